Background: an optimization exercise with open tools, aiming at small area. Do not read the settings as production practice. At most, simulation tests tie the RTL to the original design; equivalence was not proved. Order is by start time. A run may have started before the one above it ended, and the first run may already hold edits. Some runs may be left out. An edit can pass the tests and still lose a function that they never use. No functional check of the RTL was part of runs 2 to 5, 14 and 15.

[flow/config.mk]
export PLATFORM = sky130hd
export DESIGN_NAME = cordic_B
export DESIGN_NICKNAME = cordic_B
export VERILOG_FILES = /design/flow/design.v
export SDC_FILE = /design/flow/constraint.sdc
export NUM_CORES = 4
export LEC_CHECK = 0
export CAP_MARGIN = 20
export CORE_MARGIN = 2
export CORE_UTILIZATION = 40
export PLACE_DENSITY = 0.6
export SLEW_MARGIN = 20
[flow/constraint.sdc]
create_clock -name core_clock -period 6.0 [get_ports {clk}]
set_input_delay 1.2000 -clock core_clock [delete_from_list [all_inputs] [get_ports {clk}]]
set_output_delay 1.2000 -clock core_clock [all_outputs]
set_load 0.01 [all_outputs]
[flow/design.v]
module cordic_B(
input 						clk,
input 						rst_n,
input	signed [31:0]		x,
input	signed [31:0]		y,
input						start,
input						start1,
output 	reg signed[31:0]	angle,
output 	wire signed[31:0]	anglef
);
parameter angle_0 = 32'd2949120;		 
parameter angle_1 = 32'd1740992;      
parameter angle_2 = 32'd919872;       
parameter angle_3 = 32'd466944;       
parameter angle_4 = 32'd234368;       
parameter angle_5 = 32'd117312;      
parameter angle_6 = 32'd58688;       
parameter angle_7 = 32'd29312;       
parameter angle_8 = 32'd14656;       
parameter angle_9 = 32'd7360;       
parameter angle_10 = 32'd3648;       
parameter angle_11 = 32'd1856;	     
parameter angle_12 = 32'd896;       
parameter angle_13 = 32'd448;       
parameter angle_14 = 32'd256;       
parameter angle_15 = 32'd128;       
parameter pipeline = 16;
reg signed 	[31:0] 		x0,y0,z0;
reg signed 	[31:0] 		x1,y1,z1;
reg signed 	[31:0] 		x2,y2,z2;
reg signed 	[31:0] 		x3,y3,z3;
reg signed 	[31:0] 		x4,y4,z4;
reg signed 	[31:0] 		x5,y5,z5;
reg signed 	[31:0] 		x6,y6,z6;
reg signed 	[31:0] 		x7,y7,z7;
reg signed 	[31:0] 		x8,y8,z8;
reg signed 	[31:0] 		x9,y9,z9;
reg signed 	[31:0] 		x10,y10,z10;
reg signed 	[31:0] 		x11,y11,z11;
reg signed 	[31:0] 		x12,y12,z12;
reg signed 	[31:0] 		x13,y13,z13;
reg signed 	[31:0] 		x14,y14,z14;
reg signed 	[31:0] 		x15,y15,z15;
reg signed 	[31:0] 		x16,y16,z16;
reg signed [31:0] x_processed;
reg signed [31:0] y_processed;
reg [1:0] xy_sign;
wire signed [31:0] xf;
wire finished1;
wire aftertreatx_y;
wire signed [31:0] yf;
reg first_block_done;
always @(posedge clk or negedge rst_n) begin
  if (!rst_n) begin
    xy_sign <= 2'b00;
    x_processed <= 32'h0;
    y_processed <= 32'h0;
    first_block_done <= 1'b0;
  end else if (start) begin
    if (x < 0 && y < 0) begin
      xy_sign <= 2'b11;
      x_processed <= -x;
      y_processed <= -y;
    end else if (y < 0 && x > 0) begin
      xy_sign <= 2'b01;
      x_processed <= x;
      y_processed <= -y;
    end else if (y > 0 && x < 0) begin
      xy_sign <= 2'b10;
      x_processed <= -x;
      y_processed <= y;
    end else begin
      xy_sign <= 2'b00;
      x_processed <= x;
      y_processed <= y;
    end
    first_block_done <= 1'b1;
  end
end
assign xf = x_processed;
assign yf = y_processed; 
assign finished1 = first_block_done;
assign aftertreatx_y = xy_sign;
reg  [4:0]           count;
always@(posedge clk or negedge rst_n)begin
	if(!rst_n)
		count <= 'b0;
	else if(finished1)begin
		if(count != 5'd18)
			count <= count + 1'b1;
		else 
			count <= count;
	end
end
wire finished2;
assign finished2 = (count == 5'd18)?1'b1:1'b0;
always@(posedge clk or negedge rst_n)begin
	if(!rst_n)begin
		x0 <= 'b0;
		y0 <= 'b0;
		z0 <= 'b0;
	end
	else begin
		x0 <= xf<<<16;
		y0 <= yf<<<16;
		z0 <= 'b0;
	end
end 
always@(posedge clk or negedge rst_n)begin 
	if(!rst_n)begin
		x1 <= 'b0;
		y1 <= 'b0;
		z1 <= 'b0;
	end
	else if(!y0[31]) begin					
		x1 <= x0 + y0;
		y1 <= y0 - x0;
		z1 <= z0 + angle_0;
	end
	else begin
		x1 <= x0 - y0;
		y1 <= y0 + x0;
		z1 <= z0 - angle_0;		
	end
end 
always@(posedge clk or negedge rst_n)begin 
	if(!rst_n)begin
		x2 <= 'b0;
		y2 <= 'b0;
		z2 <= 'b0;
	end
	else if(!y1[31]) begin
		x2 <= x1 + (y1>>>1);
		y2 <= y1 - (x1>>>1);
		z2 <= z1 + angle_1;
	end
	else begin
		x2 <= x1 - (y1>>>1);
		y2 <= y1 + (x1>>>1);
		z2 <= z1 - angle_1;	
	end
end 
always@(posedge clk or negedge rst_n)begin 
	if(!rst_n)begin
		x3 <= 'b0;
		y3 <= 'b0;
		z3 <= 'b0;
	end
	else if(!y2[31]) begin
		x3 <= x2 + (y2>>>2);
		y3 <= y2 - (x2>>>2);
		z3 <= z2 + angle_2;
	end
	else begin
		x3 <= x2 - (y2>>>2);
		y3 <= y2 + (x2>>>2);
		z3 <= z2 - angle_2;	
	end
end 
always@(posedge clk or negedge rst_n)begin 
	if(!rst_n)begin
		x4 <= 'b0;
		y4 <= 'b0;
		z4 <= 'b0;
	end
	else if(!y3[31]) begin
		x4 <= x3 + (y3>>>3);
		y4 <= y3 - (x3>>>3);
		z4 <= z3 + angle_3;
	end
	else begin
		x4 <= x3 - (y3>>>3);
		y4 <= y3 + (x3>>>3);
		z4 <= z3 - angle_3;	
	end
end 
always@(posedge clk or negedge rst_n)begin 
	if(!rst_n)begin
		x5 <= 'b0;
		y5 <= 'b0;
		z5 <= 'b0;
	end
	else if(!y4[31]) begin
		x5 <= x4 + (y4>>>4);
		y5 <= y4 - (x4>>>4);
		z5 <= z4 + angle_4;
	end
	else begin
		x5 <= x4 - (y4>>>4);
		y5 <= y4 + (x4>>>4);
		z5 <= z4 - angle_4;	
	end
end 
always@(posedge clk or negedge rst_n)begin 
	if(!rst_n)begin
		x6 <= 'b0;
		y6 <= 'b0;
		z6 <= 'b0;
	end
	else if(!y5[31]) begin
		x6 <= x5 + (y5>>>5);
		y6 <= y5 - (x5>>>5);
		z6 <= z5 + angle_5;
	end
	else begin
		x6 <= x5 - (y5>>>5);
		y6 <= y5 + (x5>>>5);
		z6 <= z5 - angle_5;	
	end
end 
always@(posedge clk or negedge rst_n)begin 
	if(!rst_n)begin
		x7 <= 'b0;
		y7 <= 'b0;
		z7 <= 'b0;
	end
	else if(!y6[31]) begin
		x7 <= x6 + (y6>>>6);
		y7 <= y6 - (x6>>>6);
		z7 <= z6 + angle_6;
	end
	else begin
		x7 <= x6 - (y6>>>6);
		y7 <= y6 + (x6>>>6);
		z7 <= z6 - angle_6;	
	end
end 
always@(posedge clk or negedge rst_n)begin 
	if(!rst_n)begin
		x8 <= 'b0;
		y8 <= 'b0;
		z8 <= 'b0;
	end
	else if(!y7[31]) begin
		x8 <= x7 + (y7>>>7);
		y8 <= y7 - (x7>>>7);
		z8 <= z7 + angle_7;
	end
	else begin
		x8 <= x7 - (y7>>>7);
		y8 <= y7 + (x7>>>7);
		z8 <= z7 - angle_7;	
	end
end 
always@(posedge clk or negedge rst_n)begin 
	if(!rst_n)begin
		x9 <= 'b0;
		y9 <= 'b0;
		z9 <= 'b0;
	end
	else if(!y8[31]) begin
		x9 <= x8 + (y8>>>8);
		y9 <= y8 - (x8>>>8);
		z9 <= z8 + angle_8;
	end
	else begin
		x9 <= x8 - (y8>>>8);
		y9 <= y8 + (x8>>>8);
		z9 <= z8 - angle_8;	
	end
end 
always@(posedge clk or negedge rst_n)begin 
	if(!rst_n)begin
		x10 <= 'b0;
		y10 <= 'b0;
		z10 <= 'b0;
	end
	else if(!y9[31]) begin
		x10 <= x9 + (y9>>>9);
		y10 <= y9 - (x9>>>9);
		z10 <= z9 + angle_9;
	end
	else begin
		x10 <= x9 - (y9>>>9);
		y10 <= y9 + (x9>>>9);
		z10 <= z9 - angle_9;	
	end
end 
always@(posedge clk or negedge rst_n)begin 
	if(!rst_n)begin
		x11 <= 'b0;
		y11 <= 'b0;
		z11 <= 'b0;
	end
	else if(!y10[31]) begin
		x11 <= x10 + (y10>>>10);
		y11 <= y10 - (x10>>>10);
		z11 <= z10 + angle_10;
	end
	else begin
		x11 <= x10 - (y10>>>10);
		y11 <= y10 + (x10>>>10);
		z11 <= z10 - angle_10;	
	end
end 
always@(posedge clk or negedge rst_n)begin 
	if(!rst_n)begin
		x12 <= 'b0;
		y12 <= 'b0;
		z12 <= 'b0;
	end
	else if(!y11[31]) begin
		x12 <= x11 + (y11>>>11);
		y12 <= y11 - (x11>>>11);
		z12 <= z11 + angle_11;
	end
	else begin
		x12 <= x11 - (y11>>>11);
		y12 <= y11 + (x11>>>11);
		z12 <= z11 - angle_11;	
	end
end 
always@(posedge clk or negedge rst_n)begin 
	if(!rst_n)begin
		x13 <= 'b0;
		y13 <= 'b0;
		z13 <= 'b0;
	end
	else if(!y12[31]) begin
		x13 <= x12 + (y12>>>12);
		y13 <= y12 - (x12>>>12);
		z13 <= z12 + angle_12;
	end
	else begin
		x13 <= x12 - (y12>>>12);
		y13 <= y12 + (x12>>>12);
		z13 <= z12 - angle_12;	
	end
end 
always@(posedge clk or negedge rst_n)begin 
	if(!rst_n)begin
		x14 <= 'b0;
		y14 <= 'b0;
		z14 <= 'b0;
	end
	else if(!y13[31]) begin
		x14 <= x13 + (y13>>>13);
		y14 <= y13 - (x13>>>13);
		z14 <= z13 + angle_13;
	end
	else begin
		x14 <= x13 - (y13>>>13);
		y14 <= y13 + (x13>>>13);
		z14 <= z13 - angle_13;	
	end
end 
always@(posedge clk or negedge rst_n)begin 
	if(!rst_n)begin
		x15 <= 'b0;
		y15 <= 'b0;
		z15 <= 'b0;
	end
	else if(!y14[31]) begin
		x15 <= x14 + (y14>>>14);
		y15 <= y14 - (x14>>>14);
		z15 <= z14 + angle_14;
	end
	else begin
		x15 <= x14 - (y14>>>14);
		y15 <= y14 + (x14>>>14);
		z15 <= z14 - angle_14;	
	end
end 
always@(posedge clk or negedge rst_n)begin 
	if(!rst_n)begin
		x16 <= 'b0;
		y16 <= 'b0;
		z16 <= 'b0;
	end
	else if(!y15[31]) begin
		x16 <= x15 + (y15>>>15);
		y16 <= y15 - (x15>>>15);
		z16 <= z15 + angle_15;
	end
	else begin
		x16 <= x15 - (y15>>>15);
		y16 <= y15 + (x15>>>15);
		z16 <= z15 - angle_15;	
	end
end 
always@(posedge clk or negedge rst_n)begin
	if(!rst_n)begin
		angle <= 'b0;
	end
	else begin
		angle <= z16>>>16;
	end
end 
reg signed [31:0] angle_processed;
always @(posedge clk or negedge rst_n) begin
  if (!rst_n) begin
    angle_processed <= 32'h0;
  end else if (start) begin
    if (x < 0 && y < 0) begin
       angle_processed <= -angle;
    end else if (y < 0 && x > 0) begin
	   angle_processed <= -angle;
    end else if (y > 0 && x < 0) begin
       angle_processed <= -angle;
    end else begin
       angle_processed <= angle;
    end
  end
end
assign anglef = angle_processed;
endmodule
[flow/run.sh]
#!/bin/bash
# synth_recipe.tcl (not shown) runs the flow's synth.tcl, then flattens the netlist and writes it again
# the make line also repeats each setting of config.mk as NAME=value (left out here)
make -C /OpenROAD-flow-scripts/flow DESIGN_CONFIG=/design/flow/config.mk WORK_HOME=/design/flow/orfs CLKGATE_MAP_FILE= SYNTH_SCRIPT=/design/flow/synth_recipe.tcl finish
==> results.sh, run 1 <==
export IMPL_ctsHtreeMaxLevel=4
export IMPL_post_cts_buffers=0
export IMPL_grt_pass1_wl_um=405000
export IMPL_grt_remaining_overflow=0
export IMPL_unrepaired_setup_endpoints_after_global_routing="false"
export IMPL_max_cap_viol_count=0
export IMPL_setup_tns_after_final_layout_ns=0
export IMPL_yosysUniqueCellTypes=111
export IMPL_netlist_top_cells_count="sky130_fd_sc_hd__dfrtp_1, sky130_fd_sc_hd__ha_1, sky130_fd_sc_hd__a21oi_1"
export IMPL_simple_gate_share_of_the_synthesized_area=0.145
export IMPL_synth_area_um2=95800
export IMPL_design_core_area_um2=238000
export IMPL_detail_route_wirelength_um=251000
export IMPL_clkLatencyLatePin_ns=0.79
export IMPL_synthArstFlopShare=1.00
export IMPL_outcome="complete, no violations"
export IMPL_area_growth_syn_to_layout_pct=10.5
export IMPL_syn_instance_count=10600
export IMPL_syn_num_nets=11800
export IMPL_clock_tree_from_tritoncts="built"
export IMPL_gpl_final_weighted_congestion=0.949
export IMPL_synth_seq_cells=1240
export IMPL_hold_path_cell_count=0
export IMPL_post_route_min_period_ns=5.09
export IMPL_synth_top_family_by_area="compound AO/OA/AOI/OAI gates"
export IMPL_post_synth_top_area_cell="sky130_fd_sc_hd__dfrtp_1"
export IMPL_timing_critical_path_fanout_max=7
export IMPL_synth_edff_count=0
export IMPL_route_detailed_wl_per_inst_um=17.9
export IMPL_tritoncts_num_sinks=1240
export IMPL_ant_nets=0
export IMPL_first_iter_violations=4735
export IMPL_max_slew_margin=0.268
export IMPL_min_from="z16[24]"
export IMPL_finalHoldViolations=0
export IMPL_dieArea_um2=244000
export IMPL_vias_per_cell=5.48
export IMPL_grt_antenna_before_repair=5
export IMPL_worst_hold_path_endpoint="angle[8]"
export IMPL_synth_main_ff_cell="sky130_fd_sc_hd__dfrtp_1"
export IMPL_crit_arrival_ns=5.78
export IMPL_r2r_setup_slack_ns=0.91
export IMPL_critPathLaunchType="flop"
export IMPL_final_setup_viol_count=0
export IMPL_worst_hold_path_type="flop to flop"
export IMPL_post_cts_hold_buffer_count=0
export IMPL_final_max_slew_viol_count=0
export IMPL_synth_top_cells_by_area="sky130_fd_sc_hd__dfrtp_1, sky130_fd_sc_hd__ha_1, sky130_fd_sc_hd__xnor2_1"
export IMPL_start_util=0.403
export IMPL_reg2reg_to="x8[31]"
export IMPL_fin_skew_ns=0.0249
export IMPL_first_global_vias=75400
export IMPL_layout_drive_gt1_share=0.0421
export IMPL_min_period_over_period=0.848
export IMPL_clk_transition_reported_paths_ns=0.06
export IMPL_dieHeight_um=493
export IMPL_finalNetCount=12000
export IMPL_post_synth_top_area_fraction=0.324
export IMPL_drc=0
export IMPL_critPathRequiredTime_ns=6.70
export IMPL_worst_slew_pin_transition_ns=1.08
export IMPL_r2r_start="y7[7]"
export IMPL_global_route_usage_total=0.203
export IMPL_cts_root_buf="sky130_fd_sc_hd__clkbuf_16"
export IMPL_r2r_worst_path_cells=20
export IMPL_cts_repair_resized=0
export IMPL_count_of_buffers_from_port_buffering=130
export IMPL_path_class="flop to flop"
export IMPL_worst_setup_path_end_kind="flop"
export IMPL_cts_path_max_buffers=3
export IMPL_achievable_frequency_mhz=197
export IMPL_grt_start_max_net_pins=146
export IMPL_yosys_mux_area_fraction=0.00698
export IMPL_die_width_um=493
export IMPL_num_io_pins=132
export IMPL_synth_compound_area_share=0.199
export IMPL_cts_inserted_buffers=142
export IMPL_multiInputGateArea_um2=62300
export IMPL_rows=179
export IMPL_synthAdderAreaFrac=0.163
export IMPL_place_detailed_hpwl_um=199000
export IMPL_post_synth_top_count_cell="sky130_fd_sc_hd__dfrtp_1"
export IMPL_synth_xor_area_frac=0.135
export IMPL_synth_yosys_seq_area_share=0.324
export IMPL_vias=76700
export IMPL_synth_warnings=1
export IMPL_nFillCells=22700
export IMPL_area_sequential_um2=31000
export IMPL_detailed_routing_iterations_pass_1=6
export IMPL_synth_area_per_cell_um2=9.08
==> area by class of cell <==
| class | instances | area share |
|---|---|---|
| antenna | 5 | 0.000118 |
| clock buffer | 195 | 0.0388 |
| clock inverter | 65 | 0.00763 |
| sequential | 1240 | 0.293 |
| multi-input combinational | 8652 | 0.588 |
| inverter | 477 | 0.0169 |
| tap | 3167 | 0.0374 |
| timing repair buffer | 194 | 0.0181 |
==> cells by family after synthesis <==
| logic type | count (synthesis) |
|---|---|
| buffers and inverters | 662 |
| and+or+nand+nor | 2893 |
| xor gates and xnor gates | 1481 |
| DFF | 1240 |
| adders and majority gates | 1222 |
| other | 1 |
| AOI/OAI and AO/OA | 2993 |
| muxes | 62 |
==> per-layer routing <==
layer,share of wire,wire (µm),track usage
met1,0.45,114000,0.266
met2,0.48,120000,0.347
met3,0.035,8850,0.0245
met4,0.030,7590,0.0624
met5,0.00013,33,0
==> worst max-delay path by stage <==
| stage | startpoint | end | slack (ns) |
|---|---|---|---|
| 2_1_floorplan | y6[31] | y7[30] | 1.78 |
| 3_3_place_gp | y8[8] | x9[31] | 1.01 |
| 3_5_place_dp | y7[7] | x8[31] | 1.03 |
| 4_1_cts | y7[7] | x8[31] | 0.99 |
| 5_1_grt | x8[13] | y9[31] | 0.46 |
| 6_report | y7[7] | x8[31] | 0.91 |
==> through the flow <==
| stage | setup slack, ns | util | std cells | hold WS (ns) | instance area, µm² |
|---|---|---|---|---|---|
| 2_1_floorplan | 1.78 | - | 10600 | 0.331 | 95800 |
| 3_3_place_gp | 1.01 | 0.424 | 13700 | 0.334 | 101000 |
| 3_5_place_dp | 1.03 | 0.424 | 13700 | 0.336 | 101000 |
| 4_1_cts | 0.992 | 0.445 | 14000 | 0.343 | 106000 |
| 5_1_grt | 0.464 | 0.445 | 14000 | 0.354 | 106000 |
| 6_report | 0.912 | 0.445 | 14000 | 0.348 | 106000 |
==> state kept, by name (all words and copies together) (netlist names), 30 cells and up <==
| signal | flops |
|---|---|
| x10 | 32 |
| x11 | 32 |
| x9 | 32 |
| x13 | 32 |
| y7 | 32 |
| y6 | 31 |
| y8 | 32 |
| y10 | 32 |
| x12 | 32 |
| x7 | 32 |
| angle_processed | 32 |
| y14 | 32 |
| y9 | 32 |
| y12 | 32 |
| y13 | 32 |
| x8 | 32 |
| y11 | 32 |
| x6 | 30 |
==> critical path, cell delays in order (launching register included) <==
cell and delay (ns):
sky130_fd_sc_hd__dfrtp_1 0.42, sky130_fd_sc_hd__inv_1 0.09, sky130_fd_sc_hd__ha_1 0.18, sky130_fd_sc_hd__nand2b_1 0.09
sky130_fd_sc_hd__or4_1 0.47, sky130_fd_sc_hd__nor3b_1 0.49, sky130_fd_sc_hd__nand2_1 0.33, sky130_fd_sc_hd__nor2_1 0.16
sky130_fd_sc_hd__nor2_1 0.06, sky130_fd_sc_hd__xnor2_1 0.16, sky130_fd_sc_hd__ha_1 0.39, sky130_fd_sc_hd__a21o_1 0.20
sky130_fd_sc_hd__a21o_1 0.17, sky130_fd_sc_hd__a21o_1 0.17, sky130_fd_sc_hd__a21o_1 0.17, sky130_fd_sc_hd__a21oi_1 0.17
sky130_fd_sc_hd__o21ai_0 0.14, sky130_fd_sc_hd__a311oi_1 0.62, sky130_fd_sc_hd__o21ai_0 0.19, sky130_fd_sc_hd__a21oi_1 0.21
sky130_fd_sc_hd__xnor2_1 0.14
==> placed cells by master (no fill, tap or decap), drive strengths merged, types with 47 or more instances in the layout <==
cell	n
and2	66
nor2	1023
buf	66
a21oi	1091
o21a	123
ha	1181
clkbuf	195
nor3	285
clkdlybuf4s50	128
or3	73
o211ai	47
nand2	559
dfrtp	1240
nand4	68
nand3	163
and3	98
xnor2	942
a21o	485
o21ai	467
o31ai	65
a31oi	117
a211oi	77
o21bai	161
nor2b	154
inv	485
nand2b	142
nor4	90
xor2	539
Power of run 1 is not shown: default switching activity piles up to over one toggle a cycle in this logic, so the estimate is an artifact.
==> inputs of run 2 (changes only) <==
==> flow/design.v (replaced) <==
module cordic_B(
  input                    clk,
  input                    rst_n,
  input  signed [31:0]     x,
  input  signed [31:0]     y,
  input                    start,
  input                    start1,
  output wire signed [31:0] angle,
  output wire signed [31:0] anglef
);
wire x_neg = x[31] & (|y);
wire y_neg = y[31] & (|x);
reg [15:0] xp, yp;
always @(posedge clk or negedge rst_n)
  if (!rst_n) begin xp <= 16'd0; yp <= 16'd0; end
  else if (start) begin
    xp <= x_neg ? -x[15:0] : x[15:0];
    yp <= y_neg ? -y[15:0] : y[15:0];
  end
wire signed [31:0] xf1 = {xp, 16'd0};
wire signed [31:0] yf2 = {yp, 16'd0};
wire b3 = yf2[31];
wire signed [31:0] Y4 = yf2 >>> 0;
wire signed [31:0] X5 = xf1 >>> 0;
wire [16:0] xn6 = {xf1[31:16], 1'b1} + {Y4[31:16] ^ {16{b3}}, b3};
wire [16:0] yn7 = {yf2[31:16], 1'b1} + {X5[31:16] ^ {16{~b3}}, ~b3};
wire [15:0] xo8 = xn6[16:1];
wire [15:0] yo9 = yn7[16:1];
reg [15:0] c1_x;
reg [15:0] c1_y;
always @(posedge clk) begin c1_x <= xo8; c1_y <= yo9; end
reg [0:0] c1_b;
always @(posedge clk) c1_b <= {b3};
wire signed [31:0] xf10 = {c1_x, 16'd0};
wire signed [31:0] yf11 = {c1_y, 16'd0};
wire b12 = yf11[31];
wire signed [31:0] Y13 = yf11 >>> 1;
wire signed [31:0] X14 = xf10 >>> 1;
wire [17:0] xn15 = {xf10[31:15], 1'b1} + {Y13[31:15] ^ {17{b12}}, b12};
wire [17:0] yn16 = {yf11[31:15], 1'b1} + {X14[31:15] ^ {17{~b12}}, ~b12};
wire [16:0] xo17 = xn15[17:1];
wire [16:0] yo18 = yn16[17:1];
reg [16:0] c2_x;
reg [16:0] c2_y;
always @(posedge clk) begin c2_x <= xo17; c2_y <= yo18; end
reg [1:0] c2_b;
always @(posedge clk) c2_b <= {b12, c1_b[0]};
wire signed [31:0] xf19 = {c2_x, 15'd0};
wire signed [31:0] yf20 = {c2_y, 15'd0};
wire b21 = yf20[31];
wire signed [31:0] Y22 = yf20 >>> 2;
wire signed [31:0] X23 = xf19 >>> 2;
wire [19:0] xn24 = {xf19[31:13], 1'b1} + {Y22[31:13] ^ {19{b21}}, b21};
wire [19:0] yn25 = {yf20[31:13], 1'b1} + {X23[31:13] ^ {19{~b21}}, ~b21};
wire [18:0] xo26 = xn24[19:1];
wire [18:0] yo27 = yn25[19:1];
reg [18:0] c3_x;
reg [18:0] c3_y;
always @(posedge clk) begin c3_x <= xo26; c3_y <= yo27; end
reg [2:0] c3_b;
always @(posedge clk) c3_b <= {b21, c2_b[1], c2_b[0]};
wire signed [31:0] xf28 = {c3_x, 13'd0};
wire signed [31:0] yf29 = {c3_y, 13'd0};
wire b30 = yf29[31];
wire signed [31:0] Y31 = yf29 >>> 3;
wire signed [31:0] X32 = xf28 >>> 3;
wire [22:0] xn33 = {xf28[31:10], 1'b1} + {Y31[31:10] ^ {22{b30}}, b30};
wire [22:0] yn34 = {yf29[31:10], 1'b1} + {X32[31:10] ^ {22{~b30}}, ~b30};
wire [21:0] xo35 = xn33[22:1];
wire [21:0] yo36 = yn34[22:1];
reg [21:0] c4_x;
reg [21:0] c4_y;
always @(posedge clk) begin c4_x <= xo35; c4_y <= yo36; end
reg [3:0] c4_b;
always @(posedge clk) c4_b <= {b30, c3_b[2], c3_b[1], c3_b[0]};
wire signed [31:0] xf37 = {c4_x, 10'd0};
wire signed [31:0] yf38 = {c4_y, 10'd0};
wire b39 = yf38[31];
wire signed [31:0] Y40 = yf38 >>> 4;
wire signed [31:0] X41 = xf37 >>> 4;
wire [26:0] xn42 = {xf37[31:6], 1'b1} + {Y40[31:6] ^ {26{b39}}, b39};
wire [26:0] yn43 = {yf38[31:6], 1'b1} + {X41[31:6] ^ {26{~b39}}, ~b39};
wire [25:0] xo44 = xn42[26:1];
wire [25:0] yo45 = yn43[26:1];
reg [25:0] c5_x;
reg [25:0] c5_y;
always @(posedge clk) begin c5_x <= xo44; c5_y <= yo45; end
reg [4:0] c5_b;
always @(posedge clk) c5_b <= {b39, c4_b[3], c4_b[2], c4_b[1], c4_b[0]};
wire signed [31:0] xf46 = {c5_x, 6'd0};
wire signed [31:0] yf47 = {c5_y, 6'd0};
wire b48 = yf47[31];
wire signed [31:0] Y49 = yf47 >>> 5;
wire signed [31:0] X50 = xf46 >>> 5;
wire [31:0] xn51 = {xf46[31:1], 1'b1} + {Y49[31:1] ^ {31{b48}}, b48};
wire [31:0] yn52 = {yf47[31:1], 1'b1} + {X50[31:1] ^ {31{~b48}}, ~b48};
wire [30:0] xo53 = xn51[31:1];
wire [30:0] yo54 = yn52[31:1];
reg [30:0] c6_x;
reg [30:0] c6_y;
always @(posedge clk) begin c6_x <= xo53; c6_y <= yo54; end
reg [5:0] c6_b;
always @(posedge clk) c6_b <= {b48, c5_b[4], c5_b[3], c5_b[2], c5_b[1], c5_b[0]};
wire signed [31:0] xf55 = {c6_x, 1'd0};
wire signed [31:0] yf56 = {c6_y, 1'd0};
wire b57 = yf56[31];
wire signed [31:0] Y58 = yf56 >>> 6;
wire signed [31:0] X59 = xf55 >>> 6;
wire [32:0] xn60 = {xf55[31:0], 1'b1} + {Y58[31:0] ^ {32{b57}}, b57};
wire [32:0] yn61 = {yf56[31:0], 1'b1} + {X59[31:0] ^ {32{~b57}}, ~b57};
wire [31:0] xo62 = xn60[32:1];
wire [31:0] yo63 = yn61[32:1];
reg [31:0] c7_x;
reg [31:0] c7_y;
always @(posedge clk) begin c7_x <= xo62; c7_y <= yo63; end
reg [6:0] c7_b;
always @(posedge clk) c7_b <= {b57, c6_b[5], c6_b[4], c6_b[3], c6_b[2], c6_b[1], c6_b[0]};
wire signed [31:0] xf64 = c7_x;
wire signed [31:0] yf65 = c7_y;
wire b66 = yf65[31];
wire signed [31:0] Y67 = yf65 >>> 7;
wire signed [31:0] X68 = xf64 >>> 7;
wire [32:0] xn69 = {xf64[31:0], 1'b1} + {Y67[31:0] ^ {32{b66}}, b66};
wire [32:0] yn70 = {yf65[31:0], 1'b1} + {X68[31:0] ^ {32{~b66}}, ~b66};
wire [31:0] xo71 = xn69[32:1];
wire [31:0] yo72 = yn70[32:1];
reg [31:0] c8_x;
reg [31:0] c8_y;
always @(posedge clk) begin c8_x <= xo71; c8_y <= yo72; end
reg [7:0] c8_b;
always @(posedge clk) c8_b <= {b66, c7_b[6], c7_b[5], c7_b[4], c7_b[3], c7_b[2], c7_b[1], c7_b[0]};
wire signed [31:0] xf73 = c8_x;
wire signed [31:0] yf74 = c8_y;
wire b75 = yf74[31];
wire signed [31:0] Y76 = yf74 >>> 8;
wire signed [31:0] X77 = xf73 >>> 8;
wire [32:0] xn78 = {xf73[31:0], 1'b1} + {Y76[31:0] ^ {32{b75}}, b75};
wire [32:0] yn79 = {yf74[31:0], 1'b1} + {X77[31:0] ^ {32{~b75}}, ~b75};
wire [31:0] xo80 = xn78[32:1];
wire [31:0] yo81 = yn79[32:1];
reg [31:0] c9_x;
reg [31:0] c9_y;
always @(posedge clk) begin c9_x <= xo80; c9_y <= yo81; end
reg [8:0] c9_b;
always @(posedge clk) c9_b <= {b75, c8_b[7], c8_b[6], c8_b[5], c8_b[4], c8_b[3], c8_b[2], c8_b[1], c8_b[0]};
wire signed [31:0] xf82 = c9_x;
wire signed [31:0] yf83 = c9_y;
wire b84 = yf83[31];
wire signed [31:0] Y85 = yf83 >>> 9;
wire signed [31:0] X86 = xf82 >>> 9;
wire [32:0] xn87 = {xf82[31:0], 1'b1} + {Y85[31:0] ^ {32{b84}}, b84};
wire [32:0] yn88 = {yf83[31:0], 1'b1} + {X86[31:0] ^ {32{~b84}}, ~b84};
wire [31:0] xo89 = xn87[32:1];
wire [31:0] yo90 = yn88[32:1];
reg [31:0] c10_x;
reg [31:0] c10_y;
always @(posedge clk) begin c10_x <= xo89; c10_y <= yo90; end
reg [9:0] c10_b;
always @(posedge clk) c10_b <= {b84, c9_b[8], c9_b[7], c9_b[6], c9_b[5], c9_b[4], c9_b[3], c9_b[2], c9_b[1], c9_b[0]};
wire signed [31:0] xf91 = c10_x;
wire signed [31:0] yf92 = c10_y;
wire b93 = yf92[31];
wire signed [31:0] Y94 = yf92 >>> 10;
wire signed [31:0] X95 = xf91 >>> 10;
wire [32:0] xn96 = {xf91[31:0], 1'b1} + {Y94[31:0] ^ {32{b93}}, b93};
wire [32:0] yn97 = {yf92[31:0], 1'b1} + {X95[31:0] ^ {32{~b93}}, ~b93};
wire [31:0] xo98 = xn96[32:1];
wire [31:0] yo99 = yn97[32:1];
reg [31:0] c11_x;
reg [31:0] c11_y;
always @(posedge clk) begin c11_x <= xo98; c11_y <= yo99; end
reg [10:0] c11_b;
always @(posedge clk) c11_b <= {b93, c10_b[9], c10_b[8], c10_b[7], c10_b[6], c10_b[5], c10_b[4], c10_b[3], c10_b[2], c10_b[1], c10_b[0]};
wire signed [31:0] xf100 = c11_x;
wire signed [31:0] yf101 = c11_y;
wire b102 = yf101[31];
wire signed [31:0] Y103 = yf101 >>> 11;
wire signed [31:0] X104 = xf100 >>> 11;
wire [32:0] xn105 = {xf100[31:0], 1'b1} + {Y103[31:0] ^ {32{b102}}, b102};
wire [32:0] yn106 = {yf101[31:0], 1'b1} + {X104[31:0] ^ {32{~b102}}, ~b102};
wire [31:0] xo107 = xn105[32:1];
wire [31:0] yo108 = yn106[32:1];
reg [31:0] c12_x;
reg [31:0] c12_y;
always @(posedge clk) begin c12_x <= xo107; c12_y <= yo108; end
reg [11:0] c12_b;
always @(posedge clk) c12_b <= {b102, c11_b[10], c11_b[9], c11_b[8], c11_b[7], c11_b[6], c11_b[5], c11_b[4], c11_b[3], c11_b[2], c11_b[1], c11_b[0]};
wire signed [31:0] xf109 = c12_x;
wire signed [31:0] yf110 = c12_y;
wire b111 = yf110[31];
wire signed [31:0] Y112 = yf110 >>> 12;
wire signed [31:0] X113 = xf109 >>> 12;
wire [32:0] xn114 = {xf109[31:0], 1'b1} + {Y112[31:0] ^ {32{b111}}, b111};
wire [32:0] yn115 = {yf110[31:0], 1'b1} + {X113[31:0] ^ {32{~b111}}, ~b111};
wire [31:0] xo116 = xn114[32:1];
wire [31:0] yo117 = yn115[32:1];
reg [31:0] c13_x;
reg [31:0] c13_y;
always @(posedge clk) begin c13_x <= xo116; c13_y <= yo117; end
reg [12:0] c13_b;
always @(posedge clk) c13_b <= {b111, c12_b[11], c12_b[10], c12_b[9], c12_b[8], c12_b[7], c12_b[6], c12_b[5], c12_b[4], c12_b[3], c12_b[2], c12_b[1], c12_b[0]};
wire signed [31:0] xf118 = c13_x;
wire signed [31:0] yf119 = c13_y;
wire b120 = yf119[31];
wire signed [31:0] Y121 = yf119 >>> 13;
wire signed [31:0] X122 = xf118 >>> 13;
wire [32:0] xn123 = {xf118[31:0], 1'b1} + {Y121[31:0] ^ {32{b120}}, b120};
wire [32:0] yn124 = {yf119[31:0], 1'b1} + {X122[31:0] ^ {32{~b120}}, ~b120};
wire [17:0] xo125 = xn123[32:15];
wire [31:0] yo126 = yn124[32:1];
reg [17:0] c14_x;
reg [31:0] c14_y;
always @(posedge clk) begin c14_x <= xo125; c14_y <= yo126; end
reg [13:0] c14_b;
always @(posedge clk) c14_b <= {b120, c13_b[12], c13_b[11], c13_b[10], c13_b[9], c13_b[8], c13_b[7], c13_b[6], c13_b[5], c13_b[4], c13_b[3], c13_b[2], c13_b[1], c13_b[0]};
wire signed [31:0] xf127 = {c14_x, 14'd0};
wire signed [31:0] yf128 = c14_y;
wire b129 = yf128[31];
wire signed [31:0] X130 = xf127 >>> 14;
wire [32:0] yn131 = {yf128, 1'b1} + {X130 ^ {32{~b129}}, ~b129};
wire b132 = yn131[32];
reg [15:0] c15_b;
always @(posedge clk) c15_b <= {b132, b129, c14_b[13], c14_b[12], c14_b[11], c14_b[10], c14_b[9], c14_b[8], c14_b[7], c14_b[6], c14_b[5], c14_b[4], c14_b[3], c14_b[2], c14_b[1], c14_b[0]};
wire [23:0] f133_t = 24'd0
  + (c15_b[0] ? 24'd5898240 : 24'd0)
  + (c15_b[1] ? 24'd3481984 : 24'd0)
  + (c15_b[2] ? 24'd1839744 : 24'd0)
  + (c15_b[3] ? 24'd933888 : 24'd0)
  + (c15_b[4] ? 24'd468736 : 24'd0)
  + (c15_b[5] ? 24'd234624 : 24'd0)
  + (c15_b[6] ? 24'd117376 : 24'd0)
  + (c15_b[7] ? 24'd58624 : 24'd0)
  + (c15_b[8] ? 24'd29312 : 24'd0)
  + (c15_b[9] ? 24'd14720 : 24'd0)
  + (c15_b[10] ? 24'd7296 : 24'd0)
  + (c15_b[11] ? 24'd3712 : 24'd0)
  + (c15_b[12] ? 24'd1792 : 24'd0)
  + (c15_b[13] ? 24'd896 : 24'd0)
  + (c15_b[14] ? 24'd512 : 24'd0)
  + (c15_b[15] ? 24'd256 : 24'd0)
;
wire [23:0] f133_z = 24'd6545856 - f133_t;
wire [7:0] f133 = f133_z[23:16];
reg [7:0] c16_f;
always @(posedge clk) c16_f <= f133;
reg [7:0] c17_f;
always @(posedge clk) c17_f <= c16_f;
reg [4:0] cnt;
always @(posedge clk or negedge rst_n)
  if (!rst_n) cnt <= 5'd0;
  else if (cnt != 5'd17) cnt <= cnt + 5'd1;
reg [7:0] rom;
always @(*)
  case (cnt)
    5'd0: rom = 8'd0;
    5'd1: rom = 8'd0;
    5'd2: rom = 8'd0;
    5'd3: rom = 8'd0;
    5'd4: rom = 8'd0;
    5'd5: rom = 8'd0;
    5'd6: rom = 8'd0;
    5'd7: rom = 8'd0;
    5'd8: rom = 8'd0;
    5'd9: rom = 8'd0;
    5'd10: rom = 8'd1;
    5'd11: rom = 8'd3;
    5'd12: rom = 8'd7;
    5'd13: rom = 8'd14;
    5'd14: rom = 8'd28;
    5'd15: rom = 8'd54;
    5'd16: rom = 8'd99;
    default: rom = c17_f;
  endcase
reg [7:0] a_r, af_r;
wire af_neg = (x[31] & (|y)) | (y[31] & ~x[31] & (|x));
always @(posedge clk or negedge rst_n)
  if (!rst_n) a_r <= 8'd0;
  else a_r <= rom;
always @(posedge clk or negedge rst_n)
  if (!rst_n) af_r <= 8'd0;
  else if (start) af_r <= af_neg ? -a_r : a_r;
assign angle = {{24{a_r[7]}}, a_r};
assign anglef = {{24{af_r[7]}}, af_r};
endmodule
==> results.sh, run 2 <==
export IMPL_first_iter_violations=2655
export IMPL_crit_arrival_ns=6.23
export IMPL_cts_path_max_buffers=3
export IMPL_start_util=0.403
export IMPL_clkLatencyLatePin_ns=0.73
export IMPL_grt_pass1_wl_um=250000
export IMPL_syn_num_nets=7562
export IMPL_netlist_top_cells_count="sky130_fd_sc_hd__dfxtp_1, sky130_fd_sc_hd__xnor2_1, sky130_fd_sc_hd__ha_1"
export IMPL_ant_nets=0
export IMPL_synth_main_ff_cell="sky130_fd_sc_hd__dfxtp_1"
export IMPL_achievable_frequency_mhz=178
export IMPL_route_detailed_wl_per_inst_um=17.8
export IMPL_synth_seq_cells=950
export IMPL_vias_per_cell=5.25
export IMPL_count_of_buffers_from_port_buffering=130
export IMPL_post_route_min_period_ns=5.61
export IMPL_clock_tree_from_tritoncts="built"
export IMPL_synth_edff_count=0
export IMPL_synth_warnings=1
export IMPL_post_synth_top_count_cell="sky130_fd_sc_hd__dfxtp_1"
export IMPL_global_route_usage_total=0.198
export IMPL_rows=143
export IMPL_critPathRequiredTime_ns=6.62
export IMPL_synth_top_cells_by_area="sky130_fd_sc_hd__dfxtp_1, sky130_fd_sc_hd__ha_1, sky130_fd_sc_hd__xnor2_1"
export IMPL_yosysUniqueCellTypes=101
export IMPL_num_io_pins=132
export IMPL_path_class="flop to flop"
export IMPL_highest_layer="met4"
export IMPL_wl_met3_um=5230
export IMPL_outcome="complete, no violations"
export IMPL_post_synth_top_area_fraction=0.292
export IMPL_final_setup_viol_count=0
export IMPL_synth_area_per_cell_um2=9.18
export IMPL_tritoncts_num_sinks=950
export IMPL_max_cap_viol_count=0
export IMPL_area_growth_syn_to_layout_pct=11.2
export IMPL_grt_antenna_before_repair=4
export IMPL_finalNetCount=7643
export IMPL_timing_critical_path_fanout_max=5
export IMPL_met1Wirelength_um=70400
export IMPL_detail_route_wirelength_um=158000
export IMPL_cts_root_buf="sky130_fd_sc_hd__clkbuf_16"
export IMPL_fin_skew_ns=0.0473
export IMPL_gpl_final_weighted_congestion=0.902
export IMPL_first_global_vias=46000
export IMPL_cts_inserted_buffers=105
export IMPL_synth_area_um2=61400
export IMPL_setup_tns_after_final_layout_ns=0
export IMPL_detailed_routing_iterations_pass_1=5
export IMPL_worst_hold_path_type="flop to flop"
export IMPL_synthArstFlopShare=0.0558
export IMPL_layout_drive_gt1_share=0.0456
export IMPL_synth_yosys_seq_area_share=0.314
export IMPL_dieArea_um2=157000
export IMPL_die_width_um=396
export IMPL_drc=0
export IMPL_layout_cells_most_common="sky130_fd_sc_hd__dfxtp_1"
export IMPL_critPathLaunchType="flop"
export IMPL_cts_repair_resized=0
export IMPL_post_cts_hold_buffer_count=0
export IMPL_post_synth_top_area_cell="sky130_fd_sc_hd__dfxtp_1"
export IMPL_layout_common_cells="sky130_fd_sc_hd__dfxtp_1, sky130_fd_sc_hd__xnor2_1, sky130_fd_sc_hd__ha_1"
export IMPL_max_slew_margin=0.348
export IMPL_ctsHtreeMaxLevel=3
export IMPL_syn_instance_count=6693
export IMPL_design_core_area_um2=152000
export IMPL_worst_setup_path_end_kind="flop"
export IMPL_min_period_over_period=0.936
export IMPL_grt_remaining_overflow=0
export IMPL_final_max_slew_viol_count=0
export IMPL_grt_start_max_net_pins=54
export IMPL_dieHeight_um=396
export IMPL_unrepaired_setup_endpoints_after_global_routing="false"
export IMPL_worst_slew_pin_transition_ns=0.978
export IMPL_met2RoutedLength_um=77500
export IMPL_vias=46700
export IMPL_place_detailed_hpwl_um=128000
export IMPL_finalHoldViolations=0
export IMPL_clk_transition_reported_paths_ns=0.07
export IMPL_post_cts_buffers=0
run 2: cell count changes in the layout (fill, tap and decap cells not counted), moves of 198 or more:
cell,before,now
sky130_fd_sc_hd__a21o_1,485,287
sky130_fd_sc_hd__a21oi_1,1090,541
sky130_fd_sc_hd__dfrtp_1,1229,52
sky130_fd_sc_hd__dfxtp_1,0,884
sky130_fd_sc_hd__ha_1,1181,756
sky130_fd_sc_hd__inv_1,475,257
sky130_fd_sc_hd__nand2_1,556,307
sky130_fd_sc_hd__nor2_1,1021,444
run 2: final timing paths:
path                            startpoint       end  slack [ns]  cells past startpoint
max in group asynchronous            rst_n    yp[15]        4.93                      2
min in group asynchronous            rst_n    yp[15]        0.60                      2
worst min-delay path              c13_b[2]  c14_b[2]        0.30                      0
worst min register to register    c13_b[2]  c14_b[2]        0.30                      0
worst max-delay path             c15_b[11]  c16_f[7]        0.39                     22
worst max register to register   c15_b[11]  c16_f[7]        0.39                     22
run 2: area by class of cell:
type | instances | area (µm²)
inverters | 257 | 965
diodes | 1 | 2.50
well taps | 2030 | 2540
fillers | 14700 | 83900
repair buffers | 160 | 1520
clock buffers | 147 | 3110
flip-flops and latches | 950 | 19300
multi-input cells | 5300 | 40300
clock inverters | 51 | 606
run 2: kinds of logic after synthesis:
group,count (synthesis),share of synthesized area
AO/OA/AOI/OAI,1701,0.180
XOR/XNOR,1307,0.186
adder cells (fa/ha/maj),801,0.169
buffers and inverters,443,0.0305
flip-flops,950,0.314
multiplexers,14,0.00244
AND/OR/NAND/NOR,1477,0.118
run 2: routing by layer:
metal,global-route usage,vias to the layer above
li1,-,23700
met3,0.0227,245
met2,0.352,791
met5,0,-
met1,0.248,21900
met4,0.0656,0
run 2: worst max-delay path: stages (launching register included):
cell                      delay [ns]
sky130_fd_sc_hd__dfxtp_1        0.37
sky130_fd_sc_hd__inv_1          0.15
sky130_fd_sc_hd__fa_1           0.39
sky130_fd_sc_hd__inv_1          0.08
sky130_fd_sc_hd__fa_1           0.15
sky130_fd_sc_hd__inv_1          0.05
sky130_fd_sc_hd__fa_1           0.44
sky130_fd_sc_hd__fa_1           0.50
sky130_fd_sc_hd__fa_1           0.55
sky130_fd_sc_hd__inv_1          0.05
sky130_fd_sc_hd__fa_1           0.48
sky130_fd_sc_hd__inv_1          0.04
sky130_fd_sc_hd__ha_1           0.26
sky130_fd_sc_hd__o21a_1         0.17
sky130_fd_sc_hd__o21a_1         0.17
sky130_fd_sc_hd__o21ai_0        0.22
sky130_fd_sc_hd__a21oi_1        0.14
sky130_fd_sc_hd__o41a_1         0.36
sky130_fd_sc_hd__a21o_1         0.21
sky130_fd_sc_hd__a21o_1         0.20
sky130_fd_sc_hd__a21o_1         0.21
sky130_fd_sc_hd__a31oi_1        0.20
sky130_fd_sc_hd__xnor2_1        0.13
run 2: through the flow:
| step | cells | cell area [µm²] | setup slack, ns | utilization | hold WS, ns |
|---|---|---|---|---|---|
| final | 8896 | 68300 | 0.386 | 0.449 | 0.302 |
| after global routing | 8896 | 68300 | 0.00586 | 0.449 | 0.321 |
| after CTS | 8895 | 68300 | 0.291 | 0.449 | 0.287 |
| after detailed placement | 8697 | 64600 | 0.335 | 0.424 | 0.312 |
| after global placement | 8697 | 64600 | 0.319 | 0.424 | 0.311 |
| after floorplan | 6693 | 61400 | 0.746 | - | 0.310 |
Power of run 2 is left out for the same reason.
==> inputs of run 3 (changes only) <==
==> flow/design.v (replaced) <==
module cordic_B(
  input                     clk,
  input                     rst_n,
  input  signed [31:0]      x,
  input  signed [31:0]      y,
  input                     start,
  input                     start1,
  output wire signed [31:0] angle,
  output wire signed [31:0] anglef
);
wire x_neg = x[31] & (|y);
wire y_neg = y[31] & (|x);
wire [15:0] xin = x_neg ? -x[15:0] : x[15:0];
wire [15:0] yin = y_neg ? -y[15:0] : y[15:0];
wire s1 = yin[15];
wire [15:0] u2 = yin ^ {16{s1}};
wire [31:0] uf3 = {u2, {16{s1}}};
wire signed [31:0] xf4 = {xin, 16'd0};
wire signed [31:0] X5 = xf4 >>> 0;
wire [31:0] U6 = uf3 >> 0;
wire [16:0] xn7_t = {xf4[31:16], 1'b1} + {U6[31:16], s1};
wire [15:0] xn7 = xn7_t[16:1];
wire [15:0] v8 = uf3[31:16] - X5[31:16];
reg [15:0] c0_x;
reg [15:0] c0_v;
reg [0:0] c0_s;
always @(posedge clk or negedge rst_n)
  if (!rst_n) begin
    c0_x <= 16'd0;
    c0_v <= 16'd0;
    c0_s <= 1'd0;
  end else if (start) begin
    c0_x <= xn7;
    c0_v <= v8;
    c0_s <= {s1};
  end
wire s9 = c0_s[0] ^ c0_v[15];
wire [15:0] u10 = c0_v ^ {16{c0_v[15]}};
wire [31:0] uf11 = {u10, {16{s9}}};
wire signed [31:0] xf12 = {c0_x, 16'd0};
wire signed [31:0] X13 = xf12 >>> 1;
wire [31:0] U14 = uf11 >> 1;
wire [17:0] xn15_t = {xf12[31:15], 1'b1} + {U14[31:15], s9};
wire [16:0] xn15 = xn15_t[17:1];
wire [16:0] v16 = uf11[31:15] - X13[31:15];
reg [16:0] c1_x;
reg [16:0] c1_v;
reg [1:0] c1_s;
always @(posedge clk) begin
  c1_x <= xn15;
  c1_v <= v16;
  c1_s <= {s9, c0_s[0]};
end
wire s17 = c1_s[1] ^ c1_v[16];
wire [16:0] u18 = c1_v ^ {17{c1_v[16]}};
wire [31:0] uf19 = {u18, {15{s17}}};
wire signed [31:0] xf20 = {c1_x, 15'd0};
wire signed [31:0] X21 = xf20 >>> 2;
wire [31:0] U22 = uf19 >> 2;
wire [19:0] xn23_t = {xf20[31:13], 1'b1} + {U22[31:13], s17};
wire [18:0] xn23 = xn23_t[19:1];
wire [18:0] v24 = uf19[31:13] - X21[31:13];
reg [18:0] c2_x;
reg [18:0] c2_v;
reg [2:0] c2_s;
always @(posedge clk) begin
  c2_x <= xn23;
  c2_v <= v24;
  c2_s <= {s17, c1_s[1], c1_s[0]};
end
wire s25 = c2_s[2] ^ c2_v[18];
wire [18:0] u26 = c2_v ^ {19{c2_v[18]}};
wire [31:0] uf27 = {u26, {13{s25}}};
wire signed [31:0] xf28 = {c2_x, 13'd0};
wire signed [31:0] X29 = xf28 >>> 3;
wire [31:0] U30 = uf27 >> 3;
wire [22:0] xn31_t = {xf28[31:10], 1'b1} + {U30[31:10], s25};
wire [21:0] xn31 = xn31_t[22:1];
wire [21:0] v32 = uf27[31:10] - X29[31:10];
reg [21:0] c3_x;
reg [21:0] c3_v;
reg [3:0] c3_s;
always @(posedge clk) begin
  c3_x <= xn31;
  c3_v <= v32;
  c3_s <= {s25, c2_s[2], c2_s[1], c2_s[0]};
end
wire s33 = c3_s[3] ^ c3_v[21];
wire [21:0] u34 = c3_v ^ {22{c3_v[21]}};
wire [31:0] uf35 = {u34, {10{s33}}};
wire signed [31:0] xf36 = {c3_x, 10'd0};
wire signed [31:0] X37 = xf36 >>> 4;
wire [31:0] U38 = uf35 >> 4;
wire [26:0] xn39_t = {xf36[31:6], 1'b1} + {U38[31:6], s33};
wire [25:0] xn39 = xn39_t[26:1];
wire [25:0] v40 = uf35[31:6] - X37[31:6];
reg [25:0] c4_x;
reg [25:0] c4_v;
reg [4:0] c4_s;
always @(posedge clk) begin
  c4_x <= xn39;
  c4_v <= v40;
  c4_s <= {s33, c3_s[3], c3_s[2], c3_s[1], c3_s[0]};
end
wire s41 = c4_s[4] ^ c4_v[25];
wire [25:0] u42 = c4_v ^ {26{c4_v[25]}};
wire [31:0] uf43 = {u42, {6{s41}}};
wire signed [31:0] xf44 = {c4_x, 6'd0};
wire signed [31:0] X45 = xf44 >>> 5;
wire [31:0] U46 = uf43 >> 5;
wire [31:0] xn47_t = {xf44[31:1], 1'b1} + {U46[31:1], s41};
wire [30:0] xn47 = xn47_t[31:1];
wire [30:0] v48 = uf43[31:1] - X45[31:1];
reg [30:0] c5_x;
reg [30:0] c5_v;
reg [5:0] c5_s;
always @(posedge clk) begin
  c5_x <= xn47;
  c5_v <= v48;
  c5_s <= {s41, c4_s[4], c4_s[3], c4_s[2], c4_s[1], c4_s[0]};
end
wire s49 = c5_s[5] ^ c5_v[30];
wire [30:0] u50 = c5_v ^ {31{c5_v[30]}};
wire [31:0] uf51 = {u50, {1{s49}}};
wire signed [31:0] xf52 = {c5_x, 1'd0};
wire signed [31:0] X53 = xf52 >>> 6;
wire [31:0] U54 = uf51 >> 6;
wire [32:0] xn55_t = {xf52[31:0], 1'b1} + {U54[31:0], s49};
wire [31:0] xn55 = xn55_t[32:1];
wire [31:0] v56 = uf51[31:0] - X53[31:0];
reg [31:0] c6_x;
reg [31:0] c6_v;
reg [6:0] c6_s;
always @(posedge clk) begin
  c6_x <= xn55;
  c6_v <= v56;
  c6_s <= {s49, c5_s[5], c5_s[4], c5_s[3], c5_s[2], c5_s[1], c5_s[0]};
end
wire s57 = c6_s[6] ^ c6_v[31];
wire [31:0] u58 = c6_v ^ {32{c6_v[31]}};
wire [31:0] uf59 = u58;
wire signed [31:0] xf60 = c6_x;
wire signed [31:0] X61 = xf60 >>> 7;
wire [31:0] U62 = uf59 >> 7;
wire [32:0] xn63_t = {xf60[31:0], 1'b1} + {U62[31:0], s57};
wire [31:0] xn63 = xn63_t[32:1];
wire [31:0] v64 = uf59[31:0] - X61[31:0];
reg [31:0] c7_x;
reg [31:0] c7_v;
reg [7:0] c7_s;
always @(posedge clk) begin
  c7_x <= xn63;
  c7_v <= v64;
  c7_s <= {s57, c6_s[6], c6_s[5], c6_s[4], c6_s[3], c6_s[2], c6_s[1], c6_s[0]};
end
wire s65 = c7_s[7] ^ c7_v[31];
wire [31:0] u66 = c7_v ^ {32{c7_v[31]}};
wire [31:0] uf67 = u66;
wire signed [31:0] xf68 = c7_x;
wire signed [31:0] X69 = xf68 >>> 8;
wire [31:0] U70 = uf67 >> 8;
wire [32:0] xn71_t = {xf68[31:0], 1'b1} + {U70[31:0], s65};
wire [31:0] xn71 = xn71_t[32:1];
wire [31:0] v72 = uf67[31:0] - X69[31:0];
reg [31:0] c8_x;
reg [31:0] c8_v;
reg [8:0] c8_s;
always @(posedge clk) begin
  c8_x <= xn71;
  c8_v <= v72;
  c8_s <= {s65, c7_s[7], c7_s[6], c7_s[5], c7_s[4], c7_s[3], c7_s[2], c7_s[1], c7_s[0]};
end
wire s73 = c8_s[8] ^ c8_v[31];
wire [31:0] u74 = c8_v ^ {32{c8_v[31]}};
wire [31:0] uf75 = u74;
wire signed [31:0] xf76 = c8_x;
wire signed [31:0] X77 = xf76 >>> 9;
wire [31:0] U78 = uf75 >> 9;
wire [32:0] xn79_t = {xf76[31:0], 1'b1} + {U78[31:0], s73};
wire [31:0] xn79 = xn79_t[32:1];
wire [31:0] v80 = uf75[31:0] - X77[31:0];
reg [31:0] c9_x;
reg [31:0] c9_v;
reg [9:0] c9_s;
always @(posedge clk) begin
  c9_x <= xn79;
  c9_v <= v80;
  c9_s <= {s73, c8_s[8], c8_s[7], c8_s[6], c8_s[5], c8_s[4], c8_s[3], c8_s[2], c8_s[1], c8_s[0]};
end
wire s81 = c9_s[9] ^ c9_v[31];
wire [31:0] u82 = c9_v ^ {32{c9_v[31]}};
wire [31:0] uf83 = u82;
wire signed [31:0] xf84 = c9_x;
wire signed [31:0] X85 = xf84 >>> 10;
wire [31:0] U86 = uf83 >> 10;
wire [32:0] xn87_t = {xf84[31:0], 1'b1} + {U86[31:0], s81};
wire [31:0] xn87 = xn87_t[32:1];
wire [31:0] v88 = uf83[31:0] - X85[31:0];
reg [31:0] c10_x;
reg [31:0] c10_v;
reg [10:0] c10_s;
always @(posedge clk) begin
  c10_x <= xn87;
  c10_v <= v88;
  c10_s <= {s81, c9_s[9], c9_s[8], c9_s[7], c9_s[6], c9_s[5], c9_s[4], c9_s[3], c9_s[2], c9_s[1], c9_s[0]};
end
wire s89 = c10_s[10] ^ c10_v[31];
wire [31:0] u90 = c10_v ^ {32{c10_v[31]}};
wire [31:0] uf91 = u90;
wire signed [31:0] xf92 = c10_x;
wire signed [31:0] X93 = xf92 >>> 11;
wire [31:0] U94 = uf91 >> 11;
wire [32:0] xn95_t = {xf92[31:0], 1'b1} + {U94[31:0], s89};
wire [31:0] xn95 = xn95_t[32:1];
wire [31:0] v96 = uf91[31:0] - X93[31:0];
reg [31:0] c11_x;
reg [31:0] c11_v;
reg [11:0] c11_s;
always @(posedge clk) begin
  c11_x <= xn95;
  c11_v <= v96;
  c11_s <= {s89, c10_s[10], c10_s[9], c10_s[8], c10_s[7], c10_s[6], c10_s[5], c10_s[4], c10_s[3], c10_s[2], c10_s[1], c10_s[0]};
end
wire s97 = c11_s[11] ^ c11_v[31];
wire [31:0] u98 = c11_v ^ {32{c11_v[31]}};
wire [31:0] uf99 = u98;
wire signed [31:0] xf100 = c11_x;
wire signed [31:0] X101 = xf100 >>> 12;
wire [31:0] U102 = uf99 >> 12;
wire [32:0] xn103_t = {xf100[31:0], 1'b1} + {U102[31:0], s97};
wire [31:0] xn103 = xn103_t[32:1];
wire [31:0] v104 = uf99[31:0] - X101[31:0];
reg [31:0] c12_x;
reg [31:0] c12_v;
reg [12:0] c12_s;
always @(posedge clk) begin
  c12_x <= xn103;
  c12_v <= v104;
  c12_s <= {s97, c11_s[11], c11_s[10], c11_s[9], c11_s[8], c11_s[7], c11_s[6], c11_s[5], c11_s[4], c11_s[3], c11_s[2], c11_s[1], c11_s[0]};
end
wire s105 = c12_s[12] ^ c12_v[31];
wire [31:0] u106 = c12_v ^ {32{c12_v[31]}};
wire [31:0] uf107 = u106;
wire signed [31:0] xf108 = c12_x;
wire signed [31:0] X109 = xf108 >>> 13;
wire [31:0] U110 = uf107 >> 13;
wire [32:0] xn111_t = {xf108[31:0], 1'b1} + {U110[31:0], s105};
wire [17:0] xn111 = xn111_t[32:15];
wire [31:0] v112 = uf107[31:0] - X109[31:0];
reg [17:0] c13_x;
reg [31:0] c13_v;
reg [13:0] c13_s;
always @(posedge clk) begin
  c13_x <= xn111;
  c13_v <= v112;
  c13_s <= {s105, c12_s[12], c12_s[11], c12_s[10], c12_s[9], c12_s[8], c12_s[7], c12_s[6], c12_s[5], c12_s[4], c12_s[3], c12_s[2], c12_s[1], c12_s[0]};
end
wire s113 = c13_s[13] ^ c13_v[31];
wire [31:0] u114 = c13_v ^ {32{c13_v[31]}};
wire [31:0] uf115 = u114;
wire signed [31:0] xf116 = {c13_x, 14'd0};
wire signed [31:0] X117 = xf116 >>> 14;
wire [31:0] v118 = uf115 - X117;
wire s119 = s113 ^ v118[31];
reg [15:0] c14_s;
always @(posedge clk) begin
  c14_s <= {s119, s113, c13_s[13], c13_s[12], c13_s[11], c13_s[10], c13_s[9], c13_s[8], c13_s[7], c13_s[6], c13_s[5], c13_s[4], c13_s[3], c13_s[2], c13_s[1], c13_s[0]};
end
wire [23:0] f120_t = 24'd0
  + (c14_s[0] ? 24'd5898240 : 24'd0)
  + (c14_s[1] ? 24'd3481984 : 24'd0)
  + (c14_s[2] ? 24'd1839744 : 24'd0)
  + (c14_s[3] ? 24'd933888 : 24'd0)
  + (c14_s[4] ? 24'd468736 : 24'd0)
  + (c14_s[5] ? 24'd234624 : 24'd0)
  + (c14_s[6] ? 24'd117376 : 24'd0)
  + (c14_s[7] ? 24'd58624 : 24'd0)
  + (c14_s[8] ? 24'd29312 : 24'd0)
  + (c14_s[9] ? 24'd14720 : 24'd0)
  + (c14_s[10] ? 24'd7296 : 24'd0)
  + (c14_s[11] ? 24'd3712 : 24'd0)
  + (c14_s[12] ? 24'd1792 : 24'd0)
  + (c14_s[13] ? 24'd896 : 24'd0)
  + (c14_s[14] ? 24'd512 : 24'd0)
  + (c14_s[15] ? 24'd256 : 24'd0)
;
wire [23:0] f120_z = 24'd6545856 - f120_t;
wire [7:0] f120 = f120_z[23:16];
reg [7:0] c15_f;
always @(posedge clk) begin
  c15_f <= f120;
end
reg [7:0] c16_f;
always @(posedge clk) begin
  c16_f <= c15_f;
end
reg [7:0] c17_f;
always @(posedge clk) begin
  c17_f <= c16_f;
end
reg [4:0] cnt;
always @(posedge clk or negedge rst_n)
  if (!rst_n) cnt <= 5'd0;
  else if (cnt != 5'd17) cnt <= cnt + 5'd1;
reg [7:0] a_next;
always @(*)
  case (cnt)
    5'd0: a_next = 8'd0;
    5'd1: a_next = 8'd0;
    5'd2: a_next = 8'd0;
    5'd3: a_next = 8'd0;
    5'd4: a_next = 8'd0;
    5'd5: a_next = 8'd0;
    5'd6: a_next = 8'd0;
    5'd7: a_next = 8'd0;
    5'd8: a_next = 8'd0;
    5'd9: a_next = 8'd0;
    5'd10: a_next = 8'd1;
    5'd11: a_next = 8'd3;
    5'd12: a_next = 8'd7;
    5'd13: a_next = 8'd14;
    5'd14: a_next = 8'd28;
    5'd15: a_next = 8'd54;
    5'd16: a_next = 8'd99;
    default: a_next = c17_f;
  endcase
reg [7:0] a_r, af_r;
wire af_neg = (x[31] & (|y)) | (y[31] & ~x[31] & (|x));
always @(posedge clk or negedge rst_n)
  if (!rst_n) a_r <= 8'd0;
  else a_r <= a_next;
always @(posedge clk or negedge rst_n)
  if (!rst_n) af_r <= 8'd0;
  else if (start) af_r <= af_neg ? -a_r : a_r;
assign angle = {{24{a_r[7]}}, a_r};
assign anglef = {{24{af_r[7]}}, af_r};
endmodule
==> results.sh, run 3 <==
export IMPL_outcome="complete, no violations"
export IMPL_design_core_area_um2=150000
export IMPL_hold_path_cell_count=0
export IMPL_globalRoute_busiestLayer="met2"
export IMPL_synth_area_um2=60400
export IMPL_clock_tree_from_tritoncts="built"
export IMPL_worst_setup_path_end_kind="flop"
export IMPL_hold_slack_ns=0.304
export IMPL_drc=0
export IMPL_critical_path_max_stage_delay_ns=0.65
export IMPL_global_route_usage_total=0.193
export IMPL_cts_root_buf="sky130_fd_sc_hd__clkbuf_16"
export IMPL_multiInputGateArea_um2=38400
export IMPL_synth_area_per_cell_um2=8.86
export IMPL_count_of_buffers_from_port_buffering=130
export IMPL_finalNetCount=7890
export IMPL_crit_chain="clkdlybuf4s50_1, or4_4, or4_1, o41ai_4, nor3_1, nor2_2, xor2_1, ha_1, o21ba_2, o21ai_0, a21oi_1, o31ai_1, buf_4, a21oi_1, a221o_1, o21ba_2, o21bai_1, a21oi_1, o311ai_0"
export IMPL_area_sequential_um2=18800
export IMPL_r2r_worst_path_cells=22
export IMPL_clk_transition_reported_paths_ns=0.06
export IMPL_tritoncts_num_sinks=926
export IMPL_r2r_setup_slack_ns=0.56
export IMPL_min_from="c8_s[4]"
export IMPL_layout_cells_most_common="sky130_fd_sc_hd__dfxtp_1"
export IMPL_path_class="input port to flop"
export IMPL_max_slew_margin=0.380
export IMPL_worst_slew_pin_transition_ns=0.930
export IMPL_critPathLaunchType="input port"
export IMPL_nFillCells=14500
export IMPL_die_width_um=393
export IMPL_unrepaired_setup_endpoints_after_global_routing="false"
export IMPL_cts_path_max_buffers=3
export IMPL_achievable_frequency_mhz=180
export IMPL_vias_per_cell=5.16
export IMPL_grt_remaining_overflow=0
export IMPL_setup_tns_after_final_layout_ns=0
export IMPL_crit_arrival_ns=6.15
export IMPL_first_global_vias=45000
export IMPL_final_setup_viol_count=0
export IMPL_r2r_start="c14_s[10]"
export IMPL_route_detailed_wl_per_inst_um=16.7
export IMPL_globalRouteMet3Util=0.0274
export IMPL_synth_warnings=1
export IMPL_detailed_routing_iterations_pass_1=6
export IMPL_num_io_pins=132
export IMPL_synth_top_cells_by_area="sky130_fd_sc_hd__dfxtp_1, sky130_fd_sc_hd__ha_1, sky130_fd_sc_hd__xnor2_1"
export IMPL_worst_hold_path_type="flop to flop"
export IMPL_cts_inserted_buffers=104
export IMPL_layout_drive_gt1_share=0.0503
export IMPL_post_synth_top_area_fraction=0.289
export IMPL_min_period_over_period=0.926
export IMPL_first_iter_violations=3009
export IMPL_ctsHtreeMaxLevel=3
export IMPL_netlist_top_cells_count="sky130_fd_sc_hd__dfxtp_1, sky130_fd_sc_hd__ha_1, sky130_fd_sc_hd__inv_1"
export IMPL_post_route_min_period_ns=5.56
export IMPL_timing_critical_path_fanout_max=4
export IMPL_place_detailed_instances=8901
export IMPL_synth_edff_count=0
export IMPL_synth_main_ff_cell="sky130_fd_sc_hd__dfxtp_1"
export IMPL_cp_slowest_cell="sky130_fd_sc_hd__or4_1"
export IMPL_yosysUniqueCellTypes=85
export IMPL_clkLatencyLatePin_ns=0.74
export IMPL_synth_seq_cells=926
export IMPL_post_synth_top_area_cell="sky130_fd_sc_hd__dfxtp_1"
export IMPL_grtUsageMet2=0.319
export IMPL_rows=142
export IMPL_synth_yosys_seq_area_share=0.312
export IMPL_layout_common_cells="sky130_fd_sc_hd__dfxtp_1, sky130_fd_sc_hd__ha_1, sky130_fd_sc_hd__inv_1"
export IMPL_met1_demand_to_capacity_share_in_global_routing=0.259
export IMPL_final_max_slew_viol_count=0
export IMPL_post_synth_top_count_cell="sky130_fd_sc_hd__dfxtp_1"
export IMPL_worst_hold_path_endpoint="c9_s[4]"
export IMPL_post_layout_cell_count=9096
export IMPL_fin_skew_ns=0.0888
export IMPL_area_growth_syn_to_layout_pct=12.8
export IMPL_critPathRequiredTime_ns=6.60
export IMPL_grt_pass1_wl_um=239000
export IMPL_crit_path_frequent_cell="sky130_fd_sc_hd__a21oi_1"
export IMPL_synthArstFlopShare=0.0583
export IMPL_dieArea_um2=154000
export IMPL_grt_antenna_before_repair=16
export IMPL_detail_route_wirelength_um=152000
export IMPL_dieHeight_um=393
export IMPL_ant_nets=0
export IMPL_syn_instance_count=6811
export IMPL_start_util=0.403
export IMPL_reg2reg_to="c15_f[6]"
export IMPL_grt_start_max_net_pins=74
export IMPL_syn_num_nets=7710
export IMPL_max_cap_viol_count=0
export IMPL_gpl_final_weighted_congestion=0.920
export IMPL_place_detailed_hpwl_um=125000
export IMPL_vias=47000
export IMPL_finalHoldViolations=0
-- run 3: worst max path at each step --
stage	start	endpoint	slack, ns	cells after the start
after detailed placement	x[3]	c0_v[15]	-0.31	19
after CTS	c14_s[10]	c15_f[6]	0.32	22
after floorplan	x[3]	c0_v[15]	0.09	18
after global placement	x[7]	c0_v[13]	-0.24	20
final	x[3]	c0_v[15]	0.44	19
after global routing	c14_s[11]	c15_f[6]	0.09	22
-- run 3: through the flow --
step | util | worst slack [ns] | cell area [µm²]
2_1_floorplan | - | 0.0861 | 60400
3_3_place_gp | 0.428 | -0.241 | 64200
3_5_place_dp | 0.428 | -0.312 | 64200
4_1_cts | 0.455 | 0.318 | 68100
5_1_grt | 0.455 | 0.0892 | 68100
6_report | 0.455 | 0.443 | 68100
-- run 3: kinds of logic after synthesis --
group,synth area share
buf+inv,0.0532
fa+ha+maj,0.180
mux,0.00257
xor+xnor,0.150
simple gates,0.125
compound gates,0.177
flops,0.312
-- run 3: area by class of cell --
cell class              count  share of cell area
clock inverters            55              0.0139
repair buffers            226              0.0295
well taps                2016              0.0370
inverters                 654              0.0361
diodes                      1           0.0000368
flip-flops and latches    926               0.276
multi-input cells        5079               0.563
clock buffers             139              0.0437
-- run 3: worst max-delay path: cells and delay by family --
family          cells  cell delay [ns]
buf+inv             2             0.58
fa+ha+maj           1             0.28
xor+xnor            1             0.22
simple gates        4             1.53
compound gates     11             2.34
-- run 3: per-layer routing --
metal,share of wire,up-vias
li1,-,24000
met1,0.47,21700
met2,0.45,930
met3,0.047,240
met4,0.029,6
met5,0.00023,-
-- run 3: repair_timing --
action / 4_1_cts / 5_1_grt
endpoints found under the setup margin: 0 / 1
hold buffers: 0 / 0
resized for setup: 0 / 2
setup buffers: 0 / 0
Power of run 3 is left out for the same reason.
==> inputs of run 4 (changes only) <==
==> flow/design.v (replaced) <==
module cordic_B(
  input                     clk,
  input                     rst_n,
  input  signed [31:0]      x,
  input  signed [31:0]      y,
  input                     start,
  input                     start1,
  output wire signed [31:0] angle,
  output wire signed [31:0] anglef
);
wire x_neg = x[31] & (|y);
wire y_neg = y[31] & (|x);
wire [15:0] xin = x_neg ? -x[15:0] : x[15:0];
wire [15:0] yin = y_neg ? -y[15:0] : y[15:0];
reg [15:0] c0_x;
reg [15:0] c0_y;
always @(posedge clk or negedge rst_n)
  if (!rst_n) begin
    c0_x <= 16'd0;
    c0_y <= 16'd0;
  end else if (start) begin
    c0_x <= xin;
    c0_y <= yin;
  end
wire s1 = c0_y[15];
wire [15:0] u2 = c0_y ^ {16{s1}};
wire [31:0] uf3 = {u2, {16{s1}}};
wire signed [31:0] xf4 = {c0_x, 16'd0};
wire signed [31:0] X5 = xf4 >>> 0;
wire [31:0] U6 = uf3 >> 0;
wire [16:0] xn7_t = {xf4[31:16], 1'b1} + {U6[31:16], s1};
wire [15:0] xn7 = xn7_t[16:1];
wire [15:0] v8 = uf3[31:16] - X5[31:16];
reg [15:0] c1_x;
reg [15:0] c1_v;
reg [0:0] c1_s;
always @(posedge clk) begin
  c1_x <= xn7;
  c1_v <= v8;
  c1_s <= {s1};
end
wire s9 = c1_s[0] ^ c1_v[15];
wire [15:0] u10 = c1_v ^ {16{c1_v[15]}};
wire [31:0] uf11 = {u10, {16{s9}}};
wire signed [31:0] xf12 = {c1_x, 16'd0};
wire signed [31:0] X13 = xf12 >>> 1;
wire [31:0] U14 = uf11 >> 1;
wire [17:0] xn15_t = {xf12[31:15], 1'b1} + {U14[31:15], s9};
wire [16:0] xn15 = xn15_t[17:1];
wire [16:0] v16 = uf11[31:15] - X13[31:15];
reg [16:0] c2_x;
reg [16:0] c2_v;
reg [1:0] c2_s;
always @(posedge clk) begin
  c2_x <= xn15;
  c2_v <= v16;
  c2_s <= {s9, c1_s[0]};
end
wire s17 = c2_s[1] ^ c2_v[16];
wire [16:0] u18 = c2_v ^ {17{c2_v[16]}};
wire [31:0] uf19 = {u18, {15{s17}}};
wire signed [31:0] xf20 = {c2_x, 15'd0};
wire signed [31:0] X21 = xf20 >>> 2;
wire [31:0] U22 = uf19 >> 2;
wire [19:0] xn23_t = {xf20[31:13], 1'b1} + {U22[31:13], s17};
wire [18:0] xn23 = xn23_t[19:1];
wire [18:0] v24 = uf19[31:13] - X21[31:13];
reg [18:0] c3_x;
reg [18:0] c3_v;
reg [2:0] c3_s;
always @(posedge clk) begin
  c3_x <= xn23;
  c3_v <= v24;
  c3_s <= {s17, c2_s[1], c2_s[0]};
end
wire s25 = c3_s[2] ^ c3_v[18];
wire [18:0] u26 = c3_v ^ {19{c3_v[18]}};
wire [31:0] uf27 = {u26, {13{s25}}};
wire signed [31:0] xf28 = {c3_x, 13'd0};
wire signed [31:0] X29 = xf28 >>> 3;
wire [31:0] U30 = uf27 >> 3;
wire [22:0] xn31_t = {xf28[31:10], 1'b1} + {U30[31:10], s25};
wire [21:0] xn31 = xn31_t[22:1];
wire [21:0] v32 = uf27[31:10] - X29[31:10];
reg [21:0] c4_x;
reg [21:0] c4_v;
reg [3:0] c4_s;
always @(posedge clk) begin
  c4_x <= xn31;
  c4_v <= v32;
  c4_s <= {s25, c3_s[2], c3_s[1], c3_s[0]};
end
wire s33 = c4_s[3] ^ c4_v[21];
wire [21:0] u34 = c4_v ^ {22{c4_v[21]}};
wire [31:0] uf35 = {u34, {10{s33}}};
wire signed [31:0] xf36 = {c4_x, 10'd0};
wire signed [31:0] X37 = xf36 >>> 4;
wire [31:0] U38 = uf35 >> 4;
wire [26:0] xn39_t = {xf36[31:6], 1'b1} + {U38[31:6], s33};
wire [25:0] xn39 = xn39_t[26:1];
wire [25:0] v40 = uf35[31:6] - X37[31:6];
reg [25:0] c5_x;
reg [25:0] c5_v;
reg [4:0] c5_s;
always @(posedge clk) begin
  c5_x <= xn39;
  c5_v <= v40;
  c5_s <= {s33, c4_s[3], c4_s[2], c4_s[1], c4_s[0]};
end
wire s41 = c5_s[4] ^ c5_v[25];
wire [25:0] u42 = c5_v ^ {26{c5_v[25]}};
wire [31:0] uf43 = {u42, {6{s41}}};
wire signed [31:0] xf44 = {c5_x, 6'd0};
wire signed [31:0] X45 = xf44 >>> 5;
wire [31:0] U46 = uf43 >> 5;
wire [31:0] xn47_t = {xf44[31:1], 1'b1} + {U46[31:1], s41};
wire [30:0] xn47 = xn47_t[31:1];
wire [30:0] v48 = uf43[31:1] - X45[31:1];
reg [30:0] c6_x;
reg [30:0] c6_v;
reg [5:0] c6_s;
always @(posedge clk) begin
  c6_x <= xn47;
  c6_v <= v48;
  c6_s <= {s41, c5_s[4], c5_s[3], c5_s[2], c5_s[1], c5_s[0]};
end
wire s49 = c6_s[5] ^ c6_v[30];
wire [30:0] u50 = c6_v ^ {31{c6_v[30]}};
wire [31:0] uf51 = {u50, {1{s49}}};
wire signed [31:0] xf52 = {c6_x, 1'd0};
wire signed [31:0] X53 = xf52 >>> 6;
wire [31:0] U54 = uf51 >> 6;
wire [32:0] xn55_t = {xf52[31:0], 1'b1} + {U54[31:0], s49};
wire [31:0] xn55 = xn55_t[32:1];
wire [31:0] v56 = uf51[31:0] - X53[31:0];
reg [31:0] c7_x;
reg [31:0] c7_v;
reg [6:0] c7_s;
always @(posedge clk) begin
  c7_x <= xn55;
  c7_v <= v56;
  c7_s <= {s49, c6_s[5], c6_s[4], c6_s[3], c6_s[2], c6_s[1], c6_s[0]};
end
wire s57 = c7_s[6] ^ c7_v[31];
wire [31:0] u58 = c7_v ^ {32{c7_v[31]}};
wire [31:0] uf59 = u58;
wire signed [31:0] xf60 = c7_x;
wire signed [31:0] X61 = xf60 >>> 7;
wire [31:0] U62 = uf59 >> 7;
wire [32:0] xn63_t = {xf60[31:0], 1'b1} + {U62[31:0], s57};
wire [31:0] xn63 = xn63_t[32:1];
wire [31:0] v64 = uf59[31:0] - X61[31:0];
reg [31:0] c8_x;
reg [31:0] c8_v;
reg [7:0] c8_s;
always @(posedge clk) begin
  c8_x <= xn63;
  c8_v <= v64;
  c8_s <= {s57, c7_s[6], c7_s[5], c7_s[4], c7_s[3], c7_s[2], c7_s[1], c7_s[0]};
end
wire s65 = c8_s[7] ^ c8_v[31];
wire [31:0] u66 = c8_v ^ {32{c8_v[31]}};
wire [31:0] uf67 = u66;
wire signed [31:0] xf68 = c8_x;
wire signed [31:0] X69 = xf68 >>> 8;
wire [31:0] U70 = uf67 >> 8;
wire [32:0] xn71_t = {xf68[31:0], 1'b1} + {U70[31:0], s65};
wire [31:0] xn71 = xn71_t[32:1];
wire [31:0] v72 = uf67[31:0] - X69[31:0];
reg [31:0] c9_x;
reg [31:0] c9_v;
reg [8:0] c9_s;
always @(posedge clk) begin
  c9_x <= xn71;
  c9_v <= v72;
  c9_s <= {s65, c8_s[7], c8_s[6], c8_s[5], c8_s[4], c8_s[3], c8_s[2], c8_s[1], c8_s[0]};
end
wire s73 = c9_s[8] ^ c9_v[31];
wire [31:0] u74 = c9_v ^ {32{c9_v[31]}};
wire [31:0] uf75 = u74;
wire signed [31:0] xf76 = c9_x;
wire signed [31:0] X77 = xf76 >>> 9;
wire [31:0] U78 = uf75 >> 9;
wire [32:0] xn79_t = {xf76[31:0], 1'b1} + {U78[31:0], s73};
wire [31:0] xn79 = xn79_t[32:1];
wire [31:0] v80 = uf75[31:0] - X77[31:0];
reg [31:0] c10_x;
reg [31:0] c10_v;
reg [9:0] c10_s;
always @(posedge clk) begin
  c10_x <= xn79;
  c10_v <= v80;
  c10_s <= {s73, c9_s[8], c9_s[7], c9_s[6], c9_s[5], c9_s[4], c9_s[3], c9_s[2], c9_s[1], c9_s[0]};
end
wire s81 = c10_s[9] ^ c10_v[31];
wire [31:0] u82 = c10_v ^ {32{c10_v[31]}};
wire [31:0] uf83 = u82;
wire signed [31:0] xf84 = c10_x;
wire signed [31:0] X85 = xf84 >>> 10;
wire [31:0] U86 = uf83 >> 10;
wire [32:0] xn87_t = {xf84[31:0], 1'b1} + {U86[31:0], s81};
wire [31:0] xn87 = xn87_t[32:1];
wire [31:0] v88 = uf83[31:0] - X85[31:0];
reg [31:0] c11_x;
reg [31:0] c11_v;
reg [10:0] c11_s;
always @(posedge clk) begin
  c11_x <= xn87;
  c11_v <= v88;
  c11_s <= {s81, c10_s[9], c10_s[8], c10_s[7], c10_s[6], c10_s[5], c10_s[4], c10_s[3], c10_s[2], c10_s[1], c10_s[0]};
end
wire s89 = c11_s[10] ^ c11_v[31];
wire [31:0] u90 = c11_v ^ {32{c11_v[31]}};
wire [31:0] uf91 = u90;
wire signed [31:0] xf92 = c11_x;
wire signed [31:0] X93 = xf92 >>> 11;
wire [31:0] U94 = uf91 >> 11;
wire [32:0] xn95_t = {xf92[31:0], 1'b1} + {U94[31:0], s89};
wire [31:0] xn95 = xn95_t[32:1];
wire [31:0] v96 = uf91[31:0] - X93[31:0];
reg [31:0] c12_x;
reg [31:0] c12_v;
reg [11:0] c12_s;
always @(posedge clk) begin
  c12_x <= xn95;
  c12_v <= v96;
  c12_s <= {s89, c11_s[10], c11_s[9], c11_s[8], c11_s[7], c11_s[6], c11_s[5], c11_s[4], c11_s[3], c11_s[2], c11_s[1], c11_s[0]};
end
wire s97 = c12_s[11] ^ c12_v[31];
wire [31:0] u98 = c12_v ^ {32{c12_v[31]}};
wire [31:0] uf99 = u98;
wire signed [31:0] xf100 = c12_x;
wire signed [31:0] X101 = xf100 >>> 12;
wire [31:0] U102 = uf99 >> 12;
wire [32:0] xn103_t = {xf100[31:0], 1'b1} + {U102[31:0], s97};
wire [31:0] xn103 = xn103_t[32:1];
wire [31:0] v104 = uf99[31:0] - X101[31:0];
reg [31:0] c13_x;
reg [31:0] c13_v;
reg [12:0] c13_s;
always @(posedge clk) begin
  c13_x <= xn103;
  c13_v <= v104;
  c13_s <= {s97, c12_s[11], c12_s[10], c12_s[9], c12_s[8], c12_s[7], c12_s[6], c12_s[5], c12_s[4], c12_s[3], c12_s[2], c12_s[1], c12_s[0]};
end
wire s105 = c13_s[12] ^ c13_v[31];
wire [31:0] u106 = c13_v ^ {32{c13_v[31]}};
wire [31:0] uf107 = u106;
wire signed [31:0] xf108 = c13_x;
wire signed [31:0] X109 = xf108 >>> 13;
wire [31:0] U110 = uf107 >> 13;
wire [32:0] xn111_t = {xf108[31:0], 1'b1} + {U110[31:0], s105};
wire [17:0] xn111 = xn111_t[32:15];
wire [31:0] v112 = uf107[31:0] - X109[31:0];
reg [17:0] c14_x;
reg [31:0] c14_v;
reg [13:0] c14_s;
always @(posedge clk) begin
  c14_x <= xn111;
  c14_v <= v112;
  c14_s <= {s105, c13_s[12], c13_s[11], c13_s[10], c13_s[9], c13_s[8], c13_s[7], c13_s[6], c13_s[5], c13_s[4], c13_s[3], c13_s[2], c13_s[1], c13_s[0]};
end
wire s113 = c14_s[13] ^ c14_v[31];
wire [31:0] u114 = c14_v ^ {32{c14_v[31]}};
wire [31:0] uf115 = u114;
wire signed [31:0] xf116 = {c14_x, 14'd0};
wire signed [31:0] X117 = xf116 >>> 14;
wire [31:0] v118 = uf115 - X117;
wire s119 = s113 ^ v118[31];
reg [15:0] c15_s;
always @(posedge clk) begin
  c15_s <= {s119, s113, c14_s[13], c14_s[12], c14_s[11], c14_s[10], c14_s[9], c14_s[8], c14_s[7], c14_s[6], c14_s[5], c14_s[4], c14_s[3], c14_s[2], c14_s[1], c14_s[0]};
end
wire [23:0] f120_t = 24'd0
  + (c15_s[0] ? 24'd5898240 : 24'd0)
  + (c15_s[1] ? 24'd3481984 : 24'd0)
  + (c15_s[2] ? 24'd1839744 : 24'd0)
  + (c15_s[3] ? 24'd933888 : 24'd0)
  + (c15_s[4] ? 24'd468736 : 24'd0)
  + (c15_s[5] ? 24'd234624 : 24'd0)
  + (c15_s[6] ? 24'd117376 : 24'd0)
  + (c15_s[7] ? 24'd58624 : 24'd0)
  + (c15_s[8] ? 24'd29312 : 24'd0)
  + (c15_s[9] ? 24'd14720 : 24'd0)
  + (c15_s[10] ? 24'd7296 : 24'd0)
  + (c15_s[11] ? 24'd3712 : 24'd0)
  + (c15_s[12] ? 24'd1792 : 24'd0)
  + (c15_s[13] ? 24'd896 : 24'd0)
  + (c15_s[14] ? 24'd512 : 24'd0)
  + (c15_s[15] ? 24'd256 : 24'd0)
;
wire [23:0] f120_z = 24'd6545856 - f120_t;
wire [7:0] f120 = f120_z[23:16];
reg [7:0] c16_f;
always @(posedge clk) begin
  c16_f <= f120;
end
reg [7:0] c17_f;
always @(posedge clk) begin
  c17_f <= c16_f;
end
reg [4:0] cnt;
always @(posedge clk or negedge rst_n)
  if (!rst_n) cnt <= 5'd0;
  else if (cnt != 5'd17) cnt <= cnt + 5'd1;
reg [7:0] a_next;
always @(*)
  case (cnt)
    5'd0: a_next = 8'd0;
    5'd1: a_next = 8'd0;
    5'd2: a_next = 8'd0;
    5'd3: a_next = 8'd0;
    5'd4: a_next = 8'd0;
    5'd5: a_next = 8'd0;
    5'd6: a_next = 8'd0;
    5'd7: a_next = 8'd0;
    5'd8: a_next = 8'd0;
    5'd9: a_next = 8'd0;
    5'd10: a_next = 8'd1;
    5'd11: a_next = 8'd3;
    5'd12: a_next = 8'd7;
    5'd13: a_next = 8'd14;
    5'd14: a_next = 8'd28;
    5'd15: a_next = 8'd54;
    5'd16: a_next = 8'd99;
    default: a_next = c17_f;
  endcase
reg [7:0] a_r, af_r;
wire af_neg = (x[31] & (|y)) | (y[31] & ~x[31] & (|x));
always @(posedge clk or negedge rst_n)
  if (!rst_n) a_r <= 8'd0;
  else a_r <= a_next;
always @(posedge clk or negedge rst_n)
  if (!rst_n) af_r <= 8'd0;
  else if (start) af_r <= af_neg ? -a_r : a_r;
assign angle = {{24{a_r[7]}}, a_r};
assign anglef = {{24{af_r[7]}}, af_r};
endmodule
==> results.sh, run 4 <==
export IMPL_synth_seq_cells=950
export IMPL_final_max_slew_viol_count=0
export IMPL_detail_route_wirelength_um=153000
export IMPL_synth_warnings=1
export IMPL_critPathRequiredTime_ns=6.66
export IMPL_post_synth_top_area_fraction=0.293
export IMPL_synth_main_ff_cell="sky130_fd_sc_hd__dfxtp_1"
export IMPL_route_detailed_wl_per_inst_um=16.9
export IMPL_syn_instance_count=6804
export IMPL_finish_utilization=0.450
export IMPL_yosys_mux_area_fraction=0.00227
export IMPL_fin_skew_ns=0.0272
export IMPL_max_cap_viol_count=0
export IMPL_setup_tns_after_final_layout_ns=0
export IMPL_detailed_routing_iterations_pass_1=5
export IMPL_hold_slack_ns=0.316
export IMPL_rows=143
export IMPL_cts_path_max_buffers=3
export IMPL_synth_yosys_seq_area_share=0.315
export IMPL_worst_hold_path_type="flop to flop"
export IMPL_critical_path_max_stage_delay_ns=0.55
export IMPL_count_of_buffers_from_port_buffering=130
export IMPL_synth_xor_area_frac=0.156
export IMPL_grt_start_max_net_pins=54
export IMPL_grt_antenna_before_repair=5
export IMPL_synth_top_cells_by_area="sky130_fd_sc_hd__dfxtp_1, sky130_fd_sc_hd__ha_1, sky130_fd_sc_hd__xor2_1"
export IMPL_tritoncts_num_sinks=950
export IMPL_crit_arrival_ns=6.21
export IMPL_path_class="flop to flop"
export IMPL_grt_pass1_wl_um=243000
export IMPL_first_iter_violations=2681
export IMPL_ctsHtreeMaxLevel=3
export IMPL_min_period_over_period=0.925
export IMPL_synth_compound_area_share=0.183
export IMPL_synthAdderAreaFrac=0.178
export IMPL_syn_num_nets=7704
export IMPL_crit_path_frequent_cell="sky130_fd_sc_hd__fa_1"
export IMPL_layout_common_cells="sky130_fd_sc_hd__dfxtp_1, sky130_fd_sc_hd__ha_1, sky130_fd_sc_hd__inv_1"
export IMPL_global_route_usage_total=0.191
export IMPL_place_detailed_hpwl_um=126000
export IMPL_layout_drive_gt1_share=0.0444
export IMPL_post_cts_buffers=0
export IMPL_crit_chain="inv_1, fa_1, inv_1, fa_1, inv_1, fa_1, fa_1, fa_1, inv_1, fa_1, inv_1, ha_1, o21a_1, o21a_1, o21ai_2, a21oi_1, o41a_1, a41o_1, or2_2, a21oi_1, xnor2_1"
export IMPL_synth_edff_count=0
export IMPL_outcome="complete, no violations"
export IMPL_post_synth_top_count_cell="sky130_fd_sc_hd__dfxtp_1"
export IMPL_nFillCells=14600
export IMPL_synthArstFlopShare=0.0558
export IMPL_synth_area_um2=61200
export IMPL_final_design_area_no_fill_um2=68400
export IMPL_clkLatencyLatePin_ns=0.73
export IMPL_grt_remaining_overflow=0
export IMPL_layout_cells_most_common="sky130_fd_sc_hd__dfxtp_1"
export IMPL_clock_tree_from_tritoncts="built"
export IMPL_dieArea_um2=156000
export IMPL_simple_gate_share_of_the_synthesized_area=0.115
export IMPL_critPathLaunchType="flop"
export IMPL_timing_critical_path_fanout_max=4
export IMPL_vias_per_cell=5.17
export IMPL_vias=46700
export IMPL_post_route_min_period_ns=5.55
export IMPL_cts_root_buf="sky130_fd_sc_hd__clkbuf_16"
export IMPL_final_setup_viol_count=0
export IMPL_synth_area_per_cell_um2=8.99
export IMPL_finalNetCount=7812
export IMPL_die_width_um=395
export IMPL_unrepaired_setup_endpoints_after_global_routing="false"
export IMPL_area_growth_syn_to_layout_pct=11.7
export IMPL_netlist_top_cells_count="sky130_fd_sc_hd__dfxtp_1, sky130_fd_sc_hd__ha_1, sky130_fd_sc_hd__inv_1"
export IMPL_finalHoldViolations=0
export IMPL_post_synth_top_area_cell="sky130_fd_sc_hd__dfxtp_1"
export IMPL_clk_transition_reported_paths_ns=0.06
export IMPL_cts_inserted_buffers=108
export IMPL_worst_slew_pin_transition_ns=1.15
export IMPL_ant_nets=0
export IMPL_max_slew_margin=0.231
export IMPL_num_io_pins=132
export IMPL_design_core_area_um2=152000
export IMPL_synth_top_family_by_area="compound AO/OA/AOI/OAI gates"
export IMPL_cp_slowest_cell="sky130_fd_sc_hd__fa_1"
export IMPL_placement_cell_area_um2=64400
export IMPL_dieHeight_um=395
export IMPL_worst_setup_path_end_kind="flop"
export IMPL_drc=0
export IMPL_gpl_final_weighted_congestion=0.888
export IMPL_start_util=0.403
export IMPL_achievable_frequency_mhz=180
export IMPL_yosysUniqueCellTypes=94
export IMPL_first_global_vias=44900
run 4: layout make-up:
type / instances / area [µm²] / area share
Multi-Input combinational cell: 5080 / 38800 / 0.568
Sequential cell: 950 / 19300 / 0.282
Clock buffer: 133 / 2960 / 0.0433
Tap cell: 2030 / 2540 / 0.0372
Inverter: 622 / 2330 / 0.0342
Timing Repair Buffer: 150 / 1440 / 0.0211
Clock inverter: 72 / 990 / 0.0145
Antenna cell: 1 / 2.50 / 0.0000366
run 4: timing repair:
action                                  CTS  global route
endpoints found under the hold margin     0             0
hold buffers                              0             0
endpoints found under the setup margin    0             3
gates resized for setup                   0             2
run 4: cell families (layout without fill, tap and decap cells):
kind of cell	Yosys count	in the layout
and+or+nand+nor	1426	1426
AOI/OAI and AO/OA	1720	1720
other	0	1
adders and majority gates	832	832
xor gates and xnor gates	1089	1089
DFF	950	950
buffers and inverters	774	977
muxes	13	13
run 4: per-stage QoR:
stage,worst slack (ns),instances
detailed placement,0.203,8832
global route,0.0503,9037
finish,0.448,9038
global placement,0.229,8832
floorplan,0.778,6804
CTS,0.186,9037
run 4: worst max-delay path: cells and delay by family, from the launching register on:
kind | cells | cell delay, ns
AO/OA/AOI/OAI | 7 | 1.52
adder cells (fa/ha/maj) | 7 | 2.82
XOR/XNOR | 1 | 0.13
flip-flops | 1 | 0.36
AND/OR/NAND/NOR | 1 | 0.30
buffers and inverters | 5 | 0.36
run 4: worst paths after layout:
kind / from / end / slack, ns / cells after the start
setup / recovery: c15_s[10] / c16_f[6] / 0.45 / 21
hold / removal: c9_s[0] / c10_s[0] / 0.32 / 0
setup reg to reg: c15_s[10] / c16_f[6] / 0.45 / 21
hold reg to reg: c9_s[0] / c10_s[0] / 0.32 / 0
max in group asynchronous: rst_n / af_r[6] / 4.93 / 2
min in group asynchronous: rst_n / c0_x[14] / 0.57 / 2
run 4: per-layer routing:
metal,part of all wire,global-route usage
met5,0.000078,0
met4,0.023,0.0474
met3,0.036,0.0217
met2,0.47,0.321
met1,0.47,0.260
Power of run 4 is left out for the same reason.
--- run 5: outline of the changes from run 4 ---
flow/design.v: 338 -> 3585 lines; modules unchanged: 0
  cordic_B: edited, 338 -> 3585 lines, shown in part
==> module cordic_B, changes in run 5, first 40 of 3742 lines <==
@@ -12,288 +12,3535 @@
 wire y_neg = y[31] & (|x);
 wire [15:0] xin = x_neg ? -x[15:0] : x[15:0];
 wire [15:0] yin = y_neg ? -y[15:0] : y[15:0];
+wire s1 = yin[15];
+wire [15:0] u2 = yin ^ {16{s1}};
+wire [31:0] uf3 = {u2, {16{s1}}};
+wire signed [31:0] xf4 = {xin, 16'd0};
+wire signed [31:0] X5 = xf4 >>> 0;
+wire [31:0] U6 = uf3 >> 0;
+wire [15:0] xn7_s_a = xf4[31:16];
+wire [15:0] xn7_s_b = U6[31:16];
+wire [15:0] xn7_s_p = xn7_s_a ^ xn7_s_b;
+wire [15:0] xn7_s_g = xn7_s_a & xn7_s_b;
+wire xn7_s_G1 = xn7_s_g[0] | (xn7_s_p[0] & s1);
+wire xn7_s_G2 = xn7_s_g[2] | (xn7_s_p[2] & xn7_s_g[1]);
+wire xn7_s_P2 = xn7_s_p[2] & xn7_s_p[1];
+wire xn7_s_G3 = xn7_s_g[4] | (xn7_s_p[4] & xn7_s_g[3]);
+wire xn7_s_P3 = xn7_s_p[4] & xn7_s_p[3];
+wire xn7_s_G4 = xn7_s_g[6] | (xn7_s_p[6] & xn7_s_g[5]);
+wire xn7_s_P4 = xn7_s_p[6] & xn7_s_p[5];
+wire xn7_s_G5 = xn7_s_g[8] | (xn7_s_p[8] & xn7_s_g[7]);
+wire xn7_s_P5 = xn7_s_p[8] & xn7_s_p[7];
+wire xn7_s_G6 = xn7_s_g[10] | (xn7_s_p[10] & xn7_s_g[9]);
+wire xn7_s_P6 = xn7_s_p[10] & xn7_s_p[9];
+wire xn7_s_G7 = xn7_s_g[12] | (xn7_s_p[12] & xn7_s_g[11]);
+wire xn7_s_P7 = xn7_s_p[12] & xn7_s_p[11];
+wire xn7_s_G8 = xn7_s_g[14] | (xn7_s_p[14] & xn7_s_g[13]);
+wire xn7_s_P8 = xn7_s_p[14] & xn7_s_p[13];
+wire xn7_s_G9 = xn7_s_g[1] | (xn7_s_p[1] & xn7_s_G1);
+wire xn7_s_G10 = xn7_s_G2 | (xn7_s_P2 & xn7_s_G1);
+wire xn7_s_G11 = xn7_s_g[5] | (xn7_s_p[5] & xn7_s_G3);
+wire xn7_s_P11 = xn7_s_p[5] & xn7_s_P3;
+wire xn7_s_G12 = xn7_s_G4 | (xn7_s_P4 & xn7_s_G3);
+wire xn7_s_P12 = xn7_s_P4 & xn7_s_P3;
+wire xn7_s_G13 = xn7_s_g[9] | (xn7_s_p[9] & xn7_s_G5);
+wire xn7_s_P13 = xn7_s_p[9] & xn7_s_P5;
+wire xn7_s_G14 = xn7_s_G6 | (xn7_s_P6 & xn7_s_G5);
+wire xn7_s_P14 = xn7_s_P6 & xn7_s_P5;
+wire xn7_s_G15 = xn7_s_g[13] | (xn7_s_p[13] & xn7_s_G7);
==> results.sh, run 5 <==
export IMPL_yosysUniqueCellTypes=79
export IMPL_start_util=0.404
export IMPL_max_slew_margin=0.339
export IMPL_setup_tns_after_final_layout_ns=0
export IMPL_path_class="flop to flop"
export IMPL_fin_skew_ns=0.0262
export IMPL_first_global_vias=37200
export IMPL_design_core_area_um2=136000
export IMPL_final_max_slew_viol_count=0
export IMPL_ant_nets=0
export IMPL_grt_pass1_wl_um=185000
export IMPL_critical_path_top_delay_family="adder cells"
export IMPL_reg2reg_to="c15_f[7]"
export IMPL_global_route_usage_total=0.160
export IMPL_max_cap_viol_count=0
export IMPL_area_growth_syn_to_layout_pct=12.9
export IMPL_dieArea_um2=140000
export IMPL_grt_antenna_before_repair=0
export IMPL_min_from="c12_s[5]"
export IMPL_synth_main_ff_cell="sky130_fd_sc_hd__dfxtp_1"
export IMPL_post_synth_top_area_fraction=0.319
export IMPL_synth_seq_cells=926
export IMPL_r2r_setup_slack_ns=0.43
export IMPL_first_iter_violations=1430
export IMPL_timing_critical_path_fanout_max=4
export IMPL_synth_yosys_seq_area_share=0.344
export IMPL_cp_slowest_cell="sky130_fd_sc_hd__fa_1"
export IMPL_syn_num_nets=6607
export IMPL_cts_inserted_buffers=100
export IMPL_detail_route_wirelength_um=112000
export IMPL_crit_arrival_ns=6.18
export IMPL_place_detailed_hpwl_um=92300
export IMPL_clk_transition_reported_paths_ns=0.06
export IMPL_r2r_start="c14_s[10]"
export IMPL_synth_warnings=1
export IMPL_num_io_pins=132
export IMPL_post_cts_buffers=0
export IMPL_post_route_min_period_ns=5.57
export IMPL_worst_hold_path_endpoint="c13_s[5]"
export IMPL_achievable_frequency_mhz=179
export IMPL_critPathRequiredTime_ns=6.61
export IMPL_post_synth_top_count_cell="sky130_fd_sc_hd__dfxtp_1"
export IMPL_gpl_final_weighted_congestion=0.847
export IMPL_outcome="complete, no violations"
export IMPL_vias_per_cell=4.79
export IMPL_clkLatencyLatePin_ns=0.69
export IMPL_post_synth_top_area_cell="sky130_fd_sc_hd__dfxtp_1"
export IMPL_final_setup_viol_count=0
export IMPL_cp_num_cells=23
export IMPL_worst_slew_pin_transition_ns=0.984
export IMPL_clock_tree_from_tritoncts="built"
export IMPL_count_of_buffers_from_port_buffering=130
export IMPL_synth_top_cells_by_area="sky130_fd_sc_hd__dfxtp_1, sky130_fd_sc_hd__ha_1, sky130_fd_sc_hd__xor2_1"
export IMPL_synth_area_um2=54700
export IMPL_synth_edff_count=0
export IMPL_die_width_um=374
export IMPL_finalHoldViolations=0
export IMPL_r2r_worst_path_cells=23
export IMPL_netlist_top_cells_count="sky130_fd_sc_hd__dfxtp_1, sky130_fd_sc_hd__ha_1, sky130_fd_sc_hd__inv_1"
export IMPL_hold_path_cell_count=0
export IMPL_dieHeight_um=374
export IMPL_worst_hold_path_type="flop to flop"
export IMPL_drc=0
export IMPL_vias=36600
export IMPL_cts_root_buf="sky130_fd_sc_hd__clkbuf_16"
export IMPL_grt_remaining_overflow=0
export IMPL_detailed_routing_iterations_pass_1=7
export IMPL_ctsHtreeMaxLevel=3
export IMPL_cts_path_max_buffers=3
export IMPL_critPathLaunchType="flop"
export IMPL_layout_drive_gt1_share=0.0458
export IMPL_grt_start_max_net_pins=58
export IMPL_rows=135
export IMPL_synthArstFlopShare=0.0583
export IMPL_finalNetCount=6768
export IMPL_layout_common_cells="sky130_fd_sc_hd__dfxtp_1, sky130_fd_sc_hd__ha_1, sky130_fd_sc_hd__inv_1"
export IMPL_crit_chain="inv_1, fa_1, inv_1, ha_1, inv_1, fa_1, fa_1, inv_1, fa_1, fa_1, inv_1, ha_1, o21a_1, o21a_1, o21a_1, o21ai_0, nand2b_1, a21oi_2, o21ai_0, nand4_1, nand3_1, o41ai_1, xnor2_1"
export IMPL_min_period_over_period=0.929
export IMPL_syn_instance_count=5623
export IMPL_tritoncts_num_sinks=926
export IMPL_layout_cells_most_common="sky130_fd_sc_hd__dfxtp_1"
export IMPL_antenna_diode_count=0
export IMPL_critical_path_max_stage_delay_ns=0.55
export IMPL_synth_area_per_cell_um2=9.73
export IMPL_route_detailed_wl_per_inst_um=14.7
export IMPL_cp_num_buf_inv=5
export IMPL_worst_setup_path_end_kind="flop"
export IMPL_unrepaired_setup_endpoints_after_global_routing="false"
[run 5: through the flow]
stage,cells,worst slack [ns],hold WS (ns),utilization,instance area [µm²]
floorplan,5623,0.373,0.310,-,54700
global placement,7463,0.186,0.310,0.427,58000
detailed placement,7463,0.137,0.312,0.427,58000
CTS,7649,0.300,0.315,0.455,61800
global route,7649,0.0731,0.312,0.455,61800
finish,7649,0.427,0.312,0.455,61800
[run 5: cell families (layout without fill, tap and decap cells)]
logic type,count (synthesis),count (layout),share of synthesized area
AOI/OAI and AO/OA,952,952,0.114
xor gates and xnor gates,981,981,0.157
adders and majority gates,916,916,0.230
buffers and inverters,782,1027,0.0571
DFF,926,926,0.344
muxes,17,17,0.00325
and+or+nand+nor,1049,1049,0.0950
[run 5: layout make-up]
class | instances | area (µm²)
fillers | 12800 | 73900
multi-input cells | 3915 | 32800
flip-flops and latches | 926 | 18800
clock buffers | 137 | 2900
inverters | 671 | 2520
well taps | 1781 | 2230
repair buffers | 170 | 1590
clock inverters | 49 | 908
[run 5: how the worst max path moves through the flow]
stage	start	to	slack, ns
2_1_floorplan	x[0]	c0_v[15]	0.37
3_3_place_gp	y[3]	c0_v[15]	0.19
3_5_place_dp	y[3]	c0_v[15]	0.14
4_1_cts	c14_s[10]	c15_f[7]	0.30
5_1_grt	c14_s[10]	c15_f[7]	0.07
6_report	c14_s[10]	c15_f[7]	0.43
[run 5: worst register-to-register path, cell delays in order, from the launching register on]
cell                       delay, ns
sky130_fd_sc_hd__dfxtp_1        0.36
sky130_fd_sc_hd__inv_1          0.14
sky130_fd_sc_hd__fa_1           0.55
sky130_fd_sc_hd__inv_1          0.04
sky130_fd_sc_hd__ha_1           0.17
sky130_fd_sc_hd__inv_1          0.08
sky130_fd_sc_hd__fa_1           0.42
sky130_fd_sc_hd__fa_1           0.54
sky130_fd_sc_hd__inv_1          0.05
sky130_fd_sc_hd__fa_1           0.46
sky130_fd_sc_hd__fa_1           0.50
sky130_fd_sc_hd__inv_1          0.04
sky130_fd_sc_hd__ha_1           0.26
sky130_fd_sc_hd__o21a_1         0.10
sky130_fd_sc_hd__o21a_1         0.17
sky130_fd_sc_hd__o21a_1         0.16
sky130_fd_sc_hd__o21ai_0        0.14
sky130_fd_sc_hd__nand2b_1       0.11
sky130_fd_sc_hd__a21oi_2        0.22
sky130_fd_sc_hd__o21ai_0        0.22
sky130_fd_sc_hd__nand4_1        0.17
sky130_fd_sc_hd__nand3_1        0.10
sky130_fd_sc_hd__o41ai_1        0.33
sky130_fd_sc_hd__xnor2_1        0.16
[run 5: per-layer routing]
layer	track usage	part of all wire	vias to the layer above
met4	0.0507	0.030	0
met2	0.304	0.52	405
li1	-	-	19100
met5	0	0	-
met3	0.0234	0.026	193
met1	0.182	0.43	16900
[run 5: timing repair]
action | in CTS | in global routing
setup endpoints to repair | 0 | 1
hold endpoints to repair | 0 | 0
resized for setup | 0 | 1
hold buffers | 0 | 0
Power of run 5 is left out for the same reason.
==> inputs of run 6 (changes only) <==
--- a/flow/design.v
+++ b/flow/design.v
@@ -3514,33 +3514,197 @@
 always @(posedge clk) begin
   c14_s <= {s119, s113, c13_s[13], c13_s[12], c13_s[11], c13_s[10], c13_s[9], c13_s[8], c13_s[7], c13_s[6], c13_s[5], c13_s[4], c13_s[3], c13_s[2], c13_s[1], c13_s[0]};
 end
-wire [23:0] f120_t = 24'd0
-  + (c14_s[0] ? 24'd5898240 : 24'd0)
-  + (c14_s[1] ? 24'd3481984 : 24'd0)
-  + (c14_s[2] ? 24'd1839744 : 24'd0)
-  + (c14_s[3] ? 24'd933888 : 24'd0)
-  + (c14_s[4] ? 24'd468736 : 24'd0)
-  + (c14_s[5] ? 24'd234624 : 24'd0)
-  + (c14_s[6] ? 24'd117376 : 24'd0)
-  + (c14_s[7] ? 24'd58624 : 24'd0)
-  + (c14_s[8] ? 24'd29312 : 24'd0)
-  + (c14_s[9] ? 24'd14720 : 24'd0)
-  + (c14_s[10] ? 24'd7296 : 24'd0)
-  + (c14_s[11] ? 24'd3712 : 24'd0)
-  + (c14_s[12] ? 24'd1792 : 24'd0)
-  + (c14_s[13] ? 24'd896 : 24'd0)
-  + (c14_s[14] ? 24'd512 : 24'd0)
-  + (c14_s[15] ? 24'd256 : 24'd0)
-;
-wire [23:0] f120_z = 24'd6545856 - f120_t;
-wire [7:0] f120 = f120_z[23:16];
-reg [7:0] c15_f;
+wire f120_s121 = ~c14_s[1] ^ ~c14_s[2] ^ ~c14_s[5];
+wire f120_c122 = (~c14_s[1] & ~c14_s[2]) | (~c14_s[5] & (~c14_s[1] ^ ~c14_s[2]));
+wire f120_s123 = ~c14_s[6] ^ ~c14_s[8] ^ ~c14_s[9];
+wire f120_c124 = (~c14_s[6] & ~c14_s[8]) | (~c14_s[9] & (~c14_s[6] ^ ~c14_s[8]));
+wire f120_s125 = ~c14_s[10] ^ ~c14_s[11] ^ ~c14_s[13];
+wire f120_c126 = (~c14_s[10] & ~c14_s[11]) | (~c14_s[13] & (~c14_s[10] ^ ~c14_s[11]));
+wire f120_s127 = ~c14_s[1] ^ ~c14_s[4] ^ ~c14_s[7];
+wire f120_c128 = (~c14_s[1] & ~c14_s[4]) | (~c14_s[7] & (~c14_s[1] ^ ~c14_s[4]));
+wire f120_s129 = ~c14_s[9] ^ ~c14_s[12] ^ ~c14_s[13];
+wire f120_c130 = (~c14_s[9] & ~c14_s[12]) | (~c14_s[13] & (~c14_s[9] ^ ~c14_s[12]));
+wire f120_s131 = ~c14_s[2] ^ ~c14_s[4] ^ ~c14_s[6];
+wire f120_c132 = (~c14_s[2] & ~c14_s[4]) | (~c14_s[6] & (~c14_s[2] ^ ~c14_s[4]));
+wire f120_s133 = ~c14_s[8] ^ ~c14_s[11] ^ ~c14_s[12];
+wire f120_c134 = (~c14_s[8] & ~c14_s[11]) | (~c14_s[12] & (~c14_s[8] ^ ~c14_s[11]));
+wire f120_s135 = ~c14_s[13] ^ ~c14_s[14] ^ 1'b1;
+wire f120_c136 = (~c14_s[13] & ~c14_s[14]) | (1'b1 & (~c14_s[13] ^ ~c14_s[14]));
+wire f120_s137 = ~c14_s[4] ^ ~c14_s[5] ^ ~c14_s[7];
+wire f120_c138 = (~c14_s[4] & ~c14_s[5]) | (~c14_s[7] & (~c14_s[4] ^ ~c14_s[5]));
+wire f120_s139 = ~c14_s[10] ^ ~c14_s[11] ^ ~c14_s[12];
+wire f120_c140 = (~c14_s[10] & ~c14_s[11]) | (~c14_s[12] & (~c14_s[10] ^ ~c14_s[11]));
+wire f120_s141 = ~c14_s[6] ^ ~c14_s[9] ^ ~c14_s[10];
+wire f120_c142 = (~c14_s[6] & ~c14_s[9]) | (~c14_s[10] & (~c14_s[6] ^ ~c14_s[9]));
+wire f120_s143 = ~c14_s[11] ^ 1'b1;
+wire f120_c144 = ~c14_s[11] & 1'b1;
+wire f120_s145 = ~c14_s[2] ^ ~c14_s[5] ^ ~c14_s[8];
+wire f120_c146 = (~c14_s[2] & ~c14_s[5]) | (~c14_s[8] & (~c14_s[2] ^ ~c14_s[5]));
+wire f120_s147 = ~c14_s[9] ^ ~c14_s[10] ^ 1'b1;
+wire f120_c148 = (~c14_s[9] & ~c14_s[10]) | (1'b1 & (~c14_s[9] ^ ~c14_s[10]));
+wire f120_s149 = ~c14_s[1] ^ ~c14_s[4] ^ ~c14_s[7];
+wire f120_c150 = (~c14_s[1] & ~c14_s[4]) | (~c14_s[7] & (~c14_s[1] ^ ~c14_s[4]));
+wire f120_s151 = ~c14_s[8] ^ ~c14_s[9];
+wire f120_c152 = ~c14_s[8] & ~c14_s[9];
+wire f120_s153 = ~c14_s[3] ^ ~c14_s[6] ^ ~c14_s[7];
+wire f120_c154 = (~c14_s[3] & ~c14_s[6]) | (~c14_s[7] & (~c14_s[3] ^ ~c14_s[6]));
+wire f120_s155 = ~c14_s[5] ^ ~c14_s[6] ^ ~c14_s[7];
+wire f120_c156 = (~c14_s[5] & ~c14_s[6]) | (~c14_s[7] & (~c14_s[5] ^ ~c14_s[6]));
+wire f120_s157 = ~c14_s[1] ^ ~c14_s[4] ^ ~c14_s[5];
+wire f120_c158 = (~c14_s[1] & ~c14_s[4]) | (~c14_s[5] & (~c14_s[1] ^ ~c14_s[4]));
+wire f120_s159 = ~c14_s[0] ^ ~c14_s[3] ^ ~c14_s[4];
+wire f120_c160 = (~c14_s[0] & ~c14_s[3]) | (~c14_s[4] & (~c14_s[0] ^ ~c14_s[3]));
+wire f120_s161 = ~c14_s[1] ^ ~c14_s[2] ^ ~c14_s[3];
+wire f120_c162 = (~c14_s[1] & ~c14_s[2]) | (~c14_s[3] & (~c14_s[1] ^ ~c14_s[2]));
+wire f120_s163 = ~c14_s[4] ^ 1'b1;
+wire f120_c164 = ~c14_s[4] & 1'b1;
+wire f120_s165 = ~c14_s[0] ^ ~c14_s[2] ^ ~c14_s[3];
+wire f120_c166 = (~c14_s[0] & ~c14_s[2]) | (~c14_s[3] & (~c14_s[0] ^ ~c14_s[2]));
+wire f120_s167 = ~c14_s[0] ^ ~c14_s[1] ^ ~c14_s[2];
+wire f120_c168 = (~c14_s[0] & ~c14_s[1]) | (~c14_s[2] & (~c14_s[0] ^ ~c14_s[1]));
+wire f120_s169 = f120_s121 ^ f120_s123 ^ f120_s125;
+wire f120_c170 = (f120_s121 & f120_s123) | (f120_s125 & (f120_s121 ^ f120_s123));
+wire f120_s171 = f120_c122 ^ f120_c124 ^ f120_c126;
+wire f120_c172 = (f120_c122 & f120_c124) | (f120_c126 & (f120_c122 ^ f120_c124));
+wire f120_s173 = f120_s127 ^ f120_s129 ^ ~c14_s[15];
+wire f120_c174 = (f120_s127 & f120_s129) | (~c14_s[15] & (f120_s127 ^ f120_s129));
+wire f120_s175 = f120_c128 ^ f120_c130 ^ f120_s131;
+wire f120_c176 = (f120_c128 & f120_c130) | (f120_s131 & (f120_c128 ^ f120_c130));
+wire f120_s177 = f120_s133 ^ f120_s135;
+wire f120_c178 = f120_s133 & f120_s135;
+wire f120_s179 = f120_c132 ^ f120_c134 ^ f120_c136;
+wire f120_c180 = (f120_c132 & f120_c134) | (f120_c136 & (f120_c132 ^ f120_c134));
+wire f120_s181 = f120_s137 ^ f120_s139 ^ 1'b1;
+wire f120_c182 = (f120_s137 & f120_s139) | (1'b1 & (f120_s137 ^ f120_s139));
+wire f120_s183 = f120_c138 ^ f120_c140 ^ f120_s141;
+wire f120_c184 = (f120_c138 & f120_c140) | (f120_s141 & (f120_c138 ^ f120_c140));
+wire f120_s185 = f120_c142 ^ f120_c144 ^ f120_s145;
+wire f120_c186 = (f120_c142 & f120_c144) | (f120_s145 & (f120_c142 ^ f120_c144));
+wire f120_s187 = f120_c146 ^ f120_c148 ^ f120_s149;
+wire f120_c188 = (f120_c146 & f120_c148) | (f120_s149 & (f120_c146 ^ f120_c148));
+wire f120_s189 = f120_c150 ^ f120_c152 ^ f120_s153;
+wire f120_c190 = (f120_c150 & f120_c152) | (f120_s153 & (f120_c150 ^ f120_c152));
+wire f120_s191 = f120_c156 ^ f120_s157 ^ ~c14_s[6];
+wire f120_c192 = (f120_c156 & f120_s157) | (~c14_s[6] & (f120_c156 ^ f120_s157));
+wire f120_s193 = f120_c158 ^ f120_s159 ^ ~c14_s[5];
+wire f120_c194 = (f120_c158 & f120_s159) | (~c14_s[5] & (f120_c158 ^ f120_s159));
+wire f120_s195 = f120_c160 ^ f120_s161 ^ f120_s163;
+wire f120_c196 = (f120_c160 & f120_s161) | (f120_s163 & (f120_c160 ^ f120_s161));
+wire f120_s197 = f120_c162 ^ f120_c164 ^ f120_s165;
+wire f120_c198 = (f120_c162 & f120_c164) | (f120_s165 & (f120_c162 ^ f120_c164));
+wire f120_s199 = f120_c166 ^ f120_s167 ^ 1'b1;
+wire f120_c200 = (f120_c166 & f120_s167) | (1'b1 & (f120_c166 ^ f120_s167));
+wire f120_s201 = f120_c170 ^ f120_s171 ^ f120_s173;
+wire f120_c202 = (f120_c170 & f120_s171) | (f120_s173 & (f120_c170 ^ f120_s171));
+wire f120_s203 = f120_c172 ^ f120_c174 ^ f120_s175;
+wire f120_c204 = (f120_c172 & f120_c174) | (f120_s175 & (f120_c172 ^ f120_c174));
+wire f120_s205 = f120_c176 ^ f120_c178 ^ f120_s179;
+wire f120_c206 = (f120_c176 & f120_c178) | (f120_s179 & (f120_c176 ^ f120_c178));
+wire f120_s207 = f120_c180 ^ f120_c182 ^ f120_s183;
+wire f120_c208 = (f120_c180 & f120_c182) | (f120_s183 & (f120_c180 ^ f120_c182));
+wire f120_s209 = f120_c184 ^ f120_s185 ^ f120_s147;
+wire f120_c210 = (f120_c184 & f120_s185) | (f120_s147 & (f120_c184 ^ f120_s185));
+wire f120_s211 = f120_c186 ^ f120_s187 ^ f120_s151;
+wire f120_c212 = (f120_c186 & f120_s187) | (f120_s151 & (f120_c186 ^ f120_s187));
+wire f120_s213 = f120_c188 ^ f120_s189 ^ ~c14_s[8];
+wire f120_c214 = (f120_c188 & f120_s189) | (~c14_s[8] & (f120_c188 ^ f120_s189));
+wire f120_s215 = f120_c190 ^ f120_c154 ^ f120_s155;
+wire f120_c216 = (f120_c190 & f120_c154) | (f120_s155 & (f120_c190 ^ f120_c154));
+wire f120_s217 = f120_c196 ^ f120_s197 ^ 1'b1;
+wire f120_c218 = (f120_c196 & f120_s197) | (1'b1 & (f120_c196 ^ f120_s197));
+wire f120_s219 = f120_c200 ^ f120_c168 ^ ~c14_s[1];
+wire f120_c220 = (f120_c200 & f120_c168) | (~c14_s[1] & (f120_c200 ^ f120_c168));
+wire f120_s221 = f120_c202 ^ f120_s203 ^ f120_s177;
+wire f120_c222 = (f120_c202 & f120_s203) | (f120_s177 & (f120_c202 ^ f120_s203));
+wire f120_s223 = f120_c204 ^ f120_s205 ^ f120_s181;
+wire f120_c224 = (f120_c204 & f120_s205) | (f120_s181 & (f120_c204 ^ f120_s205));
+wire f120_s225 = f120_c206 ^ f120_s207 ^ f120_s143;
+wire f120_c226 = (f120_c206 & f120_s207) | (f120_s143 & (f120_c206 ^ f120_s207));
+wire f120_s227 = f120_c218 ^ f120_c198 ^ f120_s199;
+wire f120_c228 = (f120_c218 & f120_c198) | (f120_s199 & (f120_c218 ^ f120_c198));
+wire f120_s229 = f120_c226 ^ f120_c208 ^ f120_s209;
+wire f120_c230 = (f120_c226 & f120_c208) | (f120_s209 & (f120_c226 ^ f120_c208));
+wire f120_s231 = f120_c230 ^ f120_c210 ^ f120_s211;
+wire f120_c232 = (f120_c230 & f120_c210) | (f120_s211 & (f120_c230 ^ f120_c210));
+wire f120_s233 = f120_c232 ^ f120_c212 ^ f120_s213;
+wire f120_c234 = (f120_c232 & f120_c212) | (f120_s213 & (f120_c232 ^ f120_c212));
+wire f120_s235 = f120_c234 ^ f120_c214 ^ f120_s215;
+wire f120_c236 = (f120_c234 & f120_c214) | (f120_s215 & (f120_c234 ^ f120_c214));
+wire f120_s237 = f120_c236 ^ f120_c216 ^ f120_s191;
+wire f120_c238 = (f120_c236 & f120_c216) | (f120_s191 & (f120_c236 ^ f120_c216));
+wire f120_s239 = f120_c238 ^ f120_c192 ^ f120_s193;
+wire f120_c240 = (f120_c238 & f120_c192) | (f120_s193 & (f120_c238 ^ f120_c192));
+wire f120_s241 = f120_c240 ^ f120_c194 ^ f120_s195;
+wire f120_c242 = (f120_c240 & f120_c194) | (f120_s195 & (f120_c240 ^ f120_c194));
+wire [10:0] f120_lo_a = {1'b0, f120_s235, f120_s233, f120_s231, f120_s229, f120_c224, f120_c222, f120_s221, f120_s201, f120_s169, 1'b1};
+wire [10:0] f120_lo_b = {1'b0, 1'b0, 1'b0, 1'b0, 1'b0, f120_s225, f120_s223, 1'b0, 1'b0, 1'b0, 1'b0};
+wire [10:0] f120_lo_p = f120_lo_a ^ f120_lo_b;
+wire [10:0] f120_lo_g = f120_lo_a & f120_lo_b;
+wire f120_lo_G1 = f120_lo_g[0] | (f120_lo_p[0] & 1'b0);
+wire f120_lo_G2 = f120_lo_g[2] | (f120_lo_p[2] & f120_lo_g[1]);
+wire f120_lo_P2 = f120_lo_p[2] & f120_lo_p[1];
+wire f120_lo_G3 = f120_lo_g[4] | (f120_lo_p[4] & f120_lo_g[3]);
+wire f120_lo_P3 = f120_lo_p[4] & f120_lo_p[3];
+wire f120_lo_G4 = f120_lo_g[6] | (f120_lo_p[6] & f120_lo_g[5]);
+wire f120_lo_P4 = f120_lo_p[6] & f120_lo_p[5];
+wire f120_lo_G5 = f120_lo_g[8] | (f120_lo_p[8] & f120_lo_g[7]);
+wire f120_lo_P5 = f120_lo_p[8] & f120_lo_p[7];
+wire f120_lo_G6 = f120_lo_g[10] | (f120_lo_p[10] & f120_lo_g[9]);
+wire f120_lo_P6 = f120_lo_p[10] & f120_lo_p[9];
+wire f120_lo_G7 = f120_lo_g[1] | (f120_lo_p[1] & f120_lo_G1);
+wire f120_lo_G8 = f120_lo_G2 | (f120_lo_P2 & f120_lo_G1);
+wire f120_lo_G9 = f120_lo_g[5] | (f120_lo_p[5] & f120_lo_G3);
+wire f120_lo_P9 = f120_lo_p[5] & f120_lo_P3;
+wire f120_lo_G10 = f120_lo_G4 | (f120_lo_P4 & f120_lo_G3);
+wire f120_lo_P10 = f120_lo_P4 & f120_lo_P3;
+wire f120_lo_G11 = f120_lo_g[9] | (f120_lo_p[9] & f120_lo_G5);
+wire f120_lo_P11 = f120_lo_p[9] & f120_lo_P5;
+wire f120_lo_G12 = f120_lo_G6 | (f120_lo_P6 & f120_lo_G5);
+wire f120_lo_P12 = f120_lo_P6 & f120_lo_P5;
+wire f120_lo_G13 = f120_lo_g[3] | (f120_lo_p[3] & f120_lo_G8);
+wire f120_lo_G14 = f120_lo_G3 | (f120_lo_P3 & f120_lo_G8);
+wire f120_lo_G15 = f120_lo_G9 | (f120_lo_P9 & f120_lo_G8);
+wire f120_lo_G16 = f120_lo_G10 | (f120_lo_P10 & f120_lo_G8);
+wire f120_lo_G17 = f120_lo_g[7] | (f120_lo_p[7] & f120_lo_G16);
+wire f120_lo_G18 = f120_lo_G5 | (f120_lo_P5 & f120_lo_G16);
+wire f120_lo_G19 = f120_lo_G11 | (f120_lo_P11 & f120_lo_G16);
+wire f120_lo_G20 = f120_lo_G12 | (f120_lo_P12 & f120_lo_G16);
+wire [10:0] f120_lo = {f120_lo_p[10] ^ f120_lo_G19, f120_lo_p[9] ^ f120_lo_G18, f120_lo_p[8] ^ f120_lo_G17, f120_lo_p[7] ^ f120_lo_G16, f120_lo_p[6] ^ f120_lo_G15, f120_lo_p[5] ^ f120_lo_G14, f120_lo_p[4] ^ f120_lo_G13, f120_lo_p[3] ^ f120_lo_G8, f120_lo_p[2] ^ f120_lo_G7, f120_lo_p[1] ^ f120_lo_G1, f120_lo_p[0] ^ 1'b0};
+wire f120_ci = f120_lo[10];
+reg [7:0] c15_r0;
+reg [7:0] c15_r1;
+reg [0:0] c15_ci;
 always @(posedge clk) begin
-  c15_f <= f120;
+  c15_r0 <= {1'b1, f120_c220, f120_c228, f120_s227, f120_c242, f120_s241, f120_s239, f120_s237};
+  c15_r1 <= {1'b0, ~c14_s[0], f120_s219, 1'b0, f120_s217, 1'b0, 1'b0, 1'b0};
+  c15_ci <= f120_ci;
 end
+wire [7:0] f243_a = c15_r0;
+wire [7:0] f243_b = c15_r1;
+wire [7:0] f243_p = f243_a ^ f243_b;
+wire [7:0] f243_g = f243_a & f243_b;
+wire f243_G1 = f243_g[0] | (f243_p[0] & c15_ci);
+wire f243_G2 = f243_g[2] | (f243_p[2] & f243_g[1]);
+wire f243_P2 = f243_p[2] & f243_p[1];
+wire f243_G3 = f243_g[4] | (f243_p[4] & f243_g[3]);
+wire f243_P3 = f243_p[4] & f243_p[3];
+wire f243_G4 = f243_g[6] | (f243_p[6] & f243_g[5]);
+wire f243_P4 = f243_p[6] & f243_p[5];
+wire f243_G5 = f243_g[1] | (f243_p[1] & f243_G1);
+wire f243_G6 = f243_G2 | (f243_P2 & f243_G1);
+wire f243_G7 = f243_g[5] | (f243_p[5] & f243_G3);
+wire f243_P7 = f243_p[5] & f243_P3;
+wire f243_G8 = f243_G4 | (f243_P4 & f243_G3);
+wire f243_P8 = f243_P4 & f243_P3;
+wire f243_G9 = f243_g[3] | (f243_p[3] & f243_G6);
+wire f243_G10 = f243_G3 | (f243_P3 & f243_G6);
+wire f243_G11 = f243_G7 | (f243_P7 & f243_G6);
+wire f243_G12 = f243_G8 | (f243_P8 & f243_G6);
+wire f243_G13 = f243_g[7] | (f243_p[7] & f243_G12);
+wire [7:0] f243 = {f243_p[7] ^ f243_G12, f243_p[6] ^ f243_G11, f243_p[5] ^ f243_G10, f243_p[4] ^ f243_G9, f243_p[3] ^ f243_G6, f243_p[2] ^ f243_G5, f243_p[1] ^ f243_G1, f243_p[0] ^ c15_ci};
 reg [7:0] c16_f;
 always @(posedge clk) begin
-  c16_f <= c15_f;
+  c16_f <= f243;
 end
 reg [7:0] c17_f;
 always @(posedge clk) begin
==> results.sh, run 6 <==
export IMPL_global_route_usage_total=0.167
export IMPL_post_synth_top_area_cell="sky130_fd_sc_hd__dfxtp_1"
export IMPL_achievable_frequency_mhz=188
export IMPL_r2r_start="c14_s[11]"
export IMPL_tritoncts_num_sinks=929
export IMPL_place_detailed_hpwl_um=93500
export IMPL_hold_slack_ns=0.312
export IMPL_area_growth_syn_to_layout_pct=12.9
export IMPL_post_route_min_period_ns=5.32
export IMPL_drc=0
export IMPL_synth_top_cells_by_area="sky130_fd_sc_hd__dfxtp_1, sky130_fd_sc_hd__ha_1, sky130_fd_sc_hd__xor2_1"
export IMPL_post_synth_top_area_fraction=0.325
export IMPL_synth_area_um2=53900
export IMPL_clock_tree_from_tritoncts="built"
export IMPL_gpl_final_weighted_congestion=0.848
export IMPL_reg2reg_to="c15_r0[2]"
export IMPL_crit_arrival_ns=5.89
export IMPL_cts_repair_resized=0
export IMPL_dieArea_um2=138000
export IMPL_max_cap_viol_count=0
export IMPL_vias_per_cell=4.77
export IMPL_clkLatencyLatePin_ns=0.70
export IMPL_fin_skew_ns=0.0291
export IMPL_min_period_over_period=0.887
export IMPL_grt_remaining_overflow=0
export IMPL_netlist_top_cells_count="sky130_fd_sc_hd__dfxtp_1, sky130_fd_sc_hd__ha_1, sky130_fd_sc_hd__inv_1"
export IMPL_critPathRequiredTime_ns=6.57
export IMPL_count_of_buffers_from_port_buffering=130
export IMPL_synth_seq_cells=929
export IMPL_dieHeight_um=371
export IMPL_syn_num_nets=6429
export IMPL_first_global_vias=36500
export IMPL_synth_warnings=1
export IMPL_finalHoldViolations=0
export IMPL_route_detailed_wl_per_inst_um=15.0
export IMPL_path_class="input port to flop"
export IMPL_grt_pass1_wl_um=186000
export IMPL_clk_transition_reported_paths_ns=0.06
export IMPL_outcome="complete, no violations"
export IMPL_layout_common_cells="sky130_fd_sc_hd__dfxtp_1, sky130_fd_sc_hd__ha_1, sky130_fd_sc_hd__inv_1"
export IMPL_layout_cells_most_common="sky130_fd_sc_hd__dfxtp_1"
export IMPL_cts_root_buf="sky130_fd_sc_hd__clkbuf_16"
export IMPL_critPathLaunchType="input port"
export IMPL_num_io_pins=132
export IMPL_unrepaired_setup_endpoints_after_global_routing="false"
export IMPL_grt_start_max_net_pins=72
export IMPL_detail_route_wirelength_um=114000
export IMPL_synth_area_per_cell_um2=9.79
export IMPL_cts_inserted_buffers=100
export IMPL_synth_yosys_seq_area_share=0.350
export IMPL_post_cts_buffers=0
export IMPL_worst_hold_path_type="flop to flop"
export IMPL_finalNetCount=6617
export IMPL_die_width_um=371
export IMPL_final_setup_viol_count=0
export IMPL_destination_of_the_critical_timing_path="c0_v[15]"
export IMPL_r2r_worst_path_cells=16
export IMPL_worst_setup_path_end_kind="flop"
export IMPL_worst_setup_path_startpoint="x[17]"
export IMPL_layout_drive_gt1_share=0.0549
export IMPL_worst_slew_pin_transition_ns=0.889
export IMPL_design_core_area_um2=134000
export IMPL_rows=134
export IMPL_ant_nets=0
export IMPL_synth_main_ff_cell="sky130_fd_sc_hd__dfxtp_1"
export IMPL_timing_critical_path_fanout_max=6
export IMPL_start_util=0.403
export IMPL_grt_antenna_before_repair=1
export IMPL_max_slew_margin=0.406
export IMPL_final_max_slew_viol_count=0
export IMPL_post_cts_hold_buffer_count=0
export IMPL_post_synth_top_count_cell="sky130_fd_sc_hd__dfxtp_1"
export IMPL_yosysUniqueCellTypes=94
export IMPL_first_iter_violations=1543
export IMPL_ctsHtreeMaxLevel=3
export IMPL_vias=36000
export IMPL_detailed_routing_iterations_pass_1=5
export IMPL_syn_instance_count=5508
export IMPL_synth_edff_count=0
export IMPL_cts_path_max_buffers=3
export IMPL_synthArstFlopShare=0.0581
export IMPL_r2r_setup_slack_ns=0.72
==> run 6: cell types whose count changed after synthesis, moves of 33 or more <==
cell,change
sky130_fd_sc_hd__o21ai_1,+60
sky130_fd_sc_hd__a21oi_1,-42
sky130_fd_sc_hd__nand2_1,+33
sky130_fd_sc_hd__o21ai_0,-48
sky130_fd_sc_hd__ha_1,-67
sky130_fd_sc_hd__inv_1,-43
==> run 6: final cells by class <==
cell class              instances  area, µm²
fillers                     12700      72800
multi-input cells            3835      32100
flip-flops and latches        929      18900
clock buffers                 138       2850
inverters                     632       2370
well taps                    1768       2210
repair buffers                198       1810
clock inverters                47        673
diodes                          1       2.50
==> run 6: worst min-delay path by stage <==
stage,from,endpoint,slack [ns],cells after the start
global route,c9_s[8],c10_s[8],0.32,0
CTS,c13_s[11],c14_s[11],0.30,0
finish,c13_s[11],c14_s[11],0.31,0
global placement,c11_s[1],c12_s[1],0.31,0
floorplan,c9_s[0],c10_s[0],0.31,0
detailed placement,c10_s[2],c11_s[2],0.31,0
==> run 6: per-stage QoR <==
stage               setup TNS, ns  instance area, µm²  utilization  worst slack (ns)  std cells
finish                          0               60900        0.455             0.676       7548
global route                    0               60900        0.455             0.246       7547
CTS                             0               60900        0.455             0.694       7547
detailed placement       -0.00690               57300        0.429          -0.00690       7362
global placement          -0.0307               57300        0.429           -0.0307       7362
floorplan                       0               53900            -            0.0995       5508
==> run 6: kinds of logic (layout without fill, tap and decap cells) <==
| group | after synthesis | after routing | synth area share |
|---|---|---|---|
| adders and majority gates | 853 | 853 | 0.220 |
| buffers and inverters | 744 | 1015 | 0.0554 |
| and+or+nand+nor | 1061 | 1061 | 0.0976 |
| other | 0 | 1 | 0 |
| AOI/OAI and AO/OA | 926 | 926 | 0.115 |
| muxes | 17 | 17 | 0.00330 |
| DFF | 929 | 929 | 0.350 |
| xor gates and xnor gates | 978 | 978 | 0.159 |
==> run 6: layer usage <==
metal | global-route usage | share of wire | wire length, µm | vias up
met5 | 0 | 0 | 0 | -
met1 | 0.215 | 0.47 | 53000 | 16700
li1 | - | - | - | 18800
met2 | 0.291 | 0.48 | 54800 | 354
met4 | 0.0435 | 0.024 | 2750 | 0
met3 | 0.0246 | 0.027 | 3020 | 154
==> run 6: critical path, stage by stage <==
cell	delay [ns]
sky130_fd_sc_hd__clkdlybuf4s50_1	0.39
sky130_fd_sc_hd__or4_1	0.52
sky130_fd_sc_hd__nor4_1	0.24
sky130_fd_sc_hd__buf_4	0.17
sky130_fd_sc_hd__nand2_1	0.06
sky130_fd_sc_hd__and2_1	0.23
sky130_fd_sc_hd__nand2_1	0.13
sky130_fd_sc_hd__xor2_2	0.19
sky130_fd_sc_hd__buf_4	0.19
sky130_fd_sc_hd__xnor2_1	0.11
sky130_fd_sc_hd__ha_1	0.32
sky130_fd_sc_hd__inv_2	0.03
sky130_fd_sc_hd__a21oi_1	0.18
sky130_fd_sc_hd__o21bai_1	0.09
sky130_fd_sc_hd__a21oi_1	0.21
sky130_fd_sc_hd__o31ai_1	0.12
sky130_fd_sc_hd__a31oi_1	0.26
sky130_fd_sc_hd__nor4b_1	0.45
sky130_fd_sc_hd__o41ai_1	0.14
sky130_fd_sc_hd__buf_4	0.15
sky130_fd_sc_hd__a21oi_1	0.16
sky130_fd_sc_hd__xnor2_1	0.08
sky130_fd_sc_hd__mux2_2	0.26
Power of run 6 is left out for the same reason.
==> inputs of run 7 (changes only) <==
--- a/flow/config.mk
+++ b/flow/config.mk
@@ -8,5 +8,8 @@
 export CAP_MARGIN = 20
 export CORE_MARGIN = 2
 export CORE_UTILIZATION = 40
+export CTS_BUF_LIST = sky130_fd_sc_hd__clkbuf_16
+export CTS_CLUSTER_DIAMETER = 100
+export CTS_CLUSTER_SIZE = 30
 export PLACE_DENSITY = 0.6
 export SLEW_MARGIN = 20
==> results.sh, run 7 <==
export IMPL_clk_transition_reported_paths_ns=0.11
export IMPL_synth_xor_area_frac=0.159
export IMPL_synth_warnings=1
export IMPL_grt_pass1_wl_um=183000
export IMPL_gpl_final_weighted_congestion=0.848
export IMPL_min_period_over_period=0.900
export IMPL_tritoncts_num_sinks=929
export IMPL_area_growth_syn_to_layout_pct=8.65
export IMPL_vias=35500
export IMPL_crit_chain="clkdlybuf4s50_1, or4_1, nor4_1, buf_4, nand2_1, and2_1, nand2_1, xor2_2, xor2_1, buf_4, ha_1, o21bai_1, a21oi_1, o21bai_1, a21oi_1, o31ai_1, a31oi_1, nor4b_1, o41ai_1, buf_4, a21oi_1, xnor2_1, mux2_2"
export IMPL_route_detailed_wl_per_inst_um=15.0
export IMPL_critPathLaunchType="input port"
export IMPL_cp_slowest_cell="sky130_fd_sc_hd__or4_1"
export IMPL_hold_path_cell_count=0
export IMPL_synth_seq_cells=929
export IMPL_rows=134
export IMPL_clock_tree_from_tritoncts="built"
export IMPL_finalNetCount=6556
export IMPL_simple_gate_share_of_the_synthesized_area=0.0976
export IMPL_post_layout_cell_count=7421
export IMPL_layout_common_cells="sky130_fd_sc_hd__dfxtp_1, sky130_fd_sc_hd__ha_1, sky130_fd_sc_hd__inv_1"
export IMPL_final_setup_viol_count=0
export IMPL_post_cts_hold_buffer_count=0
export IMPL_synth_yosys_seq_area_share=0.350
export IMPL_ant_nets=0
export IMPL_ctsHtreeMaxLevel=2
export IMPL_place_detailed_hpwl_um=93500
export IMPL_post_cts_buffers=0
export IMPL_cts_repair_resized=0
export IMPL_crit_arrival_ns=5.92
export IMPL_grt_start_max_net_pins=72
export IMPL_nFillCells=12900
export IMPL_yosys_mux_area_fraction=0.00330
export IMPL_cts_path_max_buffers=3
export IMPL_fin_skew_ns=0.0232
export IMPL_worst_setup_path_end_kind="flop"
export IMPL_critPathRequiredTime_ns=6.52
export IMPL_synth_top_cells_by_area="sky130_fd_sc_hd__dfxtp_1, sky130_fd_sc_hd__ha_1, sky130_fd_sc_hd__xor2_1"
export IMPL_synth_compound_area_share=0.115
export IMPL_design_core_area_um2=134000
export IMPL_place_detailed_instances=7362
export IMPL_synth_main_ff_cell="sky130_fd_sc_hd__dfxtp_1"
export IMPL_first_global_vias=35700
export IMPL_critical_path_max_stage_delay_ns=0.52
export IMPL_netlist_top_cells_count="sky130_fd_sc_hd__dfxtp_1, sky130_fd_sc_hd__ha_1, sky130_fd_sc_hd__inv_1"
export IMPL_die_width_um=371
export IMPL_max_cap_viol_count=0
export IMPL_detail_route_wirelength_um=111000
export IMPL_synth_area_per_cell_um2=9.79
export IMPL_count_of_buffers_from_port_buffering=130
export IMPL_post_synth_top_count_cell="sky130_fd_sc_hd__dfxtp_1"
export IMPL_worst_slew_pin_transition_ns=0.887
export IMPL_num_io_pins=132
export IMPL_dieHeight_um=371
export IMPL_layout_cells_most_common="sky130_fd_sc_hd__dfxtp_1"
export IMPL_post_route_min_period_ns=5.40
export IMPL_area_sequential_um2=18900
export IMPL_outcome="complete, no violations"
export IMPL_yosysUniqueCellTypes=94
export IMPL_achievable_frequency_mhz=185
export IMPL_unrepaired_setup_endpoints_after_global_routing="false"
export IMPL_multiInputGateArea_um2=32100
export IMPL_synthAdderAreaFrac=0.220
export IMPL_synth_area_um2=53900
export IMPL_r2r_worst_path_cells=16
export IMPL_finish_utilization=0.438
export IMPL_grt_antenna_before_repair=1
export IMPL_synth_top_family_by_area="adder cells"
export IMPL_syn_num_nets=6429
export IMPL_cts_root_buf="sky130_fd_sc_hd__clkbuf_16"
export IMPL_path_class="input port to flop"
export IMPL_timing_critical_path_fanout_max=6
export IMPL_final_max_slew_viol_count=0
export IMPL_start_util=0.403
export IMPL_cts_inserted_buffers=39
export IMPL_post_synth_top_area_fraction=0.325
export IMPL_grt_remaining_overflow=0
export IMPL_finalHoldViolations=0
export IMPL_vias_per_cell=4.78
export IMPL_clkLatencyLatePin_ns=0.64
export IMPL_dieArea_um2=138000
export IMPL_syn_instance_count=5508
export IMPL_post_synth_top_area_cell="sky130_fd_sc_hd__dfxtp_1"
export IMPL_detailed_routing_iterations_pass_1=5
export IMPL_drc=0
export IMPL_synth_edff_count=0
export IMPL_first_iter_violations=1580
export IMPL_worst_hold_path_type="flop to flop"
export IMPL_max_slew_margin=0.408
export IMPL_global_route_usage_total=0.163
export IMPL_synthArstFlopShare=0.0581
export IMPL_layout_drive_gt1_share=0.0357
==> run 7: cell types whose count changed in the layout (fill, tap and decap cells not counted), sizes merged <==
cell / previous run / this run
clkbuf: 138 / 41
clkinv: 25 / 5
bufinv: 12 / 3
clkinvlp: 7 / 0
inv: 635 / 641
==> run 7: per-stage QoR <==
step                      hold slack (ns)  setup TNS [ns]  setup slack [ns]  cell area [µm²]
final                               0.312               0             0.600            58600
after global routing                0.326               0             0.197            58600
after CTS                           0.319               0             0.629            58600
after detailed placement            0.312        -0.00690          -0.00690            57300
after global placement              0.310         -0.0307           -0.0307            57300
after floorplan                     0.310               0            0.0995            53900
==> run 7: layout make-up <==
| type | instances | share of cell area |
|---|---|---|
| Multi-Input combinational cell | 3835 | 0.547 |
| Sequential cell | 929 | 0.322 |
| Inverter | 632 | 0.0405 |
| Tap cell | 1768 | 0.0378 |
| Timing Repair Buffer | 198 | 0.0310 |
| Clock buffer | 41 | 0.0175 |
| Clock inverter | 17 | 0.00352 |
| Antenna cell | 1 | 0.0000427 |
==> run 7: per-layer routing <==
layer,global-route usage,routed length [µm],vias up
li1,-,-,18600
met1,0.215,52600,16500
met2,0.286,53900,296
met3,0.0155,2540,111
met4,0.0389,2440,0
met5,0,0,-
==> run 7: critical path: cells and delay by family <==
| family | cells | cell delay (ns) |
|---|---|---|
| xor gates and xnor gates | 3 | 0.40 |
| AOI/OAI and AO/OA | 8 | 1.38 |
| buffers and inverters | 4 | 0.87 |
| muxes | 1 | 0.27 |
| adders and majority gates | 1 | 0.16 |
| and+or+nand+nor | 6 | 1.63 |
==> run 7: cells by family after synthesis <==
family,after synthesis
AOI/OAI and AO/OA,926
xor gates and xnor gates,978
adders and majority gates,853
buffers and inverters,744
DFF,929
muxes,17
and+or+nand+nor,1061
==> run 7: worst paths after layout <==
check,start,end,slack (ns)
worst max-delay path,x[17],c0_v[15],0.60
min in group asynchronous,rst_n,c0_x[1],0.70
max in group asynchronous,rst_n,c0_v[14],4.81
worst min register to register,c13_s[11],c14_s[11],0.31
worst min-delay path,c13_s[11],c14_s[11],0.31
worst max register to register,c14_s[11],c15_r0[2],0.71
Power of run 7 is left out for the same reason.
==> inputs of run 8 (changes only) <==
--- a/flow/config.mk
+++ b/flow/config.mk
@@ -8,8 +8,8 @@
 export CAP_MARGIN = 20
 export CORE_MARGIN = 2
 export CORE_UTILIZATION = 40
-export CTS_BUF_LIST = sky130_fd_sc_hd__clkbuf_16
-export CTS_CLUSTER_DIAMETER = 100
-export CTS_CLUSTER_SIZE = 30
+export CTS_BUF_LIST = sky130_fd_sc_hd__clkbuf_8
+export CTS_CLUSTER_DIAMETER = 60
+export CTS_CLUSTER_SIZE = 18
 export PLACE_DENSITY = 0.6
 export SLEW_MARGIN = 20
==> results.sh, run 8 <==
export IMPL_post_route_min_period_ns=5.27
export IMPL_count_of_buffers_from_port_buffering=130
export IMPL_syn_instance_count=5508
export IMPL_crit_arrival_ns=5.93
export IMPL_grt_antenna_before_repair=3
export IMPL_cts_repair_resized=0
export IMPL_post_cts_buffers=0
export IMPL_cts_path_max_buffers=3
export IMPL_layout_common_cells="sky130_fd_sc_hd__dfxtp_1, sky130_fd_sc_hd__ha_1, sky130_fd_sc_hd__inv_1"
export IMPL_fin_skew_ns=0.0449
export IMPL_clk_transition_reported_paths_ns=0.11
export IMPL_design_core_area_um2=134000
export IMPL_path_class="flop to flop"
export IMPL_detailed_routing_iterations_pass_1=5
export IMPL_tritoncts_num_sinks=929
export IMPL_syn_num_nets=6429
export IMPL_yosysUniqueCellTypes=94
export IMPL_synth_seq_cells=929
export IMPL_first_global_vias=36300
export IMPL_dieHeight_um=371
export IMPL_synth_main_ff_cell="sky130_fd_sc_hd__dfxtp_1"
export IMPL_vias=35800
export IMPL_synthArstFlopShare=0.0581
export IMPL_post_cts_hold_buffer_count=0
export IMPL_timing_critical_path_fanout_max=5
export IMPL_outcome="complete, no violations"
export IMPL_grt_remaining_overflow=0
export IMPL_first_iter_violations=1619
export IMPL_final_setup_viol_count=0
export IMPL_post_synth_top_area_fraction=0.325
export IMPL_unrepaired_setup_endpoints_after_global_routing="false"
export IMPL_area_growth_syn_to_layout_pct=10.0
export IMPL_rows=134
export IMPL_min_period_over_period=0.879
export IMPL_post_synth_top_area_cell="sky130_fd_sc_hd__dfxtp_1"
export IMPL_synth_yosys_seq_area_share=0.350
export IMPL_setup_tns_after_final_layout_ns=0
export IMPL_critPathRequiredTime_ns=6.66
export IMPL_achievable_frequency_mhz=190
export IMPL_synth_edff_count=0
export IMPL_netlist_top_cells_count="sky130_fd_sc_hd__dfxtp_1, sky130_fd_sc_hd__ha_1, sky130_fd_sc_hd__inv_1"
export IMPL_route_detailed_wl_per_inst_um=15.0
export IMPL_finalNetCount=6604
export IMPL_synth_area_per_cell_um2=9.79
export IMPL_die_width_um=371
export IMPL_final_max_slew_viol_count=0
export IMPL_critPathLaunchType="flop"
export IMPL_ctsHtreeMaxLevel=3
export IMPL_worst_hold_path_type="flop to flop"
export IMPL_gpl_final_weighted_congestion=0.848
export IMPL_global_route_usage_total=0.166
export IMPL_layout_drive_gt1_share=0.0529
export IMPL_cts_inserted_buffers=87
export IMPL_grt_pass1_wl_um=185000
export IMPL_finalHoldViolations=0
export IMPL_synth_area_um2=53900
export IMPL_cts_root_buf="sky130_fd_sc_hd__clkbuf_8"
export IMPL_max_cap_viol_count=0
export IMPL_post_synth_top_count_cell="sky130_fd_sc_hd__dfxtp_1"
export IMPL_nFillCells=12900
export IMPL_synth_top_cells_by_area="sky130_fd_sc_hd__dfxtp_1, sky130_fd_sc_hd__ha_1, sky130_fd_sc_hd__xor2_1"
export IMPL_ant_nets=0
export IMPL_clock_tree_from_tritoncts="built"
export IMPL_detail_route_wirelength_um=113000
export IMPL_worst_setup_path_end_kind="flop"
export IMPL_synth_warnings=1
export IMPL_drc=0
export IMPL_place_detailed_hpwl_um=93500
export IMPL_layout_cells_most_common="sky130_fd_sc_hd__dfxtp_1"
export IMPL_worst_slew_pin_transition_ns=0.893
export IMPL_max_slew_margin=0.404
export IMPL_vias_per_cell=4.76
export IMPL_dieArea_um2=138000
export IMPL_clkLatencyLatePin_ns=0.80
export IMPL_num_io_pins=132
export IMPL_grt_start_max_net_pins=72
export IMPL_start_util=0.403
==> run 8: cell counts after synthesis <==
No cell type changed its count.
==> run 8: cell type report <==
type,count,area (µm²),area share
multi-input cells,3835,32100,0.541
flip-flops and latches,929,18900,0.318
inverters,632,2370,0.0400
well taps,1768,2210,0.0373
repair buffers,198,1810,0.0306
clock buffers,93,1280,0.0216
clock inverters,65,678,0.0114
diodes,4,10.0,0.000169
==> run 8: cell families after synthesis <==
group,Yosys count,share of synthesized area
and+or+nand+nor,1061,0.0976
xor gates and xnor gates,978,0.159
DFF,929,0.350
AOI/OAI and AO/OA,926,0.115
adders and majority gates,853,0.220
buffers and inverters,744,0.0554
muxes,17,0.00330
==> run 8: per-layer routing <==
layer / up-vias / GRT usage / share of wire
li1: 18700 / - / -
met1: 16600 / 0.215 / 0.47
met2: 352 / 0.290 / 0.48
met3: 155 / 0.0238 / 0.027
met4: 0 / 0.0420 / 0.024
met5: - / 0 / 0
==> run 8: through the flow <==
stage               instances   util  instance area [µm²]  hold slack, ns  worst slack (ns)
CTS                      7520  0.444                59300           0.305             0.691
global placement         7362  0.429                57300           0.310           -0.0307
global route             7523  0.444                59300           0.318             0.375
finish                   7524  0.444                59300           0.321             0.727
floorplan                5508      -                53900           0.310            0.0995
detailed placement       7362  0.429                57300           0.312          -0.00690
==> run 8: path summary, 6_finish.rpt <==
| kind | startpoint | end | slack, ns | depth (start not counted) |
|---|---|---|---|---|
| hold / removal | c9_s[8] | c10_s[8] | 0.32 | 0 |
| setup / recovery | c14_s[9] | c15_r0[2] | 0.73 | 14 |
| min in group asynchronous | rst_n | c0_v[0] | 0.55 | 2 |
| hold reg to reg | c9_s[8] | c10_s[8] | 0.32 | 0 |
| max in group asynchronous | rst_n | cnt[1] | 4.96 | 2 |
| setup reg to reg | c14_s[9] | c15_r0[2] | 0.73 | 14 |
==> run 8: worst max-delay path, cell delays in order (launching register included) <==
cell and delay [ns]:
sky130_fd_sc_hd__dfxtp_1 0.49, sky130_fd_sc_hd__fa_1 0.51, sky130_fd_sc_hd__fa_1 0.54, sky130_fd_sc_hd__fa_1 0.54, sky130_fd_sc_hd__inv_1 0.05, sky130_fd_sc_hd__fa_1 0.37
sky130_fd_sc_hd__inv_1 0.07, sky130_fd_sc_hd__fa_1 0.15, sky130_fd_sc_hd__inv_1 0.05, sky130_fd_sc_hd__fa_1 0.37, sky130_fd_sc_hd__fa_1 0.39, sky130_fd_sc_hd__fa_1 0.42
sky130_fd_sc_hd__fa_1 0.39, sky130_fd_sc_hd__fa_1 0.39, sky130_fd_sc_hd__fa_1 0.42
Power of run 8 is left out for the same reason.
==> inputs of run 9 (changes only) <==
--- a/flow/config.mk
+++ b/flow/config.mk
@@ -9,7 +9,7 @@
 export CORE_MARGIN = 2
 export CORE_UTILIZATION = 40
 export CTS_BUF_LIST = sky130_fd_sc_hd__clkbuf_8
-export CTS_CLUSTER_DIAMETER = 60
-export CTS_CLUSTER_SIZE = 18
+export CTS_CLUSTER_DIAMETER = 50
+export CTS_CLUSTER_SIZE = 14
 export PLACE_DENSITY = 0.6
 export SLEW_MARGIN = 20
==> results.sh, run 9 <==
export IMPL_synthAdderAreaFrac=0.220
export IMPL_post_route_min_period_ns=5.28
export IMPL_dieHeight_um=371
export IMPL_detailed_routing_iterations_pass_1=5
export IMPL_synth_area_um2=53900
export IMPL_layout_common_cells="sky130_fd_sc_hd__dfxtp_1, sky130_fd_sc_hd__ha_1, sky130_fd_sc_hd__inv_1"
export IMPL_critical_path_max_stage_delay_ns=0.54
export IMPL_post_synth_top_count_cell="sky130_fd_sc_hd__dfxtp_1"
export IMPL_grt_remaining_overflow=0
export IMPL_final_setup_viol_count=0
export IMPL_clkLatencyLatePin_ns=0.81
export IMPL_unrepaired_setup_endpoints_after_global_routing="false"
export IMPL_detail_route_wirelength_um=113000
export IMPL_num_io_pins=132
export IMPL_finalNetCount=6623
export IMPL_crit_chain="fa_1, fa_1, fa_1, inv_1, fa_1, inv_1, fa_1, inv_1, fa_1, fa_1, fa_1, fa_1, fa_1, fa_1"
export IMPL_synth_top_family_by_area="adder cells"
export IMPL_critPathLaunchType="flop"
export IMPL_grt_start_max_net_pins=72
export IMPL_area_growth_syn_to_layout_pct=11.0
export IMPL_layout_cells_most_common="sky130_fd_sc_hd__dfxtp_1"
export IMPL_timing_critical_path_fanout_max=5
export IMPL_nFillCells=12800
export IMPL_vias_per_cell=4.76
export IMPL_grt_antenna_before_repair=3
export IMPL_layout_drive_gt1_share=0.0579
export IMPL_max_slew_margin=0.386
export IMPL_design_core_area_um2=134000
export IMPL_first_global_vias=36500
export IMPL_syn_instance_count=5508
export IMPL_cts_inserted_buffers=106
export IMPL_synth_yosys_seq_area_share=0.350
export IMPL_post_synth_top_area_fraction=0.325
export IMPL_place_detailed_hpwl_um=93500
export IMPL_post_synth_top_area_cell="sky130_fd_sc_hd__dfxtp_1"
export IMPL_post_cts_buffers=0
export IMPL_final_max_slew_viol_count=0
export IMPL_clock_tree_from_tritoncts="built"
export IMPL_tritoncts_num_sinks=929
export IMPL_synth_top_cells_by_area="sky130_fd_sc_hd__dfxtp_1, sky130_fd_sc_hd__ha_1, sky130_fd_sc_hd__xor2_1"
export IMPL_yosysUniqueCellTypes=94
export IMPL_route_detailed_wl_per_inst_um=15.0
export IMPL_die_width_um=371
export IMPL_hold_slack_ns=0.312
export IMPL_path_class="flop to flop"
export IMPL_critical_path_top_delay_family="adder cells"
export IMPL_dieArea_um2=138000
export IMPL_achievable_frequency_mhz=189
export IMPL_worst_slew_pin_transition_ns=0.919
export IMPL_synth_xor_area_frac=0.159
export IMPL_cts_root_buf="sky130_fd_sc_hd__clkbuf_8"
export IMPL_yosys_mux_area_fraction=0.00330
export IMPL_r2r_setup_slack_ns=0.72
export IMPL_global_route_usage_total=0.166
export IMPL_ctsHtreeMaxLevel=3
export IMPL_outcome="complete, no violations"
export IMPL_cp_slowest_cell="sky130_fd_sc_hd__fa_1"
export IMPL_synthArstFlopShare=0.0581
export IMPL_cts_path_max_buffers=3
export IMPL_worst_setup_path_end_kind="flop"
export IMPL_simple_gate_share_of_the_synthesized_area=0.0976
export IMPL_max_cap_viol_count=0
export IMPL_grt_pass1_wl_um=185000
export IMPL_syn_num_nets=6429
export IMPL_start_util=0.403
export IMPL_gpl_final_weighted_congestion=0.848
export IMPL_count_of_buffers_from_port_buffering=130
export IMPL_first_iter_violations=1596
export IMPL_rows=134
export IMPL_drc=0
export IMPL_cts_repair_resized=0
export IMPL_finalHoldViolations=0
export IMPL_synth_main_ff_cell="sky130_fd_sc_hd__dfxtp_1"
export IMPL_min_period_over_period=0.880
export IMPL_vias=36000
export IMPL_synth_edff_count=0
export IMPL_post_cts_hold_buffer_count=0
export IMPL_netlist_top_cells_count="sky130_fd_sc_hd__dfxtp_1, sky130_fd_sc_hd__ha_1, sky130_fd_sc_hd__inv_1"
export IMPL_synth_warnings=1
export IMPL_synth_area_per_cell_um2=9.79
export IMPL_critPathRequiredTime_ns=6.67
export IMPL_crit_arrival_ns=5.96
export IMPL_synth_compound_area_share=0.115
export IMPL_synth_seq_cells=929
export IMPL_worst_hold_path_type="flop to flop"
export IMPL_ant_nets=0
export IMPL_clk_transition_reported_paths_ns=0.08
export IMPL_cp_num_buf_inv=3
export IMPL_fin_skew_ns=0.0510
export IMPL_crit_path_frequent_cell="sky130_fd_sc_hd__fa_1"
## run 9: cell counts after synthesis
Identical to the previous run, type by type.
## run 9: metrics by stage
step	cells	utilization	setup TNS, ns	worst slack, ns	area, µm²
final	7553	0.448	0	0.717	59800
after floorplan	5508	-	0	0.0995	53900
after global placement	7362	0.429	-0.0307	-0.0307	57300
after global routing	7552	0.448	0	0.389	59800
after detailed placement	7362	0.429	-0.00690	-0.00690	57300
after CTS	7550	0.448	0	0.691	59800
## run 9: final timing paths
| check | to | startpoint | depth (start not counted) |
|---|---|---|---|
| max | c15_r0[2] | c14_s[9] | 14 |
| min | c14_s[2] | c13_s[2] | 0 |
| max reg2reg | c15_r0[2] | c14_s[9] | 14 |
| min reg2reg | c14_s[2] | c13_s[2] | 0 |
| max in group asynchronous | af_r[7] | rst_n | 2 |
| min in group asynchronous | c0_x[1] | rst_n | 2 |
## run 9: area by class of cell
class                   count  area [µm²]  area share
diodes                      3        7.51    0.000125
clock buffers             118        1620      0.0271
clock inverters            70         868      0.0145
inverters                 632        2370      0.0396
multi-input cells        3835       32100       0.536
flip-flops and latches    929       18900       0.315
well taps                1768        2210      0.0370
repair buffers            198        1810      0.0303
## run 9: per-layer routing
layer,share of wire,track usage
met1,0.47,0.214
met2,0.48,0.288
met3,0.029,0.0254
met4,0.024,0.0450
met5,0,0
## run 9: cells by family (layout without fill, tap and decap cells)
group | Yosys count | after routing
compound gates | 926 | 926
xor+xnor | 978 | 978
mux | 17 | 17
fa+ha+maj | 853 | 853
flops | 929 | 929
simple gates | 1061 | 1061
other cells | 0 | 3
buf+inv | 744 | 1018
## run 9: worst register-to-register path: cells and delay by family, from the launching register on
family                   cells  cell delay [ns]
flip-flops                   1             0.48
adder cells (fa/ha/maj)     11             4.49
buffers and inverters        3             0.17
Power of run 9 is left out for the same reason.
==> inputs of run 10 (changes only) <==
--- a/flow/config.mk
+++ b/flow/config.mk
@@ -8,8 +8,8 @@
 export CAP_MARGIN = 20
 export CORE_MARGIN = 2
 export CORE_UTILIZATION = 40
-export CTS_BUF_LIST = sky130_fd_sc_hd__clkbuf_8
+export CTS_BUF_LIST = sky130_fd_sc_hd__clkbuf_4 sky130_fd_sc_hd__clkbuf_8
 export CTS_CLUSTER_DIAMETER = 50
-export CTS_CLUSTER_SIZE = 14
+export CTS_CLUSTER_SIZE = 12
 export PLACE_DENSITY = 0.6
 export SLEW_MARGIN = 20
==> results.sh, run 10 <==
export IMPL_post_layout_cell_count=7553
export IMPL_place_detailed_hpwl_um=93500
export IMPL_crit_arrival_ns=5.95
export IMPL_cp_num_cells=16
export IMPL_dieHeight_um=371
export IMPL_synth_top_cells_by_area="sky130_fd_sc_hd__dfxtp_1, sky130_fd_sc_hd__ha_1, sky130_fd_sc_hd__xor2_1"
export IMPL_synth_area_per_cell_um2=9.79
export IMPL_final_max_slew_viol_count=0
export IMPL_drc=0
export IMPL_clock_tree_from_tritoncts="built"
export IMPL_place_detailed_instances=7362
export IMPL_setup_tns_after_final_layout_ns=0
export IMPL_crit_path_frequent_cell="sky130_fd_sc_hd__fa_1"
export IMPL_synth_seq_cells=929
export IMPL_pre_cts_slack_ns=-0.00690
export IMPL_synth_yosys_seq_area_share=0.350
export IMPL_post_cts_buffers=0
export IMPL_tritoncts_num_sinks=929
export IMPL_critPathLaunchType="flop"
export IMPL_clk_transition_reported_paths_ns=0.07
export IMPL_worst_hold_path_type="flop to flop"
export IMPL_design_core_area_um2=134000
export IMPL_post_synth_top_area_cell="sky130_fd_sc_hd__dfxtp_1"
export IMPL_global_route_usage_total=0.166
export IMPL_critical_path_top_delay_family="adder cells"
export IMPL_max_cap_viol_count=0
export IMPL_cp_num_buf_inv=5
export IMPL_synth_area_um2=53900
export IMPL_syn_num_nets=6429
export IMPL_worst_setup_path_end_kind="flop"
export IMPL_vias=36000
export IMPL_synth_main_ff_cell="sky130_fd_sc_hd__dfxtp_1"
export IMPL_vias_per_cell=4.77
export IMPL_fin_skew_ns=0.0370
export IMPL_die_width_um=371
export IMPL_crit_chain="inv_1, fa_1, inv_1, fa_1, fa_1, inv_1, fa_1, inv_1, fa_1, inv_1, fa_1, fa_1, fa_1, fa_1, fa_1, fa_1"
export IMPL_grt_pass1_wl_um=186000
export IMPL_detailed_routing_iterations_pass_1=5
export IMPL_synth_warnings=1
export IMPL_cts_root_buf="sky130_fd_sc_hd__clkbuf_8"
export IMPL_critPathRequiredTime_ns=6.67
export IMPL_timing_critical_path_fanout_max=4
export IMPL_cp_slowest_cell="sky130_fd_sc_hd__fa_1"
export IMPL_path_class="flop to flop"
export IMPL_cts_repair_resized=0
export IMPL_setup_slack_ns=0.721
export IMPL_max_slew_margin=0.405
export IMPL_first_global_vias=36500
export IMPL_hold_slack_ns=0.311
export IMPL_clkLatencyLatePin_ns=0.81
export IMPL_min_period_over_period=0.880
export IMPL_final_setup_viol_count=0
export IMPL_worst_slew_pin_transition_ns=0.891
export IMPL_grt_start_max_net_pins=72
export IMPL_layout_cells_most_common="sky130_fd_sc_hd__dfxtp_1"
export IMPL_post_synth_top_count_cell="sky130_fd_sc_hd__dfxtp_1"
export IMPL_rows=134
export IMPL_count_of_buffers_from_port_buffering=130
export IMPL_post_route_min_period_ns=5.28
export IMPL_ctsHtreeMaxLevel=3
export IMPL_outcome="complete, no violations"
export IMPL_first_iter_violations=1553
export IMPL_finalHoldViolations=0
export IMPL_start_util=0.403
export IMPL_cts_inserted_buffers=109
export IMPL_num_io_pins=132
export IMPL_yosysUniqueCellTypes=94
export IMPL_unrepaired_setup_endpoints_after_global_routing="false"
export IMPL_synth_edff_count=0
export IMPL_finalNetCount=6626
export IMPL_ant_nets=0
export IMPL_syn_instance_count=5508
export IMPL_cts_path_max_buffers=3
export IMPL_grt_remaining_overflow=0
export IMPL_detail_route_wirelength_um=113000
export IMPL_r2r_worst_path_cells=16
export IMPL_post_synth_top_area_fraction=0.325
export IMPL_netlist_top_cells_count="sky130_fd_sc_hd__dfxtp_1, sky130_fd_sc_hd__ha_1, sky130_fd_sc_hd__inv_1"
export IMPL_post_cts_hold_buffer_count=0
export IMPL_grt_antenna_before_repair=3
export IMPL_layout_drive_gt1_share=0.0586
export IMPL_route_detailed_wl_per_inst_um=15.0
export IMPL_hold_path_cell_count=0
export IMPL_area_growth_syn_to_layout_pct=10.9
export IMPL_achievable_frequency_mhz=189
export IMPL_critical_path_max_stage_delay_ns=0.54
export IMPL_layout_common_cells="sky130_fd_sc_hd__dfxtp_1, sky130_fd_sc_hd__ha_1, sky130_fd_sc_hd__inv_1"
export IMPL_synthArstFlopShare=0.0581
export IMPL_dieArea_um2=138000
export IMPL_gpl_final_weighted_congestion=0.848
run 10: cell counts after synthesis:
Identical to the previous run, type by type.
run 10: per-stage QoR:
stage                util  cell area [µm²]
floorplan               -            53900
global placement    0.429            57300
detailed placement  0.429            57300
CTS                 0.448            59800
global route        0.448            59800
finish              0.448            59800
run 10: metal layers:
layer  share of wire  vias up  GRT usage
li1                -    18800          -
met2            0.48      416      0.288
met1            0.46    16700      0.214
met4           0.024        0     0.0455
met5               0        -          0
met3           0.031      164     0.0248
run 10: area by class of cell:
class                   count  area, µm²
clock inverters            47        607
clock buffers             141       1860
diodes                      3       7.51
fillers                 12800      73800
inverters                 632       2370
flip-flops and latches    929      18900
multi-input cells        3835      32100
repair buffers            198       1810
well taps                1768       2210
run 10: final timing paths:
check,to,slack (ns),startpoint
max,c15_r0[2],0.72,c14_s[11]
min,c14_s[6],0.31,c13_s[6]
max reg2reg,c15_r0[2],0.72,c14_s[11]
min reg2reg,c14_s[6],0.31,c13_s[6]
max in group asynchronous,c0_v[14],4.97,rst_n
min in group asynchronous,c0_v[0],0.53,rst_n
run 10: kinds of logic after synthesis:
group,count (synthesis),share of synthesized area
AOI/OAI and AO/OA,926,0.115
xor gates and xnor gates,978,0.159
adders and majority gates,853,0.220
buffers and inverters,744,0.0554
DFF,929,0.350
muxes,17,0.00330
and+or+nand+nor,1061,0.0976
run 10: worst reg2reg max path, cell delays in order (launching register included):
cell                      delay, ns
sky130_fd_sc_hd__dfxtp_1       0.49
sky130_fd_sc_hd__inv_1         0.13
sky130_fd_sc_hd__fa_1          0.37
sky130_fd_sc_hd__inv_1         0.08
sky130_fd_sc_hd__fa_1          0.45
sky130_fd_sc_hd__fa_1          0.54
sky130_fd_sc_hd__inv_1         0.05
sky130_fd_sc_hd__fa_1          0.37
sky130_fd_sc_hd__inv_1         0.07
sky130_fd_sc_hd__fa_1          0.15
sky130_fd_sc_hd__inv_1         0.05
sky130_fd_sc_hd__fa_1          0.37
sky130_fd_sc_hd__fa_1          0.39
sky130_fd_sc_hd__fa_1          0.42
sky130_fd_sc_hd__fa_1          0.39
sky130_fd_sc_hd__fa_1          0.39
sky130_fd_sc_hd__fa_1          0.42
Power of run 10 is left out for the same reason.
==> inputs of run 11 (changes only) <==
--- a/flow/config.mk
+++ b/flow/config.mk
@@ -8,8 +8,8 @@
 export CAP_MARGIN = 20
 export CORE_MARGIN = 2
 export CORE_UTILIZATION = 40
-export CTS_BUF_LIST = sky130_fd_sc_hd__clkbuf_4 sky130_fd_sc_hd__clkbuf_8
-export CTS_CLUSTER_DIAMETER = 50
-export CTS_CLUSTER_SIZE = 12
+export CTS_BUF_LIST = sky130_fd_sc_hd__clkbuf_16
+export CTS_CLUSTER_DIAMETER = 80
+export CTS_CLUSTER_SIZE = 24
 export PLACE_DENSITY = 0.6
 export SLEW_MARGIN = 20
==> results.sh, run 11 <==
export IMPL_outcome="complete, no violations"
export IMPL_unrepaired_setup_endpoints_after_global_routing="false"
export IMPL_place_detailed_hpwl_um=93500
export IMPL_post_cts_hold_buffer_count=0
export IMPL_reg2reg_to="c15_r0[2]"
export IMPL_post_route_min_period_ns=5.34
export IMPL_grt_pass1_wl_um=183000
export IMPL_max_slew_margin=0.404
export IMPL_design_core_area_um2=134000
export IMPL_synth_seq_cells=929
export IMPL_layout_cells_most_common="sky130_fd_sc_hd__dfxtp_1"
export IMPL_post_cts_buffers=0
export IMPL_synth_main_ff_cell="sky130_fd_sc_hd__dfxtp_1"
export IMPL_synth_edff_count=0
export IMPL_post_synth_top_count_cell="sky130_fd_sc_hd__dfxtp_1"
export IMPL_post_synth_top_area_fraction=0.325
export IMPL_final_setup_viol_count=0
export IMPL_fin_skew_ns=0.0306
export IMPL_netlist_top_cells_count="sky130_fd_sc_hd__dfxtp_1, sky130_fd_sc_hd__ha_1, sky130_fd_sc_hd__inv_1"
export IMPL_synth_warnings=1
export IMPL_tritoncts_num_sinks=929
export IMPL_detailed_routing_iterations_pass_1=5
export IMPL_critPathRequiredTime_ns=6.56
export IMPL_num_io_pins=132
export IMPL_crit_arrival_ns=5.90
export IMPL_timing_critical_path_fanout_max=6
export IMPL_cts_inserted_buffers=50
export IMPL_dieArea_um2=138000
export IMPL_drc=0
export IMPL_clk_transition_reported_paths_ns=0.09
export IMPL_clkLatencyLatePin_ns=0.67
export IMPL_hold_slack_ns=0.327
export IMPL_cts_path_max_buffers=3
export IMPL_antenna_diode_count=0
export IMPL_cts_root_buf="sky130_fd_sc_hd__clkbuf_16"
export IMPL_first_iter_violations=1621
export IMPL_synthArstFlopShare=0.0581
export IMPL_place_detailed_instances=7362
export IMPL_layout_common_cells="sky130_fd_sc_hd__dfxtp_1, sky130_fd_sc_hd__ha_1, sky130_fd_sc_hd__inv_1"
export IMPL_ant_nets=0
export IMPL_min_period_over_period=0.890
export IMPL_cts_repair_resized=0
export IMPL_first_global_vias=35900
export IMPL_ctsHtreeMaxLevel=2
export IMPL_count_of_buffers_from_port_buffering=130
export IMPL_worst_slew_pin_transition_ns=0.893
export IMPL_r2r_setup_slack_ns=0.73
export IMPL_gpl_final_weighted_congestion=0.848
export IMPL_synth_area_per_cell_um2=9.79
export IMPL_r2r_worst_path_cells=14
export IMPL_layout_drive_gt1_share=0.0393
export IMPL_grt_antenna_before_repair=0
export IMPL_vias_per_cell=4.80
export IMPL_r2r_start="c14_s[9]"
export IMPL_path_class="input port to flop"
export IMPL_start_util=0.403
export IMPL_finish_utilization=0.441
export IMPL_route_detailed_wl_per_inst_um=15.0
export IMPL_clock_tree_from_tritoncts="built"
export IMPL_worst_setup_path_end_kind="flop"
export IMPL_global_route_usage_total=0.164
export IMPL_die_width_um=371
export IMPL_post_synth_top_area_cell="sky130_fd_sc_hd__dfxtp_1"
export IMPL_setup_slack_ns=0.662
export IMPL_worst_hold_path_type="flop to flop"
export IMPL_synth_yosys_seq_area_share=0.350
export IMPL_final_max_slew_viol_count=0
export IMPL_grt_remaining_overflow=0
export IMPL_synth_area_um2=53900
export IMPL_worst_setup_path_startpoint="x[17]"
export IMPL_finalHoldViolations=0
export IMPL_grt_start_max_net_pins=72
export IMPL_max_cap_viol_count=0
export IMPL_syn_num_nets=6429
export IMPL_destination_of_the_critical_timing_path="c0_v[15]"
export IMPL_achievable_frequency_mhz=187
export IMPL_critPathLaunchType="input port"
export IMPL_yosysUniqueCellTypes=94
export IMPL_pre_cts_slack_ns=-0.00690
export IMPL_rows=134
export IMPL_dieHeight_um=371
export IMPL_area_growth_syn_to_layout_pct=9.26
export IMPL_synth_top_cells_by_area="sky130_fd_sc_hd__dfxtp_1, sky130_fd_sc_hd__ha_1, sky130_fd_sc_hd__xor2_1"
export IMPL_syn_instance_count=5508
export IMPL_post_layout_cell_count=7441
export IMPL_finalNetCount=6567
export IMPL_vias=35700
export IMPL_detail_route_wirelength_um=112000
[run 11: logic make-up (layout without fill, tap and decap cells)]
family,Yosys count,in the layout,synth area share
compound gates,926,926,0.115
xor+xnor,978,978,0.159
fa+ha+maj,853,853,0.220
buf+inv,744,909,0.0554
flops,929,929,0.350
mux,17,17,0.00330
simple gates,1061,1061,0.0976
[run 11: per-layer routing]
layer / share of wire / GRT usage
met3: 0.025 / 0.0161
met2: 0.48 / 0.288
met5: 0 / 0
met4: 0.023 / 0.0406
met1: 0.47 / 0.214
[run 11: worst min path at each step]
stage	from	end	slack, ns	cells past startpoint
finish	c13_s[11]	c14_s[11]	0.33	0
floorplan	c9_s[0]	c10_s[0]	0.31	0
global placement	c11_s[1]	c12_s[1]	0.31	0
global route	c16_f[7]	c17_f[7]	0.34	0
CTS	c13_s[2]	c14_s[2]	0.33	0
detailed placement	c10_s[2]	c11_s[2]	0.31	0
[run 11: layout make-up]
class	instances	area, µm²
Multi-Input combinational cell	3835	32100
Fill cell	12900	74700
Tap cell	1768	2210
Timing Repair Buffer	198	1810
Inverter	632	2370
Sequential cell	929	18900
Clock buffer	51	1280
Clock inverter	28	289
[run 11: metrics by stage]
| step | setup TNS (ns) | instance area, µm² |
|---|---|---|
| after global routing | 0 | 58900 |
| final | 0 | 58900 |
| after floorplan | 0 | 53900 |
| after global placement | -0.0307 | 57300 |
| after CTS | 0 | 58900 |
| after detailed placement | -0.00690 | 57300 |
[run 11: worst max-delay path: stages]
cell,delay (ns)
sky130_fd_sc_hd__clkdlybuf4s50_1,0.39
sky130_fd_sc_hd__or4_1,0.52
sky130_fd_sc_hd__nor4_1,0.23
sky130_fd_sc_hd__buf_4,0.17
sky130_fd_sc_hd__nand2_1,0.06
sky130_fd_sc_hd__and2_1,0.23
sky130_fd_sc_hd__nand2_1,0.13
sky130_fd_sc_hd__xor2_2,0.19
sky130_fd_sc_hd__buf_4,0.19
sky130_fd_sc_hd__xnor2_1,0.11
sky130_fd_sc_hd__ha_1,0.32
sky130_fd_sc_hd__inv_2,0.03
sky130_fd_sc_hd__a21oi_1,0.18
sky130_fd_sc_hd__o21bai_1,0.10
sky130_fd_sc_hd__a21oi_1,0.21
sky130_fd_sc_hd__o31ai_1,0.12
sky130_fd_sc_hd__a31oi_1,0.26
sky130_fd_sc_hd__nor4b_1,0.45
sky130_fd_sc_hd__o41ai_1,0.14
sky130_fd_sc_hd__buf_4,0.15
sky130_fd_sc_hd__a21oi_1,0.16
sky130_fd_sc_hd__xnor2_1,0.08
sky130_fd_sc_hd__mux2_2,0.26
Power of run 11 is left out for the same reason.
==> inputs of run 12 (changes only) <==
==> flow/flow/run.sh (new file) <==
#!/bin/bash
# Own layout flow: the standard ORFS flow (standard.sh), with two changes:
#  - ABC maps the logic with an area-oriented script (flow/abc.script) in
#    place of ORFS's abc_speed.script; Yosys's synthesis script and every
#    register it makes are unchanged;
#  - port buffers use the platform's smallest buffer.
set -euo pipefail
here=$(pwd)
rm -rf "$here/scripts"
cp -r "$FLOW_HOME/scripts" "$here/scripts"
cp "$here/flow/abc.script" "$here/scripts/abc_speed.script"
export SCRIPTS_DIR="$here/scripts"
export BUFFER_PORTS_ARGS="-buffer_cell sky130_fd_sc_hd__buf_1"
bash standard.sh > "$here/standard_flow.log" 2>&1
==> flow/flow/abc.script (new file) <==
&get -n
&st
&dch -f
&nf -a -R 1000
&put
buffer -c
topo
stime -c
upsize -c
dnsize -c
==> flow/standard.sh (new file) <==
#!/bin/bash
# synth_recipe.tcl (not shown) runs the flow's synth.tcl, then flattens the netlist and writes it again
# the make line also repeats each setting of config.mk as NAME=value (left out here)
make -C /OpenROAD-flow-scripts/flow DESIGN_CONFIG=/design/flow/config.mk WORK_HOME=/design/flow/orfs CLKGATE_MAP_FILE= SYNTH_SCRIPT=/design/flow/synth_recipe.tcl "${@:-finish}"
removed: flow/run.sh
==> results.sh, run 12 <==
export IMPL_r2r_start="c14_s[6]"
export IMPL_min_from="c16_f[2]"
export IMPL_finalNetCount=6267
export IMPL_area_growth_syn_to_layout_pct=7.66
export IMPL_route_detailed_wl_per_inst_um=14.9
export IMPL_max_cap_viol_count=0
export IMPL_worst_setup_path_startpoint="c14_s[6]"
export IMPL_path_class="flop to flop"
export IMPL_ant_nets=0
export IMPL_dieHeight_um=365
export IMPL_global_route_usage_total=0.160
export IMPL_worst_slew_pin_transition_ns=1.03
export IMPL_post_synth_top_area_fraction=0.336
export IMPL_drc=0
export IMPL_clock_tree_from_tritoncts="built"
export IMPL_synth_top_cells_by_area="sky130_fd_sc_hd__dfxtp_1, sky130_fd_sc_hd__ha_1, sky130_fd_sc_hd__xor2_1"
export IMPL_cts_repair_resized=0
export IMPL_area_sequential_um2=18900
export IMPL_rows=132
export IMPL_grt_antenna_before_repair=0
export IMPL_syn_instance_count=5237
export IMPL_detail_route_wirelength_um=106000
export IMPL_post_synth_top_area_cell="sky130_fd_sc_hd__dfxtp_1"
export IMPL_die_width_um=365
export IMPL_fin_skew_ns=0.0425
export IMPL_syn_num_nets=6158
export IMPL_netlist_top_cells_count="sky130_fd_sc_hd__dfxtp_1, sky130_fd_sc_hd__ha_1, sky130_fd_sc_hd__inv_1"
export IMPL_grt_pass1_wl_um=173000
export IMPL_worst_setup_path_end_kind="flop"
export IMPL_grt_remaining_overflow=0
export IMPL_synth_area_um2=52100
export IMPL_detailed_routing_iterations_pass_1=7
export IMPL_synth_seq_cells=929
export IMPL_post_cts_buffers=0
export IMPL_final_setup_viol_count=0
export IMPL_post_route_min_period_ns=5.36
export IMPL_count_of_buffers_from_port_buffering=130
export IMPL_vias=33900
export IMPL_critPathRequiredTime_ns=6.54
export IMPL_layout_drive_gt1_share=0.0322
export IMPL_post_cts_hold_buffer_count=0
export IMPL_first_iter_violations=1353
export IMPL_dieArea_um2=133000
export IMPL_synthArstFlopShare=0.0581
export IMPL_multiInputGateArea_um2=30300
export IMPL_synth_warnings=1
export IMPL_layout_common_cells="sky130_fd_sc_hd__dfxtp_1, sky130_fd_sc_hd__ha_1, sky130_fd_sc_hd__inv_1"
export IMPL_start_util=0.403
export IMPL_synth_main_ff_cell="sky130_fd_sc_hd__dfxtp_1"
export IMPL_finish_utilization=0.434
export IMPL_outcome="complete, no violations"
export IMPL_worst_hold_path_type="flop to flop"
export IMPL_cts_path_max_buffers=3
export IMPL_finalHoldViolations=0
export IMPL_synth_yosys_seq_area_share=0.362
export IMPL_grt_start_max_net_pins=82
export IMPL_crit_arrival_ns=5.90
export IMPL_unrepaired_setup_endpoints_after_global_routing="false"
export IMPL_setup_tns_after_final_layout_ns=0
export IMPL_clk_transition_reported_paths_ns=0.09
export IMPL_layout_cells_most_common="sky130_fd_sc_hd__dfxtp_1"
export IMPL_min_period_over_period=0.893
export IMPL_cts_root_buf="sky130_fd_sc_hd__clkbuf_16"
export IMPL_vias_per_cell=4.77
export IMPL_hold_slack_ns=0.316
export IMPL_yosysUniqueCellTypes=76
export IMPL_final_design_area_no_fill_um2=56100
export IMPL_final_max_slew_viol_count=0
export IMPL_critPathLaunchType="flop"
export IMPL_timing_critical_path_fanout_max=6
export IMPL_antenna_diode_count=0
export IMPL_first_global_vias=33700
export IMPL_gpl_final_weighted_congestion=0.884
export IMPL_tritoncts_num_sinks=929
export IMPL_placement_cell_area_um2=54600
export IMPL_ctsHtreeMaxLevel=2
export IMPL_design_core_area_um2=129000
export IMPL_clkLatencyLatePin_ns=0.68
export IMPL_place_detailed_hpwl_um=88100
export IMPL_num_io_pins=132
export IMPL_cts_inserted_buffers=50
export IMPL_nFillCells=12600
export IMPL_post_synth_top_count_cell="sky130_fd_sc_hd__dfxtp_1"
export IMPL_achievable_frequency_mhz=187
export IMPL_synth_edff_count=0
export IMPL_synth_area_per_cell_um2=9.96
export IMPL_max_slew_margin=0.295
## run 12: layout make-up
class / count / share of cell area
sequential: 929 / 0.336
timing repair buffer: 177 / 0.0150
clock buffer: 52 / 0.0232
clock inverter: 29 / 0.00508
tap: 1742 / 0.0388
multi-input combinational: 3568 / 0.540
inverter: 620 / 0.0415
## run 12: worst paths after layout
path | to | depth (start not counted) | slack, ns
max reg2reg | c15_r0[2] | 14 | 0.64
min in group asynchronous | c0_v[14] | 2 | 0.67
min reg2reg | c17_f[2] | 0 | 0.32
max in group asynchronous | cnt[2] | 2 | 4.82
min | c17_f[2] | 0 | 0.32
max | c15_r0[2] | 14 | 0.64
## run 12: through the flow
stage	setup WS, ns	instances
detailed placement	0.255	7036
floorplan	0.0674	5237
global route	0.365	7117
finish	0.640	7117
global placement	0.236	7036
CTS	0.579	7117
## run 12: metal layers
metal	vias to the layer above	GRT usage	share of wire
met1	15900	0.206	0.47
met2	320	0.284	0.49
met3	138	0.0146	0.021
met4	0	0.0462	0.026
met5	-	0	0
li1	17600	-	-
## run 12: kinds of logic (layout without fill, tap and decap cells)
logic type / Yosys count / in the layout / share of synthesized area
DFF: 929 / 929 / 0.362
buffers and inverters: 740 / 878 / 0.0569
AOI/OAI and AO/OA: 883 / 883 / 0.105
adders and majority gates: 853 / 853 / 0.227
muxes: 3 / 3 / 0.000744
and+or+nand+nor: 775 / 775 / 0.0716
xor gates and xnor gates: 1054 / 1054 / 0.177
## run 12: worst max-delay path, stage by stage (launching register included)
cell and delay (ns):
sky130_fd_sc_hd__dfxtp_1 0.61, sky130_fd_sc_hd__fa_1 0.50, sky130_fd_sc_hd__fa_1 0.51, sky130_fd_sc_hd__fa_1 0.54
sky130_fd_sc_hd__inv_1 0.05, sky130_fd_sc_hd__fa_1 0.38, sky130_fd_sc_hd__inv_1 0.07, sky130_fd_sc_hd__fa_1 0.15
sky130_fd_sc_hd__inv_1 0.05, sky130_fd_sc_hd__fa_1 0.38, sky130_fd_sc_hd__fa_1 0.40, sky130_fd_sc_hd__fa_1 0.39
sky130_fd_sc_hd__fa_1 0.38, sky130_fd_sc_hd__fa_1 0.38, sky130_fd_sc_hd__fa_1 0.43
Power of run 12 is left out for the same reason.
==> inputs of run 13 (changes only) <==
==> flow/flow/abc.script (replaced) <==
&get -n
&st
&syn2
&dch -f
&nf -R 1000
&put
buffer -c
topo
stime -c
upsize -c
dnsize -c
==> results.sh, run 13 <==
export IMPL_route_detailed_wl_per_inst_um=14.1
export IMPL_area_sequential_um2=18900
export IMPL_synth_xor_area_frac=0.167
export IMPL_drc=0
export IMPL_nFillCells=12200
export IMPL_post_synth_top_count_cell="sky130_fd_sc_hd__dfxtp_1"
export IMPL_cts_root_buf="sky130_fd_sc_hd__clkbuf_16"
export IMPL_post_synth_top_area_cell="sky130_fd_sc_hd__dfxtp_1"
export IMPL_dieArea_um2=131000
export IMPL_min_period_over_period=1.01
export IMPL_die_width_um=362
export IMPL_worst_hold_path_type="flop to flop"
export IMPL_global_route_usage_total=0.153
export IMPL_crit_arrival_ns=6.53
export IMPL_reg2reg_to="c10_v[30]"
export IMPL_cts_inserted_buffers=49
export IMPL_final_design_area_no_fill_um2=55700
export IMPL_outcome="finished with violations"
export IMPL_grt_start_max_net_pins=55
export IMPL_worst_hold_path_endpoint="c14_s[10]"
export IMPL_design_core_area_um2=127000
export IMPL_post_layout_cell_count=7039
export IMPL_final_max_slew_viol_count=0
export IMPL_detail_route_wirelength_um=99600
export IMPL_worst_setup_path_startpoint="x[5]"
export IMPL_layout_drive_gt1_share=0.0441
export IMPL_post_cts_hold_buffer_count=0
export IMPL_fin_skew_ns=0.0291
export IMPL_layout_common_cells="sky130_fd_sc_hd__dfxtp_1, sky130_fd_sc_hd__ha_1, sky130_fd_sc_hd__inv_1"
export IMPL_clk_transition_reported_paths_ns=0.09
export IMPL_max_cap_viol_count=0
export IMPL_clock_tree_from_tritoncts="built"
export IMPL_place_detailed_hpwl_um=83600
export IMPL_syn_num_nets=6087
export IMPL_detailed_routing_iterations_pass_1=5
export IMPL_synthAdderAreaFrac=0.231
export IMPL_synth_edff_count=0
export IMPL_finalNetCount=6273
export IMPL_critical_path_max_stage_delay_ns=0.53
export IMPL_min_from="c13_s[10]"
export IMPL_netlist_top_cells_count="sky130_fd_sc_hd__dfxtp_1, sky130_fd_sc_hd__ha_1, sky130_fd_sc_hd__inv_1"
export IMPL_setup_slack_ns=-0.0416
export IMPL_cp_slowest_cell="sky130_fd_sc_hd__or4_4"
export IMPL_cts_path_max_buffers=3
export IMPL_synth_top_cells_by_area="sky130_fd_sc_hd__dfxtp_1, sky130_fd_sc_hd__ha_1, sky130_fd_sc_hd__xor2_1"
export IMPL_vias_per_cell=4.66
export IMPL_worst_slew_pin_transition_ns=0.857
export IMPL_rows=131
export IMPL_yosysUniqueCellTypes=65
export IMPL_synth_area_per_cell_um2=9.91
export IMPL_placement_cell_area_um2=54100
export IMPL_critPathRequiredTime_ns=6.49
export IMPL_synth_warnings=1
export IMPL_clkLatencyLatePin_ns=0.66
export IMPL_synth_seq_cells=929
export IMPL_hold_slack_ns=0.315
export IMPL_syn_instance_count=5166
export IMPL_path_class="input port to flop"
export IMPL_tritoncts_num_sinks=929
export IMPL_simple_gate_share_of_the_synthesized_area=0.0892
export IMPL_synth_area_um2=51200
export IMPL_first_iter_violations=1265
export IMPL_vias=32800
export IMPL_synth_yosys_seq_area_share=0.368
export IMPL_critPathLaunchType="input port"
export IMPL_r2r_worst_path_cells=27
export IMPL_synth_main_ff_cell="sky130_fd_sc_hd__dfxtp_1"
export IMPL_max_slew_margin=0.423
export IMPL_place_detailed_instances=6957
export IMPL_grt_remaining_overflow=0
export IMPL_post_route_min_period_ns=6.04
export IMPL_gpl_final_weighted_congestion=0.862
export IMPL_achievable_frequency_mhz=166
export IMPL_r2r_setup_slack_ns=0.51
export IMPL_first_global_vias=32900
export IMPL_grt_pass1_wl_um=164000
export IMPL_post_synth_top_area_fraction=0.342
export IMPL_dieHeight_um=362
export IMPL_r2r_start="c9_v[31]"
export IMPL_synth_top_family_by_area="adder cells"
export IMPL_layout_cells_most_common="sky130_fd_sc_hd__dfxtp_1"
export IMPL_hold_path_cell_count=0
export IMPL_ctsHtreeMaxLevel=2
export IMPL_start_util=0.402
export IMPL_unrepaired_setup_endpoints_after_global_routing="true"
export IMPL_synthArstFlopShare=0.0581
export IMPL_timing_critical_path_fanout_max=4
export IMPL_finalHoldViolations=0
export IMPL_crit_path_frequent_cell="sky130_fd_sc_hd__nor2_1"
export IMPL_count_of_buffers_from_port_buffering=130
export IMPL_multiInputGateArea_um2=29600
export IMPL_ant_nets=0
export IMPL_grt_antenna_before_repair=6
export IMPL_synth_compound_area_share=0.0889
export IMPL_num_io_pins=132
export IMPL_yosys_mux_area_fraction=0.000220
export IMPL_setup_tns_after_final_layout_ns=-0.0416
export IMPL_final_setup_viol_count=1
export IMPL_antenna_diode_count=0
export IMPL_violations="negative setup slack"
export IMPL_worst_setup_path_end_kind="flop"
export IMPL_area_growth_syn_to_layout_pct=8.78
run 13: final cells by class:
cell class / count / area share
sequential: 929 / 0.339
multi-input combinational: 3535 / 0.532
clock inverter: 26 / 0.00449
inverter: 590 / 0.0398
clock buffer: 50 / 0.0225
tap: 1662 / 0.0373
timing repair buffer: 247 / 0.0250
run 13: what timing repair did:
item | 4_1_cts | 5_1_grt
buffers inserted | 0 | 7
resized for setup | 0 | 20
pin swaps | 1 | 13
setup endpoints to repair | 1 | 9
run 13: cells by family after synthesis:
group           Yosys count
xor+xnor                975
compound gates          745
simple gates            961
flops                   929
fa+ha+maj               853
mux                       1
buf+inv                 702
run 13: worst max path at each step:
stage               endpoint  slack, ns  cells after the start
floorplan           c0_v[15]      -0.64                     32
global placement    c0_v[15]      -0.77                     33
detailed placement  c0_v[15]      -0.71                     33
CTS                 c0_v[15]       0.03                     33
global route        c0_v[15]      -0.46                     33
finish              c0_v[15]      -0.04                     33
run 13: worst max-delay path: cells and delay by family:
family,cells,cell delay (ns)
XOR/XNOR,3,0.50
AO/OA/AOI/OAI,7,1.27
AND/OR/NAND/NOR,20,3.09
adder cells (fa/ha/maj),1,0.20
buffers and inverters,2,0.25
run 13: metal layers:
metal	wire length (µm)	vias to the layer above	part of all wire	GRT usage
li1	-	17200	-	-
met4	3110	0	0.031	0.0477
met5	0	-	0	0
met3	2110	130	0.021	0.0150
met2	49700	264	0.50	0.279
met1	44700	15200	0.45	0.190
run 13: through the flow:
step	setup WS (ns)	utilization
finish	-0.0416	0.437
global route	-0.461	0.437
CTS	0.0264	0.436
detailed placement	-0.714	0.425
global placement	-0.772	0.425
floorplan	-0.642	-
Power of run 13 is left out for the same reason.
==> inputs of run 14 (changes only) <==
--- a/flow/design.v
+++ b/flow/design.v
@@ -265,18 +265,10 @@
 wire v16_G34 = v16_g[15] | (v16_p[15] & v16_G33);
 wire v16_G35 = v16_G9 | (v16_P9 & v16_G33);
 wire [16:0] v16 = {v16_p[16] ^ v16_G34, v16_p[15] ^ v16_G33, v16_p[14] ^ v16_G32, v16_p[13] ^ v16_G31, v16_p[12] ^ v16_G30, v16_p[11] ^ v16_G29, v16_p[10] ^ v16_G28, v16_p[9] ^ v16_G27, v16_p[8] ^ v16_G26, v16_p[7] ^ v16_G21, v16_p[6] ^ v16_G20, v16_p[5] ^ v16_G19, v16_p[4] ^ v16_G18, v16_p[3] ^ v16_G11, v16_p[2] ^ v16_G10, v16_p[1] ^ v16_G1, v16_p[0] ^ 1'b1};
-reg [16:0] c1_x;
-reg [16:0] c1_v;
-reg [1:0] c1_s;
-always @(posedge clk) begin
-  c1_x <= xn15;
-  c1_v <= v16;
-  c1_s <= {s9, c0_s[0]};
-end
-wire s17 = c1_s[1] ^ c1_v[16];
-wire [16:0] u18 = c1_v ^ {17{c1_v[16]}};
+wire s17 = s9 ^ v16[16];
+wire [16:0] u18 = v16 ^ {17{v16[16]}};
 wire [31:0] uf19 = {u18, {15{s17}}};
-wire signed [31:0] xf20 = {c1_x, 15'd0};
+wire signed [31:0] xf20 = {xn15, 15'd0};
 wire signed [31:0] X21 = xf20 >>> 2;
 wire [31:0] U22 = uf19 >> 2;
 wire [18:0] xn23_s_a = xf20[31:13];
@@ -412,18 +404,18 @@
 wire v24_G39 = v24_G19 | (v24_P19 & v24_G36);
 wire v24_G40 = v24_G20 | (v24_P20 & v24_G36);
 wire [18:0] v24 = {v24_p[18] ^ v24_G39, v24_p[17] ^ v24_G38, v24_p[16] ^ v24_G37, v24_p[15] ^ v24_G36, v24_p[14] ^ v24_G35, v24_p[13] ^ v24_G34, v24_p[12] ^ v24_G33, v24_p[11] ^ v24_G32, v24_p[10] ^ v24_G31, v24_p[9] ^ v24_G30, v24_p[8] ^ v24_G29, v24_p[7] ^ v24_G24, v24_p[6] ^ v24_G23, v24_p[5] ^ v24_G22, v24_p[4] ^ v24_G21, v24_p[3] ^ v24_G12, v24_p[2] ^ v24_G11, v24_p[1] ^ v24_G1, v24_p[0] ^ 1'b1};
-reg [18:0] c2_x;
-reg [18:0] c2_v;
-reg [2:0] c2_s;
+reg [18:0] c1_x;
+reg [18:0] c1_v;
+reg [2:0] c1_s;
 always @(posedge clk) begin
-  c2_x <= xn23;
-  c2_v <= v24;
-  c2_s <= {s17, c1_s[1], c1_s[0]};
+  c1_x <= xn23;
+  c1_v <= v24;
+  c1_s <= {s17, s9, c0_s[0]};
 end
-wire s25 = c2_s[2] ^ c2_v[18];
-wire [18:0] u26 = c2_v ^ {19{c2_v[18]}};
+wire s25 = c1_s[2] ^ c1_v[18];
+wire [18:0] u26 = c1_v ^ {19{c1_v[18]}};
 wire [31:0] uf27 = {u26, {13{s25}}};
-wire signed [31:0] xf28 = {c2_x, 13'd0};
+wire signed [31:0] xf28 = {c1_x, 13'd0};
 wire signed [31:0] X29 = xf28 >>> 3;
 wire [31:0] U30 = uf27 >> 3;
 wire [21:0] xn31_s_a = xf28[31:10];
@@ -585,18 +577,10 @@
 wire v32_G47 = v32_G32 | (v32_P32 & v32_G41);
 wire v32_G48 = v32_G33 | (v32_P33 & v32_G41);
 wire [21:0] v32 = {v32_p[21] ^ v32_G47, v32_p[20] ^ v32_G46, v32_p[19] ^ v32_G45, v32_p[18] ^ v32_G44, v32_p[17] ^ v32_G43, v32_p[16] ^ v32_G42, v32_p[15] ^ v32_G41, v32_p[14] ^ v32_G40, v32_p[13] ^ v32_G39, v32_p[12] ^ v32_G38, v32_p[11] ^ v32_G37, v32_p[10] ^ v32_G36, v32_p[9] ^ v32_G35, v32_p[8] ^ v32_G34, v32_p[7] ^ v32_G26, v32_p[6] ^ v32_G25, v32_p[5] ^ v32_G24, v32_p[4] ^ v32_G23, v32_p[3] ^ v32_G13, v32_p[2] ^ v32_G12, v32_p[1] ^ v32_G1, v32_p[0] ^ 1'b1};
-reg [21:0] c3_x;
-reg [21:0] c3_v;
-reg [3:0] c3_s;
-always @(posedge clk) begin
-  c3_x <= xn31;
-  c3_v <= v32;
-  c3_s <= {s25, c2_s[2], c2_s[1], c2_s[0]};
-end
-wire s33 = c3_s[3] ^ c3_v[21];
-wire [21:0] u34 = c3_v ^ {22{c3_v[21]}};
+wire s33 = s25 ^ v32[21];
+wire [21:0] u34 = v32 ^ {22{v32[21]}};
 wire [31:0] uf35 = {u34, {10{s33}}};
-wire signed [31:0] xf36 = {c3_x, 10'd0};
+wire signed [31:0] xf36 = {xn31, 10'd0};
 wire signed [31:0] X37 = xf36 >>> 4;
 wire [31:0] U38 = uf35 >> 4;
 wire [25:0] xn39_s_a = xf36[31:6];
@@ -798,18 +782,18 @@
 wire v40_G59 = v40_G48 | (v40_P48 & v40_G46);
 wire v40_G60 = v40_G49 | (v40_P49 & v40_G46);
 wire [25:0] v40 = {v40_p[25] ^ v40_G59, v40_p[24] ^ v40_G58, v40_p[23] ^ v40_G57, v40_p[22] ^ v40_G56, v40_p[21] ^ v40_G55, v40_p[20] ^ v40_G54, v40_p[19] ^ v40_G53, v40_p[18] ^ v40_G52, v40_p[17] ^ v40_G51, v40_p[16] ^ v40_G50, v40_p[15] ^ v40_G46, v40_p[14] ^ v40_G45, v40_p[13] ^ v40_G44, v40_p[12] ^ v40_G43, v40_p[11] ^ v40_G42, v40_p[10] ^ v40_G41, v40_p[9] ^ v40_G40, v40_p[8] ^ v40_G39, v40_p[7] ^ v40_G30, v40_p[6] ^ v40_G29, v40_p[5] ^ v40_G28, v40_p[4] ^ v40_G27, v40_p[3] ^ v40_G15, v40_p[2] ^ v40_G14, v40_p[1] ^ v40_G1, v40_p[0] ^ 1'b1};
-reg [25:0] c4_x;
-reg [25:0] c4_v;
-reg [4:0] c4_s;
+reg [25:0] c2_x;
+reg [25:0] c2_v;
+reg [4:0] c2_s;
 always @(posedge clk) begin
-  c4_x <= xn39;
-  c4_v <= v40;
-  c4_s <= {s33, c3_s[3], c3_s[2], c3_s[1], c3_s[0]};
+  c2_x <= xn39;
+  c2_v <= v40;
+  c2_s <= {s33, s25, c1_s[2], c1_s[1], c1_s[0]};
 end
-wire s41 = c4_s[4] ^ c4_v[25];
-wire [25:0] u42 = c4_v ^ {26{c4_v[25]}};
+wire s41 = c2_s[4] ^ c2_v[25];
+wire [25:0] u42 = c2_v ^ {26{c2_v[25]}};
 wire [31:0] uf43 = {u42, {6{s41}}};
-wire signed [31:0] xf44 = {c4_x, 6'd0};
+wire signed [31:0] xf44 = {c2_x, 6'd0};
 wire signed [31:0] X45 = xf44 >>> 5;
 wire [31:0] U46 = uf43 >> 5;
 wire [30:0] xn47_s_a = xf44[31:1];
@@ -1081,18 +1065,10 @@
 wire v48_G79 = v48_G63 | (v48_P63 & v48_G56);
 wire v48_G80 = v48_G64 | (v48_P64 & v48_G56);
 wire [30:0] v48 = {v48_p[30] ^ v48_G79, v48_p[29] ^ v48_G78, v48_p[28] ^ v48_G77, v48_p[27] ^ v48_G76, v48_p[26] ^ v48_G75, v48_p[25] ^ v48_G74, v48_p[24] ^ v48_G73, v48_p[23] ^ v48_G72, v48_p[22] ^ v48_G71, v48_p[21] ^ v48_G70, v48_p[20] ^ v48_G69, v48_p[19] ^ v48_G68, v48_p[18] ^ v48_G67, v48_p[17] ^ v48_G66, v48_p[16] ^ v48_G65, v48_p[15] ^ v48_G56, v48_p[14] ^ v48_G55, v48_p[13] ^ v48_G54, v48_p[12] ^ v48_G53, v48_p[11] ^ v48_G52, v48_p[10] ^ v48_G51, v48_p[9] ^ v48_G50, v48_p[8] ^ v48_G49, v48_p[7] ^ v48_G36, v48_p[6] ^ v48_G35, v48_p[5] ^ v48_G34, v48_p[4] ^ v48_G33, v48_p[3] ^ v48_G18, v48_p[2] ^ v48_G17, v48_p[1] ^ v48_G1, v48_p[0] ^ 1'b1};
-reg [30:0] c5_x;
-reg [30:0] c5_v;
-reg [5:0] c5_s;
-always @(posedge clk) begin
-  c5_x <= xn47;
-  c5_v <= v48;
-  c5_s <= {s41, c4_s[4], c4_s[3], c4_s[2], c4_s[1], c4_s[0]};
-end
-wire s49 = c5_s[5] ^ c5_v[30];
-wire [30:0] u50 = c5_v ^ {31{c5_v[30]}};
+wire s49 = s41 ^ v48[30];
+wire [30:0] u50 = v48 ^ {31{v48[30]}};
 wire [31:0] uf51 = {u50, {1{s49}}};
-wire signed [31:0] xf52 = {c5_x, 1'd0};
+wire signed [31:0] xf52 = {xn47, 1'd0};
 wire signed [31:0] X53 = xf52 >>> 6;
 wire [31:0] U54 = uf51 >> 6;
 wire [31:0] xn55_s_a = xf52[31:0];
@@ -1366,18 +1342,18 @@
 wire v56_G80 = v56_G64 | (v56_P64 & v56_G56);
 wire v56_G81 = v56_g[31] | (v56_p[31] & v56_G80);
 wire [31:0] v56 = {v56_p[31] ^ v56_G80, v56_p[30] ^ v56_G79, v56_p[29] ^ v56_G78, v56_p[28] ^ v56_G77, v56_p[27] ^ v56_G76, v56_p[26] ^ v56_G75, v56_p[25] ^ v56_G74, v56_p[24] ^ v56_G73, v56_p[23] ^ v56_G72, v56_p[22] ^ v56_G71, v56_p[21] ^ v56_G70, v56_p[20] ^ v56_G69, v56_p[19] ^ v56_G68, v56_p[18] ^ v56_G67, v56_p[17] ^ v56_G66, v56_p[16] ^ v56_G65, v56_p[15] ^ v56_G56, v56_p[14] ^ v56_G55, v56_p[13] ^ v56_G54, v56_p[12] ^ v56_G53, v56_p[11] ^ v56_G52, v56_p[10] ^ v56_G51, v56_p[9] ^ v56_G50, v56_p[8] ^ v56_G49, v56_p[7] ^ v56_G36, v56_p[6] ^ v56_G35, v56_p[5] ^ v56_G34, v56_p[4] ^ v56_G33, v56_p[3] ^ v56_G18, v56_p[2] ^ v56_G17, v56_p[1] ^ v56_G1, v56_p[0] ^ 1'b1};
-reg [31:0] c6_x;
-reg [31:0] c6_v;
-reg [6:0] c6_s;
+reg [31:0] c3_x;
+reg [31:0] c3_v;
+reg [6:0] c3_s;
 always @(posedge clk) begin
-  c6_x <= xn55;
-  c6_v <= v56;
-  c6_s <= {s49, c5_s[5], c5_s[4], c5_s[3], c5_s[2], c5_s[1], c5_s[0]};
+  c3_x <= xn55;
+  c3_v <= v56;
+  c3_s <= {s49, s41, c2_s[4], c2_s[3], c2_s[2], c2_s[1], c2_s[0]};
 end
-wire s57 = c6_s[6] ^ c6_v[31];
-wire [31:0] u58 = c6_v ^ {32{c6_v[31]}};
+wire s57 = c3_s[6] ^ c3_v[31];
+wire [31:0] u58 = c3_v ^ {32{c3_v[31]}};
 wire [31:0] uf59 = u58;
-wire signed [31:0] xf60 = c6_x;
+wire signed [31:0] xf60 = c3_x;
 wire signed [31:0] X61 = xf60 >>> 7;
 wire [31:0] U62 = uf59 >> 7;
 wire [31:0] xn63_s_a = xf60[31:0];
@@ -1651,18 +1627,10 @@
 wire v64_G80 = v64_G64 | (v64_P64 & v64_G56);
 wire v64_G81 = v64_g[31] | (v64_p[31] & v64_G80);
 wire [31:0] v64 = {v64_p[31] ^ v64_G80, v64_p[30] ^ v64_G79, v64_p[29] ^ v64_G78, v64_p[28] ^ v64_G77, v64_p[27] ^ v64_G76, v64_p[26] ^ v64_G75, v64_p[25] ^ v64_G74, v64_p[24] ^ v64_G73, v64_p[23] ^ v64_G72, v64_p[22] ^ v64_G71, v64_p[21] ^ v64_G70, v64_p[20] ^ v64_G69, v64_p[19] ^ v64_G68, v64_p[18] ^ v64_G67, v64_p[17] ^ v64_G66, v64_p[16] ^ v64_G65, v64_p[15] ^ v64_G56, v64_p[14] ^ v64_G55, v64_p[13] ^ v64_G54, v64_p[12] ^ v64_G53, v64_p[11] ^ v64_G52, v64_p[10] ^ v64_G51, v64_p[9] ^ v64_G50, v64_p[8] ^ v64_G49, v64_p[7] ^ v64_G36, v64_p[6] ^ v64_G35, v64_p[5] ^ v64_G34, v64_p[4] ^ v64_G33, v64_p[3] ^ v64_G18, v64_p[2] ^ v64_G17, v64_p[1] ^ v64_G1, v64_p[0] ^ 1'b1};
-reg [31:0] c7_x;
-reg [31:0] c7_v;
-reg [7:0] c7_s;
-always @(posedge clk) begin
-  c7_x <= xn63;
-  c7_v <= v64;
-  c7_s <= {s57, c6_s[6], c6_s[5], c6_s[4], c6_s[3], c6_s[2], c6_s[1], c6_s[0]};
-end
-wire s65 = c7_s[7] ^ c7_v[31];
-wire [31:0] u66 = c7_v ^ {32{c7_v[31]}};
+wire s65 = s57 ^ v64[31];
+wire [31:0] u66 = v64 ^ {32{v64[31]}};
 wire [31:0] uf67 = u66;
-wire signed [31:0] xf68 = c7_x;
+wire signed [31:0] xf68 = xn63;
 wire signed [31:0] X69 = xf68 >>> 8;
 wire [31:0] U70 = uf67 >> 8;
 wire [31:0] xn71_s_a = xf68[31:0];
@@ -1936,18 +1904,18 @@
 wire v72_G80 = v72_G64 | (v72_P64 & v72_G56);
 wire v72_G81 = v72_g[31] | (v72_p[31] & v72_G80);
 wire [31:0] v72 = {v72_p[31] ^ v72_G80, v72_p[30] ^ v72_G79, v72_p[29] ^ v72_G78, v72_p[28] ^ v72_G77, v72_p[27] ^ v72_G76, v72_p[26] ^ v72_G75, v72_p[25] ^ v72_G74, v72_p[24] ^ v72_G73, v72_p[23] ^ v72_G72, v72_p[22] ^ v72_G71, v72_p[21] ^ v72_G70, v72_p[20] ^ v72_G69, v72_p[19] ^ v72_G68, v72_p[18] ^ v72_G67, v72_p[17] ^ v72_G66, v72_p[16] ^ v72_G65, v72_p[15] ^ v72_G56, v72_p[14] ^ v72_G55, v72_p[13] ^ v72_G54, v72_p[12] ^ v72_G53, v72_p[11] ^ v72_G52, v72_p[10] ^ v72_G51, v72_p[9] ^ v72_G50, v72_p[8] ^ v72_G49, v72_p[7] ^ v72_G36, v72_p[6] ^ v72_G35, v72_p[5] ^ v72_G34, v72_p[4] ^ v72_G33, v72_p[3] ^ v72_G18, v72_p[2] ^ v72_G17, v72_p[1] ^ v72_G1, v72_p[0] ^ 1'b1};
-reg [31:0] c8_x;
-reg [31:0] c8_v;
-reg [8:0] c8_s;
+reg [31:0] c4_x;
+reg [31:0] c4_v;
+reg [8:0] c4_s;
 always @(posedge clk) begin
-  c8_x <= xn71;
-  c8_v <= v72;
-  c8_s <= {s65, c7_s[7], c7_s[6], c7_s[5], c7_s[4], c7_s[3], c7_s[2], c7_s[1], c7_s[0]};
+  c4_x <= xn71;
+  c4_v <= v72;
+  c4_s <= {s65, s57, c3_s[6], c3_s[5], c3_s[4], c3_s[3], c3_s[2], c3_s[1], c3_s[0]};
 end
-wire s73 = c8_s[8] ^ c8_v[31];
-wire [31:0] u74 = c8_v ^ {32{c8_v[31]}};
+wire s73 = c4_s[8] ^ c4_v[31];
+wire [31:0] u74 = c4_v ^ {32{c4_v[31]}};
 wire [31:0] uf75 = u74;
-wire signed [31:0] xf76 = c8_x;
+wire signed [31:0] xf76 = c4_x;
 wire signed [31:0] X77 = xf76 >>> 9;
 wire [31:0] U78 = uf75 >> 9;
 wire [31:0] xn79_s_a = xf76[31:0];
@@ -2221,18 +2189,10 @@
 wire v80_G80 = v80_G64 | (v80_P64 & v80_G56);
 wire v80_G81 = v80_g[31] | (v80_p[31] & v80_G80);
 wire [31:0] v80 = {v80_p[31] ^ v80_G80, v80_p[30] ^ v80_G79, v80_p[29] ^ v80_G78, v80_p[28] ^ v80_G77, v80_p[27] ^ v80_G76, v80_p[26] ^ v80_G75, v80_p[25] ^ v80_G74, v80_p[24] ^ v80_G73, v80_p[23] ^ v80_G72, v80_p[22] ^ v80_G71, v80_p[21] ^ v80_G70, v80_p[20] ^ v80_G69, v80_p[19] ^ v80_G68, v80_p[18] ^ v80_G67, v80_p[17] ^ v80_G66, v80_p[16] ^ v80_G65, v80_p[15] ^ v80_G56, v80_p[14] ^ v80_G55, v80_p[13] ^ v80_G54, v80_p[12] ^ v80_G53, v80_p[11] ^ v80_G52, v80_p[10] ^ v80_G51, v80_p[9] ^ v80_G50, v80_p[8] ^ v80_G49, v80_p[7] ^ v80_G36, v80_p[6] ^ v80_G35, v80_p[5] ^ v80_G34, v80_p[4] ^ v80_G33, v80_p[3] ^ v80_G18, v80_p[2] ^ v80_G17, v80_p[1] ^ v80_G1, v80_p[0] ^ 1'b1};
-reg [31:0] c9_x;
-reg [31:0] c9_v;
-reg [9:0] c9_s;
-always @(posedge clk) begin
-  c9_x <= xn79;
-  c9_v <= v80;
-  c9_s <= {s73, c8_s[8], c8_s[7], c8_s[6], c8_s[5], c8_s[4], c8_s[3], c8_s[2], c8_s[1], c8_s[0]};
-end
-wire s81 = c9_s[9] ^ c9_v[31];
-wire [31:0] u82 = c9_v ^ {32{c9_v[31]}};
+wire s81 = s73 ^ v80[31];
+wire [31:0] u82 = v80 ^ {32{v80[31]}};
 wire [31:0] uf83 = u82;
-wire signed [31:0] xf84 = c9_x;
+wire signed [31:0] xf84 = xn79;
 wire signed [31:0] X85 = xf84 >>> 10;
 wire [31:0] U86 = uf83 >> 10;
 wire [31:0] xn87_s_a = xf84[31:0];
@@ -2506,18 +2466,18 @@
 wire v88_G80 = v88_G64 | (v88_P64 & v88_G56);
 wire v88_G81 = v88_g[31] | (v88_p[31] & v88_G80);
 wire [31:0] v88 = {v88_p[31] ^ v88_G80, v88_p[30] ^ v88_G79, v88_p[29] ^ v88_G78, v88_p[28] ^ v88_G77, v88_p[27] ^ v88_G76, v88_p[26] ^ v88_G75, v88_p[25] ^ v88_G74, v88_p[24] ^ v88_G73, v88_p[23] ^ v88_G72, v88_p[22] ^ v88_G71, v88_p[21] ^ v88_G70, v88_p[20] ^ v88_G69, v88_p[19] ^ v88_G68, v88_p[18] ^ v88_G67, v88_p[17] ^ v88_G66, v88_p[16] ^ v88_G65, v88_p[15] ^ v88_G56, v88_p[14] ^ v88_G55, v88_p[13] ^ v88_G54, v88_p[12] ^ v88_G53, v88_p[11] ^ v88_G52, v88_p[10] ^ v88_G51, v88_p[9] ^ v88_G50, v88_p[8] ^ v88_G49, v88_p[7] ^ v88_G36, v88_p[6] ^ v88_G35, v88_p[5] ^ v88_G34, v88_p[4] ^ v88_G33, v88_p[3] ^ v88_G18, v88_p[2] ^ v88_G17, v88_p[1] ^ v88_G1, v88_p[0] ^ 1'b1};
-reg [31:0] c10_x;
-reg [31:0] c10_v;
-reg [10:0] c10_s;
+reg [31:0] c5_x;
+reg [31:0] c5_v;
+reg [10:0] c5_s;
 always @(posedge clk) begin
-  c10_x <= xn87;
-  c10_v <= v88;
-  c10_s <= {s81, c9_s[9], c9_s[8], c9_s[7], c9_s[6], c9_s[5], c9_s[4], c9_s[3], c9_s[2], c9_s[1], c9_s[0]};
+  c5_x <= xn87;
+  c5_v <= v88;
+  c5_s <= {s81, s73, c4_s[8], c4_s[7], c4_s[6], c4_s[5], c4_s[4], c4_s[3], c4_s[2], c4_s[1], c4_s[0]};
 end
-wire s89 = c10_s[10] ^ c10_v[31];
-wire [31:0] u90 = c10_v ^ {32{c10_v[31]}};
+wire s89 = c5_s[10] ^ c5_v[31];
+wire [31:0] u90 = c5_v ^ {32{c5_v[31]}};
 wire [31:0] uf91 = u90;
-wire signed [31:0] xf92 = c10_x;
+wire signed [31:0] xf92 = c5_x;
 wire signed [31:0] X93 = xf92 >>> 11;
 wire [31:0] U94 = uf91 >> 11;
 wire [31:0] xn95_s_a = xf92[31:0];
@@ -2791,18 +2751,10 @@
 wire v96_G80 = v96_G64 | (v96_P64 & v96_G56);
 wire v96_G81 = v96_g[31] | (v96_p[31] & v96_G80);
 wire [31:0] v96 = {v96_p[31] ^ v96_G80, v96_p[30] ^ v96_G79, v96_p[29] ^ v96_G78, v96_p[28] ^ v96_G77, v96_p[27] ^ v96_G76, v96_p[26] ^ v96_G75, v96_p[25] ^ v96_G74, v96_p[24] ^ v96_G73, v96_p[23] ^ v96_G72, v96_p[22] ^ v96_G71, v96_p[21] ^ v96_G70, v96_p[20] ^ v96_G69, v96_p[19] ^ v96_G68, v96_p[18] ^ v96_G67, v96_p[17] ^ v96_G66, v96_p[16] ^ v96_G65, v96_p[15] ^ v96_G56, v96_p[14] ^ v96_G55, v96_p[13] ^ v96_G54, v96_p[12] ^ v96_G53, v96_p[11] ^ v96_G52, v96_p[10] ^ v96_G51, v96_p[9] ^ v96_G50, v96_p[8] ^ v96_G49, v96_p[7] ^ v96_G36, v96_p[6] ^ v96_G35, v96_p[5] ^ v96_G34, v96_p[4] ^ v96_G33, v96_p[3] ^ v96_G18, v96_p[2] ^ v96_G17, v96_p[1] ^ v96_G1, v96_p[0] ^ 1'b1};
-reg [31:0] c11_x;
-reg [31:0] c11_v;
-reg [11:0] c11_s;
-always @(posedge clk) begin
-  c11_x <= xn95;
-  c11_v <= v96;
-  c11_s <= {s89, c10_s[10], c10_s[9], c10_s[8], c10_s[7], c10_s[6], c10_s[5], c10_s[4], c10_s[3], c10_s[2], c10_s[1], c10_s[0]};
-end
-wire s97 = c11_s[11] ^ c11_v[31];
-wire [31:0] u98 = c11_v ^ {32{c11_v[31]}};
+wire s97 = s89 ^ v96[31];
+wire [31:0] u98 = v96 ^ {32{v96[31]}};
 wire [31:0] uf99 = u98;
-wire signed [31:0] xf100 = c11_x;
+wire signed [31:0] xf100 = xn95;
 wire signed [31:0] X101 = xf100 >>> 12;
 wire [31:0] U102 = uf99 >> 12;
 wire [31:0] xn103_s_a = xf100[31:0];
@@ -3076,18 +3028,18 @@
 wire v104_G80 = v104_G64 | (v104_P64 & v104_G56);
 wire v104_G81 = v104_g[31] | (v104_p[31] & v104_G80);
 wire [31:0] v104 = {v104_p[31] ^ v104_G80, v104_p[30] ^ v104_G79, v104_p[29] ^ v104_G78, v104_p[28] ^ v104_G77, v104_p[27] ^ v104_G76, v104_p[26] ^ v104_G75, v104_p[25] ^ v104_G74, v104_p[24] ^ v104_G73, v104_p[23] ^ v104_G72, v104_p[22] ^ v104_G71, v104_p[21] ^ v104_G70, v104_p[20] ^ v104_G69, v104_p[19] ^ v104_G68, v104_p[18] ^ v104_G67, v104_p[17] ^ v104_G66, v104_p[16] ^ v104_G65, v104_p[15] ^ v104_G56, v104_p[14] ^ v104_G55, v104_p[13] ^ v104_G54, v104_p[12] ^ v104_G53, v104_p[11] ^ v104_G52, v104_p[10] ^ v104_G51, v104_p[9] ^ v104_G50, v104_p[8] ^ v104_G49, v104_p[7] ^ v104_G36, v104_p[6] ^ v104_G35, v104_p[5] ^ v104_G34, v104_p[4] ^ v104_G33, v104_p[3] ^ v104_G18, v104_p[2] ^ v104_G17, v104_p[1] ^ v104_G1, v104_p[0] ^ 1'b1};
-reg [31:0] c12_x;
-reg [31:0] c12_v;
-reg [12:0] c12_s;
+reg [31:0] c6_x;
+reg [31:0] c6_v;
+reg [12:0] c6_s;
 always @(posedge clk) begin
-  c12_x <= xn103;
-  c12_v <= v104;
-  c12_s <= {s97, c11_s[11], c11_s[10], c11_s[9], c11_s[8], c11_s[7], c11_s[6], c11_s[5], c11_s[4], c11_s[3], c11_s[2], c11_s[1], c11_s[0]};
+  c6_x <= xn103;
+  c6_v <= v104;
+  c6_s <= {s97, s89, c5_s[10], c5_s[9], c5_s[8], c5_s[7], c5_s[6], c5_s[5], c5_s[4], c5_s[3], c5_s[2], c5_s[1], c5_s[0]};
 end
-wire s105 = c12_s[12] ^ c12_v[31];
-wire [31:0] u106 = c12_v ^ {32{c12_v[31]}};
+wire s105 = c6_s[12] ^ c6_v[31];
+wire [31:0] u106 = c6_v ^ {32{c6_v[31]}};
 wire [31:0] uf107 = u106;
-wire signed [31:0] xf108 = c12_x;
+wire signed [31:0] xf108 = c6_x;
 wire signed [31:0] X109 = xf108 >>> 13;
 wire [31:0] U110 = uf107 >> 13;
 wire [31:0] xn111_s_a = xf108[31:0];
@@ -3361,18 +3313,10 @@
 wire v112_G80 = v112_G64 | (v112_P64 & v112_G56);
 wire v112_G81 = v112_g[31] | (v112_p[31] & v112_G80);
 wire [31:0] v112 = {v112_p[31] ^ v112_G80, v112_p[30] ^ v112_G79, v112_p[29] ^ v112_G78, v112_p[28] ^ v112_G77, v112_p[27] ^ v112_G76, v112_p[26] ^ v112_G75, v112_p[25] ^ v112_G74, v112_p[24] ^ v112_G73, v112_p[23] ^ v112_G72, v112_p[22] ^ v112_G71, v112_p[21] ^ v112_G70, v112_p[20] ^ v112_G69, v112_p[19] ^ v112_G68, v112_p[18] ^ v112_G67, v112_p[17] ^ v112_G66, v112_p[16] ^ v112_G65, v112_p[15] ^ v112_G56, v112_p[14] ^ v112_G55, v112_p[13] ^ v112_G54, v112_p[12] ^ v112_G53, v112_p[11] ^ v112_G52, v112_p[10] ^ v112_G51, v112_p[9] ^ v112_G50, v112_p[8] ^ v112_G49, v112_p[7] ^ v112_G36, v112_p[6] ^ v112_G35, v112_p[5] ^ v112_G34, v112_p[4] ^ v112_G33, v112_p[3] ^ v112_G18, v112_p[2] ^ v112_G17, v112_p[1] ^ v112_G1, v112_p[0] ^ 1'b1};
-reg [17:0] c13_x;
-reg [31:0] c13_v;
-reg [13:0] c13_s;
-always @(posedge clk) begin
-  c13_x <= xn111;
-  c13_v <= v112;
-  c13_s <= {s105, c12_s[12], c12_s[11], c12_s[10], c12_s[9], c12_s[8], c12_s[7], c12_s[6], c12_s[5], c12_s[4], c12_s[3], c12_s[2], c12_s[1], c12_s[0]};
-end
-wire s113 = c13_s[13] ^ c13_v[31];
-wire [31:0] u114 = c13_v ^ {32{c13_v[31]}};
+wire s113 = s105 ^ v112[31];
+wire [31:0] u114 = v112 ^ {32{v112[31]}};
 wire [31:0] uf115 = u114;
-wire signed [31:0] xf116 = {c13_x, 14'd0};
+wire signed [31:0] xf116 = {xn111, 14'd0};
 wire signed [31:0] X117 = xf116 >>> 14;
 wire [31:0] v118_a = uf115;
 wire [31:0] v118_b = ~X117;
@@ -3510,64 +3454,64 @@
 wire v118_G81 = v118_g[31] | (v118_p[31] & v118_G80);
 wire [31:0] v118 = {v118_p[31] ^ v118_G80, v118_p[30] ^ v118_G79, v118_p[29] ^ v118_G78, v118_p[28] ^ v118_G77, v118_p[27] ^ v118_G76, v118_p[26] ^ v118_G75, v118_p[25] ^ v118_G74, v118_p[24] ^ v118_G73, v118_p[23] ^ v118_G72, v118_p[22] ^ v118_G71, v118_p[21] ^ v118_G70, v118_p[20] ^ v118_G69, v118_p[19] ^ v118_G68, v118_p[18] ^ v118_G67, v118_p[17] ^ v118_G66, v118_p[16] ^ v118_G65, v118_p[15] ^ v118_G56, v118_p[14] ^ v118_G55, v118_p[13] ^ v118_G54, v118_p[12] ^ v118_G53, v118_p[11] ^ v118_G52, v118_p[10] ^ v118_G51, v118_p[9] ^ v118_G50, v118_p[8] ^ v118_G49, v118_p[7] ^ v118_G36, v118_p[6] ^ v118_G35, v118_p[5] ^ v118_G34, v118_p[4] ^ v118_G33, v118_p[3] ^ v118_G18, v118_p[2] ^ v118_G17, v118_p[1] ^ v118_G1, v118_p[0] ^ 1'b1};
 wire s119 = s113 ^ v118[31];
-reg [15:0] c14_s;
+reg [15:0] c7_s;
 always @(posedge clk) begin
-  c14_s <= {s119, s113, c13_s[13], c13_s[12], c13_s[11], c13_s[10], c13_s[9], c13_s[8], c13_s[7], c13_s[6], c13_s[5], c13_s[4], c13_s[3], c13_s[2], c13_s[1], c13_s[0]};
+  c7_s <= {s119, s113, s105, c6_s[12], c6_s[11], c6_s[10], c6_s[9], c6_s[8], c6_s[7], c6_s[6], c6_s[5], c6_s[4], c6_s[3], c6_s[2], c6_s[1], c6_s[0]};
 end
-wire f120_s121 = ~c14_s[1] ^ ~c14_s[2] ^ ~c14_s[5];
-wire f120_c122 = (~c14_s[1] & ~c14_s[2]) | (~c14_s[5] & (~c14_s[1] ^ ~c14_s[2]));
-wire f120_s123 = ~c14_s[6] ^ ~c14_s[8] ^ ~c14_s[9];
-wire f120_c124 = (~c14_s[6] & ~c14_s[8]) | (~c14_s[9] & (~c14_s[6] ^ ~c14_s[8]));
-wire f120_s125 = ~c14_s[10] ^ ~c14_s[11] ^ ~c14_s[13];
-wire f120_c126 = (~c14_s[10] & ~c14_s[11]) | (~c14_s[13] & (~c14_s[10] ^ ~c14_s[11]));
-wire f120_s127 = ~c14_s[1] ^ ~c14_s[4] ^ ~c14_s[7];
-wire f120_c128 = (~c14_s[1] & ~c14_s[4]) | (~c14_s[7] & (~c14_s[1] ^ ~c14_s[4]));
-wire f120_s129 = ~c14_s[9] ^ ~c14_s[12] ^ ~c14_s[13];
-wire f120_c130 = (~c14_s[9] & ~c14_s[12]) | (~c14_s[13] & (~c14_s[9] ^ ~c14_s[12]));
-wire f120_s131 = ~c14_s[2] ^ ~c14_s[4] ^ ~c14_s[6];
-wire f120_c132 = (~c14_s[2] & ~c14_s[4]) | (~c14_s[6] & (~c14_s[2] ^ ~c14_s[4]));
-wire f120_s133 = ~c14_s[8] ^ ~c14_s[11] ^ ~c14_s[12];
-wire f120_c134 = (~c14_s[8] & ~c14_s[11]) | (~c14_s[12] & (~c14_s[8] ^ ~c14_s[11]));
-wire f120_s135 = ~c14_s[13] ^ ~c14_s[14] ^ 1'b1;
-wire f120_c136 = (~c14_s[13] & ~c14_s[14]) | (1'b1 & (~c14_s[13] ^ ~c14_s[14]));
-wire f120_s137 = ~c14_s[4] ^ ~c14_s[5] ^ ~c14_s[7];
-wire f120_c138 = (~c14_s[4] & ~c14_s[5]) | (~c14_s[7] & (~c14_s[4] ^ ~c14_s[5]));
-wire f120_s139 = ~c14_s[10] ^ ~c14_s[11] ^ ~c14_s[12];
-wire f120_c140 = (~c14_s[10] & ~c14_s[11]) | (~c14_s[12] & (~c14_s[10] ^ ~c14_s[11]));
-wire f120_s141 = ~c14_s[6] ^ ~c14_s[9] ^ ~c14_s[10];
-wire f120_c142 = (~c14_s[6] & ~c14_s[9]) | (~c14_s[10] & (~c14_s[6] ^ ~c14_s[9]));
-wire f120_s143 = ~c14_s[11] ^ 1'b1;
-wire f120_c144 = ~c14_s[11] & 1'b1;
-wire f120_s145 = ~c14_s[2] ^ ~c14_s[5] ^ ~c14_s[8];
-wire f120_c146 = (~c14_s[2] & ~c14_s[5]) | (~c14_s[8] & (~c14_s[2] ^ ~c14_s[5]));
-wire f120_s147 = ~c14_s[9] ^ ~c14_s[10] ^ 1'b1;
-wire f120_c148 = (~c14_s[9] & ~c14_s[10]) | (1'b1 & (~c14_s[9] ^ ~c14_s[10]));
-wire f120_s149 = ~c14_s[1] ^ ~c14_s[4] ^ ~c14_s[7];
-wire f120_c150 = (~c14_s[1] & ~c14_s[4]) | (~c14_s[7] & (~c14_s[1] ^ ~c14_s[4]));
-wire f120_s151 = ~c14_s[8] ^ ~c14_s[9];
-wire f120_c152 = ~c14_s[8] & ~c14_s[9];
-wire f120_s153 = ~c14_s[3] ^ ~c14_s[6] ^ ~c14_s[7];
-wire f120_c154 = (~c14_s[3] & ~c14_s[6]) | (~c14_s[7] & (~c14_s[3] ^ ~c14_s[6]));
-wire f120_s155 = ~c14_s[5] ^ ~c14_s[6] ^ ~c14_s[7];
-wire f120_c156 = (~c14_s[5] & ~c14_s[6]) | (~c14_s[7] & (~c14_s[5] ^ ~c14_s[6]));
-wire f120_s157 = ~c14_s[1] ^ ~c14_s[4] ^ ~c14_s[5];
-wire f120_c158 = (~c14_s[1] & ~c14_s[4]) | (~c14_s[5] & (~c14_s[1] ^ ~c14_s[4]));
-wire f120_s159 = ~c14_s[0] ^ ~c14_s[3] ^ ~c14_s[4];
-wire f120_c160 = (~c14_s[0] & ~c14_s[3]) | (~c14_s[4] & (~c14_s[0] ^ ~c14_s[3]));
-wire f120_s161 = ~c14_s[1] ^ ~c14_s[2] ^ ~c14_s[3];
-wire f120_c162 = (~c14_s[1] & ~c14_s[2]) | (~c14_s[3] & (~c14_s[1] ^ ~c14_s[2]));
-wire f120_s163 = ~c14_s[4] ^ 1'b1;
-wire f120_c164 = ~c14_s[4] & 1'b1;
-wire f120_s165 = ~c14_s[0] ^ ~c14_s[2] ^ ~c14_s[3];
-wire f120_c166 = (~c14_s[0] & ~c14_s[2]) | (~c14_s[3] & (~c14_s[0] ^ ~c14_s[2]));
-wire f120_s167 = ~c14_s[0] ^ ~c14_s[1] ^ ~c14_s[2];
-wire f120_c168 = (~c14_s[0] & ~c14_s[1]) | (~c14_s[2] & (~c14_s[0] ^ ~c14_s[1]));
+wire f120_s121 = ~c7_s[1] ^ ~c7_s[2] ^ ~c7_s[5];
+wire f120_c122 = (~c7_s[1] & ~c7_s[2]) | (~c7_s[5] & (~c7_s[1] ^ ~c7_s[2]));
+wire f120_s123 = ~c7_s[6] ^ ~c7_s[8] ^ ~c7_s[9];
+wire f120_c124 = (~c7_s[6] & ~c7_s[8]) | (~c7_s[9] & (~c7_s[6] ^ ~c7_s[8]));
+wire f120_s125 = ~c7_s[10] ^ ~c7_s[11] ^ ~c7_s[13];
+wire f120_c126 = (~c7_s[10] & ~c7_s[11]) | (~c7_s[13] & (~c7_s[10] ^ ~c7_s[11]));
+wire f120_s127 = ~c7_s[1] ^ ~c7_s[4] ^ ~c7_s[7];
+wire f120_c128 = (~c7_s[1] & ~c7_s[4]) | (~c7_s[7] & (~c7_s[1] ^ ~c7_s[4]));
+wire f120_s129 = ~c7_s[9] ^ ~c7_s[12] ^ ~c7_s[13];
+wire f120_c130 = (~c7_s[9] & ~c7_s[12]) | (~c7_s[13] & (~c7_s[9] ^ ~c7_s[12]));
+wire f120_s131 = ~c7_s[2] ^ ~c7_s[4] ^ ~c7_s[6];
+wire f120_c132 = (~c7_s[2] & ~c7_s[4]) | (~c7_s[6] & (~c7_s[2] ^ ~c7_s[4]));
+wire f120_s133 = ~c7_s[8] ^ ~c7_s[11] ^ ~c7_s[12];
+wire f120_c134 = (~c7_s[8] & ~c7_s[11]) | (~c7_s[12] & (~c7_s[8] ^ ~c7_s[11]));
+wire f120_s135 = ~c7_s[13] ^ ~c7_s[14] ^ 1'b1;
+wire f120_c136 = (~c7_s[13] & ~c7_s[14]) | (1'b1 & (~c7_s[13] ^ ~c7_s[14]));
+wire f120_s137 = ~c7_s[4] ^ ~c7_s[5] ^ ~c7_s[7];
+wire f120_c138 = (~c7_s[4] & ~c7_s[5]) | (~c7_s[7] & (~c7_s[4] ^ ~c7_s[5]));
+wire f120_s139 = ~c7_s[10] ^ ~c7_s[11] ^ ~c7_s[12];
+wire f120_c140 = (~c7_s[10] & ~c7_s[11]) | (~c7_s[12] & (~c7_s[10] ^ ~c7_s[11]));
+wire f120_s141 = ~c7_s[6] ^ ~c7_s[9] ^ ~c7_s[10];
+wire f120_c142 = (~c7_s[6] & ~c7_s[9]) | (~c7_s[10] & (~c7_s[6] ^ ~c7_s[9]));
+wire f120_s143 = ~c7_s[11] ^ 1'b1;
+wire f120_c144 = ~c7_s[11] & 1'b1;
+wire f120_s145 = ~c7_s[2] ^ ~c7_s[5] ^ ~c7_s[8];
+wire f120_c146 = (~c7_s[2] & ~c7_s[5]) | (~c7_s[8] & (~c7_s[2] ^ ~c7_s[5]));
+wire f120_s147 = ~c7_s[9] ^ ~c7_s[10] ^ 1'b1;
+wire f120_c148 = (~c7_s[9] & ~c7_s[10]) | (1'b1 & (~c7_s[9] ^ ~c7_s[10]));
+wire f120_s149 = ~c7_s[1] ^ ~c7_s[4] ^ ~c7_s[7];
+wire f120_c150 = (~c7_s[1] & ~c7_s[4]) | (~c7_s[7] & (~c7_s[1] ^ ~c7_s[4]));
+wire f120_s151 = ~c7_s[8] ^ ~c7_s[9];
+wire f120_c152 = ~c7_s[8] & ~c7_s[9];
+wire f120_s153 = ~c7_s[3] ^ ~c7_s[6] ^ ~c7_s[7];
+wire f120_c154 = (~c7_s[3] & ~c7_s[6]) | (~c7_s[7] & (~c7_s[3] ^ ~c7_s[6]));
+wire f120_s155 = ~c7_s[5] ^ ~c7_s[6] ^ ~c7_s[7];
+wire f120_c156 = (~c7_s[5] & ~c7_s[6]) | (~c7_s[7] & (~c7_s[5] ^ ~c7_s[6]));
+wire f120_s157 = ~c7_s[1] ^ ~c7_s[4] ^ ~c7_s[5];
+wire f120_c158 = (~c7_s[1] & ~c7_s[4]) | (~c7_s[5] & (~c7_s[1] ^ ~c7_s[4]));
+wire f120_s159 = ~c7_s[0] ^ ~c7_s[3] ^ ~c7_s[4];
+wire f120_c160 = (~c7_s[0] & ~c7_s[3]) | (~c7_s[4] & (~c7_s[0] ^ ~c7_s[3]));
+wire f120_s161 = ~c7_s[1] ^ ~c7_s[2] ^ ~c7_s[3];
+wire f120_c162 = (~c7_s[1] & ~c7_s[2]) | (~c7_s[3] & (~c7_s[1] ^ ~c7_s[2]));
+wire f120_s163 = ~c7_s[4] ^ 1'b1;
+wire f120_c164 = ~c7_s[4] & 1'b1;
+wire f120_s165 = ~c7_s[0] ^ ~c7_s[2] ^ ~c7_s[3];
+wire f120_c166 = (~c7_s[0] & ~c7_s[2]) | (~c7_s[3] & (~c7_s[0] ^ ~c7_s[2]));
+wire f120_s167 = ~c7_s[0] ^ ~c7_s[1] ^ ~c7_s[2];
+wire f120_c168 = (~c7_s[0] & ~c7_s[1]) | (~c7_s[2] & (~c7_s[0] ^ ~c7_s[1]));
 wire f120_s169 = f120_s121 ^ f120_s123 ^ f120_s125;
 wire f120_c170 = (f120_s121 & f120_s123) | (f120_s125 & (f120_s121 ^ f120_s123));
 wire f120_s171 = f120_c122 ^ f120_c124 ^ f120_c126;
 wire f120_c172 = (f120_c122 & f120_c124) | (f120_c126 & (f120_c122 ^ f120_c124));
-wire f120_s173 = f120_s127 ^ f120_s129 ^ ~c14_s[15];
-wire f120_c174 = (f120_s127 & f120_s129) | (~c14_s[15] & (f120_s127 ^ f120_s129));
+wire f120_s173 = f120_s127 ^ f120_s129 ^ ~c7_s[15];
+wire f120_c174 = (f120_s127 & f120_s129) | (~c7_s[15] & (f120_s127 ^ f120_s129));
 wire f120_s175 = f120_c128 ^ f120_c130 ^ f120_s131;
 wire f120_c176 = (f120_c128 & f120_c130) | (f120_s131 & (f120_c128 ^ f120_c130));
 wire f120_s177 = f120_s133 ^ f120_s135;
@@ -3584,10 +3528,10 @@
 wire f120_c188 = (f120_c146 & f120_c148) | (f120_s149 & (f120_c146 ^ f120_c148));
 wire f120_s189 = f120_c150 ^ f120_c152 ^ f120_s153;
 wire f120_c190 = (f120_c150 & f120_c152) | (f120_s153 & (f120_c150 ^ f120_c152));
-wire f120_s191 = f120_c156 ^ f120_s157 ^ ~c14_s[6];
-wire f120_c192 = (f120_c156 & f120_s157) | (~c14_s[6] & (f120_c156 ^ f120_s157));
-wire f120_s193 = f120_c158 ^ f120_s159 ^ ~c14_s[5];
-wire f120_c194 = (f120_c158 & f120_s159) | (~c14_s[5] & (f120_c158 ^ f120_s159));
+wire f120_s191 = f120_c156 ^ f120_s157 ^ ~c7_s[6];
+wire f120_c192 = (f120_c156 & f120_s157) | (~c7_s[6] & (f120_c156 ^ f120_s157));
+wire f120_s193 = f120_c158 ^ f120_s159 ^ ~c7_s[5];
+wire f120_c194 = (f120_c158 & f120_s159) | (~c7_s[5] & (f120_c158 ^ f120_s159));
 wire f120_s195 = f120_c160 ^ f120_s161 ^ f120_s163;
 wire f120_c196 = (f120_c160 & f120_s161) | (f120_s163 & (f120_c160 ^ f120_s161));
 wire f120_s197 = f120_c162 ^ f120_c164 ^ f120_s165;
@@ -3606,14 +3550,14 @@
 wire f120_c210 = (f120_c184 & f120_s185) | (f120_s147 & (f120_c184 ^ f120_s185));
 wire f120_s211 = f120_c186 ^ f120_s187 ^ f120_s151;
 wire f120_c212 = (f120_c186 & f120_s187) | (f120_s151 & (f120_c186 ^ f120_s187));
-wire f120_s213 = f120_c188 ^ f120_s189 ^ ~c14_s[8];
-wire f120_c214 = (f120_c188 & f120_s189) | (~c14_s[8] & (f120_c188 ^ f120_s189));
+wire f120_s213 = f120_c188 ^ f120_s189 ^ ~c7_s[8];
+wire f120_c214 = (f120_c188 & f120_s189) | (~c7_s[8] & (f120_c188 ^ f120_s189));
 wire f120_s215 = f120_c190 ^ f120_c154 ^ f120_s155;
 wire f120_c216 = (f120_c190 & f120_c154) | (f120_s155 & (f120_c190 ^ f120_c154));
 wire f120_s217 = f120_c196 ^ f120_s197 ^ 1'b1;
 wire f120_c218 = (f120_c196 & f120_s197) | (1'b1 & (f120_c196 ^ f120_s197));
-wire f120_s219 = f120_c200 ^ f120_c168 ^ ~c14_s[1];
-wire f120_c220 = (f120_c200 & f120_c168) | (~c14_s[1] & (f120_c200 ^ f120_c168));
+wire f120_s219 = f120_c200 ^ f120_c168 ^ ~c7_s[1];
+wire f120_c220 = (f120_c200 & f120_c168) | (~c7_s[1] & (f120_c200 ^ f120_c168));
 wire f120_s221 = f120_c202 ^ f120_s203 ^ f120_s177;
 wire f120_c222 = (f120_c202 & f120_s203) | (f120_s177 & (f120_c202 ^ f120_s203));
 wire f120_s223 = f120_c204 ^ f120_s205 ^ f120_s181;
@@ -3671,19 +3615,19 @@
 wire f120_lo_G20 = f120_lo_G12 | (f120_lo_P12 & f120_lo_G16);
 wire [10:0] f120_lo = {f120_lo_p[10] ^ f120_lo_G19, f120_lo_p[9] ^ f120_lo_G18, f120_lo_p[8] ^ f120_lo_G17, f120_lo_p[7] ^ f120_lo_G16, f120_lo_p[6] ^ f120_lo_G15, f120_lo_p[5] ^ f120_lo_G14, f120_lo_p[4] ^ f120_lo_G13, f120_lo_p[3] ^ f120_lo_G8, f120_lo_p[2] ^ f120_lo_G7, f120_lo_p[1] ^ f120_lo_G1, f120_lo_p[0] ^ 1'b0};
 wire f120_ci = f120_lo[10];
-reg [7:0] c15_r0;
-reg [7:0] c15_r1;
-reg [0:0] c15_ci;
+reg [7:0] c8_r0;
+reg [7:0] c8_r1;
+reg [0:0] c8_ci;
 always @(posedge clk) begin
-  c15_r0 <= {1'b1, f120_c220, f120_c228, f120_s227, f120_c242, f120_s241, f120_s239, f120_s237};
-  c15_r1 <= {1'b0, ~c14_s[0], f120_s219, 1'b0, f120_s217, 1'b0, 1'b0, 1'b0};
-  c15_ci <= f120_ci;
+  c8_r0 <= {1'b1, f120_c220, f120_c228, f120_s227, f120_c242, f120_s241, f120_s239, f120_s237};
+  c8_r1 <= {1'b0, ~c7_s[0], f120_s219, 1'b0, f120_s217, 1'b0, 1'b0, 1'b0};
+  c8_ci <= f120_ci;
 end
-wire [7:0] f243_a = c15_r0;
-wire [7:0] f243_b = c15_r1;
+wire [7:0] f243_a = c8_r0;
+wire [7:0] f243_b = c8_r1;
 wire [7:0] f243_p = f243_a ^ f243_b;
 wire [7:0] f243_g = f243_a & f243_b;
-wire f243_G1 = f243_g[0] | (f243_p[0] & c15_ci);
+wire f243_G1 = f243_g[0] | (f243_p[0] & c8_ci);
 wire f243_G2 = f243_g[2] | (f243_p[2] & f243_g[1]);
 wire f243_P2 = f243_p[2] & f243_p[1];
 wire f243_G3 = f243_g[4] | (f243_p[4] & f243_g[3]);
@@ -3701,10 +3645,38 @@
 wire f243_G11 = f243_G7 | (f243_P7 & f243_G6);
 wire f243_G12 = f243_G8 | (f243_P8 & f243_G6);
 wire f243_G13 = f243_g[7] | (f243_p[7] & f243_G12);
-wire [7:0] f243 = {f243_p[7] ^ f243_G12, f243_p[6] ^ f243_G11, f243_p[5] ^ f243_G10, f243_p[4] ^ f243_G9, f243_p[3] ^ f243_G6, f243_p[2] ^ f243_G5, f243_p[1] ^ f243_G1, f243_p[0] ^ c15_ci};
+wire [7:0] f243 = {f243_p[7] ^ f243_G12, f243_p[6] ^ f243_G11, f243_p[5] ^ f243_G10, f243_p[4] ^ f243_G9, f243_p[3] ^ f243_G6, f243_p[2] ^ f243_G5, f243_p[1] ^ f243_G1, f243_p[0] ^ c8_ci};
+reg [7:0] c9_f;
+always @(posedge clk) begin
+  c9_f <= f243;
+end
+reg [7:0] c10_f;
+always @(posedge clk) begin
+  c10_f <= c9_f;
+end
+reg [7:0] c11_f;
+always @(posedge clk) begin
+  c11_f <= c10_f;
+end
+reg [7:0] c12_f;
+always @(posedge clk) begin
+  c12_f <= c11_f;
+end
+reg [7:0] c13_f;
+always @(posedge clk) begin
+  c13_f <= c12_f;
+end
+reg [7:0] c14_f;
+always @(posedge clk) begin
+  c14_f <= c13_f;
+end
+reg [7:0] c15_f;
+always @(posedge clk) begin
+  c15_f <= c14_f;
+end
 reg [7:0] c16_f;
 always @(posedge clk) begin
-  c16_f <= f243;
+  c16_f <= c15_f;
 end
 reg [7:0] c17_f;
 always @(posedge clk) begin
==> flow/flow/abc.script (replaced) <==
&get -n
&st
&dch -f
&nf -a -R 1000
&put
buffer -c
topo
stime -c
upsize -c
dnsize -c
==> results.sh, run 14 <==
export IMPL_outcome="finished with violations"
export IMPL_violations="negative setup slack"
export IMPL_clkLatencyLatePin_ns=0.61
export IMPL_grtUsageMet2=0.353
export IMPL_antenna_diode_count=0
export IMPL_fin_skew_ns=0.0298
export IMPL_unrepaired_setup_endpoints_after_global_routing="true"
export IMPL_gpl_final_weighted_congestion=0.879
export IMPL_placement_cell_area_um2=53000
export IMPL_synth_area_per_cell_um2=9.24
export IMPL_syn_instance_count=4782
export IMPL_post_synth_top_count_cell="sky130_fd_sc_hd__ha_1"
export IMPL_route_detailed_wl_per_inst_um=14.9
export IMPL_detail_route_wirelength_um=110000
export IMPL_ant_nets=0
export IMPL_max_slew_margin=0.521
export IMPL_synthArstFlopShare=0.0987
export IMPL_post_route_min_period_ns=6.45
export IMPL_final_setup_viol_count=57
export IMPL_place_detailed_hpwl_um=89100
export IMPL_globalRouteMet3Util=0.0168
export IMPL_cp_slowest_cell="sky130_fd_sc_hd__a221o_1"
export IMPL_start_util=0.405
export IMPL_synth_main_ff_cell="sky130_fd_sc_hd__dfxtp_1"
export IMPL_critical_path_max_stage_delay_ns=0.41
export IMPL_area_growth_syn_to_layout_pct=32.6
export IMPL_dieHeight_um=336
export IMPL_yosysUniqueCellTypes=96
export IMPL_post_synth_top_area_fraction=0.223
export IMPL_first_global_vias=36000
export IMPL_hold_slack_ns=0.322
export IMPL_grt_start_max_net_pins=82
export IMPL_num_io_pins=132
export IMPL_rows=121
export IMPL_clock_tree_from_tritoncts="built"
export IMPL_detailed_routing_iterations_pass_1=5
export IMPL_achievable_frequency_mhz=155
export IMPL_synth_yosys_seq_area_share=0.254
export IMPL_layout_drive_gt1_share=0.261
export IMPL_worst_slew_pin_transition_ns=0.700
export IMPL_cts_root_buf="sky130_fd_sc_hd__clkbuf_16"
export IMPL_syn_num_nets=5702
export IMPL_tritoncts_num_sinks=547
export IMPL_layout_common_cells="sky130_fd_sc_hd__buf_4, sky130_fd_sc_hd__ha_1, sky130_fd_sc_hd__inv_1"
export IMPL_synth_edff_count=0
export IMPL_grt_antenna_before_repair=1
export IMPL_synth_top_cells_by_area="sky130_fd_sc_hd__dfxtp_1, sky130_fd_sc_hd__ha_1, sky130_fd_sc_hd__xnor2_1"
export IMPL_die_width_um=336
export IMPL_max_cap_viol_count=0
export IMPL_grt_pass1_wl_um=177000
export IMPL_final_max_slew_viol_count=0
export IMPL_timing_critical_path_fanout_max=5
export IMPL_drc=0
export IMPL_critPathLaunchType="flop"
export IMPL_setup_slack_ns=-0.451
export IMPL_ctsHtreeMaxLevel=2
export IMPL_path_class="flop to flop"
export IMPL_finalNetCount=6769
export IMPL_finalHoldViolations=0
export IMPL_met1_demand_to_capacity_share_in_global_routing=0.237
export IMPL_synth_area_um2=44200
export IMPL_global_route_usage_total=0.191
export IMPL_grt_remaining_overflow=0
export IMPL_setup_tns_after_final_layout_ns=-9.80
export IMPL_cts_inserted_buffers=37
export IMPL_synth_warnings=1
export IMPL_post_cts_hold_buffer_count=0
export IMPL_cts_path_max_buffers=3
export IMPL_worst_hold_path_type="flop to flop"
export IMPL_worst_setup_path_end_kind="flop"
export IMPL_dieArea_um2=113000
export IMPL_globalRoute_busiestLayer="met2"
export IMPL_vias=35400
export IMPL_critPathRequiredTime_ns=6.50
export IMPL_count_of_buffers_from_port_buffering=130
export IMPL_design_core_area_um2=109000
export IMPL_clk_transition_reported_paths_ns=0.09
export IMPL_synth_seq_cells=547
export IMPL_final_design_area_no_fill_um2=58600
export IMPL_nFillCells=9626
export IMPL_first_iter_violations=1490
export IMPL_netlist_top_cells_count="sky130_fd_sc_hd__ha_1, sky130_fd_sc_hd__xnor2_1, sky130_fd_sc_hd__inv_1"
export IMPL_vias_per_cell=4.82
export IMPL_post_synth_top_area_cell="sky130_fd_sc_hd__dfxtp_1"
export IMPL_crit_arrival_ns=6.95
export IMPL_layout_cells_most_common="sky130_fd_sc_hd__buf_4"
export IMPL_min_period_over_period=1.08
-- run 14: cell count changes after synthesis, sizes merged, moves of 41 or more --
cell / delta
a21oi: +50
nor2: -62
dfxtp: -382
o21a: -51
xor2: -103
nand2: +85
nor2b: -49
inv: -69
nor3: -46
a211oi: +41
xnor2: +156
-- run 14: repair_timing --
action / CTS / global route
buffers inserted: 154 / 84
pin swaps: 163 / 171
resized for setup: 281 / 246
cloned: 3 / 1
setup endpoints to repair: 119 / 167
-- run 14: worst paths after layout --
| kind | cells after the start | endpoint | from | slack [ns] |
|---|---|---|---|---|
| worst max-delay path | 37 | c5_x[30] | c4_v[31] | -0.45 |
| worst min-delay path | 0 | c16_f[2] | c15_f[2] | 0.32 |
| worst max register to register | 37 | c5_x[30] | c4_v[31] | -0.45 |
| worst min register to register | 0 | c16_f[2] | c15_f[2] | 0.32 |
| max in group asynchronous | 2 | c0_v[15] | rst_n | 4.78 |
| min in group asynchronous | 2 | af_r[4] | rst_n | 0.71 |
-- run 14: final cells by class --
type,instances,area (µm²),share of cell area
repair buffers,1136,8680,0.148
multi-input cells,3606,33600,0.574
clock buffers,37,926,0.0158
well taps,1476,1850,0.0315
inverters,521,1960,0.0335
flip-flops and latches,547,11200,0.192
clock inverters,26,303,0.00517
-- run 14: cells by family (layout without fill, tap and decap cells) --
| group | count (synthesis) | in the layout | synth area share |
|---|---|---|---|
| AO/OA/AOI/OAI | 826 | 826 | 0.118 |
| XOR/XNOR | 1030 | 1030 | 0.206 |
| adder cells (fa/ha/maj) | 852 | 852 | 0.268 |
| buffers and inverters | 629 | 1720 | 0.0580 |
| flip-flops | 547 | 547 | 0.254 |
| multiplexers | 2 | 2 | 0.000482 |
| AND/OR/NAND/NOR | 896 | 896 | 0.0962 |
-- run 14: routing by layer --
layer / routed length, µm / vias to the layer above / part of all wire
met5: 0 / - / 0
met4: 2750 / 0 / 0.025
met3: 2480 / 147 / 0.023
met2: 55900 / 327 / 0.51
met1: 48700 / 16800 / 0.44
li1: - / 18100 / -
-- run 14: through the flow --
stage | utilization | setup slack (ns) | cells
after CTS | 0.519 | -0.309 | 7290
after detailed placement | 0.486 | -0.559 | 7110
after global routing | 0.536 | -0.807 | 7349
after global placement | 0.486 | -0.483 | 7110
after floorplan | - | -0.614 | 4782
final | 0.536 | -0.451 | 7349
-- run 14: critical path: cells and delay by family (launching register included) --
kind	cells	cell delay [ns]
AO/OA/AOI/OAI	12	2.18
XOR/XNOR	4	0.64
adder cells (fa/ha/maj)	2	0.64
buffers and inverters	3	0.42
flip-flops	1	0.39
AND/OR/NAND/NOR	16	2.09
Power of run 14 is left out for the same reason.
==> inputs of run 15 (changes only) <==
==> flow/flow/abc.script (replaced) <==
&get -n
&st
&dch
&nf
&st
&syn2
&if -g -K 6
&synch2
&nf
&st
&syn2
&if -g -K 6
&synch2
&nf
&st
&syn2
&if -g -K 6
&synch2
&nf
&st
&syn2
&if -g -K 6
&synch2
&nf
&st
&syn2
&if -g -K 6
&synch2
&nf
&put
buffer -c
topo
stime -c
upsize -c
dnsize -c
==> results.sh, run 15 <==
export IMPL_outcome="finished with violations"
export IMPL_violations="negative setup slack"
export IMPL_r2r_worst_path_cells=38
export IMPL_achievable_frequency_mhz=153
export IMPL_worst_hold_path_type="flop to flop"
export IMPL_dieArea_um2=118000
export IMPL_ant_nets=0
export IMPL_rows=124
export IMPL_post_synth_top_count_cell="sky130_fd_sc_hd__ha_1"
export IMPL_timing_critical_path_fanout_max=7
export IMPL_clkLatencyLatePin_ns=0.61
export IMPL_global_route_usage_total=0.198
export IMPL_worst_hold_path_endpoint="c4_s[4]"
export IMPL_setup_slack_ns=-0.545
export IMPL_clock_tree_from_tritoncts="built"
export IMPL_first_iter_violations=1693
export IMPL_synth_warnings=1
export IMPL_synth_area_per_cell_um2=9.22
export IMPL_clk_transition_reported_paths_ns=0.09
export IMPL_vias=37900
export IMPL_gpl_final_weighted_congestion=0.894
export IMPL_first_global_vias=38200
export IMPL_final_max_slew_viol_count=0
export IMPL_setup_tns_after_final_layout_ns=-22.36
export IMPL_vias_per_cell=4.87
export IMPL_grt_remaining_overflow=0
export IMPL_min_from="c3_s[4]"
export IMPL_max_slew_margin=0.441
export IMPL_crit_arrival_ns=7.07
export IMPL_synth_top_cells_by_area="sky130_fd_sc_hd__dfxtp_1, sky130_fd_sc_hd__ha_1, sky130_fd_sc_hd__xnor2_1"
export IMPL_start_util=0.404
export IMPL_synth_seq_cells=547
export IMPL_synth_yosys_seq_area_share=0.242
export IMPL_fin_skew_ns=0.0347
export IMPL_tritoncts_num_sinks=547
export IMPL_synthArstFlopShare=0.0987
export IMPL_syn_instance_count=5023
export IMPL_layout_cells_most_common="sky130_fd_sc_hd__buf_4"
export IMPL_r2r_start="c3_v[31]"
export IMPL_area_growth_syn_to_layout_pct=33.0
export IMPL_synth_main_ff_cell="sky130_fd_sc_hd__dfxtp_1"
export IMPL_count_of_buffers_from_port_buffering=130
export IMPL_place_detailed_hpwl_um=99600
export IMPL_worst_setup_path_end_kind="flop"
export IMPL_unrepaired_setup_endpoints_after_global_routing="true"
export IMPL_critPathLaunchType="flop"
export IMPL_netlist_top_cells_count="sky130_fd_sc_hd__ha_1, sky130_fd_sc_hd__xnor2_1, sky130_fd_sc_hd__inv_1"
export IMPL_layout_common_cells="sky130_fd_sc_hd__buf_4, sky130_fd_sc_hd__ha_1, sky130_fd_sc_hd__xnor2_1"
export IMPL_finalHoldViolations=0
export IMPL_synth_edff_count=0
export IMPL_hold_slack_ns=0.316
export IMPL_cts_root_buf="sky130_fd_sc_hd__clkbuf_16"
export IMPL_detailed_routing_iterations_pass_1=7
export IMPL_die_width_um=344
export IMPL_critPathRequiredTime_ns=6.53
export IMPL_grt_pass1_wl_um=190000
export IMPL_antenna_diode_count=0
export IMPL_post_synth_top_area_fraction=0.213
export IMPL_crit_path_frequent_cell="sky130_fd_sc_hd__buf_4"
export IMPL_final_setup_viol_count=91
export IMPL_yosysUniqueCellTypes=99
export IMPL_cts_path_max_buffers=3
export IMPL_layout_drive_gt1_share=0.273
export IMPL_path_class="flop to flop"
export IMPL_critical_path_max_stage_delay_ns=0.36
export IMPL_ctsHtreeMaxLevel=2
export IMPL_dieHeight_um=344
export IMPL_r2r_setup_slack_ns=-0.55
export IMPL_synth_area_um2=46300
export IMPL_grt_start_max_net_pins=72
export IMPL_reg2reg_to="c4_x[25]"
export IMPL_design_core_area_um2=115000
export IMPL_post_cts_hold_buffer_count=0
export IMPL_grt_antenna_before_repair=1
export IMPL_route_detailed_wl_per_inst_um=15.4
export IMPL_num_io_pins=132
export IMPL_finalNetCount=7159
export IMPL_cp_slowest_cell="sky130_fd_sc_hd__a2111oi_2"
export IMPL_post_synth_top_area_cell="sky130_fd_sc_hd__dfxtp_1"
export IMPL_drc=0
export IMPL_syn_num_nets=5943
export IMPL_post_route_min_period_ns=6.55
export IMPL_worst_slew_pin_transition_ns=0.827
export IMPL_min_period_over_period=1.09
export IMPL_max_cap_viol_count=0
export IMPL_hold_path_cell_count=0
export IMPL_detail_route_wirelength_um=120000
export IMPL_cts_inserted_buffers=35
==> run 15: worst max path at each step <==
stage             start  slack, ns  endpoint  cells after the start
2_1_floorplan  c3_v[31]      -0.63  c4_x[31]                     30
3_3_place_gp   c3_v[31]      -0.69  c4_x[26]                     29
3_5_place_dp   c3_v[31]      -0.73  c4_x[29]                     30
4_1_cts        c2_v[25]      -0.48  c3_v[31]                     31
5_1_grt        c3_v[31]      -0.93  c4_x[26]                     29
6_report       c3_v[31]      -0.55  c4_x[25]                     38
==> run 15: cell families after synthesis <==
| family | count (synthesis) | share of synthesized area |
|---|---|---|
| AND/OR/NAND/NOR | 1011 | 0.110 |
| buffers and inverters | 613 | 0.0550 |
| adder cells (fa/ha/maj) | 854 | 0.256 |
| multiplexers | 20 | 0.00449 |
| flip-flops | 547 | 0.242 |
| XOR/XNOR | 1009 | 0.193 |
| AO/OA/AOI/OAI | 969 | 0.140 |
==> run 15: layer usage <==
metal,track usage,share of wire
met1,0.257,0.46
met2,0.352,0.49
met3,0.0164,0.024
met4,0.0522,0.026
met5,0,0.00011
==> run 15: layout make-up <==
| cell class | instances | area, µm² |
|---|---|---|
| Clock buffer | 36 | 901 |
| Inverter | 499 | 1870 |
| Tap cell | 1512 | 1890 |
| Timing Repair Buffer | 1293 | 9750 |
| Sequential cell | 547 | 11200 |
| Multi-Input combinational cell | 3863 | 35600 |
| Clock inverter | 25 | 314 |
| Fill cell | 10300 | 52900 |
==> run 15: what timing repair did <==
| item | CTS | global route |
|---|---|---|
| buffers inserted | 135 | 68 |
| gates cloned | 4 | 1 |
| pin swaps | 160 | 182 |
| endpoints found under the setup margin | 134 | 179 |
| resized for setup | 276 | 245 |
==> run 15: metrics by stage <==
step           area, µm²  utilization  cells  setup WS, ns
4_1_cts            59900        0.523   7728        -0.476
3_5_place_dp       56300        0.492   7536        -0.731
2_1_floorplan      47200            -   5023        -0.627
5_1_grt            61600        0.538   7775        -0.925
3_3_place_gp       56300        0.491   7536        -0.690
6_report           61600        0.538   7775        -0.545
==> run 15: critical path: cells and delay by family (launching register included) <==
family,cells,cell delay (ns)
simple gates,1,0.13
compound gates,13,2.30
fa+ha+maj,3,0.97
buf+inv,17,2.20
flops,1,0.35
xor+xnor,4,0.52
Power of run 15 is left out for the same reason.
==> inputs of run 16 (changes only) <==
--- a/flow/design.v
+++ b/flow/design.v
@@ -1065,10 +1065,18 @@
 wire v48_G79 = v48_G63 | (v48_P63 & v48_G56);
 wire v48_G80 = v48_G64 | (v48_P64 & v48_G56);
 wire [30:0] v48 = {v48_p[30] ^ v48_G79, v48_p[29] ^ v48_G78, v48_p[28] ^ v48_G77, v48_p[27] ^ v48_G76, v48_p[26] ^ v48_G75, v48_p[25] ^ v48_G74, v48_p[24] ^ v48_G73, v48_p[23] ^ v48_G72, v48_p[22] ^ v48_G71, v48_p[21] ^ v48_G70, v48_p[20] ^ v48_G69, v48_p[19] ^ v48_G68, v48_p[18] ^ v48_G67, v48_p[17] ^ v48_G66, v48_p[16] ^ v48_G65, v48_p[15] ^ v48_G56, v48_p[14] ^ v48_G55, v48_p[13] ^ v48_G54, v48_p[12] ^ v48_G53, v48_p[11] ^ v48_G52, v48_p[10] ^ v48_G51, v48_p[9] ^ v48_G50, v48_p[8] ^ v48_G49, v48_p[7] ^ v48_G36, v48_p[6] ^ v48_G35, v48_p[5] ^ v48_G34, v48_p[4] ^ v48_G33, v48_p[3] ^ v48_G18, v48_p[2] ^ v48_G17, v48_p[1] ^ v48_G1, v48_p[0] ^ 1'b1};
-wire s49 = s41 ^ v48[30];
-wire [30:0] u50 = v48 ^ {31{v48[30]}};
+reg [30:0] c3_x;
+reg [30:0] c3_v;
+reg [5:0] c3_s;
+always @(posedge clk) begin
+  c3_x <= xn47;
+  c3_v <= v48;
+  c3_s <= {s41, c2_s[4], c2_s[3], c2_s[2], c2_s[1], c2_s[0]};
+end
+wire s49 = c3_s[5] ^ c3_v[30];
+wire [30:0] u50 = c3_v ^ {31{c3_v[30]}};
 wire [31:0] uf51 = {u50, {1{s49}}};
-wire signed [31:0] xf52 = {xn47, 1'd0};
+wire signed [31:0] xf52 = {c3_x, 1'd0};
 wire signed [31:0] X53 = xf52 >>> 6;
 wire [31:0] U54 = uf51 >> 6;
 wire [31:0] xn55_s_a = xf52[31:0];
@@ -1342,18 +1350,18 @@
 wire v56_G80 = v56_G64 | (v56_P64 & v56_G56);
 wire v56_G81 = v56_g[31] | (v56_p[31] & v56_G80);
 wire [31:0] v56 = {v56_p[31] ^ v56_G80, v56_p[30] ^ v56_G79, v56_p[29] ^ v56_G78, v56_p[28] ^ v56_G77, v56_p[27] ^ v56_G76, v56_p[26] ^ v56_G75, v56_p[25] ^ v56_G74, v56_p[24] ^ v56_G73, v56_p[23] ^ v56_G72, v56_p[22] ^ v56_G71, v56_p[21] ^ v56_G70, v56_p[20] ^ v56_G69, v56_p[19] ^ v56_G68, v56_p[18] ^ v56_G67, v56_p[17] ^ v56_G66, v56_p[16] ^ v56_G65, v56_p[15] ^ v56_G56, v56_p[14] ^ v56_G55, v56_p[13] ^ v56_G54, v56_p[12] ^ v56_G53, v56_p[11] ^ v56_G52, v56_p[10] ^ v56_G51, v56_p[9] ^ v56_G50, v56_p[8] ^ v56_G49, v56_p[7] ^ v56_G36, v56_p[6] ^ v56_G35, v56_p[5] ^ v56_G34, v56_p[4] ^ v56_G33, v56_p[3] ^ v56_G18, v56_p[2] ^ v56_G17, v56_p[1] ^ v56_G1, v56_p[0] ^ 1'b1};
-reg [31:0] c3_x;
-reg [31:0] c3_v;
-reg [6:0] c3_s;
+reg [31:0] c4_x;
+reg [31:0] c4_v;
+reg [6:0] c4_s;
 always @(posedge clk) begin
-  c3_x <= xn55;
-  c3_v <= v56;
-  c3_s <= {s49, s41, c2_s[4], c2_s[3], c2_s[2], c2_s[1], c2_s[0]};
+  c4_x <= xn55;
+  c4_v <= v56;
+  c4_s <= {s49, c3_s[5], c3_s[4], c3_s[3], c3_s[2], c3_s[1], c3_s[0]};
 end
-wire s57 = c3_s[6] ^ c3_v[31];
-wire [31:0] u58 = c3_v ^ {32{c3_v[31]}};
+wire s57 = c4_s[6] ^ c4_v[31];
+wire [31:0] u58 = c4_v ^ {32{c4_v[31]}};
 wire [31:0] uf59 = u58;
-wire signed [31:0] xf60 = c3_x;
+wire signed [31:0] xf60 = c4_x;
 wire signed [31:0] X61 = xf60 >>> 7;
 wire [31:0] U62 = uf59 >> 7;
 wire [31:0] xn63_s_a = xf60[31:0];
@@ -1627,10 +1635,18 @@
 wire v64_G80 = v64_G64 | (v64_P64 & v64_G56);
 wire v64_G81 = v64_g[31] | (v64_p[31] & v64_G80);
 wire [31:0] v64 = {v64_p[31] ^ v64_G80, v64_p[30] ^ v64_G79, v64_p[29] ^ v64_G78, v64_p[28] ^ v64_G77, v64_p[27] ^ v64_G76, v64_p[26] ^ v64_G75, v64_p[25] ^ v64_G74, v64_p[24] ^ v64_G73, v64_p[23] ^ v64_G72, v64_p[22] ^ v64_G71, v64_p[21] ^ v64_G70, v64_p[20] ^ v64_G69, v64_p[19] ^ v64_G68, v64_p[18] ^ v64_G67, v64_p[17] ^ v64_G66, v64_p[16] ^ v64_G65, v64_p[15] ^ v64_G56, v64_p[14] ^ v64_G55, v64_p[13] ^ v64_G54, v64_p[12] ^ v64_G53, v64_p[11] ^ v64_G52, v64_p[10] ^ v64_G51, v64_p[9] ^ v64_G50, v64_p[8] ^ v64_G49, v64_p[7] ^ v64_G36, v64_p[6] ^ v64_G35, v64_p[5] ^ v64_G34, v64_p[4] ^ v64_G33, v64_p[3] ^ v64_G18, v64_p[2] ^ v64_G17, v64_p[1] ^ v64_G1, v64_p[0] ^ 1'b1};
-wire s65 = s57 ^ v64[31];
-wire [31:0] u66 = v64 ^ {32{v64[31]}};
+reg [31:0] c5_x;
+reg [31:0] c5_v;
+reg [7:0] c5_s;
+always @(posedge clk) begin
+  c5_x <= xn63;
+  c5_v <= v64;
+  c5_s <= {s57, c4_s[6], c4_s[5], c4_s[4], c4_s[3], c4_s[2], c4_s[1], c4_s[0]};
+end
+wire s65 = c5_s[7] ^ c5_v[31];
+wire [31:0] u66 = c5_v ^ {32{c5_v[31]}};
 wire [31:0] uf67 = u66;
-wire signed [31:0] xf68 = xn63;
+wire signed [31:0] xf68 = c5_x;
 wire signed [31:0] X69 = xf68 >>> 8;
 wire [31:0] U70 = uf67 >> 8;
 wire [31:0] xn71_s_a = xf68[31:0];
@@ -1904,18 +1920,18 @@
 wire v72_G80 = v72_G64 | (v72_P64 & v72_G56);
 wire v72_G81 = v72_g[31] | (v72_p[31] & v72_G80);
 wire [31:0] v72 = {v72_p[31] ^ v72_G80, v72_p[30] ^ v72_G79, v72_p[29] ^ v72_G78, v72_p[28] ^ v72_G77, v72_p[27] ^ v72_G76, v72_p[26] ^ v72_G75, v72_p[25] ^ v72_G74, v72_p[24] ^ v72_G73, v72_p[23] ^ v72_G72, v72_p[22] ^ v72_G71, v72_p[21] ^ v72_G70, v72_p[20] ^ v72_G69, v72_p[19] ^ v72_G68, v72_p[18] ^ v72_G67, v72_p[17] ^ v72_G66, v72_p[16] ^ v72_G65, v72_p[15] ^ v72_G56, v72_p[14] ^ v72_G55, v72_p[13] ^ v72_G54, v72_p[12] ^ v72_G53, v72_p[11] ^ v72_G52, v72_p[10] ^ v72_G51, v72_p[9] ^ v72_G50, v72_p[8] ^ v72_G49, v72_p[7] ^ v72_G36, v72_p[6] ^ v72_G35, v72_p[5] ^ v72_G34, v72_p[4] ^ v72_G33, v72_p[3] ^ v72_G18, v72_p[2] ^ v72_G17, v72_p[1] ^ v72_G1, v72_p[0] ^ 1'b1};
-reg [31:0] c4_x;
-reg [31:0] c4_v;
-reg [8:0] c4_s;
+reg [31:0] c6_x;
+reg [31:0] c6_v;
+reg [8:0] c6_s;
 always @(posedge clk) begin
-  c4_x <= xn71;
-  c4_v <= v72;
-  c4_s <= {s65, s57, c3_s[6], c3_s[5], c3_s[4], c3_s[3], c3_s[2], c3_s[1], c3_s[0]};
+  c6_x <= xn71;
+  c6_v <= v72;
+  c6_s <= {s65, c5_s[7], c5_s[6], c5_s[5], c5_s[4], c5_s[3], c5_s[2], c5_s[1], c5_s[0]};
 end
-wire s73 = c4_s[8] ^ c4_v[31];
-wire [31:0] u74 = c4_v ^ {32{c4_v[31]}};
+wire s73 = c6_s[8] ^ c6_v[31];
+wire [31:0] u74 = c6_v ^ {32{c6_v[31]}};
 wire [31:0] uf75 = u74;
-wire signed [31:0] xf76 = c4_x;
+wire signed [31:0] xf76 = c6_x;
 wire signed [31:0] X77 = xf76 >>> 9;
 wire [31:0] U78 = uf75 >> 9;
 wire [31:0] xn79_s_a = xf76[31:0];
@@ -2189,10 +2205,18 @@
 wire v80_G80 = v80_G64 | (v80_P64 & v80_G56);
 wire v80_G81 = v80_g[31] | (v80_p[31] & v80_G80);
 wire [31:0] v80 = {v80_p[31] ^ v80_G80, v80_p[30] ^ v80_G79, v80_p[29] ^ v80_G78, v80_p[28] ^ v80_G77, v80_p[27] ^ v80_G76, v80_p[26] ^ v80_G75, v80_p[25] ^ v80_G74, v80_p[24] ^ v80_G73, v80_p[23] ^ v80_G72, v80_p[22] ^ v80_G71, v80_p[21] ^ v80_G70, v80_p[20] ^ v80_G69, v80_p[19] ^ v80_G68, v80_p[18] ^ v80_G67, v80_p[17] ^ v80_G66, v80_p[16] ^ v80_G65, v80_p[15] ^ v80_G56, v80_p[14] ^ v80_G55, v80_p[13] ^ v80_G54, v80_p[12] ^ v80_G53, v80_p[11] ^ v80_G52, v80_p[10] ^ v80_G51, v80_p[9] ^ v80_G50, v80_p[8] ^ v80_G49, v80_p[7] ^ v80_G36, v80_p[6] ^ v80_G35, v80_p[5] ^ v80_G34, v80_p[4] ^ v80_G33, v80_p[3] ^ v80_G18, v80_p[2] ^ v80_G17, v80_p[1] ^ v80_G1, v80_p[0] ^ 1'b1};
-wire s81 = s73 ^ v80[31];
-wire [31:0] u82 = v80 ^ {32{v80[31]}};
+reg [31:0] c7_x;
+reg [31:0] c7_v;
+reg [9:0] c7_s;
+always @(posedge clk) begin
+  c7_x <= xn79;
+  c7_v <= v80;
+  c7_s <= {s73, c6_s[8], c6_s[7], c6_s[6], c6_s[5], c6_s[4], c6_s[3], c6_s[2], c6_s[1], c6_s[0]};
+end
+wire s81 = c7_s[9] ^ c7_v[31];
+wire [31:0] u82 = c7_v ^ {32{c7_v[31]}};
 wire [31:0] uf83 = u82;
-wire signed [31:0] xf84 = xn79;
+wire signed [31:0] xf84 = c7_x;
 wire signed [31:0] X85 = xf84 >>> 10;
 wire [31:0] U86 = uf83 >> 10;
 wire [31:0] xn87_s_a = xf84[31:0];
@@ -2466,18 +2490,18 @@
 wire v88_G80 = v88_G64 | (v88_P64 & v88_G56);
 wire v88_G81 = v88_g[31] | (v88_p[31] & v88_G80);
 wire [31:0] v88 = {v88_p[31] ^ v88_G80, v88_p[30] ^ v88_G79, v88_p[29] ^ v88_G78, v88_p[28] ^ v88_G77, v88_p[27] ^ v88_G76, v88_p[26] ^ v88_G75, v88_p[25] ^ v88_G74, v88_p[24] ^ v88_G73, v88_p[23] ^ v88_G72, v88_p[22] ^ v88_G71, v88_p[21] ^ v88_G70, v88_p[20] ^ v88_G69, v88_p[19] ^ v88_G68, v88_p[18] ^ v88_G67, v88_p[17] ^ v88_G66, v88_p[16] ^ v88_G65, v88_p[15] ^ v88_G56, v88_p[14] ^ v88_G55, v88_p[13] ^ v88_G54, v88_p[12] ^ v88_G53, v88_p[11] ^ v88_G52, v88_p[10] ^ v88_G51, v88_p[9] ^ v88_G50, v88_p[8] ^ v88_G49, v88_p[7] ^ v88_G36, v88_p[6] ^ v88_G35, v88_p[5] ^ v88_G34, v88_p[4] ^ v88_G33, v88_p[3] ^ v88_G18, v88_p[2] ^ v88_G17, v88_p[1] ^ v88_G1, v88_p[0] ^ 1'b1};
-reg [31:0] c5_x;
-reg [31:0] c5_v;
-reg [10:0] c5_s;
+reg [31:0] c8_x;
+reg [31:0] c8_v;
+reg [10:0] c8_s;
 always @(posedge clk) begin
-  c5_x <= xn87;
-  c5_v <= v88;
-  c5_s <= {s81, s73, c4_s[8], c4_s[7], c4_s[6], c4_s[5], c4_s[4], c4_s[3], c4_s[2], c4_s[1], c4_s[0]};
+  c8_x <= xn87;
+  c8_v <= v88;
+  c8_s <= {s81, c7_s[9], c7_s[8], c7_s[7], c7_s[6], c7_s[5], c7_s[4], c7_s[3], c7_s[2], c7_s[1], c7_s[0]};
 end
-wire s89 = c5_s[10] ^ c5_v[31];
-wire [31:0] u90 = c5_v ^ {32{c5_v[31]}};
+wire s89 = c8_s[10] ^ c8_v[31];
+wire [31:0] u90 = c8_v ^ {32{c8_v[31]}};
 wire [31:0] uf91 = u90;
-wire signed [31:0] xf92 = c5_x;
+wire signed [31:0] xf92 = c8_x;
 wire signed [31:0] X93 = xf92 >>> 11;
 wire [31:0] U94 = uf91 >> 11;
 wire [31:0] xn95_s_a = xf92[31:0];
@@ -2751,10 +2775,18 @@
 wire v96_G80 = v96_G64 | (v96_P64 & v96_G56);
 wire v96_G81 = v96_g[31] | (v96_p[31] & v96_G80);
 wire [31:0] v96 = {v96_p[31] ^ v96_G80, v96_p[30] ^ v96_G79, v96_p[29] ^ v96_G78, v96_p[28] ^ v96_G77, v96_p[27] ^ v96_G76, v96_p[26] ^ v96_G75, v96_p[25] ^ v96_G74, v96_p[24] ^ v96_G73, v96_p[23] ^ v96_G72, v96_p[22] ^ v96_G71, v96_p[21] ^ v96_G70, v96_p[20] ^ v96_G69, v96_p[19] ^ v96_G68, v96_p[18] ^ v96_G67, v96_p[17] ^ v96_G66, v96_p[16] ^ v96_G65, v96_p[15] ^ v96_G56, v96_p[14] ^ v96_G55, v96_p[13] ^ v96_G54, v96_p[12] ^ v96_G53, v96_p[11] ^ v96_G52, v96_p[10] ^ v96_G51, v96_p[9] ^ v96_G50, v96_p[8] ^ v96_G49, v96_p[7] ^ v96_G36, v96_p[6] ^ v96_G35, v96_p[5] ^ v96_G34, v96_p[4] ^ v96_G33, v96_p[3] ^ v96_G18, v96_p[2] ^ v96_G17, v96_p[1] ^ v96_G1, v96_p[0] ^ 1'b1};
-wire s97 = s89 ^ v96[31];
-wire [31:0] u98 = v96 ^ {32{v96[31]}};
+reg [31:0] c9_x;
+reg [31:0] c9_v;
+reg [11:0] c9_s;
+always @(posedge clk) begin
+  c9_x <= xn95;
+  c9_v <= v96;
+  c9_s <= {s89, c8_s[10], c8_s[9], c8_s[8], c8_s[7], c8_s[6], c8_s[5], c8_s[4], c8_s[3], c8_s[2], c8_s[1], c8_s[0]};
+end
+wire s97 = c9_s[11] ^ c9_v[31];
+wire [31:0] u98 = c9_v ^ {32{c9_v[31]}};
 wire [31:0] uf99 = u98;
-wire signed [31:0] xf100 = xn95;
+wire signed [31:0] xf100 = c9_x;
 wire signed [31:0] X101 = xf100 >>> 12;
 wire [31:0] U102 = uf99 >> 12;
 wire [31:0] xn103_s_a = xf100[31:0];
@@ -3028,18 +3060,18 @@
 wire v104_G80 = v104_G64 | (v104_P64 & v104_G56);
 wire v104_G81 = v104_g[31] | (v104_p[31] & v104_G80);
 wire [31:0] v104 = {v104_p[31] ^ v104_G80, v104_p[30] ^ v104_G79, v104_p[29] ^ v104_G78, v104_p[28] ^ v104_G77, v104_p[27] ^ v104_G76, v104_p[26] ^ v104_G75, v104_p[25] ^ v104_G74, v104_p[24] ^ v104_G73, v104_p[23] ^ v104_G72, v104_p[22] ^ v104_G71, v104_p[21] ^ v104_G70, v104_p[20] ^ v104_G69, v104_p[19] ^ v104_G68, v104_p[18] ^ v104_G67, v104_p[17] ^ v104_G66, v104_p[16] ^ v104_G65, v104_p[15] ^ v104_G56, v104_p[14] ^ v104_G55, v104_p[13] ^ v104_G54, v104_p[12] ^ v104_G53, v104_p[11] ^ v104_G52, v104_p[10] ^ v104_G51, v104_p[9] ^ v104_G50, v104_p[8] ^ v104_G49, v104_p[7] ^ v104_G36, v104_p[6] ^ v104_G35, v104_p[5] ^ v104_G34, v104_p[4] ^ v104_G33, v104_p[3] ^ v104_G18, v104_p[2] ^ v104_G17, v104_p[1] ^ v104_G1, v104_p[0] ^ 1'b1};
-reg [31:0] c6_x;
-reg [31:0] c6_v;
-reg [12:0] c6_s;
+reg [31:0] c10_x;
+reg [31:0] c10_v;
+reg [12:0] c10_s;
 always @(posedge clk) begin
-  c6_x <= xn103;
-  c6_v <= v104;
-  c6_s <= {s97, s89, c5_s[10], c5_s[9], c5_s[8], c5_s[7], c5_s[6], c5_s[5], c5_s[4], c5_s[3], c5_s[2], c5_s[1], c5_s[0]};
+  c10_x <= xn103;
+  c10_v <= v104;
+  c10_s <= {s97, c9_s[11], c9_s[10], c9_s[9], c9_s[8], c9_s[7], c9_s[6], c9_s[5], c9_s[4], c9_s[3], c9_s[2], c9_s[1], c9_s[0]};
 end
-wire s105 = c6_s[12] ^ c6_v[31];
-wire [31:0] u106 = c6_v ^ {32{c6_v[31]}};
+wire s105 = c10_s[12] ^ c10_v[31];
+wire [31:0] u106 = c10_v ^ {32{c10_v[31]}};
 wire [31:0] uf107 = u106;
-wire signed [31:0] xf108 = c6_x;
+wire signed [31:0] xf108 = c10_x;
 wire signed [31:0] X109 = xf108 >>> 13;
 wire [31:0] U110 = uf107 >> 13;
 wire [31:0] xn111_s_a = xf108[31:0];
@@ -3313,10 +3345,18 @@
 wire v112_G80 = v112_G64 | (v112_P64 & v112_G56);
 wire v112_G81 = v112_g[31] | (v112_p[31] & v112_G80);
 wire [31:0] v112 = {v112_p[31] ^ v112_G80, v112_p[30] ^ v112_G79, v112_p[29] ^ v112_G78, v112_p[28] ^ v112_G77, v112_p[27] ^ v112_G76, v112_p[26] ^ v112_G75, v112_p[25] ^ v112_G74, v112_p[24] ^ v112_G73, v112_p[23] ^ v112_G72, v112_p[22] ^ v112_G71, v112_p[21] ^ v112_G70, v112_p[20] ^ v112_G69, v112_p[19] ^ v112_G68, v112_p[18] ^ v112_G67, v112_p[17] ^ v112_G66, v112_p[16] ^ v112_G65, v112_p[15] ^ v112_G56, v112_p[14] ^ v112_G55, v112_p[13] ^ v112_G54, v112_p[12] ^ v112_G53, v112_p[11] ^ v112_G52, v112_p[10] ^ v112_G51, v112_p[9] ^ v112_G50, v112_p[8] ^ v112_G49, v112_p[7] ^ v112_G36, v112_p[6] ^ v112_G35, v112_p[5] ^ v112_G34, v112_p[4] ^ v112_G33, v112_p[3] ^ v112_G18, v112_p[2] ^ v112_G17, v112_p[1] ^ v112_G1, v112_p[0] ^ 1'b1};
-wire s113 = s105 ^ v112[31];
-wire [31:0] u114 = v112 ^ {32{v112[31]}};
+reg [17:0] c11_x;
+reg [31:0] c11_v;
+reg [13:0] c11_s;
+always @(posedge clk) begin
+  c11_x <= xn111;
+  c11_v <= v112;
+  c11_s <= {s105, c10_s[12], c10_s[11], c10_s[10], c10_s[9], c10_s[8], c10_s[7], c10_s[6], c10_s[5], c10_s[4], c10_s[3], c10_s[2], c10_s[1], c10_s[0]};
+end
+wire s113 = c11_s[13] ^ c11_v[31];
+wire [31:0] u114 = c11_v ^ {32{c11_v[31]}};
 wire [31:0] uf115 = u114;
-wire signed [31:0] xf116 = {xn111, 14'd0};
+wire signed [31:0] xf116 = {c11_x, 14'd0};
 wire signed [31:0] X117 = xf116 >>> 14;
 wire [31:0] v118_a = uf115;
 wire [31:0] v118_b = ~X117;
@@ -3454,64 +3494,64 @@
 wire v118_G81 = v118_g[31] | (v118_p[31] & v118_G80);
 wire [31:0] v118 = {v118_p[31] ^ v118_G80, v118_p[30] ^ v118_G79, v118_p[29] ^ v118_G78, v118_p[28] ^ v118_G77, v118_p[27] ^ v118_G76, v118_p[26] ^ v118_G75, v118_p[25] ^ v118_G74, v118_p[24] ^ v118_G73, v118_p[23] ^ v118_G72, v118_p[22] ^ v118_G71, v118_p[21] ^ v118_G70, v118_p[20] ^ v118_G69, v118_p[19] ^ v118_G68, v118_p[18] ^ v118_G67, v118_p[17] ^ v118_G66, v118_p[16] ^ v118_G65, v118_p[15] ^ v118_G56, v118_p[14] ^ v118_G55, v118_p[13] ^ v118_G54, v118_p[12] ^ v118_G53, v118_p[11] ^ v118_G52, v118_p[10] ^ v118_G51, v118_p[9] ^ v118_G50, v118_p[8] ^ v118_G49, v118_p[7] ^ v118_G36, v118_p[6] ^ v118_G35, v118_p[5] ^ v118_G34, v118_p[4] ^ v118_G33, v118_p[3] ^ v118_G18, v118_p[2] ^ v118_G17, v118_p[1] ^ v118_G1, v118_p[0] ^ 1'b1};
 wire s119 = s113 ^ v118[31];
-reg [15:0] c7_s;
+reg [15:0] c12_s;
 always @(posedge clk) begin
-  c7_s <= {s119, s113, s105, c6_s[12], c6_s[11], c6_s[10], c6_s[9], c6_s[8], c6_s[7], c6_s[6], c6_s[5], c6_s[4], c6_s[3], c6_s[2], c6_s[1], c6_s[0]};
+  c12_s <= {s119, s113, c11_s[13], c11_s[12], c11_s[11], c11_s[10], c11_s[9], c11_s[8], c11_s[7], c11_s[6], c11_s[5], c11_s[4], c11_s[3], c11_s[2], c11_s[1], c11_s[0]};
 end
-wire f120_s121 = ~c7_s[1] ^ ~c7_s[2] ^ ~c7_s[5];
-wire f120_c122 = (~c7_s[1] & ~c7_s[2]) | (~c7_s[5] & (~c7_s[1] ^ ~c7_s[2]));
-wire f120_s123 = ~c7_s[6] ^ ~c7_s[8] ^ ~c7_s[9];
-wire f120_c124 = (~c7_s[6] & ~c7_s[8]) | (~c7_s[9] & (~c7_s[6] ^ ~c7_s[8]));
-wire f120_s125 = ~c7_s[10] ^ ~c7_s[11] ^ ~c7_s[13];
-wire f120_c126 = (~c7_s[10] & ~c7_s[11]) | (~c7_s[13] & (~c7_s[10] ^ ~c7_s[11]));
-wire f120_s127 = ~c7_s[1] ^ ~c7_s[4] ^ ~c7_s[7];
-wire f120_c128 = (~c7_s[1] & ~c7_s[4]) | (~c7_s[7] & (~c7_s[1] ^ ~c7_s[4]));
-wire f120_s129 = ~c7_s[9] ^ ~c7_s[12] ^ ~c7_s[13];
-wire f120_c130 = (~c7_s[9] & ~c7_s[12]) | (~c7_s[13] & (~c7_s[9] ^ ~c7_s[12]));
-wire f120_s131 = ~c7_s[2] ^ ~c7_s[4] ^ ~c7_s[6];
-wire f120_c132 = (~c7_s[2] & ~c7_s[4]) | (~c7_s[6] & (~c7_s[2] ^ ~c7_s[4]));
-wire f120_s133 = ~c7_s[8] ^ ~c7_s[11] ^ ~c7_s[12];
-wire f120_c134 = (~c7_s[8] & ~c7_s[11]) | (~c7_s[12] & (~c7_s[8] ^ ~c7_s[11]));
-wire f120_s135 = ~c7_s[13] ^ ~c7_s[14] ^ 1'b1;
-wire f120_c136 = (~c7_s[13] & ~c7_s[14]) | (1'b1 & (~c7_s[13] ^ ~c7_s[14]));
-wire f120_s137 = ~c7_s[4] ^ ~c7_s[5] ^ ~c7_s[7];
-wire f120_c138 = (~c7_s[4] & ~c7_s[5]) | (~c7_s[7] & (~c7_s[4] ^ ~c7_s[5]));
-wire f120_s139 = ~c7_s[10] ^ ~c7_s[11] ^ ~c7_s[12];
-wire f120_c140 = (~c7_s[10] & ~c7_s[11]) | (~c7_s[12] & (~c7_s[10] ^ ~c7_s[11]));
-wire f120_s141 = ~c7_s[6] ^ ~c7_s[9] ^ ~c7_s[10];
-wire f120_c142 = (~c7_s[6] & ~c7_s[9]) | (~c7_s[10] & (~c7_s[6] ^ ~c7_s[9]));
-wire f120_s143 = ~c7_s[11] ^ 1'b1;
-wire f120_c144 = ~c7_s[11] & 1'b1;
-wire f120_s145 = ~c7_s[2] ^ ~c7_s[5] ^ ~c7_s[8];
-wire f120_c146 = (~c7_s[2] & ~c7_s[5]) | (~c7_s[8] & (~c7_s[2] ^ ~c7_s[5]));
-wire f120_s147 = ~c7_s[9] ^ ~c7_s[10] ^ 1'b1;
-wire f120_c148 = (~c7_s[9] & ~c7_s[10]) | (1'b1 & (~c7_s[9] ^ ~c7_s[10]));
-wire f120_s149 = ~c7_s[1] ^ ~c7_s[4] ^ ~c7_s[7];
-wire f120_c150 = (~c7_s[1] & ~c7_s[4]) | (~c7_s[7] & (~c7_s[1] ^ ~c7_s[4]));
-wire f120_s151 = ~c7_s[8] ^ ~c7_s[9];
-wire f120_c152 = ~c7_s[8] & ~c7_s[9];
-wire f120_s153 = ~c7_s[3] ^ ~c7_s[6] ^ ~c7_s[7];
-wire f120_c154 = (~c7_s[3] & ~c7_s[6]) | (~c7_s[7] & (~c7_s[3] ^ ~c7_s[6]));
-wire f120_s155 = ~c7_s[5] ^ ~c7_s[6] ^ ~c7_s[7];
-wire f120_c156 = (~c7_s[5] & ~c7_s[6]) | (~c7_s[7] & (~c7_s[5] ^ ~c7_s[6]));
-wire f120_s157 = ~c7_s[1] ^ ~c7_s[4] ^ ~c7_s[5];
-wire f120_c158 = (~c7_s[1] & ~c7_s[4]) | (~c7_s[5] & (~c7_s[1] ^ ~c7_s[4]));
-wire f120_s159 = ~c7_s[0] ^ ~c7_s[3] ^ ~c7_s[4];
-wire f120_c160 = (~c7_s[0] & ~c7_s[3]) | (~c7_s[4] & (~c7_s[0] ^ ~c7_s[3]));
-wire f120_s161 = ~c7_s[1] ^ ~c7_s[2] ^ ~c7_s[3];
-wire f120_c162 = (~c7_s[1] & ~c7_s[2]) | (~c7_s[3] & (~c7_s[1] ^ ~c7_s[2]));
-wire f120_s163 = ~c7_s[4] ^ 1'b1;
-wire f120_c164 = ~c7_s[4] & 1'b1;
-wire f120_s165 = ~c7_s[0] ^ ~c7_s[2] ^ ~c7_s[3];
-wire f120_c166 = (~c7_s[0] & ~c7_s[2]) | (~c7_s[3] & (~c7_s[0] ^ ~c7_s[2]));
-wire f120_s167 = ~c7_s[0] ^ ~c7_s[1] ^ ~c7_s[2];
-wire f120_c168 = (~c7_s[0] & ~c7_s[1]) | (~c7_s[2] & (~c7_s[0] ^ ~c7_s[1]));
+wire f120_s121 = ~c12_s[1] ^ ~c12_s[2] ^ ~c12_s[5];
+wire f120_c122 = (~c12_s[1] & ~c12_s[2]) | (~c12_s[5] & (~c12_s[1] ^ ~c12_s[2]));
+wire f120_s123 = ~c12_s[6] ^ ~c12_s[8] ^ ~c12_s[9];
+wire f120_c124 = (~c12_s[6] & ~c12_s[8]) | (~c12_s[9] & (~c12_s[6] ^ ~c12_s[8]));
+wire f120_s125 = ~c12_s[10] ^ ~c12_s[11] ^ ~c12_s[13];
+wire f120_c126 = (~c12_s[10] & ~c12_s[11]) | (~c12_s[13] & (~c12_s[10] ^ ~c12_s[11]));
+wire f120_s127 = ~c12_s[1] ^ ~c12_s[4] ^ ~c12_s[7];
+wire f120_c128 = (~c12_s[1] & ~c12_s[4]) | (~c12_s[7] & (~c12_s[1] ^ ~c12_s[4]));
+wire f120_s129 = ~c12_s[9] ^ ~c12_s[12] ^ ~c12_s[13];
+wire f120_c130 = (~c12_s[9] & ~c12_s[12]) | (~c12_s[13] & (~c12_s[9] ^ ~c12_s[12]));
+wire f120_s131 = ~c12_s[2] ^ ~c12_s[4] ^ ~c12_s[6];
+wire f120_c132 = (~c12_s[2] & ~c12_s[4]) | (~c12_s[6] & (~c12_s[2] ^ ~c12_s[4]));
+wire f120_s133 = ~c12_s[8] ^ ~c12_s[11] ^ ~c12_s[12];
+wire f120_c134 = (~c12_s[8] & ~c12_s[11]) | (~c12_s[12] & (~c12_s[8] ^ ~c12_s[11]));
+wire f120_s135 = ~c12_s[13] ^ ~c12_s[14] ^ 1'b1;
+wire f120_c136 = (~c12_s[13] & ~c12_s[14]) | (1'b1 & (~c12_s[13] ^ ~c12_s[14]));
+wire f120_s137 = ~c12_s[4] ^ ~c12_s[5] ^ ~c12_s[7];
+wire f120_c138 = (~c12_s[4] & ~c12_s[5]) | (~c12_s[7] & (~c12_s[4] ^ ~c12_s[5]));
+wire f120_s139 = ~c12_s[10] ^ ~c12_s[11] ^ ~c12_s[12];
+wire f120_c140 = (~c12_s[10] & ~c12_s[11]) | (~c12_s[12] & (~c12_s[10] ^ ~c12_s[11]));
+wire f120_s141 = ~c12_s[6] ^ ~c12_s[9] ^ ~c12_s[10];
+wire f120_c142 = (~c12_s[6] & ~c12_s[9]) | (~c12_s[10] & (~c12_s[6] ^ ~c12_s[9]));
+wire f120_s143 = ~c12_s[11] ^ 1'b1;
+wire f120_c144 = ~c12_s[11] & 1'b1;
+wire f120_s145 = ~c12_s[2] ^ ~c12_s[5] ^ ~c12_s[8];
+wire f120_c146 = (~c12_s[2] & ~c12_s[5]) | (~c12_s[8] & (~c12_s[2] ^ ~c12_s[5]));
+wire f120_s147 = ~c12_s[9] ^ ~c12_s[10] ^ 1'b1;
+wire f120_c148 = (~c12_s[9] & ~c12_s[10]) | (1'b1 & (~c12_s[9] ^ ~c12_s[10]));
+wire f120_s149 = ~c12_s[1] ^ ~c12_s[4] ^ ~c12_s[7];
+wire f120_c150 = (~c12_s[1] & ~c12_s[4]) | (~c12_s[7] & (~c12_s[1] ^ ~c12_s[4]));
+wire f120_s151 = ~c12_s[8] ^ ~c12_s[9];
+wire f120_c152 = ~c12_s[8] & ~c12_s[9];
+wire f120_s153 = ~c12_s[3] ^ ~c12_s[6] ^ ~c12_s[7];
+wire f120_c154 = (~c12_s[3] & ~c12_s[6]) | (~c12_s[7] & (~c12_s[3] ^ ~c12_s[6]));
+wire f120_s155 = ~c12_s[5] ^ ~c12_s[6] ^ ~c12_s[7];
+wire f120_c156 = (~c12_s[5] & ~c12_s[6]) | (~c12_s[7] & (~c12_s[5] ^ ~c12_s[6]));
+wire f120_s157 = ~c12_s[1] ^ ~c12_s[4] ^ ~c12_s[5];
+wire f120_c158 = (~c12_s[1] & ~c12_s[4]) | (~c12_s[5] & (~c12_s[1] ^ ~c12_s[4]));
+wire f120_s159 = ~c12_s[0] ^ ~c12_s[3] ^ ~c12_s[4];
+wire f120_c160 = (~c12_s[0] & ~c12_s[3]) | (~c12_s[4] & (~c12_s[0] ^ ~c12_s[3]));
+wire f120_s161 = ~c12_s[1] ^ ~c12_s[2] ^ ~c12_s[3];
+wire f120_c162 = (~c12_s[1] & ~c12_s[2]) | (~c12_s[3] & (~c12_s[1] ^ ~c12_s[2]));
+wire f120_s163 = ~c12_s[4] ^ 1'b1;
+wire f120_c164 = ~c12_s[4] & 1'b1;
+wire f120_s165 = ~c12_s[0] ^ ~c12_s[2] ^ ~c12_s[3];
+wire f120_c166 = (~c12_s[0] & ~c12_s[2]) | (~c12_s[3] & (~c12_s[0] ^ ~c12_s[2]));
+wire f120_s167 = ~c12_s[0] ^ ~c12_s[1] ^ ~c12_s[2];
+wire f120_c168 = (~c12_s[0] & ~c12_s[1]) | (~c12_s[2] & (~c12_s[0] ^ ~c12_s[1]));
 wire f120_s169 = f120_s121 ^ f120_s123 ^ f120_s125;
 wire f120_c170 = (f120_s121 & f120_s123) | (f120_s125 & (f120_s121 ^ f120_s123));
 wire f120_s171 = f120_c122 ^ f120_c124 ^ f120_c126;
 wire f120_c172 = (f120_c122 & f120_c124) | (f120_c126 & (f120_c122 ^ f120_c124));
-wire f120_s173 = f120_s127 ^ f120_s129 ^ ~c7_s[15];
-wire f120_c174 = (f120_s127 & f120_s129) | (~c7_s[15] & (f120_s127 ^ f120_s129));
+wire f120_s173 = f120_s127 ^ f120_s129 ^ ~c12_s[15];
+wire f120_c174 = (f120_s127 & f120_s129) | (~c12_s[15] & (f120_s127 ^ f120_s129));
 wire f120_s175 = f120_c128 ^ f120_c130 ^ f120_s131;
 wire f120_c176 = (f120_c128 & f120_c130) | (f120_s131 & (f120_c128 ^ f120_c130));
 wire f120_s177 = f120_s133 ^ f120_s135;
@@ -3528,10 +3568,10 @@
 wire f120_c188 = (f120_c146 & f120_c148) | (f120_s149 & (f120_c146 ^ f120_c148));
 wire f120_s189 = f120_c150 ^ f120_c152 ^ f120_s153;
 wire f120_c190 = (f120_c150 & f120_c152) | (f120_s153 & (f120_c150 ^ f120_c152));
-wire f120_s191 = f120_c156 ^ f120_s157 ^ ~c7_s[6];
-wire f120_c192 = (f120_c156 & f120_s157) | (~c7_s[6] & (f120_c156 ^ f120_s157));
-wire f120_s193 = f120_c158 ^ f120_s159 ^ ~c7_s[5];
-wire f120_c194 = (f120_c158 & f120_s159) | (~c7_s[5] & (f120_c158 ^ f120_s159));
+wire f120_s191 = f120_c156 ^ f120_s157 ^ ~c12_s[6];
+wire f120_c192 = (f120_c156 & f120_s157) | (~c12_s[6] & (f120_c156 ^ f120_s157));
+wire f120_s193 = f120_c158 ^ f120_s159 ^ ~c12_s[5];
+wire f120_c194 = (f120_c158 & f120_s159) | (~c12_s[5] & (f120_c158 ^ f120_s159));
 wire f120_s195 = f120_c160 ^ f120_s161 ^ f120_s163;
 wire f120_c196 = (f120_c160 & f120_s161) | (f120_s163 & (f120_c160 ^ f120_s161));
 wire f120_s197 = f120_c162 ^ f120_c164 ^ f120_s165;
@@ -3550,14 +3590,14 @@
 wire f120_c210 = (f120_c184 & f120_s185) | (f120_s147 & (f120_c184 ^ f120_s185));
 wire f120_s211 = f120_c186 ^ f120_s187 ^ f120_s151;
 wire f120_c212 = (f120_c186 & f120_s187) | (f120_s151 & (f120_c186 ^ f120_s187));
-wire f120_s213 = f120_c188 ^ f120_s189 ^ ~c7_s[8];
-wire f120_c214 = (f120_c188 & f120_s189) | (~c7_s[8] & (f120_c188 ^ f120_s189));
+wire f120_s213 = f120_c188 ^ f120_s189 ^ ~c12_s[8];
+wire f120_c214 = (f120_c188 & f120_s189) | (~c12_s[8] & (f120_c188 ^ f120_s189));
 wire f120_s215 = f120_c190 ^ f120_c154 ^ f120_s155;
 wire f120_c216 = (f120_c190 & f120_c154) | (f120_s155 & (f120_c190 ^ f120_c154));
 wire f120_s217 = f120_c196 ^ f120_s197 ^ 1'b1;
 wire f120_c218 = (f120_c196 & f120_s197) | (1'b1 & (f120_c196 ^ f120_s197));
-wire f120_s219 = f120_c200 ^ f120_c168 ^ ~c7_s[1];
-wire f120_c220 = (f120_c200 & f120_c168) | (~c7_s[1] & (f120_c200 ^ f120_c168));
+wire f120_s219 = f120_c200 ^ f120_c168 ^ ~c12_s[1];
+wire f120_c220 = (f120_c200 & f120_c168) | (~c12_s[1] & (f120_c200 ^ f120_c168));
 wire f120_s221 = f120_c202 ^ f120_s203 ^ f120_s177;
 wire f120_c222 = (f120_c202 & f120_s203) | (f120_s177 & (f120_c202 ^ f120_s203));
 wire f120_s223 = f120_c204 ^ f120_s205 ^ f120_s181;
@@ -3615,19 +3655,19 @@
 wire f120_lo_G20 = f120_lo_G12 | (f120_lo_P12 & f120_lo_G16);
 wire [10:0] f120_lo = {f120_lo_p[10] ^ f120_lo_G19, f120_lo_p[9] ^ f120_lo_G18, f120_lo_p[8] ^ f120_lo_G17, f120_lo_p[7] ^ f120_lo_G16, f120_lo_p[6] ^ f120_lo_G15, f120_lo_p[5] ^ f120_lo_G14, f120_lo_p[4] ^ f120_lo_G13, f120_lo_p[3] ^ f120_lo_G8, f120_lo_p[2] ^ f120_lo_G7, f120_lo_p[1] ^ f120_lo_G1, f120_lo_p[0] ^ 1'b0};
 wire f120_ci = f120_lo[10];
-reg [7:0] c8_r0;
-reg [7:0] c8_r1;
-reg [0:0] c8_ci;
+reg [7:0] c13_r0;
+reg [7:0] c13_r1;
+reg [0:0] c13_ci;
 always @(posedge clk) begin
-  c8_r0 <= {1'b1, f120_c220, f120_c228, f120_s227, f120_c242, f120_s241, f120_s239, f120_s237};
-  c8_r1 <= {1'b0, ~c7_s[0], f120_s219, 1'b0, f120_s217, 1'b0, 1'b0, 1'b0};
-  c8_ci <= f120_ci;
+  c13_r0 <= {1'b1, f120_c220, f120_c228, f120_s227, f120_c242, f120_s241, f120_s239, f120_s237};
+  c13_r1 <= {1'b0, ~c12_s[0], f120_s219, 1'b0, f120_s217, 1'b0, 1'b0, 1'b0};
+  c13_ci <= f120_ci;
 end
-wire [7:0] f243_a = c8_r0;
-wire [7:0] f243_b = c8_r1;
+wire [7:0] f243_a = c13_r0;
+wire [7:0] f243_b = c13_r1;
 wire [7:0] f243_p = f243_a ^ f243_b;
 wire [7:0] f243_g = f243_a & f243_b;
-wire f243_G1 = f243_g[0] | (f243_p[0] & c8_ci);
+wire f243_G1 = f243_g[0] | (f243_p[0] & c13_ci);
 wire f243_G2 = f243_g[2] | (f243_p[2] & f243_g[1]);
 wire f243_P2 = f243_p[2] & f243_p[1];
 wire f243_G3 = f243_g[4] | (f243_p[4] & f243_g[3]);
@@ -3645,30 +3685,10 @@
 wire f243_G11 = f243_G7 | (f243_P7 & f243_G6);
 wire f243_G12 = f243_G8 | (f243_P8 & f243_G6);
 wire f243_G13 = f243_g[7] | (f243_p[7] & f243_G12);
-wire [7:0] f243 = {f243_p[7] ^ f243_G12, f243_p[6] ^ f243_G11, f243_p[5] ^ f243_G10, f243_p[4] ^ f243_G9, f243_p[3] ^ f243_G6, f243_p[2] ^ f243_G5, f243_p[1] ^ f243_G1, f243_p[0] ^ c8_ci};
-reg [7:0] c9_f;
-always @(posedge clk) begin
-  c9_f <= f243;
-end
-reg [7:0] c10_f;
-always @(posedge clk) begin
-  c10_f <= c9_f;
-end
-reg [7:0] c11_f;
-always @(posedge clk) begin
-  c11_f <= c10_f;
-end
-reg [7:0] c12_f;
-always @(posedge clk) begin
-  c12_f <= c11_f;
-end
-reg [7:0] c13_f;
-always @(posedge clk) begin
-  c13_f <= c12_f;
-end
+wire [7:0] f243 = {f243_p[7] ^ f243_G12, f243_p[6] ^ f243_G11, f243_p[5] ^ f243_G10, f243_p[4] ^ f243_G9, f243_p[3] ^ f243_G6, f243_p[2] ^ f243_G5, f243_p[1] ^ f243_G1, f243_p[0] ^ c13_ci};
 reg [7:0] c14_f;
 always @(posedge clk) begin
-  c14_f <= c13_f;
+  c14_f <= f243;
 end
 reg [7:0] c15_f;
 always @(posedge clk) begin
==> flow/flow/abc.script (replaced) <==
&get -n
&st
&dch -f
&nf -a -R 1000
&put
buffer -c
topo
stime -c
upsize -c
dnsize -c
==> results.sh, run 16 <==
export IMPL_ant_nets=0
export IMPL_layout_cells_most_common="sky130_fd_sc_hd__dfxtp_1"
export IMPL_critical_path_max_stage_delay_ns=0.44
export IMPL_layout_drive_gt1_share=0.0447
export IMPL_grt_antenna_before_repair=0
export IMPL_max_cap_viol_count=0
export IMPL_post_synth_top_area_cell="sky130_fd_sc_hd__dfxtp_1"
export IMPL_route_detailed_wl_per_inst_um=14.8
export IMPL_cp_slowest_cell="sky130_fd_sc_hd__a311o_1"
export IMPL_tritoncts_num_sinks=861
export IMPL_synthAdderAreaFrac=0.234
export IMPL_grt_pass1_wl_um=169000
export IMPL_vias=33500
export IMPL_worst_setup_path_end_kind="flop"
export IMPL_synth_edff_count=0
export IMPL_ctsHtreeMaxLevel=2
export IMPL_simple_gate_share_of_the_synthesized_area=0.0779
export IMPL_synth_seq_cells=861
export IMPL_r2r_start="c1_v[18]"
export IMPL_num_io_pins=132
export IMPL_finalHoldViolations=0
export IMPL_synthArstFlopShare=0.0627
export IMPL_final_setup_viol_count=0
export IMPL_worst_setup_path_startpoint="c1_v[18]"
export IMPL_detail_route_wirelength_um=104000
export IMPL_design_core_area_um2=126000
export IMPL_crit_chain="buf_12, xor2_1, ha_1, a21oi_1, o21ai_1, a21oi_1, o41ai_4, nand4_1, nand3_2, xnor2_4, buf_12, xor2_1, ha_1, a21oi_1, o21ai_1, a21o_1, a21oi_1, o31ai_2, a311o_1, a2111oi_1, buf_4, inv_2, a21oi_1, xnor2_1"
export IMPL_synth_warnings=1
export IMPL_max_slew_margin=0.410
export IMPL_post_synth_top_count_cell="sky130_fd_sc_hd__dfxtp_1"
export IMPL_antenna_diode_count=0
export IMPL_start_util=0.403
export IMPL_worst_hold_path_type="flop to flop"
export IMPL_yosys_mux_area_fraction=0.000840
export IMPL_clkLatencyLatePin_ns=0.66
export IMPL_critPathRequiredTime_ns=6.58
export IMPL_crit_arrival_ns=6.14
export IMPL_drc=0
export IMPL_grt_start_max_net_pins=81
export IMPL_clock_tree_from_tritoncts="built"
export IMPL_synth_compound_area_share=0.101
export IMPL_timing_critical_path_fanout_max=21
export IMPL_min_period_over_period=0.927
export IMPL_synth_yosys_seq_area_share=0.346
export IMPL_die_width_um=360
export IMPL_syn_instance_count=5183
export IMPL_place_detailed_hpwl_um=86600
export IMPL_synth_area_um2=50600
export IMPL_global_route_usage_total=0.159
export IMPL_cts_root_buf="sky130_fd_sc_hd__clkbuf_16"
export IMPL_yosysUniqueCellTypes=76
export IMPL_critPathLaunchType="flop"
export IMPL_cts_inserted_buffers=47
export IMPL_first_iter_violations=1261
export IMPL_crit_path_frequent_cell="sky130_fd_sc_hd__a21oi_1"
export IMPL_dieArea_um2=129000
export IMPL_gpl_final_weighted_congestion=0.859
export IMPL_rows=130
export IMPL_min_from="c9_s[4]"
export IMPL_pre_cts_slack_ns=0.0434
export IMPL_r2r_setup_slack_ns=0.44
export IMPL_path_class="flop to flop"
export IMPL_post_cts_hold_buffer_count=0
export IMPL_fin_skew_ns=0.0281
export IMPL_clk_transition_reported_paths_ns=0.10
export IMPL_netlist_top_cells_count="sky130_fd_sc_hd__dfxtp_1, sky130_fd_sc_hd__ha_1, sky130_fd_sc_hd__inv_1"
export IMPL_post_route_min_period_ns=5.56
export IMPL_cts_path_max_buffers=3
export IMPL_dieHeight_um=360
export IMPL_layout_common_cells="sky130_fd_sc_hd__dfxtp_1, sky130_fd_sc_hd__ha_1, sky130_fd_sc_hd__inv_1"
export IMPL_detailed_routing_iterations_pass_1=5
export IMPL_grt_remaining_overflow=0
export IMPL_finalNetCount=6263
export IMPL_post_synth_top_area_fraction=0.319
export IMPL_vias_per_cell=4.77
export IMPL_outcome="complete, no violations"
export IMPL_first_global_vias=33400
export IMPL_setup_slack_ns=0.438
export IMPL_final_max_slew_viol_count=0
export IMPL_nFillCells=12100
export IMPL_worst_slew_pin_transition_ns=0.879
export IMPL_hold_slack_ns=0.320
export IMPL_achievable_frequency_mhz=180
export IMPL_synth_top_family_by_area="adder cells"
export IMPL_synth_main_ff_cell="sky130_fd_sc_hd__dfxtp_1"
export IMPL_syn_num_nets=6103
export IMPL_synth_top_cells_by_area="sky130_fd_sc_hd__dfxtp_1, sky130_fd_sc_hd__ha_1, sky130_fd_sc_hd__xor2_1"
export IMPL_synth_area_per_cell_um2=9.77
export IMPL_synth_xor_area_frac=0.183
export IMPL_count_of_buffers_from_port_buffering=130
export IMPL_area_growth_syn_to_layout_pct=8.47
run 16: stage by stage:
stage          std cells   util  setup TNS [ns]  cell area (µm²)
2_1_floorplan       5183      -               0            50600
3_3_place_gp        6940  0.424               0            53300
3_5_place_dp        6940  0.424               0            53300
4_1_cts             7018  0.436               0            54800
5_1_grt             7021  0.437         -0.0102            54900
6_report            7021  0.437               0            54900
run 16: final cells by class:
cell class | instances | area [µm²] | area share
Inverter | 612 | 2300 | 0.0418
Clock buffer | 47 | 1180 | 0.0214
Tap cell | 1650 | 2060 | 0.0376
Clock inverter | 30 | 289 | 0.00526
Timing Repair Buffer | 226 | 1240 | 0.0226
Sequential cell | 861 | 17500 | 0.319
Multi-Input combinational cell | 3595 | 30300 | 0.552
run 16: layer usage:
metal,global-route usage,vias up,wire length (µm)
met3,0.0142,124,2260
met1,0.207,15600,48500
met4,0.0413,0,2240
met5,0,-,0
met2,0.283,297,50600
li1,-,17400,-
run 16: final timing paths:
check                            to  depth (start not counted)
min in group asynchronous  c0_x[14]                          2
hold reg to reg            c10_s[4]                          0
max in group asynchronous  c0_v[15]                          2
setup / recovery           c2_v[24]                         24
setup reg to reg           c2_v[24]                         24
hold / removal             c10_s[4]                          0
run 16: kinds of logic after synthesis:
| logic type | Yosys count |
|---|---|
| buffers and inverters | 727 |
| XOR/XNOR | 1052 |
| AO/OA/AOI/OAI | 839 |
| AND/OR/NAND/NOR | 848 |
| adder cells (fa/ha/maj) | 852 |
| multiplexers | 4 |
| flip-flops | 861 |
run 16: timing repair:
item                       in CTS  in global routing
setup buffers                   1                  2
setup endpoints to repair       2                 20
cloned                          0                  0
pin swaps                       2                  5
resized for setup               2                 24
run 16: critical path: cells and delay by family, from the launching register on:
kind            cells  cell delay (ns)
simple gates        2             0.24
buf+inv             4             0.64
fa+ha+maj           2             0.67
flops               1             0.36
xor+xnor            4             1.02
compound gates     12             2.53
Power of run 16 is left out for the same reason.
==> inputs of run 17 (changes only) <==
--- a/flow/config.mk
+++ b/flow/config.mk
@@ -7,9 +7,9 @@
 export LEC_CHECK = 0
 export CAP_MARGIN = 20
 export CORE_MARGIN = 2
-export CORE_UTILIZATION = 40
+export CORE_UTILIZATION = 55
 export CTS_BUF_LIST = sky130_fd_sc_hd__clkbuf_16
 export CTS_CLUSTER_DIAMETER = 80
 export CTS_CLUSTER_SIZE = 24
-export PLACE_DENSITY = 0.6
+export PLACE_DENSITY = 0.75
 export SLEW_MARGIN = 20
==> results.sh, run 17 <==
export IMPL_outcome="complete, no violations"
export IMPL_worst_slew_pin_transition_ns=1.07
export IMPL_post_synth_top_count_cell="sky130_fd_sc_hd__dfxtp_1"
export IMPL_setup_tns_after_final_layout_ns=0
export IMPL_ctsHtreeMaxLevel=2
export IMPL_final_setup_viol_count=0
export IMPL_unrepaired_setup_endpoints_after_global_routing="true"
export IMPL_synth_top_cells_by_area="sky130_fd_sc_hd__dfxtp_1, sky130_fd_sc_hd__ha_1, sky130_fd_sc_hd__xor2_1"
export IMPL_critPathLaunchType="flop"
export IMPL_vias_per_cell=5.25
export IMPL_grt_start_max_net_pins=81
export IMPL_gpl_final_weighted_congestion=0.905
export IMPL_r2r_setup_slack_ns=0.21
export IMPL_critical_path_max_stage_delay_ns=0.47
export IMPL_cp_slowest_cell="sky130_fd_sc_hd__dfrtp_2"
export IMPL_area_growth_syn_to_layout_pct=6.75
export IMPL_cts_path_max_buffers=3
export IMPL_place_detailed_hpwl_um=84300
export IMPL_synth_area_um2=50600
export IMPL_worst_setup_path_end_kind="flop"
export IMPL_r2r_worst_path_cells=29
export IMPL_layout_cells_most_common="sky130_fd_sc_hd__dfxtp_1"
export IMPL_post_route_min_period_ns=5.79
export IMPL_synth_area_per_cell_um2=9.77
export IMPL_hold_path_cell_count=0
export IMPL_worst_hold_path_type="flop to flop"
export IMPL_synth_yosys_seq_area_share=0.346
export IMPL_clk_transition_reported_paths_ns=0.09
export IMPL_cts_inserted_buffers=45
export IMPL_first_global_vias=34200
export IMPL_first_iter_violations=1757
export IMPL_post_cts_buffers=0
export IMPL_fin_skew_ns=0.0398
export IMPL_tritoncts_num_sinks=861
export IMPL_max_slew_margin=0.278
export IMPL_layout_drive_gt1_share=0.0386
export IMPL_grt_antenna_before_repair=1
export IMPL_ant_nets=0
export IMPL_r2r_start="c0_v[15]"
export IMPL_syn_num_nets=6103
export IMPL_dieArea_um2=94500
export IMPL_die_width_um=307
export IMPL_yosysUniqueCellTypes=76
export IMPL_synth_main_ff_cell="sky130_fd_sc_hd__dfxtp_1"
export IMPL_synth_edff_count=0
export IMPL_synth_seq_cells=861
export IMPL_post_synth_top_area_cell="sky130_fd_sc_hd__dfxtp_1"
export IMPL_drc=0
export IMPL_reg2reg_to="c1_v[18]"
export IMPL_grt_remaining_overflow=0
export IMPL_final_design_area_no_fill_um2=54000
export IMPL_max_cap_viol_count=0
export IMPL_synth_warnings=1
export IMPL_critPathRequiredTime_ns=6.48
export IMPL_rows=111
export IMPL_clkLatencyLatePin_ns=0.62
export IMPL_crit_arrival_ns=6.26
export IMPL_synthArstFlopShare=0.0627
export IMPL_finalHoldViolations=0
export IMPL_timing_critical_path_fanout_max=14
export IMPL_crit_path_frequent_cell="sky130_fd_sc_hd__a21oi_1"
export IMPL_design_core_area_um2=91400
export IMPL_destination_of_the_critical_timing_path="c1_v[18]"
export IMPL_post_synth_top_area_fraction=0.319
export IMPL_cts_root_buf="sky130_fd_sc_hd__clkbuf_16"
export IMPL_clock_tree_from_tritoncts="built"
export IMPL_vias=34200
export IMPL_start_util=0.554
export IMPL_route_detailed_wl_per_inst_um=15.6
export IMPL_post_cts_hold_buffer_count=0
export IMPL_num_io_pins=132
export IMPL_layout_common_cells="sky130_fd_sc_hd__dfxtp_1, sky130_fd_sc_hd__ha_1, sky130_fd_sc_hd__inv_1"
export IMPL_grt_pass1_wl_um=167000
export IMPL_nFillCells=7726
export IMPL_achievable_frequency_mhz=173
export IMPL_final_max_slew_viol_count=0
export IMPL_antenna_diode_count=0
export IMPL_count_of_buffers_from_port_buffering=130
export IMPL_detail_route_wirelength_um=102000
export IMPL_placement_cell_area_um2=52500
export IMPL_detailed_routing_iterations_pass_1=7
export IMPL_syn_instance_count=5183
export IMPL_worst_setup_path_startpoint="c0_v[15]"
export IMPL_dieHeight_um=307
export IMPL_global_route_usage_total=0.215
export IMPL_netlist_top_cells_count="sky130_fd_sc_hd__dfxtp_1, sky130_fd_sc_hd__ha_1, sky130_fd_sc_hd__inv_1"
export IMPL_finalNetCount=6237
export IMPL_path_class="flop to flop"
export IMPL_min_period_over_period=0.964
-- run 17: cell types whose count changed in the layout (fill, tap and decap cells not counted), moves of 2 or more --
cell                       delta
sky130_fd_sc_hd__buf_12       -2
sky130_fd_sc_hd__inv_1        -3
sky130_fd_sc_hd__buf_4       -21
sky130_fd_sc_hd__a21oi_2      -2
sky130_fd_sc_hd__clkinv_1     -3
sky130_fd_sc_hd__xnor2_1      +5
sky130_fd_sc_hd__xnor2_4      +2
sky130_fd_sc_hd__inv_6        -4
sky130_fd_sc_hd__xor2_1       -3
sky130_fd_sc_hd__xor2_2       +3
sky130_fd_sc_hd__xnor2_2      -7
-- run 17: cell families (layout without fill, tap and decap cells) --
kind of cell	after synthesis	in the layout	share of synthesized area
xor+xnor	1052	1052	0.183
simple gates	848	848	0.0779
compound gates	839	839	0.101
mux	4	4	0.000840
flops	861	861	0.346
buf+inv	727	877	0.0577
fa+ha+maj	852	852	0.234
-- run 17: what timing repair did --
action / CTS / global route
pin swaps: 2 / 6
hold endpoints to repair: 0 / 0
gates cloned: 0 / 0
setup endpoints to repair: 4 / 24
gates resized for setup: 5 / 23
-- run 17: worst min-delay path by stage --
stage	from	end
finish	c16_f[0]	c17_f[0]
global route	c16_f[0]	c17_f[0]
CTS	c11_s[7]	c12_s[7]
detailed placement	c11_s[7]	c12_s[7]
global placement	c5_s[3]	c6_s[3]
floorplan	c9_s[0]	c10_s[0]
-- run 17: critical path: cells and delay by family, from the launching register on --
kind | cells | cell delay, ns
simple gates | 3 | 0.33
fa+ha+maj | 3 | 0.92
flops | 1 | 0.47
xor+xnor | 4 | 0.66
buf+inv | 3 | 0.40
compound gates | 16 | 2.88
-- run 17: final cells by class --
type	instances	area, µm²	share of cell area
multi-input combinational	3595	30300	0.562
sequential	861	17500	0.324
inverter	612	2300	0.0425
tap	1186	1480	0.0275
clock buffer	46	1150	0.0213
timing repair buffer	202	1040	0.0193
clock inverter	17	204	0.00377
-- run 17: per-layer routing --
layer / part of all wire / vias up / GRT usage / wire length [µm]
met2: 0.51 / 475 / 0.395 / 51600
met4: 0.027 / 0 / 0.0606 / 2760
met3: 0.026 / 148 / 0.0179 / 2670
met1: 0.44 / 16200 / 0.270 / 45000
met5: 0 / - / 0 / 0
li1: - / 17400 / - / -
-- run 17: metrics by stage --
stage / worst slack [ns] / cells / util / hold slack (ns)
floorplan: 0.0104 / 5183 / - / 0.310
global placement: 0.00873 / 6456 / 0.575 / 0.310
detailed placement: -0.105 / 6456 / 0.575 / 0.312
CTS: 0.00253 / 6519 / 0.590 / 0.322
global route: -0.0820 / 6519 / 0.591 / 0.329
finish: 0.214 / 6519 / 0.591 / 0.312
Power of run 17 is left out for the same reason.
==> inputs of run 18 (changes only) <==
--- a/flow/design.v
+++ b/flow/design.v
@@ -3345,18 +3345,10 @@
 wire v112_G80 = v112_G64 | (v112_P64 & v112_G56);
 wire v112_G81 = v112_g[31] | (v112_p[31] & v112_G80);
 wire [31:0] v112 = {v112_p[31] ^ v112_G80, v112_p[30] ^ v112_G79, v112_p[29] ^ v112_G78, v112_p[28] ^ v112_G77, v112_p[27] ^ v112_G76, v112_p[26] ^ v112_G75, v112_p[25] ^ v112_G74, v112_p[24] ^ v112_G73, v112_p[23] ^ v112_G72, v112_p[22] ^ v112_G71, v112_p[21] ^ v112_G70, v112_p[20] ^ v112_G69, v112_p[19] ^ v112_G68, v112_p[18] ^ v112_G67, v112_p[17] ^ v112_G66, v112_p[16] ^ v112_G65, v112_p[15] ^ v112_G56, v112_p[14] ^ v112_G55, v112_p[13] ^ v112_G54, v112_p[12] ^ v112_G53, v112_p[11] ^ v112_G52, v112_p[10] ^ v112_G51, v112_p[9] ^ v112_G50, v112_p[8] ^ v112_G49, v112_p[7] ^ v112_G36, v112_p[6] ^ v112_G35, v112_p[5] ^ v112_G34, v112_p[4] ^ v112_G33, v112_p[3] ^ v112_G18, v112_p[2] ^ v112_G17, v112_p[1] ^ v112_G1, v112_p[0] ^ 1'b1};
-reg [17:0] c11_x;
-reg [31:0] c11_v;
-reg [13:0] c11_s;
-always @(posedge clk) begin
-  c11_x <= xn111;
-  c11_v <= v112;
-  c11_s <= {s105, c10_s[12], c10_s[11], c10_s[10], c10_s[9], c10_s[8], c10_s[7], c10_s[6], c10_s[5], c10_s[4], c10_s[3], c10_s[2], c10_s[1], c10_s[0]};
-end
-wire s113 = c11_s[13] ^ c11_v[31];
-wire [31:0] u114 = c11_v ^ {32{c11_v[31]}};
+wire s113 = s105 ^ v112[31];
+wire [31:0] u114 = v112 ^ {32{v112[31]}};
 wire [31:0] uf115 = u114;
-wire signed [31:0] xf116 = {c11_x, 14'd0};
+wire signed [31:0] xf116 = {xn111, 14'd0};
 wire signed [31:0] X117 = xf116 >>> 14;
 wire [31:0] v118_a = uf115;
 wire [31:0] v118_b = ~X117;
@@ -3494,64 +3486,64 @@
 wire v118_G81 = v118_g[31] | (v118_p[31] & v118_G80);
 wire [31:0] v118 = {v118_p[31] ^ v118_G80, v118_p[30] ^ v118_G79, v118_p[29] ^ v118_G78, v118_p[28] ^ v118_G77, v118_p[27] ^ v118_G76, v118_p[26] ^ v118_G75, v118_p[25] ^ v118_G74, v118_p[24] ^ v118_G73, v118_p[23] ^ v118_G72, v118_p[22] ^ v118_G71, v118_p[21] ^ v118_G70, v118_p[20] ^ v118_G69, v118_p[19] ^ v118_G68, v118_p[18] ^ v118_G67, v118_p[17] ^ v118_G66, v118_p[16] ^ v118_G65, v118_p[15] ^ v118_G56, v118_p[14] ^ v118_G55, v118_p[13] ^ v118_G54, v118_p[12] ^ v118_G53, v118_p[11] ^ v118_G52, v118_p[10] ^ v118_G51, v118_p[9] ^ v118_G50, v118_p[8] ^ v118_G49, v118_p[7] ^ v118_G36, v118_p[6] ^ v118_G35, v118_p[5] ^ v118_G34, v118_p[4] ^ v118_G33, v118_p[3] ^ v118_G18, v118_p[2] ^ v118_G17, v118_p[1] ^ v118_G1, v118_p[0] ^ 1'b1};
 wire s119 = s113 ^ v118[31];
-reg [15:0] c12_s;
+reg [15:0] c11_s;
 always @(posedge clk) begin
-  c12_s <= {s119, s113, c11_s[13], c11_s[12], c11_s[11], c11_s[10], c11_s[9], c11_s[8], c11_s[7], c11_s[6], c11_s[5], c11_s[4], c11_s[3], c11_s[2], c11_s[1], c11_s[0]};
+  c11_s <= {s119, s113, s105, c10_s[12], c10_s[11], c10_s[10], c10_s[9], c10_s[8], c10_s[7], c10_s[6], c10_s[5], c10_s[4], c10_s[3], c10_s[2], c10_s[1], c10_s[0]};
 end
-wire f120_s121 = ~c12_s[1] ^ ~c12_s[2] ^ ~c12_s[5];
-wire f120_c122 = (~c12_s[1] & ~c12_s[2]) | (~c12_s[5] & (~c12_s[1] ^ ~c12_s[2]));
-wire f120_s123 = ~c12_s[6] ^ ~c12_s[8] ^ ~c12_s[9];
-wire f120_c124 = (~c12_s[6] & ~c12_s[8]) | (~c12_s[9] & (~c12_s[6] ^ ~c12_s[8]));
-wire f120_s125 = ~c12_s[10] ^ ~c12_s[11] ^ ~c12_s[13];
-wire f120_c126 = (~c12_s[10] & ~c12_s[11]) | (~c12_s[13] & (~c12_s[10] ^ ~c12_s[11]));
-wire f120_s127 = ~c12_s[1] ^ ~c12_s[4] ^ ~c12_s[7];
-wire f120_c128 = (~c12_s[1] & ~c12_s[4]) | (~c12_s[7] & (~c12_s[1] ^ ~c12_s[4]));
-wire f120_s129 = ~c12_s[9] ^ ~c12_s[12] ^ ~c12_s[13];
-wire f120_c130 = (~c12_s[9] & ~c12_s[12]) | (~c12_s[13] & (~c12_s[9] ^ ~c12_s[12]));
-wire f120_s131 = ~c12_s[2] ^ ~c12_s[4] ^ ~c12_s[6];
-wire f120_c132 = (~c12_s[2] & ~c12_s[4]) | (~c12_s[6] & (~c12_s[2] ^ ~c12_s[4]));
-wire f120_s133 = ~c12_s[8] ^ ~c12_s[11] ^ ~c12_s[12];
-wire f120_c134 = (~c12_s[8] & ~c12_s[11]) | (~c12_s[12] & (~c12_s[8] ^ ~c12_s[11]));
-wire f120_s135 = ~c12_s[13] ^ ~c12_s[14] ^ 1'b1;
-wire f120_c136 = (~c12_s[13] & ~c12_s[14]) | (1'b1 & (~c12_s[13] ^ ~c12_s[14]));
-wire f120_s137 = ~c12_s[4] ^ ~c12_s[5] ^ ~c12_s[7];
-wire f120_c138 = (~c12_s[4] & ~c12_s[5]) | (~c12_s[7] & (~c12_s[4] ^ ~c12_s[5]));
-wire f120_s139 = ~c12_s[10] ^ ~c12_s[11] ^ ~c12_s[12];
-wire f120_c140 = (~c12_s[10] & ~c12_s[11]) | (~c12_s[12] & (~c12_s[10] ^ ~c12_s[11]));
-wire f120_s141 = ~c12_s[6] ^ ~c12_s[9] ^ ~c12_s[10];
-wire f120_c142 = (~c12_s[6] & ~c12_s[9]) | (~c12_s[10] & (~c12_s[6] ^ ~c12_s[9]));
-wire f120_s143 = ~c12_s[11] ^ 1'b1;
-wire f120_c144 = ~c12_s[11] & 1'b1;
-wire f120_s145 = ~c12_s[2] ^ ~c12_s[5] ^ ~c12_s[8];
-wire f120_c146 = (~c12_s[2] & ~c12_s[5]) | (~c12_s[8] & (~c12_s[2] ^ ~c12_s[5]));
-wire f120_s147 = ~c12_s[9] ^ ~c12_s[10] ^ 1'b1;
-wire f120_c148 = (~c12_s[9] & ~c12_s[10]) | (1'b1 & (~c12_s[9] ^ ~c12_s[10]));
-wire f120_s149 = ~c12_s[1] ^ ~c12_s[4] ^ ~c12_s[7];
-wire f120_c150 = (~c12_s[1] & ~c12_s[4]) | (~c12_s[7] & (~c12_s[1] ^ ~c12_s[4]));
-wire f120_s151 = ~c12_s[8] ^ ~c12_s[9];
-wire f120_c152 = ~c12_s[8] & ~c12_s[9];
-wire f120_s153 = ~c12_s[3] ^ ~c12_s[6] ^ ~c12_s[7];
-wire f120_c154 = (~c12_s[3] & ~c12_s[6]) | (~c12_s[7] & (~c12_s[3] ^ ~c12_s[6]));
-wire f120_s155 = ~c12_s[5] ^ ~c12_s[6] ^ ~c12_s[7];
-wire f120_c156 = (~c12_s[5] & ~c12_s[6]) | (~c12_s[7] & (~c12_s[5] ^ ~c12_s[6]));
-wire f120_s157 = ~c12_s[1] ^ ~c12_s[4] ^ ~c12_s[5];
-wire f120_c158 = (~c12_s[1] & ~c12_s[4]) | (~c12_s[5] & (~c12_s[1] ^ ~c12_s[4]));
-wire f120_s159 = ~c12_s[0] ^ ~c12_s[3] ^ ~c12_s[4];
-wire f120_c160 = (~c12_s[0] & ~c12_s[3]) | (~c12_s[4] & (~c12_s[0] ^ ~c12_s[3]));
-wire f120_s161 = ~c12_s[1] ^ ~c12_s[2] ^ ~c12_s[3];
-wire f120_c162 = (~c12_s[1] & ~c12_s[2]) | (~c12_s[3] & (~c12_s[1] ^ ~c12_s[2]));
-wire f120_s163 = ~c12_s[4] ^ 1'b1;
-wire f120_c164 = ~c12_s[4] & 1'b1;
-wire f120_s165 = ~c12_s[0] ^ ~c12_s[2] ^ ~c12_s[3];
-wire f120_c166 = (~c12_s[0] & ~c12_s[2]) | (~c12_s[3] & (~c12_s[0] ^ ~c12_s[2]));
-wire f120_s167 = ~c12_s[0] ^ ~c12_s[1] ^ ~c12_s[2];
-wire f120_c168 = (~c12_s[0] & ~c12_s[1]) | (~c12_s[2] & (~c12_s[0] ^ ~c12_s[1]));
+wire f120_s121 = ~c11_s[1] ^ ~c11_s[2] ^ ~c11_s[5];
+wire f120_c122 = (~c11_s[1] & ~c11_s[2]) | (~c11_s[5] & (~c11_s[1] ^ ~c11_s[2]));
+wire f120_s123 = ~c11_s[6] ^ ~c11_s[8] ^ ~c11_s[9];
+wire f120_c124 = (~c11_s[6] & ~c11_s[8]) | (~c11_s[9] & (~c11_s[6] ^ ~c11_s[8]));
+wire f120_s125 = ~c11_s[10] ^ ~c11_s[11] ^ ~c11_s[13];
+wire f120_c126 = (~c11_s[10] & ~c11_s[11]) | (~c11_s[13] & (~c11_s[10] ^ ~c11_s[11]));
+wire f120_s127 = ~c11_s[1] ^ ~c11_s[4] ^ ~c11_s[7];
+wire f120_c128 = (~c11_s[1] & ~c11_s[4]) | (~c11_s[7] & (~c11_s[1] ^ ~c11_s[4]));
+wire f120_s129 = ~c11_s[9] ^ ~c11_s[12] ^ ~c11_s[13];
+wire f120_c130 = (~c11_s[9] & ~c11_s[12]) | (~c11_s[13] & (~c11_s[9] ^ ~c11_s[12]));
+wire f120_s131 = ~c11_s[2] ^ ~c11_s[4] ^ ~c11_s[6];
+wire f120_c132 = (~c11_s[2] & ~c11_s[4]) | (~c11_s[6] & (~c11_s[2] ^ ~c11_s[4]));
+wire f120_s133 = ~c11_s[8] ^ ~c11_s[11] ^ ~c11_s[12];
+wire f120_c134 = (~c11_s[8] & ~c11_s[11]) | (~c11_s[12] & (~c11_s[8] ^ ~c11_s[11]));
+wire f120_s135 = ~c11_s[13] ^ ~c11_s[14] ^ 1'b1;
+wire f120_c136 = (~c11_s[13] & ~c11_s[14]) | (1'b1 & (~c11_s[13] ^ ~c11_s[14]));
+wire f120_s137 = ~c11_s[4] ^ ~c11_s[5] ^ ~c11_s[7];
+wire f120_c138 = (~c11_s[4] & ~c11_s[5]) | (~c11_s[7] & (~c11_s[4] ^ ~c11_s[5]));
+wire f120_s139 = ~c11_s[10] ^ ~c11_s[11] ^ ~c11_s[12];
+wire f120_c140 = (~c11_s[10] & ~c11_s[11]) | (~c11_s[12] & (~c11_s[10] ^ ~c11_s[11]));
+wire f120_s141 = ~c11_s[6] ^ ~c11_s[9] ^ ~c11_s[10];
+wire f120_c142 = (~c11_s[6] & ~c11_s[9]) | (~c11_s[10] & (~c11_s[6] ^ ~c11_s[9]));
+wire f120_s143 = ~c11_s[11] ^ 1'b1;
+wire f120_c144 = ~c11_s[11] & 1'b1;
+wire f120_s145 = ~c11_s[2] ^ ~c11_s[5] ^ ~c11_s[8];
+wire f120_c146 = (~c11_s[2] & ~c11_s[5]) | (~c11_s[8] & (~c11_s[2] ^ ~c11_s[5]));
+wire f120_s147 = ~c11_s[9] ^ ~c11_s[10] ^ 1'b1;
+wire f120_c148 = (~c11_s[9] & ~c11_s[10]) | (1'b1 & (~c11_s[9] ^ ~c11_s[10]));
+wire f120_s149 = ~c11_s[1] ^ ~c11_s[4] ^ ~c11_s[7];
+wire f120_c150 = (~c11_s[1] & ~c11_s[4]) | (~c11_s[7] & (~c11_s[1] ^ ~c11_s[4]));
+wire f120_s151 = ~c11_s[8] ^ ~c11_s[9];
+wire f120_c152 = ~c11_s[8] & ~c11_s[9];
+wire f120_s153 = ~c11_s[3] ^ ~c11_s[6] ^ ~c11_s[7];
+wire f120_c154 = (~c11_s[3] & ~c11_s[6]) | (~c11_s[7] & (~c11_s[3] ^ ~c11_s[6]));
+wire f120_s155 = ~c11_s[5] ^ ~c11_s[6] ^ ~c11_s[7];
+wire f120_c156 = (~c11_s[5] & ~c11_s[6]) | (~c11_s[7] & (~c11_s[5] ^ ~c11_s[6]));
+wire f120_s157 = ~c11_s[1] ^ ~c11_s[4] ^ ~c11_s[5];
+wire f120_c158 = (~c11_s[1] & ~c11_s[4]) | (~c11_s[5] & (~c11_s[1] ^ ~c11_s[4]));
+wire f120_s159 = ~c11_s[0] ^ ~c11_s[3] ^ ~c11_s[4];
+wire f120_c160 = (~c11_s[0] & ~c11_s[3]) | (~c11_s[4] & (~c11_s[0] ^ ~c11_s[3]));
+wire f120_s161 = ~c11_s[1] ^ ~c11_s[2] ^ ~c11_s[3];
+wire f120_c162 = (~c11_s[1] & ~c11_s[2]) | (~c11_s[3] & (~c11_s[1] ^ ~c11_s[2]));
+wire f120_s163 = ~c11_s[4] ^ 1'b1;
+wire f120_c164 = ~c11_s[4] & 1'b1;
+wire f120_s165 = ~c11_s[0] ^ ~c11_s[2] ^ ~c11_s[3];
+wire f120_c166 = (~c11_s[0] & ~c11_s[2]) | (~c11_s[3] & (~c11_s[0] ^ ~c11_s[2]));
+wire f120_s167 = ~c11_s[0] ^ ~c11_s[1] ^ ~c11_s[2];
+wire f120_c168 = (~c11_s[0] & ~c11_s[1]) | (~c11_s[2] & (~c11_s[0] ^ ~c11_s[1]));
 wire f120_s169 = f120_s121 ^ f120_s123 ^ f120_s125;
 wire f120_c170 = (f120_s121 & f120_s123) | (f120_s125 & (f120_s121 ^ f120_s123));
 wire f120_s171 = f120_c122 ^ f120_c124 ^ f120_c126;
 wire f120_c172 = (f120_c122 & f120_c124) | (f120_c126 & (f120_c122 ^ f120_c124));
-wire f120_s173 = f120_s127 ^ f120_s129 ^ ~c12_s[15];
-wire f120_c174 = (f120_s127 & f120_s129) | (~c12_s[15] & (f120_s127 ^ f120_s129));
+wire f120_s173 = f120_s127 ^ f120_s129 ^ ~c11_s[15];
+wire f120_c174 = (f120_s127 & f120_s129) | (~c11_s[15] & (f120_s127 ^ f120_s129));
 wire f120_s175 = f120_c128 ^ f120_c130 ^ f120_s131;
 wire f120_c176 = (f120_c128 & f120_c130) | (f120_s131 & (f120_c128 ^ f120_c130));
 wire f120_s177 = f120_s133 ^ f120_s135;
@@ -3568,10 +3560,10 @@
 wire f120_c188 = (f120_c146 & f120_c148) | (f120_s149 & (f120_c146 ^ f120_c148));
 wire f120_s189 = f120_c150 ^ f120_c152 ^ f120_s153;
 wire f120_c190 = (f120_c150 & f120_c152) | (f120_s153 & (f120_c150 ^ f120_c152));
-wire f120_s191 = f120_c156 ^ f120_s157 ^ ~c12_s[6];
-wire f120_c192 = (f120_c156 & f120_s157) | (~c12_s[6] & (f120_c156 ^ f120_s157));
-wire f120_s193 = f120_c158 ^ f120_s159 ^ ~c12_s[5];
-wire f120_c194 = (f120_c158 & f120_s159) | (~c12_s[5] & (f120_c158 ^ f120_s159));
+wire f120_s191 = f120_c156 ^ f120_s157 ^ ~c11_s[6];
+wire f120_c192 = (f120_c156 & f120_s157) | (~c11_s[6] & (f120_c156 ^ f120_s157));
+wire f120_s193 = f120_c158 ^ f120_s159 ^ ~c11_s[5];
+wire f120_c194 = (f120_c158 & f120_s159) | (~c11_s[5] & (f120_c158 ^ f120_s159));
 wire f120_s195 = f120_c160 ^ f120_s161 ^ f120_s163;
 wire f120_c196 = (f120_c160 & f120_s161) | (f120_s163 & (f120_c160 ^ f120_s161));
 wire f120_s197 = f120_c162 ^ f120_c164 ^ f120_s165;
@@ -3590,14 +3582,14 @@
 wire f120_c210 = (f120_c184 & f120_s185) | (f120_s147 & (f120_c184 ^ f120_s185));
 wire f120_s211 = f120_c186 ^ f120_s187 ^ f120_s151;
 wire f120_c212 = (f120_c186 & f120_s187) | (f120_s151 & (f120_c186 ^ f120_s187));
-wire f120_s213 = f120_c188 ^ f120_s189 ^ ~c12_s[8];
-wire f120_c214 = (f120_c188 & f120_s189) | (~c12_s[8] & (f120_c188 ^ f120_s189));
+wire f120_s213 = f120_c188 ^ f120_s189 ^ ~c11_s[8];
+wire f120_c214 = (f120_c188 & f120_s189) | (~c11_s[8] & (f120_c188 ^ f120_s189));
 wire f120_s215 = f120_c190 ^ f120_c154 ^ f120_s155;
 wire f120_c216 = (f120_c190 & f120_c154) | (f120_s155 & (f120_c190 ^ f120_c154));
 wire f120_s217 = f120_c196 ^ f120_s197 ^ 1'b1;
 wire f120_c218 = (f120_c196 & f120_s197) | (1'b1 & (f120_c196 ^ f120_s197));
-wire f120_s219 = f120_c200 ^ f120_c168 ^ ~c12_s[1];
-wire f120_c220 = (f120_c200 & f120_c168) | (~c12_s[1] & (f120_c200 ^ f120_c168));
+wire f120_s219 = f120_c200 ^ f120_c168 ^ ~c11_s[1];
+wire f120_c220 = (f120_c200 & f120_c168) | (~c11_s[1] & (f120_c200 ^ f120_c168));
 wire f120_s221 = f120_c202 ^ f120_s203 ^ f120_s177;
 wire f120_c222 = (f120_c202 & f120_s203) | (f120_s177 & (f120_c202 ^ f120_s203));
 wire f120_s223 = f120_c204 ^ f120_s205 ^ f120_s181;
@@ -3655,19 +3647,19 @@
 wire f120_lo_G20 = f120_lo_G12 | (f120_lo_P12 & f120_lo_G16);
 wire [10:0] f120_lo = {f120_lo_p[10] ^ f120_lo_G19, f120_lo_p[9] ^ f120_lo_G18, f120_lo_p[8] ^ f120_lo_G17, f120_lo_p[7] ^ f120_lo_G16, f120_lo_p[6] ^ f120_lo_G15, f120_lo_p[5] ^ f120_lo_G14, f120_lo_p[4] ^ f120_lo_G13, f120_lo_p[3] ^ f120_lo_G8, f120_lo_p[2] ^ f120_lo_G7, f120_lo_p[1] ^ f120_lo_G1, f120_lo_p[0] ^ 1'b0};
 wire f120_ci = f120_lo[10];
-reg [7:0] c13_r0;
-reg [7:0] c13_r1;
-reg [0:0] c13_ci;
+reg [7:0] c12_r0;
+reg [7:0] c12_r1;
+reg [0:0] c12_ci;
 always @(posedge clk) begin
-  c13_r0 <= {1'b1, f120_c220, f120_c228, f120_s227, f120_c242, f120_s241, f120_s239, f120_s237};
-  c13_r1 <= {1'b0, ~c12_s[0], f120_s219, 1'b0, f120_s217, 1'b0, 1'b0, 1'b0};
-  c13_ci <= f120_ci;
+  c12_r0 <= {1'b1, f120_c220, f120_c228, f120_s227, f120_c242, f120_s241, f120_s239, f120_s237};
+  c12_r1 <= {1'b0, ~c11_s[0], f120_s219, 1'b0, f120_s217, 1'b0, 1'b0, 1'b0};
+  c12_ci <= f120_ci;
 end
-wire [7:0] f243_a = c13_r0;
-wire [7:0] f243_b = c13_r1;
+wire [7:0] f243_a = c12_r0;
+wire [7:0] f243_b = c12_r1;
 wire [7:0] f243_p = f243_a ^ f243_b;
 wire [7:0] f243_g = f243_a & f243_b;
-wire f243_G1 = f243_g[0] | (f243_p[0] & c13_ci);
+wire f243_G1 = f243_g[0] | (f243_p[0] & c12_ci);
 wire f243_G2 = f243_g[2] | (f243_p[2] & f243_g[1]);
 wire f243_P2 = f243_p[2] & f243_p[1];
 wire f243_G3 = f243_g[4] | (f243_p[4] & f243_g[3]);
@@ -3685,10 +3677,14 @@
 wire f243_G11 = f243_G7 | (f243_P7 & f243_G6);
 wire f243_G12 = f243_G8 | (f243_P8 & f243_G6);
 wire f243_G13 = f243_g[7] | (f243_p[7] & f243_G12);
-wire [7:0] f243 = {f243_p[7] ^ f243_G12, f243_p[6] ^ f243_G11, f243_p[5] ^ f243_G10, f243_p[4] ^ f243_G9, f243_p[3] ^ f243_G6, f243_p[2] ^ f243_G5, f243_p[1] ^ f243_G1, f243_p[0] ^ c13_ci};
+wire [7:0] f243 = {f243_p[7] ^ f243_G12, f243_p[6] ^ f243_G11, f243_p[5] ^ f243_G10, f243_p[4] ^ f243_G9, f243_p[3] ^ f243_G6, f243_p[2] ^ f243_G5, f243_p[1] ^ f243_G1, f243_p[0] ^ c12_ci};
+reg [7:0] c13_f;
+always @(posedge clk) begin
+  c13_f <= f243;
+end
 reg [7:0] c14_f;
 always @(posedge clk) begin
-  c14_f <= f243;
+  c14_f <= c13_f;
 end
 reg [7:0] c15_f;
 always @(posedge clk) begin
--- a/flow/config.mk
+++ b/flow/config.mk
@@ -7,9 +7,9 @@
 export LEC_CHECK = 0
 export CAP_MARGIN = 20
 export CORE_MARGIN = 2
-export CORE_UTILIZATION = 55
+export CORE_UTILIZATION = 40
 export CTS_BUF_LIST = sky130_fd_sc_hd__clkbuf_16
 export CTS_CLUSTER_DIAMETER = 80
 export CTS_CLUSTER_SIZE = 24
-export PLACE_DENSITY = 0.75
+export PLACE_DENSITY = 0.6
 export SLEW_MARGIN = 20
==> results.sh, run 18 <==
export IMPL_max_cap_viol_count=0
export IMPL_vias=33100
export IMPL_worst_setup_path_end_kind="flop"
export IMPL_grt_remaining_overflow=0
export IMPL_finalNetCount=6235
export IMPL_netlist_top_cells_count="sky130_fd_sc_hd__dfxtp_1, sky130_fd_sc_hd__ha_1, sky130_fd_sc_hd__inv_1"
export IMPL_fin_skew_ns=0.0352
export IMPL_synthAdderAreaFrac=0.241
export IMPL_r2r_setup_slack_ns=0.32
export IMPL_synth_seq_cells=805
export IMPL_outcome="complete, no violations"
export IMPL_synth_top_family_by_area="adder cells"
export IMPL_synth_area_um2=49200
export IMPL_dieArea_um2=126000
export IMPL_cts_path_max_buffers=3
export IMPL_layout_common_cells="sky130_fd_sc_hd__dfxtp_1, sky130_fd_sc_hd__ha_1, sky130_fd_sc_hd__inv_1"
export IMPL_first_iter_violations=1304
export IMPL_count_of_buffers_from_port_buffering=130
export IMPL_worst_hold_path_type="flop to flop"
export IMPL_max_slew_margin=0.457
export IMPL_gpl_final_weighted_congestion=0.889
export IMPL_setup_tns_after_final_layout_ns=0
export IMPL_clk_transition_reported_paths_ns=0.10
export IMPL_synth_edff_count=0
export IMPL_grt_antenna_before_repair=1
export IMPL_global_route_usage_total=0.161
export IMPL_synth_main_ff_cell="sky130_fd_sc_hd__dfxtp_1"
export IMPL_syn_num_nets=6001
export IMPL_yosysUniqueCellTypes=85
export IMPL_dieHeight_um=355
export IMPL_design_core_area_um2=122000
export IMPL_antenna_diode_count=0
export IMPL_synth_xor_area_frac=0.188
export IMPL_cts_inserted_buffers=47
export IMPL_synth_area_per_cell_um2=9.68
export IMPL_layout_drive_gt1_share=0.0625
export IMPL_synth_yosys_seq_area_share=0.333
export IMPL_rows=128
export IMPL_achievable_frequency_mhz=176
export IMPL_grt_start_max_net_pins=82
export IMPL_path_class="flop to flop"
export IMPL_vias_per_cell=4.75
export IMPL_post_synth_top_area_fraction=0.306
export IMPL_placement_cell_area_um2=52400
export IMPL_clock_tree_from_tritoncts="built"
export IMPL_final_design_area_no_fill_um2=54300
export IMPL_synthArstFlopShare=0.0671
export IMPL_synth_warnings=1
export IMPL_synth_compound_area_share=0.0990
export IMPL_post_route_min_period_ns=5.68
export IMPL_tritoncts_num_sinks=805
export IMPL_route_detailed_wl_per_inst_um=14.7
export IMPL_start_util=0.404
export IMPL_finalHoldViolations=0
export IMPL_layout_cells_most_common="sky130_fd_sc_hd__dfxtp_1"
export IMPL_final_setup_viol_count=0
export IMPL_pre_cts_slack_ns=-0.218
export IMPL_detailed_routing_iterations_pass_1=5
export IMPL_post_synth_top_area_cell="sky130_fd_sc_hd__dfxtp_1"
export IMPL_area_growth_syn_to_layout_pct=10.4
export IMPL_grt_pass1_wl_um=165000
export IMPL_critPathLaunchType="flop"
export IMPL_crit_arrival_ns=6.25
export IMPL_critPathRequiredTime_ns=6.57
export IMPL_syn_instance_count=5081
export IMPL_first_global_vias=32400
export IMPL_die_width_um=355
export IMPL_clkLatencyLatePin_ns=0.65
export IMPL_setup_slack_ns=0.319
export IMPL_yosys_mux_area_fraction=0.000636
export IMPL_detail_route_wirelength_um=102000
export IMPL_simple_gate_share_of_the_synthesized_area=0.0813
export IMPL_ctsHtreeMaxLevel=2
export IMPL_post_synth_top_count_cell="sky130_fd_sc_hd__dfxtp_1"
export IMPL_num_io_pins=132
export IMPL_worst_slew_pin_transition_ns=0.807
export IMPL_cts_root_buf="sky130_fd_sc_hd__clkbuf_16"
export IMPL_ant_nets=0
export IMPL_timing_critical_path_fanout_max=15
export IMPL_min_period_over_period=0.947
export IMPL_drc=0
export IMPL_place_detailed_hpwl_um=85600
export IMPL_final_max_slew_viol_count=0
export IMPL_synth_top_cells_by_area="sky130_fd_sc_hd__dfxtp_1, sky130_fd_sc_hd__ha_1, sky130_fd_sc_hd__xor2_1"
[run 18: kinds of logic after synthesis]
| family | after synthesis |
|---|---|
| buf+inv | 700 |
| mux | 3 |
| compound gates | 808 |
| fa+ha+maj | 852 |
| flops | 805 |
| xor+xnor | 1049 |
| simple gates | 864 |
[run 18: path summary, 6_finish.rpt]
kind | start | end | depth (start not counted)
setup / recovery | c10_v[31] | c11_s[15] | 25
hold / removal | c2_s[0] | c3_s[0] | 0
setup reg to reg | c10_v[31] | c11_s[15] | 25
hold reg to reg | c2_s[0] | c3_s[0] | 0
max in group asynchronous | rst_n | c0_v[15] | 2
min in group asynchronous | rst_n | c0_x[11] | 2
[run 18: per-layer routing]
metal	vias up	part of all wire	GRT usage
met1	15400	0.46	0.209
met4	0	0.018	0.0326
met2	284	0.50	0.289
li1	17300	-	-
met3	97	0.021	0.0137
met5	-	0	0
[run 18: metrics by stage]
| step | hold WS (ns) | std cells | utilization |
|---|---|---|---|
| floorplan | 0.310 | 5081 | - |
| global placement | 0.311 | 6881 | 0.430 |
| detailed placement | 0.312 | 6881 | 0.430 |
| CTS | 0.320 | 6959 | 0.443 |
| global route | 0.329 | 6969 | 0.446 |
| finish | 0.320 | 6969 | 0.446 |
[run 18: timing repair]
action,4_1_cts,5_1_grt
buffers inserted,0,10
pin swaps,0,32
hold buffers,0,0
gates resized for setup,5,50
endpoints found under the hold margin,0,0
endpoints found under the setup margin,5,25
[run 18: layout make-up]
type / instances / area, µm²
clock buffers: 48 / 1200
clock inverters: 30 / 395
fillers: 11700 / 67600
inverters: 588 / 2210
multi-input cells: 3576 / 30300
flip-flops and latches: 805 / 16400
well taps: 1625 / 2030
repair buffers: 297 / 1800
[run 18: critical path: stages (launching register included)]
cell and delay (ns):
sky130_fd_sc_hd__dfxtp_2 0.37, sky130_fd_sc_hd__buf_12 0.16, sky130_fd_sc_hd__xor2_1 0.16, sky130_fd_sc_hd__ha_1 0.33, sky130_fd_sc_hd__a21o_1 0.13, sky130_fd_sc_hd__a31oi_1 0.07
sky130_fd_sc_hd__o31a_2 0.48, sky130_fd_sc_hd__o41ai_4 0.52, sky130_fd_sc_hd__a311oi_2 0.25, sky130_fd_sc_hd__xnor2_4 0.21, sky130_fd_sc_hd__buf_12 0.16, sky130_fd_sc_hd__buf_4 0.16
sky130_fd_sc_hd__xnor2_1 0.12, sky130_fd_sc_hd__ha_1 0.30, sky130_fd_sc_hd__o211ai_2 0.07, sky130_fd_sc_hd__a21oi_1 0.10, sky130_fd_sc_hd__a2111oi_2 0.37, sky130_fd_sc_hd__buf_4 0.21
sky130_fd_sc_hd__nor4_1 0.06, sky130_fd_sc_hd__a2111oi_1 0.36, sky130_fd_sc_hd__buf_4 0.18, sky130_fd_sc_hd__nor4_1 0.06, sky130_fd_sc_hd__nor4_2 0.29, sky130_fd_sc_hd__xor2_1 0.18
sky130_fd_sc_hd__buf_4 0.17, sky130_fd_sc_hd__xnor2_1 0.12
Power of run 18 is left out for the same reason.
==> inputs of run 19 (changes only) <==
==> flow/flow/run.sh (replaced) <==
#!/bin/bash
# Own layout flow: the standard ORFS flow (standard.sh), with two changes:
#  - ABC maps the logic with an area-oriented script (flow/abc.script) in
#    place of ORFS's abc_speed.script; Yosys's synthesis script and every
#    register it makes are unchanged;
#  - port buffers use the platform's smallest buffer;
#  - clock tree synthesis inserts no dummy loads.
set -euo pipefail
here=$(pwd)
rm -rf "$here/scripts"
cp -r "$FLOW_HOME/scripts" "$here/scripts"
cp "$here/flow/abc.script" "$here/scripts/abc_speed.script"
export SCRIPTS_DIR="$here/scripts"
export BUFFER_PORTS_ARGS="-buffer_cell sky130_fd_sc_hd__buf_1"
export CTS_ARGS="-sink_clustering_enable -repair_clock_nets -sink_clustering_size 24 -sink_clustering_max_diameter 80 -buf_list sky130_fd_sc_hd__clkbuf_16 -dont_use_dummy_load"
bash standard.sh > "$here/standard_flow.log" 2>&1
==> results.sh, run 19 <==
export IMPL_achievable_frequency_mhz=176
export IMPL_count_of_buffers_from_port_buffering=130
export IMPL_post_cts_hold_buffer_count=0
export IMPL_synth_edff_count=0
export IMPL_area_growth_syn_to_layout_pct=9.59
export IMPL_syn_instance_count=5081
export IMPL_fin_skew_ns=0.0700
export IMPL_design_core_area_um2=122000
export IMPL_r2r_start="c0_v[1]"
export IMPL_crit_path_frequent_cell="sky130_fd_sc_hd__a21oi_2"
export IMPL_rows=128
export IMPL_cp_num_buf_inv=1
export IMPL_ctsHtreeMaxLevel=2
export IMPL_r2r_setup_slack_ns=0.32
export IMPL_synth_top_cells_by_area="sky130_fd_sc_hd__dfxtp_1, sky130_fd_sc_hd__ha_1, sky130_fd_sc_hd__xor2_1"
export IMPL_r2r_worst_path_cells=33
export IMPL_grt_antenna_before_repair=1
export IMPL_max_cap_viol_count=0
export IMPL_grt_pass1_wl_um=165000
export IMPL_clkLatencyLatePin_ns=0.64
export IMPL_min_from="c2_s[0]"
export IMPL_cts_path_max_buffers=3
export IMPL_netlist_top_cells_count="sky130_fd_sc_hd__dfxtp_1, sky130_fd_sc_hd__ha_1, sky130_fd_sc_hd__inv_1"
export IMPL_synth_area_um2=49200
export IMPL_final_design_area_no_fill_um2=53900
export IMPL_cp_num_cells=33
export IMPL_critPathLaunchType="flop"
export IMPL_start_util=0.404
export IMPL_critical_path_top_delay_family="compound AO/OA/AOI/OAI gates"
export IMPL_antenna_diode_count=0
export IMPL_unrepaired_setup_endpoints_after_global_routing="true"
export IMPL_detailed_routing_iterations_pass_1=5
export IMPL_final_setup_viol_count=0
export IMPL_layout_cells_most_common="sky130_fd_sc_hd__dfxtp_1"
export IMPL_synth_yosys_seq_area_share=0.333
export IMPL_min_period_over_period=0.946
export IMPL_tritoncts_num_sinks=805
export IMPL_worst_hold_path_type="flop to flop"
export IMPL_outcome="complete, no violations"
export IMPL_vias=33000
export IMPL_hold_path_cell_count=0
export IMPL_cts_root_buf="sky130_fd_sc_hd__clkbuf_16"
export IMPL_die_width_um=355
export IMPL_reg2reg_to="c1_v[18]"
export IMPL_timing_critical_path_fanout_max=4
export IMPL_path_class="flop to flop"
export IMPL_worst_hold_path_endpoint="c3_s[0]"
export IMPL_layout_common_cells="sky130_fd_sc_hd__dfxtp_1, sky130_fd_sc_hd__ha_1, sky130_fd_sc_hd__inv_1"
export IMPL_hold_slack_ns=0.294
export IMPL_post_synth_top_count_cell="sky130_fd_sc_hd__dfxtp_1"
export IMPL_first_global_vias=32300
export IMPL_layout_drive_gt1_share=0.0589
export IMPL_synth_seq_cells=805
export IMPL_met1Wirelength_um=47400
export IMPL_final_max_slew_viol_count=0
export IMPL_syn_num_nets=6001
export IMPL_placement_cell_area_um2=52400
export IMPL_highest_layer="met4"
export IMPL_vias_per_cell=4.75
export IMPL_worst_setup_path_end_kind="flop"
export IMPL_post_synth_top_area_cell="sky130_fd_sc_hd__dfxtp_1"
export IMPL_drc=0
export IMPL_critPathRequiredTime_ns=6.50
export IMPL_gpl_final_weighted_congestion=0.889
export IMPL_detail_route_wirelength_um=102000
export IMPL_cp_slowest_cell="sky130_fd_sc_hd__dfrtp_1"
export IMPL_cts_inserted_buffers=47
export IMPL_crit_arrival_ns=6.18
export IMPL_place_detailed_hpwl_um=85600
export IMPL_dieHeight_um=355
export IMPL_worst_slew_pin_transition_ns=0.775
export IMPL_num_io_pins=132
export IMPL_clk_transition_reported_paths_ns=0.09
export IMPL_synth_area_per_cell_um2=9.68
export IMPL_clock_tree_from_tritoncts="built"
export IMPL_finalNetCount=6236
export IMPL_yosysUniqueCellTypes=85
export IMPL_wl_met3_um=2110
export IMPL_post_synth_top_area_fraction=0.306
export IMPL_finalHoldViolations=0
export IMPL_post_route_min_period_ns=5.68
export IMPL_synthArstFlopShare=0.0671
export IMPL_met2RoutedLength_um=50700
export IMPL_global_route_usage_total=0.161
export IMPL_max_slew_margin=0.479
export IMPL_synth_warnings=1
export IMPL_critical_path_max_stage_delay_ns=0.41
export IMPL_route_detailed_wl_per_inst_um=14.7
export IMPL_first_iter_violations=1353
export IMPL_dieArea_um2=126000
export IMPL_finish_utilization=0.442
export IMPL_synth_main_ff_cell="sky130_fd_sc_hd__dfxtp_1"
export IMPL_grt_start_max_net_pins=82
export IMPL_ant_nets=0
export IMPL_grt_remaining_overflow=0
## run 19: cell counts after synthesis
Identical to the previous run, type by type.
## run 19: worst max-delay path by stage
stage                  start  endpoint
detailed placement  c0_v[15]  c1_v[18]
CTS                 c0_v[15]  c1_v[16]
floorplan           c0_v[15]  c1_v[18]
finish               c0_v[1]  c1_v[18]
global placement    c0_v[15]  c1_v[18]
global route         c0_v[1]  c1_v[18]
## run 19: area by class of cell
cell class | count | area [µm²]
fillers | 11800 | 68000
flip-flops and latches | 805 | 16400
well taps | 1625 | 2030
repair buffers | 298 | 1800
clock buffers | 47 | 1180
multi-input cells | 3576 | 30300
inverters | 588 | 2210
## run 19: routing by layer
metal | vias to the layer above | GRT usage
met5 | - | 0
met4 | 0 | 0.0316
met3 | 90 | 0.0138
met2 | 263 | 0.289
met1 | 15400 | 0.209
li1 | 17200 | -
## run 19: cells by family (layout without fill, tap and decap cells)
logic type,count (synthesis),in the layout,synth area share
flip-flops,805,805,0.333
adder cells (fa/ha/maj),852,852,0.241
AO/OA/AOI/OAI,808,808,0.0990
buffers and inverters,700,933,0.0573
multiplexers,3,3,0.000636
XOR/XNOR,1049,1049,0.188
AND/OR/NAND/NOR,864,864,0.0813
## run 19: metrics by stage
| step | worst slack [ns] | setup TNS (ns) | instances |
|---|---|---|---|
| finish | 0.321 | 0 | 6939 |
| global placement | -0.171 | -0.452 | 6881 |
| CTS | 0.0314 | 0 | 6928 |
| detailed placement | -0.218 | -0.678 | 6881 |
| floorplan | -0.0457 | -0.123 | 5081 |
| global route | -0.0573 | -0.196 | 6939 |
## run 19: timing repair
item / 4_1_cts / 5_1_grt
setup endpoints to repair: 4 / 25
resized for setup: 5 / 50
buffers inserted: 0 / 11
endpoints found under the hold margin: 0 / 0
pin swaps: 0 / 33
## run 19: worst reg2reg max path: cells and delay by family, from the launching register on
family                     cells  cell delay [ns]
DFF                            1             0.41
xor gates and xnor gates       4             0.78
adders and majority gates      3             0.98
buffers and inverters          1             0.08
and+or+nand+nor                9             0.83
AOI/OAI and AO/OA             16             2.48
Power of run 19 is left out for the same reason.
==> inputs of run 20 (changes only) <==
--- a/flow/flow/run.sh
+++ b/flow/flow/run.sh
@@ -12,5 +12,5 @@
 cp "$here/flow/abc.script" "$here/scripts/abc_speed.script"
 export SCRIPTS_DIR="$here/scripts"
 export BUFFER_PORTS_ARGS="-buffer_cell sky130_fd_sc_hd__buf_1"
-export CTS_ARGS="-sink_clustering_enable -repair_clock_nets -sink_clustering_size 24 -sink_clustering_max_diameter 80 -buf_list sky130_fd_sc_hd__clkbuf_16 -dont_use_dummy_load"
+export CTS_ARGS="-sink_clustering_enable -repair_clock_nets -sink_clustering_size 28 -sink_clustering_max_diameter 80 -buf_list sky130_fd_sc_hd__clkbuf_16 -dont_use_dummy_load"
 bash standard.sh > "$here/standard_flow.log" 2>&1
==> results.sh, run 20 <==
export IMPL_min_from="c13_f[3]"
export IMPL_nFillCells=11800
export IMPL_place_detailed_hpwl_um=85600
export IMPL_design_core_area_um2=122000
export IMPL_vias=33100
export IMPL_cts_path_max_buffers=3
export IMPL_timing_critical_path_fanout_max=4
export IMPL_yosys_mux_area_fraction=0.000636
export IMPL_r2r_worst_path_cells=32
export IMPL_r2r_start="c0_v[15]"
export IMPL_die_width_um=355
export IMPL_first_global_vias=32300
export IMPL_dieArea_um2=126000
export IMPL_clk_transition_reported_paths_ns=0.10
export IMPL_r2r_setup_slack_ns=0.26
export IMPL_worst_hold_path_type="flop to flop"
export IMPL_post_synth_top_area_cell="sky130_fd_sc_hd__dfxtp_1"
export IMPL_count_of_buffers_from_port_buffering=130
export IMPL_worst_slew_pin_transition_ns=0.778
export IMPL_ant_nets=0
export IMPL_synth_top_family_by_area="adder cells"
export IMPL_synth_area_per_cell_um2=9.68
export IMPL_final_max_slew_viol_count=0
export IMPL_route_detailed_wl_per_inst_um=14.7
export IMPL_post_cts_hold_buffer_count=0
export IMPL_worst_setup_path_end_kind="flop"
export IMPL_crit_path_frequent_cell="sky130_fd_sc_hd__a21oi_2"
export IMPL_synthArstFlopShare=0.0671
export IMPL_fin_skew_ns=0.0650
export IMPL_post_route_min_period_ns=5.74
export IMPL_setup_tns_after_final_layout_ns=0
export IMPL_rows=128
export IMPL_worst_hold_path_endpoint="c14_f[3]"
export IMPL_path_class="flop to flop"
export IMPL_cts_inserted_buffers=44
export IMPL_post_synth_top_area_fraction=0.306
export IMPL_finalHoldViolations=0
export IMPL_grt_remaining_overflow=0
export IMPL_setup_slack_ns=0.258
export IMPL_dieHeight_um=355
export IMPL_synth_main_ff_cell="sky130_fd_sc_hd__dfxtp_1"
export IMPL_vias_per_cell=4.76
export IMPL_tritoncts_num_sinks=805
export IMPL_gpl_final_weighted_congestion=0.889
export IMPL_syn_instance_count=5081
export IMPL_yosysUniqueCellTypes=85
export IMPL_crit_arrival_ns=6.23
export IMPL_ctsHtreeMaxLevel=2
export IMPL_detail_route_wirelength_um=102000
export IMPL_achievable_frequency_mhz=174
export IMPL_post_synth_top_count_cell="sky130_fd_sc_hd__dfxtp_1"
export IMPL_reg2reg_to="c1_v[18]"
export IMPL_drc=0
export IMPL_synth_compound_area_share=0.0990
export IMPL_num_io_pins=132
export IMPL_unrepaired_setup_endpoints_after_global_routing="true"
export IMPL_min_period_over_period=0.957
export IMPL_grt_antenna_before_repair=1
export IMPL_cts_root_buf="sky130_fd_sc_hd__clkbuf_16"
export IMPL_start_util=0.404
export IMPL_synth_area_um2=49200
export IMPL_finalNetCount=6234
export IMPL_clkLatencyLatePin_ns=0.63
export IMPL_simple_gate_share_of_the_synthesized_area=0.0813
export IMPL_max_slew_margin=0.477
export IMPL_syn_num_nets=6001
export IMPL_antenna_diode_count=0
export IMPL_layout_cells_most_common="sky130_fd_sc_hd__dfxtp_1"
export IMPL_area_growth_syn_to_layout_pct=9.46
export IMPL_grt_start_max_net_pins=82
export IMPL_clock_tree_from_tritoncts="built"
export IMPL_synth_top_cells_by_area="sky130_fd_sc_hd__dfxtp_1, sky130_fd_sc_hd__ha_1, sky130_fd_sc_hd__xor2_1"
export IMPL_grt_pass1_wl_um=165000
export IMPL_layout_drive_gt1_share=0.0585
export IMPL_netlist_top_cells_count="sky130_fd_sc_hd__dfxtp_1, sky130_fd_sc_hd__ha_1, sky130_fd_sc_hd__inv_1"
export IMPL_synth_edff_count=0
export IMPL_detailed_routing_iterations_pass_1=5
export IMPL_critPathLaunchType="flop"
export IMPL_global_route_usage_total=0.161
export IMPL_synth_xor_area_frac=0.188
export IMPL_synthAdderAreaFrac=0.241
export IMPL_layout_common_cells="sky130_fd_sc_hd__dfxtp_1, sky130_fd_sc_hd__ha_1, sky130_fd_sc_hd__inv_1"
export IMPL_outcome="complete, no violations"
export IMPL_finish_utilization=0.442
export IMPL_synth_seq_cells=805
export IMPL_pre_cts_slack_ns=-0.218
export IMPL_synth_yosys_seq_area_share=0.333
export IMPL_critPathRequiredTime_ns=6.49
export IMPL_cp_slowest_cell="sky130_fd_sc_hd__dfrtp_2"
export IMPL_hold_path_cell_count=0
export IMPL_max_cap_viol_count=0
export IMPL_synth_warnings=1
export IMPL_critical_path_max_stage_delay_ns=0.44
export IMPL_final_setup_viol_count=0
export IMPL_first_iter_violations=1216
==> run 20: logic make-up after synthesis <==
kind of cell,after synthesis
AOI/OAI and AO/OA,808
xor gates and xnor gates,1049
adders and majority gates,852
buffers and inverters,700
DFF,805
muxes,3
and+or+nand+nor,864
==> run 20: layout make-up <==
class	instances	area, µm²	share of cell area
Clock buffer	44	1100	0.0205
Inverter	588	2210	0.0410
Multi-Input combinational cell	3576	30300	0.563
Sequential cell	805	16400	0.305
Tap cell	1625	2030	0.0378
Timing Repair Buffer	299	1810	0.0336
==> run 20: critical path, delay by kind of cell (launching register included) <==
kind,cells,cell delay (ns)
flops,1,0.44
fa+ha+maj,3,0.94
simple gates,7,0.72
xor+xnor,4,0.74
buf+inv,2,0.24
compound gates,16,2.53
==> run 20: through the flow <==
step / cell area [µm²] / hold slack [ns] / instances
after detailed placement: 52400 / 0.312 / 6881
after floorplan: 49300 / 0.310 / 5081
after CTS: 53500 / 0.312 / 6925
final: 53800 / 0.315 / 6937
after global routing: 53800 / 0.312 / 6937
after global placement: 52400 / 0.311 / 6881
==> run 20: worst max path at each step <==
stage	start	end	depth (start not counted)
final	c0_v[15]	c1_v[18]	32
after floorplan	c0_v[15]	c1_v[18]	35
after global routing	c0_v[15]	c1_v[18]	32
after global placement	c0_v[15]	c1_v[18]	33
after detailed placement	c0_v[15]	c1_v[18]	33
after CTS	c0_v[15]	c1_v[18]	33
==> run 20: per-layer routing <==
metal  global-route usage  up-vias  routed length, µm
li1                     -    17200                  -
met1                0.209    15500              47300
met2                0.290      270              51000
met3               0.0150       81               2260
met4               0.0299        0               1590
met5                    0        -                  0
==> run 20: what timing repair did <==
action / CTS / global route
endpoints found under the setup margin: 6 / 27
gates resized for setup: 6 / 49
gates cloned: 0 / 0
pin swaps: 0 / 31
buffers inserted: 0 / 12
Power of run 20 is left out for the same reason.
==> inputs of run 21 (changes only) <==
--- a/flow/flow/run.sh
+++ b/flow/flow/run.sh
@@ -12,5 +12,5 @@
 cp "$here/flow/abc.script" "$here/scripts/abc_speed.script"
 export SCRIPTS_DIR="$here/scripts"
 export BUFFER_PORTS_ARGS="-buffer_cell sky130_fd_sc_hd__buf_1"
-export CTS_ARGS="-sink_clustering_enable -repair_clock_nets -sink_clustering_size 28 -sink_clustering_max_diameter 80 -buf_list sky130_fd_sc_hd__clkbuf_16 -dont_use_dummy_load"
+export CTS_ARGS="-sink_clustering_enable -repair_clock_nets -sink_clustering_size 24 -sink_clustering_max_diameter 80 -buf_list sky130_fd_sc_hd__clkbuf_16 -dont_use_dummy_load"
 bash standard.sh > "$here/standard_flow.log" 2>&1
--- a/flow/config.mk
+++ b/flow/config.mk
@@ -8,8 +8,6 @@
 export CAP_MARGIN = 20
 export CORE_MARGIN = 2
 export CORE_UTILIZATION = 40
-export CTS_BUF_LIST = sky130_fd_sc_hd__clkbuf_16
-export CTS_CLUSTER_DIAMETER = 80
-export CTS_CLUSTER_SIZE = 24
+export GPL_TIMING_DRIVEN = 0
 export PLACE_DENSITY = 0.6
 export SLEW_MARGIN = 20
==> results.sh, run 21 <==
export IMPL_finalHoldViolations=0
export IMPL_ant_nets=0
export IMPL_crit_arrival_ns=6.37
export IMPL_syn_instance_count=5081
export IMPL_hold_slack_ns=0.319
export IMPL_gpl_final_weighted_congestion=0.870
export IMPL_drc=0
export IMPL_worst_hold_path_type="flop to flop"
export IMPL_cts_path_max_buffers=3
export IMPL_first_iter_violations=1186
export IMPL_num_io_pins=132
export IMPL_clk_transition_reported_paths_ns=0.10
export IMPL_reg2reg_to="c1_v[15]"
export IMPL_start_util=0.404
export IMPL_unrepaired_setup_endpoints_after_global_routing="true"
export IMPL_grt_remaining_overflow=0
export IMPL_critPathLaunchType="flop"
export IMPL_r2r_worst_path_cells=33
export IMPL_setup_tns_after_final_layout_ns=0
export IMPL_yosysUniqueCellTypes=85
export IMPL_post_synth_top_area_fraction=0.306
export IMPL_cts_inserted_buffers=46
export IMPL_detail_route_wirelength_um=105000
export IMPL_post_layout_cell_count=6946
export IMPL_grt_antenna_before_repair=2
export IMPL_detailed_routing_iterations_pass_1=5
export IMPL_critical_path_max_stage_delay_ns=0.58
export IMPL_route_detailed_wl_per_inst_um=15.1
export IMPL_vias_per_cell=4.78
export IMPL_r2r_setup_slack_ns=0.17
export IMPL_path_class="flop to flop"
export IMPL_post_route_min_period_ns=5.83
export IMPL_max_slew_margin=0.304
export IMPL_layout_common_cells="sky130_fd_sc_hd__dfxtp_1, sky130_fd_sc_hd__ha_1, sky130_fd_sc_hd__inv_1"
export IMPL_ctsHtreeMaxLevel=2
export IMPL_clock_tree_from_tritoncts="built"
export IMPL_count_of_buffers_from_port_buffering=129
export IMPL_max_cap_viol_count=0
export IMPL_cp_slowest_cell="sky130_fd_sc_hd__dfrtp_4"
export IMPL_design_core_area_um2=122000
export IMPL_worst_setup_path_end_kind="flop"
export IMPL_outcome="complete, no violations"
export IMPL_place_detailed_instances=6837
export IMPL_synth_edff_count=0
export IMPL_achievable_frequency_mhz=172
export IMPL_rows=128
export IMPL_layout_drive_gt1_share=0.0667
export IMPL_area_growth_syn_to_layout_pct=11.0
export IMPL_antenna_diode_count=0
export IMPL_worst_setup_path_startpoint="c0_v[15]"
export IMPL_die_width_um=355
export IMPL_critPathRequiredTime_ns=6.54
export IMPL_clkLatencyLatePin_ns=0.63
export IMPL_grt_start_max_net_pins=29
export IMPL_synth_area_um2=49200
export IMPL_synth_yosys_seq_area_share=0.333
export IMPL_place_detailed_hpwl_um=87700
export IMPL_fin_skew_ns=0.0989
export IMPL_post_cts_hold_buffer_count=0
export IMPL_final_max_slew_viol_count=0
export IMPL_timing_critical_path_fanout_max=6
export IMPL_layout_cells_most_common="sky130_fd_sc_hd__dfxtp_1"
export IMPL_synth_warnings=1
export IMPL_synthArstFlopShare=0.0671
export IMPL_synth_seq_cells=805
export IMPL_first_global_vias=32900
export IMPL_synth_top_cells_by_area="sky130_fd_sc_hd__dfxtp_1, sky130_fd_sc_hd__ha_1, sky130_fd_sc_hd__xor2_1"
export IMPL_global_route_usage_total=0.165
export IMPL_post_synth_top_count_cell="sky130_fd_sc_hd__dfxtp_1"
export IMPL_r2r_start="c0_v[15]"
export IMPL_worst_slew_pin_transition_ns=1.04
export IMPL_synth_area_per_cell_um2=9.68
export IMPL_destination_of_the_critical_timing_path="c1_v[15]"
export IMPL_netlist_top_cells_count="sky130_fd_sc_hd__dfxtp_1, sky130_fd_sc_hd__ha_1, sky130_fd_sc_hd__inv_1"
export IMPL_syn_num_nets=6001
export IMPL_crit_path_frequent_cell="sky130_fd_sc_hd__a21oi_2"
export IMPL_post_synth_top_area_cell="sky130_fd_sc_hd__dfxtp_1"
export IMPL_synth_main_ff_cell="sky130_fd_sc_hd__dfxtp_1"
export IMPL_dieHeight_um=355
export IMPL_grt_pass1_wl_um=169000
export IMPL_min_period_over_period=0.971
export IMPL_vias=33200
export IMPL_finalNetCount=6243
export IMPL_cts_root_buf="sky130_fd_sc_hd__clkbuf_16"
export IMPL_tritoncts_num_sinks=805
export IMPL_final_setup_viol_count=0
export IMPL_dieArea_um2=126000
## run 21: changes by cell type in the layout (fill, tap and decap cells not counted), sizes merged
cell,previous run,this run
buf,297,273
clkdlybuf4s18,0,1
clkbuf,46,78
## run 21: stage by stage
step / worst slack [ns] / area [µm²] / util
finish: 0.173 / 54600 / 0.448
global route: -0.165 / 54600 / 0.448
detailed placement: -2.76 / 51800 / 0.425
floorplan: -0.0457 / 49300 / -
CTS: -0.117 / 53800 / 0.441
global placement: -2.76 / 51800 / 0.425
## run 21: cell families (layout without fill, tap and decap cells)
| family | count (synthesis) | after routing | share of synthesized area |
|---|---|---|---|
| AO/OA/AOI/OAI | 808 | 808 | 0.0990 |
| XOR/XNOR | 1049 | 1049 | 0.188 |
| adder cells (fa/ha/maj) | 852 | 852 | 0.241 |
| buffers and inverters | 700 | 940 | 0.0573 |
| flip-flops | 805 | 805 | 0.333 |
| multiplexers | 3 | 3 | 0.000636 |
| AND/OR/NAND/NOR | 864 | 864 | 0.0813 |
## run 21: final cells by class
cell class,instances,area [µm²]
Clock buffer,46,1150
Timing Repair Buffer,196,1050
Sequential cell,805,16400
Multi-Input combinational cell,3576,31000
Fill cell,11700,67300
Inverter,588,2210
Buffer,110,722
Tap cell,1625,2030
## run 21: worst min path at each step
stage | from | end | slack [ns] | depth (start not counted)
2_1_floorplan | c9_s[0] | c10_s[0] | 0.31 | 0
3_3_place_gp | c14_f[7] | c15_f[7] | 0.31 | 0
3_5_place_dp | c15_f[5] | c16_f[5] | 0.31 | 0
4_1_cts | c3_s[0] | c4_s[0] | 0.31 | 0
5_1_grt | c3_s[0] | c4_s[0] | 0.33 | 0
6_report | c9_s[8] | c10_s[8] | 0.32 | 0
## run 21: critical path: cells and delay by family, from the launching register on
family                   cells  cell delay (ns)
adder cells (fa/ha/maj)      4             1.31
flip-flops                   1             0.58
XOR/XNOR                     3             0.45
buffers and inverters        4             0.40
AO/OA/AOI/OAI               15             2.25
AND/OR/NAND/NOR              7             0.72
## run 21: layer usage
layer  up-vias  share of wire  GRT usage
met1     15500           0.46      0.215
met5         -       0.000095          0
li1      17200              -          -
met3       135          0.025     0.0172
met2       333           0.48      0.289
met4         2          0.028     0.0481
## run 21: what timing repair did
item                                    4_1_cts  5_1_grt
resized for setup                           111      107
pin swaps                                    27       66
endpoints found under the setup margin       82       64
setup buffers                                27       39
Power of run 21 is left out for the same reason.
==> inputs of run 22 (changes only) <==
--- a/flow/flow/run.sh
+++ b/flow/flow/run.sh
@@ -1,5 +1,5 @@
 #!/bin/bash
-# Own layout flow: the standard ORFS flow (standard.sh), with two changes:
+# Own layout flow: the standard ORFS flow (standard.sh), with these changes:
 #  - ABC maps the logic with an area-oriented script (flow/abc.script) in
 #    place of ORFS's abc_speed.script; Yosys's synthesis script and every
 #    register it makes are unchanged;
--- a/flow/config.mk
+++ b/flow/config.mk
@@ -8,6 +8,8 @@
 export CAP_MARGIN = 20
 export CORE_MARGIN = 2
 export CORE_UTILIZATION = 40
-export GPL_TIMING_DRIVEN = 0
+export CTS_BUF_LIST = sky130_fd_sc_hd__clkbuf_16
+export CTS_CLUSTER_DIAMETER = 80
+export CTS_CLUSTER_SIZE = 24
 export PLACE_DENSITY = 0.6
 export SLEW_MARGIN = 20
==> results.sh, run 22 <==
export IMPL_outcome="complete, no violations"
export IMPL_grt_remaining_overflow=0
export IMPL_grt_start_max_net_pins=82
export IMPL_cp_slowest_cell="sky130_fd_sc_hd__dfrtp_1"
export IMPL_post_route_min_period_ns=5.68
export IMPL_syn_instance_count=5081
export IMPL_cts_root_buf="sky130_fd_sc_hd__clkbuf_16"
export IMPL_dieHeight_um=355
export IMPL_detail_route_wirelength_um=102000
export IMPL_num_io_pins=132
export IMPL_yosysUniqueCellTypes=85
export IMPL_start_util=0.404
export IMPL_critPathLaunchType="flop"
export IMPL_pre_cts_slack_ns=-0.218
export IMPL_route_detailed_wl_per_inst_um=14.7
export IMPL_path_class="flop to flop"
export IMPL_crit_arrival_ns=6.18
export IMPL_area_growth_syn_to_layout_pct=9.59
export IMPL_design_core_area_um2=122000
export IMPL_vias_per_cell=4.75
export IMPL_synth_warnings=1
export IMPL_synth_top_cells_by_area="sky130_fd_sc_hd__dfxtp_1, sky130_fd_sc_hd__ha_1, sky130_fd_sc_hd__xor2_1"
export IMPL_synth_main_ff_cell="sky130_fd_sc_hd__dfxtp_1"
export IMPL_grt_pass1_wl_um=165000
export IMPL_final_max_slew_viol_count=0
export IMPL_synth_seq_cells=805
export IMPL_post_synth_top_count_cell="sky130_fd_sc_hd__dfxtp_1"
export IMPL_rows=128
export IMPL_synthArstFlopShare=0.0671
export IMPL_synth_area_um2=49200
export IMPL_first_iter_violations=1353
export IMPL_ctsHtreeMaxLevel=2
export IMPL_synth_edff_count=0
export IMPL_finalHoldViolations=0
export IMPL_worst_setup_path_end_kind="flop"
export IMPL_min_period_over_period=0.946
export IMPL_cts_inserted_buffers=47
export IMPL_dieArea_um2=126000
export IMPL_tritoncts_num_sinks=805
export IMPL_post_cts_hold_buffer_count=0
export IMPL_max_slew_margin=0.479
export IMPL_gpl_final_weighted_congestion=0.889
export IMPL_timing_critical_path_fanout_max=4
export IMPL_layout_cells_most_common="sky130_fd_sc_hd__dfxtp_1"
export IMPL_max_cap_viol_count=0
export IMPL_clock_tree_from_tritoncts="built"
export IMPL_cts_path_max_buffers=3
export IMPL_synth_yosys_seq_area_share=0.333
export IMPL_clkLatencyLatePin_ns=0.64
export IMPL_global_route_usage_total=0.161
export IMPL_achievable_frequency_mhz=176
export IMPL_place_detailed_hpwl_um=85600
export IMPL_die_width_um=355
export IMPL_first_global_vias=32300
export IMPL_netlist_top_cells_count="sky130_fd_sc_hd__dfxtp_1, sky130_fd_sc_hd__ha_1, sky130_fd_sc_hd__inv_1"
export IMPL_layout_common_cells="sky130_fd_sc_hd__dfxtp_1, sky130_fd_sc_hd__ha_1, sky130_fd_sc_hd__inv_1"
export IMPL_layout_drive_gt1_share=0.0589
export IMPL_reg2reg_to="c1_v[18]"
export IMPL_unrepaired_setup_endpoints_after_global_routing="true"
export IMPL_crit_path_frequent_cell="sky130_fd_sc_hd__a21oi_2"
export IMPL_r2r_worst_path_cells=33
export IMPL_setup_slack_ns=0.321
export IMPL_worst_setup_path_startpoint="c0_v[1]"
export IMPL_synth_area_per_cell_um2=9.68
export IMPL_destination_of_the_critical_timing_path="c1_v[18]"
export IMPL_fin_skew_ns=0.0700
export IMPL_drc=0
export IMPL_clk_transition_reported_paths_ns=0.09
export IMPL_post_synth_top_area_cell="sky130_fd_sc_hd__dfxtp_1"
export IMPL_worst_slew_pin_transition_ns=0.775
export IMPL_finish_utilization=0.442
export IMPL_detailed_routing_iterations_pass_1=5
export IMPL_vias=33000
export IMPL_r2r_setup_slack_ns=0.32
export IMPL_antenna_diode_count=0
export IMPL_worst_hold_path_type="flop to flop"
export IMPL_count_of_buffers_from_port_buffering=130
export IMPL_post_synth_top_area_fraction=0.306
export IMPL_finalNetCount=6236
export IMPL_ant_nets=0
export IMPL_syn_num_nets=6001
export IMPL_final_setup_viol_count=0
export IMPL_grt_antenna_before_repair=1
export IMPL_critPathRequiredTime_ns=6.50
export IMPL_r2r_start="c0_v[1]"
export IMPL_critical_path_max_stage_delay_ns=0.41
[run 22: cell counts after synthesis]
Identical to the previous run, type by type.
[run 22: repair_timing]
item	CTS	global route
pin swaps	0	33
hold endpoints to repair	0	0
buffers inserted	0	11
gates resized for setup	5	50
setup endpoints to repair	4	25
[run 22: worst min-delay path by stage]
| stage | cells after the start | startpoint | endpoint |
|---|---|---|---|
| after floorplan | 0 | c9_s[0] | c10_s[0] |
| after global placement | 0 | c14_f[2] | c15_f[2] |
| after detailed placement | 0 | c9_s[5] | c10_s[5] |
| after CTS | 0 | c2_s[0] | c3_s[0] |
| after global routing | 0 | c2_s[0] | c3_s[0] |
| final | 0 | c2_s[0] | c3_s[0] |
[run 22: final cells by class]
cell class	count	area [µm²]
clock buffers	47	1180
well taps	1625	2030
fillers	11800	68000
inverters	588	2210
multi-input cells	3576	30300
flip-flops and latches	805	16400
repair buffers	298	1800
[run 22: critical path, delay by kind of cell (launching register included)]
kind	cells	cell delay (ns)
DFF	1	0.41
adders and majority gates	3	0.98
xor gates and xnor gates	4	0.77
buffers and inverters	1	0.08
and+or+nand+nor	9	0.83
AOI/OAI and AO/OA	16	2.48
[run 22: cells by family after synthesis]
kind of cell,after synthesis,share of synthesized area
compound gates,808,0.0990
xor+xnor,1049,0.188
flops,805,0.333
simple gates,864,0.0813
fa+ha+maj,852,0.241
mux,3,0.000636
buf+inv,700,0.0573
[run 22: metrics by stage]
stage / instance area [µm²] / cells / hold WS [ns] / TNS (ns)
2_1_floorplan: 49300 / 5081 / 0.310 / -0.123
3_3_place_gp: 52400 / 6881 / 0.311 / -0.452
3_5_place_dp: 52400 / 6881 / 0.312 / -0.678
4_1_cts: 53600 / 6928 / 0.292 / 0
5_1_grt: 53900 / 6939 / 0.301 / -0.196
6_report: 53900 / 6939 / 0.294 / 0
[run 22: layer usage]
| layer | part of all wire | GRT usage | vias up |
|---|---|---|---|
| li1 | - | - | 17200 |
| met1 | 0.47 | 0.209 | 15400 |
| met2 | 0.50 | 0.289 | 263 |
| met3 | 0.021 | 0.0138 | 90 |
| met4 | 0.017 | 0.0316 | 0 |
| met5 | 0 | 0 | - |
Power of run 22 is left out for the same reason.
==> inputs of run 23 (changes only) <==
==> flow/flow/abc.script (replaced) <==
&get -n
&st
&dch
&nf -R 1000
&put
buffer -c
topo
stime -c
upsize -c
dnsize -c
--- a/flow/config.mk
+++ b/flow/config.mk
@@ -8,8 +8,5 @@
 export CAP_MARGIN = 20
 export CORE_MARGIN = 2
 export CORE_UTILIZATION = 40
-export CTS_BUF_LIST = sky130_fd_sc_hd__clkbuf_16
-export CTS_CLUSTER_DIAMETER = 80
-export CTS_CLUSTER_SIZE = 24
 export PLACE_DENSITY = 0.6
 export SLEW_MARGIN = 20
==> results.sh, run 23 <==
export IMPL_outcome="complete, no violations"
export IMPL_tritoncts_num_sinks=805
export IMPL_final_max_slew_viol_count=0
export IMPL_destination_of_the_critical_timing_path="c1_x[16]"
export IMPL_post_cts_hold_buffer_count=0
export IMPL_place_detailed_hpwl_um=84900
export IMPL_count_of_buffers_from_port_buffering=130
export IMPL_min_period_over_period=0.964
export IMPL_synthAdderAreaFrac=0.242
export IMPL_reg2reg_to="c1_x[16]"
export IMPL_cts_root_buf="sky130_fd_sc_hd__clkbuf_16"
export IMPL_cp_num_buf_inv=16
export IMPL_synth_edff_count=0
export IMPL_layout_cells_most_common="sky130_fd_sc_hd__dfxtp_1"
export IMPL_cp_slowest_cell="sky130_fd_sc_hd__dfrtp_1"
export IMPL_route_detailed_wl_per_inst_um=14.7
export IMPL_finalNetCount=6198
export IMPL_gpl_final_weighted_congestion=0.881
export IMPL_clk_transition_reported_paths_ns=0.09
export IMPL_clkLatencyLatePin_ns=0.63
export IMPL_synth_top_family_by_area="adder cells"
export IMPL_detailed_routing_iterations_pass_1=5
export IMPL_crit_path_frequent_cell="sky130_fd_sc_hd__buf_4"
export IMPL_num_io_pins=132
export IMPL_max_slew_margin=0.299
export IMPL_rows=128
export IMPL_setup_slack_ns=0.217
export IMPL_final_design_area_no_fill_um2=53700
export IMPL_grt_start_max_net_pins=82
export IMPL_grt_antenna_before_repair=1
export IMPL_worst_slew_pin_transition_ns=1.04
export IMPL_dieArea_um2=125000
export IMPL_r2r_worst_path_cells=33
export IMPL_post_layout_cell_count=6901
export IMPL_yosysUniqueCellTypes=78
export IMPL_fin_skew_ns=0.0695
export IMPL_yosys_mux_area_fraction=0.000639
export IMPL_die_width_um=354
export IMPL_cts_path_max_buffers=3
export IMPL_synth_area_per_cell_um2=9.73
export IMPL_ctsHtreeMaxLevel=2
export IMPL_drc=0
export IMPL_post_synth_top_count_cell="sky130_fd_sc_hd__dfxtp_1"
export IMPL_global_route_usage_total=0.160
export IMPL_synth_area_um2=49000
export IMPL_synth_main_ff_cell="sky130_fd_sc_hd__dfxtp_1"
export IMPL_syn_instance_count=5031
export IMPL_dieHeight_um=354
export IMPL_layout_drive_gt1_share=0.0603
export IMPL_first_iter_violations=1148
export IMPL_clock_tree_from_tritoncts="built"
export IMPL_pre_cts_slack_ns=-0.0635
export IMPL_path_class="flop to flop"
export IMPL_critical_path_max_stage_delay_ns=0.42
export IMPL_grt_remaining_overflow=0
export IMPL_syn_num_nets=5951
export IMPL_critPathLaunchType="flop"
export IMPL_final_setup_viol_count=0
export IMPL_synth_warnings=1
export IMPL_layout_common_cells="sky130_fd_sc_hd__dfxtp_1, sky130_fd_sc_hd__ha_1, sky130_fd_sc_hd__inv_1"
export IMPL_crit_arrival_ns=6.26
export IMPL_antenna_diode_count=0
export IMPL_simple_gate_share_of_the_synthesized_area=0.0749
export IMPL_synthArstFlopShare=0.0671
export IMPL_first_global_vias=32300
export IMPL_achievable_frequency_mhz=173
export IMPL_critical_path_top_delay_family="buffers and inverters"
export IMPL_timing_critical_path_fanout_max=3
export IMPL_post_synth_top_area_fraction=0.307
export IMPL_synth_top_cells_by_area="sky130_fd_sc_hd__dfxtp_1, sky130_fd_sc_hd__ha_1, sky130_fd_sc_hd__xor2_1"
export IMPL_max_cap_viol_count=0
export IMPL_finish_utilization=0.442
export IMPL_post_route_min_period_ns=5.78
export IMPL_area_growth_syn_to_layout_pct=9.65
export IMPL_r2r_start="c0_v[1]"
export IMPL_critPathRequiredTime_ns=6.48
export IMPL_netlist_top_cells_count="sky130_fd_sc_hd__dfxtp_1, sky130_fd_sc_hd__ha_1, sky130_fd_sc_hd__inv_1"
export IMPL_cts_inserted_buffers=46
export IMPL_post_synth_top_area_cell="sky130_fd_sc_hd__dfxtp_1"
export IMPL_start_util=0.403
export IMPL_unrepaired_setup_endpoints_after_global_routing="true"
export IMPL_place_detailed_instances=6829
export IMPL_worst_setup_path_end_kind="flop"
export IMPL_ant_nets=0
export IMPL_worst_setup_path_startpoint="c0_v[1]"
export IMPL_vias_per_cell=4.71
export IMPL_design_core_area_um2=122000
export IMPL_vias=32500
export IMPL_synth_seq_cells=805
export IMPL_worst_hold_path_type="flop to flop"
export IMPL_synth_compound_area_share=0.101
export IMPL_r2r_setup_slack_ns=0.22
export IMPL_synth_yosys_seq_area_share=0.335
export IMPL_placement_cell_area_um2=52100
export IMPL_synth_xor_area_frac=0.189
export IMPL_detail_route_wirelength_um=101000
export IMPL_finalHoldViolations=0
export IMPL_grt_pass1_wl_um=164000
export IMPL_cp_num_cells=33
## run 23: repair_timing
action	in CTS	in global routing
cloned	0	0
resized for setup	5	38
pin swaps	12	47
buffers inserted	19	8
endpoints found under the setup margin	5	20
## run 23: metal layers
layer	vias to the layer above	wire, µm	global-route usage
li1	17000	-	-
met1	15100	46500	0.203
met2	286	50000	0.288
met3	114	2010	0.0145
met4	0	2630	0.0438
met5	-	0	0
## run 23: worst reg2reg max path: cells and delay by family (launching register included)
kind	cells	cell delay, ns
xor gates and xnor gates	4	0.69
and+or+nand+nor	2	0.16
AOI/OAI and AO/OA	7	1.13
DFF	1	0.42
adders and majority gates	4	1.34
buffers and inverters	16	1.93
## run 23: cells by family (layout without fill, tap and decap cells)
| family | after synthesis | after routing |
|---|---|---|
| buf+inv | 710 | 955 |
| xor+xnor | 1045 | 1045 |
| fa+ha+maj | 852 | 852 |
| simple gates | 793 | 793 |
| flops | 805 | 805 |
| compound gates | 823 | 823 |
| mux | 3 | 3 |
## run 23: metrics by stage
stage | setup TNS (ns) | hold WS, ns
finish | 0 | 0.314
global route | -1.20 | 0.320
CTS | 0 | 0.319
detailed placement | -0.133 | 0.312
global placement | -0.0413 | 0.310
floorplan | -0.0140 | 0.310
## run 23: layout make-up
cell class                 instances  area [µm²]
clock buffer                      46        1150
fill                           11700       67900
inverter                         598        2240
multi-input combinational       3516       30000
sequential                       805       16400
tap                             1625        2030
timing repair buffer             311        1890
## run 23: how the worst min path moves through the flow
stage	start	cells after the start	to	slack, ns
after floorplan	c9_s[0]	0	c10_s[0]	0.31
after global placement	c14_f[5]	0	c15_f[5]	0.31
after detailed placement	c9_s[0]	0	c10_s[0]	0.31
after CTS	c9_s[8]	0	c10_s[8]	0.32
after global routing	c3_s[0]	0	c4_s[0]	0.32
final	c3_s[0]	0	c4_s[0]	0.31
Power of run 23 is left out for the same reason.
==> inputs of run 24 (changes only) <==
==> flow/flow/abc.script (replaced) <==
&get -n
&st
&dch -f
&nf -a -R 1000
&put
buffer -c
topo
stime -c
upsize -c
dnsize -c
--- a/flow/config.mk
+++ b/flow/config.mk
@@ -7,6 +7,6 @@
 export LEC_CHECK = 0
 export CAP_MARGIN = 20
 export CORE_MARGIN = 2
-export CORE_UTILIZATION = 40
-export PLACE_DENSITY = 0.6
+export CORE_UTILIZATION = 55
+export PLACE_DENSITY = 0.75
 export SLEW_MARGIN = 20
==> results.sh, run 24 <==
export IMPL_outcome="complete, no violations"
export IMPL_synth_yosys_seq_area_share=0.333
export IMPL_synthArstFlopShare=0.0671
export IMPL_critPathLaunchType="flop"
export IMPL_post_cts_hold_buffer_count=0
export IMPL_critPathRequiredTime_ns=6.45
export IMPL_r2r_setup_slack_ns=0.18
export IMPL_final_max_slew_viol_count=0
export IMPL_critical_path_max_stage_delay_ns=0.49
export IMPL_r2r_start="c0_v[15]"
export IMPL_finalNetCount=6204
export IMPL_cp_num_buf_inv=4
export IMPL_grt_remaining_overflow=0
export IMPL_grt_pass1_wl_um=164000
export IMPL_synth_edff_count=0
export IMPL_unrepaired_setup_endpoints_after_global_routing="true"
export IMPL_post_route_min_period_ns=5.82
export IMPL_finalHoldViolations=0
export IMPL_first_iter_violations=1363
export IMPL_synth_area_um2=49200
export IMPL_placement_cell_area_um2=51600
export IMPL_fin_skew_ns=0.0561
export IMPL_yosysUniqueCellTypes=85
export IMPL_hold_path_cell_count=0
export IMPL_worst_slew_pin_transition_ns=0.787
export IMPL_ctsHtreeMaxLevel=2
export IMPL_cp_slowest_cell="sky130_fd_sc_hd__dfrtp_2"
export IMPL_grt_start_max_net_pins=82
export IMPL_clk_transition_reported_paths_ns=0.09
export IMPL_min_period_over_period=0.970
export IMPL_grt_antenna_before_repair=1
export IMPL_design_core_area_um2=88500
export IMPL_vias=33400
export IMPL_path_class="flop to flop"
export IMPL_dieHeight_um=303
export IMPL_tritoncts_num_sinks=805
export IMPL_vias_per_cell=5.19
export IMPL_detailed_routing_iterations_pass_1=5
export IMPL_antenna_diode_count=0
export IMPL_detail_route_wirelength_um=101000
export IMPL_num_io_pins=132
export IMPL_max_cap_viol_count=0
export IMPL_cts_path_max_buffers=3
export IMPL_worst_hold_path_type="flop to flop"
export IMPL_synth_area_per_cell_um2=9.68
export IMPL_syn_num_nets=6001
export IMPL_grtUsageMet2=0.401
export IMPL_global_route_usage_total=0.220
export IMPL_post_layout_cell_count=6447
export IMPL_crit_path_frequent_cell="sky130_fd_sc_hd__a21oi_2"
export IMPL_gpl_final_weighted_congestion=0.937
export IMPL_synth_top_cells_by_area="sky130_fd_sc_hd__dfxtp_1, sky130_fd_sc_hd__ha_1, sky130_fd_sc_hd__xor2_1"
export IMPL_first_global_vias=33500
export IMPL_clkLatencyLatePin_ns=0.61
export IMPL_post_synth_top_area_fraction=0.306
export IMPL_syn_instance_count=5081
export IMPL_globalRoute_busiestLayer="met2"
export IMPL_layout_drive_gt1_share=0.0570
export IMPL_drc=0
export IMPL_die_width_um=303
export IMPL_cts_inserted_buffers=43
export IMPL_globalRouteMet3Util=0.0190
export IMPL_layout_common_cells="sky130_fd_sc_hd__dfxtp_1, sky130_fd_sc_hd__ha_1, sky130_fd_sc_hd__inv_1"
export IMPL_timing_critical_path_fanout_max=12
export IMPL_route_detailed_wl_per_inst_um=15.6
export IMPL_crit_arrival_ns=6.27
export IMPL_hold_slack_ns=0.323
export IMPL_max_slew_margin=0.471
export IMPL_synth_main_ff_cell="sky130_fd_sc_hd__dfxtp_1"
export IMPL_worst_hold_path_endpoint="c4_s[4]"
export IMPL_final_design_area_no_fill_um2=53200
export IMPL_min_from="c3_s[4]"
export IMPL_post_synth_top_count_cell="sky130_fd_sc_hd__dfxtp_1"
export IMPL_synth_warnings=1
export IMPL_place_detailed_hpwl_um=83600
export IMPL_r2r_worst_path_cells=33
export IMPL_pre_cts_slack_ns=-0.203
export IMPL_dieArea_um2=91800
export IMPL_worst_setup_path_end_kind="flop"
export IMPL_rows=109
export IMPL_start_util=0.556
export IMPL_clock_tree_from_tritoncts="built"
export IMPL_achievable_frequency_mhz=172
export IMPL_cts_root_buf="sky130_fd_sc_hd__clkbuf_16"
export IMPL_netlist_top_cells_count="sky130_fd_sc_hd__dfxtp_1, sky130_fd_sc_hd__ha_1, sky130_fd_sc_hd__inv_1"
export IMPL_place_detailed_instances=6395
export IMPL_synth_seq_cells=805
export IMPL_layout_cells_most_common="sky130_fd_sc_hd__dfxtp_1"
export IMPL_reg2reg_to="c1_v[18]"
export IMPL_area_growth_syn_to_layout_pct=8.24
export IMPL_met1_demand_to_capacity_share_in_global_routing=0.273
export IMPL_setup_slack_ns=0.178
export IMPL_count_of_buffers_from_port_buffering=130
export IMPL_final_setup_viol_count=0
export IMPL_ant_nets=0
export IMPL_critical_path_top_delay_family="compound AO/OA/AOI/OAI gates"
export IMPL_post_synth_top_area_cell="sky130_fd_sc_hd__dfxtp_1"
-- run 24: changes by cell type after synthesis, moves of 8 or more --
cell | before | now
sky130_fd_sc_hd__inv_1 | 598 | 587
sky130_fd_sc_hd__o41ai_2 | 9 | 0
sky130_fd_sc_hd__nand2b_1 | 21 | 7
sky130_fd_sc_hd__nand2_1 | 269 | 292
sky130_fd_sc_hd__a21oi_1 | 445 | 423
sky130_fd_sc_hd__and3_1 | 19 | 30
sky130_fd_sc_hd__and4_1 | 12 | 3
sky130_fd_sc_hd__nor2_1 | 217 | 242
sky130_fd_sc_hd__nor2b_1 | 16 | 25
sky130_fd_sc_hd__a21o_1 | 102 | 77
sky130_fd_sc_hd__xor2_1 | 557 | 565
sky130_fd_sc_hd__a211oi_1 | 30 | 50
sky130_fd_sc_hd__o31ai_1 | 10 | 32
-- run 24: cells by family (layout without fill, tap and decap cells) --
logic type,Yosys count,in the layout,synth area share
compound gates,808,808,0.0990
xor+xnor,1049,1049,0.188
fa+ha+maj,852,852,0.241
buf+inv,700,901,0.0573
flops,805,805,0.333
mux,3,3,0.000636
simple gates,864,864,0.0813
-- run 24: worst max path at each step --
stage | start | to | slack (ns) | cells after the start
global placement | c0_v[15] | c1_v[18] | -0.09 | 33
global route | c0_v[15] | c1_v[18] | -0.25 | 34
finish | c0_v[15] | c1_v[18] | 0.18 | 33
CTS | c0_v[15] | c1_x[13] | 0.01 | 32
detailed placement | x[0] | c0_v[15] | -0.20 | 33
floorplan | c0_v[15] | c1_v[18] | -0.05 | 35
-- run 24: final cells by class --
cell class / instances / area, µm²
Fill cell: 7278 / 35300
Sequential cell: 805 / 16400
Multi-Input combinational cell: 3576 / 30500
Timing Repair Buffer: 270 / 1610
Inverter: 588 / 2210
Clock buffer: 43 / 1080
Tap cell: 1165 / 1460
-- run 24: routing by layer --
layer,vias up,part of all wire
met3,167,0.023
met2,432,0.50
met5,-,0
met1,15700,0.44
li1,17200,-
met4,0,0.033
-- run 24: stage by stage --
step                utilization  setup TNS [ns]
floorplan                     -          -0.123
CTS                       0.596               0
finish                    0.601               0
global placement          0.583         -0.0896
detailed placement        0.583          -0.935
global route              0.601          -0.951
-- run 24: repair_timing --
action	4_1_cts	5_1_grt
resized for setup	13	72
pin swaps	6	42
endpoints found under the setup margin	11	29
setup buffers	0	9
Power of run 24 is left out for the same reason.
==> inputs of run 25 (changes only) <==
--- a/flow/design.v
+++ b/flow/design.v
@@ -3490,130 +3490,106 @@
 always @(posedge clk) begin
   c11_s <= {s119, s113, s105, c10_s[12], c10_s[11], c10_s[10], c10_s[9], c10_s[8], c10_s[7], c10_s[6], c10_s[5], c10_s[4], c10_s[3], c10_s[2], c10_s[1], c10_s[0]};
 end
-wire f120_s121 = ~c11_s[1] ^ ~c11_s[2] ^ ~c11_s[5];
-wire f120_c122 = (~c11_s[1] & ~c11_s[2]) | (~c11_s[5] & (~c11_s[1] ^ ~c11_s[2]));
-wire f120_s123 = ~c11_s[6] ^ ~c11_s[8] ^ ~c11_s[9];
-wire f120_c124 = (~c11_s[6] & ~c11_s[8]) | (~c11_s[9] & (~c11_s[6] ^ ~c11_s[8]));
-wire f120_s125 = ~c11_s[10] ^ ~c11_s[11] ^ ~c11_s[13];
-wire f120_c126 = (~c11_s[10] & ~c11_s[11]) | (~c11_s[13] & (~c11_s[10] ^ ~c11_s[11]));
-wire f120_s127 = ~c11_s[1] ^ ~c11_s[4] ^ ~c11_s[7];
-wire f120_c128 = (~c11_s[1] & ~c11_s[4]) | (~c11_s[7] & (~c11_s[1] ^ ~c11_s[4]));
-wire f120_s129 = ~c11_s[9] ^ ~c11_s[12] ^ ~c11_s[13];
-wire f120_c130 = (~c11_s[9] & ~c11_s[12]) | (~c11_s[13] & (~c11_s[9] ^ ~c11_s[12]));
-wire f120_s131 = ~c11_s[2] ^ ~c11_s[4] ^ ~c11_s[6];
-wire f120_c132 = (~c11_s[2] & ~c11_s[4]) | (~c11_s[6] & (~c11_s[2] ^ ~c11_s[4]));
-wire f120_s133 = ~c11_s[8] ^ ~c11_s[11] ^ ~c11_s[12];
-wire f120_c134 = (~c11_s[8] & ~c11_s[11]) | (~c11_s[12] & (~c11_s[8] ^ ~c11_s[11]));
-wire f120_s135 = ~c11_s[13] ^ ~c11_s[14] ^ 1'b1;
-wire f120_c136 = (~c11_s[13] & ~c11_s[14]) | (1'b1 & (~c11_s[13] ^ ~c11_s[14]));
-wire f120_s137 = ~c11_s[4] ^ ~c11_s[5] ^ ~c11_s[7];
-wire f120_c138 = (~c11_s[4] & ~c11_s[5]) | (~c11_s[7] & (~c11_s[4] ^ ~c11_s[5]));
-wire f120_s139 = ~c11_s[10] ^ ~c11_s[11] ^ ~c11_s[12];
-wire f120_c140 = (~c11_s[10] & ~c11_s[11]) | (~c11_s[12] & (~c11_s[10] ^ ~c11_s[11]));
-wire f120_s141 = ~c11_s[6] ^ ~c11_s[9] ^ ~c11_s[10];
-wire f120_c142 = (~c11_s[6] & ~c11_s[9]) | (~c11_s[10] & (~c11_s[6] ^ ~c11_s[9]));
+wire f120_s121 = c11_s[1] ^ ~c11_s[2] ^ ~c11_s[5];
+wire f120_c122 = (c11_s[1] & ~c11_s[2]) | (~c11_s[5] & (c11_s[1] ^ ~c11_s[2]));
+wire f120_s123 = ~c11_s[6] ^ ~c11_s[8] ^ c11_s[9];
+wire f120_c124 = (~c11_s[6] & ~c11_s[8]) | (c11_s[9] & (~c11_s[6] ^ ~c11_s[8]));
+wire f120_s125 = ~c11_s[10] ^ ~c11_s[11] ^ c11_s[13];
+wire f120_c126 = (~c11_s[10] & ~c11_s[11]) | (c11_s[13] & (~c11_s[10] ^ ~c11_s[11]));
+wire f120_s127 = c11_s[4] ^ ~c11_s[7] ^ c11_s[12];
+wire f120_c128 = (c11_s[4] & ~c11_s[7]) | (c11_s[12] & (c11_s[4] ^ ~c11_s[7]));
+wire f120_s129 = ~c11_s[1] ^ ~c11_s[2] ^ ~c11_s[6];
+wire f120_c130 = (~c11_s[1] & ~c11_s[2]) | (~c11_s[6] & (~c11_s[1] ^ ~c11_s[2]));
+wire f120_s131 = ~c11_s[8] ^ ~c11_s[9] ^ c11_s[11];
+wire f120_c132 = (~c11_s[8] & ~c11_s[9]) | (c11_s[11] & (~c11_s[8] ^ ~c11_s[9]));
+wire f120_s133 = ~c11_s[5] ^ ~c11_s[7] ^ c11_s[10];
+wire f120_c134 = (~c11_s[5] & ~c11_s[7]) | (c11_s[10] & (~c11_s[5] ^ ~c11_s[7]));
+wire f120_s135 = ~c11_s[13] ^ 1'b1;
+wire f120_c136 = ~c11_s[13] & 1'b1;
+wire f120_s137 = ~c11_s[4] ^ ~c11_s[6] ^ c11_s[9];
+wire f120_c138 = (~c11_s[4] & ~c11_s[6]) | (c11_s[9] & (~c11_s[4] ^ ~c11_s[6]));
+wire f120_s139 = ~c11_s[12] ^ 1'b1;
+wire f120_c140 = ~c11_s[12] & 1'b1;
+wire f120_s141 = ~c11_s[2] ^ ~c11_s[5] ^ c11_s[8];
+wire f120_c142 = (~c11_s[2] & ~c11_s[5]) | (c11_s[8] & (~c11_s[2] ^ ~c11_s[5]));
 wire f120_s143 = ~c11_s[11] ^ 1'b1;
 wire f120_c144 = ~c11_s[11] & 1'b1;
-wire f120_s145 = ~c11_s[2] ^ ~c11_s[5] ^ ~c11_s[8];
-wire f120_c146 = (~c11_s[2] & ~c11_s[5]) | (~c11_s[8] & (~c11_s[2] ^ ~c11_s[5]));
-wire f120_s147 = ~c11_s[9] ^ ~c11_s[10] ^ 1'b1;
-wire f120_c148 = (~c11_s[9] & ~c11_s[10]) | (1'b1 & (~c11_s[9] ^ ~c11_s[10]));
-wire f120_s149 = ~c11_s[1] ^ ~c11_s[4] ^ ~c11_s[7];
-wire f120_c150 = (~c11_s[1] & ~c11_s[4]) | (~c11_s[7] & (~c11_s[1] ^ ~c11_s[4]));
-wire f120_s151 = ~c11_s[8] ^ ~c11_s[9];
-wire f120_c152 = ~c11_s[8] & ~c11_s[9];
-wire f120_s153 = ~c11_s[3] ^ ~c11_s[6] ^ ~c11_s[7];
-wire f120_c154 = (~c11_s[3] & ~c11_s[6]) | (~c11_s[7] & (~c11_s[3] ^ ~c11_s[6]));
-wire f120_s155 = ~c11_s[5] ^ ~c11_s[6] ^ ~c11_s[7];
-wire f120_c156 = (~c11_s[5] & ~c11_s[6]) | (~c11_s[7] & (~c11_s[5] ^ ~c11_s[6]));
-wire f120_s157 = ~c11_s[1] ^ ~c11_s[4] ^ ~c11_s[5];
-wire f120_c158 = (~c11_s[1] & ~c11_s[4]) | (~c11_s[5] & (~c11_s[1] ^ ~c11_s[4]));
-wire f120_s159 = ~c11_s[0] ^ ~c11_s[3] ^ ~c11_s[4];
-wire f120_c160 = (~c11_s[0] & ~c11_s[3]) | (~c11_s[4] & (~c11_s[0] ^ ~c11_s[3]));
-wire f120_s161 = ~c11_s[1] ^ ~c11_s[2] ^ ~c11_s[3];
-wire f120_c162 = (~c11_s[1] & ~c11_s[2]) | (~c11_s[3] & (~c11_s[1] ^ ~c11_s[2]));
-wire f120_s163 = ~c11_s[4] ^ 1'b1;
-wire f120_c164 = ~c11_s[4] & 1'b1;
-wire f120_s165 = ~c11_s[0] ^ ~c11_s[2] ^ ~c11_s[3];
-wire f120_c166 = (~c11_s[0] & ~c11_s[2]) | (~c11_s[3] & (~c11_s[0] ^ ~c11_s[2]));
-wire f120_s167 = ~c11_s[0] ^ ~c11_s[1] ^ ~c11_s[2];
-wire f120_c168 = (~c11_s[0] & ~c11_s[1]) | (~c11_s[2] & (~c11_s[0] ^ ~c11_s[1]));
-wire f120_s169 = f120_s121 ^ f120_s123 ^ f120_s125;
-wire f120_c170 = (f120_s121 & f120_s123) | (f120_s125 & (f120_s121 ^ f120_s123));
-wire f120_s171 = f120_c122 ^ f120_c124 ^ f120_c126;
-wire f120_c172 = (f120_c122 & f120_c124) | (f120_c126 & (f120_c122 ^ f120_c124));
-wire f120_s173 = f120_s127 ^ f120_s129 ^ ~c11_s[15];
-wire f120_c174 = (f120_s127 & f120_s129) | (~c11_s[15] & (f120_s127 ^ f120_s129));
-wire f120_s175 = f120_c128 ^ f120_c130 ^ f120_s131;
-wire f120_c176 = (f120_c128 & f120_c130) | (f120_s131 & (f120_c128 ^ f120_c130));
-wire f120_s177 = f120_s133 ^ f120_s135;
-wire f120_c178 = f120_s133 & f120_s135;
-wire f120_s179 = f120_c132 ^ f120_c134 ^ f120_c136;
-wire f120_c180 = (f120_c132 & f120_c134) | (f120_c136 & (f120_c132 ^ f120_c134));
-wire f120_s181 = f120_s137 ^ f120_s139 ^ 1'b1;
-wire f120_c182 = (f120_s137 & f120_s139) | (1'b1 & (f120_s137 ^ f120_s139));
-wire f120_s183 = f120_c138 ^ f120_c140 ^ f120_s141;
-wire f120_c184 = (f120_c138 & f120_c140) | (f120_s141 & (f120_c138 ^ f120_c140));
-wire f120_s185 = f120_c142 ^ f120_c144 ^ f120_s145;
-wire f120_c186 = (f120_c142 & f120_c144) | (f120_s145 & (f120_c142 ^ f120_c144));
-wire f120_s187 = f120_c146 ^ f120_c148 ^ f120_s149;
-wire f120_c188 = (f120_c146 & f120_c148) | (f120_s149 & (f120_c146 ^ f120_c148));
-wire f120_s189 = f120_c150 ^ f120_c152 ^ f120_s153;
-wire f120_c190 = (f120_c150 & f120_c152) | (f120_s153 & (f120_c150 ^ f120_c152));
-wire f120_s191 = f120_c156 ^ f120_s157 ^ ~c11_s[6];
-wire f120_c192 = (f120_c156 & f120_s157) | (~c11_s[6] & (f120_c156 ^ f120_s157));
-wire f120_s193 = f120_c158 ^ f120_s159 ^ ~c11_s[5];
-wire f120_c194 = (f120_c158 & f120_s159) | (~c11_s[5] & (f120_c158 ^ f120_s159));
-wire f120_s195 = f120_c160 ^ f120_s161 ^ f120_s163;
-wire f120_c196 = (f120_c160 & f120_s161) | (f120_s163 & (f120_c160 ^ f120_s161));
-wire f120_s197 = f120_c162 ^ f120_c164 ^ f120_s165;
-wire f120_c198 = (f120_c162 & f120_c164) | (f120_s165 & (f120_c162 ^ f120_c164));
-wire f120_s199 = f120_c166 ^ f120_s167 ^ 1'b1;
-wire f120_c200 = (f120_c166 & f120_s167) | (1'b1 & (f120_c166 ^ f120_s167));
-wire f120_s201 = f120_c170 ^ f120_s171 ^ f120_s173;
-wire f120_c202 = (f120_c170 & f120_s171) | (f120_s173 & (f120_c170 ^ f120_s171));
-wire f120_s203 = f120_c172 ^ f120_c174 ^ f120_s175;
-wire f120_c204 = (f120_c172 & f120_c174) | (f120_s175 & (f120_c172 ^ f120_c174));
-wire f120_s205 = f120_c176 ^ f120_c178 ^ f120_s179;
-wire f120_c206 = (f120_c176 & f120_c178) | (f120_s179 & (f120_c176 ^ f120_c178));
-wire f120_s207 = f120_c180 ^ f120_c182 ^ f120_s183;
-wire f120_c208 = (f120_c180 & f120_c182) | (f120_s183 & (f120_c180 ^ f120_c182));
-wire f120_s209 = f120_c184 ^ f120_s185 ^ f120_s147;
-wire f120_c210 = (f120_c184 & f120_s185) | (f120_s147 & (f120_c184 ^ f120_s185));
-wire f120_s211 = f120_c186 ^ f120_s187 ^ f120_s151;
-wire f120_c212 = (f120_c186 & f120_s187) | (f120_s151 & (f120_c186 ^ f120_s187));
-wire f120_s213 = f120_c188 ^ f120_s189 ^ ~c11_s[8];
-wire f120_c214 = (f120_c188 & f120_s189) | (~c11_s[8] & (f120_c188 ^ f120_s189));
-wire f120_s215 = f120_c190 ^ f120_c154 ^ f120_s155;
-wire f120_c216 = (f120_c190 & f120_c154) | (f120_s155 & (f120_c190 ^ f120_c154));
-wire f120_s217 = f120_c196 ^ f120_s197 ^ 1'b1;
-wire f120_c218 = (f120_c196 & f120_s197) | (1'b1 & (f120_c196 ^ f120_s197));
-wire f120_s219 = f120_c200 ^ f120_c168 ^ ~c11_s[1];
-wire f120_c220 = (f120_c200 & f120_c168) | (~c11_s[1] & (f120_c200 ^ f120_c168));
-wire f120_s221 = f120_c202 ^ f120_s203 ^ f120_s177;
-wire f120_c222 = (f120_c202 & f120_s203) | (f120_s177 & (f120_c202 ^ f120_s203));
-wire f120_s223 = f120_c204 ^ f120_s205 ^ f120_s181;
-wire f120_c224 = (f120_c204 & f120_s205) | (f120_s181 & (f120_c204 ^ f120_s205));
-wire f120_s225 = f120_c206 ^ f120_s207 ^ f120_s143;
-wire f120_c226 = (f120_c206 & f120_s207) | (f120_s143 & (f120_c206 ^ f120_s207));
-wire f120_s227 = f120_c218 ^ f120_c198 ^ f120_s199;
-wire f120_c228 = (f120_c218 & f120_c198) | (f120_s199 & (f120_c218 ^ f120_c198));
-wire f120_s229 = f120_c226 ^ f120_c208 ^ f120_s209;
-wire f120_c230 = (f120_c226 & f120_c208) | (f120_s209 & (f120_c226 ^ f120_c208));
-wire f120_s231 = f120_c230 ^ f120_c210 ^ f120_s211;
-wire f120_c232 = (f120_c230 & f120_c210) | (f120_s211 & (f120_c230 ^ f120_c210));
-wire f120_s233 = f120_c232 ^ f120_c212 ^ f120_s213;
-wire f120_c234 = (f120_c232 & f120_c212) | (f120_s213 & (f120_c232 ^ f120_c212));
-wire f120_s235 = f120_c234 ^ f120_c214 ^ f120_s215;
-wire f120_c236 = (f120_c234 & f120_c214) | (f120_s215 & (f120_c234 ^ f120_c214));
-wire f120_s237 = f120_c236 ^ f120_c216 ^ f120_s191;
-wire f120_c238 = (f120_c236 & f120_c216) | (f120_s191 & (f120_c236 ^ f120_c216));
-wire f120_s239 = f120_c238 ^ f120_c192 ^ f120_s193;
-wire f120_c240 = (f120_c238 & f120_c192) | (f120_s193 & (f120_c238 ^ f120_c192));
-wire f120_s241 = f120_c240 ^ f120_c194 ^ f120_s195;
-wire f120_c242 = (f120_c240 & f120_c194) | (f120_s195 & (f120_c240 ^ f120_c194));
-wire [10:0] f120_lo_a = {1'b0, f120_s235, f120_s233, f120_s231, f120_s229, f120_c224, f120_c222, f120_s221, f120_s201, f120_s169, 1'b1};
-wire [10:0] f120_lo_b = {1'b0, 1'b0, 1'b0, 1'b0, 1'b0, f120_s225, f120_s223, 1'b0, 1'b0, 1'b0, 1'b0};
+wire f120_s145 = ~c11_s[1] ^ ~c11_s[4] ^ c11_s[7];
+wire f120_c146 = (~c11_s[1] & ~c11_s[4]) | (c11_s[7] & (~c11_s[1] ^ ~c11_s[4]));
+wire f120_s147 = ~c11_s[3] ^ c11_s[6] ^ ~c11_s[9];
+wire f120_c148 = (~c11_s[3] & c11_s[6]) | (~c11_s[9] & (~c11_s[3] ^ c11_s[6]));
+wire f120_s149 = ~c11_s[1] ^ c11_s[4] ^ ~c11_s[7];
+wire f120_c150 = (~c11_s[1] & c11_s[4]) | (~c11_s[7] & (~c11_s[1] ^ c11_s[4]));
+wire f120_s151 = ~c11_s[0] ^ c11_s[3] ^ ~c11_s[6];
+wire f120_c152 = (~c11_s[0] & c11_s[3]) | (~c11_s[6] & (~c11_s[0] ^ c11_s[3]));
+wire f120_s153 = ~c11_s[1] ^ c11_s[2] ^ ~c11_s[5];
+wire f120_c154 = (~c11_s[1] & c11_s[2]) | (~c11_s[5] & (~c11_s[1] ^ c11_s[2]));
+wire f120_s155 = c11_s[0] ^ ~c11_s[4] ^ 1'b1;
+wire f120_c156 = (c11_s[0] & ~c11_s[4]) | (1'b1 & (c11_s[0] ^ ~c11_s[4]));
+wire f120_s157 = c11_s[1] ^ ~c11_s[3] ^ 1'b1;
+wire f120_c158 = (c11_s[1] & ~c11_s[3]) | (1'b1 & (c11_s[1] ^ ~c11_s[3]));
+wire f120_s159 = f120_s121 ^ f120_s123 ^ f120_s125;
+wire f120_c160 = (f120_s121 & f120_s123) | (f120_s125 & (f120_s121 ^ f120_s123));
+wire f120_s161 = f120_c122 ^ f120_c124 ^ f120_c126;
+wire f120_c162 = (f120_c122 & f120_c124) | (f120_c126 & (f120_c122 ^ f120_c124));
+wire f120_s163 = f120_s127 ^ ~c11_s[15];
+wire f120_c164 = f120_s127 & ~c11_s[15];
+wire f120_s165 = f120_c128 ^ f120_s129 ^ f120_s131;
+wire f120_c166 = (f120_c128 & f120_s129) | (f120_s131 & (f120_c128 ^ f120_s129));
+wire f120_s167 = f120_c130 ^ f120_c132 ^ f120_s133;
+wire f120_c168 = (f120_c130 & f120_c132) | (f120_s133 & (f120_c130 ^ f120_c132));
+wire f120_s169 = f120_c134 ^ f120_c136 ^ f120_s137;
+wire f120_c170 = (f120_c134 & f120_c136) | (f120_s137 & (f120_c134 ^ f120_c136));
+wire f120_s171 = f120_c138 ^ f120_c140 ^ f120_s141;
+wire f120_c172 = (f120_c138 & f120_c140) | (f120_s141 & (f120_c138 ^ f120_c140));
+wire f120_s173 = f120_c142 ^ f120_c144 ^ f120_s145;
+wire f120_c174 = (f120_c142 & f120_c144) | (f120_s145 & (f120_c142 ^ f120_c144));
+wire f120_s175 = f120_c148 ^ c11_s[5] ^ ~c11_s[8];
+wire f120_c176 = (f120_c148 & c11_s[5]) | (~c11_s[8] & (f120_c148 ^ c11_s[5]));
+wire f120_s177 = f120_c152 ^ f120_s153 ^ 1'b1;
+wire f120_c178 = (f120_c152 & f120_s153) | (1'b1 & (f120_c152 ^ f120_s153));
+wire f120_s179 = f120_c158 ^ c11_s[0] ^ ~c11_s[2];
+wire f120_c180 = (f120_c158 & c11_s[0]) | (~c11_s[2] & (f120_c158 ^ c11_s[0]));
+wire f120_s181 = f120_c160 ^ f120_s161 ^ f120_s163;
+wire f120_c182 = (f120_c160 & f120_s161) | (f120_s163 & (f120_c160 ^ f120_s161));
+wire f120_s183 = f120_c162 ^ f120_c164 ^ f120_s165;
+wire f120_c184 = (f120_c162 & f120_c164) | (f120_s165 & (f120_c162 ^ f120_c164));
+wire f120_s185 = f120_c166 ^ f120_s167 ^ f120_s135;
+wire f120_c186 = (f120_c166 & f120_s167) | (f120_s135 & (f120_c166 ^ f120_s167));
+wire f120_s187 = f120_c168 ^ f120_s169 ^ f120_s139;
+wire f120_c188 = (f120_c168 & f120_s169) | (f120_s139 & (f120_c168 ^ f120_s169));
+wire f120_s189 = f120_c170 ^ f120_s171 ^ f120_s143;
+wire f120_c190 = (f120_c170 & f120_s171) | (f120_s143 & (f120_c170 ^ f120_s171));
+wire f120_s191 = f120_c172 ^ f120_s173 ^ ~c11_s[10];
+wire f120_c192 = (f120_c172 & f120_s173) | (~c11_s[10] & (f120_c172 ^ f120_s173));
+wire f120_s193 = f120_c174 ^ f120_c146 ^ f120_s147;
+wire f120_c194 = (f120_c174 & f120_c146) | (f120_s147 & (f120_c174 ^ f120_c146));
+wire f120_s195 = f120_c178 ^ f120_c154 ^ f120_s155;
+wire f120_c196 = (f120_c178 & f120_c154) | (f120_s155 & (f120_c178 ^ f120_c154));
+wire f120_s197 = f120_c180 ^ ~c11_s[1] ^ 1'b1;
+wire f120_c198 = (f120_c180 & ~c11_s[1]) | (1'b1 & (f120_c180 ^ ~c11_s[1]));
+wire f120_s199 = f120_c182 ^ f120_s183 ^ ~c11_s[14];
+wire f120_c200 = (f120_c182 & f120_s183) | (~c11_s[14] & (f120_c182 ^ f120_s183));
+wire f120_s201 = f120_c196 ^ f120_c156 ^ f120_s157;
+wire f120_c202 = (f120_c196 & f120_c156) | (f120_s157 & (f120_c196 ^ f120_c156));
+wire f120_s203 = f120_c200 ^ f120_c184 ^ f120_s185;
+wire f120_c204 = (f120_c200 & f120_c184) | (f120_s185 & (f120_c200 ^ f120_c184));
+wire f120_s205 = f120_c204 ^ f120_c186 ^ f120_s187;
+wire f120_c206 = (f120_c204 & f120_c186) | (f120_s187 & (f120_c204 ^ f120_c186));
+wire f120_s207 = f120_c206 ^ f120_c188 ^ f120_s189;
+wire f120_c208 = (f120_c206 & f120_c188) | (f120_s189 & (f120_c206 ^ f120_c188));
+wire f120_s209 = f120_c208 ^ f120_c190 ^ f120_s191;
+wire f120_c210 = (f120_c208 & f120_c190) | (f120_s191 & (f120_c208 ^ f120_c190));
+wire f120_s211 = f120_c210 ^ f120_c192 ^ f120_s193;
+wire f120_c212 = (f120_c210 & f120_c192) | (f120_s193 & (f120_c210 ^ f120_c192));
+wire f120_s213 = f120_c212 ^ f120_c194 ^ f120_s175;
+wire f120_c214 = (f120_c212 & f120_c194) | (f120_s175 & (f120_c212 ^ f120_c194));
+wire f120_s215 = f120_c214 ^ f120_c176 ^ f120_s149;
+wire f120_c216 = (f120_c214 & f120_c176) | (f120_s149 & (f120_c214 ^ f120_c176));
+wire f120_s217 = f120_c216 ^ f120_c150 ^ f120_s151;
+wire f120_c218 = (f120_c216 & f120_c150) | (f120_s151 & (f120_c216 ^ f120_c150));
+wire [10:0] f120_lo_a = {1'b0, f120_s213, f120_s211, f120_s209, f120_s207, f120_s205, f120_s203, f120_s199, f120_s181, f120_s159, 1'b1};
+wire [10:0] f120_lo_b = {1'b0, 1'b0, 1'b0, 1'b0, 1'b0, 1'b0, 1'b0, 1'b0, 1'b0, 1'b1, 1'b0};
 wire [10:0] f120_lo_p = f120_lo_a ^ f120_lo_b;
 wire [10:0] f120_lo_g = f120_lo_a & f120_lo_b;
 wire f120_lo_G1 = f120_lo_g[0] | (f120_lo_p[0] & 1'b0);
@@ -3651,36 +3627,36 @@
 reg [7:0] c12_r1;
 reg [0:0] c12_ci;
 always @(posedge clk) begin
-  c12_r0 <= {1'b1, f120_c220, f120_c228, f120_s227, f120_c242, f120_s241, f120_s239, f120_s237};
-  c12_r1 <= {1'b0, ~c11_s[0], f120_s219, 1'b0, f120_s217, 1'b0, 1'b0, 1'b0};
+  c12_r0 <= {f120_c198, f120_s197, f120_c202, f120_s201, f120_s195, f120_c218, f120_s217, f120_s215};
+  c12_r1 <= {~c11_s[0], 1'b0, f120_s179, 1'b0, 1'b0, f120_s177, 1'b0, 1'b0};
   c12_ci <= f120_ci;
 end
-wire [7:0] f243_a = c12_r0;
-wire [7:0] f243_b = c12_r1;
-wire [7:0] f243_p = f243_a ^ f243_b;
-wire [7:0] f243_g = f243_a & f243_b;
-wire f243_G1 = f243_g[0] | (f243_p[0] & c12_ci);
-wire f243_G2 = f243_g[2] | (f243_p[2] & f243_g[1]);
-wire f243_P2 = f243_p[2] & f243_p[1];
-wire f243_G3 = f243_g[4] | (f243_p[4] & f243_g[3]);
-wire f243_P3 = f243_p[4] & f243_p[3];
-wire f243_G4 = f243_g[6] | (f243_p[6] & f243_g[5]);
-wire f243_P4 = f243_p[6] & f243_p[5];
-wire f243_G5 = f243_g[1] | (f243_p[1] & f243_G1);
-wire f243_G6 = f243_G2 | (f243_P2 & f243_G1);
-wire f243_G7 = f243_g[5] | (f243_p[5] & f243_G3);
-wire f243_P7 = f243_p[5] & f243_P3;
-wire f243_G8 = f243_G4 | (f243_P4 & f243_G3);
-wire f243_P8 = f243_P4 & f243_P3;
-wire f243_G9 = f243_g[3] | (f243_p[3] & f243_G6);
-wire f243_G10 = f243_G3 | (f243_P3 & f243_G6);
-wire f243_G11 = f243_G7 | (f243_P7 & f243_G6);
-wire f243_G12 = f243_G8 | (f243_P8 & f243_G6);
-wire f243_G13 = f243_g[7] | (f243_p[7] & f243_G12);
-wire [7:0] f243 = {f243_p[7] ^ f243_G12, f243_p[6] ^ f243_G11, f243_p[5] ^ f243_G10, f243_p[4] ^ f243_G9, f243_p[3] ^ f243_G6, f243_p[2] ^ f243_G5, f243_p[1] ^ f243_G1, f243_p[0] ^ c12_ci};
+wire [7:0] f219_a = c12_r0;
+wire [7:0] f219_b = c12_r1;
+wire [7:0] f219_p = f219_a ^ f219_b;
+wire [7:0] f219_g = f219_a & f219_b;
+wire f219_G1 = f219_g[0] | (f219_p[0] & c12_ci);
+wire f219_G2 = f219_g[2] | (f219_p[2] & f219_g[1]);
+wire f219_P2 = f219_p[2] & f219_p[1];
+wire f219_G3 = f219_g[4] | (f219_p[4] & f219_g[3]);
+wire f219_P3 = f219_p[4] & f219_p[3];
+wire f219_G4 = f219_g[6] | (f219_p[6] & f219_g[5]);
+wire f219_P4 = f219_p[6] & f219_p[5];
+wire f219_G5 = f219_g[1] | (f219_p[1] & f219_G1);
+wire f219_G6 = f219_G2 | (f219_P2 & f219_G1);
+wire f219_G7 = f219_g[5] | (f219_p[5] & f219_G3);
+wire f219_P7 = f219_p[5] & f219_P3;
+wire f219_G8 = f219_G4 | (f219_P4 & f219_G3);
+wire f219_P8 = f219_P4 & f219_P3;
+wire f219_G9 = f219_g[3] | (f219_p[3] & f219_G6);
+wire f219_G10 = f219_G3 | (f219_P3 & f219_G6);
+wire f219_G11 = f219_G7 | (f219_P7 & f219_G6);
+wire f219_G12 = f219_G8 | (f219_P8 & f219_G6);
+wire f219_G13 = f219_g[7] | (f219_p[7] & f219_G12);
+wire [7:0] f219 = {f219_p[7] ^ f219_G12, f219_p[6] ^ f219_G11, f219_p[5] ^ f219_G10, f219_p[4] ^ f219_G9, f219_p[3] ^ f219_G6, f219_p[2] ^ f219_G5, f219_p[1] ^ f219_G1, f219_p[0] ^ c12_ci};
 reg [7:0] c13_f;
 always @(posedge clk) begin
-  c13_f <= f243;
+  c13_f <= f219;
 end
 reg [7:0] c14_f;
 always @(posedge clk) begin
--- a/flow/config.mk
+++ b/flow/config.mk
@@ -7,6 +7,9 @@
 export LEC_CHECK = 0
 export CAP_MARGIN = 20
 export CORE_MARGIN = 2
-export CORE_UTILIZATION = 55
-export PLACE_DENSITY = 0.75
+export CORE_UTILIZATION = 40
+export CTS_BUF_LIST = sky130_fd_sc_hd__clkbuf_16
+export CTS_CLUSTER_DIAMETER = 80
+export CTS_CLUSTER_SIZE = 24
+export PLACE_DENSITY = 0.6
 export SLEW_MARGIN = 20
==> results.sh, run 25 <==
export IMPL_synth_top_cells_by_area="sky130_fd_sc_hd__dfxtp_1, sky130_fd_sc_hd__ha_1, sky130_fd_sc_hd__xor2_1"
export IMPL_worst_slew_pin_transition_ns=0.866
export IMPL_grt_antenna_before_repair=3
export IMPL_synth_area_per_cell_um2=9.70
export IMPL_area_sequential_um2=16400
export IMPL_finalNetCount=6155
export IMPL_unrepaired_setup_endpoints_after_global_routing="true"
export IMPL_count_of_buffers_from_port_buffering=130
export IMPL_dieHeight_um=354
export IMPL_critical_path_top_delay_family="adder cells"
export IMPL_antenna_diode_count=0
export IMPL_clk_transition_reported_paths_ns=0.09
export IMPL_achievable_frequency_mhz=176
export IMPL_num_io_pins=132
export IMPL_setup_tns_after_final_layout_ns=0
export IMPL_multiInputGateArea_um2=30000
export IMPL_path_class="flop to flop"
export IMPL_layout_cells_most_common="sky130_fd_sc_hd__dfxtp_1"
export IMPL_start_util=0.403
export IMPL_syn_num_nets=5949
export IMPL_place_detailed_hpwl_um=84700
export IMPL_pre_cts_slack_ns=-0.0780
export IMPL_cp_slowest_cell="sky130_fd_sc_hd__fa_1"
export IMPL_clkLatencyLatePin_ns=0.62
export IMPL_critical_path_max_stage_delay_ns=0.62
export IMPL_post_synth_top_area_fraction=0.308
export IMPL_synth_warnings=1
export IMPL_min_period_over_period=0.946
export IMPL_gpl_final_weighted_congestion=0.865
export IMPL_crit_path_frequent_cell="sky130_fd_sc_hd__fa_1"
export IMPL_yosysUniqueCellTypes=83
export IMPL_synth_area_um2=48900
export IMPL_dieArea_um2=125000
export IMPL_design_core_area_um2=122000
export IMPL_critPathLaunchType="flop"
export IMPL_die_width_um=354
export IMPL_rows=128
export IMPL_layout_drive_gt1_share=0.0536
export IMPL_hold_slack_ns=0.310
export IMPL_cts_inserted_buffers=46
export IMPL_grt_pass1_wl_um=164000
export IMPL_global_route_usage_total=0.159
export IMPL_drc=0
export IMPL_post_synth_top_count_cell="sky130_fd_sc_hd__dfxtp_1"
export IMPL_tritoncts_num_sinks=806
export IMPL_layout_common_cells="sky130_fd_sc_hd__dfxtp_1, sky130_fd_sc_hd__ha_1, sky130_fd_sc_hd__inv_1, sky130_fd_sc_hd__xor2_1, sky130_fd_sc_hd__xnor2_1"
export IMPL_nFillCells=11700
export IMPL_ctsHtreeMaxLevel=2
export IMPL_detailed_routing_iterations_pass_1=5
export IMPL_synthArstFlopShare=0.0670
export IMPL_detail_route_wirelength_um=101000
export IMPL_max_cap_viol_count=0
export IMPL_final_design_area_no_fill_um2=53300
export IMPL_worst_hold_path_type="flop to flop"
export IMPL_cp_num_buf_inv=3
export IMPL_max_slew_margin=0.421
export IMPL_synth_yosys_seq_area_share=0.335
export IMPL_cts_path_max_buffers=3
export IMPL_synth_main_ff_cell="sky130_fd_sc_hd__dfxtp_1"
export IMPL_fin_skew_ns=0.0634
export IMPL_syn_instance_count=5043
export IMPL_clock_tree_from_tritoncts="built"
export IMPL_first_global_vias=32400
export IMPL_ant_nets=0
export IMPL_vias=32600
export IMPL_crit_arrival_ns=6.17
export IMPL_final_setup_viol_count=0
export IMPL_grt_remaining_overflow=0
export IMPL_area_growth_syn_to_layout_pct=8.91
export IMPL_first_iter_violations=1265
export IMPL_finalHoldViolations=0
export IMPL_post_route_min_period_ns=5.67
export IMPL_cts_root_buf="sky130_fd_sc_hd__clkbuf_16"
export IMPL_grt_start_max_net_pins=82
export IMPL_post_synth_top_area_cell="sky130_fd_sc_hd__dfxtp_1"
export IMPL_crit_chain="inv_1, fa_1, fa_1, fa_1, inv_1, fa_1, inv_1, fa_1, fa_1, fa_1, fa_1, fa_1, fa_1, fa_1, fa_1"
export IMPL_setup_slack_ns=0.327
export IMPL_final_max_slew_viol_count=0
export IMPL_worst_setup_path_end_kind="flop"
export IMPL_route_detailed_wl_per_inst_um=14.7
export IMPL_timing_critical_path_fanout_max=5
export IMPL_synth_edff_count=0
export IMPL_vias_per_cell=4.74
export IMPL_placement_cell_area_um2=51900
export IMPL_synth_seq_cells=806
export IMPL_netlist_top_cells_count="sky130_fd_sc_hd__dfxtp_1, sky130_fd_sc_hd__ha_1, sky130_fd_sc_hd__xor2_1"
export IMPL_outcome="complete, no violations"
export IMPL_critPathRequiredTime_ns=6.50
-- run 25: kinds of logic (layout without fill, tap and decap cells) --
kind of cell               count (synthesis)  in the layout  synth area share
adders and majority gates                838            838             0.237
buffers and inverters                    684            888            0.0566
AOI/OAI and AO/OA                        818            818             0.101
and+or+nand+nor                          850            850            0.0810
xor gates and xnor gates                1045           1045             0.189
muxes                                      2              2          0.000435
DFF                                      806            806             0.335
-- run 25: path summary, 6_finish.rpt --
check	startpoint	end	slack, ns	cells past startpoint
setup / recovery	c11_s[1]	c12_r0[1]	0.33	15
hold / removal	c2_s[0]	c3_s[0]	0.31	0
setup reg to reg	c11_s[1]	c12_r0[1]	0.33	15
hold reg to reg	c2_s[0]	c3_s[0]	0.31	0
max in group asynchronous	rst_n	c0_v[15]	4.73	2
min in group asynchronous	rst_n	c0_x[12]	0.73	2
-- run 25: layout make-up --
class                           count  share of cell area
Sequential cell                   806               0.308
Multi-Input combinational cell   3553               0.562
Tap cell                         1625              0.0382
Inverter                          570              0.0401
Clock buffer                       46              0.0216
Timing Repair Buffer              272              0.0299
-- run 25: metal layers --
layer	routed length (µm)	GRT usage
met3	2040	0.0136
met4	1880	0.0332
met5	0	0
met1	46900	0.205
met2	50000	0.290
-- run 25: timing repair --
action,4_1_cts,5_1_grt
setup endpoints to repair,5,18
hold buffers,0,0
buffers inserted,0,3
pin swaps,0,19
cloned,0,0
resized for setup,5,37
-- run 25: metrics by stage --
| step | util | std cells |
|---|---|---|
| floorplan | - | 5043 |
| global placement | 0.427 | 6823 |
| detailed placement | 0.427 | 6823 |
| CTS | 0.437 | 6869 |
| global route | 0.438 | 6872 |
| finish | 0.438 | 6872 |
-- run 25: worst reg2reg max path: cells and delay by family (launching register included) --
family | cells | cell delay [ns]
adder cells (fa/ha/maj) | 12 | 4.84
buffers and inverters | 3 | 0.31
flip-flops | 1 | 0.39
Power of run 25 is left out for the same reason.
==> inputs of run 26 (changes only) <==
==> flow/flow/abc.script (replaced) <==
&get -n
&st
&dch -f -x
&nf -R 1000
&put
buffer -c
topo
stime -c
upsize -c
dnsize -c
==> results.sh, run 26 <==
export IMPL_synth_area_um2=49000
export IMPL_finalHoldViolations=0
export IMPL_clkLatencyLatePin_ns=0.63
export IMPL_synth_seq_cells=806
export IMPL_final_setup_viol_count=0
export IMPL_syn_num_nets=5956
export IMPL_r2r_start="c11_s[1]"
export IMPL_synth_edff_count=0
export IMPL_final_max_slew_viol_count=0
export IMPL_globalRoute_busiestLayer="met2"
export IMPL_grtUsageMet2=0.291
export IMPL_outcome="complete, no violations"
export IMPL_design_core_area_um2=122000
export IMPL_finalNetCount=6186
export IMPL_layout_cells_most_common="sky130_fd_sc_hd__dfxtp_1"
export IMPL_min_from="c1_s[0]"
export IMPL_timing_critical_path_fanout_max=5
export IMPL_detail_route_wirelength_um=102000
export IMPL_worst_hold_path_type="flop to flop"
export IMPL_vias_per_cell=4.73
export IMPL_route_detailed_wl_per_inst_um=14.8
export IMPL_crit_chain="inv_1, fa_1, fa_1, fa_1, inv_1, fa_1, inv_1, fa_1, fa_1, fa_1, fa_1, fa_1, fa_1, fa_1, fa_1"
export IMPL_cp_slowest_cell="sky130_fd_sc_hd__fa_1"
export IMPL_layout_drive_gt1_share=0.0574
export IMPL_reg2reg_to="c12_r0[1]"
export IMPL_min_period_over_period=0.953
export IMPL_global_route_usage_total=0.162
export IMPL_critPathRequiredTime_ns=6.51
export IMPL_grt_start_max_net_pins=82
export IMPL_synth_yosys_seq_area_share=0.335
export IMPL_critical_path_max_stage_delay_ns=0.63
export IMPL_syn_instance_count=5050
export IMPL_achievable_frequency_mhz=175
export IMPL_dieArea_um2=125000
export IMPL_grt_antenna_before_repair=3
export IMPL_clk_transition_reported_paths_ns=0.09
export IMPL_r2r_setup_slack_ns=0.28
export IMPL_yosysUniqueCellTypes=82
export IMPL_unrepaired_setup_endpoints_after_global_routing="true"
export IMPL_tritoncts_num_sinks=806
export IMPL_dieHeight_um=354
export IMPL_ant_nets=0
export IMPL_finish_utilization=0.440
export IMPL_fin_skew_ns=0.0545
export IMPL_globalRouteMet3Util=0.0175
export IMPL_first_iter_violations=1372
export IMPL_worst_slew_pin_transition_ns=0.809
export IMPL_count_of_buffers_from_port_buffering=130
export IMPL_die_width_um=354
export IMPL_grt_remaining_overflow=0
export IMPL_detailed_routing_iterations_pass_1=7
export IMPL_cts_root_buf="sky130_fd_sc_hd__clkbuf_16"
export IMPL_crit_arrival_ns=6.23
export IMPL_start_util=0.402
export IMPL_worst_setup_path_end_kind="flop"
export IMPL_gpl_final_weighted_congestion=0.871
export IMPL_r2r_worst_path_cells=15
export IMPL_vias=32700
export IMPL_post_synth_top_count_cell="sky130_fd_sc_hd__dfxtp_1"
export IMPL_cts_path_max_buffers=3
export IMPL_synth_area_per_cell_um2=9.70
export IMPL_first_global_vias=32800
export IMPL_ctsHtreeMaxLevel=2
export IMPL_max_slew_margin=0.456
export IMPL_post_synth_top_area_fraction=0.307
export IMPL_place_detailed_hpwl_um=86400
export IMPL_critical_path_top_delay_family="adder cells"
export IMPL_post_synth_top_area_cell="sky130_fd_sc_hd__dfxtp_1"
export IMPL_crit_path_frequent_cell="sky130_fd_sc_hd__fa_1"
export IMPL_synth_main_ff_cell="sky130_fd_sc_hd__dfxtp_1"
export IMPL_grt_pass1_wl_um=166000
export IMPL_met1_demand_to_capacity_share_in_global_routing=0.206
export IMPL_post_cts_hold_buffer_count=0
export IMPL_cts_inserted_buffers=47
export IMPL_worst_hold_path_endpoint="c2_s[0]"
export IMPL_num_io_pins=132
export IMPL_cp_num_buf_inv=3
export IMPL_hold_path_cell_count=0
export IMPL_drc=0
export IMPL_synth_warnings=1
export IMPL_synth_top_cells_by_area="sky130_fd_sc_hd__dfxtp_1, sky130_fd_sc_hd__ha_1, sky130_fd_sc_hd__xor2_1"
export IMPL_area_growth_syn_to_layout_pct=9.35
export IMPL_synthArstFlopShare=0.0670
export IMPL_path_class="flop to flop"
export IMPL_critPathLaunchType="flop"
export IMPL_layout_common_cells="sky130_fd_sc_hd__dfxtp_1, sky130_fd_sc_hd__ha_1, sky130_fd_sc_hd__inv_1"
export IMPL_clock_tree_from_tritoncts="built"
export IMPL_rows=128
export IMPL_netlist_top_cells_count="sky130_fd_sc_hd__dfxtp_1, sky130_fd_sc_hd__ha_1, sky130_fd_sc_hd__inv_1"
export IMPL_post_route_min_period_ns=5.72
export IMPL_max_cap_viol_count=0
run 26: what timing repair did:
action                                  in CTS  in global routing
setup buffers                                0                  5
endpoints found under the setup margin       4                 26
pin swaps                                    0                 19
resized for setup                            3                 38
run 26: logic make-up (layout without fill, tap and decap cells):
group	Yosys count	count (layout)	synth area share
AOI/OAI and AO/OA	812	812	0.101
xor gates and xnor gates	1049	1049	0.190
adders and majority gates	838	838	0.237
buffers and inverters	691	919	0.0569
DFF	806	806	0.335
muxes	2	2	0.000511
other	0	1	0
and+or+nand+nor	852	852	0.0806
run 26: cell type report:
class | count | area, µm²
fill | 11800 | 68200
multi-input combinational | 3553 | 30000
sequential | 806 | 16400
inverter | 578 | 2170
tap | 1625 | 2030
timing repair buffer | 294 | 1780
clock buffer | 47 | 1180
antenna | 1 | 2.50
run 26: worst max path at each step:
stage	from	end	cells past startpoint
CTS	c10_v[31]	c11_s[15]	27
global route	c0_v[15]	c1_v[18]	32
floorplan	x[0]	c0_v[15]	30
detailed placement	c0_v[15]	c1_v[18]	34
global placement	c0_v[15]	c1_v[18]	33
finish	c11_s[1]	c12_r0[1]	15
run 26: layer usage:
metal	part of all wire	vias to the layer above	routed length, µm
li1	-	17100	-
met1	0.46	15200	46900
met2	0.49	291	50200
met3	0.025	125	2570
met4	0.027	2	2770
met5	0.00013	-	13
run 26: through the flow:
stage	cell area, µm²	TNS (ns)	hold WS (ns)	setup WS, ns	instances
2_1_floorplan	49000	0	0.310	0.0174	5050
3_3_place_gp	52200	-0.0568	0.310	-0.0568	6851
3_5_place_dp	52200	-0.153	0.312	-0.0961	6851
4_1_cts	53400	0	0.313	0.0235	6898
5_1_grt	53500	-0.0707	0.326	-0.0482	6903
6_report	53600	0	0.313	0.279	6904
Power of run 26 is left out for the same reason.
==> inputs of run 27 (changes only) <==
--- a/flow/flow/run.sh
+++ b/flow/flow/run.sh
@@ -12,5 +12,5 @@
 cp "$here/flow/abc.script" "$here/scripts/abc_speed.script"
 export SCRIPTS_DIR="$here/scripts"
 export BUFFER_PORTS_ARGS="-buffer_cell sky130_fd_sc_hd__buf_1"
-export CTS_ARGS="-sink_clustering_enable -repair_clock_nets -sink_clustering_size 24 -sink_clustering_max_diameter 80 -buf_list sky130_fd_sc_hd__clkbuf_16 -dont_use_dummy_load"
+export CTS_ARGS="-sink_clustering_enable -repair_clock_nets -sink_clustering_size 16 -sink_clustering_max_diameter 60 -buf_list sky130_fd_sc_hd__clkbuf_8 -dont_use_dummy_load"
 bash standard.sh > "$here/standard_flow.log" 2>&1
==> flow/flow/abc.script (replaced) <==
&get -n
&st
&dch -f
&nf -a -R 1000
&put
buffer -c
topo
stime -c
upsize -c
dnsize -c
==> results.sh, run 27 <==
export IMPL_max_slew_margin=0.379
export IMPL_critPathRequiredTime_ns=6.59
export IMPL_synth_top_cells_by_area="sky130_fd_sc_hd__dfxtp_1, sky130_fd_sc_hd__ha_1, sky130_fd_sc_hd__xor2_1"
export IMPL_achievable_frequency_mhz=176
export IMPL_netlist_top_cells_count="sky130_fd_sc_hd__dfxtp_1, sky130_fd_sc_hd__ha_1, sky130_fd_sc_hd__xor2_1"
export IMPL_finalNetCount=6186
export IMPL_synth_area_um2=48900
export IMPL_first_global_vias=32600
export IMPL_dieArea_um2=125000
export IMPL_r2r_worst_path_cells=15
export IMPL_final_design_area_no_fill_um2=53200
export IMPL_final_setup_viol_count=0
export IMPL_place_detailed_hpwl_um=84700
export IMPL_grt_start_max_net_pins=82
export IMPL_path_class="flop to flop"
export IMPL_count_of_buffers_from_port_buffering=130
export IMPL_layout_common_cells="sky130_fd_sc_hd__dfxtp_1, sky130_fd_sc_hd__ha_1, sky130_fd_sc_hd__inv_1"
export IMPL_syn_num_nets=5949
export IMPL_synth_seq_cells=806
export IMPL_timing_critical_path_fanout_max=5
export IMPL_ant_nets=0
export IMPL_nFillCells=11700
export IMPL_worst_hold_path_type="flop to flop"
export IMPL_placement_cell_area_um2=51900
export IMPL_synth_edff_count=0
export IMPL_die_width_um=354
export IMPL_syn_instance_count=5043
export IMPL_synth_warnings=1
export IMPL_synthArstFlopShare=0.0670
export IMPL_reg2reg_to="c12_r0[1]"
export IMPL_num_io_pins=132
export IMPL_grt_remaining_overflow=0
export IMPL_max_cap_viol_count=0
export IMPL_cts_root_buf="sky130_fd_sc_hd__clkbuf_8"
export IMPL_post_route_min_period_ns=5.67
export IMPL_detailed_routing_iterations_pass_1=5
export IMPL_critPathLaunchType="flop"
export IMPL_global_route_usage_total=0.160
export IMPL_drc=0
export IMPL_crit_arrival_ns=6.26
export IMPL_cts_path_max_buffers=3
export IMPL_first_iter_violations=1249
export IMPL_post_synth_top_area_cell="sky130_fd_sc_hd__dfxtp_1"
export IMPL_final_max_slew_viol_count=0
export IMPL_worst_hold_path_endpoint="c5_s[0]"
export IMPL_unrepaired_setup_endpoints_after_global_routing="true"
export IMPL_layout_drive_gt1_share=0.0582
export IMPL_detail_route_wirelength_um=101000
export IMPL_rows=128
export IMPL_clkLatencyLatePin_ns=0.71
export IMPL_r2r_setup_slack_ns=0.33
export IMPL_post_synth_top_count_cell="sky130_fd_sc_hd__dfxtp_1"
export IMPL_post_synth_top_area_fraction=0.308
export IMPL_grt_antenna_before_repair=5
export IMPL_hold_path_cell_count=0
export IMPL_clk_transition_reported_paths_ns=0.09
export IMPL_finalHoldViolations=0
export IMPL_layout_cells_most_common="sky130_fd_sc_hd__dfxtp_1"
export IMPL_cts_inserted_buffers=79
export IMPL_start_util=0.403
export IMPL_post_cts_hold_buffer_count=0
export IMPL_area_growth_syn_to_layout_pct=8.71
export IMPL_min_period_over_period=0.944
export IMPL_synth_main_ff_cell="sky130_fd_sc_hd__dfxtp_1"
export IMPL_dieHeight_um=354
export IMPL_r2r_start="c11_s[1]"
export IMPL_route_detailed_wl_per_inst_um=14.6
export IMPL_gpl_final_weighted_congestion=0.865
export IMPL_worst_setup_path_end_kind="flop"
export IMPL_outcome="complete, no violations"
export IMPL_fin_skew_ns=0.0778
export IMPL_synth_area_per_cell_um2=9.70
export IMPL_synth_yosys_seq_area_share=0.335
export IMPL_min_from="c4_s[0]"
export IMPL_grt_pass1_wl_um=165000
export IMPL_yosysUniqueCellTypes=83
export IMPL_worst_slew_pin_transition_ns=0.924
export IMPL_design_core_area_um2=122000
export IMPL_vias=32700
export IMPL_clock_tree_from_tritoncts="built"
export IMPL_tritoncts_num_sinks=806
export IMPL_ctsHtreeMaxLevel=3
export IMPL_vias_per_cell=4.74
run 27: cell count changes in the layout (fill, tap and decap cells not counted), sizes merged, moves of 5 or more:
cell / before / now
inv: 578 / 570
xor2: 565 / 573
buf: 292 / 268
nor2: 233 / 226
a31oi: 29 / 36
xnor2: 483 / 471
clkbuf: 49 / 81
a211oi: 57 / 52
and3: 25 / 34
a21o: 81 / 87
a21oi: 418 / 424
run 27: stage by stage:
step                      hold WS, ns  TNS (ns)  utilization  instances  setup slack [ns]
final                           0.286         0        0.438       6904             0.333
after global routing            0.281    -0.161        0.438       6904            -0.111
after CTS                       0.273         0        0.436       6902            0.0411
after detailed placement        0.312    -0.159        0.427       6823           -0.0780
after global placement          0.311    -0.260        0.427       6823            -0.127
after floorplan                 0.310         0            -       5043            0.0375
run 27: worst max path at each step:
stage | start | end | slack [ns] | cells after the start
after floorplan | c0_v[15] | c1_v[18] | 0.04 | 34
final | c11_s[1] | c12_r0[1] | 0.33 | 15
after CTS | c0_v[1] | c1_v[18] | 0.04 | 32
after global placement | c0_v[15] | c1_v[18] | -0.13 | 32
after global routing | c0_v[15] | c1_v[18] | -0.11 | 34
after detailed placement | c0_v[15] | c1_v[18] | -0.08 | 31
run 27: cells by family (layout without fill, tap and decap cells):
| logic type | after synthesis | after routing | synth area share |
|---|---|---|---|
| other cells | 0 | 1 | 0 |
| fa+ha+maj | 838 | 838 | 0.237 |
| compound gates | 818 | 818 | 0.101 |
| buf+inv | 684 | 919 | 0.0566 |
| mux | 2 | 2 | 0.000435 |
| simple gates | 850 | 850 | 0.0810 |
| xor+xnor | 1045 | 1045 | 0.189 |
| flops | 806 | 806 | 0.335 |
run 27: routing by layer:
layer | vias to the layer above | share of wire | routed length, µm | track usage
li1 | 17100 | - | - | -
met1 | 15200 | 0.46 | 46700 | 0.204
met2 | 312 | 0.49 | 50000 | 0.289
met3 | 119 | 0.023 | 2290 | 0.0191
met4 | 0 | 0.020 | 2040 | 0.0359
met5 | - | 0 | 0 | 0
run 27: critical path, cell delays in order (launching register included):
cell and delay (ns):
sky130_fd_sc_hd__dfxtp_1 0.39, sky130_fd_sc_hd__inv_1 0.18, sky130_fd_sc_hd__fa_1 0.62, sky130_fd_sc_hd__fa_1 0.46, sky130_fd_sc_hd__fa_1 0.48, sky130_fd_sc_hd__inv_1 0.08, sky130_fd_sc_hd__fa_1 0.16, sky130_fd_sc_hd__inv_1 0.05
sky130_fd_sc_hd__fa_1 0.38, sky130_fd_sc_hd__fa_1 0.39, sky130_fd_sc_hd__fa_1 0.38, sky130_fd_sc_hd__fa_1 0.39, sky130_fd_sc_hd__fa_1 0.38, sky130_fd_sc_hd__fa_1 0.38, sky130_fd_sc_hd__fa_1 0.38, sky130_fd_sc_hd__fa_1 0.43
run 27: layout make-up:
| class | count | area, µm² | area share |
|---|---|---|---|
| diodes | 1 | 2.50 | 0.0000470 |
| clock buffers | 79 | 1090 | 0.0204 |
| inverters | 570 | 2140 | 0.0402 |
| multi-input cells | 3553 | 29900 | 0.563 |
| flip-flops and latches | 806 | 16400 | 0.309 |
| well taps | 1625 | 2030 | 0.0382 |
| repair buffers | 270 | 1570 | 0.0296 |
run 27: what timing repair did:
| item | 4_1_cts | 5_1_grt |
|---|---|---|
| resized for setup | 5 | 31 |
| setup buffers | 0 | 1 |
| endpoints found under the hold margin | 0 | 0 |
| setup endpoints to repair | 5 | 17 |
| gates cloned | 0 | 0 |
| pin swaps | 0 | 14 |
Power of run 27 is left out for the same reason.

[what the ideal ports hide]
The flow's constraints put no driver on any port. The routed layouts listed below were extracted and timed again, unchanged, in two steps. Step 1: set_driving_cell puts a clkbuf_16 on clk and a buf_2 on each other input, an assumption about the parent block. Step 2 moves the port delays by t, midway between the first and last clock arrival at a register: inputs arrive t later, outputs are due t later. That takes back most of the time a late clock gives input paths. Slacks: no drivers / after step 1 / after step 2; pairs: no drivers / after step 1.
run	t, ns	setup WS [ns]	worst register clock-pin slew, ns	worst data-port slew with drivers (ns)	cell pins on the clock port's net
run 1	0.869	0.912 / 0.912 / 0.912	0.07 / 0.07	0.08	1
run 2	0.782	0.386 / 0.386 / 0.386	0.07 / 0.07	0.09	1
run 3	0.774	0.443 / 0.496 / -0.278	0.07 / 0.07	0.05	1
run 4	0.792	0.448 / 0.448 / 0.448	0.07 / 0.07	0.05	1
run 5	0.752	0.427 / 0.427 / 0.112	0.07 / 0.07	0.04	1
run 6	0.760	0.676 / 0.720 / -0.037	0.07 / 0.07	0.04	1
run 7	0.696	0.600 / 0.648 / -0.048	0.12 / 0.12	0.04	1
run 8	0.830	0.727 / 0.727 / -0.028	0.12 / 0.12	0.04	1
run 9	0.855	0.717 / 0.717 / -0.029	0.09 / 0.09	0.04	1
run 10	0.862	0.721 / 0.721 / -0.031	0.09 / 0.09	0.04	1
run 11	0.725	0.662 / 0.709 / -0.016	0.10 / 0.10	0.04	1
run 12	0.733	0.640 / 0.640 / 0.246	0.10 / 0.10	0.05	1
run 13	0.707	-0.042 / -0.012 / -0.719	0.10 / 0.10	0.05	1
run 14	0.663	-0.451 / -0.451 / -0.451	0.09 / 0.09	0.04	1
run 15	0.659	-0.545 / -0.545 / -0.545	0.10 / 0.10	0.05	1
run 16	0.717	0.438 / 0.438 / 0.131	0.10 / 0.10	0.04	1
run 17	0.668	0.214 / 0.214 / 0.037	0.10 / 0.10	0.04	1
run 18	0.693	0.319 / 0.319 / 0.037	0.10 / 0.10	0.04	1
run 19	0.667	0.321 / 0.321 / 0.020	0.10 / 0.10	0.04	1
run 20	0.668	0.258 / 0.258 / 0.048	0.11 / 0.11	0.04	1
run 21	0.647	0.173 / 0.173 / -0.137	0.10 / 0.10	0.04	1
run 22	0.667	0.321 / 0.321 / 0.020	0.10 / 0.10	0.04	1
run 23	0.664	0.217 / 0.217 / -0.078	0.10 / 0.10	0.04	1
run 24	0.645	0.178 / 0.178 / -0.030	0.10 / 0.10	0.04	1
run 25	0.651	0.327 / 0.327 / 0.139	0.10 / 0.10	0.03	1
run 26	0.672	0.279 / 0.279 / -0.037	0.10 / 0.10	0.04	1
run 27	0.732	0.333 / 0.333 / 0.036	0.10 / 0.10	0.03	1
Met with ideal ports but missed after step 2: setup timing in 11 of these runs. For run 8, which loses most, drivers alone change the setup slack by 0.000 ns; drivers and shift together by -0.755 ns.
